This design comes from an exercise in tuning for small area and a short achievable clock period on the open sky130 flow, not from production work. At most, simulation tests tie the RTL to the original design; equivalence was not proved. The runs stand in the order in which they began. Some may have run side by side, so a run need not build on the results above it, and the first need not be the original design. Not every run is shown, and edits may drop behaviour that the tests do not exercise. No functional check of the RTL was part of runs 2 to 8 and 23.

<file path="flow/config.mk">
export PLATFORM = sky130hd
export DESIGN_NAME = LIFSIM
export DESIGN_NICKNAME = LIFSIM
export VERILOG_FILES = /design/flow/design.v
export SDC_FILE = /design/flow/constraint.sdc
export NUM_CORES = 4
export LEC_CHECK = 0
export CAP_MARGIN = 20
export CORE_MARGIN = 2
export CORE_UTILIZATION = 40
export SLEW_MARGIN = 20
</file>
<file path="flow/constraint.sdc">
create_clock -name core_clock -period 7.0 [get_ports {clk}]
set_input_delay 1.4000 -clock core_clock [delete_from_list [all_inputs] [get_ports {clk}]]
set_output_delay 1.4000 -clock core_clock [all_outputs]
set_load 0.01 [all_outputs]
</file>
<file path="flow/run.sh">
#!/bin/bash
# synth_recipe.tcl (not shown) runs the flow's synth.tcl, then flattens the netlist and writes it again
# the make line also repeats each setting of config.mk as NAME=value (left out here)
make -C /OpenROAD-flow-scripts/flow DESIGN_CONFIG=/design/flow/config.mk WORK_HOME=/design/flow/orfs CLKGATE_MAP_FILE= SYNTH_SCRIPT=/design/flow/synth_recipe.tcl finish
</file>
<file path="flow/design.v">
module LIFSIM (
    input  wire        clk,
    input  wire        reset,
    input  wire [15:0] I_app,
    input  wire [15:0] I_fb,
    output wire [15:0] V_mem,
    output wire [15:0] V_out,
    output wire [15:0] U_leak,
    output wire [31:0] dU_dt,
    output wire [31:0] dV_dt
);
    reg [15:0] u_r;      
    reg [15:0] du_r;     
    reg [15:0] v_r;      
    reg [15:0] dv_r;     
    reg        fire_r;   
    reg        spk_r;    
    wire [27:0] prod = v_r * 16'd3277;
    wire [15:0] dv_n = v_r - {4'd0, prod[27:16]};
    always @(posedge clk) begin
        if (reset) begin
            u_r    <= 16'd0;
            du_r   <= 16'd0;
            v_r    <= 16'd0;
            dv_r   <= 16'd0;
            fire_r <= 1'b0;
            spk_r  <= 1'b0;
        end else begin
            du_r   <= {1'b0, u_r[15:1]} + {15'd0, u_r[0]};
            u_r    <= I_app + I_fb + du_r;
            fire_r <= $signed(v_r) >= 16'sd3277;
            spk_r  <= fire_r;
            if (fire_r) begin
                v_r  <= 16'd0;
                dv_r <= 16'd0;
            end else begin
                v_r  <= u_r + dv_r;
                dv_r <= dv_n;
            end
        end
    end
    assign V_mem  = v_r;
    assign V_out  = {15'd0, spk_r};
    assign U_leak = u_r;
    assign dU_dt  = {16'd0, du_r};
    assign dV_dt  = {16'd0, dv_r};
endmodule
</file>
==> results of run 1 <==
area by class of cell:
| type | count | area (µm²) |
|---|---|---|
| Fill cell | 1956 | 10600 |
| Multi-Input combinational cell | 688 | 6140 |
| Sequential cell | 66 | 1320 |
| Timing Repair Buffer | 109 | 1060 |
| Inverter | 143 | 537 |
| Tap cell | 270 | 338 |
| Clock buffer | 13 | 250 |
| Clock inverter | 3 | 15.0 |
synthesized netlist by cell type (18+ instances only):
master   instances  area, µm²
buf_4           48        360
a21o_1          22        165
a21oi_1         42        210
fa_1            74       1480
nand3_1         18       90.1
xor2_1          34        298
ha_1           155       1940
nand2_1         36        135
dfxtp_1         66       1320
xnor2_1         28        245
o21ai_0         27        135
nor2_1          66        248
inv_1          143        537
logic make-up after synthesis:
logic type | Yosys count | share of synthesized area [%]
xor+xnor | 62 | 6.60
flops | 66 | 16.1
mux | 3 | 0.365
other cells | 1 | 0.0456
fa+ha+maj | 229 | 41.6
buf+inv | 203 | 11.5
compound gates | 143 | 11.6
simple gates | 204 | 12.3
registers in the layout, indices dropped and copies added (netlist names):
| signal | flops |
|---|---|
| v_r | 16 |
| fire_r | 1 |
| u_r | 16 |
| dv_r | 16 |
| spk_r | 1 |
| du_r | 16 |
per-stage QoR:
step / worst slack (ns) / hold slack (ns) / utilization (%) / cell area (µm²)
after floorplan: 0.907 / 0.475 / - / 8400
after global placement: 0.509 / 0.515 / 46.4 / 9390
after detailed placement: 0.353 / 0.507 / 46.4 / 9390
after CTS: 0.338 / 0.519 / 47.7 / 9660
after global routing: 0.0657 / 0.558 / 47.8 / 9670
final: 0.470 / 0.519 / 47.8 / 9670
path summary, 6_finish.rpt:
check | startpoint | to | slack, ns
max | v_r[1] | dv_r[14] | 0.47
min | fire_r | spk_r | 0.52
max reg2reg | v_r[1] | dv_r[14] | 0.47
min reg2reg | fire_r | spk_r | 0.52
critical path, cell delays in order (launching register included):
cell and delay (ns):
dfxtp_1 0.61, inv_1 0.14, ha_1 0.33, ha_1 0.28, inv_1 0.05, fa_1 0.52, inv_1 0.05, fa_1 0.53
inv_1 0.06, fa_1 0.52, inv_1 0.04, ha_1 0.32, and3_1 0.19, and3_4 0.17, a211o_1 0.31, a211o_2 0.36
a21oi_1 0.19, xor2_1 0.17, ha_1 0.30, a21oi_1 0.29, o21ai_0 0.26, a311oi_2 0.40, nand2_1 0.12, xnor2_1 0.15
nor2_1 0.05
routing by layer:
metal	vias to the layer above	wire, µm
met5	-	0
met4	0	155
met3	12	737
met2	131	9140
met1	2929	9690
li1	3153	-
==> qor.yml, run 1 <==
cts_made_buffers: 9
wl_per_cell_um: 15.3
synth-async-reset-ratio_pct: 0
cp_data_required_time_ns: 7.20
grt_pass1_vias: 6272
layout_commonest_cell: "ha_1"
slew_viol_final: 0
htreeDepth: 3
cap_viol_max_count: 0
synthesis.instances: 911
whs_path_depth: 1
ys_seq_area_share_pct: 16.1
first_pass_iters: 4
path_clk_slew_ns: 0.06
drt_wl_total_um: 19700
ant_nets: 0
syn_area_per_cell_um2: 9.03
place.gp.congestion: 0.875
hold_viol_final: 0
clock_latency_ns: 0.34
grt_busiest_layer: "met2"
setup_tns_ns: 0
die_x_um: 147
cts_root_buf: "clkbuf_16"
placeableCoreArea_um2: 20200
finalSetupViolations: 0
tightest_slew_ns: 0.700
grt_util_met2_pct: 30.9
rsz0062_at_grt: "no"
synth_cell_type_count: 57
syn_to_final_growth_pct: 17.5
track_usage_pct: 18.6
post_cts_buffers: 0
timing.slew.headroom_pct: 52.8
critical_path_arrival_ns: 6.74
grt_remaining_overflow: 0
rr_worst_depth: 24
finalNetCount: 1280
end_kind: "flip-flop"
yosysWarningCount: 1
drc: 0
syn_area_um2: 8230
yosys_most_used_dff: "dfxtp_1"
synth_edf_count: 0
place_hpwl_um: 16600
met3_usage_pct: 2.35
cts_tree: "built"
via_per_inst: 4.82
status: "timing/DRC/antenna clean"
drive_gt1_share_pct: 3.62
cts.sinks: 66
cts_buffer_depth: 2
drt-initial-drc-count: 318
ctsHoldBuffers: 0
fin_skew_ns: 0.0123
grt_pass1_wl_um: 32300
critPathLaunchType: "flip-flop"
layout.cells.non_filler: 1292
grt_max_degree: 42
min-delay-path-class: "reg2reg"
vias: 6225
max_freq_mhz: 153
path_max_fanout: 10
antenna_found_initial: 0
dp_cells: 1276
port_buffers: 98
io_pins: 146
grtUsageMet1_pct: 26.2
final_cell_mix: "155 x ha_1, 143 x inv_1, 98 x clkdlybuf4s50_1, 74 x fa_1"
period_minus_slack_ns: 6.53
die_h_um: 147
die_area_um2: 21700
ys_ff_latch: 66
critPathKind: "reg2reg"
fin_crit_sh_pct: 93.3
num_antenna_cells: 0
cts_resized: 0
initial_core_util_pct: 40.7
fp-row-count: 52
Power of run 1 is not shown: default switching activity piles up to over one toggle a cycle in this logic, so the estimate is an artifact.
==> run 2, diff against run 1 <==
--- a/flow/design.v
+++ b/flow/design.v
@@ -17,4 +17,5 @@
     reg        spk_r;    
-    wire [27:0] prod = v_r * 16'd3277;
-    wire [15:0] dv_n = v_r - {4'd0, prod[27:16]};
+    wire [17:0] t = {2'b0,v_r} + {1'b0,v_r,1'b0};
+    wire [31:0] prod = {4'b0,t,10'b0} + {8'b0,t,6'b0} + {12'b0,t,2'b0} + {16'b0,v_r};
+    wire [15:0] dv_n = v_r - prod[31:16];
     always @(posedge clk) begin
==> run 2 against run 1 <==
  * Synthesized area down 16%
  * First-iteration DRC count is 31% lower
  * Final cell count decreased by 13%
  * Critical path depth up 6
  * Critical endpoint is now dv_r[13]
==> qor.yml, run 2 <==
whs_path_depth: 1  # unchanged
ys_ff_latch: 66  # unchanged
yosys-mux-area-fraction_pct: 0.291  # -0.074 points
ctsHoldBuffers: 0  # unchanged
synth_simple_gate_area_share_pct: 15.7  # +3.4 points
first_pass_iters: 4  # unchanged
syn_area_um2: 6870  # -16%
slowest_stage: "fa_1"
drc: 0  # unchanged
synthTopCellsByArea: "ha_1 21%, dfxtp_1 19%, fa_1 11%"
synth_cell_type_count: 66  # +16%
num_antenna_cells: 0  # unchanged
drt-initial-drc-count: 221  # -31%
synthMostInstantiatedCell: "ha_1"
drt_wl_total_um: 16400  # -17%
layout_commonest_cell: "ha_1"
ant_nets: 0  # unchanged
critPathKind: "reg2reg"
yosysWarningCount: 1  # unchanged
io_pins: 146  # unchanged
critical_path_arrival_ns: 6.81  # +0.07 ns
place_hpwl_um: 13600  # -18%
end_kind: "flip-flop"
max_freq_mhz: 152  # -0.94%
die_area_um2: 18200  # -16%
synth_compound_area_share_pct: 15.1  # +3.5 points
fin_ws_ns: 0.408  # -0.0621 ns
place.gp.congestion: 0.919  # +5.1%
cp_data_required_time_ns: 7.21  # about the same
clock_latency_ns: 0.33  # about the same
cts.sinks: 66  # unchanged
synth_top_area_cell: "ha_1"
slowest_delay_ns: 0.52  # -0.09 ns
final_cell_mix: "113 x ha_1, 98 x clkdlybuf4s50_1, 79 x nor2_1, 71 x inv_1, 65 x dfxtp_1"
ys_seq_area_share_pct: 19.2  # +3.2 points
synth_top_area_share_pct: 20.7  # -2.8 points
timing.slew.headroom_pct: 23.1  # -30 points
tightest_slew_ns: 1.15  # +0.449 ns
fp-row-count: 47  # -9.6%
synthesis.instances: 774  # -15%
cts_root_buf: "clkbuf_16"
synth-xor-area-share_pct: 8.25  # +1.6 points
drive_gt1_share_pct: 7.68  # +4.1 points
yosys_most_used_dff: "dfxtp_1"
rr_worst_depth: 30  # +25%
synth_top_family_by_area: "adder cells"
cts_buffer_depth: 2  # unchanged
path_max_fanout: 3  # -7
final.fill_count: 1621  # -17%
cts_tree: "built"
wl_per_cell_um: 14.6  # -4.2%
syn_area_per_cell_um2: 8.88  # -1.6%
cap_viol_max_count: 0  # unchanged
fin_skew_ns: 0.00893  # -0.00340 ns
grt_max_degree: 37  # -12%
period_minus_slack_ns: 6.59  # +0.0621 ns
min-delay-path-class: "reg2reg"
finalSetupViolations: 0  # unchanged
finalNetCount: 1082  # -15%
htreeDepth: 3  # unchanged
placeableCoreArea_um2: 16700  # -17%
initial_core_util_pct: 41.2  # +0.51 points
antenna_found_initial: 0  # unchanged
utilization_pct: 50.5  # +2.7 points
die_h_um: 135  # -8.4%
vias: 5573  # -10%
fin_crit_sh_pct: 94.2  # +0.89 points
pre_cts_ws_ns: -0.00219  # -0.355 ns
track_usage_pct: 18.6  # -0.019 points
path_clk_slew_ns: 0.05  # about the same
grt_remaining_overflow: 0  # unchanged
via_per_inst: 4.98  # +3.4%
hold_viol_final: 0  # unchanged
rr_startpoint: "v_r[1]"
synth_adder_area_share_pct: 31.8  # -9.8 points
slew_viol_final: 0  # unchanged
r2r_slack_ns: 0.41  # -0.06 ns
cts_made_buffers: 9  # unchanged
die_x_um: 135  # -8.4%
yosys-top-cells-count: "114 x ha_1, 79 x nor2_1, 71 x inv_1"
hold_end: "spk_r"
grt_pass1_vias: 5399  # -14%
reg2reg_to: "dv_r[13]"
hp-start: "fire_r"
syn_to_final_growth_pct: 22.7
grt_pass1_wl_um: 26800  # -17%
synth_edf_count: 0  # unchanged
status: "timing/DRC/antenna clean"
synth-async-reset-ratio_pct: 0  # unchanged
port_buffers: 98  # unchanged
critPathLaunchType: "flip-flop"
-- run 2: cells by family (layout without fill, tap and decap cells) --
| family | after synthesis | in the layout |
|---|---|---|
| AO/OA/AOI/OAI | 151 | 151 |
| XOR/XNOR | 63 | 63 |
| adder cells (fa/ha/maj) | 152 | 152 |
| buffers and inverters | 128 | 207 |
| flip-flops | 66 | 66 |
| multiplexers | 2 | 2 |
| other | 1 | 47 |
| AND/OR/NAND/NOR | 211 | 211 |
-- run 2: stage by stage --
| stage | hold slack (ns) | TNS (ns) | std cells | area, µm² |
|---|---|---|---|---|
| 4_1_cts | 0.494 | 0 | 1116 | 8370 |
| 2_1_floorplan | 0.453 | 0 | 820 | 7050 |
| 5_1_grt | 0.519 | -0.0181 | 1119 | 8430 |
| 6_report | 0.488 | 0 | 1119 | 8430 |
| 3_5_place_dp | 0.484 | -0.00219 | 1102 | 8070 |
| 3_3_place_gp | 0.477 | 0 | 1102 | 8070 |
-- run 2: worst max path at each step --
stage               startpoint       end  slack (ns)  depth (start not counted)
global route            v_r[1]  dv_r[14]       -0.01                         31
finish                  v_r[1]  dv_r[13]        0.41                         30
floorplan               v_r[0]  dv_r[14]        0.16                         31
global placement        v_r[1]  dv_r[14]        0.13                         31
CTS                     v_r[1]  dv_r[14]        0.02                         31
detailed placement      v_r[1]  dv_r[14]      -0.002                         31
-- run 2: final cells by class --
class	count	area [µm²]	share of cell area (%)
clock buffer	12	256	3.04
clock inverter	2	37.5	0.445
inverter	71	267	3.16
multi-input combinational	626	5110	60.6
sequential	66	1320	15.7
tap	220	275	3.26
timing repair buffer	122	1160	13.8
-- run 2: metal layers --
metal / GRT usage, % / routed length [µm]
met4: 2.84 / 131
met1: 26.8 / 8240
met2: 29.6 / 7280
met3: 3.30 / 723
met5: 0 / 0
-- run 2: what timing repair did --
item | in CTS | in global routing
pin swaps | 0 | 8
setup endpoints to repair | 1 | 8
gates cloned | 0 | 0
gates resized for setup | 1 | 12
setup buffers | 0 | 3
-- run 2: worst max-delay path: cells and delay by family (launching register included) --
| family | cells | cell delay [ns] |
|---|---|---|
| buffers and inverters | 3 | 0.18 |
| flip-flops | 1 | 0.34 |
| adder cells (fa/ha/maj) | 6 | 2.11 |
| XOR/XNOR | 1 | 0.20 |
| AO/OA/AOI/OAI | 14 | 2.44 |
| multiplexers | 1 | 0.12 |
| AND/OR/NAND/NOR | 5 | 1.07 |
Power of run 2 is left out for the same reason.
==> run 3, diff against run 2 <==
--- a/flow/design.v
+++ b/flow/design.v
@@ -17,5 +17,4 @@
     reg        spk_r;    
-    wire [17:0] t = {2'b0,v_r} + {1'b0,v_r,1'b0};
-    wire [31:0] prod = {4'b0,t,10'b0} + {8'b0,t,6'b0} + {12'b0,t,2'b0} + {16'b0,v_r};
-    wire [15:0] dv_n = v_r - prod[31:16];
+    wire [31:0] s = {v_r,16'b0} + ~{5'b0,v_r,11'b0} + ~{6'b0,v_r,10'b0} + ~{9'b0,v_r,7'b0} + ~{10'b0,v_r,6'b0} + ~{13'b0,v_r,3'b0} + ~{14'b0,v_r,2'b0} + ~{16'b0,v_r} + 32'd7 + 32'd65535;
+    wire [15:0] dv_n = s[31:16];
     always @(posedge clk) begin
==> run 3 against run 2 <==
  * Synthesized cell count grew 1.9%
  * Clock skew is 0.0024 ns lower
  * Core utilization is 2.1 points lower
  * Setup slack improved by 1.5 ns
  * Count of clock-buffer cells in the layout is the same
  * Still clean on timing, DRC and antenna
  * Global-route usage fell by 0.64 points
==> qor.yml, run 3 <==
status: "timing/DRC/antenna clean"
yosys_most_used_dff: "dfxtp_1"
cts_tree: "built"
num_antenna_cells: 0  # unchanged
finalSetupViolations: 0  # unchanged
final.fill_count: 1750  # +8.0%
slowest_stage: "fa_1"
min-delay-path-class: "reg2reg"
antenna_found_initial: 0  # unchanged
seq_area_um2: 1320  # about the same
hold_viol_final: 0  # unchanged
path_max_fanout: 8  # +5
crit_chain: "inv_1, fa_1, fa_1, fa_1, inv_1, fa_1, inv_1, ha_1, and4_1, nand3_1, a211o_1, and2_4, o22ai_4, a31oi_1, and4_1, a211o_1"
cts_buffer_depth: 2  # unchanged
crit_path_frequent_cell: "fa_1"
slowest_delay_ns: 0.55  # +0.03 ns
post_cts_buffers: 0  # unchanged
final_cell_mix: "122 x ha_1, 120 x inv_1, 98 x clkdlybuf4s50_1, 81 x fa_1, 66 x dfxtp_1"
ys_seq_area_share_pct: 17.9  # -1.4 points
ant_nets: 0  # unchanged
rsz0062_at_grt: "no"
drc: 0  # unchanged
ys_ff_latch: 66  # unchanged
grt_pass1_wl_um: 28200  # +5.0%
cts.sinks: 66  # unchanged
placeableCoreArea_um2: 18000  # +7.9%
fin_skew_ns: 0.00650  # -0.00243 ns
synth_top_area_cell: "fa_1"
utilization_pct: 48.4  # -2.1 points
track_usage_pct: 17.9  # -0.64 points
yosys-top-cells-count: "122 x ha_1, 120 x inv_1, 81 x fa_1"
timing.slew.headroom_pct: 63.7  # +41 points
syn_to_final_growth_pct: 18.0
setup.worst_path.start: "v_r[6]"
fp-row-count: 49  # +4.3%
drive_gt1_share_pct: 2.58  # -5.1 points
syn_area_per_cell_um2: 9.37  # +5.5%
whs_path_depth: 2  # +1
wl_per_cell_um: 15.2  # +3.6%
place.gp.congestion: 0.858  # -6.7%
initial_core_util_pct: 41.0  # -0.14 points
grt_max_degree: 42  # +14%
cap_viol_max_count: 0  # unchanged
end_kind: "flip-flop"
cp_data_required_time_ns: 7.22  # about the same
fin_crit_sh_pct: 72.9  # -21 points
setup_tns_ns: 0  # unchanged
syn_area_um2: 7390  # +7.6%
synthTopCellsByArea: "fa_1 22%, ha_1 21%, dfxtp_1 18%"
synth-async-reset-ratio_pct: 0  # unchanged
die_h_um: 140  # +3.6%
drt-initial-drc-count: 232  # +5.0%
via_per_inst: 4.83  # -3.0%
synth_cell_type_count: 53  # -20%
synth_edf_count: 0  # unchanged
synthMostInstantiatedCell: "ha_1"
drt_wl_total_um: 17000  # +3.6%
yosysWarningCount: 1  # unchanged
period_minus_slack_ns: 5.10  # -1.49 ns
synthesis.instances: 789  # +1.9%
port_buffers: 98  # unchanged
first_pass_iters: 4  # unchanged
critPathLaunchType: "flip-flop"
vias: 5404  # -3.0%
hp-start: "u_r[11]"
layout_commonest_cell: "ha_1"
critical_path_arrival_ns: 5.32  # -1.49 ns
multi_input_area_um2: 5390  # +5.5%
tightest_slew_ns: 0.542  # -0.607 ns
ctsHoldBuffers: 0  # unchanged
synth_top_area_share_pct: 21.9  # +1.2 points
finalNetCount: 1123  # +3.8%
rr_worst_depth: 16  # -47%
die_area_um2: 19600  # +7.3%
cts_resized: 0  # -1
clock_latency_ns: 0.34  # about the same
place_hpwl_um: 14400  # +6.0%
grt_remaining_overflow: 0  # unchanged
critPathKind: "reg2reg"
max_freq_mhz: 196  # +29%
io_pins: 146  # unchanged
cts_root_buf: "clkbuf_16"
path_clk_slew_ns: 0.05  # about the same
cts_made_buffers: 9  # unchanged
htreeDepth: 3  # unchanged
rr_startpoint: "v_r[6]"
grt_pass1_vias: 5546  # +2.7%
slew_viol_final: 0  # unchanged
die_x_um: 140  # +3.6%
run 3: stage by stage:
stage	setup WS [ns]	hold slack, ns	instances	instance area, µm²
finish	1.90	0.533	1119	8730
detailed placement	1.91	0.521	1104	8440
global route	1.59	0.555	1119	8730
CTS	1.88	0.535	1119	8730
global placement	1.97	0.513	1104	8440
floorplan	2.20	0.475	835	7570
run 3: path summary, 6_finish.rpt:
path	to	slack, ns
hold reg to reg	du_r[10]	0.53
hold / removal	du_r[10]	0.53
setup / recovery	dv_r[15]	1.90
setup reg to reg	dv_r[15]	1.90
run 3: layer usage:
layer / vias to the layer above / global-route usage, % / part of all wire [%]
met1: 2599 / 23.9 / 46
met4: 0 / 2.21 / 0.46
li1: 2701 / - / -
met3: 6 / 3.25 / 3.5
met5: - / 0 / 0
met2: 98 / 31.3 / 50
run 3: cell type report:
cell class | instances | share of cell area, %
multi-input combinational | 590 | 61.8
sequential | 66 | 15.1
timing repair buffer | 99 | 11.3
inverter | 120 | 5.16
tap | 229 | 3.28
clock buffer | 12 | 2.82
clock inverter | 3 | 0.459
run 3: logic make-up after synthesis:
kind of cell | count (synthesis) | share of synthesized area, %
fa+ha+maj | 203 | 42.6
buf+inv | 179 | 11.5
simple gates | 166 | 11.0
compound gates | 123 | 10.9
flops | 66 | 17.9
xor+xnor | 48 | 5.69
mux | 3 | 0.406
other cells | 1 | 0.0507
run 3: worst max-delay path, delay by kind of cell, from the launching register on:
| family | cells | cell delay [ns] |
|---|---|---|
| flops | 1 | 0.46 |
| fa+ha+maj | 5 | 2.47 |
| simple gates | 4 | 0.70 |
| compound gates | 4 | 1.02 |
| buf+inv | 3 | 0.31 |
Power of run 3 is left out for the same reason.
==> run 4, diff against run 3 <==
--- a/flow/design.v
+++ b/flow/design.v
@@ -17,4 +17,5 @@
     reg        spk_r;    
-    wire [31:0] s = {v_r,16'b0} + ~{5'b0,v_r,11'b0} + ~{6'b0,v_r,10'b0} + ~{9'b0,v_r,7'b0} + ~{10'b0,v_r,6'b0} + ~{13'b0,v_r,3'b0} + ~{14'b0,v_r,2'b0} + ~{16'b0,v_r} + 32'd7 + 32'd65535;
-    wire [15:0] dv_n = s[31:16];
+    wire [17:0] t = {2'b0,v_r} + {1'b0,v_r,1'b0};
+    wire [31:0] prod = {4'b0,t,10'b0} + {8'b0,t,6'b0} + {12'b0,t,2'b0} + {16'b0,v_r};
+    wire [15:0] dv_n = v_r - prod[31:16];
     always @(posedge clk) begin
--- a/flow/config.mk
+++ b/flow/config.mk
@@ -7,2 +7,3 @@
 export LEC_CHECK = 0
+export ABC_CLOCK_PERIOD_IN_PS = 2500
 export CAP_MARGIN = 20
@@ -10,2 +11,3 @@
 export CORE_UTILIZATION = 40
+export SETUP_SLACK_MARGIN = 4.5
 export SLEW_MARGIN = 20
==> run 4 against run 3 <==
  * Register-to-register slack lost 1.2 ns
  * Hold slack lost 0.012 ns
  * Sequential share of layout area shrank 0.67 points
  * Critical endpoint is now dv_r[13]
  * Synthesized area shrank 7.0%
  * Final cell count grew 5.0%
  * Critical path type unchanged
  * Critical path depth grew 14
  * Via count grew 8.9%
  * Largest cell class unchanged
==> qor.yml, run 4 <==
clock_latency_ns: 0.33  # about the same
crit_buf_inv: 3  # unchanged
die_area_um2: 18200  # -6.8%
ant_nets: 0  # unchanged
syn_area_per_cell_um2: 8.88  # -5.2%
max_freq_mhz: 159  # -19%
period_minus_slack_ns: 6.29  # +1.18 ns
synth-async-reset-ratio_pct: 0  # unchanged
synth_edf_count: 0  # unchanged
critical_path_arrival_ns: 6.50  # +1.18 ns
placeableCoreArea_um2: 16700  # -7.3%
layout.cells.non_filler: 1175  # +5.0%
rr_startpoint: "v_r[1]"
drt_wl_total_um: 18600  # +9.4%
hold_viol_final: 0  # unchanged
status: "timing/DRC/antenna clean"
wl_per_cell_um: 15.8  # +4.2%
yosys-top-cells-count: "114 x ha_1, 79 x nor2_1, 71 x inv_1"
port_buffers: 98  # unchanged
vias: 5884  # +8.9%
tightest_slew_ns: 0.637  # +0.0951 ns
ctsHoldBuffers: 0  # unchanged
num_antenna_cells: 0  # unchanged
hold_end: "du_r[15]"
grt_pass1_wl_um: 29100  # +3.3%
synthMostInstantiatedCell: "ha_1"
place_hpwl_um: 13500  # -6.3%
first_pass_iters: 5  # +1
finalNetCount: 1136  # +1.2%
cap_viol_max_count: 0  # unchanged
cts.sinks: 66  # unchanged
io_pins: 146  # unchanged
whs_path_depth: 1  # -1
antenna_found_initial: 0  # unchanged
track_usage_pct: 20.3  # +2.4 points
r2r_slack_ns: 0.71  # -1.18 ns
setup_tns_ns: 0  # unchanged
synth_top_area_cell: "ha_1"
fin_skew_ns: 0.00676  # +0.000261 ns
synth_top_area_share_pct: 20.7  # -1.2 points
min-delay-path-class: "reg2reg"
slowest_delay_ns: 0.53  # -0.02 ns
syn_area_um2: 6870  # -7.0%
cp_data_required_time_ns: 7.22  # about the same
fin_crit_sh_pct: 89.8  # +17 points
rr_worst_depth: 30  # +14
finalSetupViolations: 0  # unchanged
slew_viol_final: 0  # unchanged
fp-row-count: 47  # -4.1%
cts_made_buffers: 9  # unchanged
die_x_um: 135  # -3.5%
cts_root_buf: "clkbuf_16"
rsz0062_at_grt: "yes"
via_per_inst: 5.01  # +3.7%
timing.slew.headroom_pct: 57.5  # -6.3 points
holdWs_ns: 0.521  # -0.0122 ns
synth_cell_type_count: 66  # +25%
critPathLaunchType: "flip-flop"
path_max_fanout: 5  # -3
dp_cells: 1088  # -1.4%
slowest_stage: "fa_1"
syn_to_final_growth_pct: 38.8
synthTopCellsByArea: "ha_1 21%, dfxtp_1 19%, fa_1 11%"
yosys_most_used_dff: "dfxtp_1"
cts_buffer_depth: 2  # unchanged
drc: 0  # unchanged
drt-initial-drc-count: 268  # +16%
path_clk_slew_ns: 0.05  # about the same
die_h_um: 135  # -3.5%
yosysWarningCount: 1  # unchanged
grt_pass1_vias: 5691  # +2.6%
cts_tree: "built"
ys_ff_latch: 66  # unchanged
drive_gt1_share_pct: 26.3  # +24 points
ys_seq_area_share_pct: 19.2  # +1.4 points
htreeDepth: 3  # unchanged
reg2reg_to: "dv_r[13]"
final_cell_mix: "101 x ha_1, 73 x nor2_1, 64 x inv_1, 59 x dlygate4sd2_1, 53 x buf_4"
layout_commonest_cell: "ha_1"
critPathKind: "reg2reg"
crit_family: "compound AO/OA/AOI/OAI gates"
place.gp.congestion: 0.854  # -0.37%
grt_remaining_overflow: 0  # unchanged
utilization_pct: 57.1  # +8.7 points
end_kind: "flip-flop"
grt_max_degree: 19  # -55%
initial_core_util_pct: 41.2  # +0.14 points
synthesis.instances: 774  # -1.9%
hp-start: "u_r[15]"
==> run 4: changes by cell type after synthesis, sizes merged, moves of 8 or more <==
| cell | change |
|---|---|
| fa | -43 |
| nor2 | +19 |
| nor3 | +13 |
| xnor2 | +13 |
| ha | -8 |
| inv | -49 |
| nand2b | +8 |
| o21a | +9 |
==> run 4: how the worst max path moves through the flow <==
stage	from	to	slack, ns	cells past startpoint
2_1_floorplan	v_r[0]	dv_r[13]	1.0	30
4_1_cts	v_r[1]	dv_r[14]	0.76	31
3_5_place_dp	v_r[4]	dv_r[14]	0.35	27
6_report	v_r[1]	dv_r[13]	0.71	30
3_3_place_gp	v_r[4]	dv_r[14]	0.38	27
5_1_grt	v_r[1]	dv_r[15]	0.45	30
==> run 4: worst reg2reg max path: cells and delay by family, from the launching register on <==
family	cells	cell delay (ns)
buf+inv	3	0.16
compound gates	14	2.40
flops	1	0.38
mux	1	0.12
xor+xnor	1	0.19
simple gates	5	0.96
fa+ha+maj	6	1.98
==> run 4: routing by layer <==
metal | global-route usage [%] | routed length [µm]
met5 | 0 | 0
met4 | 3.88 | 226
met3 | 3.19 | 716
met2 | 32.6 | 8640
met1 | 29.0 | 8970
==> run 4: cells by family after synthesis <==
kind of cell	share of synthesized area (%)
AND/OR/NAND/NOR	15.7
AO/OA/AOI/OAI	15.1
flip-flops	19.2
buffers and inverters	9.61
multiplexers	0.291
XOR/XNOR	8.25
adder cells (fa/ha/maj)	31.8
other	0.0546
==> run 4: timing repair <==
action                                  CTS  global route
endpoints found under the hold margin     0             0
endpoints found under the setup margin  112            41
gates cloned                              2             0
pin swaps                                60            74
setup buffers                            45            24
resized for setup                       200            74
==> run 4: layout make-up <==
class / instances / area, µm²
flip-flops and latches: 66 / 1380
repair buffers: 175 / 1610
inverters: 71 / 267
clock inverters: 5 / 55.1
fillers: 1522 / 7160
multi-input cells: 627 / 5720
clock buffers: 11 / 233
well taps: 220 / 275
==> run 4: per-stage QoR <==
stage / area, µm² / setup WS, ns
4_1_cts: 9100 / 0.761
5_1_grt: 9540 / 0.455
3_3_place_gp: 8130 / 0.376
6_report: 9540 / 0.712
3_5_place_dp: 8130 / 0.353
2_1_floorplan: 7220 / 0.995
Power of run 4 is left out for the same reason.
==> run 5, diff against run 4 <==
--- a/flow/design.v
+++ b/flow/design.v
@@ -17,5 +17,4 @@
     reg        spk_r;    
-    wire [17:0] t = {2'b0,v_r} + {1'b0,v_r,1'b0};
-    wire [31:0] prod = {4'b0,t,10'b0} + {8'b0,t,6'b0} + {12'b0,t,2'b0} + {16'b0,v_r};
-    wire [15:0] dv_n = v_r - prod[31:16];
+    wire [31:0] s = {v_r,16'b0} + ~{5'b0,v_r,11'b0} + ~{6'b0,v_r,10'b0} + ~{9'b0,v_r,7'b0} + ~{10'b0,v_r,6'b0} + ~{13'b0,v_r,3'b0} + ~{14'b0,v_r,2'b0} + ~{16'b0,v_r} + 32'd7 + 32'd65535;
+    wire [15:0] dv_n = s[31:16];
     always @(posedge clk) begin
==> run 5 against run 4 <==
  * Global-route usage down 0.42 points
  * Synthesized cell count is 1.9% higher
  * Sequential share of layout area down 0.52 points
  * Critical path depth is 13 lower
  * Synthesized area increased by 7.6%
  * Final cell count increased by 3.1%
  * Fmax rose by 38%
  * Highest routed layer unchanged
==> qor.yml, run 5 <==
synth_edf_count: 0  # unchanged
via_per_inst: 4.79  # -4.3%
placeableCoreArea_um2: 18000  # +7.9%
ys_ff_latch: 66  # unchanged
yosys-top-cells-count: "122 x ha_1, 120 x inv_1, 81 x fa_1"
finalNetCount: 1215  # +7.0%
die_h_um: 140  # +3.6%
crit_path_frequent_cell: "fa_1"
setup_tns_ns: 0  # unchanged
place.gp.congestion: 0.878  # +2.7%
clock_latency_ns: 0.34  # about the same
min-delay-path-class: "reg2reg"
grt_pass1_wl_um: 31000  # +6.6%
status: "timing/DRC/antenna clean"
cp_data_required_time_ns: 7.23  # about the same
crit_buf_inv: 4  # +1
syn_area_um2: 7390  # +7.6%
ys_seq_area_share_pct: 17.9  # -1.4 points
place_hpwl_um: 14600  # +8.0%
port_buffers: 98  # unchanged
cts_root_buf: "clkbuf_16"
synth_top_area_share_pct: 21.9  # +1.2 points
drt-initial-drc-count: 244  # -9.0%
synth_cell_type_count: 53  # -20%
drt_wl_total_um: 19600  # +5.4%
slowest_delay_ns: 0.55  # +0.02 ns
vias: 5808  # -1.3%
crit_family: "adder cells"
cap_viol_max_count: 0  # unchanged
num_antenna_cells: 0  # unchanged
synthesis.instances: 789  # +1.9%
slew_viol_final: 0  # unchanged
track_usage_pct: 19.9  # -0.42 points
max_freq_mhz: 219  # +38%
cts.sinks: 66  # unchanged
drc: 0  # unchanged
fin_crit_sh_pct: 65.2  # -25 points
cts_made_buffers: 9  # unchanged
hold_viol_final: 0  # unchanged
fp-row-count: 49  # +4.3%
grt_max_degree: 42  # +23
cts_buffer_depth: 2  # unchanged
io_pins: 146  # unchanged
htreeDepth: 3  # unchanged
antenna_found_initial: 0  # unchanged
first_pass_iters: 4  # -1
grt_pass1_vias: 5957  # +4.7%
synth-async-reset-ratio_pct: 0  # unchanged
wl_per_cell_um: 16.1  # +2.2%
rsz0062_at_grt: "yes"
ant_nets: 0  # unchanged
cts_tree: "built"
period_minus_slack_ns: 4.57  # -1.72 ns
slowest_stage: "fa_1"
critPathLaunchType: "flip-flop"
path_clk_slew_ns: 0.06  # about the same
drive_gt1_share_pct: 25.7  # -0.55 points
critical_path_arrival_ns: 4.80  # -1.70 ns
yosys_most_used_dff: "dfxtp_1"
syn_area_per_cell_um2: 9.37  # +5.5%
layout_commonest_cell: "ha_1"
synthTopCellsByArea: "fa_1 22%, ha_1 21%, dfxtp_1 18%"
fin_skew_ns: 0.00595  # -0.000815 ns
final_cell_mix: "106 x ha_1, 94 x inv_1, 77 x fa_1, 73 x buf_4, 65 x dlygate4sd2_1"
end_kind: "flip-flop"
die_x_um: 140  # +3.6%
yosysWarningCount: 1  # unchanged
syn_to_final_growth_pct: 35.3
finalSetupViolations: 0  # unchanged
synth_top_area_cell: "fa_1"
ctsHoldBuffers: 0  # unchanged
crit_chain: "inv_8, fa_1, inv_1, fa_1, inv_2, fa_1, fa_1, ha_4, and4_4, nand3_2, a211o_1, and2_4, o22ai_4, buf_12, a31oi_4, and4_1, a211o_1"
grt_remaining_overflow: 0  # unchanged
path_max_fanout: 3  # -2
die_area_um2: 19600  # +7.3%
critPathKind: "reg2reg"
synthMostInstantiatedCell: "ha_1"
initial_core_util_pct: 41.0  # -0.14 points
-- run 5: changes by cell type after synthesis, moves of 9 or more --
cell / change
inv_1: +49
xnor2_1: -11
nor2_1: -19
nor3_1: -11
fa_1: +43
o21a_1: -9
-- run 5: metal layers --
| metal | up-vias | global-route usage [%] | part of all wire [%] |
|---|---|---|---|
| li1 | 2887 | - | - |
| met1 | 2797 | 25.9 | 44 |
| met2 | 105 | 34.2 | 51 |
| met3 | 19 | 3.76 | 4.2 |
| met4 | 0 | 4.58 | 1.6 |
| met5 | - | 0 | 0 |
-- run 5: cells by family after synthesis --
| kind of cell | Yosys count | synth area share (%) |
|---|---|---|
| AOI/OAI and AO/OA | 123 | 10.9 |
| and+or+nand+nor | 166 | 11.0 |
| DFF | 66 | 17.9 |
| xor gates and xnor gates | 48 | 5.69 |
| other | 1 | 0.0507 |
| adders and majority gates | 203 | 42.6 |
| muxes | 3 | 0.406 |
| buffers and inverters | 179 | 11.5 |
-- run 5: area by class of cell --
type | count | area (µm²)
clock buffers | 10 | 239
clock inverters | 6 | 38.8
fillers | 1635 | 8020
inverters | 120 | 510
multi-input cells | 591 | 5870
flip-flops and latches | 66 | 1400
well taps | 229 | 287
repair buffers | 190 | 1670
-- run 5: what timing repair did --
| action | CTS | global route |
|---|---|---|
| pin swaps | 49 | 42 |
| buffers inserted | 59 | 32 |
| gates cloned | 0 | 1 |
| setup endpoints to repair | 111 | 53 |
| gates resized for setup | 179 | 60 |
-- run 5: through the flow --
stage	setup slack [ns]	area [µm²]	hold WS, ns	util [%]	std cells
2_1_floorplan	2.51	7770	0.475	-	835
4_1_cts	2.41	9560	0.525	53.1	1179
5_1_grt	2.29	10000	0.529	55.5	1212
6_report	2.43	10000	0.514	55.5	1212
3_3_place_gp	2.27	8640	0.505	48.0	1104
3_5_place_dp	2.19	8640	0.497	48.0	1104
-- run 5: final timing paths --
kind           start       end  slack (ns)  cells after the start
max          v_r[13]  dv_r[15]        2.43                     17
max reg2reg  v_r[13]  dv_r[15]        2.43                     17
min          u_r[15]  du_r[15]        0.51                      1
min reg2reg  u_r[15]  du_r[15]        0.51                      1
Power of run 5 is left out for the same reason.
==> run 6, diff against run 5 <==
==> flow/design.v (replaced) <==
module LIFSIM (
    input  wire        clk,
    input  wire        reset,
    input  wire [15:0] I_app,
    input  wire [15:0] I_fb,
    output wire [15:0] V_mem,
    output wire [15:0] V_out,
    output wire [15:0] U_leak,
    output wire [31:0] dU_dt,
    output wire [31:0] dV_dt
);
    reg [15:0] u_r;      
    reg [15:0] du_r;     
    reg [15:0] v_r;      
    reg [15:0] dv_r;     
    reg        fire_r;   
    reg        spk_r;    
    wire n1 = I_app[0] ^ I_fb[0];
    wire n2 = n1 ^ du_r[0];
    wire n3 = I_app[0] & I_fb[0];
    wire n4 = I_app[0] | I_fb[0];
    wire n5 = du_r[0] & n4;
    wire n6 = n3 | n5;
    wire n7 = I_app[1] ^ I_fb[1];
    wire n8 = n7 ^ du_r[1];
    wire n9 = I_app[1] & I_fb[1];
    wire n10 = I_app[1] | I_fb[1];
    wire n11 = du_r[1] & n10;
    wire n12 = n9 | n11;
    wire n13 = I_app[2] ^ I_fb[2];
    wire n14 = n13 ^ du_r[2];
    wire n15 = I_app[2] & I_fb[2];
    wire n16 = I_app[2] | I_fb[2];
    wire n17 = du_r[2] & n16;
    wire n18 = n15 | n17;
    wire n19 = I_app[3] ^ I_fb[3];
    wire n20 = n19 ^ du_r[3];
    wire n21 = I_app[3] & I_fb[3];
    wire n22 = I_app[3] | I_fb[3];
    wire n23 = du_r[3] & n22;
    wire n24 = n21 | n23;
    wire n25 = I_app[4] ^ I_fb[4];
    wire n26 = n25 ^ du_r[4];
    wire n27 = I_app[4] & I_fb[4];
    wire n28 = I_app[4] | I_fb[4];
    wire n29 = du_r[4] & n28;
    wire n30 = n27 | n29;
    wire n31 = I_app[5] ^ I_fb[5];
    wire n32 = n31 ^ du_r[5];
    wire n33 = I_app[5] & I_fb[5];
    wire n34 = I_app[5] | I_fb[5];
    wire n35 = du_r[5] & n34;
    wire n36 = n33 | n35;
    wire n37 = I_app[6] ^ I_fb[6];
    wire n38 = n37 ^ du_r[6];
    wire n39 = I_app[6] & I_fb[6];
    wire n40 = I_app[6] | I_fb[6];
    wire n41 = du_r[6] & n40;
    wire n42 = n39 | n41;
    wire n43 = I_app[7] ^ I_fb[7];
    wire n44 = n43 ^ du_r[7];
    wire n45 = I_app[7] & I_fb[7];
    wire n46 = I_app[7] | I_fb[7];
    wire n47 = du_r[7] & n46;
    wire n48 = n45 | n47;
    wire n49 = I_app[8] ^ I_fb[8];
    wire n50 = n49 ^ du_r[8];
    wire n51 = I_app[8] & I_fb[8];
    wire n52 = I_app[8] | I_fb[8];
    wire n53 = du_r[8] & n52;
    wire n54 = n51 | n53;
    wire n55 = I_app[9] ^ I_fb[9];
    wire n56 = n55 ^ du_r[9];
    wire n57 = I_app[9] & I_fb[9];
    wire n58 = I_app[9] | I_fb[9];
    wire n59 = du_r[9] & n58;
    wire n60 = n57 | n59;
    wire n61 = I_app[10] ^ I_fb[10];
    wire n62 = n61 ^ du_r[10];
    wire n63 = I_app[10] & I_fb[10];
    wire n64 = I_app[10] | I_fb[10];
    wire n65 = du_r[10] & n64;
    wire n66 = n63 | n65;
    wire n67 = I_app[11] ^ I_fb[11];
    wire n68 = n67 ^ du_r[11];
    wire n69 = I_app[11] & I_fb[11];
    wire n70 = I_app[11] | I_fb[11];
    wire n71 = du_r[11] & n70;
    wire n72 = n69 | n71;
    wire n73 = I_app[12] ^ I_fb[12];
    wire n74 = n73 ^ du_r[12];
    wire n75 = I_app[12] & I_fb[12];
    wire n76 = I_app[12] | I_fb[12];
    wire n77 = du_r[12] & n76;
    wire n78 = n75 | n77;
    wire n79 = I_app[13] ^ I_fb[13];
    wire n80 = n79 ^ du_r[13];
    wire n81 = I_app[13] & I_fb[13];
    wire n82 = I_app[13] | I_fb[13];
    wire n83 = du_r[13] & n82;
    wire n84 = n81 | n83;
    wire n85 = I_app[14] ^ I_fb[14];
    wire n86 = n85 ^ du_r[14];
    wire n87 = I_app[14] & I_fb[14];
    wire n88 = I_app[14] | I_fb[14];
    wire n89 = du_r[14] & n88;
    wire n90 = n87 | n89;
    wire n91 = I_app[15] ^ I_fb[15];
    wire n92 = n91 ^ du_r[15];
    wire n93 = I_app[15] & I_fb[15];
    wire n94 = I_app[15] | I_fb[15];
    wire n95 = du_r[15] & n94;
    wire n96 = n93 | n95;
    wire n97 = n8 ^ n6;
    wire n98 = n8 & n6;
    wire n99 = n14 ^ n12;
    wire n100 = n14 & n12;
    wire n101 = n20 ^ n18;
    wire n102 = n20 & n18;
    wire n103 = n26 ^ n24;
    wire n104 = n26 & n24;
    wire n105 = n32 ^ n30;
    wire n106 = n32 & n30;
    wire n107 = n38 ^ n36;
    wire n108 = n38 & n36;
    wire n109 = n44 ^ n42;
    wire n110 = n44 & n42;
    wire n111 = n50 ^ n48;
    wire n112 = n50 & n48;
    wire n113 = n56 ^ n54;
    wire n114 = n56 & n54;
    wire n115 = n62 ^ n60;
    wire n116 = n62 & n60;
    wire n117 = n68 ^ n66;
    wire n118 = n68 & n66;
    wire n119 = n74 ^ n72;
    wire n120 = n74 & n72;
    wire n121 = n80 ^ n78;
    wire n122 = n80 & n78;
    wire n123 = n86 ^ n84;
    wire n124 = n86 & n84;
    wire n125 = n92 ^ n90;
    wire n126 = n92 & n90;
    wire n127 = n97 & n2;
    wire n128 = n101 & n100;
    wire n129 = n102 | n128;
    wire n130 = n101 & n99;
    wire n131 = n105 & n104;
    wire n132 = n106 | n131;
    wire n133 = n105 & n103;
    wire n134 = n109 & n108;
    wire n135 = n110 | n134;
    wire n136 = n109 & n107;
    wire n137 = n113 & n112;
    wire n138 = n114 | n137;
    wire n139 = n113 & n111;
    wire n140 = n117 & n116;
    wire n141 = n118 | n140;
    wire n142 = n117 & n115;
    wire n143 = n121 & n120;
    wire n144 = n122 | n143;
    wire n145 = n121 & n119;
    wire n146 = n125 & n124;
    wire n147 = n126 | n146;
    wire n148 = n125 & n123;
    wire n149 = n99 & n98;
    wire n150 = n100 | n149;
    wire n151 = n99 & n127;
    wire n152 = n130 & n98;
    wire n153 = n129 | n152;
    wire n154 = n130 & n127;
    wire n155 = n107 & n132;
    wire n156 = n108 | n155;
    wire n157 = n107 & n133;
    wire n158 = n136 & n132;
    wire n159 = n135 | n158;
    wire n160 = n136 & n133;
    wire n161 = n115 & n138;
    wire n162 = n116 | n161;
    wire n163 = n115 & n139;
    wire n164 = n142 & n138;
    wire n165 = n141 | n164;
    wire n166 = n142 & n139;
    wire n167 = n123 & n144;
    wire n168 = n124 | n167;
    wire n169 = n123 & n145;
    wire n170 = n148 & n144;
    wire n171 = n147 | n170;
    wire n172 = n148 & n145;
    wire n173 = n103 & n153;
    wire n174 = n104 | n173;
    wire n175 = n103 & n154;
    wire n176 = n133 & n153;
    wire n177 = n132 | n176;
    wire n178 = n133 & n154;
    wire n179 = n157 & n153;
    wire n180 = n156 | n179;
    wire n181 = n157 & n154;
    wire n182 = n160 & n153;
    wire n183 = n159 | n182;
    wire n184 = n160 & n154;
    wire n185 = n119 & n165;
    wire n186 = n120 | n185;
    wire n187 = n119 & n166;
    wire n188 = n145 & n165;
    wire n189 = n144 | n188;
    wire n190 = n145 & n166;
    wire n191 = n169 & n165;
    wire n192 = n168 | n191;
    wire n193 = n169 & n166;
    wire n194 = n172 & n165;
    wire n195 = n171 | n194;
    wire n196 = n172 & n166;
    wire n197 = n111 & n183;
    wire n198 = n112 | n197;
    wire n199 = n111 & n184;
    wire n200 = n139 & n183;
    wire n201 = n138 | n200;
    wire n202 = n139 & n184;
    wire n203 = n163 & n183;
    wire n204 = n162 | n203;
    wire n205 = n163 & n184;
    wire n206 = n166 & n183;
    wire n207 = n165 | n206;
    wire n208 = n166 & n184;
    wire n209 = n187 & n183;
    wire n210 = n186 | n209;
    wire n211 = n187 & n184;
    wire n212 = n190 & n183;
    wire n213 = n189 | n212;
    wire n214 = n190 & n184;
    wire n215 = n193 & n183;
    wire n216 = n192 | n215;
    wire n217 = n193 & n184;
    wire n218 = n196 & n183;
    wire n219 = n195 | n218;
    wire n220 = n196 & n184;
    wire n221 = n99 ^ n98;
    wire n222 = n101 ^ n150;
    wire n223 = n103 ^ n153;
    wire n224 = n105 ^ n174;
    wire n225 = n107 ^ n177;
    wire n226 = n109 ^ n180;
    wire n227 = n111 ^ n183;
    wire n228 = n113 ^ n198;
    wire n229 = n115 ^ n201;
    wire n230 = n117 ^ n204;
    wire n231 = n119 ^ n207;
    wire n232 = n121 ^ n210;
    wire n233 = n123 ^ n213;
    wire n234 = n125 ^ n216;
    wire n235 = u_r[1] & u_r[0];
    wire n236 = u_r[1] & u_r[0];
    wire n237 = u_r[2] & n236;
    wire n238 = u_r[2] & u_r[1];
    wire n239 = u_r[4] & u_r[3];
    wire n240 = u_r[6] & u_r[5];
    wire n241 = u_r[8] & u_r[7];
    wire n242 = u_r[10] & u_r[9];
    wire n243 = u_r[12] & u_r[11];
    wire n244 = u_r[14] & u_r[13];
    wire n245 = u_r[3] & n237;
    wire n246 = u_r[3] & n238;
    wire n247 = n239 & n237;
    wire n248 = n239 & n238;
    wire n249 = u_r[7] & n240;
    wire n250 = n241 & n240;
    wire n251 = u_r[11] & n242;
    wire n252 = n243 & n242;
    wire n253 = u_r[15] & n244;
    wire n254 = u_r[5] & n247;
    wire n255 = u_r[5] & n248;
    wire n256 = n240 & n247;
    wire n257 = n240 & n248;
    wire n258 = n249 & n247;
    wire n259 = n249 & n248;
    wire n260 = n250 & n247;
    wire n261 = n250 & n248;
    wire n262 = u_r[13] & n252;
    wire n263 = n244 & n252;
    wire n264 = n253 & n252;
    wire n265 = u_r[9] & n260;
    wire n266 = u_r[9] & n261;
    wire n267 = n242 & n260;
    wire n268 = n242 & n261;
    wire n269 = n251 & n260;
    wire n270 = n251 & n261;
    wire n271 = n252 & n260;
    wire n272 = n252 & n261;
    wire n273 = n262 & n260;
    wire n274 = n262 & n261;
    wire n275 = n263 & n260;
    wire n276 = n263 & n261;
    wire n277 = n264 & n260;
    wire n278 = n264 & n261;
    wire n279 = u_r[1] ^ u_r[0];
    wire n280 = u_r[2] ^ n236;
    wire n281 = u_r[3] ^ n237;
    wire n282 = u_r[4] ^ n245;
    wire n283 = u_r[5] ^ n247;
    wire n284 = u_r[6] ^ n254;
    wire n285 = u_r[7] ^ n256;
    wire n286 = u_r[8] ^ n258;
    wire n287 = u_r[9] ^ n260;
    wire n288 = u_r[10] ^ n265;
    wire n289 = u_r[11] ^ n267;
    wire n290 = u_r[12] ^ n269;
    wire n291 = u_r[13] ^ n271;
    wire n292 = u_r[14] ^ n273;
    wire n293 = u_r[15] ^ n275;
    wire n294 = u_r[0] ^ dv_r[0];
    wire n295 = u_r[0] & dv_r[0];
    wire n296 = u_r[1] ^ dv_r[1];
    wire n297 = u_r[1] & dv_r[1];
    wire n298 = u_r[2] ^ dv_r[2];
    wire n299 = u_r[2] & dv_r[2];
    wire n300 = u_r[3] ^ dv_r[3];
    wire n301 = u_r[3] & dv_r[3];
    wire n302 = u_r[4] ^ dv_r[4];
    wire n303 = u_r[4] & dv_r[4];
    wire n304 = u_r[5] ^ dv_r[5];
    wire n305 = u_r[5] & dv_r[5];
    wire n306 = u_r[6] ^ dv_r[6];
    wire n307 = u_r[6] & dv_r[6];
    wire n308 = u_r[7] ^ dv_r[7];
    wire n309 = u_r[7] & dv_r[7];
    wire n310 = u_r[8] ^ dv_r[8];
    wire n311 = u_r[8] & dv_r[8];
    wire n312 = u_r[9] ^ dv_r[9];
    wire n313 = u_r[9] & dv_r[9];
    wire n314 = u_r[10] ^ dv_r[10];
    wire n315 = u_r[10] & dv_r[10];
    wire n316 = u_r[11] ^ dv_r[11];
    wire n317 = u_r[11] & dv_r[11];
    wire n318 = u_r[12] ^ dv_r[12];
    wire n319 = u_r[12] & dv_r[12];
    wire n320 = u_r[13] ^ dv_r[13];
    wire n321 = u_r[13] & dv_r[13];
    wire n322 = u_r[14] ^ dv_r[14];
    wire n323 = u_r[14] & dv_r[14];
    wire n324 = u_r[15] ^ dv_r[15];
    wire n325 = u_r[15] & dv_r[15];
    wire n326 = n296 & n295;
    wire n327 = n297 | n326;
    wire n328 = n296 & n294;
    wire n329 = n300 & n299;
    wire n330 = n301 | n329;
    wire n331 = n300 & n298;
    wire n332 = n304 & n303;
    wire n333 = n305 | n332;
    wire n334 = n304 & n302;
    wire n335 = n308 & n307;
    wire n336 = n309 | n335;
    wire n337 = n308 & n306;
    wire n338 = n312 & n311;
    wire n339 = n313 | n338;
    wire n340 = n312 & n310;
    wire n341 = n316 & n315;
    wire n342 = n317 | n341;
    wire n343 = n316 & n314;
    wire n344 = n320 & n319;
    wire n345 = n321 | n344;
    wire n346 = n320 & n318;
    wire n347 = n324 & n323;
    wire n348 = n325 | n347;
    wire n349 = n324 & n322;
    wire n350 = n298 & n327;
    wire n351 = n299 | n350;
    wire n352 = n298 & n328;
    wire n353 = n331 & n327;
    wire n354 = n330 | n353;
    wire n355 = n331 & n328;
    wire n356 = n306 & n333;
    wire n357 = n307 | n356;
    wire n358 = n306 & n334;
    wire n359 = n337 & n333;
    wire n360 = n336 | n359;
    wire n361 = n337 & n334;
    wire n362 = n314 & n339;
    wire n363 = n315 | n362;
    wire n364 = n314 & n340;
    wire n365 = n343 & n339;
    wire n366 = n342 | n365;
    wire n367 = n343 & n340;
    wire n368 = n322 & n345;
    wire n369 = n323 | n368;
    wire n370 = n322 & n346;
    wire n371 = n349 & n345;
    wire n372 = n348 | n371;
    wire n373 = n349 & n346;
    wire n374 = n302 & n354;
    wire n375 = n303 | n374;
    wire n376 = n302 & n355;
    wire n377 = n334 & n354;
    wire n378 = n333 | n377;
    wire n379 = n334 & n355;
    wire n380 = n358 & n354;
    wire n381 = n357 | n380;
    wire n382 = n358 & n355;
    wire n383 = n361 & n354;
    wire n384 = n360 | n383;
    wire n385 = n361 & n355;
    wire n386 = n318 & n366;
    wire n387 = n319 | n386;
    wire n388 = n318 & n367;
    wire n389 = n346 & n366;
    wire n390 = n345 | n389;
    wire n391 = n346 & n367;
    wire n392 = n370 & n366;
    wire n393 = n369 | n392;
    wire n394 = n370 & n367;
    wire n395 = n373 & n366;
    wire n396 = n372 | n395;
    wire n397 = n373 & n367;
    wire n398 = n310 & n384;
    wire n399 = n311 | n398;
    wire n400 = n310 & n385;
    wire n401 = n340 & n384;
    wire n402 = n339 | n401;
    wire n403 = n340 & n385;
    wire n404 = n364 & n384;
    wire n405 = n363 | n404;
    wire n406 = n364 & n385;
    wire n407 = n367 & n384;
    wire n408 = n366 | n407;
    wire n409 = n367 & n385;
    wire n410 = n388 & n384;
    wire n411 = n387 | n410;
    wire n412 = n388 & n385;
    wire n413 = n391 & n384;
    wire n414 = n390 | n413;
    wire n415 = n391 & n385;
    wire n416 = n394 & n384;
    wire n417 = n393 | n416;
    wire n418 = n394 & n385;
    wire n419 = n397 & n384;
    wire n420 = n396 | n419;
    wire n421 = n397 & n385;
    wire n422 = n296 ^ n295;
    wire n423 = n298 ^ n327;
    wire n424 = n300 ^ n351;
    wire n425 = n302 ^ n354;
    wire n426 = n304 ^ n375;
    wire n427 = n306 ^ n378;
    wire n428 = n308 ^ n381;
    wire n429 = n310 ^ n384;
    wire n430 = n312 ^ n399;
    wire n431 = n314 ^ n402;
    wire n432 = n316 ^ n405;
    wire n433 = n318 ^ n408;
    wire n434 = n320 ^ n411;
    wire n435 = n322 ^ n414;
    wire n436 = n324 ^ n417;
    wire n437 = ~v_r[0];
    wire n438 = ~v_r[1];
    wire n439 = ~v_r[2];
    wire n440 = ~v_r[3];
    wire n441 = ~v_r[4];
    wire n442 = ~v_r[5];
    wire n443 = ~v_r[6];
    wire n444 = ~v_r[7];
    wire n445 = ~v_r[8];
    wire n446 = ~v_r[9];
    wire n447 = ~v_r[10];
    wire n448 = ~v_r[11];
    wire n449 = ~v_r[12];
    wire n450 = ~v_r[13];
    wire n451 = ~v_r[14];
    wire n452 = ~v_r[15];
    wire n453 = n447 ^ n445;
    wire n454 = n447 & n445;
    wire n455 = n448 ^ n446;
    wire n456 = n455 ^ n445;
    wire n457 = n448 & n446;
    wire n458 = n448 | n446;
    wire n459 = n445 & n458;
    wire n460 = n457 | n459;
    wire n461 = n442 ^ n441;
    wire n462 = n442 & n441;
    wire n463 = n449 ^ n447;
    wire n464 = n463 ^ n446;
    wire n465 = n449 & n447;
    wire n466 = n449 | n447;
    wire n467 = n446 & n466;
    wire n468 = n465 | n467;
    wire n469 = n443 ^ n442;
    wire n470 = n443 & n442;
    wire n471 = n450 ^ n448;
    wire n472 = n471 ^ n447;
    wire n473 = n450 & n448;
    wire n474 = n450 | n448;
    wire n475 = n447 & n474;
    wire n476 = n473 | n475;
    wire n477 = n444 ^ n443;
    wire n478 = n444 & n443;
    wire n479 = n451 ^ n449;
    wire n480 = n479 ^ n448;
    wire n481 = n451 & n449;
    wire n482 = n451 | n449;
    wire n483 = n448 & n482;
    wire n484 = n481 | n483;
    wire n485 = n445 ^ n444;
    wire n486 = n445 & n444;
    wire n487 = n452 ^ n450;
    wire n488 = n487 ^ n449;
    wire n489 = n452 & n450;
    wire n490 = n452 | n450;
    wire n491 = n449 & n490;
    wire n492 = n489 | n491;
    wire n493 = n446 ^ n445;
    wire n494 = n446 & n445;
    wire n495 = v_r[0] ^ n451;
    wire n496 = n495 ^ n450;
    wire n497 = v_r[0] & n451;
    wire n498 = v_r[0] | n451;
    wire n499 = n450 & n498;
    wire n500 = n497 | n499;
    wire n501 = n447 ^ n446;
    wire n502 = n447 & n446;
    wire n503 = v_r[1] ^ n452;
    wire n504 = n503 ^ n451;
    wire n505 = v_r[1] & n452;
    wire n506 = v_r[1] | n452;
    wire n507 = n451 & n506;
    wire n508 = n505 | n507;
    wire n509 = n448 ^ n447;
    wire n510 = n448 & n447;
    wire n511 = v_r[2] ^ n452;
    wire n512 = n511 ^ n449;
    wire n513 = v_r[2] & n452;
    wire n514 = v_r[2] | n452;
    wire n515 = n449 & n514;
    wire n516 = n513 | n515;
    wire n517 = n448 ^ n445;
    wire n518 = n448 & n445;
    wire n519 = v_r[3] ^ n450;
    wire n520 = v_r[3] & n450;
    wire n521 = v_r[4] ^ n451;
    wire n522 = v_r[4] & n451;
    wire n523 = v_r[5] ^ n452;
    wire n524 = v_r[5] & n452;
    wire n525 = n443 ^ n441;
    wire n526 = n443 & n441;
    wire n527 = n444 ^ n442;
    wire n528 = n527 ^ n441;
    wire n529 = n444 & n442;
    wire n530 = n444 | n442;
    wire n531 = n441 & n530;
    wire n532 = n529 | n531;
    wire n533 = n438 ^ n437;
    wire n534 = n438 & n437;
    wire n535 = n445 ^ n443;
    wire n536 = n535 ^ n442;
    wire n537 = n445 & n443;
    wire n538 = n445 | n443;
    wire n539 = n442 & n538;
    wire n540 = n537 | n539;
    wire n541 = n439 ^ n438;
    wire n542 = n439 & n438;
    wire n543 = n446 ^ n444;
    wire n544 = n543 ^ n443;
    wire n545 = n446 & n444;
    wire n546 = n446 | n444;
    wire n547 = n443 & n546;
    wire n548 = n545 | n547;
    wire n549 = n440 ^ n439;
    wire n550 = n440 & n439;
    wire n551 = n444 ^ n441;
    wire n552 = n551 ^ n440;
    wire n553 = n444 & n441;
    wire n554 = n444 | n441;
    wire n555 = n440 & n554;
    wire n556 = n553 | n555;
    wire n557 = ~n437;
    wire n558 = n557 ^ n453;
    wire n559 = n437 | n453;
    wire n560 = n438 ^ n437;
    wire n561 = ~n560;
    wire n562 = n438 | n437;
    wire n563 = n454 ^ n456;
    wire n564 = n563 ^ n461;
    wire n565 = n454 & n456;
    wire n566 = n454 | n456;
    wire n567 = n461 & n566;
    wire n568 = n565 | n567;
    wire n569 = n439 ^ n438;
    wire n570 = n569 ^ n460;
    wire n571 = n439 & n438;
    wire n572 = n439 | n438;
    wire n573 = n460 & n572;
    wire n574 = n571 | n573;
    wire n575 = n462 ^ n464;
    wire n576 = n575 ^ n469;
    wire n577 = n462 & n464;
    wire n578 = n462 | n464;
    wire n579 = n469 & n578;
    wire n580 = n577 | n579;
    wire n581 = n440 ^ n439;
    wire n582 = n581 ^ n468;
    wire n583 = n440 & n439;
    wire n584 = n440 | n439;
    wire n585 = n468 & n584;
    wire n586 = n583 | n585;
    wire n587 = n470 ^ n472;
    wire n588 = n587 ^ n477;
    wire n589 = n470 & n472;
    wire n590 = n470 | n472;
    wire n591 = n477 & n590;
    wire n592 = n589 | n591;
    wire n593 = n441 ^ n440;
    wire n594 = n593 ^ n476;
    wire n595 = n441 & n440;
    wire n596 = n441 | n440;
    wire n597 = n476 & n596;
    wire n598 = n595 | n597;
    wire n599 = n478 ^ n480;
    wire n600 = n599 ^ n485;
    wire n601 = n478 & n480;
    wire n602 = n478 | n480;
    wire n603 = n485 & n602;
    wire n604 = n601 | n603;
    wire n605 = n442 ^ n441;
    wire n606 = n605 ^ n484;
    wire n607 = n442 & n441;
    wire n608 = n442 | n441;
    wire n609 = n484 & n608;
    wire n610 = n607 | n609;
    wire n611 = n486 ^ n488;
    wire n612 = n611 ^ n493;
    wire n613 = n486 & n488;
    wire n614 = n486 | n488;
    wire n615 = n493 & n614;
    wire n616 = n613 | n615;
    wire n617 = n443 ^ n442;
    wire n618 = n617 ^ n492;
    wire n619 = n443 & n442;
    wire n620 = n443 | n442;
    wire n621 = n492 & n620;
    wire n622 = n619 | n621;
    wire n623 = n494 ^ n496;
    wire n624 = n623 ^ n501;
    wire n625 = n494 & n496;
    wire n626 = n494 | n496;
    wire n627 = n501 & n626;
    wire n628 = n625 | n627;
    wire n629 = n444 ^ n443;
    wire n630 = n629 ^ n500;
    wire n631 = n444 & n443;
    wire n632 = n444 | n443;
    wire n633 = n500 & n632;
    wire n634 = n631 | n633;
    wire n635 = n502 ^ n504;
    wire n636 = n635 ^ n509;
    wire n637 = n502 & n504;
    wire n638 = n502 | n504;
    wire n639 = n509 & n638;
    wire n640 = n637 | n639;
    wire n641 = ~n444;
    wire n642 = n641 ^ n508;
    wire n643 = n444 | n508;
    wire n644 = n510 ^ n512;
    wire n645 = n644 ^ n517;
    wire n646 = n510 & n512;
    wire n647 = n510 | n512;
    wire n648 = n517 & n647;
    wire n649 = n646 | n648;
    wire n650 = n449 ^ n446;
    wire n651 = n650 ^ n445;
    wire n652 = n449 & n446;
    wire n653 = n449 | n446;
    wire n654 = n445 & n653;
    wire n655 = n652 | n654;
    wire n656 = n516 ^ n518;
    wire n657 = n656 ^ n519;
    wire n658 = n516 & n518;
    wire n659 = n516 | n518;
    wire n660 = n519 & n659;
    wire n661 = n658 | n660;
    wire n662 = n450 ^ n447;
    wire n663 = n662 ^ n446;
    wire n664 = n450 & n447;
    wire n665 = n450 | n447;
    wire n666 = n446 & n665;
    wire n667 = n664 | n666;
    wire n668 = ~n520;
    wire n669 = n668 ^ n521;
    wire n670 = n520 | n521;
    wire n671 = n451 ^ n448;
    wire n672 = n671 ^ n447;
    wire n673 = n451 & n448;
    wire n674 = n451 | n448;
    wire n675 = n447 & n674;
    wire n676 = n673 | n675;
    wire n677 = ~n522;
    wire n678 = n677 ^ n523;
    wire n679 = n522 | n523;
    wire n680 = v_r[6] ^ n452;
    wire n681 = n680 ^ n449;
    wire n682 = v_r[6] & n452;
    wire n683 = v_r[6] | n452;
    wire n684 = n449 & n683;
    wire n685 = n682 | n684;
    wire n686 = n448 ^ n524;
    wire n687 = n448 & n524;
    wire n688 = v_r[7] ^ n450;
    wire n689 = v_r[7] & n450;
    wire n690 = v_r[8] ^ n451;
    wire n691 = v_r[8] & n451;
    wire n692 = v_r[9] ^ n452;
    wire n693 = v_r[9] & n452;
    wire n694 = n440 ^ n438;
    wire n695 = n440 & n438;
    wire n696 = n441 ^ n439;
    wire n697 = n441 & n439;
    wire n698 = n442 ^ n440;
    wire n699 = n442 & n440;
    wire n700 = n440 ^ n437;
    wire n701 = ~n700;
    wire n702 = n440 | n437;
    wire n703 = ~n526;
    wire n704 = n703 ^ n528;
    wire n705 = n526 | n528;
    wire n706 = n532 ^ n534;
    wire n707 = n706 ^ n536;
    wire n708 = n532 & n534;
    wire n709 = n532 | n534;
    wire n710 = n536 & n709;
    wire n711 = n708 | n710;
    wire n712 = n540 ^ n542;
    wire n713 = n712 ^ n544;
    wire n714 = n540 & n542;
    wire n715 = n540 | n542;
    wire n716 = n544 & n715;
    wire n717 = n714 | n716;
    wire n718 = n548 ^ n550;
    wire n719 = n718 ^ n552;
    wire n720 = n548 & n550;
    wire n721 = n548 | n550;
    wire n722 = n552 & n721;
    wire n723 = n720 | n722;
    wire n724 = n556 ^ n559;
    wire n725 = n724 ^ n561;
    wire n726 = n556 & n559;
    wire n727 = n556 | n559;
    wire n728 = n561 & n727;
    wire n729 = n726 | n728;
    wire n730 = n562 ^ n568;
    wire n731 = n730 ^ n570;
    wire n732 = n562 & n568;
    wire n733 = n562 | n568;
    wire n734 = n570 & n733;
    wire n735 = n732 | n734;
    wire n736 = n574 ^ n580;
    wire n737 = n736 ^ n582;
    wire n738 = n574 & n580;
    wire n739 = n574 | n580;
    wire n740 = n582 & n739;
    wire n741 = n738 | n740;
    wire n742 = n586 ^ n592;
    wire n743 = n742 ^ n594;
    wire n744 = n586 & n592;
    wire n745 = n586 | n592;
    wire n746 = n594 & n745;
    wire n747 = n744 | n746;
    wire n748 = n598 ^ n604;
    wire n749 = n748 ^ n606;
    wire n750 = n598 & n604;
    wire n751 = n598 | n604;
    wire n752 = n606 & n751;
    wire n753 = n750 | n752;
    wire n754 = n610 ^ n616;
    wire n755 = n754 ^ n618;
    wire n756 = n610 & n616;
    wire n757 = n610 | n616;
    wire n758 = n618 & n757;
    wire n759 = n756 | n758;
    wire n760 = n622 ^ n628;
    wire n761 = n760 ^ n630;
    wire n762 = n622 & n628;
    wire n763 = n622 | n628;
    wire n764 = n630 & n763;
    wire n765 = n762 | n764;
    wire n766 = n634 ^ n640;
    wire n767 = n766 ^ n642;
    wire n768 = n634 & n640;
    wire n769 = n634 | n640;
    wire n770 = n642 & n769;
    wire n771 = n768 | n770;
    wire n772 = n643 ^ n649;
    wire n773 = n772 ^ n651;
    wire n774 = n643 & n649;
    wire n775 = n643 | n649;
    wire n776 = n651 & n775;
    wire n777 = n774 | n776;
    wire n778 = n655 ^ n661;
    wire n779 = n778 ^ n663;
    wire n780 = n655 & n661;
    wire n781 = n655 | n661;
    wire n782 = n663 & n781;
    wire n783 = n780 | n782;
    wire n784 = n667 ^ n670;
    wire n785 = n784 ^ n672;
    wire n786 = n667 & n670;
    wire n787 = n667 | n670;
    wire n788 = n672 & n787;
    wire n789 = n786 | n788;
    wire n790 = n676 ^ n679;
    wire n791 = n790 ^ n681;
    wire n792 = n676 & n679;
    wire n793 = n676 | n679;
    wire n794 = n681 & n793;
    wire n795 = n792 | n794;
    wire n796 = n449 ^ n685;
    wire n797 = n796 ^ n687;
    wire n798 = n449 & n685;
    wire n799 = n449 | n685;
    wire n800 = n687 & n799;
    wire n801 = n798 | n800;
    wire n802 = ~n450;
    wire n803 = n802 ^ n689;
    wire n804 = n450 | n689;
    wire n805 = ~n451;
    wire n806 = n805 ^ n691;
    wire n807 = n451 | n691;
    wire n808 = v_r[10] ^ n452;
    wire n809 = v_r[10] & n452;
    wire n810 = n439 ^ n437;
    wire n811 = n439 & n437;
    wire n812 = ~n437;
    wire n813 = n812 ^ n694;
    wire n814 = n437 | n694;
    wire n815 = n438 ^ n695;
    wire n816 = n815 ^ n696;
    wire n817 = n438 & n695;
    wire n818 = n438 | n695;
    wire n819 = n696 & n818;
    wire n820 = n817 | n819;
    wire n821 = n439 ^ n697;
    wire n822 = n821 ^ n698;
    wire n823 = n439 & n697;
    wire n824 = n439 | n697;
    wire n825 = n698 & n824;
    wire n826 = n823 | n825;
    wire n827 = n525 ^ n699;
    wire n828 = n827 ^ n701;
    wire n829 = n525 & n699;
    wire n830 = n525 | n699;
    wire n831 = n701 & n830;
    wire n832 = n829 | n831;
    wire n833 = n533 ^ n702;
    wire n834 = n833 ^ n704;
    wire n835 = n533 & n702;
    wire n836 = n533 | n702;
    wire n837 = n704 & n836;
    wire n838 = n835 | n837;
    wire n839 = n541 ^ n705;
    wire n840 = n839 ^ n707;
    wire n841 = n541 & n705;
    wire n842 = n541 | n705;
    wire n843 = n707 & n842;
    wire n844 = n841 | n843;
    wire n845 = n549 ^ n711;
    wire n846 = n845 ^ n713;
    wire n847 = n549 & n711;
    wire n848 = n549 | n711;
    wire n849 = n713 & n848;
    wire n850 = n847 | n849;
    wire n851 = n558 ^ n717;
    wire n852 = n851 ^ n719;
    wire n853 = n558 & n717;
    wire n854 = n558 | n717;
    wire n855 = n719 & n854;
    wire n856 = n853 | n855;
    wire n857 = n564 ^ n723;
    wire n858 = n857 ^ n725;
    wire n859 = n564 & n723;
    wire n860 = n564 | n723;
    wire n861 = n725 & n860;
    wire n862 = n859 | n861;
    wire n863 = n576 ^ n729;
    wire n864 = n863 ^ n731;
    wire n865 = n576 & n729;
    wire n866 = n576 | n729;
    wire n867 = n731 & n866;
    wire n868 = n865 | n867;
    wire n869 = n588 ^ n735;
    wire n870 = n869 ^ n737;
    wire n871 = n588 & n735;
    wire n872 = n588 | n735;
    wire n873 = n737 & n872;
    wire n874 = n871 | n873;
    wire n875 = n600 ^ n741;
    wire n876 = n875 ^ n743;
    wire n877 = n600 & n741;
    wire n878 = n600 | n741;
    wire n879 = n743 & n878;
    wire n880 = n877 | n879;
    wire n881 = n612 ^ n747;
    wire n882 = n881 ^ n749;
    wire n883 = n612 & n747;
    wire n884 = n612 | n747;
    wire n885 = n749 & n884;
    wire n886 = n883 | n885;
    wire n887 = n624 ^ n753;
    wire n888 = n887 ^ n755;
    wire n889 = n624 & n753;
    wire n890 = n624 | n753;
    wire n891 = n755 & n890;
    wire n892 = n889 | n891;
    wire n893 = n636 ^ n759;
    wire n894 = n893 ^ n761;
    wire n895 = n636 & n759;
    wire n896 = n636 | n759;
    wire n897 = n761 & n896;
    wire n898 = n895 | n897;
    wire n899 = n645 ^ n765;
    wire n900 = n899 ^ n767;
    wire n901 = n645 & n765;
    wire n902 = n645 | n765;
    wire n903 = n767 & n902;
    wire n904 = n901 | n903;
    wire n905 = n657 ^ n771;
    wire n906 = n905 ^ n773;
    wire n907 = n657 & n771;
    wire n908 = n657 | n771;
    wire n909 = n773 & n908;
    wire n910 = n907 | n909;
    wire n911 = n669 ^ n777;
    wire n912 = n911 ^ n779;
    wire n913 = n669 & n777;
    wire n914 = n669 | n777;
    wire n915 = n779 & n914;
    wire n916 = n913 | n915;
    wire n917 = n678 ^ n783;
    wire n918 = n917 ^ n785;
    wire n919 = n678 & n783;
    wire n920 = n678 | n783;
    wire n921 = n785 & n920;
    wire n922 = n919 | n921;
    wire n923 = n686 ^ n789;
    wire n924 = n923 ^ n791;
    wire n925 = n686 & n789;
    wire n926 = n686 | n789;
    wire n927 = n791 & n926;
    wire n928 = n925 | n927;
    wire n929 = n688 ^ n795;
    wire n930 = n929 ^ n797;
    wire n931 = n688 & n795;
    wire n932 = n688 | n795;
    wire n933 = n797 & n932;
    wire n934 = n931 | n933;
    wire n935 = n690 ^ n801;
    wire n936 = n935 ^ n803;
    wire n937 = n690 & n801;
    wire n938 = n690 | n801;
    wire n939 = n803 & n938;
    wire n940 = n937 | n939;
    wire n941 = n692 ^ n804;
    wire n942 = n941 ^ n806;
    wire n943 = n692 & n804;
    wire n944 = n692 | n804;
    wire n945 = n806 & n944;
    wire n946 = n943 | n945;
    wire n947 = n693 ^ n807;
    wire n948 = n947 ^ n808;
    wire n949 = n693 & n807;
    wire n950 = n693 | n807;
    wire n951 = n808 & n950;
    wire n952 = n949 | n951;
    wire n953 = v_r[11] ^ n809;
    wire n954 = v_r[11] & n809;
    wire n955 = ~v_r[12];
    wire n956 = ~v_r[13];
    wire n957 = ~v_r[14];
    wire n958 = ~v_r[15];
    wire n959 = ~n810;
    wire n960 = n811 ^ n813;
    wire n961 = n811 & n813;
    wire n962 = n814 ^ n816;
    wire n963 = n814 & n816;
    wire n964 = n820 ^ n822;
    wire n965 = n820 & n822;
    wire n966 = n826 ^ n828;
    wire n967 = n826 & n828;
    wire n968 = n832 ^ n834;
    wire n969 = n832 & n834;
    wire n970 = n838 ^ n840;
    wire n971 = n838 & n840;
    wire n972 = n844 ^ n846;
    wire n973 = n844 & n846;
    wire n974 = n850 ^ n852;
    wire n975 = n850 & n852;
    wire n976 = n856 ^ n858;
    wire n977 = n856 & n858;
    wire n978 = n862 ^ n864;
    wire n979 = n862 & n864;
    wire n980 = n868 ^ n870;
    wire n981 = n868 & n870;
    wire n982 = n874 ^ n876;
    wire n983 = n874 & n876;
    wire n984 = n880 ^ n882;
    wire n985 = n880 & n882;
    wire n986 = n886 ^ n888;
    wire n987 = n886 & n888;
    wire n988 = n892 ^ n894;
    wire n989 = n892 & n894;
    wire n990 = n898 ^ n900;
    wire n991 = n898 & n900;
    wire n992 = n904 ^ n906;
    wire n993 = n904 & n906;
    wire n994 = n910 ^ n912;
    wire n995 = n910 & n912;
    wire n996 = n916 ^ n918;
    wire n997 = n916 & n918;
    wire n998 = n922 ^ n924;
    wire n999 = n922 & n924;
    wire n1000 = n928 ^ n930;
    wire n1001 = n928 & n930;
    wire n1002 = n934 ^ n936;
    wire n1003 = n934 & n936;
    wire n1004 = n940 ^ n942;
    wire n1005 = n940 & n942;
    wire n1006 = n946 ^ n948;
    wire n1007 = n946 & n948;
    wire n1008 = n952 ^ n953;
    wire n1009 = n952 & n953;
    wire n1010 = n954 ^ n955;
    wire n1011 = n954 & n955;
    wire n1012 = v_r[12] ^ n956;
    wire n1013 = v_r[12] & n956;
    wire n1014 = v_r[13] ^ n957;
    wire n1015 = v_r[13] & n957;
    wire n1016 = v_r[14] ^ n958;
    wire n1017 = v_r[14] & n958;
    wire n1018 = n438 & n437;
    wire n1019 = n960 & n810;
    wire n1020 = n961 | n1019;
    wire n1021 = n960 & n959;
    wire n1022 = n964 & n963;
    wire n1023 = n965 | n1022;
    wire n1024 = n964 & n962;
    wire n1025 = n968 & n967;
    wire n1026 = n969 | n1025;
    wire n1027 = n968 & n966;
    wire n1028 = n972 & n971;
    wire n1029 = n973 | n1028;
    wire n1030 = n972 & n970;
    wire n1031 = n976 & n975;
    wire n1032 = n977 | n1031;
    wire n1033 = n976 & n974;
    wire n1034 = n980 & n979;
    wire n1035 = n981 | n1034;
    wire n1036 = n980 & n978;
    wire n1037 = n984 & n983;
    wire n1038 = n985 | n1037;
    wire n1039 = n984 & n982;
    wire n1040 = n988 & n987;
    wire n1041 = n989 | n1040;
    wire n1042 = n988 & n986;
    wire n1043 = n992 & n991;
    wire n1044 = n993 | n1043;
    wire n1045 = n992 & n990;
    wire n1046 = n996 & n995;
    wire n1047 = n997 | n1046;
    wire n1048 = n996 & n994;
    wire n1049 = n1000 & n999;
    wire n1050 = n1001 | n1049;
    wire n1051 = n1000 & n998;
    wire n1052 = n1004 & n1003;
    wire n1053 = n1005 | n1052;
    wire n1054 = n1004 & n1002;
    wire n1055 = n1008 & n1007;
    wire n1056 = n1009 | n1055;
    wire n1057 = n1008 & n1006;
    wire n1058 = n1012 & n1011;
    wire n1059 = n1013 | n1058;
    wire n1060 = n1012 & n1010;
    wire n1061 = n1016 & n1015;
    wire n1062 = n1017 | n1061;
    wire n1063 = n1016 & n1014;
    wire n1064 = n959 & n1018;
    wire n1065 = n1021 & n1018;
    wire n1066 = n966 & n1023;
    wire n1067 = n967 | n1066;
    wire n1068 = n966 & n1024;
    wire n1069 = n1027 & n1023;
    wire n1070 = n1026 | n1069;
    wire n1071 = n1027 & n1024;
    wire n1072 = n974 & n1029;
    wire n1073 = n975 | n1072;
    wire n1074 = n974 & n1030;
    wire n1075 = n1033 & n1029;
    wire n1076 = n1032 | n1075;
    wire n1077 = n1033 & n1030;
    wire n1078 = n982 & n1035;
    wire n1079 = n983 | n1078;
    wire n1080 = n982 & n1036;
    wire n1081 = n1039 & n1035;
    wire n1082 = n1038 | n1081;
    wire n1083 = n1039 & n1036;
    wire n1084 = n990 & n1041;
    wire n1085 = n991 | n1084;
    wire n1086 = n990 & n1042;
    wire n1087 = n1045 & n1041;
    wire n1088 = n1044 | n1087;
    wire n1089 = n1045 & n1042;
    wire n1090 = n998 & n1047;
    wire n1091 = n999 | n1090;
    wire n1092 = n998 & n1048;
    wire n1093 = n1051 & n1047;
    wire n1094 = n1050 | n1093;
    wire n1095 = n1051 & n1048;
    wire n1096 = n1006 & n1053;
    wire n1097 = n1007 | n1096;
    wire n1098 = n1006 & n1054;
    wire n1099 = n1057 & n1053;
    wire n1100 = n1056 | n1099;
    wire n1101 = n1057 & n1054;
    wire n1102 = n1014 & n1059;
    wire n1103 = n1015 | n1102;
    wire n1104 = n1014 & n1060;
    wire n1105 = n1063 & n1059;
    wire n1106 = n1062 | n1105;
    wire n1107 = n1063 & n1060;
    wire n1108 = n962 & n1020;
    wire n1109 = n963 | n1108;
    wire n1110 = n962 & n1065;
    wire n1111 = n1024 & n1020;
    wire n1112 = n1023 | n1111;
    wire n1113 = n1024 & n1065;
    wire n1114 = n1068 & n1020;
    wire n1115 = n1067 | n1114;
    wire n1116 = n1068 & n1065;
    wire n1117 = n1071 & n1020;
    wire n1118 = n1070 | n1117;
    wire n1119 = n1071 & n1065;
    wire n1120 = n978 & n1076;
    wire n1121 = n979 | n1120;
    wire n1122 = n978 & n1077;
    wire n1123 = n1036 & n1076;
    wire n1124 = n1035 | n1123;
    wire n1125 = n1036 & n1077;
    wire n1126 = n1080 & n1076;
    wire n1127 = n1079 | n1126;
    wire n1128 = n1080 & n1077;
    wire n1129 = n1083 & n1076;
    wire n1130 = n1082 | n1129;
    wire n1131 = n1083 & n1077;
    wire n1132 = n994 & n1088;
    wire n1133 = n995 | n1132;
    wire n1134 = n994 & n1089;
    wire n1135 = n1048 & n1088;
    wire n1136 = n1047 | n1135;
    wire n1137 = n1048 & n1089;
    wire n1138 = n1092 & n1088;
    wire n1139 = n1091 | n1138;
    wire n1140 = n1092 & n1089;
    wire n1141 = n1095 & n1088;
    wire n1142 = n1094 | n1141;
    wire n1143 = n1095 & n1089;
    wire n1144 = n1010 & n1100;
    wire n1145 = n1011 | n1144;
    wire n1146 = n1010 & n1101;
    wire n1147 = n1060 & n1100;
    wire n1148 = n1059 | n1147;
    wire n1149 = n1060 & n1101;
    wire n1150 = n1104 & n1100;
    wire n1151 = n1103 | n1150;
    wire n1152 = n1104 & n1101;
    wire n1153 = n1107 & n1100;
    wire n1154 = n1106 | n1153;
    wire n1155 = n1107 & n1101;
    wire n1156 = n970 & n1118;
    wire n1157 = n971 | n1156;
    wire n1158 = n970 & n1119;
    wire n1159 = n1030 & n1118;
    wire n1160 = n1029 | n1159;
    wire n1161 = n1030 & n1119;
    wire n1162 = n1074 & n1118;
    wire n1163 = n1073 | n1162;
    wire n1164 = n1074 & n1119;
    wire n1165 = n1077 & n1118;
    wire n1166 = n1076 | n1165;
    wire n1167 = n1077 & n1119;
    wire n1168 = n1122 & n1118;
    wire n1169 = n1121 | n1168;
    wire n1170 = n1122 & n1119;
    wire n1171 = n1125 & n1118;
    wire n1172 = n1124 | n1171;
    wire n1173 = n1125 & n1119;
    wire n1174 = n1128 & n1118;
    wire n1175 = n1127 | n1174;
    wire n1176 = n1128 & n1119;
    wire n1177 = n1131 & n1118;
    wire n1178 = n1130 | n1177;
    wire n1179 = n1131 & n1119;
    wire n1180 = n1002 & n1142;
    wire n1181 = n1003 | n1180;
    wire n1182 = n1002 & n1143;
    wire n1183 = n1054 & n1142;
    wire n1184 = n1053 | n1183;
    wire n1185 = n1054 & n1143;
    wire n1186 = n1098 & n1142;
    wire n1187 = n1097 | n1186;
    wire n1188 = n1098 & n1143;
    wire n1189 = n1101 & n1142;
    wire n1190 = n1100 | n1189;
    wire n1191 = n1101 & n1143;
    wire n1192 = n1146 & n1142;
    wire n1193 = n1145 | n1192;
    wire n1194 = n1146 & n1143;
    wire n1195 = n1149 & n1142;
    wire n1196 = n1148 | n1195;
    wire n1197 = n1149 & n1143;
    wire n1198 = n1152 & n1142;
    wire n1199 = n1151 | n1198;
    wire n1200 = n1152 & n1143;
    wire n1201 = n1155 & n1142;
    wire n1202 = n1154 | n1201;
    wire n1203 = n1155 & n1143;
    wire n1204 = n986 & n1178;
    wire n1205 = n987 | n1204;
    wire n1206 = n986 & n1179;
    wire n1207 = n1042 & n1178;
    wire n1208 = n1041 | n1207;
    wire n1209 = n1042 & n1179;
    wire n1210 = n1086 & n1178;
    wire n1211 = n1085 | n1210;
    wire n1212 = n1086 & n1179;
    wire n1213 = n1089 & n1178;
    wire n1214 = n1088 | n1213;
    wire n1215 = n1089 & n1179;
    wire n1216 = n1134 & n1178;
    wire n1217 = n1133 | n1216;
    wire n1218 = n1134 & n1179;
    wire n1219 = n1137 & n1178;
    wire n1220 = n1136 | n1219;
    wire n1221 = n1137 & n1179;
    wire n1222 = n1140 & n1178;
    wire n1223 = n1139 | n1222;
    wire n1224 = n1140 & n1179;
    wire n1225 = n1143 & n1178;
    wire n1226 = n1142 | n1225;
    wire n1227 = n1143 & n1179;
    wire n1228 = n1182 & n1178;
    wire n1229 = n1181 | n1228;
    wire n1230 = n1182 & n1179;
    wire n1231 = n1185 & n1178;
    wire n1232 = n1184 | n1231;
    wire n1233 = n1185 & n1179;
    wire n1234 = n1188 & n1178;
    wire n1235 = n1187 | n1234;
    wire n1236 = n1188 & n1179;
    wire n1237 = n1191 & n1178;
    wire n1238 = n1190 | n1237;
    wire n1239 = n1191 & n1179;
    wire n1240 = n1194 & n1178;
    wire n1241 = n1193 | n1240;
    wire n1242 = n1194 & n1179;
    wire n1243 = n1197 & n1178;
    wire n1244 = n1196 | n1243;
    wire n1245 = n1197 & n1179;
    wire n1246 = n1200 & n1178;
    wire n1247 = n1199 | n1246;
    wire n1248 = n1200 & n1179;
    wire n1249 = n1203 & n1178;
    wire n1250 = n1202 | n1249;
    wire n1251 = n1203 & n1179;
    wire n1252 = n960 ^ n810;
    wire n1253 = n962 ^ n1020;
    wire n1254 = n964 ^ n1109;
    wire n1255 = n966 ^ n1112;
    wire n1256 = n968 ^ n1115;
    wire n1257 = n970 ^ n1118;
    wire n1258 = n972 ^ n1157;
    wire n1259 = n974 ^ n1160;
    wire n1260 = n976 ^ n1163;
    wire n1261 = n978 ^ n1166;
    wire n1262 = n980 ^ n1169;
    wire n1263 = n982 ^ n1172;
    wire n1264 = n984 ^ n1175;
    wire n1265 = n986 ^ n1178;
    wire n1266 = n988 ^ n1205;
    wire n1267 = n990 ^ n1208;
    wire n1268 = n992 ^ n1211;
    wire n1269 = n994 ^ n1214;
    wire n1270 = n996 ^ n1217;
    wire n1271 = n998 ^ n1220;
    wire n1272 = n1000 ^ n1223;
    wire n1273 = n1002 ^ n1226;
    wire n1274 = n1004 ^ n1229;
    wire n1275 = n1006 ^ n1232;
    wire n1276 = n1008 ^ n1235;
    wire n1277 = n1010 ^ n1238;
    wire n1278 = n1012 ^ n1241;
    wire n1279 = n1014 ^ n1244;
    wire n1280 = n1016 ^ n1247;
    wire [15:0] u_n  = {n234, n233, n232, n231, n230, n229, n228, n227, n226, n225, n224, n223, n222, n221, n97, n2};
    wire [15:0] du_n = {n277, n293, n292, n291, n290, n289, n288, n287, n286, n285, n284, n283, n282, n281, n280, n279};
    wire [15:0] v_n  = {n436, n435, n434, n433, n432, n431, n430, n429, n428, n427, n426, n425, n424, n423, n422, n294};
    wire [15:0] dv_n = {n1280, n1279, n1278, n1277, n1276, n1275, n1274, n1273, n1272, n1271, n1270, n1269, n1268, n1267, n1266, n1265};
    always @(posedge clk) begin
        if (reset) begin
            u_r    <= 16'd0;
            du_r   <= 16'd0;
            v_r    <= 16'd0;
            dv_r   <= 16'd0;
            fire_r <= 1'b0;
            spk_r  <= 1'b0;
        end else begin
            u_r    <= u_n;
            du_r   <= du_n;
            fire_r <= $signed(v_r) >= 16'sd3277;
            spk_r  <= fire_r;
            if (fire_r) begin
                v_r  <= 16'd0;
                dv_r <= 16'd0;
            end else begin
                v_r  <= v_n;
                dv_r <= dv_n;
            end
        end
    end
    assign V_mem  = v_r;
    assign V_out  = {15'd0, spk_r};
    assign U_leak = u_r;
    assign dU_dt  = {16'd0, du_r};
    assign dV_dt  = {16'd0, dv_r};
endmodule
--- a/flow/config.mk
+++ b/flow/config.mk
@@ -10,4 +10,3 @@
 export CORE_MARGIN = 2
-export CORE_UTILIZATION = 40
-export SETUP_SLACK_MARGIN = 4.5
+export CORE_UTILIZATION = 60
 export SLEW_MARGIN = 20
==> run 6 against run 5 <==
  * Die area is 34% lower
  * Critical path type unchanged
  * Still clean on timing, DRC and antenna
  * Global-route usage up 6.1 points
  * Flip-flop and latch count unchanged
  * Largest cell class unchanged
  * Fmax is 9.1% lower
==> qor.yml, run 6 <==
status: "timing/DRC/antenna clean"
cts_buffer_depth: 2  # unchanged
yosys_most_used_dff: "dfxtp_1"
fp-row-count: 40  # -18%
synthMostInstantiatedCell: "inv_1"
die_h_um: 114  # -19%
drt_wl_total_um: 16000  # -18%
synthesis.instances: 752  # -4.7%
end_kind: "flip-flop"
critical_path_arrival_ns: 5.25  # +0.45 ns
port_buffers: 98  # unchanged
htreeDepth: 3  # unchanged
die_area_um2: 12900  # -34%
initial_core_util_pct: 60.7  # +20 points
finalNetCount: 1084  # -11%
grt_remaining_overflow: 0  # unchanged
cts.sinks: 66  # unchanged
setup_tns_ns: 0  # unchanged
place.gp.congestion: 0.908  # +3.5%
multi_input_area_um2: 5100  # -13%
cts_resized: 0  # -100%
slew_viol_final: 0  # unchanged
slowest_stage: "a2111oi_2"
grt_max_degree: 39  # -7.1%
cts_root_buf: "clkbuf_16"
cts_made_buffers: 9  # unchanged
min-delay-path-class: "reg2reg"
cts_tree: "built"
finalSetupViolations: 0  # unchanged
hold_viol_final: 0  # unchanged
place_hpwl_um: 13500  # -7.3%
synth_cell_type_count: 49  # -7.5%
io_pins: 146  # unchanged
post_cts_buffers: 0  # -100%
critPathKind: "reg2reg"
rsz0062_at_grt: "no"
ys_ff_latch: 66  # unchanged
ctsHoldBuffers: 0  # unchanged
wl_per_cell_um: 16.0  # -0.99%
synth_top_area_cell: "fa_1"
seq_area_um2: 1320  # -5.4%
via_per_inst: 5.18  # +8.0%
antenna_found_initial: 0  # unchanged
vias: 5183  # -11%
first_pass_iters: 4  # unchanged
synth_edf_count: 0  # unchanged
drc: 0  # unchanged
grt_pass1_wl_um: 26300  # -15%
syn_area_per_cell_um2: 9.57  # +2.1%
placeableCoreArea_um2: 11900  # -34%
grt_pass1_vias: 5333  # -10%
yosysWarningCount: 1  # unchanged
period_minus_slack_ns: 5.02  # +0.455 ns
final_cell_mix: "142 x inv_1, 111 x ha_1, 98 x clkdlybuf4s50_1, 90 x fa_1, 66 x dfxtp_1"
max_freq_mhz: 199  # -9.1%
cap_viol_max_count: 0  # unchanged
crit_chain: "inv_1, fa_1, fa_1, inv_1, fa_1, fa_1, inv_1, ha_1, nand4_2, nor3_2, a2111oi_2, a211oi_1, or4_1, and3_1"
num_antenna_cells: 0  # unchanged
tightest_slew_ns: 0.669
fin_crit_sh_pct: 71.7  # +6.5 points
ant_nets: 0  # unchanged
path_max_fanout: 8  # +5
drive_gt1_share_pct: 3.51  # -22 points
syn_to_final_growth_pct: 17.0
crit_path_frequent_cell: "fa_1"
clock_latency_ns: 0.34  # about the same
yosys-top-cells-count: "142 x inv_1, 111 x ha_1, 90 x fa_1"
path_clk_slew_ns: 0.06  # about the same
die_x_um: 114  # -19%
slowest_delay_ns: 0.67  # +0.12 ns
synth-async-reset-ratio_pct: 0  # unchanged
critPathLaunchType: "flip-flop"
final.fill_count: 942  # -42%
synth_top_area_share_pct: 25.0  # +3.1 points
timing.slew.headroom_pct: 55.3
syn_area_um2: 7200  # -2.7%
layout_commonest_cell: "inv_1"
fin_skew_ns: 0.00818  # +0.00223 ns
drt-initial-drc-count: 218  # -11%
ys_seq_area_share_pct: 18.4  # +0.49 points
track_usage_pct: 25.9  # +6.1 points
synthTopCellsByArea: "fa_1 25%, ha_1 19%, dfxtp_1 18%"
cp_data_required_time_ns: 7.23  # about the same
==> run 6: logic make-up after synthesis <==
kind of cell / Yosys count / share of synthesized area (%)
flip-flops: 66 / 18.4
other: 1 / 0.0521
adder cells (fa/ha/maj): 201 / 44.3
multiplexers: 2 / 0.296
AND/OR/NAND/NOR: 149 / 10.5
AO/OA/AOI/OAI: 95 / 8.76
XOR/XNOR: 37 / 4.50
buffers and inverters: 201 / 13.2
==> run 6: worst max-delay path, delay by kind of cell (launching register included) <==
family | cells | cell delay, ns
flops | 1 | 0.47
fa+ha+maj | 5 | 2.22
buf+inv | 3 | 0.42
simple gates | 4 | 0.90
compound gates | 2 | 0.91
==> run 6: final timing paths <==
check | cells past startpoint | slack, ns | end | start
worst max-delay path | 14 | 1.98 | dv_r[6] | v_r[12]
worst min-delay path | 1 | 0.52 | spk_r | fire_r
worst max register to register | 14 | 1.98 | dv_r[6] | v_r[12]
worst min register to register | 1 | 0.52 | spk_r | fire_r
==> run 6: area by class of cell <==
class	count	area share, %
multi-input cells	531	60.5
flip-flops and latches	66	15.7
repair buffers	99	11.7
inverters	142	6.33
clock buffers	9	2.67
well taps	147	2.18
clock inverters	7	0.832
==> run 6: metrics by stage <==
stage	util (%)	cell area (µm²)	instances	hold slack, ns	setup WS [ns]
floorplan	-	7370	798	0.465	2.38
global placement	68.5	8130	985	0.504	2.20
detailed placement	68.5	8130	985	0.496	1.99
CTS	71.0	8420	1001	0.517	1.97
global route	71.0	8420	1001	0.540	1.64
finish	71.0	8420	1001	0.520	1.98
==> run 6: per-layer routing <==
metal / routed length (µm) / share of wire [%] / GRT usage (%)
met1: 6910 / 43 / 33.5
met2: 8050 / 50 / 44.9
met3: 837 / 5.2 / 5.74
met4: 199 / 1.2 / 5.77
met5: 0 / 0 / 0
Power of run 6 is left out for the same reason.
==> run 7, diff against run 6 <==
==> flow/design.v (replaced) <==
module LIFSIM (
    input  wire        clk,
    input  wire        reset,
    input  wire [15:0] I_app,
    input  wire [15:0] I_fb,
    output wire [15:0] V_mem,
    output wire [15:0] V_out,
    output wire [15:0] U_leak,
    output wire [31:0] dU_dt,
    output wire [31:0] dV_dt
);
    reg [15:0] u_r;      
    reg [15:0] du_r;     
    reg [15:0] v_r;      
    reg [15:0] dv_r;     
    reg        fire_r;   
    reg        spk_r;    
    wire n1 = I_app[0] ^ I_fb[0];
    wire n2 = n1 ^ du_r[0];
    wire n3 = I_app[0] & I_fb[0];
    wire n4 = I_app[0] | I_fb[0];
    wire n5 = du_r[0] & n4;
    wire n6 = n3 | n5;
    wire n7 = I_app[1] ^ I_fb[1];
    wire n8 = n7 ^ du_r[1];
    wire n9 = I_app[1] & I_fb[1];
    wire n10 = I_app[1] | I_fb[1];
    wire n11 = du_r[1] & n10;
    wire n12 = n9 | n11;
    wire n13 = I_app[2] ^ I_fb[2];
    wire n14 = n13 ^ du_r[2];
    wire n15 = I_app[2] & I_fb[2];
    wire n16 = I_app[2] | I_fb[2];
    wire n17 = du_r[2] & n16;
    wire n18 = n15 | n17;
    wire n19 = I_app[3] ^ I_fb[3];
    wire n20 = n19 ^ du_r[3];
    wire n21 = I_app[3] & I_fb[3];
    wire n22 = I_app[3] | I_fb[3];
    wire n23 = du_r[3] & n22;
    wire n24 = n21 | n23;
    wire n25 = I_app[4] ^ I_fb[4];
    wire n26 = n25 ^ du_r[4];
    wire n27 = I_app[4] & I_fb[4];
    wire n28 = I_app[4] | I_fb[4];
    wire n29 = du_r[4] & n28;
    wire n30 = n27 | n29;
    wire n31 = I_app[5] ^ I_fb[5];
    wire n32 = n31 ^ du_r[5];
    wire n33 = I_app[5] & I_fb[5];
    wire n34 = I_app[5] | I_fb[5];
    wire n35 = du_r[5] & n34;
    wire n36 = n33 | n35;
    wire n37 = I_app[6] ^ I_fb[6];
    wire n38 = n37 ^ du_r[6];
    wire n39 = I_app[6] & I_fb[6];
    wire n40 = I_app[6] | I_fb[6];
    wire n41 = du_r[6] & n40;
    wire n42 = n39 | n41;
    wire n43 = I_app[7] ^ I_fb[7];
    wire n44 = n43 ^ du_r[7];
    wire n45 = I_app[7] & I_fb[7];
    wire n46 = I_app[7] | I_fb[7];
    wire n47 = du_r[7] & n46;
    wire n48 = n45 | n47;
    wire n49 = I_app[8] ^ I_fb[8];
    wire n50 = n49 ^ du_r[8];
    wire n51 = I_app[8] & I_fb[8];
    wire n52 = I_app[8] | I_fb[8];
    wire n53 = du_r[8] & n52;
    wire n54 = n51 | n53;
    wire n55 = I_app[9] ^ I_fb[9];
    wire n56 = n55 ^ du_r[9];
    wire n57 = I_app[9] & I_fb[9];
    wire n58 = I_app[9] | I_fb[9];
    wire n59 = du_r[9] & n58;
    wire n60 = n57 | n59;
    wire n61 = I_app[10] ^ I_fb[10];
    wire n62 = n61 ^ du_r[10];
    wire n63 = I_app[10] & I_fb[10];
    wire n64 = I_app[10] | I_fb[10];
    wire n65 = du_r[10] & n64;
    wire n66 = n63 | n65;
    wire n67 = I_app[11] ^ I_fb[11];
    wire n68 = n67 ^ du_r[11];
    wire n69 = I_app[11] & I_fb[11];
    wire n70 = I_app[11] | I_fb[11];
    wire n71 = du_r[11] & n70;
    wire n72 = n69 | n71;
    wire n73 = I_app[12] ^ I_fb[12];
    wire n74 = n73 ^ du_r[12];
    wire n75 = I_app[12] & I_fb[12];
    wire n76 = I_app[12] | I_fb[12];
    wire n77 = du_r[12] & n76;
    wire n78 = n75 | n77;
    wire n79 = I_app[13] ^ I_fb[13];
    wire n80 = n79 ^ du_r[13];
    wire n81 = I_app[13] & I_fb[13];
    wire n82 = I_app[13] | I_fb[13];
    wire n83 = du_r[13] & n82;
    wire n84 = n81 | n83;
    wire n85 = I_app[14] ^ I_fb[14];
    wire n86 = n85 ^ du_r[14];
    wire n87 = I_app[14] & I_fb[14];
    wire n88 = I_app[14] | I_fb[14];
    wire n89 = du_r[14] & n88;
    wire n90 = n87 | n89;
    wire n91 = I_app[15] ^ I_fb[15];
    wire n92 = n91 ^ du_r[15];
    wire n93 = I_app[15] & I_fb[15];
    wire n94 = I_app[15] | I_fb[15];
    wire n95 = du_r[15] & n94;
    wire n96 = n93 | n95;
    wire n97 = n8 ^ n6;
    wire n98 = n8 & n6;
    wire n99 = n14 ^ n12;
    wire n100 = n14 & n12;
    wire n101 = n20 ^ n18;
    wire n102 = n20 & n18;
    wire n103 = n26 ^ n24;
    wire n104 = n26 & n24;
    wire n105 = n32 ^ n30;
    wire n106 = n32 & n30;
    wire n107 = n38 ^ n36;
    wire n108 = n38 & n36;
    wire n109 = n44 ^ n42;
    wire n110 = n44 & n42;
    wire n111 = n50 ^ n48;
    wire n112 = n50 & n48;
    wire n113 = n56 ^ n54;
    wire n114 = n56 & n54;
    wire n115 = n62 ^ n60;
    wire n116 = n62 & n60;
    wire n117 = n68 ^ n66;
    wire n118 = n68 & n66;
    wire n119 = n74 ^ n72;
    wire n120 = n74 & n72;
    wire n121 = n80 ^ n78;
    wire n122 = n80 & n78;
    wire n123 = n86 ^ n84;
    wire n124 = n86 & n84;
    wire n125 = n92 ^ n90;
    wire n126 = n92 & n90;
    wire n127 = n97 & n2;
    wire n128 = n101 & n100;
    wire n129 = n102 | n128;
    wire n130 = n101 & n99;
    wire n131 = n105 & n104;
    wire n132 = n106 | n131;
    wire n133 = n105 & n103;
    wire n134 = n109 & n108;
    wire n135 = n110 | n134;
    wire n136 = n109 & n107;
    wire n137 = n113 & n112;
    wire n138 = n114 | n137;
    wire n139 = n113 & n111;
    wire n140 = n117 & n116;
    wire n141 = n118 | n140;
    wire n142 = n117 & n115;
    wire n143 = n121 & n120;
    wire n144 = n122 | n143;
    wire n145 = n121 & n119;
    wire n146 = n125 & n124;
    wire n147 = n126 | n146;
    wire n148 = n125 & n123;
    wire n149 = n130 & n98;
    wire n150 = n129 | n149;
    wire n151 = n130 & n127;
    wire n152 = n136 & n132;
    wire n153 = n135 | n152;
    wire n154 = n136 & n133;
    wire n155 = n142 & n138;
    wire n156 = n141 | n155;
    wire n157 = n142 & n139;
    wire n158 = n148 & n144;
    wire n159 = n147 | n158;
    wire n160 = n148 & n145;
    wire n161 = n154 & n150;
    wire n162 = n153 | n161;
    wire n163 = n154 & n151;
    wire n164 = n160 & n156;
    wire n165 = n159 | n164;
    wire n166 = n160 & n157;
    wire n167 = n166 & n162;
    wire n168 = n165 | n167;
    wire n169 = n166 & n163;
    wire n170 = n157 & n162;
    wire n171 = n156 | n170;
    wire n172 = n157 & n163;
    wire n173 = n133 & n150;
    wire n174 = n132 | n173;
    wire n175 = n133 & n151;
    wire n176 = n139 & n162;
    wire n177 = n138 | n176;
    wire n178 = n139 & n163;
    wire n179 = n145 & n171;
    wire n180 = n144 | n179;
    wire n181 = n145 & n172;
    wire n182 = n99 & n98;
    wire n183 = n100 | n182;
    wire n184 = n99 & n127;
    wire n185 = n103 & n150;
    wire n186 = n104 | n185;
    wire n187 = n103 & n151;
    wire n188 = n107 & n174;
    wire n189 = n108 | n188;
    wire n190 = n107 & n175;
    wire n191 = n111 & n162;
    wire n192 = n112 | n191;
    wire n193 = n111 & n163;
    wire n194 = n115 & n177;
    wire n195 = n116 | n194;
    wire n196 = n115 & n178;
    wire n197 = n119 & n171;
    wire n198 = n120 | n197;
    wire n199 = n119 & n172;
    wire n200 = n123 & n180;
    wire n201 = n124 | n200;
    wire n202 = n123 & n181;
    wire n203 = n99 ^ n98;
    wire n204 = n101 ^ n183;
    wire n205 = n103 ^ n150;
    wire n206 = n105 ^ n186;
    wire n207 = n107 ^ n174;
    wire n208 = n109 ^ n189;
    wire n209 = n111 ^ n162;
    wire n210 = n113 ^ n192;
    wire n211 = n115 ^ n177;
    wire n212 = n117 ^ n195;
    wire n213 = n119 ^ n171;
    wire n214 = n121 ^ n198;
    wire n215 = n123 ^ n180;
    wire n216 = n125 ^ n201;
    wire n217 = u_r[1] & u_r[0];
    wire n218 = u_r[1] & u_r[0];
    wire n219 = u_r[2] & n218;
    wire n220 = u_r[2] & u_r[1];
    wire n221 = u_r[4] & u_r[3];
    wire n222 = u_r[6] & u_r[5];
    wire n223 = u_r[8] & u_r[7];
    wire n224 = u_r[10] & u_r[9];
    wire n225 = u_r[12] & u_r[11];
    wire n226 = u_r[14] & u_r[13];
    wire n227 = u_r[3] & n219;
    wire n228 = u_r[3] & n220;
    wire n229 = n221 & n219;
    wire n230 = n221 & n220;
    wire n231 = u_r[7] & n222;
    wire n232 = n223 & n222;
    wire n233 = u_r[11] & n224;
    wire n234 = n225 & n224;
    wire n235 = u_r[15] & n226;
    wire n236 = u_r[5] & n229;
    wire n237 = u_r[5] & n230;
    wire n238 = n222 & n229;
    wire n239 = n222 & n230;
    wire n240 = n231 & n229;
    wire n241 = n231 & n230;
    wire n242 = n232 & n229;
    wire n243 = n232 & n230;
    wire n244 = u_r[13] & n234;
    wire n245 = n226 & n234;
    wire n246 = n235 & n234;
    wire n247 = u_r[9] & n242;
    wire n248 = u_r[9] & n243;
    wire n249 = n224 & n242;
    wire n250 = n224 & n243;
    wire n251 = n233 & n242;
    wire n252 = n233 & n243;
    wire n253 = n234 & n242;
    wire n254 = n234 & n243;
    wire n255 = n244 & n242;
    wire n256 = n244 & n243;
    wire n257 = n245 & n242;
    wire n258 = n245 & n243;
    wire n259 = n246 & n242;
    wire n260 = n246 & n243;
    wire n261 = u_r[1] ^ u_r[0];
    wire n262 = u_r[2] ^ n218;
    wire n263 = u_r[3] ^ n219;
    wire n264 = u_r[4] ^ n227;
    wire n265 = u_r[5] ^ n229;
    wire n266 = u_r[6] ^ n236;
    wire n267 = u_r[7] ^ n238;
    wire n268 = u_r[8] ^ n240;
    wire n269 = u_r[9] ^ n242;
    wire n270 = u_r[10] ^ n247;
    wire n271 = u_r[11] ^ n249;
    wire n272 = u_r[12] ^ n251;
    wire n273 = u_r[13] ^ n253;
    wire n274 = u_r[14] ^ n255;
    wire n275 = u_r[15] ^ n257;
    wire n276 = u_r[0] ^ dv_r[0];
    wire n277 = u_r[0] & dv_r[0];
    wire n278 = u_r[1] ^ dv_r[1];
    wire n279 = u_r[1] & dv_r[1];
    wire n280 = u_r[2] ^ dv_r[2];
    wire n281 = u_r[2] & dv_r[2];
    wire n282 = u_r[3] ^ dv_r[3];
    wire n283 = u_r[3] & dv_r[3];
    wire n284 = u_r[4] ^ dv_r[4];
    wire n285 = u_r[4] & dv_r[4];
    wire n286 = u_r[5] ^ dv_r[5];
    wire n287 = u_r[5] & dv_r[5];
    wire n288 = u_r[6] ^ dv_r[6];
    wire n289 = u_r[6] & dv_r[6];
    wire n290 = u_r[7] ^ dv_r[7];
    wire n291 = u_r[7] & dv_r[7];
    wire n292 = u_r[8] ^ dv_r[8];
    wire n293 = u_r[8] & dv_r[8];
    wire n294 = u_r[9] ^ dv_r[9];
    wire n295 = u_r[9] & dv_r[9];
    wire n296 = u_r[10] ^ dv_r[10];
    wire n297 = u_r[10] & dv_r[10];
    wire n298 = u_r[11] ^ dv_r[11];
    wire n299 = u_r[11] & dv_r[11];
    wire n300 = u_r[12] ^ dv_r[12];
    wire n301 = u_r[12] & dv_r[12];
    wire n302 = u_r[13] ^ dv_r[13];
    wire n303 = u_r[13] & dv_r[13];
    wire n304 = u_r[14] ^ dv_r[14];
    wire n305 = u_r[14] & dv_r[14];
    wire n306 = u_r[15] ^ dv_r[15];
    wire n307 = u_r[15] & dv_r[15];
    wire n308 = n278 & n277;
    wire n309 = n279 | n308;
    wire n310 = n278 & n276;
    wire n311 = n282 & n281;
    wire n312 = n283 | n311;
    wire n313 = n282 & n280;
    wire n314 = n286 & n285;
    wire n315 = n287 | n314;
    wire n316 = n286 & n284;
    wire n317 = n290 & n289;
    wire n318 = n291 | n317;
    wire n319 = n290 & n288;
    wire n320 = n294 & n293;
    wire n321 = n295 | n320;
    wire n322 = n294 & n292;
    wire n323 = n298 & n297;
    wire n324 = n299 | n323;
    wire n325 = n298 & n296;
    wire n326 = n302 & n301;
    wire n327 = n303 | n326;
    wire n328 = n302 & n300;
    wire n329 = n306 & n305;
    wire n330 = n307 | n329;
    wire n331 = n306 & n304;
    wire n332 = n313 & n309;
    wire n333 = n312 | n332;
    wire n334 = n313 & n310;
    wire n335 = n319 & n315;
    wire n336 = n318 | n335;
    wire n337 = n319 & n316;
    wire n338 = n325 & n321;
    wire n339 = n324 | n338;
    wire n340 = n325 & n322;
    wire n341 = n331 & n327;
    wire n342 = n330 | n341;
    wire n343 = n331 & n328;
    wire n344 = n337 & n333;
    wire n345 = n336 | n344;
    wire n346 = n337 & n334;
    wire n347 = n343 & n339;
    wire n348 = n342 | n347;
    wire n349 = n343 & n340;
    wire n350 = n349 & n345;
    wire n351 = n348 | n350;
    wire n352 = n349 & n346;
    wire n353 = n340 & n345;
    wire n354 = n339 | n353;
    wire n355 = n340 & n346;
    wire n356 = n316 & n333;
    wire n357 = n315 | n356;
    wire n358 = n316 & n334;
    wire n359 = n322 & n345;
    wire n360 = n321 | n359;
    wire n361 = n322 & n346;
    wire n362 = n328 & n354;
    wire n363 = n327 | n362;
    wire n364 = n328 & n355;
    wire n365 = n280 & n309;
    wire n366 = n281 | n365;
    wire n367 = n280 & n310;
    wire n368 = n284 & n333;
    wire n369 = n285 | n368;
    wire n370 = n284 & n334;
    wire n371 = n288 & n357;
    wire n372 = n289 | n371;
    wire n373 = n288 & n358;
    wire n374 = n292 & n345;
    wire n375 = n293 | n374;
    wire n376 = n292 & n346;
    wire n377 = n296 & n360;
    wire n378 = n297 | n377;
    wire n379 = n296 & n361;
    wire n380 = n300 & n354;
    wire n381 = n301 | n380;
    wire n382 = n300 & n355;
    wire n383 = n304 & n363;
    wire n384 = n305 | n383;
    wire n385 = n304 & n364;
    wire n386 = n278 ^ n277;
    wire n387 = n280 ^ n309;
    wire n388 = n282 ^ n366;
    wire n389 = n284 ^ n333;
    wire n390 = n286 ^ n369;
    wire n391 = n288 ^ n357;
    wire n392 = n290 ^ n372;
    wire n393 = n292 ^ n345;
    wire n394 = n294 ^ n375;
    wire n395 = n296 ^ n360;
    wire n396 = n298 ^ n378;
    wire n397 = n300 ^ n354;
    wire n398 = n302 ^ n381;
    wire n399 = n304 ^ n363;
    wire n400 = n306 ^ n384;
    wire n401 = ~v_r[0];
    wire n402 = ~v_r[1];
    wire n403 = ~v_r[2];
    wire n404 = ~v_r[3];
    wire n405 = ~v_r[4];
    wire n406 = ~v_r[5];
    wire n407 = ~v_r[6];
    wire n408 = ~v_r[7];
    wire n409 = ~v_r[8];
    wire n410 = ~v_r[9];
    wire n411 = ~v_r[10];
    wire n412 = ~v_r[11];
    wire n413 = ~v_r[12];
    wire n414 = ~v_r[13];
    wire n415 = ~v_r[14];
    wire n416 = ~v_r[15];
    wire n417 = n411 ^ n409;
    wire n418 = n411 & n409;
    wire n419 = n412 ^ n410;
    wire n420 = n419 ^ n409;
    wire n421 = n412 & n410;
    wire n422 = n412 | n410;
    wire n423 = n409 & n422;
    wire n424 = n421 | n423;
    wire n425 = n406 ^ n405;
    wire n426 = n406 & n405;
    wire n427 = n413 ^ n411;
    wire n428 = n427 ^ n410;
    wire n429 = n413 & n411;
    wire n430 = n413 | n411;
    wire n431 = n410 & n430;
    wire n432 = n429 | n431;
    wire n433 = n407 ^ n406;
    wire n434 = n407 & n406;
    wire n435 = n414 ^ n412;
    wire n436 = n435 ^ n411;
    wire n437 = n414 & n412;
    wire n438 = n414 | n412;
    wire n439 = n411 & n438;
    wire n440 = n437 | n439;
    wire n441 = n408 ^ n407;
    wire n442 = n408 & n407;
    wire n443 = n415 ^ n413;
    wire n444 = n443 ^ n412;
    wire n445 = n415 & n413;
    wire n446 = n415 | n413;
    wire n447 = n412 & n446;
    wire n448 = n445 | n447;
    wire n449 = n409 ^ n408;
    wire n450 = n409 & n408;
    wire n451 = n416 ^ n414;
    wire n452 = n451 ^ n413;
    wire n453 = n416 & n414;
    wire n454 = n416 | n414;
    wire n455 = n413 & n454;
    wire n456 = n453 | n455;
    wire n457 = n410 ^ n409;
    wire n458 = n410 & n409;
    wire n459 = v_r[0] ^ n415;
    wire n460 = n459 ^ n414;
    wire n461 = v_r[0] & n415;
    wire n462 = v_r[0] | n415;
    wire n463 = n414 & n462;
    wire n464 = n461 | n463;
    wire n465 = n411 ^ n410;
    wire n466 = n411 & n410;
    wire n467 = v_r[1] ^ n416;
    wire n468 = n467 ^ n415;
    wire n469 = v_r[1] & n416;
    wire n470 = v_r[1] | n416;
    wire n471 = n415 & n470;
    wire n472 = n469 | n471;
    wire n473 = n412 ^ n411;
    wire n474 = n412 & n411;
    wire n475 = v_r[2] ^ n416;
    wire n476 = n475 ^ n413;
    wire n477 = v_r[2] & n416;
    wire n478 = v_r[2] | n416;
    wire n479 = n413 & n478;
    wire n480 = n477 | n479;
    wire n481 = n412 ^ n409;
    wire n482 = n412 & n409;
    wire n483 = v_r[3] ^ n414;
    wire n484 = v_r[3] & n414;
    wire n485 = v_r[4] ^ n415;
    wire n486 = v_r[4] & n415;
    wire n487 = v_r[5] ^ n416;
    wire n488 = v_r[5] & n416;
    wire n489 = n407 ^ n405;
    wire n490 = n407 & n405;
    wire n491 = n408 ^ n406;
    wire n492 = n491 ^ n405;
    wire n493 = n408 & n406;
    wire n494 = n408 | n406;
    wire n495 = n405 & n494;
    wire n496 = n493 | n495;
    wire n497 = n402 ^ n401;
    wire n498 = n402 & n401;
    wire n499 = n409 ^ n407;
    wire n500 = n499 ^ n406;
    wire n501 = n409 & n407;
    wire n502 = n409 | n407;
    wire n503 = n406 & n502;
    wire n504 = n501 | n503;
    wire n505 = n403 ^ n402;
    wire n506 = n403 & n402;
    wire n507 = n410 ^ n408;
    wire n508 = n507 ^ n407;
    wire n509 = n410 & n408;
    wire n510 = n410 | n408;
    wire n511 = n407 & n510;
    wire n512 = n509 | n511;
    wire n513 = n404 ^ n403;
    wire n514 = n404 & n403;
    wire n515 = n408 ^ n405;
    wire n516 = n515 ^ n404;
    wire n517 = n408 & n405;
    wire n518 = n408 | n405;
    wire n519 = n404 & n518;
    wire n520 = n517 | n519;
    wire n521 = ~n401;
    wire n522 = n521 ^ n417;
    wire n523 = n401 | n417;
    wire n524 = n402 ^ n401;
    wire n525 = ~n524;
    wire n526 = n402 | n401;
    wire n527 = n418 ^ n420;
    wire n528 = n527 ^ n425;
    wire n529 = n418 & n420;
    wire n530 = n418 | n420;
    wire n531 = n425 & n530;
    wire n532 = n529 | n531;
    wire n533 = n403 ^ n402;
    wire n534 = n533 ^ n424;
    wire n535 = n403 & n402;
    wire n536 = n403 | n402;
    wire n537 = n424 & n536;
    wire n538 = n535 | n537;
    wire n539 = n426 ^ n428;
    wire n540 = n539 ^ n433;
    wire n541 = n426 & n428;
    wire n542 = n426 | n428;
    wire n543 = n433 & n542;
    wire n544 = n541 | n543;
    wire n545 = n404 ^ n403;
    wire n546 = n545 ^ n432;
    wire n547 = n404 & n403;
    wire n548 = n404 | n403;
    wire n549 = n432 & n548;
    wire n550 = n547 | n549;
    wire n551 = n434 ^ n436;
    wire n552 = n551 ^ n441;
    wire n553 = n434 & n436;
    wire n554 = n434 | n436;
    wire n555 = n441 & n554;
    wire n556 = n553 | n555;
    wire n557 = n405 ^ n404;
    wire n558 = n557 ^ n440;
    wire n559 = n405 & n404;
    wire n560 = n405 | n404;
    wire n561 = n440 & n560;
    wire n562 = n559 | n561;
    wire n563 = n442 ^ n444;
    wire n564 = n563 ^ n449;
    wire n565 = n442 & n444;
    wire n566 = n442 | n444;
    wire n567 = n449 & n566;
    wire n568 = n565 | n567;
    wire n569 = n406 ^ n405;
    wire n570 = n569 ^ n448;
    wire n571 = n406 & n405;
    wire n572 = n406 | n405;
    wire n573 = n448 & n572;
    wire n574 = n571 | n573;
    wire n575 = n450 ^ n452;
    wire n576 = n575 ^ n457;
    wire n577 = n450 & n452;
    wire n578 = n450 | n452;
    wire n579 = n457 & n578;
    wire n580 = n577 | n579;
    wire n581 = n407 ^ n406;
    wire n582 = n581 ^ n456;
    wire n583 = n407 & n406;
    wire n584 = n407 | n406;
    wire n585 = n456 & n584;
    wire n586 = n583 | n585;
    wire n587 = n458 ^ n460;
    wire n588 = n587 ^ n465;
    wire n589 = n458 & n460;
    wire n590 = n458 | n460;
    wire n591 = n465 & n590;
    wire n592 = n589 | n591;
    wire n593 = n408 ^ n407;
    wire n594 = n593 ^ n464;
    wire n595 = n408 & n407;
    wire n596 = n408 | n407;
    wire n597 = n464 & n596;
    wire n598 = n595 | n597;
    wire n599 = n466 ^ n468;
    wire n600 = n599 ^ n473;
    wire n601 = n466 & n468;
    wire n602 = n466 | n468;
    wire n603 = n473 & n602;
    wire n604 = n601 | n603;
    wire n605 = ~n408;
    wire n606 = n605 ^ n472;
    wire n607 = n408 | n472;
    wire n608 = n474 ^ n476;
    wire n609 = n608 ^ n481;
    wire n610 = n474 & n476;
    wire n611 = n474 | n476;
    wire n612 = n481 & n611;
    wire n613 = n610 | n612;
    wire n614 = n413 ^ n410;
    wire n615 = n614 ^ n409;
    wire n616 = n413 & n410;
    wire n617 = n413 | n410;
    wire n618 = n409 & n617;
    wire n619 = n616 | n618;
    wire n620 = n480 ^ n482;
    wire n621 = n620 ^ n483;
    wire n622 = n480 & n482;
    wire n623 = n480 | n482;
    wire n624 = n483 & n623;
    wire n625 = n622 | n624;
    wire n626 = n414 ^ n411;
    wire n627 = n626 ^ n410;
    wire n628 = n414 & n411;
    wire n629 = n414 | n411;
    wire n630 = n410 & n629;
    wire n631 = n628 | n630;
    wire n632 = ~n484;
    wire n633 = n632 ^ n485;
    wire n634 = n484 | n485;
    wire n635 = n415 ^ n412;
    wire n636 = n635 ^ n411;
    wire n637 = n415 & n412;
    wire n638 = n415 | n412;
    wire n639 = n411 & n638;
    wire n640 = n637 | n639;
    wire n641 = ~n486;
    wire n642 = n641 ^ n487;
    wire n643 = n486 | n487;
    wire n644 = v_r[6] ^ n416;
    wire n645 = n644 ^ n413;
    wire n646 = v_r[6] & n416;
    wire n647 = v_r[6] | n416;
    wire n648 = n413 & n647;
    wire n649 = n646 | n648;
    wire n650 = n412 ^ n488;
    wire n651 = n412 & n488;
    wire n652 = v_r[7] ^ n414;
    wire n653 = v_r[7] & n414;
    wire n654 = v_r[8] ^ n415;
    wire n655 = v_r[8] & n415;
    wire n656 = v_r[9] ^ n416;
    wire n657 = v_r[9] & n416;
    wire n658 = n404 ^ n402;
    wire n659 = n404 & n402;
    wire n660 = n405 ^ n403;
    wire n661 = n405 & n403;
    wire n662 = n406 ^ n404;
    wire n663 = n406 & n404;
    wire n664 = n404 ^ n401;
    wire n665 = ~n664;
    wire n666 = n404 | n401;
    wire n667 = ~n490;
    wire n668 = n667 ^ n492;
    wire n669 = n490 | n492;
    wire n670 = n496 ^ n498;
    wire n671 = n670 ^ n500;
    wire n672 = n496 & n498;
    wire n673 = n496 | n498;
    wire n674 = n500 & n673;
    wire n675 = n672 | n674;
    wire n676 = n504 ^ n506;
    wire n677 = n676 ^ n508;
    wire n678 = n504 & n506;
    wire n679 = n504 | n506;
    wire n680 = n508 & n679;
    wire n681 = n678 | n680;
    wire n682 = n512 ^ n514;
    wire n683 = n682 ^ n516;
    wire n684 = n512 & n514;
    wire n685 = n512 | n514;
    wire n686 = n516 & n685;
    wire n687 = n684 | n686;
    wire n688 = n520 ^ n523;
    wire n689 = n688 ^ n525;
    wire n690 = n520 & n523;
    wire n691 = n520 | n523;
    wire n692 = n525 & n691;
    wire n693 = n690 | n692;
    wire n694 = n526 ^ n532;
    wire n695 = n694 ^ n534;
    wire n696 = n526 & n532;
    wire n697 = n526 | n532;
    wire n698 = n534 & n697;
    wire n699 = n696 | n698;
    wire n700 = n538 ^ n544;
    wire n701 = n700 ^ n546;
    wire n702 = n538 & n544;
    wire n703 = n538 | n544;
    wire n704 = n546 & n703;
    wire n705 = n702 | n704;
    wire n706 = n550 ^ n556;
    wire n707 = n706 ^ n558;
    wire n708 = n550 & n556;
    wire n709 = n550 | n556;
    wire n710 = n558 & n709;
    wire n711 = n708 | n710;
    wire n712 = n562 ^ n568;
    wire n713 = n712 ^ n570;
    wire n714 = n562 & n568;
    wire n715 = n562 | n568;
    wire n716 = n570 & n715;
    wire n717 = n714 | n716;
    wire n718 = n574 ^ n580;
    wire n719 = n718 ^ n582;
    wire n720 = n574 & n580;
    wire n721 = n574 | n580;
    wire n722 = n582 & n721;
    wire n723 = n720 | n722;
    wire n724 = n586 ^ n592;
    wire n725 = n724 ^ n594;
    wire n726 = n586 & n592;
    wire n727 = n586 | n592;
    wire n728 = n594 & n727;
    wire n729 = n726 | n728;
    wire n730 = n598 ^ n604;
    wire n731 = n730 ^ n606;
    wire n732 = n598 & n604;
    wire n733 = n598 | n604;
    wire n734 = n606 & n733;
    wire n735 = n732 | n734;
    wire n736 = n607 ^ n613;
    wire n737 = n736 ^ n615;
    wire n738 = n607 & n613;
    wire n739 = n607 | n613;
    wire n740 = n615 & n739;
    wire n741 = n738 | n740;
    wire n742 = n619 ^ n625;
    wire n743 = n742 ^ n627;
    wire n744 = n619 & n625;
    wire n745 = n619 | n625;
    wire n746 = n627 & n745;
    wire n747 = n744 | n746;
    wire n748 = n631 ^ n634;
    wire n749 = n748 ^ n636;
    wire n750 = n631 & n634;
    wire n751 = n631 | n634;
    wire n752 = n636 & n751;
    wire n753 = n750 | n752;
    wire n754 = n640 ^ n643;
    wire n755 = n754 ^ n645;
    wire n756 = n640 & n643;
    wire n757 = n640 | n643;
    wire n758 = n645 & n757;
    wire n759 = n756 | n758;
    wire n760 = n413 ^ n649;
    wire n761 = n760 ^ n651;
    wire n762 = n413 & n649;
    wire n763 = n413 | n649;
    wire n764 = n651 & n763;
    wire n765 = n762 | n764;
    wire n766 = ~n414;
    wire n767 = n766 ^ n653;
    wire n768 = n414 | n653;
    wire n769 = ~n415;
    wire n770 = n769 ^ n655;
    wire n771 = n415 | n655;
    wire n772 = v_r[10] ^ n416;
    wire n773 = v_r[10] & n416;
    wire n774 = n403 ^ n401;
    wire n775 = n403 & n401;
    wire n776 = ~n401;
    wire n777 = n776 ^ n658;
    wire n778 = n401 | n658;
    wire n779 = n402 ^ n659;
    wire n780 = n779 ^ n660;
    wire n781 = n402 & n659;
    wire n782 = n402 | n659;
    wire n783 = n660 & n782;
    wire n784 = n781 | n783;
    wire n785 = n403 ^ n661;
    wire n786 = n785 ^ n662;
    wire n787 = n403 & n661;
    wire n788 = n403 | n661;
    wire n789 = n662 & n788;
    wire n790 = n787 | n789;
    wire n791 = n489 ^ n663;
    wire n792 = n791 ^ n665;
    wire n793 = n489 & n663;
    wire n794 = n489 | n663;
    wire n795 = n665 & n794;
    wire n796 = n793 | n795;
    wire n797 = n497 ^ n666;
    wire n798 = n797 ^ n668;
    wire n799 = n497 & n666;
    wire n800 = n497 | n666;
    wire n801 = n668 & n800;
    wire n802 = n799 | n801;
    wire n803 = n505 ^ n669;
    wire n804 = n803 ^ n671;
    wire n805 = n505 & n669;
    wire n806 = n505 | n669;
    wire n807 = n671 & n806;
    wire n808 = n805 | n807;
    wire n809 = n513 ^ n675;
    wire n810 = n809 ^ n677;
    wire n811 = n513 & n675;
    wire n812 = n513 | n675;
    wire n813 = n677 & n812;
    wire n814 = n811 | n813;
    wire n815 = n522 ^ n681;
    wire n816 = n815 ^ n683;
    wire n817 = n522 & n681;
    wire n818 = n522 | n681;
    wire n819 = n683 & n818;
    wire n820 = n817 | n819;
    wire n821 = n528 ^ n687;
    wire n822 = n821 ^ n689;
    wire n823 = n528 & n687;
    wire n824 = n528 | n687;
    wire n825 = n689 & n824;
    wire n826 = n823 | n825;
    wire n827 = n540 ^ n693;
    wire n828 = n827 ^ n695;
    wire n829 = n540 & n693;
    wire n830 = n540 | n693;
    wire n831 = n695 & n830;
    wire n832 = n829 | n831;
    wire n833 = n552 ^ n699;
    wire n834 = n833 ^ n701;
    wire n835 = n552 & n699;
    wire n836 = n552 | n699;
    wire n837 = n701 & n836;
    wire n838 = n835 | n837;
    wire n839 = n564 ^ n705;
    wire n840 = n839 ^ n707;
    wire n841 = n564 & n705;
    wire n842 = n564 | n705;
    wire n843 = n707 & n842;
    wire n844 = n841 | n843;
    wire n845 = n576 ^ n711;
    wire n846 = n845 ^ n713;
    wire n847 = n576 & n711;
    wire n848 = n576 | n711;
    wire n849 = n713 & n848;
    wire n850 = n847 | n849;
    wire n851 = n588 ^ n717;
    wire n852 = n851 ^ n719;
    wire n853 = n588 & n717;
    wire n854 = n588 | n717;
    wire n855 = n719 & n854;
    wire n856 = n853 | n855;
    wire n857 = n600 ^ n723;
    wire n858 = n857 ^ n725;
    wire n859 = n600 & n723;
    wire n860 = n600 | n723;
    wire n861 = n725 & n860;
    wire n862 = n859 | n861;
    wire n863 = n609 ^ n729;
    wire n864 = n863 ^ n731;
    wire n865 = n609 & n729;
    wire n866 = n609 | n729;
    wire n867 = n731 & n866;
    wire n868 = n865 | n867;
    wire n869 = n621 ^ n735;
    wire n870 = n869 ^ n737;
    wire n871 = n621 & n735;
    wire n872 = n621 | n735;
    wire n873 = n737 & n872;
    wire n874 = n871 | n873;
    wire n875 = n633 ^ n741;
    wire n876 = n875 ^ n743;
    wire n877 = n633 & n741;
    wire n878 = n633 | n741;
    wire n879 = n743 & n878;
    wire n880 = n877 | n879;
    wire n881 = n642 ^ n747;
    wire n882 = n881 ^ n749;
    wire n883 = n642 & n747;
    wire n884 = n642 | n747;
    wire n885 = n749 & n884;
    wire n886 = n883 | n885;
    wire n887 = n650 ^ n753;
    wire n888 = n887 ^ n755;
    wire n889 = n650 & n753;
    wire n890 = n650 | n753;
    wire n891 = n755 & n890;
    wire n892 = n889 | n891;
    wire n893 = n652 ^ n759;
    wire n894 = n893 ^ n761;
    wire n895 = n652 & n759;
    wire n896 = n652 | n759;
    wire n897 = n761 & n896;
    wire n898 = n895 | n897;
    wire n899 = n654 ^ n765;
    wire n900 = n899 ^ n767;
    wire n901 = n654 & n765;
    wire n902 = n654 | n765;
    wire n903 = n767 & n902;
    wire n904 = n901 | n903;
    wire n905 = n656 ^ n768;
    wire n906 = n905 ^ n770;
    wire n907 = n656 & n768;
    wire n908 = n656 | n768;
    wire n909 = n770 & n908;
    wire n910 = n907 | n909;
    wire n911 = n657 ^ n771;
    wire n912 = n911 ^ n772;
    wire n913 = n657 & n771;
    wire n914 = n657 | n771;
    wire n915 = n772 & n914;
    wire n916 = n913 | n915;
    wire n917 = v_r[11] ^ n773;
    wire n918 = v_r[11] & n773;
    wire n919 = ~v_r[12];
    wire n920 = ~v_r[13];
    wire n921 = ~v_r[14];
    wire n922 = ~v_r[15];
    wire n923 = ~n774;
    wire n924 = n775 ^ n777;
    wire n925 = n775 & n777;
    wire n926 = n778 ^ n780;
    wire n927 = n778 & n780;
    wire n928 = n784 ^ n786;
    wire n929 = n784 & n786;
    wire n930 = n790 ^ n792;
    wire n931 = n790 & n792;
    wire n932 = n796 ^ n798;
    wire n933 = n796 & n798;
    wire n934 = n802 ^ n804;
    wire n935 = n802 & n804;
    wire n936 = n808 ^ n810;
    wire n937 = n808 & n810;
    wire n938 = n814 ^ n816;
    wire n939 = n814 & n816;
    wire n940 = n820 ^ n822;
    wire n941 = n820 & n822;
    wire n942 = n826 ^ n828;
    wire n943 = n826 & n828;
    wire n944 = n832 ^ n834;
    wire n945 = n832 & n834;
    wire n946 = n838 ^ n840;
    wire n947 = n838 & n840;
    wire n948 = n844 ^ n846;
    wire n949 = n844 & n846;
    wire n950 = n850 ^ n852;
    wire n951 = n850 & n852;
    wire n952 = n856 ^ n858;
    wire n953 = n856 & n858;
    wire n954 = n862 ^ n864;
    wire n955 = n862 & n864;
    wire n956 = n868 ^ n870;
    wire n957 = n868 & n870;
    wire n958 = n874 ^ n876;
    wire n959 = n874 & n876;
    wire n960 = n880 ^ n882;
    wire n961 = n880 & n882;
    wire n962 = n886 ^ n888;
    wire n963 = n886 & n888;
    wire n964 = n892 ^ n894;
    wire n965 = n892 & n894;
    wire n966 = n898 ^ n900;
    wire n967 = n898 & n900;
    wire n968 = n904 ^ n906;
    wire n969 = n904 & n906;
    wire n970 = n910 ^ n912;
    wire n971 = n910 & n912;
    wire n972 = n916 ^ n917;
    wire n973 = n916 & n917;
    wire n974 = n918 ^ n919;
    wire n975 = n918 & n919;
    wire n976 = v_r[12] ^ n920;
    wire n977 = v_r[12] & n920;
    wire n978 = v_r[13] ^ n921;
    wire n979 = v_r[13] & n921;
    wire n980 = v_r[14] ^ n922;
    wire n981 = v_r[14] & n922;
    wire n982 = n402 & n401;
    wire n983 = n924 & n774;
    wire n984 = n925 | n983;
    wire n985 = n924 & n923;
    wire n986 = n928 & n927;
    wire n987 = n929 | n986;
    wire n988 = n928 & n926;
    wire n989 = n932 & n931;
    wire n990 = n933 | n989;
    wire n991 = n932 & n930;
    wire n992 = n936 & n935;
    wire n993 = n937 | n992;
    wire n994 = n936 & n934;
    wire n995 = n940 & n939;
    wire n996 = n941 | n995;
    wire n997 = n940 & n938;
    wire n998 = n944 & n943;
    wire n999 = n945 | n998;
    wire n1000 = n944 & n942;
    wire n1001 = n948 & n947;
    wire n1002 = n949 | n1001;
    wire n1003 = n948 & n946;
    wire n1004 = n952 & n951;
    wire n1005 = n953 | n1004;
    wire n1006 = n952 & n950;
    wire n1007 = n956 & n955;
    wire n1008 = n957 | n1007;
    wire n1009 = n956 & n954;
    wire n1010 = n960 & n959;
    wire n1011 = n961 | n1010;
    wire n1012 = n960 & n958;
    wire n1013 = n964 & n963;
    wire n1014 = n965 | n1013;
    wire n1015 = n964 & n962;
    wire n1016 = n968 & n967;
    wire n1017 = n969 | n1016;
    wire n1018 = n968 & n966;
    wire n1019 = n972 & n971;
    wire n1020 = n973 | n1019;
    wire n1021 = n972 & n970;
    wire n1022 = n976 & n975;
    wire n1023 = n977 | n1022;
    wire n1024 = n976 & n974;
    wire n1025 = n980 & n979;
    wire n1026 = n981 | n1025;
    wire n1027 = n980 & n978;
    wire n1028 = n985 & n982;
    wire n1029 = n991 & n987;
    wire n1030 = n990 | n1029;
    wire n1031 = n991 & n988;
    wire n1032 = n997 & n993;
    wire n1033 = n996 | n1032;
    wire n1034 = n997 & n994;
    wire n1035 = n1003 & n999;
    wire n1036 = n1002 | n1035;
    wire n1037 = n1003 & n1000;
    wire n1038 = n1009 & n1005;
    wire n1039 = n1008 | n1038;
    wire n1040 = n1009 & n1006;
    wire n1041 = n1015 & n1011;
    wire n1042 = n1014 | n1041;
    wire n1043 = n1015 & n1012;
    wire n1044 = n1021 & n1017;
    wire n1045 = n1020 | n1044;
    wire n1046 = n1021 & n1018;
    wire n1047 = n1027 & n1023;
    wire n1048 = n1026 | n1047;
    wire n1049 = n1027 & n1024;
    wire n1050 = n1031 & n984;
    wire n1051 = n1030 | n1050;
    wire n1052 = n1031 & n1028;
    wire n1053 = n1037 & n1033;
    wire n1054 = n1036 | n1053;
    wire n1055 = n1037 & n1034;
    wire n1056 = n1043 & n1039;
    wire n1057 = n1042 | n1056;
    wire n1058 = n1043 & n1040;
    wire n1059 = n1049 & n1045;
    wire n1060 = n1048 | n1059;
    wire n1061 = n1049 & n1046;
    wire n1062 = n1055 & n1051;
    wire n1063 = n1054 | n1062;
    wire n1064 = n1055 & n1052;
    wire n1065 = n1061 & n1057;
    wire n1066 = n1060 | n1065;
    wire n1067 = n1061 & n1058;
    wire n1068 = n1067 & n1063;
    wire n1069 = n1066 | n1068;
    wire n1070 = n1067 & n1064;
    wire n1071 = n1058 & n1063;
    wire n1072 = n1057 | n1071;
    wire n1073 = n1058 & n1064;
    wire n1074 = n1034 & n1051;
    wire n1075 = n1033 | n1074;
    wire n1076 = n1034 & n1052;
    wire n1077 = n1040 & n1063;
    wire n1078 = n1039 | n1077;
    wire n1079 = n1040 & n1064;
    wire n1080 = n1046 & n1072;
    wire n1081 = n1045 | n1080;
    wire n1082 = n1046 & n1073;
    wire n1083 = n988 & n984;
    wire n1084 = n987 | n1083;
    wire n1085 = n988 & n1028;
    wire n1086 = n994 & n1051;
    wire n1087 = n993 | n1086;
    wire n1088 = n994 & n1052;
    wire n1089 = n1000 & n1075;
    wire n1090 = n999 | n1089;
    wire n1091 = n1000 & n1076;
    wire n1092 = n1006 & n1063;
    wire n1093 = n1005 | n1092;
    wire n1094 = n1006 & n1064;
    wire n1095 = n1012 & n1078;
    wire n1096 = n1011 | n1095;
    wire n1097 = n1012 & n1079;
    wire n1098 = n1018 & n1072;
    wire n1099 = n1017 | n1098;
    wire n1100 = n1018 & n1073;
    wire n1101 = n1024 & n1081;
    wire n1102 = n1023 | n1101;
    wire n1103 = n1024 & n1082;
    wire n1104 = n923 & n982;
    wire n1105 = n926 & n984;
    wire n1106 = n927 | n1105;
    wire n1107 = n926 & n1028;
    wire n1108 = n930 & n1084;
    wire n1109 = n931 | n1108;
    wire n1110 = n930 & n1085;
    wire n1111 = n934 & n1051;
    wire n1112 = n935 | n1111;
    wire n1113 = n934 & n1052;
    wire n1114 = n938 & n1087;
    wire n1115 = n939 | n1114;
    wire n1116 = n938 & n1088;
    wire n1117 = n942 & n1075;
    wire n1118 = n943 | n1117;
    wire n1119 = n942 & n1076;
    wire n1120 = n946 & n1090;
    wire n1121 = n947 | n1120;
    wire n1122 = n946 & n1091;
    wire n1123 = n950 & n1063;
    wire n1124 = n951 | n1123;
    wire n1125 = n950 & n1064;
    wire n1126 = n954 & n1093;
    wire n1127 = n955 | n1126;
    wire n1128 = n954 & n1094;
    wire n1129 = n958 & n1078;
    wire n1130 = n959 | n1129;
    wire n1131 = n958 & n1079;
    wire n1132 = n962 & n1096;
    wire n1133 = n963 | n1132;
    wire n1134 = n962 & n1097;
    wire n1135 = n966 & n1072;
    wire n1136 = n967 | n1135;
    wire n1137 = n966 & n1073;
    wire n1138 = n970 & n1099;
    wire n1139 = n971 | n1138;
    wire n1140 = n970 & n1100;
    wire n1141 = n974 & n1081;
    wire n1142 = n975 | n1141;
    wire n1143 = n974 & n1082;
    wire n1144 = n978 & n1102;
    wire n1145 = n979 | n1144;
    wire n1146 = n978 & n1103;
    wire n1147 = n924 ^ n774;
    wire n1148 = n926 ^ n984;
    wire n1149 = n928 ^ n1106;
    wire n1150 = n930 ^ n1084;
    wire n1151 = n932 ^ n1109;
    wire n1152 = n934 ^ n1051;
    wire n1153 = n936 ^ n1112;
    wire n1154 = n938 ^ n1087;
    wire n1155 = n940 ^ n1115;
    wire n1156 = n942 ^ n1075;
    wire n1157 = n944 ^ n1118;
    wire n1158 = n946 ^ n1090;
    wire n1159 = n948 ^ n1121;
    wire n1160 = n950 ^ n1063;
    wire n1161 = n952 ^ n1124;
    wire n1162 = n954 ^ n1093;
    wire n1163 = n956 ^ n1127;
    wire n1164 = n958 ^ n1078;
    wire n1165 = n960 ^ n1130;
    wire n1166 = n962 ^ n1096;
    wire n1167 = n964 ^ n1133;
    wire n1168 = n966 ^ n1072;
    wire n1169 = n968 ^ n1136;
    wire n1170 = n970 ^ n1099;
    wire n1171 = n972 ^ n1139;
    wire n1172 = n974 ^ n1081;
    wire n1173 = n976 ^ n1142;
    wire n1174 = n978 ^ n1102;
    wire n1175 = n980 ^ n1145;
    wire [15:0] u_n  = {n216, n215, n214, n213, n212, n211, n210, n209, n208, n207, n206, n205, n204, n203, n97, n2};
    wire [15:0] du_n = {n259, n275, n274, n273, n272, n271, n270, n269, n268, n267, n266, n265, n264, n263, n262, n261};
    wire [15:0] v_n  = {n400, n399, n398, n397, n396, n395, n394, n393, n392, n391, n390, n389, n388, n387, n386, n276};
    wire [15:0] dv_n = {n1175, n1174, n1173, n1172, n1171, n1170, n1169, n1168, n1167, n1166, n1165, n1164, n1163, n1162, n1161, n1160};
    always @(posedge clk) begin
        if (reset) begin
            u_r    <= 16'd0;
            du_r   <= 16'd0;
            v_r    <= 16'd0;
            dv_r   <= 16'd0;
            fire_r <= 1'b0;
            spk_r  <= 1'b0;
        end else begin
            u_r    <= u_n;
            du_r   <= du_n;
            fire_r <= $signed(v_r) >= 16'sd3277;
            spk_r  <= fire_r;
            if (fire_r) begin
                v_r  <= 16'd0;
                dv_r <= 16'd0;
            end else begin
                v_r  <= v_n;
                dv_r <= dv_n;
            end
        end
    end
    assign V_mem  = v_r;
    assign V_out  = {15'd0, spk_r};
    assign U_leak = u_r;
    assign dU_dt  = {16'd0, du_r};
    assign dV_dt  = {16'd0, dv_r};
endmodule
==> run 7 against run 6 <==
  * Final cell count down 5.2%
  * Synthesized cell count down 6.3%
  * First-iteration DRC count down 25%
  * Critical path type unchanged
  * Setup slack worse by 0.093 ns
  * Sequential share of layout area up 0.15 points
  * Wire length down 5.7%
  * Critical endpoint is now dv_r[15]
==> qor.yml, run 7 <==
status: "timing/DRC/antenna clean"
cts_tree: "built"
cap_viol_max_count: 0  # unchanged
drt-initial-drc-count: 163  # -25%
slowest_delay_ns: 0.60  # -0.07 ns
initial_core_util_pct: 61.8  # +1.1 points
synth_edf_count: 0  # unchanged
cts_made_buffers: 9  # unchanged
cts.sinks: 66  # unchanged
synth_top_area_cell: "fa_1"
final.fill_count: 903  # -4.1%
synth-async-reset-ratio_pct: 0  # unchanged
cp_data_required_time_ns: 7.20  # -0.03 ns
synth_top_area_share_pct: 29.5  # +4.5 points
fp-row-count: 39  # -2.5%
synth_cell_type_count: 42  # -14%
synthesis.instances: 705  # -6.3%
post_cts_buffers: 0  # unchanged
finalNetCount: 1048  # -3.3%
syn_to_final_growth_pct: 17.3
wl_per_cell_um: 15.9  # -0.57%
grt_remaining_overflow: 0  # unchanged
port_buffers: 98  # unchanged
whs_path_depth: 1  # unchanged
min-delay-path-class: "reg2reg"
ys_ff_latch: 66  # unchanged
cts_resized: 0  # unchanged
crit_path_frequent_cell: "fa_1"
io_pins: 146  # unchanged
syn_area_per_cell_um2: 10.1  # +5.4%
track_usage_pct: 25.6  # -0.35 points
yosys_most_used_dff: "dfxtp_1"
ctsHoldBuffers: 0  # unchanged
end_kind: "flip-flop"
ant_nets: 0  # unchanged
die_x_um: 113  # -0.55%
fin_skew_ns: 0.0116  # +0.00340 ns
die_h_um: 113  # -0.55%
rsz0062_at_grt: "no"
cp.depth: 17  # +3
clock_latency_ns: 0.32  # -0.02 ns
layout_commonest_cell: "inv_1"
multi_input_area_um2: 5020  # -1.5%
hold_viol_final: 0  # unchanged
via_per_inst: 5.09  # -1.7%
tightest_slew_ns: 0.696  # +0.0264 ns
grt_max_degree: 37  # -5.1%
slowest_stage: "fa_1"
num_antenna_cells: 0  # unchanged
grt_pass1_vias: 5211  # -2.3%
antenna_found_initial: 0  # unchanged
synthMostInstantiatedCell: "inv_1"
synthTopCellsByArea: "fa_1 30%, ha_1 19%, dfxtp_1 19%"
die_area_um2: 12700  # -1.1%
max_freq_mhz: 196  # -1.8%
first_pass_iters: 21  # +17
seq_area_um2: 1320  # unchanged
drt_wl_total_um: 15100  # -5.7%
cts_buffer_depth: 2  # unchanged
finalSetupViolations: 0  # unchanged
grt_pass1_wl_um: 25500  # -2.9%
crit_family: "adder cells"
cts_root_buf: "clkbuf_16"
rr_worst_depth: 17  # +3
drive_gt1_share_pct: 2.98  # -0.54 points
period_minus_slack_ns: 5.11  # +0.0927 ns
critical_path_arrival_ns: 5.31  # +0.06 ns
placeableCoreArea_um2: 11500  # -2.9%
slew_viol_final: 0  # unchanged
setup_tns_ns: 0  # unchanged
path_clk_slew_ns: 0.05  # about the same
yosys-top-cells-count: "140 x inv_1, 107 x ha_1, 105 x fa_1"
vias: 4831  # -6.8%
crit_chain: "inv_1, fa_1, inv_1, fa_1, fa_1, fa_1, inv_1, ha_1, nand4_2, nor3_2, o2111ai_1, a211oi_2, nor2_1, o31a_1, fa_1, xnor2_1, nor2_1"
critPathLaunchType: "flip-flop"
final_cell_mix: "140 x inv_1, 107 x ha_1, 105 x fa_1, 98 x clkdlybuf4s50_1, 66 x dfxtp_1"
htreeDepth: 3  # unchanged
path_max_fanout: 8  # unchanged
syn_area_um2: 7110  # -1.1%
fin_crit_sh_pct: 73.0  # +1.3 points
timing.slew.headroom_pct: 53.5  # -1.8 points
crit_buf_inv: 3  # unchanged
yosysWarningCount: 1  # unchanged
ys_seq_area_share_pct: 18.6  # +0.21 points
drc: 0  # unchanged
place.gp.congestion: 0.941  # +3.6%
critPathKind: "reg2reg"
place_hpwl_um: 12800  # -5.1%
## run 7: cell count changes after synthesis, sizes merged, moves of 6 or more
cell / previous run / this run
a21oi: 30 / 20
xnor2: 20 / 28
nor3: 22 / 2
and2: 4 / 16
a211oi: 7 / 1
fa: 90 / 105
nand2: 22 / 12
## run 7: kinds of logic after synthesis
| family | Yosys count | share of synthesized area, % |
|---|---|---|
| compound gates | 65 | 6.05 |
| xor+xnor | 40 | 4.92 |
| fa+ha+maj | 212 | 48.4 |
| buf+inv | 199 | 13.2 |
| flops | 66 | 18.6 |
| other cells | 1 | 0.0527 |
| simple gates | 122 | 8.79 |
## run 7: final timing paths
check	slack, ns	end	startpoint
worst min register to register	0.48	spk_r	fire_r
worst max register to register	1.89	dv_r[15]	v_r[12]
worst max-delay path	1.89	dv_r[15]	v_r[12]
worst min-delay path	0.48	spk_r	fire_r
## run 7: through the flow
stage / hold WS [ns] / cells / setup slack, ns / util [%] / cell area (µm²)
final: 0.478 / 949 / 1.89 / 72.4 / 8340
after floorplan: 0.453 / 751 / 2.18 / - / 7290
after detailed placement: 0.466 / 934 / 1.88 / 69.8 / 8040
after global placement: 0.472 / 934 / 2.01 / 69.8 / 8040
after global routing: 0.518 / 949 / 1.57 / 72.4 / 8340
after CTS: 0.478 / 949 / 1.86 / 72.4 / 8340
## run 7: worst register-to-register path: stages (launching register included)
cell and delay [ns]:
dfxtp_1 0.52, inv_1 0.29, fa_1 0.60, inv_1 0.05, fa_1 0.41, fa_1 0.48
fa_1 0.49, inv_1 0.04, ha_1 0.32, nand4_2 0.12, nor3_2 0.19, o2111ai_1 0.17
a211oi_2 0.25, nor2_1 0.14, o31a_1 0.34, fa_1 0.38, xnor2_1 0.16, nor2_1 0.06
## run 7: per-layer routing
layer | part of all wire (%) | wire length [µm] | global-route usage (%) | up-vias
li1 | - | - | - | 2284
met1 | 42 | 6370 | 32.4 | 2372
met2 | 51 | 7620 | 44.9 | 151
met3 | 5.2 | 783 | 5.73 | 24
met4 | 2.0 | 306 | 6.10 | 0
met5 | 0 | 0 | 0 | -
## run 7: area by class of cell
cell class	instances	area share, %
clock buffers	13	3.24
clock inverters	2	0.420
inverters	140	6.30
multi-input cells	486	60.2
flip-flops and latches	66	15.8
well taps	143	2.14
repair buffers	99	11.8
Power of run 7 is left out for the same reason.
## Run 8: large edit since run 7, in outline
flow/design.v: 1224 -> 1324 lines; modules unchanged: 0
  LIFSIM: edited, 1224 -> 1324 lines, shown in part
==> module LIFSIM as of run 8, first 60 of 1324 lines <==
module LIFSIM (
    input  wire        clk,
    input  wire        reset,
    input  wire [15:0] I_app,
    input  wire [15:0] I_fb,
    output wire [15:0] V_mem,
    output wire [15:0] V_out,
    output wire [15:0] U_leak,
    output wire [31:0] dU_dt,
    output wire [31:0] dV_dt
);
    reg [15:0] u_r;      
    reg [15:0] du_r;     
    reg [15:0] v_r;      
    reg [15:0] dv_r;     
    reg        fire_r;   
    reg        spk_r;    
    wire n1 = I_app[0] ^ I_fb[0];
    wire n2 = n1 ^ du_r[0];
    wire n3 = I_app[0] & I_fb[0];
    wire n4 = I_app[0] | I_fb[0];
    wire n5 = du_r[0] & n4;
    wire n6 = n3 | n5;
    wire n7 = I_app[1] ^ I_fb[1];
    wire n8 = n7 ^ du_r[1];
    wire n9 = I_app[1] & I_fb[1];
    wire n10 = I_app[1] | I_fb[1];
    wire n11 = du_r[1] & n10;
    wire n12 = n9 | n11;
    wire n13 = I_app[2] ^ I_fb[2];
    wire n14 = n13 ^ du_r[2];
    wire n15 = I_app[2] & I_fb[2];
    wire n16 = I_app[2] | I_fb[2];
    wire n17 = du_r[2] & n16;
    wire n18 = n15 | n17;
    wire n19 = I_app[3] ^ I_fb[3];
    wire n20 = n19 ^ du_r[3];
    wire n21 = I_app[3] & I_fb[3];
    wire n22 = I_app[3] | I_fb[3];
    wire n23 = du_r[3] & n22;
    wire n24 = n21 | n23;
    wire n25 = I_app[4] ^ I_fb[4];
    wire n26 = n25 ^ du_r[4];
    wire n27 = I_app[4] & I_fb[4];
    wire n28 = I_app[4] | I_fb[4];
    wire n29 = du_r[4] & n28;
    wire n30 = n27 | n29;
    wire n31 = I_app[5] ^ I_fb[5];
    wire n32 = n31 ^ du_r[5];
    wire n33 = I_app[5] & I_fb[5];
    wire n34 = I_app[5] | I_fb[5];
    wire n35 = du_r[5] & n34;
    wire n36 = n33 | n35;
    wire n37 = I_app[6] ^ I_fb[6];
    wire n38 = n37 ^ du_r[6];
    wire n39 = I_app[6] & I_fb[6];
    wire n40 = I_app[6] | I_fb[6];
    wire n41 = du_r[6] & n40;
    wire n42 = n39 | n41;
    wire n43 = I_app[7] ^ I_fb[7];
--- a/flow/config.mk
+++ b/flow/config.mk
@@ -7,3 +7,2 @@
 export LEC_CHECK = 0
-export ABC_CLOCK_PERIOD_IN_PS = 2500
 export CAP_MARGIN = 20
==> run 8 against run 7 <==
  * Largest cell class unchanged
  * Register-to-register slack worse by 0.05 ns
  * Hold slack better by 0.058 ns
  * Clock skew up 0.011 ns
  * Final area down 8.3%
  * Wire length up 3.8%
  * Synthesized cell count up 10%
==> qor.yml, run 8 <==
status: "timing/DRC/antenna clean"
min-delay-path-class: "reg2reg"
met3_usage_pct: 4.30  # -1.4 points
final.fill_count: 856  # -5.2%
path_max_fanout: 9  # +1
fin_ws_ns: 1.83  # -0.0549 ns
synth_top_area_cell: "dfxtp_1"
period_minus_slack_ns: 5.17  # +0.0549 ns
initial_core_util_pct: 61.2  # -0.55 points
critical_path_arrival_ns: 5.42  # +0.11 ns
slowest_delay_ns: 0.52  # -0.08 ns
finalSetupViolations: 0  # unchanged
ant_nets: 0  # unchanged
crit_path_frequent_cell: "inv_1"
yosys-top-cells-count: "96 x ha_1, 82 x nor2_1, 66 x dfxtp_1"
place.gp.congestion: 0.933  # -0.88%
grt_remaining_overflow: 0  # unchanged
slew_viol_final: 0  # unchanged
hold_end: "du_r[15]"
synthesis.instances: 776  # +10%
syn_area_um2: 6580  # -7.5%
clock_latency_ns: 0.35  # +0.03 ns
ctsHoldBuffers: 0  # unchanged
cap_viol_max_count: 0  # unchanged
rr_startpoint: "v_r[9]"
grt_util_met2_pct: 44.7  # -0.21 points
crit_buf_inv: 3  # unchanged
cts_resized: 0  # unchanged
synth_edf_count: 0  # unchanged
reg2reg_to: "dv_r[15]"
fp-row-count: 38  # -2.6%
utilization_pct: 71.2  # -1.3 points
synth_top_area_share_pct: 20.1  # -9.5 points
post-route-cell-area_um2: 7650  # -8.3%
post_cts_buffers: 0  # unchanged
vias: 5494  # +14%
pre_cts_ws_ns: 1.88  # +0.00831 ns
cts_tree: "built"
via_per_inst: 5.46  # +7.3%
synth-async-reset-ratio_pct: 0  # unchanged
fin_skew_ns: 0.0223  # +0.0108 ns
port_buffers: 98  # unchanged
layout_commonest_cell: "clkdlybuf4s50_1"
die_area_um2: 11800  # -7.3%
whs_path_depth: 1  # unchanged
track_usage_pct: 26.5  # +0.90 points
grt_max_degree: 38  # +2.7%
place_hpwl_um: 12700  # -1.0%
ys_ff_latch: 66  # unchanged
die_h_um: 109  # -3.7%
critPathLaunchType: "flip-flop"
placeableCoreArea_um2: 10700  # -6.7%
wl_per_cell_um: 15.6  # -2.1%
first_pass_iters: 6  # -71%
syn_area_per_cell_um2: 8.48  # -16%
setup_tns_ns: 0  # unchanged
cts.sinks: 66  # unchanged
drc: 0  # unchanged
htreeDepth: 3  # unchanged
synth_cell_type_count: 53  # +26%
slowest_stage: "dfxtp_1"
timing.slew.headroom_pct: 45.5  # -8.0 points
antenna_found_initial: 0  # unchanged
drt-initial-drc-count: 307  # +88%
drive_gt1_share_pct: 2.77  # -0.21 points
grt_busiest_layer: "met2"
critPathKind: "reg2reg"
rr_worst_depth: 20  # +3
end_kind: "flip-flop"
hold_viol_final: 0  # unchanged
crit_family: "adder cells"
crit_chain: "inv_1, ha_1, nor2_1, a21oi_1, nand2_1, o21ai_0, inv_1, fa_1, inv_1, fa_1, ha_1, a21oi_1, o21ai_0, a221oi_1, a211oi_2, o2111ai_1, a21oi_2, a21oi_2, or4_1, and4_1"
synthMostInstantiatedCell: "ha_1"
max_freq_mhz: 193  # -1.1%
die_x_um: 109  # -3.7%
rsz0062_at_grt: "no"
yosysWarningCount: 1  # unchanged
fin_crit_sh_pct: 73.8  # +0.78 points
cts_root_buf: "clkbuf_8"
final_cell_mix: "98 x clkdlybuf4s50_1, 96 x ha_1, 82 x nor2_1, 66 x dfxtp_1, 65 x inv_1"
hp-start: "u_r[15]"
cts_buffer_depth: 2  # unchanged
path_clk_slew_ns: 0.09  # +0.04 ns
placed_area_um2: 7460  # -7.1%
grtUsageMet1_pct: 35.7  # +3.3 points
synthTopCellsByArea: "dfxtp_1 20%, ha_1 18%, fa_1 12%"
tightest_slew_ns: 0.807  # +0.111 ns
cp_data_required_time_ns: 7.26  # +0.06 ns
ys_seq_area_share_pct: 20.1  # +1.5 points
drt_wl_total_um: 15700  # +3.8%
grt_pass1_wl_um: 24400  # -4.3%
yosys_most_used_dff: "dfxtp_1"
syn_to_final_growth_pct: 16.3
io_pins: 146  # unchanged
finalNetCount: 1030  # -1.7%
cts_made_buffers: 9  # unchanged
r2r_slack_ns: 1.83  # -0.05 ns
num_antenna_cells: 0  # unchanged
grt_pass1_vias: 5081  # -2.5%
-- run 8: cell types whose count changed after synthesis, moves of 7 or more --
| cell | change |
|---|---|
| inv_1 | -75 |
| fa_1 | -67 |
| o21ai_0 | +37 |
| nand2_1 | +36 |
| nor2_1 | +35 |
| a21oi_1 | +30 |
| and2_1 | -11 |
| clkbuf_1 | +11 |
| ha_1 | -11 |
| xor2_1 | +11 |
| mux2i_1 | +10 |
| nor3_1 | +9 |
| nor2b_1 | +7 |
-- run 8: cell families after synthesis --
logic type / after synthesis / share of synthesized area (%)
adders and majority gates: 134 / 29.8
DFF: 66 / 20.1
and+or+nand+nor: 213 / 15.1
other: 1 / 0.0570
xor gates and xnor gates: 51 / 6.79
muxes: 14 / 2.61
AOI/OAI and AO/OA: 162 / 14.9
buffers and inverters: 135 / 10.6
-- run 8: through the flow --
step	cells	hold WS (ns)
after floorplan	822	0.465
after global placement	991	0.532
after detailed placement	991	0.523
after CTS	1006	0.538
after global routing	1006	0.569
final	1006	0.536
-- run 8: worst reg2reg max path, stage by stage (launching register included) --
cell       delay (ns)
dfxtp_1          0.52
inv_1            0.15
ha_1             0.43
nor2_1           0.09
a21oi_1          0.16
nand2_1          0.06
o21ai_0          0.22
inv_1            0.11
fa_1             0.49
inv_1            0.05
fa_1             0.44
ha_1             0.42
a21oi_1          0.10
o21ai_0          0.23
a221oi_1         0.16
a211oi_2         0.26
o2111ai_1        0.20
a21oi_2          0.21
a21oi_2          0.11
or4_1            0.47
and4_1           0.18
-- run 8: area by class of cell --
type,count,area [µm²],area share (%)
multi-input combinational,621,4740,61.9
sequential,66,1320,17.3
tap,140,175,2.29
inverter,65,244,3.19
timing repair buffer,99,988,12.9
clock buffer,12,145,1.90
clock inverter,3,40.0,0.523
-- run 8: worst max path at each step --
| stage | start | endpoint | slack [ns] | cells past startpoint |
|---|---|---|---|---|
| 6_report | v_r[9] | dv_r[15] | 1.83 | 20 |
| 2_1_floorplan | v_r[4] | dv_r[15] | 2.38 | 16 |
| 3_5_place_dp | v_r[8] | dv_r[15] | 1.88 | 16 |
| 5_1_grt | v_r[9] | dv_r[15] | 1.38 | 20 |
| 4_1_cts | v_r[9] | dv_r[15] | 1.87 | 20 |
| 3_3_place_gp | v_r[9] | dv_r[15] | 2.06 | 20 |
-- run 8: per-layer routing --
layer	wire length, µm	up-vias	part of all wire [%]
met5	0	-	0
met4	216	0	1.4
met3	945	21	6.0
met2	7540	193	48
met1	6960	2593	44
li1	-	2687	-
Power of run 8 is left out for the same reason.
==> run 9, diff against run 8 <==
==> flow/design.v (replaced) <==
module LIFSIM (
    input  wire        clk,
    input  wire        reset,
    input  wire [15:0] I_app,
    input  wire [15:0] I_fb,
    output wire [15:0] V_mem,
    output wire [15:0] V_out,
    output wire [15:0] U_leak,
    output wire [31:0] dU_dt,
    output wire [31:0] dV_dt
);
    reg [15:0] u_r;      
    reg [15:0] du_r;     
    reg [15:0] v_r;      
    reg [15:0] dv_r;     
    reg        fire_r;   
    reg        spk_r;    
    wire n1 = I_app[0] ^ I_fb[0];
    wire n2 = n1 ^ du_r[0];
    wire n3 = I_app[0] & I_fb[0];
    wire n4 = I_app[0] | I_fb[0];
    wire n5 = du_r[0] & n4;
    wire n6 = n3 | n5;
    wire n7 = I_app[1] ^ I_fb[1];
    wire n8 = n7 ^ du_r[1];
    wire n9 = I_app[1] & I_fb[1];
    wire n10 = I_app[1] | I_fb[1];
    wire n11 = du_r[1] & n10;
    wire n12 = n9 | n11;
    wire n13 = I_app[2] ^ I_fb[2];
    wire n14 = n13 ^ du_r[2];
    wire n15 = I_app[2] & I_fb[2];
    wire n16 = I_app[2] | I_fb[2];
    wire n17 = du_r[2] & n16;
    wire n18 = n15 | n17;
    wire n19 = I_app[3] ^ I_fb[3];
    wire n20 = n19 ^ du_r[3];
    wire n21 = I_app[3] & I_fb[3];
    wire n22 = I_app[3] | I_fb[3];
    wire n23 = du_r[3] & n22;
    wire n24 = n21 | n23;
    wire n25 = I_app[4] ^ I_fb[4];
    wire n26 = n25 ^ du_r[4];
    wire n27 = I_app[4] & I_fb[4];
    wire n28 = I_app[4] | I_fb[4];
    wire n29 = du_r[4] & n28;
    wire n30 = n27 | n29;
    wire n31 = I_app[5] ^ I_fb[5];
    wire n32 = n31 ^ du_r[5];
    wire n33 = I_app[5] & I_fb[5];
    wire n34 = I_app[5] | I_fb[5];
    wire n35 = du_r[5] & n34;
    wire n36 = n33 | n35;
    wire n37 = I_app[6] ^ I_fb[6];
    wire n38 = n37 ^ du_r[6];
    wire n39 = I_app[6] & I_fb[6];
    wire n40 = I_app[6] | I_fb[6];
    wire n41 = du_r[6] & n40;
    wire n42 = n39 | n41;
    wire n43 = I_app[7] ^ I_fb[7];
    wire n44 = n43 ^ du_r[7];
    wire n45 = I_app[7] & I_fb[7];
    wire n46 = I_app[7] | I_fb[7];
    wire n47 = du_r[7] & n46;
    wire n48 = n45 | n47;
    wire n49 = I_app[8] ^ I_fb[8];
    wire n50 = n49 ^ du_r[8];
    wire n51 = I_app[8] & I_fb[8];
    wire n52 = I_app[8] | I_fb[8];
    wire n53 = du_r[8] & n52;
    wire n54 = n51 | n53;
    wire n55 = I_app[9] ^ I_fb[9];
    wire n56 = n55 ^ du_r[9];
    wire n57 = I_app[9] & I_fb[9];
    wire n58 = I_app[9] | I_fb[9];
    wire n59 = du_r[9] & n58;
    wire n60 = n57 | n59;
    wire n61 = I_app[10] ^ I_fb[10];
    wire n62 = n61 ^ du_r[10];
    wire n63 = I_app[10] & I_fb[10];
    wire n64 = I_app[10] | I_fb[10];
    wire n65 = du_r[10] & n64;
    wire n66 = n63 | n65;
    wire n67 = I_app[11] ^ I_fb[11];
    wire n68 = n67 ^ du_r[11];
    wire n69 = I_app[11] & I_fb[11];
    wire n70 = I_app[11] | I_fb[11];
    wire n71 = du_r[11] & n70;
    wire n72 = n69 | n71;
    wire n73 = I_app[12] ^ I_fb[12];
    wire n74 = n73 ^ du_r[12];
    wire n75 = I_app[12] & I_fb[12];
    wire n76 = I_app[12] | I_fb[12];
    wire n77 = du_r[12] & n76;
    wire n78 = n75 | n77;
    wire n79 = I_app[13] ^ I_fb[13];
    wire n80 = n79 ^ du_r[13];
    wire n81 = I_app[13] & I_fb[13];
    wire n82 = I_app[13] | I_fb[13];
    wire n83 = du_r[13] & n82;
    wire n84 = n81 | n83;
    wire n85 = I_app[14] ^ I_fb[14];
    wire n86 = n85 ^ du_r[14];
    wire n87 = I_app[14] & I_fb[14];
    wire n88 = I_app[14] | I_fb[14];
    wire n89 = du_r[14] & n88;
    wire n90 = n87 | n89;
    wire n91 = I_app[15] ^ I_fb[15];
    wire n92 = n91 ^ du_r[15];
    wire n93 = I_app[15] & I_fb[15];
    wire n94 = I_app[15] | I_fb[15];
    wire n95 = du_r[15] & n94;
    wire n96 = n93 | n95;
    wire n97 = n8 ^ n6;
    wire n98 = n8 & n6;
    wire n99 = n14 ^ n12;
    wire n100 = n14 & n12;
    wire n101 = n20 ^ n18;
    wire n102 = n20 & n18;
    wire n103 = n26 ^ n24;
    wire n104 = n26 & n24;
    wire n105 = n32 ^ n30;
    wire n106 = n32 & n30;
    wire n107 = n38 ^ n36;
    wire n108 = n38 & n36;
    wire n109 = n44 ^ n42;
    wire n110 = n44 & n42;
    wire n111 = n50 ^ n48;
    wire n112 = n50 & n48;
    wire n113 = n56 ^ n54;
    wire n114 = n56 & n54;
    wire n115 = n62 ^ n60;
    wire n116 = n62 & n60;
    wire n117 = n68 ^ n66;
    wire n118 = n68 & n66;
    wire n119 = n74 ^ n72;
    wire n120 = n74 & n72;
    wire n121 = n80 ^ n78;
    wire n122 = n80 & n78;
    wire n123 = n86 ^ n84;
    wire n124 = n86 & n84;
    wire n125 = n92 ^ n90;
    wire n126 = n92 & n90;
    wire n127 = n97 & n2;
    wire n128 = n101 & n100;
    wire n129 = n102 | n128;
    wire n130 = n101 & n99;
    wire n131 = n105 & n104;
    wire n132 = n106 | n131;
    wire n133 = n105 & n103;
    wire n134 = n109 & n108;
    wire n135 = n110 | n134;
    wire n136 = n109 & n107;
    wire n137 = n113 & n112;
    wire n138 = n114 | n137;
    wire n139 = n113 & n111;
    wire n140 = n117 & n116;
    wire n141 = n118 | n140;
    wire n142 = n117 & n115;
    wire n143 = n121 & n120;
    wire n144 = n122 | n143;
    wire n145 = n121 & n119;
    wire n146 = n125 & n124;
    wire n147 = n126 | n146;
    wire n148 = n125 & n123;
    wire n149 = n130 & n98;
    wire n150 = n129 | n149;
    wire n151 = n130 & n127;
    wire n152 = n136 & n132;
    wire n153 = n135 | n152;
    wire n154 = n136 & n133;
    wire n155 = n142 & n138;
    wire n156 = n141 | n155;
    wire n157 = n142 & n139;
    wire n158 = n148 & n144;
    wire n159 = n147 | n158;
    wire n160 = n148 & n145;
    wire n161 = n154 & n150;
    wire n162 = n153 | n161;
    wire n163 = n154 & n151;
    wire n164 = n160 & n156;
    wire n165 = n159 | n164;
    wire n166 = n160 & n157;
    wire n167 = n166 & n162;
    wire n168 = n165 | n167;
    wire n169 = n166 & n163;
    wire n170 = n157 & n162;
    wire n171 = n156 | n170;
    wire n172 = n157 & n163;
    wire n173 = n133 & n150;
    wire n174 = n132 | n173;
    wire n175 = n133 & n151;
    wire n176 = n139 & n162;
    wire n177 = n138 | n176;
    wire n178 = n139 & n163;
    wire n179 = n145 & n171;
    wire n180 = n144 | n179;
    wire n181 = n145 & n172;
    wire n182 = n99 & n98;
    wire n183 = n100 | n182;
    wire n184 = n99 & n127;
    wire n185 = n103 & n150;
    wire n186 = n104 | n185;
    wire n187 = n103 & n151;
    wire n188 = n107 & n174;
    wire n189 = n108 | n188;
    wire n190 = n107 & n175;
    wire n191 = n111 & n162;
    wire n192 = n112 | n191;
    wire n193 = n111 & n163;
    wire n194 = n115 & n177;
    wire n195 = n116 | n194;
    wire n196 = n115 & n178;
    wire n197 = n119 & n171;
    wire n198 = n120 | n197;
    wire n199 = n119 & n172;
    wire n200 = n123 & n180;
    wire n201 = n124 | n200;
    wire n202 = n123 & n181;
    wire n203 = n99 ^ n98;
    wire n204 = n101 ^ n183;
    wire n205 = n103 ^ n150;
    wire n206 = n105 ^ n186;
    wire n207 = n107 ^ n174;
    wire n208 = n109 ^ n189;
    wire n209 = n111 ^ n162;
    wire n210 = n113 ^ n192;
    wire n211 = n115 ^ n177;
    wire n212 = n117 ^ n195;
    wire n213 = n119 ^ n171;
    wire n214 = n121 ^ n198;
    wire n215 = n123 ^ n180;
    wire n216 = n125 ^ n201;
    wire n217 = u_r[1] & u_r[0];
    wire n218 = u_r[1] & u_r[0];
    wire n219 = u_r[2] & n218;
    wire n220 = u_r[2] & u_r[1];
    wire n221 = u_r[4] & u_r[3];
    wire n222 = u_r[6] & u_r[5];
    wire n223 = u_r[8] & u_r[7];
    wire n224 = u_r[10] & u_r[9];
    wire n225 = u_r[12] & u_r[11];
    wire n226 = u_r[14] & u_r[13];
    wire n227 = u_r[3] & n219;
    wire n228 = u_r[3] & n220;
    wire n229 = n221 & n219;
    wire n230 = n221 & n220;
    wire n231 = u_r[7] & n222;
    wire n232 = n223 & n222;
    wire n233 = u_r[11] & n224;
    wire n234 = n225 & n224;
    wire n235 = u_r[15] & n226;
    wire n236 = u_r[5] & n229;
    wire n237 = u_r[5] & n230;
    wire n238 = n222 & n229;
    wire n239 = n222 & n230;
    wire n240 = n231 & n229;
    wire n241 = n231 & n230;
    wire n242 = n232 & n229;
    wire n243 = n232 & n230;
    wire n244 = u_r[13] & n234;
    wire n245 = n226 & n234;
    wire n246 = n235 & n234;
    wire n247 = u_r[9] & n242;
    wire n248 = u_r[9] & n243;
    wire n249 = n224 & n242;
    wire n250 = n224 & n243;
    wire n251 = n233 & n242;
    wire n252 = n233 & n243;
    wire n253 = n234 & n242;
    wire n254 = n234 & n243;
    wire n255 = n244 & n242;
    wire n256 = n244 & n243;
    wire n257 = n245 & n242;
    wire n258 = n245 & n243;
    wire n259 = n246 & n242;
    wire n260 = n246 & n243;
    wire n261 = u_r[1] ^ u_r[0];
    wire n262 = u_r[2] ^ n218;
    wire n263 = u_r[3] ^ n219;
    wire n264 = u_r[4] ^ n227;
    wire n265 = u_r[5] ^ n229;
    wire n266 = u_r[6] ^ n236;
    wire n267 = u_r[7] ^ n238;
    wire n268 = u_r[8] ^ n240;
    wire n269 = u_r[9] ^ n242;
    wire n270 = u_r[10] ^ n247;
    wire n271 = u_r[11] ^ n249;
    wire n272 = u_r[12] ^ n251;
    wire n273 = u_r[13] ^ n253;
    wire n274 = u_r[14] ^ n255;
    wire n275 = u_r[15] ^ n257;
    wire n276 = u_r[0] ^ dv_r[0];
    wire n277 = u_r[0] & dv_r[0];
    wire n278 = u_r[1] ^ dv_r[1];
    wire n279 = u_r[1] & dv_r[1];
    wire n280 = u_r[2] ^ dv_r[2];
    wire n281 = u_r[2] & dv_r[2];
    wire n282 = u_r[3] ^ dv_r[3];
    wire n283 = u_r[3] & dv_r[3];
    wire n284 = u_r[4] ^ dv_r[4];
    wire n285 = u_r[4] & dv_r[4];
    wire n286 = u_r[5] ^ dv_r[5];
    wire n287 = u_r[5] & dv_r[5];
    wire n288 = u_r[6] ^ dv_r[6];
    wire n289 = u_r[6] & dv_r[6];
    wire n290 = u_r[7] ^ dv_r[7];
    wire n291 = u_r[7] & dv_r[7];
    wire n292 = u_r[8] ^ dv_r[8];
    wire n293 = u_r[8] & dv_r[8];
    wire n294 = u_r[9] ^ dv_r[9];
    wire n295 = u_r[9] & dv_r[9];
    wire n296 = u_r[10] ^ dv_r[10];
    wire n297 = u_r[10] & dv_r[10];
    wire n298 = u_r[11] ^ dv_r[11];
    wire n299 = u_r[11] & dv_r[11];
    wire n300 = u_r[12] ^ dv_r[12];
    wire n301 = u_r[12] & dv_r[12];
    wire n302 = u_r[13] ^ dv_r[13];
    wire n303 = u_r[13] & dv_r[13];
    wire n304 = u_r[14] ^ dv_r[14];
    wire n305 = u_r[14] & dv_r[14];
    wire n306 = u_r[15] ^ dv_r[15];
    wire n307 = u_r[15] & dv_r[15];
    wire n308 = n278 & n277;
    wire n309 = n279 | n308;
    wire n310 = n278 & n276;
    wire n311 = n282 & n281;
    wire n312 = n283 | n311;
    wire n313 = n282 & n280;
    wire n314 = n286 & n285;
    wire n315 = n287 | n314;
    wire n316 = n286 & n284;
    wire n317 = n290 & n289;
    wire n318 = n291 | n317;
    wire n319 = n290 & n288;
    wire n320 = n294 & n293;
    wire n321 = n295 | n320;
    wire n322 = n294 & n292;
    wire n323 = n298 & n297;
    wire n324 = n299 | n323;
    wire n325 = n298 & n296;
    wire n326 = n302 & n301;
    wire n327 = n303 | n326;
    wire n328 = n302 & n300;
    wire n329 = n306 & n305;
    wire n330 = n307 | n329;
    wire n331 = n306 & n304;
    wire n332 = n280 & n309;
    wire n333 = n281 | n332;
    wire n334 = n280 & n310;
    wire n335 = n313 & n309;
    wire n336 = n312 | n335;
    wire n337 = n313 & n310;
    wire n338 = n288 & n315;
    wire n339 = n289 | n338;
    wire n340 = n288 & n316;
    wire n341 = n319 & n315;
    wire n342 = n318 | n341;
    wire n343 = n319 & n316;
    wire n344 = n296 & n321;
    wire n345 = n297 | n344;
    wire n346 = n296 & n322;
    wire n347 = n325 & n321;
    wire n348 = n324 | n347;
    wire n349 = n325 & n322;
    wire n350 = n304 & n327;
    wire n351 = n305 | n350;
    wire n352 = n304 & n328;
    wire n353 = n331 & n327;
    wire n354 = n330 | n353;
    wire n355 = n331 & n328;
    wire n356 = n284 & n336;
    wire n357 = n285 | n356;
    wire n358 = n284 & n337;
    wire n359 = n316 & n336;
    wire n360 = n315 | n359;
    wire n361 = n316 & n337;
    wire n362 = n340 & n336;
    wire n363 = n339 | n362;
    wire n364 = n340 & n337;
    wire n365 = n343 & n336;
    wire n366 = n342 | n365;
    wire n367 = n343 & n337;
    wire n368 = n300 & n348;
    wire n369 = n301 | n368;
    wire n370 = n300 & n349;
    wire n371 = n328 & n348;
    wire n372 = n327 | n371;
    wire n373 = n328 & n349;
    wire n374 = n352 & n348;
    wire n375 = n351 | n374;
    wire n376 = n352 & n349;
    wire n377 = n355 & n348;
    wire n378 = n354 | n377;
    wire n379 = n355 & n349;
    wire n380 = n292 & n366;
    wire n381 = n293 | n380;
    wire n382 = n292 & n367;
    wire n383 = n322 & n366;
    wire n384 = n321 | n383;
    wire n385 = n322 & n367;
    wire n386 = n346 & n366;
    wire n387 = n345 | n386;
    wire n388 = n346 & n367;
    wire n389 = n349 & n366;
    wire n390 = n348 | n389;
    wire n391 = n349 & n367;
    wire n392 = n370 & n366;
    wire n393 = n369 | n392;
    wire n394 = n370 & n367;
    wire n395 = n373 & n366;
    wire n396 = n372 | n395;
    wire n397 = n373 & n367;
    wire n398 = n376 & n366;
    wire n399 = n375 | n398;
    wire n400 = n376 & n367;
    wire n401 = n379 & n366;
    wire n402 = n378 | n401;
    wire n403 = n379 & n367;
    wire n404 = n278 ^ n277;
    wire n405 = n280 ^ n309;
    wire n406 = n282 ^ n333;
    wire n407 = n284 ^ n336;
    wire n408 = n286 ^ n357;
    wire n409 = n288 ^ n360;
    wire n410 = n290 ^ n363;
    wire n411 = n292 ^ n366;
    wire n412 = n294 ^ n381;
    wire n413 = n296 ^ n384;
    wire n414 = n298 ^ n387;
    wire n415 = n300 ^ n390;
    wire n416 = n302 ^ n393;
    wire n417 = n304 ^ n396;
    wire n418 = n306 ^ n399;
    wire [20:0] pp0;
    wire [15:0] pp0_m0 = 16'h5555;
    assign pp0[0] = pp0_m0[v_r[3:0]];
    wire [15:0] pp0_m1 = 16'h3333;
    assign pp0[1] = pp0_m1[v_r[3:0]];
    wire [15:0] pp0_m2 = 16'ha5a5;
    assign pp0[2] = pp0_m2[v_r[3:0]];
    wire [15:0] pp0_m3 = 16'hc639;
    assign pp0[3] = pp0_m3[v_r[3:0]];
    wire [15:0] pp0_m4 = 16'had6b;
    assign pp0[4] = pp0_m4[v_r[3:0]];
    wire [15:0] pp0_m5 = 16'h9ce7;
    assign pp0[5] = pp0_m5[v_r[3:0]];
    wire [15:0] pp0_m6 = 16'hd6b5;
    assign pp0[6] = pp0_m6[v_r[3:0]];
    wire [15:0] pp0_m7 = 16'he739;
    assign pp0[7] = pp0_m7[v_r[3:0]];
    wire [15:0] pp0_m8 = 16'had6b;
    assign pp0[8] = pp0_m8[v_r[3:0]];
    wire [15:0] pp0_m9 = 16'h9ce7;
    assign pp0[9] = pp0_m9[v_r[3:0]];
    wire [15:0] pp0_m10 = 16'hd6b5;
    assign pp0[10] = pp0_m10[v_r[3:0]];
    wire [15:0] pp0_m11 = 16'he739;
    assign pp0[11] = pp0_m11[v_r[3:0]];
    wire [15:0] pp0_m12 = 16'had6b;
    assign pp0[12] = pp0_m12[v_r[3:0]];
    wire [15:0] pp0_m13 = 16'h9ce7;
    assign pp0[13] = pp0_m13[v_r[3:0]];
    wire [15:0] pp0_m14 = 16'h7c1f;
    assign pp0[14] = pp0_m14[v_r[3:0]];
    wire [15:0] pp0_m15 = 16'h03ff;
    assign pp0[15] = pp0_m15[v_r[3:0]];
    wire [15:0] pp0_m16 = 16'haaaa;
    assign pp0[16] = pp0_m16[v_r[3:0]];
    wire [15:0] pp0_m17 = 16'hcccc;
    assign pp0[17] = pp0_m17[v_r[3:0]];
    wire [15:0] pp0_m18 = 16'hf0f0;
    assign pp0[18] = pp0_m18[v_r[3:0]];
    wire [15:0] pp0_m19 = 16'hff00;
    assign pp0[19] = pp0_m19[v_r[3:0]];
    wire [15:0] pp0_m20 = 16'h0000;
    assign pp0[20] = pp0_m20[v_r[3:0]];
    wire [19:0] pp1;
    wire [15:0] pp1_m0 = 16'haaaa;
    assign pp1[0] = pp1_m0[v_r[7:4]];
    wire [15:0] pp1_m1 = 16'h6666;
    assign pp1[1] = pp1_m1[v_r[7:4]];
    wire [15:0] pp1_m2 = 16'hb4b4;
    assign pp1[2] = pp1_m2[v_r[7:4]];
    wire [15:0] pp1_m3 = 16'hc738;
    assign pp1[3] = pp1_m3[v_r[7:4]];
    wire [15:0] pp1_m4 = 16'had6a;
    assign pp1[4] = pp1_m4[v_r[7:4]];
    wire [15:0] pp1_m5 = 16'h9ce6;
    assign pp1[5] = pp1_m5[v_r[7:4]];
    wire [15:0] pp1_m6 = 16'hd6b4;
    assign pp1[6] = pp1_m6[v_r[7:4]];
    wire [15:0] pp1_m7 = 16'he738;
    assign pp1[7] = pp1_m7[v_r[7:4]];
    wire [15:0] pp1_m8 = 16'had6a;
    assign pp1[8] = pp1_m8[v_r[7:4]];
    wire [15:0] pp1_m9 = 16'h9ce6;
    assign pp1[9] = pp1_m9[v_r[7:4]];
    wire [15:0] pp1_m10 = 16'hd6b4;
    assign pp1[10] = pp1_m10[v_r[7:4]];
    wire [15:0] pp1_m11 = 16'he738;
    assign pp1[11] = pp1_m11[v_r[7:4]];
    wire [15:0] pp1_m12 = 16'had6a;
    assign pp1[12] = pp1_m12[v_r[7:4]];
    wire [15:0] pp1_m13 = 16'h9ce6;
    assign pp1[13] = pp1_m13[v_r[7:4]];
    wire [15:0] pp1_m14 = 16'h7c1e;
    assign pp1[14] = pp1_m14[v_r[7:4]];
    wire [15:0] pp1_m15 = 16'h03fe;
    assign pp1[15] = pp1_m15[v_r[7:4]];
    wire [15:0] pp1_m16 = 16'h5554;
    assign pp1[16] = pp1_m16[v_r[7:4]];
    wire [15:0] pp1_m17 = 16'h9998;
    assign pp1[17] = pp1_m17[v_r[7:4]];
    wire [15:0] pp1_m18 = 16'he1e0;
    assign pp1[18] = pp1_m18[v_r[7:4]];
    wire [15:0] pp1_m19 = 16'hfe00;
    assign pp1[19] = pp1_m19[v_r[7:4]];
    wire [19:0] pp2;
    wire [15:0] pp2_m0 = 16'haaaa;
    assign pp2[0] = pp2_m0[v_r[11:8]];
    wire [15:0] pp2_m1 = 16'h6666;
    assign pp2[1] = pp2_m1[v_r[11:8]];
    wire [15:0] pp2_m2 = 16'hb4b4;
    assign pp2[2] = pp2_m2[v_r[11:8]];
    wire [15:0] pp2_m3 = 16'hc738;
    assign pp2[3] = pp2_m3[v_r[11:8]];
    wire [15:0] pp2_m4 = 16'had6a;
    assign pp2[4] = pp2_m4[v_r[11:8]];
    wire [15:0] pp2_m5 = 16'h9ce6;
    assign pp2[5] = pp2_m5[v_r[11:8]];
    wire [15:0] pp2_m6 = 16'hd6b4;
    assign pp2[6] = pp2_m6[v_r[11:8]];
    wire [15:0] pp2_m7 = 16'he738;
    assign pp2[7] = pp2_m7[v_r[11:8]];
    wire [15:0] pp2_m8 = 16'had6a;
    assign pp2[8] = pp2_m8[v_r[11:8]];
    wire [15:0] pp2_m9 = 16'h9ce6;
    assign pp2[9] = pp2_m9[v_r[11:8]];
    wire [15:0] pp2_m10 = 16'hd6b4;
    assign pp2[10] = pp2_m10[v_r[11:8]];
    wire [15:0] pp2_m11 = 16'he738;
    assign pp2[11] = pp2_m11[v_r[11:8]];
    wire [15:0] pp2_m12 = 16'had6a;
    assign pp2[12] = pp2_m12[v_r[11:8]];
    wire [15:0] pp2_m13 = 16'h9ce6;
    assign pp2[13] = pp2_m13[v_r[11:8]];
    wire [15:0] pp2_m14 = 16'h7c1e;
    assign pp2[14] = pp2_m14[v_r[11:8]];
    wire [15:0] pp2_m15 = 16'h03fe;
    assign pp2[15] = pp2_m15[v_r[11:8]];
    wire [15:0] pp2_m16 = 16'h5554;
    assign pp2[16] = pp2_m16[v_r[11:8]];
    wire [15:0] pp2_m17 = 16'h9998;
    assign pp2[17] = pp2_m17[v_r[11:8]];
    wire [15:0] pp2_m18 = 16'he1e0;
    assign pp2[18] = pp2_m18[v_r[11:8]];
    wire [15:0] pp2_m19 = 16'hfe00;
    assign pp2[19] = pp2_m19[v_r[11:8]];
    wire [19:0] pp3;
    wire [15:0] pp3_m0 = 16'haaaa;
    assign pp3[0] = pp3_m0[v_r[15:12]];
    wire [15:0] pp3_m1 = 16'h6666;
    assign pp3[1] = pp3_m1[v_r[15:12]];
    wire [15:0] pp3_m2 = 16'hb4b4;
    assign pp3[2] = pp3_m2[v_r[15:12]];
    wire [15:0] pp3_m3 = 16'hc738;
    assign pp3[3] = pp3_m3[v_r[15:12]];
    wire [15:0] pp3_m4 = 16'had6a;
    assign pp3[4] = pp3_m4[v_r[15:12]];
    wire [15:0] pp3_m5 = 16'h9ce6;
    assign pp3[5] = pp3_m5[v_r[15:12]];
    wire [15:0] pp3_m6 = 16'hd6b4;
    assign pp3[6] = pp3_m6[v_r[15:12]];
    wire [15:0] pp3_m7 = 16'he738;
    assign pp3[7] = pp3_m7[v_r[15:12]];
    wire [15:0] pp3_m8 = 16'had6a;
    assign pp3[8] = pp3_m8[v_r[15:12]];
    wire [15:0] pp3_m9 = 16'h9ce6;
    assign pp3[9] = pp3_m9[v_r[15:12]];
    wire [15:0] pp3_m10 = 16'hd6b4;
    assign pp3[10] = pp3_m10[v_r[15:12]];
    wire [15:0] pp3_m11 = 16'he738;
    assign pp3[11] = pp3_m11[v_r[15:12]];
    wire [15:0] pp3_m12 = 16'had6a;
    assign pp3[12] = pp3_m12[v_r[15:12]];
    wire [15:0] pp3_m13 = 16'h9ce6;
    assign pp3[13] = pp3_m13[v_r[15:12]];
    wire [15:0] pp3_m14 = 16'h7c1e;
    assign pp3[14] = pp3_m14[v_r[15:12]];
    wire [15:0] pp3_m15 = 16'h03fe;
    assign pp3[15] = pp3_m15[v_r[15:12]];
    wire [15:0] pp3_m16 = 16'h5554;
    assign pp3[16] = pp3_m16[v_r[15:12]];
    wire [15:0] pp3_m17 = 16'h9998;
    assign pp3[17] = pp3_m17[v_r[15:12]];
    wire [15:0] pp3_m18 = 16'he1e0;
    assign pp3[18] = pp3_m18[v_r[15:12]];
    wire [15:0] pp3_m19 = 16'hfe00;
    assign pp3[19] = pp3_m19[v_r[15:12]];
    wire n419 = pp0[12] ^ pp1[8];
    wire n420 = pp0[12] & pp1[8];
    wire n421 = pp0[13] ^ pp1[9];
    wire n422 = n421 ^ pp2[5];
    wire n423 = pp0[13] & pp1[9];
    wire n424 = pp0[13] | pp1[9];
    wire n425 = pp2[5] & n424;
    wire n426 = n423 | n425;
    wire n427 = pp0[14] ^ pp1[10];
    wire n428 = n427 ^ pp2[6];
    wire n429 = pp0[14] & pp1[10];
    wire n430 = pp0[14] | pp1[10];
    wire n431 = pp2[6] & n430;
    wire n432 = n429 | n431;
    wire n433 = pp0[15] ^ pp1[11];
    wire n434 = n433 ^ pp2[7];
    wire n435 = pp0[15] & pp1[11];
    wire n436 = pp0[15] | pp1[11];
    wire n437 = pp2[7] & n436;
    wire n438 = n435 | n437;
    wire n439 = pp0[16] ^ pp1[12];
    wire n440 = n439 ^ pp2[8];
    wire n441 = pp0[16] & pp1[12];
    wire n442 = pp0[16] | pp1[12];
    wire n443 = pp2[8] & n442;
    wire n444 = n441 | n443;
    wire n445 = pp0[17] ^ pp1[13];
    wire n446 = n445 ^ pp2[9];
    wire n447 = pp0[17] & pp1[13];
    wire n448 = pp0[17] | pp1[13];
    wire n449 = pp2[9] & n448;
    wire n450 = n447 | n449;
    wire n451 = pp0[18] ^ pp1[14];
    wire n452 = n451 ^ pp2[10];
    wire n453 = pp0[18] & pp1[14];
    wire n454 = pp0[18] | pp1[14];
    wire n455 = pp2[10] & n454;
    wire n456 = n453 | n455;
    wire n457 = pp0[19] ^ pp1[15];
    wire n458 = n457 ^ pp2[11];
    wire n459 = pp0[19] & pp1[15];
    wire n460 = pp0[19] | pp1[15];
    wire n461 = pp2[11] & n460;
    wire n462 = n459 | n461;
    wire n463 = pp0[20] ^ pp1[16];
    wire n464 = n463 ^ pp2[12];
    wire n465 = pp0[20] & pp1[16];
    wire n466 = pp0[20] | pp1[16];
    wire n467 = pp2[12] & n466;
    wire n468 = n465 | n467;
    wire n469 = pp1[17] ^ pp2[13];
    wire n470 = pp1[17] & pp2[13];
    wire n471 = pp1[18] ^ pp2[14];
    wire n472 = pp1[18] & pp2[14];
    wire n473 = pp1[19] ^ pp2[15];
    wire n474 = pp1[19] & pp2[15];
    wire n475 = pp0[8] ^ pp1[4];
    wire n476 = pp0[8] & pp1[4];
    wire n477 = pp0[9] ^ pp1[5];
    wire n478 = n477 ^ pp2[1];
    wire n479 = pp0[9] & pp1[5];
    wire n480 = pp0[9] | pp1[5];
    wire n481 = pp2[1] & n480;
    wire n482 = n479 | n481;
    wire n483 = pp0[10] ^ pp1[6];
    wire n484 = n483 ^ pp2[2];
    wire n485 = pp0[10] & pp1[6];
    wire n486 = pp0[10] | pp1[6];
    wire n487 = pp2[2] & n486;
    wire n488 = n485 | n487;
    wire n489 = pp0[11] ^ pp1[7];
    wire n490 = n489 ^ pp2[3];
    wire n491 = pp0[11] & pp1[7];
    wire n492 = pp0[11] | pp1[7];
    wire n493 = pp2[3] & n492;
    wire n494 = n491 | n493;
    wire n495 = pp2[4] ^ pp3[0];
    wire n496 = n495 ^ n419;
    wire n497 = pp2[4] & pp3[0];
    wire n498 = pp2[4] | pp3[0];
    wire n499 = n419 & n498;
    wire n500 = n497 | n499;
    wire n501 = pp3[1] ^ n420;
    wire n502 = n501 ^ n422;
    wire n503 = pp3[1] & n420;
    wire n504 = pp3[1] | n420;
    wire n505 = n422 & n504;
    wire n506 = n503 | n505;
    wire n507 = pp3[2] ^ n426;
    wire n508 = n507 ^ n428;
    wire n509 = pp3[2] & n426;
    wire n510 = pp3[2] | n426;
    wire n511 = n428 & n510;
    wire n512 = n509 | n511;
    wire n513 = pp3[3] ^ n432;
    wire n514 = n513 ^ n434;
    wire n515 = pp3[3] & n432;
    wire n516 = pp3[3] | n432;
    wire n517 = n434 & n516;
    wire n518 = n515 | n517;
    wire n519 = pp3[4] ^ n438;
    wire n520 = n519 ^ n440;
    wire n521 = pp3[4] & n438;
    wire n522 = pp3[4] | n438;
    wire n523 = n440 & n522;
    wire n524 = n521 | n523;
    wire n525 = pp3[5] ^ n444;
    wire n526 = n525 ^ n446;
    wire n527 = pp3[5] & n444;
    wire n528 = pp3[5] | n444;
    wire n529 = n446 & n528;
    wire n530 = n527 | n529;
    wire n531 = pp3[6] ^ n450;
    wire n532 = n531 ^ n452;
    wire n533 = pp3[6] & n450;
    wire n534 = pp3[6] | n450;
    wire n535 = n452 & n534;
    wire n536 = n533 | n535;
    wire n537 = pp3[7] ^ n456;
    wire n538 = n537 ^ n458;
    wire n539 = pp3[7] & n456;
    wire n540 = pp3[7] | n456;
    wire n541 = n458 & n540;
    wire n542 = n539 | n541;
    wire n543 = pp3[8] ^ n462;
    wire n544 = n543 ^ n464;
    wire n545 = pp3[8] & n462;
    wire n546 = pp3[8] | n462;
    wire n547 = n464 & n546;
    wire n548 = n545 | n547;
    wire n549 = pp3[9] ^ n468;
    wire n550 = n549 ^ n469;
    wire n551 = pp3[9] & n468;
    wire n552 = pp3[9] | n468;
    wire n553 = n469 & n552;
    wire n554 = n551 | n553;
    wire n555 = pp3[10] ^ n470;
    wire n556 = n555 ^ n471;
    wire n557 = pp3[10] & n470;
    wire n558 = pp3[10] | n470;
    wire n559 = n471 & n558;
    wire n560 = n557 | n559;
    wire n561 = pp3[11] ^ n472;
    wire n562 = n561 ^ n473;
    wire n563 = pp3[11] & n472;
    wire n564 = pp3[11] | n472;
    wire n565 = n473 & n564;
    wire n566 = n563 | n565;
    wire n567 = pp2[16] ^ pp3[12];
    wire n568 = n567 ^ n474;
    wire n569 = pp2[16] & pp3[12];
    wire n570 = pp2[16] | pp3[12];
    wire n571 = n474 & n570;
    wire n572 = n569 | n571;
    wire n573 = pp2[17] ^ pp3[13];
    wire n574 = pp2[17] & pp3[13];
    wire n575 = pp2[18] ^ pp3[14];
    wire n576 = pp2[18] & pp3[14];
    wire n577 = pp2[19] ^ pp3[15];
    wire n578 = pp2[19] & pp3[15];
    wire n579 = pp0[4] ^ pp1[0];
    wire n580 = pp0[4] & pp1[0];
    wire n581 = pp0[5] ^ pp1[1];
    wire n582 = pp0[5] & pp1[1];
    wire n583 = pp0[6] ^ pp1[2];
    wire n584 = pp0[6] & pp1[2];
    wire n585 = pp0[7] ^ pp1[3];
    wire n586 = pp0[7] & pp1[3];
    wire n587 = pp2[0] ^ n475;
    wire n588 = pp2[0] & n475;
    wire n589 = n476 ^ n478;
    wire n590 = n476 & n478;
    wire n591 = n482 ^ n484;
    wire n592 = n482 & n484;
    wire n593 = n488 ^ n490;
    wire n594 = n488 & n490;
    wire n595 = n494 ^ n496;
    wire n596 = n494 & n496;
    wire n597 = n500 ^ n502;
    wire n598 = n500 & n502;
    wire n599 = n506 ^ n508;
    wire n600 = n506 & n508;
    wire n601 = n512 ^ n514;
    wire n602 = n512 & n514;
    wire n603 = n518 ^ n520;
    wire n604 = n518 & n520;
    wire n605 = n524 ^ n526;
    wire n606 = n524 & n526;
    wire n607 = n530 ^ n532;
    wire n608 = n530 & n532;
    wire n609 = n536 ^ n538;
    wire n610 = n536 & n538;
    wire n611 = n542 ^ n544;
    wire n612 = n542 & n544;
    wire n613 = n548 ^ n550;
    wire n614 = n548 & n550;
    wire n615 = n554 ^ n556;
    wire n616 = n554 & n556;
    wire n617 = n560 ^ n562;
    wire n618 = n560 & n562;
    wire n619 = n566 ^ n568;
    wire n620 = n566 & n568;
    wire n621 = n572 ^ n573;
    wire n622 = n572 & n573;
    wire n623 = n574 ^ n575;
    wire n624 = n574 & n575;
    wire n625 = n576 ^ n577;
    wire n626 = n576 & n577;
    wire n627 = pp3[16] ^ n578;
    wire n628 = pp3[16] & n578;
    wire n629 = pp0[1] & pp0[0];
    wire n630 = pp0[3] & pp0[2];
    wire n631 = n581 & n580;
    wire n632 = n582 | n631;
    wire n633 = n581 & n579;
    wire n634 = n585 & n584;
    wire n635 = n586 | n634;
    wire n636 = n585 & n583;
    wire n637 = n589 & n588;
    wire n638 = n590 | n637;
    wire n639 = n589 & n587;
    wire n640 = n593 & n592;
    wire n641 = n594 | n640;
    wire n642 = n593 & n591;
    wire n643 = n597 & n596;
    wire n644 = n598 | n643;
    wire n645 = n597 & n595;
    wire n646 = n601 & n600;
    wire n647 = n602 | n646;
    wire n648 = n601 & n599;
    wire n649 = n605 & n604;
    wire n650 = n606 | n649;
    wire n651 = n605 & n603;
    wire n652 = n609 & n608;
    wire n653 = n610 | n652;
    wire n654 = n609 & n607;
    wire n655 = n613 & n612;
    wire n656 = n614 | n655;
    wire n657 = n613 & n611;
    wire n658 = n617 & n616;
    wire n659 = n618 | n658;
    wire n660 = n617 & n615;
    wire n661 = n621 & n620;
    wire n662 = n622 | n661;
    wire n663 = n621 & n619;
    wire n664 = n625 & n624;
    wire n665 = n626 | n664;
    wire n666 = n625 & n623;
    wire n667 = pp3[17] & n628;
    wire n668 = pp3[17] & n627;
    wire n669 = pp3[19] & pp3[18];
    wire n670 = pp0[2] & n629;
    wire n671 = n630 & n629;
    wire n672 = n583 & n632;
    wire n673 = n584 | n672;
    wire n674 = n583 & n633;
    wire n675 = n636 & n632;
    wire n676 = n635 | n675;
    wire n677 = n636 & n633;
    wire n678 = n591 & n638;
    wire n679 = n592 | n678;
    wire n680 = n591 & n639;
    wire n681 = n642 & n638;
    wire n682 = n641 | n681;
    wire n683 = n642 & n639;
    wire n684 = n599 & n644;
    wire n685 = n600 | n684;
    wire n686 = n599 & n645;
    wire n687 = n648 & n644;
    wire n688 = n647 | n687;
    wire n689 = n648 & n645;
    wire n690 = n607 & n650;
    wire n691 = n608 | n690;
    wire n692 = n607 & n651;
    wire n693 = n654 & n650;
    wire n694 = n653 | n693;
    wire n695 = n654 & n651;
    wire n696 = n615 & n656;
    wire n697 = n616 | n696;
    wire n698 = n615 & n657;
    wire n699 = n660 & n656;
    wire n700 = n659 | n699;
    wire n701 = n660 & n657;
    wire n702 = n623 & n662;
    wire n703 = n624 | n702;
    wire n704 = n623 & n663;
    wire n705 = n666 & n662;
    wire n706 = n665 | n705;
    wire n707 = n666 & n663;
    wire n708 = pp3[18] & n667;
    wire n709 = pp3[18] & n668;
    wire n710 = n669 & n667;
    wire n711 = n669 & n668;
    wire n712 = n579 & n671;
    wire n713 = n633 & n671;
    wire n714 = n674 & n671;
    wire n715 = n677 & n671;
    wire n716 = n595 & n682;
    wire n717 = n596 | n716;
    wire n718 = n595 & n683;
    wire n719 = n645 & n682;
    wire n720 = n644 | n719;
    wire n721 = n645 & n683;
    wire n722 = n686 & n682;
    wire n723 = n685 | n722;
    wire n724 = n686 & n683;
    wire n725 = n689 & n682;
    wire n726 = n688 | n725;
    wire n727 = n689 & n683;
    wire n728 = n611 & n694;
    wire n729 = n612 | n728;
    wire n730 = n611 & n695;
    wire n731 = n657 & n694;
    wire n732 = n656 | n731;
    wire n733 = n657 & n695;
    wire n734 = n698 & n694;
    wire n735 = n697 | n734;
    wire n736 = n698 & n695;
    wire n737 = n701 & n694;
    wire n738 = n700 | n737;
    wire n739 = n701 & n695;
    wire n740 = n627 & n706;
    wire n741 = n628 | n740;
    wire n742 = n627 & n707;
    wire n743 = n668 & n706;
    wire n744 = n667 | n743;
    wire n745 = n668 & n707;
    wire n746 = n709 & n706;
    wire n747 = n708 | n746;
    wire n748 = n709 & n707;
    wire n749 = n711 & n706;
    wire n750 = n710 | n749;
    wire n751 = n711 & n707;
    wire n752 = n587 & n676;
    wire n753 = n588 | n752;
    wire n754 = n587 & n715;
    wire n755 = n639 & n676;
    wire n756 = n638 | n755;
    wire n757 = n639 & n715;
    wire n758 = n680 & n676;
    wire n759 = n679 | n758;
    wire n760 = n680 & n715;
    wire n761 = n683 & n676;
    wire n762 = n682 | n761;
    wire n763 = n683 & n715;
    wire n764 = n718 & n676;
    wire n765 = n717 | n764;
    wire n766 = n718 & n715;
    wire n767 = n721 & n676;
    wire n768 = n720 | n767;
    wire n769 = n721 & n715;
    wire n770 = n724 & n676;
    wire n771 = n723 | n770;
    wire n772 = n724 & n715;
    wire n773 = n727 & n676;
    wire n774 = n726 | n773;
    wire n775 = n727 & n715;
    wire n776 = n619 & n738;
    wire n777 = n620 | n776;
    wire n778 = n619 & n739;
    wire n779 = n663 & n738;
    wire n780 = n662 | n779;
    wire n781 = n663 & n739;
    wire n782 = n704 & n738;
    wire n783 = n703 | n782;
    wire n784 = n704 & n739;
    wire n785 = n707 & n738;
    wire n786 = n706 | n785;
    wire n787 = n707 & n739;
    wire n788 = n742 & n738;
    wire n789 = n741 | n788;
    wire n790 = n742 & n739;
    wire n791 = n745 & n738;
    wire n792 = n744 | n791;
    wire n793 = n745 & n739;
    wire n794 = n748 & n738;
    wire n795 = n747 | n794;
    wire n796 = n748 & n739;
    wire n797 = n751 & n738;
    wire n798 = n750 | n797;
    wire n799 = n751 & n739;
    wire n800 = n603 & n774;
    wire n801 = n604 | n800;
    wire n802 = n603 & n775;
    wire n803 = n651 & n774;
    wire n804 = n650 | n803;
    wire n805 = n651 & n775;
    wire n806 = n692 & n774;
    wire n807 = n691 | n806;
    wire n808 = n692 & n775;
    wire n809 = n695 & n774;
    wire n810 = n694 | n809;
    wire n811 = n695 & n775;
    wire n812 = n730 & n774;
    wire n813 = n729 | n812;
    wire n814 = n730 & n775;
    wire n815 = n733 & n774;
    wire n816 = n732 | n815;
    wire n817 = n733 & n775;
    wire n818 = n736 & n774;
    wire n819 = n735 | n818;
    wire n820 = n736 & n775;
    wire n821 = n739 & n774;
    wire n822 = n738 | n821;
    wire n823 = n739 & n775;
    wire n824 = n778 & n774;
    wire n825 = n777 | n824;
    wire n826 = n778 & n775;
    wire n827 = n781 & n774;
    wire n828 = n780 | n827;
    wire n829 = n781 & n775;
    wire n830 = n784 & n774;
    wire n831 = n783 | n830;
    wire n832 = n784 & n775;
    wire n833 = n787 & n774;
    wire n834 = n786 | n833;
    wire n835 = n787 & n775;
    wire n836 = n790 & n774;
    wire n837 = n789 | n836;
    wire n838 = n790 & n775;
    wire n839 = n793 & n774;
    wire n840 = n792 | n839;
    wire n841 = n793 & n775;
    wire n842 = n796 & n774;
    wire n843 = n795 | n842;
    wire n844 = n796 & n775;
    wire n845 = n799 & n774;
    wire n846 = n798 | n845;
    wire n847 = n799 & n775;
    wire n848 = n581 ^ n580;
    wire n849 = n583 ^ n632;
    wire n850 = n585 ^ n673;
    wire n851 = n587 ^ n676;
    wire n852 = n589 ^ n753;
    wire n853 = n591 ^ n756;
    wire n854 = n593 ^ n759;
    wire n855 = n595 ^ n762;
    wire n856 = n597 ^ n765;
    wire n857 = n599 ^ n768;
    wire n858 = n601 ^ n771;
    wire n859 = n603 ^ n774;
    wire n860 = n605 ^ n801;
    wire n861 = n607 ^ n804;
    wire n862 = n609 ^ n807;
    wire n863 = n611 ^ n810;
    wire n864 = n613 ^ n813;
    wire n865 = n615 ^ n816;
    wire n866 = n617 ^ n819;
    wire n867 = n619 ^ n822;
    wire n868 = n621 ^ n825;
    wire n869 = n623 ^ n828;
    wire n870 = n625 ^ n831;
    wire n871 = n627 ^ n834;
    wire n872 = pp3[17] ^ n837;
    wire n873 = pp3[18] ^ n840;
    wire n874 = pp3[19] ^ n843;
    wire [15:0] u_n  = {n216, n215, n214, n213, n212, n211, n210, n209, n208, n207, n206, n205, n204, n203, n97, n2};
    wire [15:0] du_n = {n259, n275, n274, n273, n272, n271, n270, n269, n268, n267, n266, n265, n264, n263, n262, n261};
    wire [15:0] v_n  = {n418, n417, n416, n415, n414, n413, n412, n411, n410, n409, n408, n407, n406, n405, n404, n276};
    wire [15:0] dv_n = {n874, n873, n872, n871, n870, n869, n868, n867, n866, n865, n864, n863, n862, n861, n860, n859};
    always @(posedge clk) begin
        if (reset) begin
            u_r    <= 16'd0;
            du_r   <= 16'd0;
            v_r    <= 16'd0;
            dv_r   <= 16'd0;
            fire_r <= 1'b0;
            spk_r  <= 1'b0;
        end else begin
            u_r    <= u_n;
            du_r   <= du_n;
            fire_r <= $signed(v_r) >= 16'sd3277;
            spk_r  <= fire_r;
            if (fire_r) begin
                v_r  <= 16'd0;
                dv_r <= 16'd0;
            end else begin
                v_r  <= v_n;
                dv_r <= dv_n;
            end
        end
    end
    assign V_mem  = v_r;
    assign V_out  = {15'd0, spk_r};
    assign U_leak = u_r;
    assign dU_dt  = {16'd0, du_r};
    assign dV_dt  = {16'd0, dv_r};
endmodule
==> flow/flow/run.sh (new file) <==
#!/bin/bash
# Standard ORFS layout; only synthesis's abc mapping (flow/my_synth.tcl) and the port
# buffer cell differ. Each tool's output goes to a log in this folder.
set -euo pipefail
W=$(pwd)
export MY_ABC_SCRIPT=$W/flow/abc_main.script
export MY_CONE_SCRIPT=$W/flow/abc_cone.script
export MY_NO_FA=1
PORTBUF=$(cat $W/flow/portbuf 2>/dev/null || echo sky130_fd_sc_hd__buf_1)
bash standard.sh SYNTH_SCRIPT=$W/flow/my_synth.tcl "BUFFER_PORTS_ARGS=-buffer_cell $PORTBUF" finish > $W/make_finish.log 2>&1
==> flow/flow/abc_cone.script (new file) <==
strash
dch -f
map -D 700
topo
upsize -D 700
dnsize -D 700
==> flow/flow/abc_main.script (new file) <==
strash
dch -f
map -D 2000
topo
upsize -D 2000
dnsize -D 2000
==> flow/flow/my_synth.tcl (new file) <==
proc synth {args} { yosys synth -nofsm -noshare {*}$args }
# Same synthesis as synth_recipe.tcl, with a different abc script and delay target.
proc abc {args} {
  set out {}
  set skip 0
  foreach a $args {
    if { $skip } { set skip 0; continue }
    if { $a eq "-script" || $a eq "-D" } { set skip 1; continue }
    lappend out $a
  }
  if { [info exists ::env(MY_ABC_SCRIPT)] && $::env(MY_ABC_SCRIPT) ne "" } {
    lappend out -script $::env(MY_ABC_SCRIPT)
  } else {
    lappend out -script $::env(SCRIPTS_DIR)/abc_speed.script
  }
  if { [info exists ::env(MY_ABC_D)] && $::env(MY_ABC_D) ne "" } {
    lappend out -D $::env(MY_ABC_D)
  }
  if { [info exists ::env(MY_CONE_SCRIPT)] && $::env(MY_CONE_SCRIPT) ne "" } {
    # map the input cone of the U_leak registers first, with its own (tighter) script
    set cone {}
    foreach a $out { lappend cone $a }
    set i [lsearch $cone -script]
    set cone [lreplace $cone [expr {$i + 1}] [expr {$i + 1}] $::env(MY_CONE_SCRIPT)]
    yosys select -set ucone c:u_r* %ci*:-sky130_fd_sc_hd__dfxtp_1\[Q\]
    yosys select -list @ucone
    yosys abc {*}$cone @ucone
  }
  yosys abc {*}$out
}
if { [info exists ::env(MY_NO_FA)] && $::env(MY_NO_FA) eq "1" } {
  proc extract_fa {args} { puts "extract_fa skipped" }
}
source $::env(SCRIPTS_DIR)/synth.tcl
# left out here: clear keep_hierarchy, flatten, clean up, hide names made inside functions, write 1_2_yosys.v
==> flow/standard.sh (new file) <==
#!/bin/bash
# synth_recipe.tcl (not shown) runs the flow's synth.tcl, then flattens the netlist and writes it again
# the make line also repeats each setting of config.mk as NAME=value (left out here)
make -C /OpenROAD-flow-scripts/flow DESIGN_CONFIG=/design/flow/config.mk WORK_HOME=/design/flow/orfs CLKGATE_MAP_FILE= SYNTH_SCRIPT=/design/flow/synth_recipe.tcl "${@:-finish}"
removed: flow/run.sh
==> run 9 against run 8 <==
  * Die area down 0.36%
  * Final area down 7.3%
  * Register-to-register slack better by 1.8 ns
  * Non-clock buffer count up 1
  * Core utilization down 5.2 points
==> qor.yml, run 9 <==
status: "timing/DRC/antenna clean"
port_buffers: 98  # unchanged
drt_wl_total_um: 16100  # +2.9%
yosys_most_used_dff: "dfxtp_1"
critical_path_arrival_ns: 3.69  # -1.73 ns
synthTopCellsByArea: "dfxtp_1 20%, nand2_1 15%, nor2_1 8.7%"
ant_nets: 0  # unchanged
grt_pass1_wl_um: 25900  # +5.9%
drive_gt1_share_pct: 7.58  # +4.8 points
fin_skew_ns: 0.0109  # -0.0115 ns
yosys-top-cells-count: "261 x nand2_1, 152 x nor2_1, 112 x clkinv_1"
r2r_slack_ns: 3.59  # +1.76 ns
finalNetCount: 1243  # +21%
timing.slew.headroom_pct: 60.0  # +15 points
whs_path_depth: 2  # +1
final_cell_mix: "261 x nand2_1, 152 x nor2_1, 112 x clkinv_1, 98 x buf_1, 78 x a21oi_1"
min-delay-path-class: "reg2reg"
crit_path_frequent_cell: "nand2_1"
grt_pass1_vias: 5823  # +15%
vias: 7121  # +30%
reg2reg_to: "dv_r[12]"
wl_per_cell_um: 11.9  # -23%
clock_latency_ns: 0.35  # about the same
fin_crit_sh_pct: 48.7  # -25 points
die_area_um2: 11800  # -0.36%
place_hpwl_um: 13200  # +4.3%
critPathKind: "reg2reg"
finalSetupViolations: 0  # unchanged
htreeDepth: 3  # unchanged
setup_tns_ns: 0  # unchanged
rr_startpoint: "v_r[12]"
io_pins: 146  # unchanged
via_per_inst: 5.26  # -3.6%
synth-async-reset-ratio_pct: 0  # unchanged
track_usage_pct: 27.3  # +0.87 points
cts_made_buffers: 9  # unchanged
die_x_um: 109  # -0.18%
fp-row-count: 38  # unchanged
post_cts_buffers: 0  # unchanged
cp_data_required_time_ns: 7.28  # +0.02 ns
cts_tree: "built"
place.gp.congestion: 0.914  # -2.0%
slowest_delay_ns: 0.47  # -0.05 ns
crit_chain: "nand2_1, clkinv_1, nor2_1, o21ai_1, a21boi_1, clkinv_1, nand2_1, nand2_1, xor2_2, xor2_2, nand2_1, nor2_1, nand2_1, o21bai_2, nand3_1, nand4_1, nand2_1, a21oi_1"
path_clk_slew_ns: 0.08  # about the same
syn_area_per_cell_um2: 5.96  # -30%
slew_viol_final: 0  # unchanged
period_minus_slack_ns: 3.41  # -1.76 ns
die_h_um: 109  # -0.18%
yosysWarningCount: 1  # unchanged
rsz0062_at_grt: "no"
crit_family: "simple AND/OR/NAND/NOR gates"
critPathLaunchType: "flip-flop"
cts_resized: 0  # unchanged
hold_viol_final: 0  # unchanged
syn_area_um2: 6550  # -0.38%
ctsHoldBuffers: 0  # unchanged
placeableCoreArea_um2: 10700  # unchanged
ys_ff_latch: 66  # unchanged
num_antenna_cells: 0  # unchanged
hold_end: "spk_r"
drt-initial-drc-count: 388  # +26%
rr_worst_depth: 18  # -10%
first_pass_iters: 5  # -1
max_freq_mhz: 293  # +52%
tightest_slew_ns: 0.598  # -0.209 ns
initial_core_util_pct: 61.0  # -0.23 points
end_kind: "flip-flop"
drc: 0  # unchanged
hp-start: "fire_r"
path_max_fanout: 8  # -1
syn_to_final_growth_pct: 8.25
ys_seq_area_share_pct: 20.2  # +0.077 points
synth_top_area_share_pct: 20.2  # +0.077 points
cts.sinks: 66  # unchanged
cap_viol_max_count: 0  # unchanged
utilization_pct: 66.0  # -5.2 points
antenna_found_initial: 0  # unchanged
grt_max_degree: 23  # -39%
synth_edf_count: 0  # unchanged
layout_commonest_cell: "nand2_1"
synth_cell_type_count: 62  # +17%
synthesis.instances: 1100  # +42%
slowest_stage: "a21boi_1"
synthMostInstantiatedCell: "nand2_1"
grt_remaining_overflow: 0  # unchanged
cts_root_buf: "clkbuf_8"
synth_top_area_cell: "dfxtp_1"
cts_buffer_depth: 2  # unchanged
crit_buf_inv: 2  # -1
-- run 9: stage by stage --
stage          cells  hold slack (ns)  worst slack [ns]  cell area, µm²
6_report        1353            0.423              3.59            7090
2_1_floorplan   1146            0.398              4.19            6730
3_3_place_gp    1338            0.409              3.69            6920
4_1_cts         1353            0.430              3.62            7090
3_5_place_dp    1338            0.414              3.63            6920
5_1_grt         1353            0.454              3.15            7090
-- run 9: layout make-up --
type                            instances  area [µm²]
Multi-Input combinational cell        900        4550
Fill cell                            1090        3650
Sequential cell                        66        1320
Inverter                              132         495
Timing Repair Buffer                  100         383
Tap cell                              140         175
Clock buffer                           11         141
Clock inverter                          4        28.8
-- run 9: worst max path at each step --
stage            start        to  slack (ns)  cells after the start
2_1_floorplan  v_r[14]  dv_r[13]        4.19                     18
3_3_place_gp   v_r[12]  dv_r[12]        3.69                     18
3_5_place_dp   v_r[12]  dv_r[12]        3.63                     18
4_1_cts        v_r[12]  dv_r[12]        3.62                     18
5_1_grt        v_r[13]  dv_r[14]        3.15                     17
6_report       v_r[12]  dv_r[12]        3.59                     18
-- run 9: metal layers --
| metal | up-vias | part of all wire [%] | global-route usage, % |
|---|---|---|---|
| li1 | 3770 | - | - |
| met1 | 3085 | 47 | 36.5 |
| met2 | 247 | 44 | 45.0 |
| met3 | 19 | 7.6 | 6.45 |
| met4 | 0 | 1.2 | 5.49 |
| met5 | - | 0 | 0 |
-- run 9: kinds of logic (layout without fill, tap and decap cells) --
family,after synthesis,after routing,synth area share [%]
simple gates,553,553,36.4
compound gates,253,253,23.3
buf+inv,180,247,13.1
flops,66,66,20.2
xor+xnor,45,45,6.70
fa+ha+maj,2,2,0.325
other cells,1,47,0.0572
-- run 9: worst register-to-register path: cells and delay by family (launching register included) --
kind            cells  cell delay [ns]
simple gates       10             1.23
compound gates      4             0.94
xor+xnor            2             0.48
flops               1             0.39
buf+inv             2             0.29
Power of run 9 is left out for the same reason.
==> run 10, diff against run 9 <==
--- a/flow/flow/run.sh
+++ b/flow/flow/run.sh
@@ -9,2 +9,2 @@
 PORTBUF=$(cat $W/flow/portbuf 2>/dev/null || echo sky130_fd_sc_hd__buf_1)
-bash standard.sh SYNTH_SCRIPT=$W/flow/my_synth.tcl "BUFFER_PORTS_ARGS=-buffer_cell $PORTBUF" finish > $W/make_finish.log 2>&1
+bash standard.sh SYNTH_SCRIPT=$W/flow/my_synth.tcl "BUFFER_PORTS_ARGS=-buffer_cell $PORTBUF" $(cat $W/flow/extra 2>/dev/null || true) finish > $W/make_finish.log 2>&1
==> flow/flow/extra (new file) <==
SKIP_REPAIR_TIE_FANOUT=1
--- a/flow/config.mk
+++ b/flow/config.mk
@@ -10,2 +10,3 @@
 export CORE_UTILIZATION = 60
+export SETUP_SLACK_MARGIN = 4.0
 export SLEW_MARGIN = 20
==> run 10 against run 9 <==
  * Still clean on timing, DRC and antenna
  * Count of clock-buffer cells in the layout decreased by 1
  * Global-route usage increased by 0.79 points
  * Final cell count decreased by 1.3%
  * Non-clock buffer count increased by 28
  * Core utilization increased by 7.5 points
  * Die area unchanged
  * Final area increased by 11%
  * First-iteration DRC count increased by 14%
  * Wire length increased by 11%
  * Fmax increased by 11%
  * Critical path depth increased by 2
  * Setup slack improved by 0.35 ns
  * Largest cell class unchanged
==> qor.yml, run 10 <==
status: "timing/DRC/antenna clean"
grt_pass1_vias: 6020  # +3.4%
initial_core_util_pct: 61.0  # unchanged
track_usage_pct: 28.1  # +0.79 points
htreeDepth: 3  # unchanged
synthTopCellsByArea: "dfxtp_1 20%, nand2_1 15%, nor2_1 8.7%"
port_buffers: 98  # unchanged
hp-start: "fire_r"
syn_to_final_growth_pct: 20.5
synth_cell_type_count: 62  # unchanged
multi_input_area_um2: 4980  # +9.5%
critPathKind: "reg2reg"
die_x_um: 109  # unchanged
synth_top_area_share_pct: 20.2  # unchanged
ys_seq_area_share_pct: 20.2  # unchanged
end_kind: "flip-flop"
grt_pass1_wl_um: 26900  # +4.1%
cp_data_required_time_ns: 7.23  # -0.05 ns
synth_edf_count: 0  # unchanged
synthMostInstantiatedCell: "nand2_1"
r2r_slack_ns: 3.94  # +0.35 ns
utilization_pct: 73.5  # +7.5 points
hold_viol_final: 0  # unchanged
ys_ff_latch: 66  # unchanged
period_minus_slack_ns: 3.06  # -0.349 ns
die_h_um: 109  # unchanged
vias: 7349  # +3.2%
rr_startpoint: "v_r[9]"
final.fill_count: 916  # -16%
rr_worst_depth: 20  # +2
layout_commonest_cell: "nand2_1"
io_pins: 146  # unchanged
path_clk_slew_ns: 0.08  # about the same
yosysWarningCount: 1  # unchanged
place.gp.congestion: 0.966  # +5.6%
slew_viol_final: 0  # unchanged
via_per_inst: 5.50  # +4.5%
cts_root_buf: "clkbuf_8"
grt_remaining_overflow: 0  # unchanged
hold_end: "spk_r"
synthesis.instances: 1100  # unchanged
syn_area_per_cell_um2: 5.96  # unchanged
synth_top_area_cell: "dfxtp_1"
reg2reg_to: "dv_r[8]"
drt_wl_total_um: 18000  # +11%
grt_max_degree: 48  # +110%
min-delay-path-class: "reg2reg"
setup_tns_ns: 0  # unchanged
finalSetupViolations: 0  # unchanged
yosys-top-cells-count: "261 x nand2_1, 152 x nor2_1, 112 x clkinv_1"
wl_per_cell_um: 13.4  # +13%
first_pass_iters: 7  # +2
fin_skew_ns: 0.0131  # +0.00226 ns
clock_latency_ns: 0.35  # about the same
final_cell_mix: "240 x nand2_1, 128 x nor2_1, 103 x clkinv_1, 96 x buf_1, 67 x a21oi_1"
yosys_most_used_dff: "dfxtp_1"
finalNetCount: 1225  # -1.4%
fp-row-count: 38  # unchanged
ant_nets: 0  # unchanged
timing.slew.headroom_pct: 60.5  # +0.42 points
drive_gt1_share_pct: 20.8  # +13 points
synth-async-reset-ratio_pct: 0  # unchanged
num_antenna_cells: 0  # unchanged
drc: 0  # unchanged
critical_path_arrival_ns: 3.29  # -0.40 ns
max_freq_mhz: 327  # +11%
place_hpwl_um: 13000  # -1.9%
seq_area_um2: 1370  # +3.6%
tightest_slew_ns: 0.587  # -0.0113 ns
cts.sinks: 66  # unchanged
cts_buffer_depth: 2  # unchanged
path_max_fanout: 8  # unchanged
cts_tree: "built"
cts_made_buffers: 9  # unchanged
antenna_found_initial: 0  # unchanged
drt-initial-drc-count: 442  # +14%
die_area_um2: 11800  # unchanged
whs_path_depth: 2  # unchanged
cap_viol_max_count: 0  # unchanged
fin_crit_sh_pct: 43.7  # -5.0 points
placeableCoreArea_um2: 10700  # unchanged
syn_area_um2: 6550  # unchanged
critPathLaunchType: "flip-flop"
rsz0062_at_grt: "yes"
[run 10: cell counts after synthesis]
No cell type changed its count.
[run 10: logic make-up after synthesis]
family / after synthesis / synth area share [%]
XOR/XNOR: 45 / 6.70
flip-flops: 66 / 20.2
adder cells (fa/ha/maj): 2 / 0.325
other: 1 / 0.0572
buffers and inverters: 180 / 13.1
AND/OR/NAND/NOR: 553 / 36.4
AO/OA/AOI/OAI: 253 / 23.3
[run 10: how the worst max path moves through the flow]
| stage | start | endpoint | slack (ns) | cells past startpoint |
|---|---|---|---|---|
| after CTS | v_r[5] | dv_r[13] | 3.96 | 19 |
| after detailed placement | v_r[4] | dv_r[13] | 3.70 | 17 |
| after floorplan | v_r[14] | dv_r[13] | 4.19 | 18 |
| after global placement | v_r[5] | dv_r[8] | 3.73 | 19 |
| final | v_r[9] | dv_r[8] | 3.94 | 20 |
| after global routing | v_r[9] | dv_r[13] | 3.72 | 21 |
[run 10: final cells by class]
cell class              count  area share [%]
clock buffers              10            1.74
inverters                 132            6.37
repair buffers            128            7.86
multi-input cells         854            63.1
well taps                 140            2.22
flip-flops and latches     66            17.3
clock inverters             6            1.44
[run 10: repair_timing]
action	in CTS	in global routing
endpoints found under the hold margin	0	0
endpoints found under the setup margin	18	28
buffers inserted	11	17
hold buffers	0	0
resized for setup	60	125
pin swaps	9	38
[run 10: critical path, stage by stage, from the launching register on]
cell and delay [ns]:
dfxtp_4 0.44, nand2_1 0.13, nand2_1 0.11, inv_2 0.07
o211ai_1 0.21, o21ai_2 0.12, inv_2 0.15, nand2_1 0.09
nand2_1 0.06, nand2_1 0.09, nand2_1 0.13, nor2_4 0.05
o21bai_1 0.15, nand4_1 0.16, a211oi_2 0.16, buf_4 0.16
a21oi_4 0.06, buf_12 0.16, o21ai_4 0.17, nand2_1 0.07
nor3b_2 0.16
[run 10: stage by stage]
stage               worst slack [ns]  area (µm²)  hold slack [ns]  cells
floorplan                       4.19        6550            0.398   1100
global placement                3.73        6750            0.411   1292
detailed placement              3.70        6750            0.405   1292
CTS                             3.96        7290            0.421   1319
global route                    3.72        7900            0.441   1336
finish                          3.94        7900            0.421   1336
[run 10: routing by layer]
layer,track usage (%),vias to the layer above,wire length (µm)
li1,-,3780,-
met1,38.2,3257,8170
met2,46.6,269,8310
met3,5.24,43,1160
met4,5.77,0,323
met5,0,-,0
Power of run 10 is left out for the same reason.
==> run 11, diff against run 10 <==
--- a/flow/design.v
+++ b/flow/design.v
@@ -435,3 +435,3 @@
     wire n418 = n306 ^ n399;
-    wire [20:0] pp0;
+    wire [19:0] pp0;
     wire [15:0] pp0_m0 = 16'h5555;
@@ -466,3 +466,3 @@
     assign pp0[14] = pp0_m14[v_r[3:0]];
-    wire [15:0] pp0_m15 = 16'h03ff;
+    wire [15:0] pp0_m15 = 16'h3ff;
     assign pp0[15] = pp0_m15[v_r[3:0]];
@@ -476,4 +476,2 @@
     assign pp0[19] = pp0_m19[v_r[3:0]];
-    wire [15:0] pp0_m20 = 16'h0000;
-    assign pp0[20] = pp0_m20[v_r[3:0]];
     wire [19:0] pp1;
@@ -509,3 +507,3 @@
     assign pp1[14] = pp1_m14[v_r[7:4]];
-    wire [15:0] pp1_m15 = 16'h03fe;
+    wire [15:0] pp1_m15 = 16'h3fe;
     assign pp1[15] = pp1_m15[v_r[7:4]];
@@ -550,3 +548,3 @@
     assign pp2[14] = pp2_m14[v_r[11:8]];
-    wire [15:0] pp2_m15 = 16'h03fe;
+    wire [15:0] pp2_m15 = 16'h3fe;
     assign pp2[15] = pp2_m15[v_r[11:8]];
@@ -591,3 +589,3 @@
     assign pp3[14] = pp3_m14[v_r[15:12]];
-    wire [15:0] pp3_m15 = 16'h03fe;
+    wire [15:0] pp3_m15 = 16'h3fe;
     assign pp3[15] = pp3_m15[v_r[15:12]];
@@ -645,414 +643,410 @@
     wire n462 = n459 | n461;
-    wire n463 = pp0[20] ^ pp1[16];
-    wire n464 = n463 ^ pp2[12];
-    wire n465 = pp0[20] & pp1[16];
-    wire n466 = pp0[20] | pp1[16];
-    wire n467 = pp2[12] & n466;
-    wire n468 = n465 | n467;
-    wire n469 = pp1[17] ^ pp2[13];
-    wire n470 = pp1[17] & pp2[13];
-    wire n471 = pp1[18] ^ pp2[14];
-    wire n472 = pp1[18] & pp2[14];
-    wire n473 = pp1[19] ^ pp2[15];
-    wire n474 = pp1[19] & pp2[15];
-    wire n475 = pp0[8] ^ pp1[4];
-    wire n476 = pp0[8] & pp1[4];
-    wire n477 = pp0[9] ^ pp1[5];
-    wire n478 = n477 ^ pp2[1];
-    wire n479 = pp0[9] & pp1[5];
-    wire n480 = pp0[9] | pp1[5];
-    wire n481 = pp2[1] & n480;
-    wire n482 = n479 | n481;
-    wire n483 = pp0[10] ^ pp1[6];
-    wire n484 = n483 ^ pp2[2];
-    wire n485 = pp0[10] & pp1[6];
-    wire n486 = pp0[10] | pp1[6];
-    wire n487 = pp2[2] & n486;
-    wire n488 = n485 | n487;
-    wire n489 = pp0[11] ^ pp1[7];
-    wire n490 = n489 ^ pp2[3];
-    wire n491 = pp0[11] & pp1[7];
-    wire n492 = pp0[11] | pp1[7];
-    wire n493 = pp2[3] & n492;
-    wire n494 = n491 | n493;
-    wire n495 = pp2[4] ^ pp3[0];
-    wire n496 = n495 ^ n419;
-    wire n497 = pp2[4] & pp3[0];
-    wire n498 = pp2[4] | pp3[0];
-    wire n499 = n419 & n498;
-    wire n500 = n497 | n499;
-    wire n501 = pp3[1] ^ n420;
-    wire n502 = n501 ^ n422;
-    wire n503 = pp3[1] & n420;
-    wire n504 = pp3[1] | n420;
-    wire n505 = n422 & n504;
-    wire n506 = n503 | n505;
-    wire n507 = pp3[2] ^ n426;
-    wire n508 = n507 ^ n428;
-    wire n509 = pp3[2] & n426;
-    wire n510 = pp3[2] | n426;
-    wire n511 = n428 & n510;
-    wire n512 = n509 | n511;
-    wire n513 = pp3[3] ^ n432;
-    wire n514 = n513 ^ n434;
-    wire n515 = pp3[3] & n432;
-    wire n516 = pp3[3] | n432;
-    wire n517 = n434 & n516;
-    wire n518 = n515 | n517;
-    wire n519 = pp3[4] ^ n438;
-    wire n520 = n519 ^ n440;
-    wire n521 = pp3[4] & n438;
-    wire n522 = pp3[4] | n438;
-    wire n523 = n440 & n522;
-    wire n524 = n521 | n523;
-    wire n525 = pp3[5] ^ n444;
-    wire n526 = n525 ^ n446;
-    wire n527 = pp3[5] & n444;
-    wire n528 = pp3[5] | n444;
-    wire n529 = n446 & n528;
-    wire n530 = n527 | n529;
-    wire n531 = pp3[6] ^ n450;
-    wire n532 = n531 ^ n452;
-    wire n533 = pp3[6] & n450;
-    wire n534 = pp3[6] | n450;
-    wire n535 = n452 & n534;
-    wire n536 = n533 | n535;
-    wire n537 = pp3[7] ^ n456;
-    wire n538 = n537 ^ n458;
-    wire n539 = pp3[7] & n456;
-    wire n540 = pp3[7] | n456;
-    wire n541 = n458 & n540;
-    wire n542 = n539 | n541;
-    wire n543 = pp3[8] ^ n462;
-    wire n544 = n543 ^ n464;
-    wire n545 = pp3[8] & n462;
-    wire n546 = pp3[8] | n462;
-    wire n547 = n464 & n546;
-    wire n548 = n545 | n547;
-    wire n549 = pp3[9] ^ n468;
-    wire n550 = n549 ^ n469;
-    wire n551 = pp3[9] & n468;
-    wire n552 = pp3[9] | n468;
-    wire n553 = n469 & n552;
-    wire n554 = n551 | n553;
-    wire n555 = pp3[10] ^ n470;
-    wire n556 = n555 ^ n471;
-    wire n557 = pp3[10] & n470;
-    wire n558 = pp3[10] | n470;
-    wire n559 = n471 & n558;
-    wire n560 = n557 | n559;
-    wire n561 = pp3[11] ^ n472;
-    wire n562 = n561 ^ n473;
-    wire n563 = pp3[11] & n472;
-    wire n564 = pp3[11] | n472;
-    wire n565 = n473 & n564;
-    wire n566 = n563 | n565;
-    wire n567 = pp2[16] ^ pp3[12];
-    wire n568 = n567 ^ n474;
-    wire n569 = pp2[16] & pp3[12];
-    wire n570 = pp2[16] | pp3[12];
-    wire n571 = n474 & n570;
-    wire n572 = n569 | n571;
-    wire n573 = pp2[17] ^ pp3[13];
-    wire n574 = pp2[17] & pp3[13];
-    wire n575 = pp2[18] ^ pp3[14];
-    wire n576 = pp2[18] & pp3[14];
-    wire n577 = pp2[19] ^ pp3[15];
-    wire n578 = pp2[19] & pp3[15];
-    wire n579 = pp0[4] ^ pp1[0];
-    wire n580 = pp0[4] & pp1[0];
-    wire n581 = pp0[5] ^ pp1[1];
-    wire n582 = pp0[5] & pp1[1];
-    wire n583 = pp0[6] ^ pp1[2];
-    wire n584 = pp0[6] & pp1[2];
-    wire n585 = pp0[7] ^ pp1[3];
-    wire n586 = pp0[7] & pp1[3];
-    wire n587 = pp2[0] ^ n475;
-    wire n588 = pp2[0] & n475;
-    wire n589 = n476 ^ n478;
-    wire n590 = n476 & n478;
-    wire n591 = n482 ^ n484;
-    wire n592 = n482 & n484;
-    wire n593 = n488 ^ n490;
-    wire n594 = n488 & n490;
-    wire n595 = n494 ^ n496;
-    wire n596 = n494 & n496;
-    wire n597 = n500 ^ n502;
-    wire n598 = n500 & n502;
-    wire n599 = n506 ^ n508;
-    wire n600 = n506 & n508;
-    wire n601 = n512 ^ n514;
-    wire n602 = n512 & n514;
-    wire n603 = n518 ^ n520;
-    wire n604 = n518 & n520;
-    wire n605 = n524 ^ n526;
-    wire n606 = n524 & n526;
-    wire n607 = n530 ^ n532;
-    wire n608 = n530 & n532;
-    wire n609 = n536 ^ n538;
-    wire n610 = n536 & n538;
-    wire n611 = n542 ^ n544;
-    wire n612 = n542 & n544;
-    wire n613 = n548 ^ n550;
-    wire n614 = n548 & n550;
-    wire n615 = n554 ^ n556;
-    wire n616 = n554 & n556;
-    wire n617 = n560 ^ n562;
-    wire n618 = n560 & n562;
-    wire n619 = n566 ^ n568;
-    wire n620 = n566 & n568;
+    wire n463 = pp1[16] ^ pp2[12];
+    wire n464 = pp1[16] & pp2[12];
+    wire n465 = pp1[17] ^ pp2[13];
+    wire n466 = pp1[17] & pp2[13];
+    wire n467 = pp1[18] ^ pp2[14];
+    wire n468 = pp1[18] & pp2[14];
+    wire n469 = pp1[19] ^ pp2[15];
+    wire n470 = pp1[19] & pp2[15];
+    wire n471 = pp0[8] ^ pp1[4];
+    wire n472 = pp0[8] & pp1[4];
+    wire n473 = pp0[9] ^ pp1[5];
+    wire n474 = n473 ^ pp2[1];
+    wire n475 = pp0[9] & pp1[5];
+    wire n476 = pp0[9] | pp1[5];
+    wire n477 = pp2[1] & n476;
+    wire n478 = n475 | n477;
+    wire n479 = pp0[10] ^ pp1[6];
+    wire n480 = n479 ^ pp2[2];
+    wire n481 = pp0[10] & pp1[6];
+    wire n482 = pp0[10] | pp1[6];
+    wire n483 = pp2[2] & n482;
+    wire n484 = n481 | n483;
+    wire n485 = pp0[11] ^ pp1[7];
+    wire n486 = n485 ^ pp2[3];
+    wire n487 = pp0[11] & pp1[7];
+    wire n488 = pp0[11] | pp1[7];
+    wire n489 = pp2[3] & n488;
+    wire n490 = n487 | n489;
+    wire n491 = pp2[4] ^ pp3[0];
+    wire n492 = n491 ^ n419;
+    wire n493 = pp2[4] & pp3[0];
+    wire n494 = pp2[4] | pp3[0];
+    wire n495 = n419 & n494;
+    wire n496 = n493 | n495;
+    wire n497 = pp3[1] ^ n420;
+    wire n498 = n497 ^ n422;
+    wire n499 = pp3[1] & n420;
+    wire n500 = pp3[1] | n420;
+    wire n501 = n422 & n500;
+    wire n502 = n499 | n501;
+    wire n503 = pp3[2] ^ n426;
+    wire n504 = n503 ^ n428;
+    wire n505 = pp3[2] & n426;
+    wire n506 = pp3[2] | n426;
+    wire n507 = n428 & n506;
+    wire n508 = n505 | n507;
+    wire n509 = pp3[3] ^ n432;
+    wire n510 = n509 ^ n434;
+    wire n511 = pp3[3] & n432;
+    wire n512 = pp3[3] | n432;
+    wire n513 = n434 & n512;
+    wire n514 = n511 | n513;
+    wire n515 = pp3[4] ^ n438;
+    wire n516 = n515 ^ n440;
+    wire n517 = pp3[4] & n438;
+    wire n518 = pp3[4] | n438;
+    wire n519 = n440 & n518;
+    wire n520 = n517 | n519;
+    wire n521 = pp3[5] ^ n444;
+    wire n522 = n521 ^ n446;
+    wire n523 = pp3[5] & n444;
+    wire n524 = pp3[5] | n444;
+    wire n525 = n446 & n524;
+    wire n526 = n523 | n525;
+    wire n527 = pp3[6] ^ n450;
+    wire n528 = n527 ^ n452;
+    wire n529 = pp3[6] & n450;
+    wire n530 = pp3[6] | n450;
+    wire n531 = n452 & n530;
+    wire n532 = n529 | n531;
+    wire n533 = pp3[7] ^ n456;
+    wire n534 = n533 ^ n458;
+    wire n535 = pp3[7] & n456;
+    wire n536 = pp3[7] | n456;
+    wire n537 = n458 & n536;
+    wire n538 = n535 | n537;
+    wire n539 = pp3[8] ^ n462;
+    wire n540 = n539 ^ n463;
+    wire n541 = pp3[8] & n462;
+    wire n542 = pp3[8] | n462;
+    wire n543 = n463 & n542;
+    wire n544 = n541 | n543;
+    wire n545 = pp3[9] ^ n464;
+    wire n546 = n545 ^ n465;
+    wire n547 = pp3[9] & n464;
+    wire n548 = pp3[9] | n464;
+    wire n549 = n465 & n548;
+    wire n550 = n547 | n549;
+    wire n551 = pp3[10] ^ n466;
+    wire n552 = n551 ^ n467;
+    wire n553 = pp3[10] & n466;
+    wire n554 = pp3[10] | n466;
+    wire n555 = n467 & n554;
+    wire n556 = n553 | n555;
+    wire n557 = pp3[11] ^ n468;
+    wire n558 = n557 ^ n469;
+    wire n559 = pp3[11] & n468;
+    wire n560 = pp3[11] | n468;
+    wire n561 = n469 & n560;
+    wire n562 = n559 | n561;
+    wire n563 = pp2[16] ^ pp3[12];
+    wire n564 = n563 ^ n470;
+    wire n565 = pp2[16] & pp3[12];
+    wire n566 = pp2[16] | pp3[12];
+    wire n567 = n470 & n566;
+    wire n568 = n565 | n567;
+    wire n569 = pp2[17] ^ pp3[13];
+    wire n570 = pp2[17] & pp3[13];
+    wire n571 = pp2[18] ^ pp3[14];
+    wire n572 = pp2[18] & pp3[14];
+    wire n573 = pp2[19] ^ pp3[15];
+    wire n574 = pp2[19] & pp3[15];
+    wire n575 = pp0[4] ^ pp1[0];
+    wire n576 = pp0[4] & pp1[0];
+    wire n577 = pp0[5] ^ pp1[1];
+    wire n578 = pp0[5] & pp1[1];
+    wire n579 = pp0[6] ^ pp1[2];
+    wire n580 = pp0[6] & pp1[2];
+    wire n581 = pp0[7] ^ pp1[3];
+    wire n582 = pp0[7] & pp1[3];
+    wire n583 = pp2[0] ^ n471;
+    wire n584 = pp2[0] & n471;
+    wire n585 = n472 ^ n474;
+    wire n586 = n472 & n474;
+    wire n587 = n478 ^ n480;
+    wire n588 = n478 & n480;
+    wire n589 = n484 ^ n486;
+    wire n590 = n484 & n486;
+    wire n591 = n490 ^ n492;
+    wire n592 = n490 & n492;
+    wire n593 = n496 ^ n498;
+    wire n594 = n496 & n498;
+    wire n595 = n502 ^ n504;
+    wire n596 = n502 & n504;
+    wire n597 = n508 ^ n510;
+    wire n598 = n508 & n510;
+    wire n599 = n514 ^ n516;
+    wire n600 = n514 & n516;
+    wire n601 = n520 ^ n522;
+    wire n602 = n520 & n522;
+    wire n603 = n526 ^ n528;
+    wire n604 = n526 & n528;
+    wire n605 = n532 ^ n534;
+    wire n606 = n532 & n534;
+    wire n607 = n538 ^ n540;
+    wire n608 = n538 & n540;
+    wire n609 = n544 ^ n546;
+    wire n610 = n544 & n546;
+    wire n611 = n550 ^ n552;
+    wire n612 = n550 & n552;
+    wire n613 = n556 ^ n558;
+    wire n614 = n556 & n558;
+    wire n615 = n562 ^ n564;
+    wire n616 = n562 & n564;
+    wire n617 = n568 ^ n569;
+    wire n618 = n568 & n569;
+    wire n619 = n570 ^ n571;
+    wire n620 = n570 & n571;
     wire n621 = n572 ^ n573;
     wire n622 = n572 & n573;
-    wire n623 = n574 ^ n575;
-    wire n624 = n574 & n575;
-    wire n625 = n576 ^ n577;
-    wire n626 = n576 & n577;
-    wire n627 = pp3[16] ^ n578;
-    wire n628 = pp3[16] & n578;
-    wire n629 = pp0[1] & pp0[0];
-    wire n630 = pp0[3] & pp0[2];
-    wire n631 = n581 & n580;
-    wire n632 = n582 | n631;
-    wire n633 = n581 & n579;
-    wire n634 = n585 & n584;
-    wire n635 = n586 | n634;
-    wire n636 = n585 & n583;
-    wire n637 = n589 & n588;
-    wire n638 = n590 | n637;
-    wire n639 = n589 & n587;
-    wire n640 = n593 & n592;
-    wire n641 = n594 | n640;
-    wire n642 = n593 & n591;
-    wire n643 = n597 & n596;
-    wire n644 = n598 | n643;
-    wire n645 = n597 & n595;
-    wire n646 = n601 & n600;
-    wire n647 = n602 | n646;
-    wire n648 = n601 & n599;
-    wire n649 = n605 & n604;
-    wire n650 = n606 | n649;
-    wire n651 = n605 & n603;
-    wire n652 = n609 & n608;
-    wire n653 = n610 | n652;
-    wire n654 = n609 & n607;
-    wire n655 = n613 & n612;
-    wire n656 = n614 | n655;
-    wire n657 = n613 & n611;
-    wire n658 = n617 & n616;
-    wire n659 = n618 | n658;
-    wire n660 = n617 & n615;
-    wire n661 = n621 & n620;
-    wire n662 = n622 | n661;
-    wire n663 = n621 & n619;
-    wire n664 = n625 & n624;
-    wire n665 = n626 | n664;
-    wire n666 = n625 & n623;
-    wire n667 = pp3[17] & n628;
-    wire n668 = pp3[17] & n627;
-    wire n669 = pp3[19] & pp3[18];
-    wire n670 = pp0[2] & n629;
-    wire n671 = n630 & n629;
-    wire n672 = n583 & n632;
-    wire n673 = n584 | n672;
-    wire n674 = n583 & n633;
-    wire n675 = n636 & n632;
-    wire n676 = n635 | n675;
-    wire n677 = n636 & n633;
-    wire n678 = n591 & n638;
-    wire n679 = n592 | n678;
-    wire n680 = n591 & n639;
-    wire n681 = n642 & n638;
-    wire n682 = n641 | n681;
-    wire n683 = n642 & n639;
-    wire n684 = n599 & n644;
-    wire n685 = n600 | n684;
-    wire n686 = n599 & n645;
-    wire n687 = n648 & n644;
-    wire n688 = n647 | n687;
-    wire n689 = n648 & n645;
-    wire n690 = n607 & n650;
-    wire n691 = n608 | n690;
-    wire n692 = n607 & n651;
-    wire n693 = n654 & n650;
-    wire n694 = n653 | n693;
-    wire n695 = n654 & n651;
-    wire n696 = n615 & n656;
-    wire n697 = n616 | n696;
-    wire n698 = n615 & n657;
-    wire n699 = n660 & n656;
-    wire n700 = n659 | n699;
-    wire n701 = n660 & n657;
-    wire n702 = n623 & n662;
-    wire n703 = n624 | n702;
-    wire n704 = n623 & n663;
-    wire n705 = n666 & n662;
-    wire n706 = n665 | n705;
-    wire n707 = n666 & n663;
-    wire n708 = pp3[18] & n667;
-    wire n709 = pp3[18] & n668;
-    wire n710 = n669 & n667;
-    wire n711 = n669 & n668;
-    wire n712 = n579 & n671;
-    wire n713 = n633 & n671;
-    wire n714 = n674 & n671;
-    wire n715 = n677 & n671;
-    wire n716 = n595 & n682;
-    wire n717 = n596 | n716;
-    wire n718 = n595 & n683;
-    wire n719 = n645 & n682;
-    wire n720 = n644 | n719;
-    wire n721 = n645 & n683;
-    wire n722 = n686 & n682;
-    wire n723 = n685 | n722;
-    wire n724 = n686 & n683;
-    wire n725 = n689 & n682;
-    wire n726 = n688 | n725;
-    wire n727 = n689 & n683;
-    wire n728 = n611 & n694;
-    wire n729 = n612 | n728;
-    wire n730 = n611 & n695;
-    wire n731 = n657 & n694;
-    wire n732 = n656 | n731;
-    wire n733 = n657 & n695;
-    wire n734 = n698 & n694;
-    wire n735 = n697 | n734;
-    wire n736 = n698 & n695;
-    wire n737 = n701 & n694;
-    wire n738 = n700 | n737;
-    wire n739 = n701 & n695;
-    wire n740 = n627 & n706;
-    wire n741 = n628 | n740;
-    wire n742 = n627 & n707;
-    wire n743 = n668 & n706;
-    wire n744 = n667 | n743;
-    wire n745 = n668 & n707;
-    wire n746 = n709 & n706;
-    wire n747 = n708 | n746;
-    wire n748 = n709 & n707;
-    wire n749 = n711 & n706;
-    wire n750 = n710 | n749;
-    wire n751 = n711 & n707;
-    wire n752 = n587 & n676;
-    wire n753 = n588 | n752;
-    wire n754 = n587 & n715;
-    wire n755 = n639 & n676;
-    wire n756 = n638 | n755;
-    wire n757 = n639 & n715;
-    wire n758 = n680 & n676;
-    wire n759 = n679 | n758;
-    wire n760 = n680 & n715;
-    wire n761 = n683 & n676;
-    wire n762 = n682 | n761;
-    wire n763 = n683 & n715;
-    wire n764 = n718 & n676;
-    wire n765 = n717 | n764;
-    wire n766 = n718 & n715;
-    wire n767 = n721 & n676;
-    wire n768 = n720 | n767;
-    wire n769 = n721 & n715;
-    wire n770 = n724 & n676;
-    wire n771 = n723 | n770;
-    wire n772 = n724 & n715;
-    wire n773 = n727 & n676;
-    wire n774 = n726 | n773;
-    wire n775 = n727 & n715;
-    wire n776 = n619 & n738;
-    wire n777 = n620 | n776;
-    wire n778 = n619 & n739;
-    wire n779 = n663 & n738;
-    wire n780 = n662 | n779;
-    wire n781 = n663 & n739;
-    wire n782 = n704 & n738;
-    wire n783 = n703 | n782;
-    wire n784 = n704 & n739;
-    wire n785 = n707 & n738;
-    wire n786 = n706 | n785;
-    wire n787 = n707 & n739;
-    wire n788 = n742 & n738;
-    wire n789 = n741 | n788;
-    wire n790 = n742 & n739;
-    wire n791 = n745 & n738;
-    wire n792 = n744 | n791;
-    wire n793 = n745 & n739;
-    wire n794 = n748 & n738;
-    wire n795 = n747 | n794;
-    wire n796 = n748 & n739;
-    wire n797 = n751 & n738;
-    wire n798 = n750 | n797;
-    wire n799 = n751 & n739;
-    wire n800 = n603 & n774;
-    wire n801 = n604 | n800;
-    wire n802 = n603 & n775;
-    wire n803 = n651 & n774;
-    wire n804 = n650 | n803;
-    wire n805 = n651 & n775;
-    wire n806 = n692 & n774;
-    wire n807 = n691 | n806;
-    wire n808 = n692 & n775;
-    wire n809 = n695 & n774;
-    wire n810 = n694 | n809;
-    wire n811 = n695 & n775;
-    wire n812 = n730 & n774;
-    wire n813 = n729 | n812;
-    wire n814 = n730 & n775;
-    wire n815 = n733 & n774;
-    wire n816 = n732 | n815;
-    wire n817 = n733 & n775;
-    wire n818 = n736 & n774;
-    wire n819 = n735 | n818;
-    wire n820 = n736 & n775;
-    wire n821 = n739 & n774;
-    wire n822 = n738 | n821;
-    wire n823 = n739 & n775;
-    wire n824 = n778 & n774;
-    wire n825 = n777 | n824;
-    wire n826 = n778 & n775;
-    wire n827 = n781 & n774;
-    wire n828 = n780 | n827;
-    wire n829 = n781 & n775;
-    wire n830 = n784 & n774;
-    wire n831 = n783 | n830;
-    wire n832 = n784 & n775;
-    wire n833 = n787 & n774;
-    wire n834 = n786 | n833;
-    wire n835 = n787 & n775;
-    wire n836 = n790 & n774;
-    wire n837 = n789 | n836;
-    wire n838 = n790 & n775;
-    wire n839 = n793 & n774;
-    wire n840 = n792 | n839;
-    wire n841 = n793 & n775;
-    wire n842 = n796 & n774;
-    wire n843 = n795 | n842;
-    wire n844 = n796 & n775;
-    wire n845 = n799 & n774;
-    wire n846 = n798 | n845;
-    wire n847 = n799 & n775;
-    wire n848 = n581 ^ n580;
-    wire n849 = n583 ^ n632;
-    wire n850 = n585 ^ n673;
-    wire n851 = n587 ^ n676;
-    wire n852 = n589 ^ n753;
-    wire n853 = n591 ^ n756;
-    wire n854 = n593 ^ n759;
-    wire n855 = n595 ^ n762;
-    wire n856 = n597 ^ n765;
-    wire n857 = n599 ^ n768;
-    wire n858 = n601 ^ n771;
-    wire n859 = n603 ^ n774;
-    wire n860 = n605 ^ n801;
-    wire n861 = n607 ^ n804;
-    wire n862 = n609 ^ n807;
-    wire n863 = n611 ^ n810;
-    wire n864 = n613 ^ n813;
-    wire n865 = n615 ^ n816;
-    wire n866 = n617 ^ n819;
-    wire n867 = n619 ^ n822;
-    wire n868 = n621 ^ n825;
-    wire n869 = n623 ^ n828;
-    wire n870 = n625 ^ n831;
-    wire n871 = n627 ^ n834;
-    wire n872 = pp3[17] ^ n837;
-    wire n873 = pp3[18] ^ n840;
-    wire n874 = pp3[19] ^ n843;
+    wire n623 = pp3[16] ^ n574;
+    wire n624 = pp3[16] & n574;
+    wire n625 = pp0[1] & pp0[0];
+    wire n626 = pp0[3] & pp0[2];
+    wire n627 = n577 & n576;
+    wire n628 = n578 | n627;
+    wire n629 = n577 & n575;
+    wire n630 = n581 & n580;
+    wire n631 = n582 | n630;
+    wire n632 = n581 & n579;
+    wire n633 = n585 & n584;
+    wire n634 = n586 | n633;
+    wire n635 = n585 & n583;
+    wire n636 = n589 & n588;
+    wire n637 = n590 | n636;
+    wire n638 = n589 & n587;
+    wire n639 = n593 & n592;
+    wire n640 = n594 | n639;
+    wire n641 = n593 & n591;
+    wire n642 = n597 & n596;
+    wire n643 = n598 | n642;
+    wire n644 = n597 & n595;
+    wire n645 = n601 & n600;
+    wire n646 = n602 | n645;
+    wire n647 = n601 & n599;
+    wire n648 = n605 & n604;
+    wire n649 = n606 | n648;
+    wire n650 = n605 & n603;
+    wire n651 = n609 & n608;
+    wire n652 = n610 | n651;
+    wire n653 = n609 & n607;
+    wire n654 = n613 & n612;
+    wire n655 = n614 | n654;
+    wire n656 = n613 & n611;
+    wire n657 = n617 & n616;
+    wire n658 = n618 | n657;
+    wire n659 = n617 & n615;
+    wire n660 = n621 & n620;
+    wire n661 = n622 | n660;
+    wire n662 = n621 & n619;
+    wire n663 = pp3[17] & n624;
+    wire n664 = pp3[17] & n623;
+    wire n665 = pp3[19] & pp3[18];
+    wire n666 = pp0[2] & n625;
+    wire n667 = n626 & n625;
+    wire n668 = n579 & n628;
+    wire n669 = n580 | n668;
+    wire n670 = n579 & n629;
+    wire n671 = n632 & n628;
+    wire n672 = n631 | n671;
+    wire n673 = n632 & n629;
+    wire n674 = n587 & n634;
+    wire n675 = n588 | n674;
+    wire n676 = n587 & n635;
+    wire n677 = n638 & n634;
+    wire n678 = n637 | n677;
+    wire n679 = n638 & n635;
+    wire n680 = n595 & n640;
+    wire n681 = n596 | n680;
+    wire n682 = n595 & n641;
+    wire n683 = n644 & n640;
+    wire n684 = n643 | n683;
+    wire n685 = n644 & n641;
+    wire n686 = n603 & n646;
+    wire n687 = n604 | n686;
+    wire n688 = n603 & n647;
+    wire n689 = n650 & n646;
+    wire n690 = n649 | n689;
+    wire n691 = n650 & n647;
+    wire n692 = n611 & n652;
+    wire n693 = n612 | n692;
+    wire n694 = n611 & n653;
+    wire n695 = n656 & n652;
+    wire n696 = n655 | n695;
+    wire n697 = n656 & n653;
+    wire n698 = n619 & n658;
+    wire n699 = n620 | n698;
+    wire n700 = n619 & n659;
+    wire n701 = n662 & n658;
+    wire n702 = n661 | n701;
+    wire n703 = n662 & n659;
+    wire n704 = pp3[18] & n663;
+    wire n705 = pp3[18] & n664;
+    wire n706 = n665 & n663;
+    wire n707 = n665 & n664;
+    wire n708 = n575 & n667;
+    wire n709 = n629 & n667;
+    wire n710 = n670 & n667;
+    wire n711 = n673 & n667;
+    wire n712 = n591 & n678;
+    wire n713 = n592 | n712;
+    wire n714 = n591 & n679;
+    wire n715 = n641 & n678;
+    wire n716 = n640 | n715;
+    wire n717 = n641 & n679;
+    wire n718 = n682 & n678;
+    wire n719 = n681 | n718;
+    wire n720 = n682 & n679;
+    wire n721 = n685 & n678;
+    wire n722 = n684 | n721;
+    wire n723 = n685 & n679;
+    wire n724 = n607 & n690;
+    wire n725 = n608 | n724;
+    wire n726 = n607 & n691;
+    wire n727 = n653 & n690;
+    wire n728 = n652 | n727;
+    wire n729 = n653 & n691;
+    wire n730 = n694 & n690;
+    wire n731 = n693 | n730;
+    wire n732 = n694 & n691;
+    wire n733 = n697 & n690;
+    wire n734 = n696 | n733;
+    wire n735 = n697 & n691;
+    wire n736 = n623 & n702;
+    wire n737 = n624 | n736;
+    wire n738 = n623 & n703;
+    wire n739 = n664 & n702;
+    wire n740 = n663 | n739;
+    wire n741 = n664 & n703;
+    wire n742 = n705 & n702;
+    wire n743 = n704 | n742;
+    wire n744 = n705 & n703;
+    wire n745 = n707 & n702;
+    wire n746 = n706 | n745;
+    wire n747 = n707 & n703;
+    wire n748 = n583 & n672;
+    wire n749 = n584 | n748;
+    wire n750 = n583 & n711;
+    wire n751 = n635 & n672;
+    wire n752 = n634 | n751;
+    wire n753 = n635 & n711;
+    wire n754 = n676 & n672;
+    wire n755 = n675 | n754;
+    wire n756 = n676 & n711;
+    wire n757 = n679 & n672;
+    wire n758 = n678 | n757;
+    wire n759 = n679 & n711;
+    wire n760 = n714 & n672;
+    wire n761 = n713 | n760;
+    wire n762 = n714 & n711;
+    wire n763 = n717 & n672;
+    wire n764 = n716 | n763;
+    wire n765 = n717 & n711;
+    wire n766 = n720 & n672;
+    wire n767 = n719 | n766;
+    wire n768 = n720 & n711;
+    wire n769 = n723 & n672;
+    wire n770 = n722 | n769;
+    wire n771 = n723 & n711;
+    wire n772 = n615 & n734;
+    wire n773 = n616 | n772;
+    wire n774 = n615 & n735;
+    wire n775 = n659 & n734;
+    wire n776 = n658 | n775;
+    wire n777 = n659 & n735;
+    wire n778 = n700 & n734;
+    wire n779 = n699 | n778;
+    wire n780 = n700 & n735;
+    wire n781 = n703 & n734;
+    wire n782 = n702 | n781;
+    wire n783 = n703 & n735;
+    wire n784 = n738 & n734;
+    wire n785 = n737 | n784;
+    wire n786 = n738 & n735;
+    wire n787 = n741 & n734;
+    wire n788 = n740 | n787;
+    wire n789 = n741 & n735;
+    wire n790 = n744 & n734;
+    wire n791 = n743 | n790;
+    wire n792 = n744 & n735;
+    wire n793 = n747 & n734;
+    wire n794 = n746 | n793;
+    wire n795 = n747 & n735;
+    wire n796 = n599 & n770;
+    wire n797 = n600 | n796;
+    wire n798 = n599 & n771;
+    wire n799 = n647 & n770;
+    wire n800 = n646 | n799;
+    wire n801 = n647 & n771;
+    wire n802 = n688 & n770;
+    wire n803 = n687 | n802;
+    wire n804 = n688 & n771;
+    wire n805 = n691 & n770;
+    wire n806 = n690 | n805;
+    wire n807 = n691 & n771;
+    wire n808 = n726 & n770;
+    wire n809 = n725 | n808;
+    wire n810 = n726 & n771;
+    wire n811 = n729 & n770;
+    wire n812 = n728 | n811;
+    wire n813 = n729 & n771;
+    wire n814 = n732 & n770;
+    wire n815 = n731 | n814;
+    wire n816 = n732 & n771;
+    wire n817 = n735 & n770;
+    wire n818 = n734 | n817;
+    wire n819 = n735 & n771;
+    wire n820 = n774 & n770;
+    wire n821 = n773 | n820;
+    wire n822 = n774 & n771;
+    wire n823 = n777 & n770;
+    wire n824 = n776 | n823;
+    wire n825 = n777 & n771;
+    wire n826 = n780 & n770;
+    wire n827 = n779 | n826;
+    wire n828 = n780 & n771;
+    wire n829 = n783 & n770;
+    wire n830 = n782 | n829;
+    wire n831 = n783 & n771;
+    wire n832 = n786 & n770;
+    wire n833 = n785 | n832;
+    wire n834 = n786 & n771;
+    wire n835 = n789 & n770;
+    wire n836 = n788 | n835;
+    wire n837 = n789 & n771;
+    wire n838 = n792 & n770;
+    wire n839 = n791 | n838;
+    wire n840 = n792 & n771;
+    wire n841 = n795 & n770;
+    wire n842 = n794 | n841;
+    wire n843 = n795 & n771;
+    wire n844 = n577 ^ n576;
+    wire n845 = n579 ^ n628;
+    wire n846 = n581 ^ n669;
+    wire n847 = n583 ^ n672;
+    wire n848 = n585 ^ n749;
+    wire n849 = n587 ^ n752;
+    wire n850 = n589 ^ n755;
+    wire n851 = n591 ^ n758;
+    wire n852 = n593 ^ n761;
+    wire n853 = n595 ^ n764;
+    wire n854 = n597 ^ n767;
+    wire n855 = n599 ^ n770;
+    wire n856 = n601 ^ n797;
+    wire n857 = n603 ^ n800;
+    wire n858 = n605 ^ n803;
+    wire n859 = n607 ^ n806;
+    wire n860 = n609 ^ n809;
+    wire n861 = n611 ^ n812;
+    wire n862 = n613 ^ n815;
+    wire n863 = n615 ^ n818;
+    wire n864 = n617 ^ n821;
+    wire n865 = n619 ^ n824;
+    wire n866 = n621 ^ n827;
+    wire n867 = n623 ^ n830;
+    wire n868 = pp3[17] ^ n833;
+    wire n869 = pp3[18] ^ n836;
+    wire n870 = pp3[19] ^ n839;
     wire [15:0] u_n  = {n216, n215, n214, n213, n212, n211, n210, n209, n208, n207, n206, n205, n204, n203, n97, n2};
@@ -1060,3 +1054,3 @@
     wire [15:0] v_n  = {n418, n417, n416, n415, n414, n413, n412, n411, n410, n409, n408, n407, n406, n405, n404, n276};
-    wire [15:0] dv_n = {n874, n873, n872, n871, n870, n869, n868, n867, n866, n865, n864, n863, n862, n861, n860, n859};
+    wire [15:0] dv_n = {n870, n869, n868, n867, n866, n865, n864, n863, n862, n861, n860, n859, n858, n857, n856, n855};
     always @(posedge clk) begin
--- a/flow/config.mk
+++ b/flow/config.mk
@@ -10,3 +10,6 @@
 export CORE_UTILIZATION = 60
-export SETUP_SLACK_MARGIN = 4.0
+export CTS_BUF_LIST = sky130_fd_sc_hd__clkbuf_4
+export CTS_CLUSTER_DIAMETER = 150
+export CTS_CLUSTER_SIZE = 40
+export SETUP_SLACK_MARGIN = 3.7
 export SLEW_MARGIN = 20
==> run 11 against run 10 <==
  * Synthesized cell count is 2.3% lower
  * Fmax is 0.63% lower
  * Final area is 12% lower
  * First-iteration DRC count is 14% higher
  * Die area is 2.3% lower
  * Flip-flop and latch count stayed put
  * Core utilization is 6.1 points lower
  * Synthesized area is 2.4% lower
  * Critical path depth is 4 lower
  * Non-clock buffer count is 22 lower
  * Via count is 5.1% lower
  * Critical path type unchanged
  * Highest routed layer unchanged
==> qor.yml, run 11 <==
status: "timing/DRC/antenna clean"
syn_area_um2: 6400  # -2.4%
slew_viol_final: 0  # unchanged
drt-initial-drc-count: 506  # +14%
post-route-cell-area_um2: 6960  # -12%
yosys_most_used_dff: "dfxtp_1"
grt_max_degree: 48  # unchanged
die_area_um2: 11500  # -2.3%
grt_pass1_wl_um: 25400  # -5.7%
initial_core_util_pct: 62.0  # +0.99 points
end_kind: "flip-flop"
synthesis.instances: 1075  # -2.3%
ant_nets: 0  # unchanged
ys_ff_latch: 66  # unchanged
place_hpwl_um: 12600  # -2.6%
fin_crit_sh_pct: 44.0  # +0.28 points
setup_tns_ns: 0  # unchanged
drc: 0  # unchanged
placed_area_um2: 6590  # -2.4%
hold_viol_final: 0  # unchanged
synth_edf_count: 0  # unchanged
cts_made_buffers: 9  # unchanged
vias: 6975  # -5.1%
wl_per_cell_um: 12.6  # -6.1%
cts_root_buf: "clkbuf_4"
track_usage_pct: 27.4  # -0.78 points
layout_commonest_cell: "nand2_1"
synthTopCellsByArea: "dfxtp_1 21%, nand2_1 14%, nor2_1 9.6%"
drt_wl_total_um: 16200  # -10%
die_h_um: 107  # -1.1%
synth_top_area_cell: "dfxtp_1"
path_clk_slew_ns: 0.10  # +0.02 ns
placeableCoreArea_um2: 10300  # -3.9%
final_cell_mix: "243 x nand2_1, 154 x nor2_1, 108 x clkinv_1, 98 x buf_1, 68 x a21oi_1"
period_minus_slack_ns: 3.08  # +0.0193 ns
finalNetCount: 1178  # -3.8%
first_pass_iters: 5  # -2
yosys-top-cells-count: "247 x nand2_1, 163 x nor2_1, 108 x clkinv_1"
synth_cell_type_count: 57  # -8.1%
grt_pass1_vias: 5724  # -4.9%
finalSetupViolations: 0  # unchanged
cts.sinks: 66  # unchanged
cap_viol_max_count: 0  # unchanged
fin_skew_ns: 0.0172  # +0.00403 ns
cts_buffer_depth: 2  # unchanged
fp-row-count: 37  # -2.6%
cts_tree: "built"
grt_remaining_overflow: 0  # unchanged
die_x_um: 107  # -1.1%
place.gp.congestion: 0.966  # about the same
critPathLaunchType: "flip-flop"
antenna_found_initial: 0  # unchanged
syn_area_per_cell_um2: 5.95  # about the same
synthMostInstantiatedCell: "nand2_1"
via_per_inst: 5.44  # -1.0%
critPathKind: "reg2reg"
yosysWarningCount: 1  # unchanged
synth-async-reset-ratio_pct: 0  # unchanged
drive_gt1_share_pct: 10.7  # -10 points
min-delay-path-class: "reg2reg"
port_buffers: 98  # unchanged
clock_latency_ns: 0.42  # +0.07 ns
path_max_fanout: 6  # -2
synth_top_area_share_pct: 20.6  # +0.49 points
ys_seq_area_share_pct: 20.6  # +0.49 points
rsz0062_at_grt: "no"
final.fill_count: 1009  # +10%
syn_to_final_growth_pct: 8.78
num_antenna_cells: 0  # unchanged
critical_path_arrival_ns: 3.39  # +0.10 ns
ctsHoldBuffers: 0  # unchanged
io_pins: 146  # unchanged
cp_data_required_time_ns: 7.31  # +0.08 ns
htreeDepth: 3  # unchanged
max_freq_mhz: 325  # -0.63%
run 11: worst paths after layout:
kind / start / end / slack [ns] / cells past startpoint
setup / recovery: v_r[2] / dv_r[11] / 3.92 / 16
hold / removal: fire_r / spk_r / 0.42 / 2
setup reg to reg: v_r[2] / dv_r[11] / 3.92 / 16
hold reg to reg: fire_r / spk_r / 0.42 / 2
run 11: logic make-up (layout without fill, tap and decap cells):
group                      after synthesis  after routing  synth area share, %
and+or+nand+nor                        544            544                 36.5
adders and majority gates                2              2                0.313
other                                    1              1               0.0586
AOI/OAI and AO/OA                      245            245                 23.3
xor gates and xnor gates                43             43                 6.12
DFF                                     66             66                 20.6
buffers and inverters                  174            244                 13.0
run 11: worst max-delay path: stages (launching register included):
cell and delay [ns]:
dfxtp_1 0.44, inv_2 0.11, nor2_2 0.19, clkinv_1 0.08, o21ai_1 0.15, o21ai_0 0.13, nand2_1 0.16, nand2_1 0.11
xor2_1 0.18, a21boi_1 0.20, o22ai_1 0.13, nand3b_4 0.20, a211oi_4 0.30, buf_4 0.20, o211ai_1 0.11, a31oi_1 0.20
nor2_1 0.06
run 11: area by class of cell:
| class | count | area (µm²) | share of cell area, % |
|---|---|---|---|
| inverter | 126 | 473 | 6.79 |
| timing repair buffer | 106 | 428 | 6.15 |
| clock buffer | 11 | 82.6 | 1.19 |
| multi-input combinational | 835 | 4420 | 63.6 |
| clock inverter | 1 | 30.0 | 0.431 |
| tap | 136 | 170 | 2.44 |
| sequential | 66 | 1350 | 19.4 |
run 11: stage by stage:
stage	utilization, %	worst slack (ns)	std cells	hold WS, ns
finish	67.4	3.92	1281	0.423
global route	67.4	3.64	1281	0.448
CTS	65.0	3.70	1275	0.428
detailed placement	63.8	3.69	1263	0.411
global placement	63.8	3.64	1263	0.410
floorplan	-	4.20	1075	0.398
run 11: per-layer routing:
metal	up-vias	global-route usage, %	share of wire, %
met1	3059	36.7	47
li1	3672	-	-
met3	29	4.72	6.3
met4	0	8.16	1.8
met5	-	0	0
met2	215	44.9	45
run 11: timing repair:
action / 4_1_cts / 5_1_grt
endpoints found under the hold margin: 0 / 0
endpoints found under the setup margin: 6 / 18
pin swaps: 0 / 5
resized for setup: 2 / 57
setup buffers: 0 / 6
Power of run 11 is left out for the same reason.
==> run 12, diff against run 11 <==
--- a/flow/config.mk
+++ b/flow/config.mk
@@ -10,6 +10,3 @@
 export CORE_UTILIZATION = 60
-export CTS_BUF_LIST = sky130_fd_sc_hd__clkbuf_4
-export CTS_CLUSTER_DIAMETER = 150
-export CTS_CLUSTER_SIZE = 40
-export SETUP_SLACK_MARGIN = 3.7
+export SETUP_SLACK_MARGIN = 4.0
 export SLEW_MARGIN = 20
==> run 12 against run 11 <==
  * Setup slack better by 0.048 ns
  * Critical path depth rose by 2
  * Final area rose by 13%
  * Via count up 6.5%
  * Clock skew decreased by 0.0052 ns
  * Register-to-register slack gained 0.05 ns
  * Flip-flop and latch count unchanged
  * Non-clock buffer count rose by 34
  * Wire length up 16%
==> qor.yml, run 12 <==
cts_root_buf: "clkbuf_8"
die_x_um: 107  # unchanged
synth_simple_gate_area_share_pct: 36.5  # unchanged
setup_tns_ns: 0  # unchanged
ant_nets: 0  # unchanged
synth-xor-area-share_pct: 6.12  # unchanged
yosysWarningCount: 1  # unchanged
synthMostInstantiatedCell: "nand2_1"
synth-async-reset-ratio_pct: 0  # unchanged
antenna_found_initial: 0  # unchanged
cts_buffer_depth: 2  # unchanged
utilization_pct: 76.5  # +9.1 points
synthesis.instances: 1075  # unchanged
holdWs_ns: 0.419  # -0.00436 ns
status: "timing/DRC/antenna clean"
synth_top_family_by_area: "simple AND/OR/NAND/NOR gates"
pre_cts_ws_ns: 3.69  # unchanged
place_hpwl_um: 12600  # unchanged
cp_data_required_time_ns: 7.29  # -0.02 ns
path_max_fanout: 8  # +2
wl_per_cell_um: 14.2  # +13%
min-delay-path-class: "reg2reg"
synth_adder_area_share_pct: 0.313  # unchanged
rsz0062_at_grt: "yes"
die_h_um: 107  # unchanged
ys_seq_area_share_pct: 20.6  # unchanged
yosys-top-cells-count: "247 x nand2_1, 163 x nor2_1, 108 x clkinv_1"
synth_cell_type_count: 57  # unchanged
place.gp.congestion: 0.966  # unchanged
path_clk_slew_ns: 0.07  # -0.03 ns
setup.worst_path.start: "v_r[10]"
synth_top_area_share_pct: 20.6  # unchanged
critPathLaunchType: "flip-flop"
grt_max_degree: 48  # unchanged
syn_area_um2: 6400  # unchanged
fin_ws_ns: 3.97  # +0.0478 ns
slew_viol_final: 0  # unchanged
fin_skew_ns: 0.0120  # -0.00517 ns
fin_crit_sh_pct: 43.3  # -0.68 points
cts_tree: "built"
yosys-mux-area-fraction_pct: 0  # unchanged
port_buffers: 98  # unchanged
drt-initial-drc-count: 640  # +26%
r2r_slack_ns: 3.97  # +0.05 ns
max_freq_mhz: 330  # +1.6%
rr_worst_depth: 18  # +2
placeableCoreArea_um2: 10300  # unchanged
drive_gt1_share_pct: 22.8  # +12 points
synth_compound_area_share_pct: 23.3  # unchanged
yosys_most_used_dff: "dfxtp_1"
period_minus_slack_ns: 3.03  # -0.0478 ns
grt_remaining_overflow: 0  # unchanged
final.fill_count: 833  # -17%
grt_pass1_vias: 5843  # +2.1%
io_pins: 146  # unchanged
vias: 7428  # +6.5%
fp-row-count: 37  # unchanged
die_area_um2: 11500  # unchanged
layout_commonest_cell: "nand2_1"
ys_ff_latch: 66  # unchanged
rr_startpoint: "v_r[10]"
initial_core_util_pct: 62.0  # unchanged
final_cell_mix: "206 x nand2_1, 137 x nor2_1, 101 x clkinv_1, 94 x buf_1, 56 x a21oi_1"
track_usage_pct: 27.9  # +0.59 points
via_per_inst: 5.65  # +3.7%
critPathCapture: "dv_r[15]"
drc: 0  # unchanged
synthTopCellsByArea: "dfxtp_1 21%, nand2_1 14%, nor2_1 9.6%"
cts.sinks: 66  # unchanged
syn_area_per_cell_um2: 5.95  # unchanged
critical_path_arrival_ns: 3.33  # -0.06 ns
reg2reg_to: "dv_r[15]"
htreeDepth: 3  # unchanged
end_kind: "flip-flop"
clock_latency_ns: 0.36  # -0.06 ns
hold_viol_final: 0  # unchanged
synth_top_area_cell: "dfxtp_1"
drt_wl_total_um: 18700  # +16%
ctsHoldBuffers: 0  # unchanged
grt_pass1_wl_um: 25900  # +2.2%
num_antenna_cells: 0  # unchanged
cts_made_buffers: 9  # unchanged
cap_viol_max_count: 0  # unchanged
critPathKind: "reg2reg"
synth_edf_count: 0  # unchanged
finalNetCount: 1212  # +2.9%
first_pass_iters: 7  # +2
finalSetupViolations: 0  # unchanged
syn_to_final_growth_pct: 23.4
-- run 12: cell counts after synthesis --
No cell type changed its count.
-- run 12: worst max-delay path, cell delays in order, from the launching register on --
cell and delay [ns]:
dfxtp_4 0.39, inv_6 0.11, nor2_1 0.07, nand2_1 0.12, nand3_4 0.12, a22o_4 0.27, o21bai_4 0.20, nand2_2 0.09
nand2_2 0.07, nand2_4 0.09, xor2_4 0.21, xor2_4 0.25, nand2_2 0.12, o21a_4 0.25, o21bai_4 0.24, nand2_1 0.13
nand3_1 0.10, nor2_1 0.05, nor2_1 0.09
-- run 12: stage by stage --
| step | area [µm²] | cells |
|---|---|---|
| floorplan | 6400 | 1075 |
| global placement | 6590 | 1263 |
| detailed placement | 6590 | 1263 |
| CTS | 6930 | 1282 |
| global route | 7900 | 1315 |
| finish | 7900 | 1315 |
-- run 12: layout make-up --
cell class | count | area [µm²] | share of cell area (%)
multi-input combinational | 835 | 4970 | 63.0
sequential | 66 | 1370 | 17.4
clock inverter | 1 | 30.0 | 0.380
timing repair buffer | 140 | 731 | 9.25
clock buffer | 11 | 131 | 1.66
inverter | 126 | 488 | 6.18
tap | 136 | 170 | 2.15
-- run 12: cell families (layout without fill, tap and decap cells) --
family / after synthesis / count (layout)
buf+inv: 174 / 278
flops: 66 / 66
xor+xnor: 43 / 43
fa+ha+maj: 2 / 2
other cells: 1 / 1
simple gates: 544 / 544
compound gates: 245 / 245
-- run 12: metal layers --
layer | global-route usage (%) | vias to the layer above | share of wire, %
met5 | 0 | - | 0
met4 | 7.88 | 0 | 3.3
met2 | 47.0 | 330 | 47
li1 | - | 3735 | -
met1 | 37.3 | 3296 | 42
met3 | 4.00 | 67 | 7.0
-- run 12: how the worst min path moves through the flow --
stage,startpoint,to,slack (ns),cells past startpoint
3_5_place_dp,fire_r,spk_r,0.41,2
3_3_place_gp,fire_r,spk_r,0.41,2
2_1_floorplan,fire_r,spk_r,0.40,2
4_1_cts,fire_r,spk_r,0.42,2
5_1_grt,fire_r,spk_r,0.44,2
6_report,fire_r,spk_r,0.42,2
-- run 12: timing repair --
item | 4_1_cts | 5_1_grt
buffers inserted | 7 | 33
setup endpoints to repair | 17 | 29
pin swaps | 4 | 54
cloned | 0 | 0
gates resized for setup | 36 | 196
Power of run 12 is left out for the same reason.
==> run 13, diff against run 12 <==
--- a/flow/config.mk
+++ b/flow/config.mk
@@ -9,4 +9,4 @@
 export CORE_MARGIN = 2
-export CORE_UTILIZATION = 60
-export SETUP_SLACK_MARGIN = 4.0
+export CORE_UTILIZATION = 70
+export SETUP_SLACK_MARGIN = 3.85
 export SLEW_MARGIN = 20
==> run 13 against run 12 <==
  * Die area decreased by 14%
  * Wire length decreased by 7.0%
  * Global-route usage increased by 4.6 points
  * First-iteration DRC count decreased by 20%
  * Setup slack got worse by 0.070 ns
  * Fmax decreased by 2.3%
  * Synthesized cell count unchanged
  * Clock skew increased by 0.0015 ns
  * Flip-flop and latch count unchanged
  * Critical endpoint is now dv_r[10]
==> qor.yml, run 13 <==
tightest_slew_ns: 0.616
antenna_found_initial: 0  # unchanged
finalSetupViolations: 0  # unchanged
fin_crit_sh_pct: 44.3  # +1.0 points
max_freq_mhz: 322  # -2.3%
drt_wl_total_um: 17400  # -7.0%
port_buffers: 98  # unchanged
die_area_um2: 9920  # -14%
place.gp.congestion: 1.04  # +7.9%
die_x_um: 99.6  # -7.1%
io_pins: 146  # unchanged
cts_made_buffers: 9  # unchanged
htreeDepth: 3  # unchanged
timing.slew.headroom_pct: 58.5
track_usage_pct: 32.5  # +4.6 points
grt_pass1_vias: 6186  # +5.9%
syn_area_per_cell_um2: 5.95  # unchanged
period_minus_slack_ns: 3.10  # +0.0699 ns
setup_tns_ns: 0  # unchanged
yosysWarningCount: 1  # unchanged
cts.sinks: 66  # unchanged
layout_commonest_cell: "nand2_1"
fin_ws_ns: 3.90  # -0.0699 ns
vias: 7294  # -1.8%
fin_skew_ns: 0.0135  # +0.00148 ns
synth-async-reset-ratio_pct: 0  # unchanged
cap_viol_max_count: 0  # unchanged
initial_core_util_pct: 72.7  # +11 points
utilization_pct: 82.8  # +6.3 points
grt_max_degree: 48  # unchanged
critPathLaunchType: "flip-flop"
final.fill_count: 641  # -23%
min-delay-path-class: "reg2reg"
via_per_inst: 5.76  # +1.9%
placed_area_um2: 6560  # -0.53%
finalNetCount: 1188  # -2.0%
syn_area_um2: 6400  # unchanged
synth_edf_count: 0  # unchanged
ys_seq_area_share_pct: 20.6  # unchanged
first_pass_iters: 5  # -2
ant_nets: 0  # unchanged
cts_tree: "built"
drc: 0  # unchanged
synth_cell_type_count: 57  # unchanged
wl_per_cell_um: 13.7  # -3.4%
synthTopCellsByArea: "dfxtp_1 21%, nand2_1 14%, nor2_1 9.6%"
synthesis.instances: 1075  # unchanged
drive_gt1_share_pct: 16.2  # -6.6 points
synth_top_area_share_pct: 20.6  # unchanged
cts_root_buf: "clkbuf_8"
grt_remaining_overflow: 0  # unchanged
status: "timing/DRC/antenna clean"
num_antenna_cells: 0  # unchanged
drt-initial-drc-count: 509  # -20%
critPathKind: "reg2reg"
cts_buffer_depth: 2  # unchanged
rsz0062_at_grt: "yes"
end_kind: "flip-flop"
yosys-top-cells-count: "247 x nand2_1, 163 x nor2_1, 108 x clkinv_1"
final_cell_mix: "228 x nand2_1, 147 x nor2_1, 103 x clkinv_1, 98 x buf_1, 61 x a21oi_1"
die_h_um: 99.6  # -7.1%
post-route-cell-area_um2: 7290  # -7.7%
cp_data_required_time_ns: 7.26  # -0.03 ns
path_max_fanout: 6  # -2
critical_path_arrival_ns: 3.37  # +0.04 ns
grt_pass1_wl_um: 27000  # +4.1%
synth_top_area_cell: "dfxtp_1"
syn_to_final_growth_pct: 14.0
slew_viol_final: 0  # unchanged
clock_latency_ns: 0.36  # about the same
yosys_most_used_dff: "dfxtp_1"
fp-row-count: 34  # -8.1%
place_hpwl_um: 12600  # about the same
ys_ff_latch: 66  # unchanged
path_clk_slew_ns: 0.08  # about the same
ctsHoldBuffers: 0  # unchanged
placeableCoreArea_um2: 8810  # -15%
synthMostInstantiatedCell: "nand2_1"
hold_viol_final: 0  # unchanged
pre_cts_ws_ns: 3.75  # +0.0569 ns
[run 13: cell counts after synthesis]
Identical to the previous run, type by type.
[run 13: per-stage QoR]
stage          std cells  hold WS (ns)
2_1_floorplan       1075         0.398
3_3_place_gp        1235         0.409
3_5_place_dp        1235         0.413
4_1_cts             1254         0.422
5_1_grt             1267         0.452
6_report            1267         0.422
[run 13: layer usage]
layer  part of all wire, %  track usage (%)
met4                   1.5             7.69
met2                    48             54.0
met5                     0                0
met3                   8.8             7.94
met1                    42             42.8
[run 13: cell families (layout without fill, tap and decap cells)]
logic type	after synthesis	count (layout)	synth area share (%)
DFF	66	66	20.6
xor gates and xnor gates	43	43	6.12
buffers and inverters	174	258	13.0
other	1	1	0.0586
adders and majority gates	2	2	0.313
and+or+nand+nor	544	544	36.5
AOI/OAI and AO/OA	245	245	23.3
[run 13: timing repair]
item,CTS,global route
setup endpoints to repair,14,22
resized for setup,13,115
pin swaps,2,17
buffers inserted,3,13
hold endpoints to repair,0,0
[run 13: final timing paths]
check	from	end	slack (ns)	cells after the start
worst min-delay path	fire_r	spk_r	0.42	2
worst max register to register	v_r[5]	dv_r[10]	3.90	16
worst min register to register	fire_r	spk_r	0.42	2
worst max-delay path	v_r[5]	dv_r[10]	3.90	16
[run 13: layout make-up]
type                       instances  area [µm²]  area share [%]
clock buffer                      10         128            1.75
sequential                        66        1370            18.7
multi-input combinational        835        4620            63.3
inverter                         126         478            6.55
clock inverter                     6        67.6           0.927
tap                              108         135            1.85
timing repair buffer             116         503            6.90
[run 13: worst max-delay path, stage by stage (launching register included)]
cell	delay [ns]
dfxtp_4	0.38
nor2_2	0.17
nand2_2	0.11
nand2_2	0.13
o22ai_2	0.12
or2_1	0.28
nand2_1	0.11
xor2_2	0.24
xor2_2	0.22
o22ai_2	0.11
nand3b_4	0.20
a211oi_4	0.29
buf_4	0.21
o211ai_1	0.10
nand4_1	0.12
nand2_1	0.06
nor2_1	0.16
Power of run 13 is left out for the same reason.
==> run 14, diff against run 13 <==
--- a/flow/config.mk
+++ b/flow/config.mk
@@ -9,4 +9,4 @@
 export CORE_MARGIN = 2
-export CORE_UTILIZATION = 70
-export SETUP_SLACK_MARGIN = 3.85
+export CORE_UTILIZATION = 60
+export SETUP_SLACK_MARGIN = 3.7
 export SLEW_MARGIN = 20
==> run 14 against run 13 <==
  * Still clean
  * Synthesized area unchanged
  * Global-route usage is 5.1 points lower
  * Clock skew is 0.0021 ns lower
  * Final cell count increased by 1.0%
  * Fmax grew 0.45%
  * Register-to-register slack about the same
  * Via count decreased by 4.3%
  * Sequential share of layout area increased by 0.62 points
  * Non-clock buffer count down 11
  * Wire length is 7.0% lower
  * Critical endpoint is now dv_r[11]
==> qor.yml, run 14 <==
synth_edf_count: 0  # unchanged
synth_top_area_share_pct: 20.6  # unchanged
ctsHoldBuffers: 0  # unchanged
die_x_um: 107  # +7.7%
io_pins: 146  # unchanged
yosys-top-cells-count: "247 x nand2_1, 163 x nor2_1, 108 x clkinv_1"
synthTopCellsByArea: "dfxtp_1 21%, nand2_1 14%, nor2_1 9.6%"
cts_root_buf: "clkbuf_8"
ys_seq_area_share_pct: 20.6  # unchanged
drc: 0  # unchanged
yosysWarningCount: 1  # unchanged
htreeDepth: 3  # unchanged
fin_skew_ns: 0.0114  # -0.00210 ns
layout_commonest_cell: "nand2_1"
grt_remaining_overflow: 0  # unchanged
clock_latency_ns: 0.35  # about the same
critical_path_arrival_ns: 3.32  # -0.05 ns
rsz0062_at_grt: "no"
port_buffers: 98  # unchanged
grt_pass1_vias: 5756  # -7.0%
track_usage_pct: 27.5  # -5.1 points
synthesis.instances: 1075  # unchanged
num_antenna_cells: 0  # unchanged
antenna_found_initial: 0  # unchanged
max_freq_mhz: 324  # +0.45%
fin_crit_sh_pct: 44.1  # -0.20 points
synthMostInstantiatedCell: "nand2_1"
path_max_fanout: 6  # unchanged
grtUsageMet1_pct: 36.9  # -5.9 points
end_kind: "flip-flop"
cp_data_required_time_ns: 7.23  # -0.03 ns
ant_nets: 0  # unchanged
initial_core_util_pct: 62.0  # -11 points
synth-async-reset-ratio_pct: 0  # unchanged
hold_viol_final: 0  # unchanged
cts.sinks: 66  # unchanged
grt_util_met2_pct: 45.5  # -8.5 points
syn_area_per_cell_um2: 5.95  # unchanged
wl_per_cell_um: 12.7  # -7.9%
dp_cells: 1263  # +2.3%
grt_busiest_layer: "met2"
cap_viol_max_count: 0  # unchanged
finalSetupViolations: 0  # unchanged
die_area_um2: 11500  # +16%
period_minus_slack_ns: 3.09  # -0.0139 ns
place_hpwl_um: 12600  # about the same
yosys_most_used_dff: "dfxtp_1"
drt_wl_total_um: 16200  # -7.0%
met3_usage_pct: 4.18  # -3.8 points
min-delay-path-class: "reg2reg"
synth_cell_type_count: 57  # unchanged
critPathKind: "reg2reg"
critPathLaunchType: "flip-flop"
cts_tree: "built"
drive_gt1_share_pct: 10.2  # -6.0 points
placeableCoreArea_um2: 10300  # +17%
grt_pass1_wl_um: 25600  # -5.4%
first_pass_iters: 6  # +1
grt_max_degree: 48  # unchanged
syn_to_final_growth_pct: 8.70
die_h_um: 107  # +7.7%
status: "timing/DRC/antenna clean"
place.gp.congestion: 0.966  # -7.3%
drt-initial-drc-count: 592  # +16%
syn_area_um2: 6400  # unchanged
synth_top_area_cell: "dfxtp_1"
cts_made_buffers: 9  # unchanged
finalNetCount: 1177  # -0.93%
cts_buffer_depth: 2  # unchanged
vias: 6983  # -4.3%
path_clk_slew_ns: 0.07  # about the same
layout.cells.non_filler: 1280  # +1.0%
fp-row-count: 37  # +8.8%
slew_viol_final: 0  # unchanged
final_cell_mix: "244 x nand2_1, 154 x nor2_1, 108 x clkinv_1, 98 x buf_1, 68 x a21oi_1"
via_per_inst: 5.46  # -5.2%
ys_ff_latch: 66  # unchanged
setup_tns_ns: 0  # unchanged
==> run 14: critical path, cell delays in order (launching register included) <==
cell and delay (ns):
dfxtp_2 0.43, nand2_1 0.15, nand2_1 0.12, nand2_1 0.07, nand2_1 0.10, nand2_1 0.10, or2_1 0.25, nand2_1 0.12
xor2_2 0.21, xor2_1 0.24, o22ai_1 0.13, nand3b_4 0.20, a211oi_4 0.29, buf_4 0.20, o211ai_1 0.11, a31oi_1 0.20
nor2_1 0.06
==> run 14: cell type report <==
| class | instances | area (µm²) |
|---|---|---|
| multi-input combinational | 835 | 4390 |
| clock buffer | 11 | 131 |
| clock inverter | 1 | 30.0 |
| timing repair buffer | 105 | 420 |
| inverter | 126 | 473 |
| fill | 1009 | 3370 |
| sequential | 66 | 1350 |
| tap | 136 | 170 |
==> run 14: what timing repair did <==
item,4_1_cts,5_1_grt
setup endpoints to repair,4,18
gates resized for setup,2,49
buffers inserted,0,5
pin swaps,0,4
==> run 14: through the flow <==
step	worst slack, ns	utilization [%]	hold WS [ns]	cell area (µm²)
after floorplan	4.20	-	0.398	6400
after global placement	3.64	63.8	0.410	6590
after detailed placement	3.69	63.8	0.411	6590
after CTS	3.69	65.5	0.422	6760
after global routing	3.65	67.4	0.442	6960
final	3.91	67.4	0.419	6960
==> run 14: path summary, 6_finish.rpt <==
check        slack [ns]       end    from  cells past startpoint
max                3.91  dv_r[11]  v_r[4]                     16
min                0.42     spk_r  fire_r                      2
max reg2reg        3.91  dv_r[11]  v_r[4]                     16
min reg2reg        0.42     spk_r  fire_r                      2
==> run 14: cell families (layout without fill, tap and decap cells) <==
family	count (synthesis)	after routing	synth area share, %
buffers and inverters	174	243	13.0
adder cells (fa/ha/maj)	2	2	0.313
flip-flops	66	66	20.6
AND/OR/NAND/NOR	544	544	36.5
XOR/XNOR	43	43	6.12
AO/OA/AOI/OAI	245	245	23.3
other	1	1	0.0586
==> run 14: per-layer routing <==
metal	wire, µm	part of all wire, %
met1	7660	47
met5	0	0
met3	933	5.8
met2	7300	45
met4	297	1.8
Power of run 14 is left out for the same reason.
==> run 15, diff against run 14 <==
==> flow/flow/run.sh (replaced) <==
#!/bin/bash
# Standard ORFS layout; only synthesis's abc mapping (flow/my_synth.tcl), the port
# buffer cell and the make settings in flow/extra differ. Tool output goes to logs here.
set -euo pipefail
W=$(pwd)
export MY_ABC_SCRIPT=$W/flow/abc_main.script
export MY_CONE_SCRIPT=$W/flow/abc_cone.script
export MY_NO_FA=1
EXTRA=()
if [[ -f $W/flow/extra ]]; then mapfile -t EXTRA < $W/flow/extra; fi
bash standard.sh SYNTH_SCRIPT=$W/flow/my_synth.tcl "${EXTRA[@]}" finish > $W/make_finish.log 2>&1
==> flow/flow/abc_cone.script (replaced) <==
strash
dch -f
map -D 1200
topo
upsize -D 1200
dnsize -D 1200
==> flow/flow/abc_main.script (replaced) <==
strash
dch -f
map -D 2400
topo
upsize -D 2400
dnsize -D 2400
==> flow/flow/extra (replaced) <==
BUFFER_PORTS_ARGS=-buffer_cell sky130_fd_sc_hd__buf_1
SKIP_REPAIR_TIE_FANOUT=1
==> run 15 against run 14 <==
  * Still clean on timing, DRC and antenna
  * Clock skew rose by 0.016 ns
  * Final cell count rose by 0.39%
  * Core utilization rose by 5.2 points
  * Synthesized cell count fell by 1.4%
  * Non-clock buffer count rose by 17
  * Fmax fell by 7.2%
==> qor.yml, run 15 <==
status: "timing/DRC/antenna clean"
final.fill_count: 906  # -10%
cp_data_required_time_ns: 7.24  # about the same
first_pass_iters: 5  # -1
synth_cell_type_count: 55  # -3.5%
finalSetupViolations: 0  # unchanged
utilization_pct: 72.5  # +5.2 points
seq_area_um2: 1360  # +1.3%
critPathCapture: "dv_r[11]"
synth_adder_area_share_pct: 0.339  # +0.026 points
ys_seq_area_share_pct: 21.0  # +0.40 points
r2r_slack_ns: 3.67  # -0.24 ns
final_cell_mix: "199 x nand2_1, 173 x nor2_1, 98 x buf_1, 97 x clkinv_1, 62 x a21oi_1"
critical_path_arrival_ns: 3.57  # +0.25 ns
grtUsageMet1_pct: 38.0  # +1.1 points
drc: 0  # unchanged
synth-xor-area-share_pct: 6.20  # +0.078 points
die_h_um: 106  # -0.92%
synthTopCellsByArea: "dfxtp_1 21%, nand2_1 13%, nor2_1 11%"
syn_to_final_growth_pct: 18.2
setup.worst_path.start: "v_r[5]"
synth_top_family_by_area: "simple AND/OR/NAND/NOR gates"
grt_pass1_wl_um: 25400  # -0.54%
place_hpwl_um: 12300  # -2.2%
cts_buffer_depth: 2  # unchanged
layout_commonest_cell: "nand2_1"
grt_pass1_vias: 5617  # -2.4%
reg2reg_to: "dv_r[11]"
synth_compound_area_share_pct: 21.1  # -2.2 points
synth_top_area_share_pct: 21.0  # +0.40 points
rsz0062_at_grt: "yes"
vias: 6935  # -0.69%
place.gp.congestion: 0.970  # +0.39%
drive_gt1_share_pct: 19.5  # +9.3 points
post-route-cell-area_um2: 7420  # +6.7%
placed_area_um2: 6470  # -1.8%
clock_latency_ns: 0.37  # +0.02 ns
end_kind: "flip-flop"
period_minus_slack_ns: 3.33  # +0.239 ns
ant_nets: 0  # unchanged
cap_viol_max_count: 0  # unchanged
fin_skew_ns: 0.0274  # +0.0161 ns
ys_ff_latch: 66  # unchanged
yosys-top-cells-count: "218 x nand2_1, 192 x nor2_1, 101 x clkinv_1"
cts_root_buf: "clkbuf_8"
rr_startpoint: "v_r[5]"
synth-async-reset-ratio_pct: 0  # unchanged
yosys_most_used_dff: "dfxtp_1"
path_max_fanout: 6  # unchanged
port_buffers: 98  # unchanged
antenna_found_initial: 0  # unchanged
critPathKind: "reg2reg"
setup_tns_ns: 0  # unchanged
met3_usage_pct: 4.11  # -0.069 points
synthesis.instances: 1060  # -1.4%
fin_crit_sh_pct: 47.5  # +3.4 points
cts.sinks: 66  # unchanged
htreeDepth: 3  # unchanged
syn_area_um2: 6280  # -1.9%
rr_worst_depth: 19  # +3
hold_viol_final: 0  # unchanged
finalNetCount: 1179  # +0.17%
path_clk_slew_ns: 0.10  # +0.03 ns
io_pins: 146  # unchanged
multi_input_area_um2: 4580  # +4.4%
grt_max_degree: 48  # unchanged
die_area_um2: 11300  # -1.8%
min-delay-path-class: "reg2reg"
fp-row-count: 37  # unchanged
yosys-mux-area-fraction_pct: 0  # unchanged
drt_wl_total_um: 16700  # +3.2%
fin_ws_ns: 3.67  # -0.239 ns
initial_core_util_pct: 61.4  # -0.63 points
hp-start: "fire_r"
via_per_inst: 5.40  # -1.1%
die_x_um: 106  # -0.92%
pre_cts_ws_ns: 3.66  # -0.0322 ns
grt_busiest_layer: "met2"
track_usage_pct: 27.4  # -0.090 points
synth_top_area_cell: "dfxtp_1"
cts_tree: "built"
grt_remaining_overflow: 0  # unchanged
synthMostInstantiatedCell: "nand2_1"
slew_viol_final: 0  # unchanged
critPathLaunchType: "flip-flop"
synth_simple_gate_area_share_pct: 37.1  # +0.63 points
drt-initial-drc-count: 452  # -24%
max_freq_mhz: 301  # -7.2%
synth_edf_count: 0  # unchanged
cts_made_buffers: 9  # unchanged
num_antenna_cells: 0  # unchanged
syn_area_per_cell_um2: 5.92  # -0.51%
grt_util_met2_pct: 44.7  # -0.79 points
placeableCoreArea_um2: 10200  # -0.90%
yosysWarningCount: 1  # unchanged
wl_per_cell_um: 13.0  # +2.8%
run 15: critical path, stage by stage, from the launching register on:
cell and delay [ns]:
dfxtp_4 0.40, nand2_4 0.09, inv_2 0.07, buf_4 0.13, o21ai_1 0.21, nand2_2 0.18
nor2_2 0.15, inv_1 0.05, nand2_1 0.06, xor2_1 0.21, nand2_1 0.08, nand2_1 0.16
xor2_2 0.22, buf_4 0.15, nand4_1 0.23, nor4_4 0.33, nor2_4 0.10, o21bai_1 0.17
xor2_1 0.15, nor2_1 0.05
run 15: worst min-delay path by stage:
stage             to  slack (ns)  cells past startpoint
2_1_floorplan  spk_r        0.40                      2
5_1_grt        spk_r        0.46                      2
4_1_cts        spk_r        0.42                      2
3_3_place_gp   spk_r        0.41                      2
6_report       spk_r        0.42                      2
3_5_place_dp   spk_r        0.41                      2
run 15: final cells by class:
type | count | share of cell area [%]
timing repair buffer | 122 | 7.54
multi-input combinational | 807 | 61.7
tap | 136 | 2.29
clock inverter | 4 | 1.03
sequential | 66 | 18.4
inverter | 139 | 7.20
clock buffer | 11 | 1.90
run 15: what timing repair did:
item	4_1_cts	5_1_grt
setup buffers	1	21
resized for setup	14	136
pin swaps	2	27
endpoints found under the setup margin	10	19
hold buffers	0	0
run 15: cell families after synthesis:
kind of cell | count (synthesis)
AO/OA/AOI/OAI | 224
XOR/XNOR | 41
adder cells (fa/ha/maj) | 2
buffers and inverters | 187
flip-flops | 66
other | 1
AND/OR/NAND/NOR | 539
run 15: metrics by stage:
step	hold slack (ns)	std cells
after floorplan	0.398	1060
final	0.421	1285
after global placement	0.410	1248
after CTS	0.422	1264
after detailed placement	0.408	1248
after global routing	0.462	1285
run 15: metal layers:
metal	vias up	share of wire (%)	routed length (µm)
li1	3590	-	-
met1	3093	44	7340
met2	224	46	7750
met3	28	8.0	1340
met4	0	1.7	285
met5	-	0	0
Power of run 15 is left out for the same reason.
==> run 16, diff against run 15 <==
==> flow/flow/abc_main.script (replaced) <==
strash
dch -f
map -D 2000
topo
upsize -D 2000
dnsize -D 2000
--- a/flow/config.mk
+++ b/flow/config.mk
@@ -10,3 +10,3 @@
 export CORE_UTILIZATION = 60
-export SETUP_SLACK_MARGIN = 3.7
+export SETUP_SLACK_MARGIN = 3.55
 export SLEW_MARGIN = 20
==> run 16 against run 15 <==
  * Core utilization decreased by 6.2 points
  * Synthesized area increased by 1.9%
  * Sequential share of layout area increased by 1.1 points
  * Setup slack improved by 0.12 ns
  * Die area increased by 1.9%
  * Fmax increased by 3.7%
==> qor.yml, run 16 <==
critical_path_arrival_ns: 3.47  # -0.10 ns
whs_path_depth: 2  # unchanged
synthTopCellsByArea: "dfxtp_1 21%, nand2_1 14%, nor2_1 9.6%"
finalNetCount: 1175  # -0.34%
yosysWarningCount: 1  # unchanged
vias: 6922  # -0.19%
io_pins: 146  # unchanged
drt-initial-drc-count: 533  # +18%
r2r_slack_ns: 3.79  # +0.12 ns
clock_latency_ns: 0.35  # -0.02 ns
slowest_delay_ns: 0.37  # -0.03 ns
syn_area_per_cell_um2: 5.95  # +0.51%
fp-row-count: 37  # unchanged
first_pass_iters: 5  # unchanged
syn_to_final_growth_pct: 7.12
min-delay-path-class: "reg2reg"
cap_viol_max_count: 0  # unchanged
placeableCoreArea_um2: 10300  # +0.91%
initial_core_util_pct: 62.0  # +0.63 points
reg2reg_to: "dv_r[13]"
crit_path_frequent_cell: "nand2_1"
drt_wl_total_um: 16000  # -4.3%
fin_crit_sh_pct: 45.8  # -1.7 points
cts_buffer_depth: 2  # unchanged
place.gp.congestion: 0.966  # -0.39%
layout_commonest_cell: "nand2_1"
drc: 0  # unchanged
die_area_um2: 11500  # +1.9%
drive_gt1_share_pct: 8.14  # -11 points
period_minus_slack_ns: 3.21  # -0.120 ns
antenna_found_initial: 0  # unchanged
grt_remaining_overflow: 0  # unchanged
path_clk_slew_ns: 0.07  # -0.03 ns
critPathKind: "reg2reg"
status: "timing/DRC/antenna clean"
ant_nets: 0  # unchanged
synth_cell_type_count: 57  # +3.6%
ys_ff_latch: 66  # unchanged
setup.worst_path.start: "v_r[6]"
htreeDepth: 3  # unchanged
final_cell_mix: "247 x nand2_1, 160 x nor2_1, 108 x clkinv_1, 98 x buf_1, 70 x a21oi_1"
synth_simple_gate_area_share_pct: 36.5  # -0.63 points
grt_util_met2_pct: 45.5  # +0.74 points
rr_worst_depth: 16  # -3
grt_max_degree: 48  # unchanged
synth_top_area_share_pct: 20.6  # -0.40 points
synth_compound_area_share_pct: 23.3  # +2.2 points
path_max_fanout: 9  # +3
synth_top_family_by_area: "simple AND/OR/NAND/NOR gates"
met3_usage_pct: 4.18  # +0.069 points
grtUsageMet1_pct: 36.9  # -1.1 points
synth_top_area_cell: "dfxtp_1"
grt_pass1_wl_um: 25500  # +0.46%
cts_made_buffers: 9  # unchanged
track_usage_pct: 27.5  # +0.078 points
slowest_stage: "dfxtp_2"
critPathLaunchType: "flip-flop"
synthesis.instances: 1075  # +1.4%
max_freq_mhz: 312  # +3.7%
synth_adder_area_share_pct: 0.313  # -0.026 points
num_antenna_cells: 0  # unchanged
fin_skew_ns: 0.0121  # -0.0153 ns
crit_chain: "inv_2, nand2_1, a31oi_1, o22ai_2, or2_1, nand2_1, xor2_1, xor2_1, o22ai_1, nand3b_4, a211oi_4, buf_4, o21ai_1, nand2_1, nand2_1, a21oi_1"
ctsHoldBuffers: 0  # unchanged
die_h_um: 107  # +0.93%
grt_pass1_vias: 5747  # +2.3%
die_x_um: 107  # +0.93%
finalSetupViolations: 0  # unchanged
syn_area_um2: 6400  # +1.9%
setup_tns_ns: 0  # unchanged
cp_data_required_time_ns: 7.27  # +0.03 ns
via_per_inst: 5.42  # +0.36%
end_kind: "flip-flop"
ys_seq_area_share_pct: 20.6  # -0.40 points
hold_viol_final: 0  # unchanged
grt_busiest_layer: "met2"
hold_end: "spk_r"
synth-xor-area-share_pct: 6.12  # -0.078 points
wl_per_cell_um: 12.5  # -3.8%
rsz0062_at_grt: "no"
place_hpwl_um: 12600  # +2.3%
yosys-mux-area-fraction_pct: 0  # unchanged
cts_root_buf: "clkbuf_8"
synth-async-reset-ratio_pct: 0  # unchanged
yosys_most_used_dff: "dfxtp_1"
cts.sinks: 66  # unchanged
cts_tree: "built"
synth_edf_count: 0  # unchanged
yosys-top-cells-count: "247 x nand2_1, 163 x nor2_1, 108 x clkinv_1"
synthMostInstantiatedCell: "nand2_1"
port_buffers: 98  # unchanged
hp-start: "fire_r"
rr_startpoint: "v_r[6]"
slew_viol_final: 0  # unchanged
-- run 16: how the worst max path moves through the flow --
stage                    end  cells after the start
floorplan            u_r[11]                     12
global placement    dv_r[14]                     15
detailed placement  dv_r[13]                     15
CTS                 dv_r[13]                     15
global route        dv_r[15]                     21
finish              dv_r[13]                     16
-- run 16: per-stage QoR --
stage / std cells / util [%] / cell area, µm² / hold slack [ns] / setup WS [ns]
6_report: 1278 / 66.4 / 6850 / 0.419 / 3.79
5_1_grt: 1278 / 66.4 / 6850 / 0.442 / 3.56
4_1_cts: 1275 / 65.4 / 6750 / 0.422 / 3.66
3_5_place_dp: 1263 / 63.8 / 6590 / 0.411 / 3.69
3_3_place_gp: 1263 / 63.8 / 6590 / 0.410 / 3.64
2_1_floorplan: 1075 / - / 6400 / 0.398 / 4.20
-- run 16: cell families (layout without fill, tap and decap cells) --
logic type | after synthesis | count (layout)
flops | 66 | 66
compound gates | 245 | 245
xor+xnor | 43 | 43
other cells | 1 | 1
buf+inv | 174 | 241
fa+ha+maj | 2 | 2
simple gates | 544 | 544
-- run 16: timing repair --
| item | CTS | global route |
|---|---|---|
| setup endpoints to repair | 0 | 17 |
| hold endpoints to repair | 0 | 0 |
| buffers inserted | 0 | 3 |
| resized for setup | 0 | 25 |
-- run 16: worst max-delay path: cells and delay by family (launching register included) --
family | cells | cell delay (ns)
XOR/XNOR | 2 | 0.44
AND/OR/NAND/NOR | 6 | 0.93
flip-flops | 1 | 0.37
AO/OA/AOI/OAI | 6 | 1.03
buffers and inverters | 2 | 0.35
-- run 16: area by class of cell --
cell class / instances / area [µm²]
tap: 136 / 170
clock inverter: 1 / 30.0
sequential: 66 / 1330
clock buffer: 11 / 131
fill: 1014 / 3470
multi-input combinational: 835 / 4310
inverter: 126 / 473
timing repair buffer: 103 / 405
-- run 16: layer usage --
layer	share of wire, %	vias to the layer above
li1	-	3648
met5	0	-
met4	1.9	0
met3	5.4	31
met2	45	199
met1	48	3044
Power of run 16 is left out for the same reason.
==> run 17, diff against run 16 <==
--- a/flow/config.mk
+++ b/flow/config.mk
@@ -10,3 +10,4 @@
 export CORE_UTILIZATION = 60
-export SETUP_SLACK_MARGIN = 3.55
+export PLACE_DENSITY = 0.75
+export SETUP_SLACK_MARGIN = 3.7
 export SLEW_MARGIN = 20
==> run 17 against run 16 <==
  * Still clean on timing, DRC and antenna
  * Clock skew decreased by 0.0024 ns
  * First-iteration DRC count decreased by 11%
  * Via count increased by 0.75%
  * Synthesized cell count unchanged
  * Non-clock buffer count increased by 3
  * Final area increased by 3.2%
  * Register-to-register slack improved by 0.07 ns
  * Hold slack improved by 0.0043 ns
  * Count of clock-buffer cells in the layout unchanged
  * Synthesized area unchanged
  * Critical endpoint is now dv_r[7]
  * Highest routed layer unchanged
==> qor.yml, run 17 <==
cts.sinks: 66  # unchanged
critPathKind: "reg2reg"
grt_pass1_wl_um: 26400  # +3.5%
track_usage_pct: 28.6  # +1.1 points
port_buffers: 98  # unchanged
final.fill_count: 1044  # +3.0%
critical_path_arrival_ns: 3.44  # -0.03 ns
htreeDepth: 3  # unchanged
ant_nets: 0  # unchanged
layout.cells.non_filler: 1286  # +0.63%
io_pins: 146  # unchanged
tightest_slew_ns: 0.489
drt_wl_total_um: 16600  # +4.0%
grtUsageMet1_pct: 38.8  # +1.9 points
status: "timing/DRC/antenna clean"
initial_core_util_pct: 62.0  # unchanged
antenna_found_initial: 0  # unchanged
synth_edf_count: 0  # unchanged
drc: 0  # unchanged
clock_latency_ns: 0.37  # +0.02 ns
end_kind: "flip-flop"
cp_data_required_time_ns: 7.29  # +0.02 ns
synthesis.instances: 1075  # unchanged
met3_usage_pct: 4.60  # +0.42 points
place.gp.congestion: 0.932  # -3.5%
synth_top_area_share_pct: 20.6  # unchanged
yosys_most_used_dff: "dfxtp_1"
vias: 6974  # +0.75%
place_hpwl_um: 12700  # +0.88%
die_h_um: 107  # unchanged
syn_to_final_growth_pct: 10.6
dp_cells: 1263  # unchanged
finalNetCount: 1179  # +0.34%
cts_buffer_depth: 2  # unchanged
ctsHoldBuffers: 0  # unchanged
yosys-top-cells-count: "247 x nand2_1, 163 x nor2_1, 108 x clkinv_1"
fp-row-count: 37  # unchanged
cap_viol_max_count: 0  # unchanged
synth_top_area_cell: "dfxtp_1"
fin_crit_sh_pct: 44.9  # -0.95 points
synth-async-reset-ratio_pct: 0  # unchanged
slew_viol_final: 0  # unchanged
post-route-cell-area_um2: 7070  # +3.2%
timing.slew.headroom_pct: 67.1
synth_cell_type_count: 57  # unchanged
rr_worst_depth: 17  # +1
final_cell_mix: "243 x nand2_1, 155 x nor2_1, 107 x clkinv_1, 98 x buf_1, 65 x a21oi_1"
num_antenna_cells: 0  # unchanged
grt_util_met2_pct: 47.3  # +1.9 points
wl_per_cell_um: 12.9  # +3.4%
synthMostInstantiatedCell: "nand2_1"
period_minus_slack_ns: 3.14  # -0.0664 ns
ys_ff_latch: 66  # unchanged
grt_max_degree: 48  # unchanged
drt-initial-drc-count: 475  # -11%
syn_area_per_cell_um2: 5.95  # unchanged
die_area_um2: 11500  # unchanged
hold_viol_final: 0  # unchanged
synthTopCellsByArea: "dfxtp_1 21%, nand2_1 14%, nor2_1 9.6%"
rsz0062_at_grt: "yes"
via_per_inst: 5.42  # +0.12%
placed_area_um2: 6590  # unchanged
grt_remaining_overflow: 0  # unchanged
grt_busiest_layer: "met2"
min-delay-path-class: "reg2reg"
grt_pass1_vias: 5844  # +1.7%
critPathLaunchType: "flip-flop"
cts_tree: "built"
whs_path_depth: 2  # unchanged
setup_tns_ns: 0  # unchanged
die_x_um: 107  # unchanged
path_clk_slew_ns: 0.07  # about the same
syn_area_um2: 6400  # unchanged
fin_skew_ns: 0.00973  # -0.00242 ns
max_freq_mhz: 318  # +2.1%
cts_made_buffers: 9  # unchanged
finalSetupViolations: 0  # unchanged
first_pass_iters: 5  # unchanged
path_max_fanout: 6  # -3
yosysWarningCount: 1  # unchanged
layout_commonest_cell: "nand2_1"
cts_root_buf: "clkbuf_8"
ys_seq_area_share_pct: 20.6  # unchanged
drive_gt1_share_pct: 11.3  # +3.2 points
placeableCoreArea_um2: 10300  # unchanged
==> run 17: cell types whose count changed in the layout (fill, tap and decap cells not counted), sizes merged <==
cell | previous run | this run
clkinvlp | 0 | 1
bufinv | 1 | 2
inv | 18 | 19
buf | 103 | 106
nor2 | 173 | 174
clkinv | 108 | 109
==> run 17: final timing paths <==
| path | start | to | slack [ns] |
|---|---|---|---|
| setup / recovery | v_r[4] | dv_r[7] | 3.86 |
| hold / removal | fire_r | spk_r | 0.42 |
| setup reg to reg | v_r[4] | dv_r[7] | 3.86 |
| hold reg to reg | fire_r | spk_r | 0.42 |
==> run 17: cells by family after synthesis <==
kind of cell	Yosys count	share of synthesized area [%]
and+or+nand+nor	544	36.5
xor gates and xnor gates	43	6.12
adders and majority gates	2	0.313
other	1	0.0586
DFF	66	20.6
AOI/OAI and AO/OA	245	23.3
buffers and inverters	174	13.0
==> run 17: worst max-delay path, cell delays in order (launching register included) <==
cell	delay (ns)
dfxtp_2	0.42
nand2_1	0.15
nand2_1	0.12
nand2_1	0.07
nand2_1	0.11
nand2_1	0.11
or2_1	0.25
nand2_1	0.08
xor2_1	0.25
xor2_1	0.25
o22ai_1	0.14
nand3b_4	0.20
a211oi_4	0.19
buf_4	0.18
nor2_4	0.07
o211ai_1	0.24
nand2_1	0.09
a31oi_1	0.13
==> run 17: timing repair <==
| action | in CTS | in global routing |
|---|---|---|
| endpoints found under the setup margin | 8 | 19 |
| endpoints found under the hold margin | 0 | 0 |
| pin swaps | 1 | 7 |
| gates resized for setup | 5 | 57 |
| gates cloned | 0 | 1 |
| setup buffers | 0 | 6 |
==> run 17: area by class of cell <==
class / instances / area, µm² / area share (%)
clock buffers: 11 / 141 / 2.00
inverters: 126 / 473 / 6.69
multi-input cells: 836 / 4440 / 62.7
flip-flops and latches: 66 / 1350 / 19.1
clock inverters: 5 / 77.6 / 1.10
repair buffers: 106 / 428 / 6.05
well taps: 136 / 170 / 2.41
==> run 17: metal layers <==
metal / share of wire (%) / vias to the layer above
met5: 0 / -
met4: 1.5 / 0
met3: 6.9 / 21
met2: 45 / 212
met1: 46 / 3065
li1: - / 3676
==> run 17: through the flow <==
| stage | setup slack (ns) | utilization [%] | hold slack, ns |
|---|---|---|---|
| after floorplan | 4.20 | - | 0.398 |
| after global placement | 3.66 | 63.8 | 0.408 |
| after detailed placement | 3.68 | 63.8 | 0.411 |
| after CTS | 3.71 | 66.1 | 0.423 |
| after global routing | 3.60 | 68.5 | 0.450 |
| final | 3.86 | 68.5 | 0.423 |
Power of run 17 is left out for the same reason.
==> run 18, diff against run 17 <==
--- a/flow/config.mk
+++ b/flow/config.mk
@@ -10,4 +10,3 @@
 export CORE_UTILIZATION = 60
-export PLACE_DENSITY = 0.75
-export SETUP_SLACK_MARGIN = 3.7
+export SETUP_SLACK_MARGIN = 3.8
 export SLEW_MARGIN = 20
==> run 18 against run 17 <==
  * Critical path depth decreased by 2
  * Die area stayed put
  * Sequential share of layout area shrank 0.14 points
  * Non-clock buffer count increased by 7
  * Hold slack lost 0.0042 ns
  * Via count rose by 1.1%
  * Count of clock-buffer cells in the layout is the same
==> qor.yml, run 18 <==
status: "timing/DRC/antenna clean"
grt_max_degree: 48  # unchanged
ys_seq_area_share_pct: 20.6  # unchanged
grt_pass1_vias: 5757  # -1.5%
period_minus_slack_ns: 3.04  # -0.104 ns
critPathLaunchType: "flip-flop"
cts_buffer_depth: 2  # unchanged
grt_pass1_wl_um: 25600  # -3.3%
rr_startpoint: "v_r[5]"
synth_top_area_share_pct: 20.6  # unchanged
critPathKind: "reg2reg"
synth_cell_type_count: 57  # unchanged
ys_ff_latch: 66  # unchanged
max_freq_mhz: 329  # +3.4%
place.gp.congestion: 0.966  # +3.6%
multi_input_area_um2: 4510  # +1.7%
grt_util_met2_pct: 45.7  # -1.6 points
antenna_found_initial: 0  # unchanged
ctsHoldBuffers: 0  # unchanged
fin_crit_sh_pct: 43.4  # -1.5 points
die_x_um: 107  # unchanged
via_per_inst: 5.48  # +0.99%
yosysWarningCount: 1  # unchanged
die_h_um: 107  # unchanged
rr_worst_depth: 15  # -2
cap_viol_max_count: 0  # unchanged
drt_wl_total_um: 16400  # -1.4%
synthesis.instances: 1075  # unchanged
synth_edf_count: 0  # unchanged
wl_per_cell_um: 12.7  # -1.5%
hold_viol_final: 0  # unchanged
syn_area_per_cell_um2: 5.95  # unchanged
synth_top_area_cell: "dfxtp_1"
finalNetCount: 1185  # +0.51%
r2r_slack_ns: 3.96  # +0.10 ns
grt_remaining_overflow: 0  # unchanged
reg2reg_to: "dv_r[2]"
placeableCoreArea_um2: 10300  # unchanged
cts_root_buf: "clkbuf_8"
path_clk_slew_ns: 0.07  # about the same
synth-async-reset-ratio_pct: 0  # unchanged
fin_skew_ns: 0.0120  # +0.00224 ns
clock_latency_ns: 0.35  # -0.02 ns
cp_data_required_time_ns: 7.23  # -0.06 ns
path_max_fanout: 11  # +5
drt-initial-drc-count: 499  # +5.1%
layout_commonest_cell: "nand2_1"
track_usage_pct: 27.5  # -1.1 points
syn_area_um2: 6400  # unchanged
finalSetupViolations: 0  # unchanged
drc: 0  # unchanged
vias: 7054  # +1.1%
critPathCapture: "dv_r[2]"
drive_gt1_share_pct: 12.8  # +1.5 points
rsz0062_at_grt: "yes"
first_pass_iters: 6  # +1
synthTopCellsByArea: "dfxtp_1 21%, nand2_1 14%, nor2_1 9.6%"
cts_tree: "built"
die_area_um2: 11500  # unchanged
slew_viol_final: 0  # unchanged
final_cell_mix: "238 x nand2_1, 153 x nor2_1, 106 x clkinv_1, 98 x buf_1, 63 x a21oi_1"
met3_usage_pct: 4.18  # -0.42 points
cts.sinks: 66  # unchanged
cts_made_buffers: 9  # unchanged
io_pins: 146  # unchanged
htreeDepth: 3  # unchanged
yosys-top-cells-count: "247 x nand2_1, 163 x nor2_1, 108 x clkinv_1"
port_buffers: 98  # unchanged
fp-row-count: 37  # unchanged
synthMostInstantiatedCell: "nand2_1"
min-delay-path-class: "reg2reg"
end_kind: "flip-flop"
yosys_most_used_dff: "dfxtp_1"
place_hpwl_um: 12600  # -0.87%
setup_tns_ns: 0  # unchanged
syn_to_final_growth_pct: 11.8
initial_core_util_pct: 62.0  # unchanged
grtUsageMet1_pct: 36.9  # -1.8 points
critical_path_arrival_ns: 3.27  # -0.17 ns
num_antenna_cells: 0  # unchanged
setup.worst_path.start: "v_r[5]"
grt_busiest_layer: "met2"
final.fill_count: 984  # -5.7%
seq_area_um2: 1350  # +0.37%
ant_nets: 0  # unchanged
==> run 18: cell types whose count changed in the layout (fill, tap and decap cells not counted), moves of 3 or more <==
cell and delta:
o21ai_1 -3, nand2_2 +5, o21ai_2 +4, buf_4 +6, nand2_1 -5
==> run 18: logic make-up (layout without fill, tap and decap cells) <==
group	Yosys count	after routing	synth area share, %
AO/OA/AOI/OAI	245	245	23.3
other	1	1	0.0586
AND/OR/NAND/NOR	544	544	36.5
flip-flops	66	66	20.6
adder cells (fa/ha/maj)	2	2	0.313
XOR/XNOR	43	43	6.12
buffers and inverters	174	251	13.0
==> run 18: cell type report <==
class | instances | area share (%)
Tap cell | 136 | 2.38
Timing Repair Buffer | 113 | 6.77
Multi-Input combinational cell | 835 | 63.1
Clock buffer | 11 | 1.84
Sequential cell | 66 | 18.9
Inverter | 126 | 6.61
Clock inverter | 1 | 0.420
==> run 18: per-layer routing <==
layer,vias to the layer above,part of all wire [%],routed length [µm]
met1,3107,47,7650
met4,0,1.7,283
met3,40,6.0,989
met5,-,0,0
li1,3675,-,-
met2,232,46,7490
==> run 18: through the flow <==
| step | cells | area, µm² | hold WS (ns) | util (%) | worst slack, ns |
|---|---|---|---|---|---|
| 6_report | 1288 | 7150 | 0.419 | 69.3 | 3.96 |
| 5_1_grt | 1288 | 7150 | 0.442 | 69.3 | 3.72 |
| 4_1_cts | 1276 | 6780 | 0.422 | 65.7 | 3.79 |
| 3_5_place_dp | 1263 | 6590 | 0.411 | 63.8 | 3.69 |
| 3_3_place_gp | 1263 | 6590 | 0.410 | 63.8 | 3.64 |
| 2_1_floorplan | 1075 | 6400 | 0.398 | - | 4.20 |
==> run 18: critical path, stage by stage, from the launching register on <==
cell and delay, ns:
dfxtp_4 0.38, nor2_2 0.17, nand2_1 0.13, nand2_1 0.17, o22ai_2 0.14, or2_1 0.26
nand2_1 0.08, xor2_1 0.23, a21boi_0 0.17, o22ai_1 0.24, nand3b_4 0.20, o21ai_4 0.10
nor2_4 0.31, o21ai_1 0.12, o21ai_0 0.16, a21oi_1 0.05
==> run 18: how the worst min path moves through the flow <==
| stage | from | to | slack, ns | cells past startpoint |
|---|---|---|---|---|
| after floorplan | fire_r | spk_r | 0.40 | 2 |
| after global placement | fire_r | spk_r | 0.41 | 2 |
| after detailed placement | fire_r | spk_r | 0.41 | 2 |
| after CTS | fire_r | spk_r | 0.42 | 2 |
| after global routing | fire_r | spk_r | 0.44 | 2 |
| final | fire_r | spk_r | 0.42 | 2 |
==> run 18: repair_timing <==
item,CTS,global route
pin swaps,1,7
gates resized for setup,6,78
setup buffers,1,12
setup endpoints to repair,14,23
Power of run 18 is left out for the same reason.
==> run 19, diff against run 18 <==
==> flow/flow/abc_main.script (replaced) <==
strash
dch
map -B 0.9
topo
stime -c
buffer -c
upsize -c
dnsize -c
--- a/flow/config.mk
+++ b/flow/config.mk
@@ -10,3 +10,3 @@
 export CORE_UTILIZATION = 60
-export SETUP_SLACK_MARGIN = 3.8
+export SETUP_SLACK_MARGIN = 3.7
 export SLEW_MARGIN = 20
==> run 19 against run 18 <==
  * Die area rose by 17%
  * Still clean
  * Sequential share of layout area fell by 2.2 points
  * Wire length rose by 13%
  * Synthesized cell count rose by 27%
  * Via count rose by 16%
  * Synthesized area rose by 18%
  * Final cell count rose by 23%
  * Clock skew fell by 0.0054 ns
  * Core utilization fell by 3.6 points
  * Register-to-register slack improved by 0.06 ns
  * Count of clock-buffer cells in the layout fell by 2
==> qor.yml, run 19 <==
seq_area_um2: 1330  # -1.9%
whs_path_depth: 2  # unchanged
synth_edf_count: 0  # unchanged
route.met2.wl_um: 8600  # +15%
yosysWarningCount: 1  # unchanged
placeableCoreArea_um2: 12100  # +17%
yosys-top-cells-count: "441 x nand2_1, 140 x nor2_1, 138 x nand3_1"
status: "timing/DRC/antenna clean"
post-route-cell-area_um2: 7960  # +11%
first_pass_iters: 5  # -1
fin_skew_ns: 0.00657  # -0.00540 ns
synth_top_family_by_area: "simple AND/OR/NAND/NOR gates"
synth_adder_area_share_pct: 0  # -0.31 points
reg2reg_to: "dv_r[11]"
cp_data_required_time_ns: 7.25  # +0.02 ns
finalSetupViolations: 0  # unchanged
synth_top_area_cell: "nand2_1"
io_pins: 146  # unchanged
synthTopCellsByArea: "nand2_1 22%, dfxtp_1 18%, nand3_1 9.2%"
min-delay-path-class: "reg2reg"
syn_area_um2: 7520  # +18%
synth-async-reset-ratio_pct: 0  # unchanged
max_freq_mhz: 336  # +2.2%
synth_top_area_share_pct: 22.0  # +1.3 points
synthesis.instances: 1361  # +27%
syn_area_per_cell_um2: 5.53  # -7.1%
cts_root_buf: "clkbuf_16"
synth-xor-area-share_pct: 1.16  # -5.0 points
met1Wirelength_um: 8360  # +9.3%
yosys-mux-area-fraction_pct: 0  # unchanged
grt_pass1_wl_um: 29900  # +17%
layout_commonest_cell: "nand2_1"
synth_compound_area_share_pct: 14.0  # -9.4 points
clock_latency_ns: 0.33  # -0.02 ns
vias: 8161  # +16%
hp-start: "fire_r"
yosys_most_used_dff: "dfxtp_1"
antenna_found_initial: 0  # unchanged
fin_ws_ns: 4.03  # +0.0645 ns
fin_crit_sh_pct: 42.5  # -0.92 points
path_clk_slew_ns: 0.06  # about the same
tightest_slew_ns: 0.541
setup_tns_ns: 0  # unchanged
rr_startpoint: "v_r[0]"
ys_seq_area_share_pct: 17.6  # -3.1 points
grt_remaining_overflow: 0  # unchanged
critPathKind: "reg2reg"
final.fill_count: 1248  # +27%
cts_made_buffers: 9  # unchanged
port_buffers: 98  # unchanged
placed_area_um2: 7630  # +16%
slew_viol_final: 0  # unchanged
num_antenna_cells: 0  # unchanged
layout.cells.non_filler: 1578  # +23%
initial_core_util_pct: 62.1  # +0.15 points
place.gp.congestion: 0.948  # -1.8%
drc: 0  # unchanged
drt-initial-drc-count: 457  # -8.4%
cap_viol_max_count: 0  # unchanged
grt_pass1_vias: 6856  # +19%
dp_cells: 1562  # +24%
final_cell_mix: "441 x nand2_1, 140 x nor2_1, 138 x nand3_1, 114 x inv_1, 98 x buf_1"
ys_ff_latch: 66  # unchanged
synthMostInstantiatedCell: "nand2_1"
die_area_um2: 13500  # +17%
grt_max_degree: 48  # unchanged
die_h_um: 116  # +8.1%
synth_cell_type_count: 52  # -8.8%
cts_buffer_depth: 2  # unchanged
fp-row-count: 40  # +8.1%
period_minus_slack_ns: 2.97  # -0.0645 ns
die_x_um: 116  # +8.1%
critPathLaunchType: "flip-flop"
finalNetCount: 1439  # +21%
syn_to_final_growth_pct: 5.79
r2r_slack_ns: 4.03  # +0.06 ns
routed.top_layer: "met4"
track_usage_pct: 27.4  # -0.080 points
wl_per_cell_um: 11.7  # -8.1%
drt_wl_total_um: 18500  # +13%
cts_tree: "built"
critical_path_arrival_ns: 3.22  # -0.05 ns
ant_nets: 0  # unchanged
place_hpwl_um: 15000  # +19%
drive_gt1_share_pct: 11.6  # -1.2 points
multi_input_area_um2: 5050  # +12%
hold_viol_final: 0  # unchanged
timing.slew.headroom_pct: 63.6
htreeDepth: 3  # unchanged
cts.sinks: 66  # unchanged
via_per_inst: 5.17  # -5.6%
rsz0062_at_grt: "no"
end_kind: "flip-flop"
rr_worst_depth: 20  # +5
hold_end: "spk_r"
synth_simple_gate_area_share_pct: 52.0  # +15 points
ctsHoldBuffers: 0  # unchanged
path_max_fanout: 15  # +4
met3_length_um: 911  # -7.9%
pre_cts_ws_ns: 3.84  # +0.151 ns
## run 19: changes by cell type in the layout (fill, tap and decap cells not counted), sizes merged, moves of 17 or more
| cell | change |
|---|---|
| clkinv | -71 |
| inv | +126 |
| nand2 | +236 |
| nand3 | +109 |
| nor3 | -17 |
| o21ai | -24 |
| xor2 | -28 |
## run 19: metal layers
metal	up-vias	global-route usage, %
met2	178	47.9
met1	3532	33.9
met4	0	11.2
met5	-	0
li1	4419	-
met3	32	3.97
## run 19: critical path, stage by stage (launching register included)
cell     delay, ns
dfxtp_1       0.57
nand2_1       0.19
nand2_1       0.11
nand2_1       0.05
nand2_1       0.07
nand2_1       0.09
nor2_1        0.30
nand2_1       0.16
nand2_1       0.12
inv_1         0.04
nand2_1       0.07
nand2_1       0.05
nand3_1       0.08
nand2_1       0.05
nor2_1        0.11
nand3_1       0.10
nand2_2       0.31
nand2_1       0.12
nand4_1       0.11
nand2_1       0.05
nor2_1        0.13
## run 19: worst max-delay path by stage
| stage | from | depth (start not counted) | to | slack (ns) |
|---|---|---|---|---|
| floorplan | I_fb[3] | 12 | u_r[11] | 4.20 |
| global placement | I_app[0] | 12 | u_r[11] | 3.89 |
| detailed placement | I_app[0] | 12 | u_r[11] | 3.84 |
| CTS | v_r[4] | 20 | dv_r[11] | 3.87 |
| global route | v_r[0] | 22 | dv_r[11] | 3.73 |
| finish | v_r[0] | 20 | dv_r[11] | 4.03 |
## run 19: cells by family after synthesis
kind of cell,count (synthesis)
other,1
AOI/OAI and AO/OA,178
DFF,66
buffers and inverters,245
and+or+nand+nor,861
xor gates and xnor gates,10
## run 19: final cells by class
type | instances | area share (%)
inverter | 178 | 8.39
sequential | 66 | 16.7
timing repair buffer | 100 | 4.81
tap | 168 | 2.64
multi-input combinational | 1050 | 63.5
clock buffer | 9 | 2.83
clock inverter | 7 | 1.18
## run 19: stage by stage
| stage | hold slack (ns) | utilization [%] |
|---|---|---|
| after floorplan | 0.403 | - |
| after global placement | 0.417 | 63.0 |
| after detailed placement | 0.419 | 63.0 |
| after CTS | 0.429 | 65.7 |
| after global routing | 0.451 | 65.7 |
| final | 0.428 | 65.7 |
## run 19: what timing repair did
action                                  4_1_cts  5_1_grt
endpoints found under the setup margin        0       10
resized for setup                             0        5
setup buffers                                 0        0
Power of run 19 is not shown: the default activity estimate is doubtful for this run.
==> run 20, diff against run 19 <==
--- a/flow/config.mk
+++ b/flow/config.mk
@@ -10,3 +10,3 @@
 export CORE_UTILIZATION = 60
-export SETUP_SLACK_MARGIN = 3.7
+export SETUP_SLACK_MARGIN = 4.0
 export SLEW_MARGIN = 20
==> run 20 against run 19 <==
  * Hold slack is essentially flat
  * Clock skew is essentially flat
  * Core utilization grew 0.58 points
  * Die area is the same
  * Critical path type is now in2reg
  * Setup slack gained 0.20 ns
  * Still clean on timing, DRC and antenna
  * Final cell count is essentially flat
==> qor.yml, run 20 <==
status: "timing/DRC/antenna clean"
syn_area_um2: 7520  # unchanged
place.gp.congestion: 0.948  # unchanged
yosys-top-cells-count: "441 x nand2_1, 140 x nor2_1, 138 x nand3_1"
slew_viol_final: 0  # unchanged
die_x_um: 116  # unchanged
hold_viol_final: 0  # unchanged
critical_path_arrival_ns: 2.99  # -0.23 ns
reg2reg_to: "dv_r[11]"
grt_pass1_wl_um: 29900  # unchanged
critPathKind: "in2reg"
yosysWarningCount: 1  # unchanged
path_clk_slew_ns: 0.06  # about the same
synth_top_area_share_pct: 22.0  # unchanged
htreeDepth: 3  # unchanged
utilization_pct: 66.3  # +0.58 points
slowest_stage: "a21oi_2"
placed_area_um2: 7630  # unchanged
setup.worst_path.start: "I_app[9]"
grt_remaining_overflow: 0  # unchanged
slowest_delay_ns: 0.22  # -0.35 ns
cap_viol_max_count: 0  # unchanged
wl_per_cell_um: 11.8  # +0.68%
drive_gt1_share_pct: 13.0  # +1.4 points
cts_root_buf: "clkbuf_16"
port_buffers: 98  # unchanged
synth_top_area_cell: "nand2_1"
syn_area_per_cell_um2: 5.53  # unchanged
crit_path_frequent_cell: "a21oi_2"
rr_startpoint: "v_r[2]"
synthMostInstantiatedCell: "nand2_1"
clock_latency_ns: 0.33  # about the same
max_freq_mhz: 360  # +7.0%
layout_commonest_cell: "nand2_1"
fp-row-count: 40  # unchanged
cts.sinks: 66  # unchanged
grt_max_degree: 48  # unchanged
ctsHoldBuffers: 0  # unchanged
cts_made_buffers: 9  # unchanged
via_per_inst: 5.18  # +0.16%
period_minus_slack_ns: 2.78  # -0.195 ns
antenna_found_initial: 0  # unchanged
setup_tns_ns: 0  # unchanged
finalSetupViolations: 0  # unchanged
place_hpwl_um: 15000  # unchanged
synth_edf_count: 0  # unchanged
cts_tree: "built"
min-delay-path-class: "reg2reg"
placeableCoreArea_um2: 12100  # unchanged
rsz0062_at_grt: "yes"
ys_seq_area_share_pct: 17.6  # unchanged
ys_ff_latch: 66  # unchanged
num_antenna_cells: 0  # unchanged
ant_nets: 0  # unchanged
drt_wl_total_um: 18600  # +0.74%
drt-initial-drc-count: 436  # -4.6%
first_pass_iters: 5  # unchanged
grt_pass1_vias: 6856  # unchanged
die_area_um2: 13500  # unchanged
cts_buffer_depth: 2  # unchanged
die_h_um: 116  # unchanged
fin_crit_sh_pct: 39.7  # -2.8 points
critPathLaunchType: "primary input"
end_kind: "flip-flop"
timing.slew.headroom_pct: 63.9  # +0.28 points
critPathCapture: "u_r[14]"
synth_cell_type_count: 52  # unchanged
final_cell_mix: "441 x nand2_1, 138 x nor2_1, 138 x nand3_1, 114 x inv_1, 96 x buf_1"
path_max_fanout: 4  # -11
track_usage_pct: 27.4  # unchanged
synth-async-reset-ratio_pct: 0  # unchanged
finalNetCount: 1440  # +0.069%
final.fill_count: 1241  # -0.56%
r2r_slack_ns: 4.28  # +0.25 ns
drc: 0  # unchanged
yosys_most_used_dff: "dfxtp_1"
io_pins: 146  # unchanged
rr_worst_depth: 18  # -10%
post-route-cell-area_um2: 8030  # +0.88%
tightest_slew_ns: 0.537  # -0.00416 ns
fin_skew_ns: 0.00649  # -0.0000741 ns
synthTopCellsByArea: "nand2_1 22%, dfxtp_1 18%, nand3_1 9.2%"
vias: 8179  # +0.22%
hp-start: "fire_r"
initial_core_util_pct: 62.1  # unchanged
crit_chain: "buf_1, nand2_1, a21oi_2, nand2_1, a21o_1, a21oi_2, o211ai_2, a21oi_2, o21bai_1, o21ai_0, nor2_1"
synthesis.instances: 1361  # unchanged
syn_to_final_growth_pct: 6.72
cp_data_required_time_ns: 7.22  # -0.03 ns
run 20: cell count changes in the layout (fill, tap and decap cells not counted), moves of 2 or more:
cell and change:
nor2_1 -2, dfxtp_1 -11, dfxtp_2 +6, buf_1 -2
a21oi_2 +2, clkbuf_2 +2, a21oi_1 -2, dfxtp_4 +5
run 20: repair_timing:
| item | CTS | global route |
|---|---|---|
| buffers inserted | 0 | 1 |
| resized for setup | 2 | 30 |
| pin swaps | 0 | 1 |
| setup endpoints to repair | 14 | 20 |
run 20: worst min-delay path by stage:
stage	endpoint	slack [ns]	depth (start not counted)
2_1_floorplan	spk_r	0.40	2
3_3_place_gp	spk_r	0.42	2
3_5_place_dp	spk_r	0.42	2
4_1_cts	spk_r	0.43	2
5_1_grt	spk_r	0.45	2
6_report	spk_r	0.43	2
run 20: area by class of cell:
cell class / instances / area [µm²] / area share (%)
Tap cell: 168 / 210 / 2.62
Clock buffer: 9 / 225 / 2.80
Timing Repair Buffer: 101 / 393 / 4.89
Inverter: 178 / 671 / 8.35
Clock inverter: 7 / 93.8 / 1.17
Sequential cell: 66 / 1350 / 16.9
Multi-Input combinational cell: 1050 / 5080 / 63.3
run 20: layer usage:
metal  track usage [%]  part of all wire (%)
met3              3.97                   5.2
met2              47.9                    47
met1              33.9                    45
met5                 0                     0
met4              11.2                   3.2
run 20: logic make-up after synthesis:
logic type | share of synthesized area (%)
DFF | 17.6
AOI/OAI and AO/OA | 14.0
and+or+nand+nor | 52.0
other | 0.0498
buffers and inverters | 15.3
xor gates and xnor gates | 1.16
run 20: worst max-delay path: cells and delay by family:
family,cells,cell delay [ns]
compound gates,7,1.20
simple gates,3,0.27
buf+inv,1,0.12
run 20: metrics by stage:
stage,instances,worst slack [ns],hold slack [ns]
final,1579,4.22,0.428
after global routing,1579,3.99,0.451
after CTS,1578,4.02,0.429
after detailed placement,1562,3.84,0.419
after global placement,1562,3.89,0.417
after floorplan,1361,4.20,0.403
Power of run 20 is not shown: the default activity estimate is doubtful for this run.
==> run 21, diff against run 20 <==
==> flow/flow/abc_main.script (replaced) <==
strash
dch -f
map -B 0.9
topo
stime -c
buffer -c
upsize -c
dnsize -c
==> run 21 against run 20 <==
  * Core utilization grew 0.084 points
  * Die area decreased by 4.4%
  * Count of clock-buffer cells in the layout rose by 3
  * Largest cell class unchanged
==> qor.yml, run 21 <==
grt_pass1_vias: 6896  # +0.58%
cp_data_required_time_ns: 7.23  # about the same
grtUsageMet1_pct: 40.8  # +6.9 points
min-delay-path-class: "reg2reg"
grt_pass1_wl_um: 31300  # +4.7%
placeableCoreArea_um2: 11600  # -4.5%
holdWs_ns: 0.429  # +0.000438 ns
synth_cell_type_count: 50  # -3.8%
setup_tns_ns: 0  # unchanged
critPathKind: "in2reg"
cts_root_buf: "clkbuf_16"
fin_crit_sh_pct: 40.4  # +0.74 points
yosys_most_used_dff: "dfxtp_1"
met3_usage_pct: 4.73  # +0.75 points
path_max_fanout: 8  # +4
antenna_found_initial: 0  # unchanged
end_kind: "flip-flop"
fin_skew_ns: 0.0113  # +0.00478 ns
status: "timing/DRC/antenna clean"
slowest_delay_ns: 0.25  # +0.03 ns
grt_max_degree: 48  # unchanged
drive_gt1_share_pct: 9.22  # -3.8 points
ant_nets: 0  # unchanged
grt_remaining_overflow: 0  # unchanged
port_buffers: 98  # unchanged
synth_top_area_share_pct: 23.5  # +1.5 points
period_minus_slack_ns: 2.83  # +0.0521 ns
ctsHoldBuffers: 0  # unchanged
cap_viol_max_count: 0  # unchanged
synth_edf_count: 0  # unchanged
track_usage_pct: 29.5  # +2.1 points
path_clk_slew_ns: 0.06  # about the same
die_h_um: 113  # -2.2%
place.gp.congestion: 0.918  # -3.2%
fp-row-count: 39  # -2.5%
finalSetupViolations: 0  # unchanged
vias: 8186  # +0.086%
cts_buffer_depth: 2  # unchanged
post_cts_buffers: 0  # unchanged
rsz0062_at_grt: "no"
io_pins: 146  # unchanged
max_freq_mhz: 353  # -1.8%
first_pass_iters: 5  # unchanged
synth_top_area_cell: "nand2_1"
slowest_stage: "buf_1"
pre_cts_ws_ns: 3.79  # -0.0519 ns
grt_util_met2_pct: 48.3  # +0.43 points
utilization_pct: 66.4  # +0.084 points
synthMostInstantiatedCell: "nand2_1"
num_antenna_cells: 0  # unchanged
ys_ff_latch: 66  # unchanged
wl_per_cell_um: 12.4  # +5.2%
cts.sinks: 66  # unchanged
die_area_um2: 12900  # -4.4%
htreeDepth: 3  # unchanged
tightest_slew_ns: 0.592  # +0.0543 ns
slew_viol_final: 0  # unchanged
drt-initial-drc-count: 577  # +32%
die_x_um: 113  # -2.2%
fin_ws_ns: 4.17  # -0.0521 ns
critical_path_arrival_ns: 3.06  # +0.07 ns
cts_made_buffers: 9  # unchanged
yosysWarningCount: 1  # unchanged
critPathLaunchType: "primary input"
initial_core_util_pct: 62.1  # about the same
yosys-top-cells-count: "450 x nand2_1, 148 x nor2_1, 134 x nand3_1"
drc: 0  # unchanged
drt_wl_total_um: 18900  # +1.3%
synthesis.instances: 1326  # -2.6%
final_cell_mix: "448 x nand2_1, 143 x nor2_1, 134 x nand3_1, 118 x inv_1, 97 x buf_1"
syn_area_per_cell_um2: 5.41  # -2.1%
clock_latency_ns: 0.34  # about the same
crit_chain: "buf_1, a21o_1, o211ai_1, nand3_1, nand2_1, nor2_1, nand4_2, nand2_2, nand3_1, a21boi_2, o21ai_0, nand2_1, nor2_1"
synth-async-reset-ratio_pct: 0  # unchanged
hold_viol_final: 0  # unchanged
syn_area_um2: 7180  # -4.6%
via_per_inst: 5.38  # +3.9%
layout_commonest_cell: "nand2_1"
grt_busiest_layer: "met2"
ys_seq_area_share_pct: 18.4  # +0.84 points
cts_tree: "built"
synthTopCellsByArea: "nand2_1 24%, dfxtp_1 18%, nand3_1 9.3%"
syn_to_final_growth_pct: 6.94
timing.slew.headroom_pct: 60.6  # -3.3 points
finalNetCount: 1407  # -2.3%
place_hpwl_um: 15200  # +1.5%
run 21: changes by cell type after synthesis, sizes merged, moves of 3 or more:
cell	change
nand3	-20
a21oi	-6
nor3	+7
o21ai	+7
nor3b	+3
nand2	-12
inv	-12
run 21: final timing paths:
| path | endpoint | start | slack [ns] | depth (start not counted) |
|---|---|---|---|---|
| worst max-delay path | u_r[11] | I_app[7] | 4.17 | 13 |
| worst min-delay path | spk_r | fire_r | 0.43 | 2 |
| worst max register to register | dv_r[8] | v_r[12] | 4.27 | 18 |
| worst min register to register | spk_r | fire_r | 0.43 | 2 |
run 21: cell families after synthesis:
family	Yosys count	share of synthesized area, %
AND/OR/NAND/NOR	842	51.1
AO/OA/AOI/OAI	178	14.3
XOR/XNOR	11	1.34
other	1	0.0522
flip-flops	66	18.4
buffers and inverters	228	14.8
run 21: area by class of cell:
type	count	area (µm²)
multi-input combinational	1032	4840
clock buffer	12	256
fill	1185	3890
sequential	66	1350
timing repair buffer	100	384
clock inverter	4	50.0
inverter	164	616
tap	143	179
run 21: routing by layer:
layer  wire length (µm)  share of wire (%)
met4                282                1.5
met1               8950                 47
met3               1210                6.4
met2               8410                 45
met5                  0                  0
run 21: repair_timing:
| action | CTS | global route |
|---|---|---|
| cloned | 0 | 0 |
| resized for setup | 1 | 37 |
| setup endpoints to repair | 2 | 28 |
run 21: through the flow:
| stage | instances | area (µm²) |
|---|---|---|
| finish | 1521 | 7680 |
| global route | 1521 | 7680 |
| CTS | 1521 | 7600 |
| detailed placement | 1505 | 7290 |
| global placement | 1505 | 7290 |
| floorplan | 1326 | 7180 |
run 21: worst max-delay path: cells and delay by family:
family                 cells  cell delay, ns
buffers and inverters      1            0.25
AO/OA/AOI/OAI              4            0.54
AND/OR/NAND/NOR            8            0.87
Power of run 21 is not shown: the default activity estimate is doubtful for this run.
==> run 22, diff against run 21 <==
==> flow/flow/abc_main.script (replaced) <==
strash
dch -f
map -D 2000
topo
stime -c
buffer -c
upsize -c
dnsize -c
--- a/flow/config.mk
+++ b/flow/config.mk
@@ -10,3 +10,3 @@
 export CORE_UTILIZATION = 60
-export SETUP_SLACK_MARGIN = 4.0
+export SETUP_SLACK_MARGIN = 3.8
 export SLEW_MARGIN = 20
==> run 22 against run 21 <==
  * Highest routed layer unchanged
  * Still clean on timing, DRC and antenna
  * Final cell count shrank 15%
  * Final area shrank 5.3%
  * Via count shrank 15%
  * Core utilization grew 1.3 points
==> qor.yml, run 22 <==
antenna_found_initial: 0  # unchanged
hold_end: "spk_r"
ys_ff_latch: 66  # unchanged
place.gp.congestion: 0.930  # +1.3%
clock_latency_ns: 0.35  # about the same
yosysWarningCount: 1  # unchanged
io_pins: 146  # unchanged
final_cell_mix: "236 x nand2_1, 151 x nor2_1, 98 x buf_1, 82 x inv_1, 63 x a21oi_1"
slew_viol_final: 0  # unchanged
r2r_slack_ns: 3.95  # -0.32 ns
synth_edf_count: 0  # unchanged
num_antenna_cells: 0  # unchanged
cts_tree: "built"
synth_top_area_share_pct: 20.1  # -3.4 points
fin_skew_ns: 0.0223  # +0.0111 ns
synthTopCellsByArea: "dfxtp_1 20%, nand2_1 14%, nor2_1 9.2%"
die_h_um: 109  # -4.2%
met3_length_um: 951  # -21%
critPathLaunchType: "flip-flop"
cts_root_buf: "clkbuf_8"
cts_buffer_depth: 2  # unchanged
vias: 6966  # -15%
critical_path_arrival_ns: 3.31  # +0.25 ns
wl_per_cell_um: 12.8  # +3.6%
drt_wl_total_um: 16600  # -12%
path_max_fanout: 6  # -2
syn_area_per_cell_um2: 6.06  # +12%
layout_commonest_cell: "nand2_1"
drc: 0  # unchanged
first_pass_iters: 5  # unchanged
place_hpwl_um: 12900  # -15%
grt_pass1_wl_um: 26000  # -17%
period_minus_slack_ns: 3.05  # +0.217 ns
htreeDepth: 3  # unchanged
yosys_most_used_dff: "dfxtp_1"
max_freq_mhz: 328  # -7.1%
ant_nets: 0  # unchanged
syn_to_final_growth_pct: 10.6
die_x_um: 109  # -4.2%
met1Wirelength_um: 7880  # -12%
route.met2.wl_um: 7650  # -9.1%
status: "timing/DRC/antenna clean"
setup_tns_ns: 0  # unchanged
yosys-top-cells-count: "241 x nand2_1, 161 x nor2_1, 82 x inv_1"
grt_max_degree: 48  # unchanged
synth_top_family_by_area: "simple AND/OR/NAND/NOR gates"
synthMostInstantiatedCell: "nand2_1"
via_per_inst: 5.39  # +0.10%
cts.sinks: 66  # unchanged
finalNetCount: 1182  # -16%
min-delay-path-class: "reg2reg"
cp_data_required_time_ns: 7.26  # +0.03 ns
die_area_um2: 11800  # -8.2%
drive_gt1_share_pct: 13.3  # +4.1 points
rr_worst_depth: 15  # -3
port_buffers: 98  # unchanged
fin_crit_sh_pct: 43.5  # +3.1 points
synth_adder_area_share_pct: 0.305  # +0.30 points
ctsHoldBuffers: 0  # unchanged
placeableCoreArea_um2: 10700  # -7.1%
routed.top_layer: "met4"
end_kind: "flip-flop"
ys_seq_area_share_pct: 20.1  # +1.7 points
path_clk_slew_ns: 0.09  # +0.03 ns
synth_compound_area_share_pct: 23.7  # +9.4 points
initial_core_util_pct: 61.1  # -0.94 points
whs_path_depth: 2  # unchanged
track_usage_pct: 27.6  # -2.0 points
synthesis.instances: 1085  # -18%
cts_made_buffers: 9  # unchanged
hold_viol_final: 0  # unchanged
hp-start: "fire_r"
synth_top_area_cell: "dfxtp_1"
tightest_slew_ns: 0.493  # -0.0985 ns
critPathKind: "reg2reg"
rsz0062_at_grt: "yes"
syn_area_um2: 6570  # -8.5%
grt_pass1_vias: 5757  # -17%
synth_cell_type_count: 66  # +32%
rr_startpoint: "v_r[6]"
finalSetupViolations: 0  # unchanged
drt-initial-drc-count: 440  # -24%
grt_remaining_overflow: 0  # unchanged
yosys-mux-area-fraction_pct: 0  # unchanged
fp-row-count: 38  # -2.6%
reg2reg_to: "dv_r[12]"
synth-xor-area-share_pct: 6.19  # +4.8 points
synth_simple_gate_area_share_pct: 36.1  # -15 points
cap_viol_max_count: 0  # unchanged
synth-async-reset-ratio_pct: 0  # unchanged
timing.slew.headroom_pct: 66.8  # +6.3 points
[run 22: logic make-up after synthesis]
group	after synthesis
simple gates	544
compound gates	245
buf+inv	184
flops	66
xor+xnor	43
fa+ha+maj	2
other cells	1
[run 22: area by class of cell]
class,count,area (µm²)
Sequential cell,66,1360
Tap cell,140,175
Inverter,126,477
Fill cell,1042,3480
Timing Repair Buffer,110,483
Clock inverter,4,98.8
Clock buffer,12,145
Multi-Input combinational cell,835,4540
[run 22: worst max path at each step]
| stage | startpoint | slack (ns) | to | depth (start not counted) |
|---|---|---|---|---|
| finish | v_r[6] | 3.95 | dv_r[12] | 15 |
| global route | v_r[5] | 3.74 | dv_r[10] | 19 |
| CTS | v_r[5] | 3.83 | dv_r[8] | 18 |
| detailed placement | v_r[11] | 3.57 | dv_r[1] | 14 |
| global placement | v_r[11] | 3.66 | dv_r[1] | 14 |
| floorplan | I_fb[3] | 4.20 | u_r[11] | 12 |
[run 22: per-stage QoR]
stage / setup WS [ns] / std cells / cell area [µm²] / util (%) / hold slack [ns]
4_1_cts: 3.83 / 1284 / 6970 / 64.9 / 0.432
6_report: 3.95 / 1293 / 7270 / 67.7 / 0.430
2_1_floorplan: 4.20 / 1085 / 6570 / - / 0.403
3_5_place_dp: 3.57 / 1267 / 6710 / 62.5 / 0.417
5_1_grt: 3.74 / 1293 / 7270 / 67.7 / 0.451
3_3_place_gp: 3.66 / 1267 / 6710 / 62.5 / 0.410
[run 22: worst max-delay path, cell delays in order, from the launching register on]
cell	delay [ns]
dfxtp_2	0.43
nand2_1	0.13
a31oi_2	0.27
o22ai_2	0.17
or2_4	0.27
nand2_2	0.07
xor2_2	0.19
xor2_1	0.21
o22ai_1	0.11
nand3b_4	0.20
a211oi_4	0.25
buf_4	0.21
o211ai_1	0.11
nand4_1	0.11
nand2_1	0.07
a21oi_1	0.15
[run 22: repair_timing]
action,4_1_cts,5_1_grt
setup buffers,1,9
endpoints found under the setup margin,15,23
resized for setup,5,61
pin swaps,1,12
[run 22: metal layers]
metal  global-route usage [%]  vias to the layer above
met1                     37.9                     3122
met5                        0                        -
met4                     5.77                        0
met3                     4.48                       12
li1                         -                     3644
met2                     45.8                      188
Power of run 22 is left out: the tool's default activity adds up to more than one toggle a clock period on the data nets, which glitch-free logic cannot reach.
==> run 23, diff against run 22 <==
==> flow/design.v (replaced) <==
module LIFSIM (
    input  wire        clk,
    input  wire        reset,
    input  wire [15:0] I_app,
    input  wire [15:0] I_fb,
    output wire [15:0] V_mem,
    output wire [15:0] V_out,
    output wire [15:0] U_leak,
    output wire [31:0] dU_dt,
    output wire [31:0] dV_dt
);
    reg [15:0] u_r;      
    reg [15:0] du_r;     
    reg [15:0] v_r;      
    reg [15:0] dv_r;     
    reg        fire_r;   
    reg        spk_r;    
    wire n1 = I_app[0] ^ I_fb[0];
    wire n2 = n1 ^ du_r[0];
    wire n3 = I_app[0] & I_fb[0];
    wire n4 = I_app[0] | I_fb[0];
    wire n5 = du_r[0] & n4;
    wire n6 = n3 | n5;
    wire n7 = I_app[1] ^ I_fb[1];
    wire n8 = n7 ^ du_r[1];
    wire n9 = I_app[1] & I_fb[1];
    wire n10 = I_app[1] | I_fb[1];
    wire n11 = du_r[1] & n10;
    wire n12 = n9 | n11;
    wire n13 = I_app[2] ^ I_fb[2];
    wire n14 = n13 ^ du_r[2];
    wire n15 = I_app[2] & I_fb[2];
    wire n16 = I_app[2] | I_fb[2];
    wire n17 = du_r[2] & n16;
    wire n18 = n15 | n17;
    wire n19 = I_app[3] ^ I_fb[3];
    wire n20 = n19 ^ du_r[3];
    wire n21 = I_app[3] & I_fb[3];
    wire n22 = I_app[3] | I_fb[3];
    wire n23 = du_r[3] & n22;
    wire n24 = n21 | n23;
    wire n25 = I_app[4] ^ I_fb[4];
    wire n26 = n25 ^ du_r[4];
    wire n27 = I_app[4] & I_fb[4];
    wire n28 = I_app[4] | I_fb[4];
    wire n29 = du_r[4] & n28;
    wire n30 = n27 | n29;
    wire n31 = I_app[5] ^ I_fb[5];
    wire n32 = n31 ^ du_r[5];
    wire n33 = I_app[5] & I_fb[5];
    wire n34 = I_app[5] | I_fb[5];
    wire n35 = du_r[5] & n34;
    wire n36 = n33 | n35;
    wire n37 = I_app[6] ^ I_fb[6];
    wire n38 = n37 ^ du_r[6];
    wire n39 = I_app[6] & I_fb[6];
    wire n40 = I_app[6] | I_fb[6];
    wire n41 = du_r[6] & n40;
    wire n42 = n39 | n41;
    wire n43 = I_app[7] ^ I_fb[7];
    wire n44 = n43 ^ du_r[7];
    wire n45 = I_app[7] & I_fb[7];
    wire n46 = I_app[7] | I_fb[7];
    wire n47 = du_r[7] & n46;
    wire n48 = n45 | n47;
    wire n49 = I_app[8] ^ I_fb[8];
    wire n50 = n49 ^ du_r[8];
    wire n51 = I_app[8] & I_fb[8];
    wire n52 = I_app[8] | I_fb[8];
    wire n53 = du_r[8] & n52;
    wire n54 = n51 | n53;
    wire n55 = I_app[9] ^ I_fb[9];
    wire n56 = n55 ^ du_r[9];
    wire n57 = I_app[9] & I_fb[9];
    wire n58 = I_app[9] | I_fb[9];
    wire n59 = du_r[9] & n58;
    wire n60 = n57 | n59;
    wire n61 = I_app[10] ^ I_fb[10];
    wire n62 = n61 ^ du_r[10];
    wire n63 = I_app[10] & I_fb[10];
    wire n64 = I_app[10] | I_fb[10];
    wire n65 = du_r[10] & n64;
    wire n66 = n63 | n65;
    wire n67 = I_app[11] ^ I_fb[11];
    wire n68 = n67 ^ du_r[11];
    wire n69 = I_app[11] & I_fb[11];
    wire n70 = I_app[11] | I_fb[11];
    wire n71 = du_r[11] & n70;
    wire n72 = n69 | n71;
    wire n73 = I_app[12] ^ I_fb[12];
    wire n74 = n73 ^ du_r[12];
    wire n75 = I_app[12] & I_fb[12];
    wire n76 = I_app[12] | I_fb[12];
    wire n77 = du_r[12] & n76;
    wire n78 = n75 | n77;
    wire n79 = I_app[13] ^ I_fb[13];
    wire n80 = n79 ^ du_r[13];
    wire n81 = I_app[13] & I_fb[13];
    wire n82 = I_app[13] | I_fb[13];
    wire n83 = du_r[13] & n82;
    wire n84 = n81 | n83;
    wire n85 = I_app[14] ^ I_fb[14];
    wire n86 = n85 ^ du_r[14];
    wire n87 = I_app[14] & I_fb[14];
    wire n88 = I_app[14] | I_fb[14];
    wire n89 = du_r[14] & n88;
    wire n90 = n87 | n89;
    wire n91 = I_app[15] ^ I_fb[15];
    wire n92 = n91 ^ du_r[15];
    wire n93 = I_app[15] & I_fb[15];
    wire n94 = I_app[15] | I_fb[15];
    wire n95 = du_r[15] & n94;
    wire n96 = n93 | n95;
    wire n97 = u_r[1] & u_r[0];
    wire n98 = u_r[1] & u_r[0];
    wire n99 = u_r[2] & n98;
    wire n100 = u_r[2] & u_r[1];
    wire n101 = u_r[4] & u_r[3];
    wire n102 = u_r[6] & u_r[5];
    wire n103 = u_r[8] & u_r[7];
    wire n104 = u_r[10] & u_r[9];
    wire n105 = u_r[12] & u_r[11];
    wire n106 = u_r[14] & u_r[13];
    wire n107 = u_r[3] & n99;
    wire n108 = u_r[3] & n100;
    wire n109 = n101 & n99;
    wire n110 = n101 & n100;
    wire n111 = u_r[7] & n102;
    wire n112 = n103 & n102;
    wire n113 = u_r[11] & n104;
    wire n114 = n105 & n104;
    wire n115 = u_r[15] & n106;
    wire n116 = u_r[5] & n109;
    wire n117 = u_r[5] & n110;
    wire n118 = n102 & n109;
    wire n119 = n102 & n110;
    wire n120 = n111 & n109;
    wire n121 = n111 & n110;
    wire n122 = n112 & n109;
    wire n123 = n112 & n110;
    wire n124 = u_r[13] & n114;
    wire n125 = n106 & n114;
    wire n126 = n115 & n114;
    wire n127 = u_r[9] & n122;
    wire n128 = u_r[9] & n123;
    wire n129 = n104 & n122;
    wire n130 = n104 & n123;
    wire n131 = n113 & n122;
    wire n132 = n113 & n123;
    wire n133 = n114 & n122;
    wire n134 = n114 & n123;
    wire n135 = n124 & n122;
    wire n136 = n124 & n123;
    wire n137 = n125 & n122;
    wire n138 = n125 & n123;
    wire n139 = n126 & n122;
    wire n140 = n126 & n123;
    wire n141 = u_r[1] ^ u_r[0];
    wire n142 = u_r[2] ^ n98;
    wire n143 = u_r[3] ^ n99;
    wire n144 = u_r[4] ^ n107;
    wire n145 = u_r[5] ^ n109;
    wire n146 = u_r[6] ^ n116;
    wire n147 = u_r[7] ^ n118;
    wire n148 = u_r[8] ^ n120;
    wire n149 = u_r[9] ^ n122;
    wire n150 = u_r[10] ^ n127;
    wire n151 = u_r[11] ^ n129;
    wire n152 = u_r[12] ^ n131;
    wire n153 = u_r[13] ^ n133;
    wire n154 = u_r[14] ^ n135;
    wire n155 = u_r[15] ^ n137;
    wire n156 = u_r[0] ^ dv_r[0];
    wire n157 = u_r[0] & dv_r[0];
    wire n158 = u_r[1] ^ dv_r[1];
    wire n159 = u_r[1] & dv_r[1];
    wire n160 = u_r[2] ^ dv_r[2];
    wire n161 = u_r[2] & dv_r[2];
    wire n162 = u_r[3] ^ dv_r[3];
    wire n163 = u_r[3] & dv_r[3];
    wire n164 = u_r[4] ^ dv_r[4];
    wire n165 = u_r[4] & dv_r[4];
    wire n166 = u_r[5] ^ dv_r[5];
    wire n167 = u_r[5] & dv_r[5];
    wire n168 = u_r[6] ^ dv_r[6];
    wire n169 = u_r[6] & dv_r[6];
    wire n170 = u_r[7] ^ dv_r[7];
    wire n171 = u_r[7] & dv_r[7];
    wire n172 = u_r[8] ^ dv_r[8];
    wire n173 = u_r[8] & dv_r[8];
    wire n174 = u_r[9] ^ dv_r[9];
    wire n175 = u_r[9] & dv_r[9];
    wire n176 = u_r[10] ^ dv_r[10];
    wire n177 = u_r[10] & dv_r[10];
    wire n178 = u_r[11] ^ dv_r[11];
    wire n179 = u_r[11] & dv_r[11];
    wire n180 = u_r[12] ^ dv_r[12];
    wire n181 = u_r[12] & dv_r[12];
    wire n182 = u_r[13] ^ dv_r[13];
    wire n183 = u_r[13] & dv_r[13];
    wire n184 = u_r[14] ^ dv_r[14];
    wire n185 = u_r[14] & dv_r[14];
    wire n186 = u_r[15] ^ dv_r[15];
    wire n187 = u_r[15] & dv_r[15];
    wire n188 = n158 & n157;
    wire n189 = n159 | n188;
    wire n190 = n158 & n156;
    wire n191 = n162 & n161;
    wire n192 = n163 | n191;
    wire n193 = n162 & n160;
    wire n194 = n166 & n165;
    wire n195 = n167 | n194;
    wire n196 = n166 & n164;
    wire n197 = n170 & n169;
    wire n198 = n171 | n197;
    wire n199 = n170 & n168;
    wire n200 = n174 & n173;
    wire n201 = n175 | n200;
    wire n202 = n174 & n172;
    wire n203 = n178 & n177;
    wire n204 = n179 | n203;
    wire n205 = n178 & n176;
    wire n206 = n182 & n181;
    wire n207 = n183 | n206;
    wire n208 = n182 & n180;
    wire n209 = n186 & n185;
    wire n210 = n187 | n209;
    wire n211 = n186 & n184;
    wire n212 = n160 & n189;
    wire n213 = n161 | n212;
    wire n214 = n160 & n190;
    wire n215 = n193 & n189;
    wire n216 = n192 | n215;
    wire n217 = n193 & n190;
    wire n218 = n168 & n195;
    wire n219 = n169 | n218;
    wire n220 = n168 & n196;
    wire n221 = n199 & n195;
    wire n222 = n198 | n221;
    wire n223 = n199 & n196;
    wire n224 = n176 & n201;
    wire n225 = n177 | n224;
    wire n226 = n176 & n202;
    wire n227 = n205 & n201;
    wire n228 = n204 | n227;
    wire n229 = n205 & n202;
    wire n230 = n184 & n207;
    wire n231 = n185 | n230;
    wire n232 = n184 & n208;
    wire n233 = n211 & n207;
    wire n234 = n210 | n233;
    wire n235 = n211 & n208;
    wire n236 = n164 & n216;
    wire n237 = n165 | n236;
    wire n238 = n164 & n217;
    wire n239 = n196 & n216;
    wire n240 = n195 | n239;
    wire n241 = n196 & n217;
    wire n242 = n220 & n216;
    wire n243 = n219 | n242;
    wire n244 = n220 & n217;
    wire n245 = n223 & n216;
    wire n246 = n222 | n245;
    wire n247 = n223 & n217;
    wire n248 = n180 & n228;
    wire n249 = n181 | n248;
    wire n250 = n180 & n229;
    wire n251 = n208 & n228;
    wire n252 = n207 | n251;
    wire n253 = n208 & n229;
    wire n254 = n232 & n228;
    wire n255 = n231 | n254;
    wire n256 = n232 & n229;
    wire n257 = n235 & n228;
    wire n258 = n234 | n257;
    wire n259 = n235 & n229;
    wire n260 = n172 & n246;
    wire n261 = n173 | n260;
    wire n262 = n172 & n247;
    wire n263 = n202 & n246;
    wire n264 = n201 | n263;
    wire n265 = n202 & n247;
    wire n266 = n226 & n246;
    wire n267 = n225 | n266;
    wire n268 = n226 & n247;
    wire n269 = n229 & n246;
    wire n270 = n228 | n269;
    wire n271 = n229 & n247;
    wire n272 = n250 & n246;
    wire n273 = n249 | n272;
    wire n274 = n250 & n247;
    wire n275 = n253 & n246;
    wire n276 = n252 | n275;
    wire n277 = n253 & n247;
    wire n278 = n256 & n246;
    wire n279 = n255 | n278;
    wire n280 = n256 & n247;
    wire n281 = n259 & n246;
    wire n282 = n258 | n281;
    wire n283 = n259 & n247;
    wire n284 = n158 ^ n157;
    wire n285 = n160 ^ n189;
    wire n286 = n162 ^ n213;
    wire n287 = n164 ^ n216;
    wire n288 = n166 ^ n237;
    wire n289 = n168 ^ n240;
    wire n290 = n170 ^ n243;
    wire n291 = n172 ^ n246;
    wire n292 = n174 ^ n261;
    wire n293 = n176 ^ n264;
    wire n294 = n178 ^ n267;
    wire n295 = n180 ^ n270;
    wire n296 = n182 ^ n273;
    wire n297 = n184 ^ n276;
    wire n298 = n186 ^ n279;
    wire [19:0] pp0;
    wire [15:0] pp0_m0 = 16'h5555;
    assign pp0[0] = pp0_m0[v_r[3:0]];
    wire [15:0] pp0_m1 = 16'h3333;
    assign pp0[1] = pp0_m1[v_r[3:0]];
    wire [15:0] pp0_m2 = 16'ha5a5;
    assign pp0[2] = pp0_m2[v_r[3:0]];
    wire [15:0] pp0_m3 = 16'hc639;
    assign pp0[3] = pp0_m3[v_r[3:0]];
    wire [15:0] pp0_m4 = 16'had6b;
    assign pp0[4] = pp0_m4[v_r[3:0]];
    wire [15:0] pp0_m5 = 16'h9ce7;
    assign pp0[5] = pp0_m5[v_r[3:0]];
    wire [15:0] pp0_m6 = 16'hd6b5;
    assign pp0[6] = pp0_m6[v_r[3:0]];
    wire [15:0] pp0_m7 = 16'he739;
    assign pp0[7] = pp0_m7[v_r[3:0]];
    wire [15:0] pp0_m8 = 16'had6b;
    assign pp0[8] = pp0_m8[v_r[3:0]];
    wire [15:0] pp0_m9 = 16'h9ce7;
    assign pp0[9] = pp0_m9[v_r[3:0]];
    wire [15:0] pp0_m10 = 16'hd6b5;
    assign pp0[10] = pp0_m10[v_r[3:0]];
    wire [15:0] pp0_m11 = 16'he739;
    assign pp0[11] = pp0_m11[v_r[3:0]];
    wire [15:0] pp0_m12 = 16'had6b;
    assign pp0[12] = pp0_m12[v_r[3:0]];
    wire [15:0] pp0_m13 = 16'h9ce7;
    assign pp0[13] = pp0_m13[v_r[3:0]];
    wire [15:0] pp0_m14 = 16'h7c1f;
    assign pp0[14] = pp0_m14[v_r[3:0]];
    wire [15:0] pp0_m15 = 16'h3ff;
    assign pp0[15] = pp0_m15[v_r[3:0]];
    wire [15:0] pp0_m16 = 16'haaaa;
    assign pp0[16] = pp0_m16[v_r[3:0]];
    wire [15:0] pp0_m17 = 16'hcccc;
    assign pp0[17] = pp0_m17[v_r[3:0]];
    wire [15:0] pp0_m18 = 16'hf0f0;
    assign pp0[18] = pp0_m18[v_r[3:0]];
    wire [15:0] pp0_m19 = 16'hff00;
    assign pp0[19] = pp0_m19[v_r[3:0]];
    wire [19:0] pp1;
    wire [15:0] pp1_m0 = 16'haaaa;
    assign pp1[0] = pp1_m0[v_r[7:4]];
    wire [15:0] pp1_m1 = 16'h6666;
    assign pp1[1] = pp1_m1[v_r[7:4]];
    wire [15:0] pp1_m2 = 16'hb4b4;
    assign pp1[2] = pp1_m2[v_r[7:4]];
    wire [15:0] pp1_m3 = 16'hc738;
    assign pp1[3] = pp1_m3[v_r[7:4]];
    wire [15:0] pp1_m4 = 16'had6a;
    assign pp1[4] = pp1_m4[v_r[7:4]];
    wire [15:0] pp1_m5 = 16'h9ce6;
    assign pp1[5] = pp1_m5[v_r[7:4]];
    wire [15:0] pp1_m6 = 16'hd6b4;
    assign pp1[6] = pp1_m6[v_r[7:4]];
    wire [15:0] pp1_m7 = 16'he738;
    assign pp1[7] = pp1_m7[v_r[7:4]];
    wire [15:0] pp1_m8 = 16'had6a;
    assign pp1[8] = pp1_m8[v_r[7:4]];
    wire [15:0] pp1_m9 = 16'h9ce6;
    assign pp1[9] = pp1_m9[v_r[7:4]];
    wire [15:0] pp1_m10 = 16'hd6b4;
    assign pp1[10] = pp1_m10[v_r[7:4]];
    wire [15:0] pp1_m11 = 16'he738;
    assign pp1[11] = pp1_m11[v_r[7:4]];
    wire [15:0] pp1_m12 = 16'had6a;
    assign pp1[12] = pp1_m12[v_r[7:4]];
    wire [15:0] pp1_m13 = 16'h9ce6;
    assign pp1[13] = pp1_m13[v_r[7:4]];
    wire [15:0] pp1_m14 = 16'h7c1e;
    assign pp1[14] = pp1_m14[v_r[7:4]];
    wire [15:0] pp1_m15 = 16'h3fe;
    assign pp1[15] = pp1_m15[v_r[7:4]];
    wire [15:0] pp1_m16 = 16'h5554;
    assign pp1[16] = pp1_m16[v_r[7:4]];
    wire [15:0] pp1_m17 = 16'h9998;
    assign pp1[17] = pp1_m17[v_r[7:4]];
    wire [15:0] pp1_m18 = 16'he1e0;
    assign pp1[18] = pp1_m18[v_r[7:4]];
    wire [15:0] pp1_m19 = 16'hfe00;
    assign pp1[19] = pp1_m19[v_r[7:4]];
    wire [19:0] pp2;
    wire [15:0] pp2_m0 = 16'haaaa;
    assign pp2[0] = pp2_m0[v_r[11:8]];
    wire [15:0] pp2_m1 = 16'h6666;
    assign pp2[1] = pp2_m1[v_r[11:8]];
    wire [15:0] pp2_m2 = 16'hb4b4;
    assign pp2[2] = pp2_m2[v_r[11:8]];
    wire [15:0] pp2_m3 = 16'hc738;
    assign pp2[3] = pp2_m3[v_r[11:8]];
    wire [15:0] pp2_m4 = 16'had6a;
    assign pp2[4] = pp2_m4[v_r[11:8]];
    wire [15:0] pp2_m5 = 16'h9ce6;
    assign pp2[5] = pp2_m5[v_r[11:8]];
    wire [15:0] pp2_m6 = 16'hd6b4;
    assign pp2[6] = pp2_m6[v_r[11:8]];
    wire [15:0] pp2_m7 = 16'he738;
    assign pp2[7] = pp2_m7[v_r[11:8]];
    wire [15:0] pp2_m8 = 16'had6a;
    assign pp2[8] = pp2_m8[v_r[11:8]];
    wire [15:0] pp2_m9 = 16'h9ce6;
    assign pp2[9] = pp2_m9[v_r[11:8]];
    wire [15:0] pp2_m10 = 16'hd6b4;
    assign pp2[10] = pp2_m10[v_r[11:8]];
    wire [15:0] pp2_m11 = 16'he738;
    assign pp2[11] = pp2_m11[v_r[11:8]];
    wire [15:0] pp2_m12 = 16'had6a;
    assign pp2[12] = pp2_m12[v_r[11:8]];
    wire [15:0] pp2_m13 = 16'h9ce6;
    assign pp2[13] = pp2_m13[v_r[11:8]];
    wire [15:0] pp2_m14 = 16'h7c1e;
    assign pp2[14] = pp2_m14[v_r[11:8]];
    wire [15:0] pp2_m15 = 16'h3fe;
    assign pp2[15] = pp2_m15[v_r[11:8]];
    wire [15:0] pp2_m16 = 16'h5554;
    assign pp2[16] = pp2_m16[v_r[11:8]];
    wire [15:0] pp2_m17 = 16'h9998;
    assign pp2[17] = pp2_m17[v_r[11:8]];
    wire [15:0] pp2_m18 = 16'he1e0;
    assign pp2[18] = pp2_m18[v_r[11:8]];
    wire [15:0] pp2_m19 = 16'hfe00;
    assign pp2[19] = pp2_m19[v_r[11:8]];
    wire [19:0] pp3;
    wire [15:0] pp3_m0 = 16'haaaa;
    assign pp3[0] = pp3_m0[v_r[15:12]];
    wire [15:0] pp3_m1 = 16'h6666;
    assign pp3[1] = pp3_m1[v_r[15:12]];
    wire [15:0] pp3_m2 = 16'hb4b4;
    assign pp3[2] = pp3_m2[v_r[15:12]];
    wire [15:0] pp3_m3 = 16'hc738;
    assign pp3[3] = pp3_m3[v_r[15:12]];
    wire [15:0] pp3_m4 = 16'had6a;
    assign pp3[4] = pp3_m4[v_r[15:12]];
    wire [15:0] pp3_m5 = 16'h9ce6;
    assign pp3[5] = pp3_m5[v_r[15:12]];
    wire [15:0] pp3_m6 = 16'hd6b4;
    assign pp3[6] = pp3_m6[v_r[15:12]];
    wire [15:0] pp3_m7 = 16'he738;
    assign pp3[7] = pp3_m7[v_r[15:12]];
    wire [15:0] pp3_m8 = 16'had6a;
    assign pp3[8] = pp3_m8[v_r[15:12]];
    wire [15:0] pp3_m9 = 16'h9ce6;
    assign pp3[9] = pp3_m9[v_r[15:12]];
    wire [15:0] pp3_m10 = 16'hd6b4;
    assign pp3[10] = pp3_m10[v_r[15:12]];
    wire [15:0] pp3_m11 = 16'he738;
    assign pp3[11] = pp3_m11[v_r[15:12]];
    wire [15:0] pp3_m12 = 16'had6a;
    assign pp3[12] = pp3_m12[v_r[15:12]];
    wire [15:0] pp3_m13 = 16'h9ce6;
    assign pp3[13] = pp3_m13[v_r[15:12]];
    wire [15:0] pp3_m14 = 16'h7c1e;
    assign pp3[14] = pp3_m14[v_r[15:12]];
    wire [15:0] pp3_m15 = 16'h3fe;
    assign pp3[15] = pp3_m15[v_r[15:12]];
    wire [15:0] pp3_m16 = 16'h5554;
    assign pp3[16] = pp3_m16[v_r[15:12]];
    wire [15:0] pp3_m17 = 16'h9998;
    assign pp3[17] = pp3_m17[v_r[15:12]];
    wire [15:0] pp3_m18 = 16'he1e0;
    assign pp3[18] = pp3_m18[v_r[15:12]];
    wire [15:0] pp3_m19 = 16'hfe00;
    assign pp3[19] = pp3_m19[v_r[15:12]];
    wire n299 = pp0[12] ^ pp1[8];
    wire n300 = pp0[12] & pp1[8];
    wire n301 = pp0[13] ^ pp1[9];
    wire n302 = n301 ^ pp2[5];
    wire n303 = pp0[13] & pp1[9];
    wire n304 = pp0[13] | pp1[9];
    wire n305 = pp2[5] & n304;
    wire n306 = n303 | n305;
    wire n307 = pp0[14] ^ pp1[10];
    wire n308 = n307 ^ pp2[6];
    wire n309 = pp0[14] & pp1[10];
    wire n310 = pp0[14] | pp1[10];
    wire n311 = pp2[6] & n310;
    wire n312 = n309 | n311;
    wire n313 = pp0[15] ^ pp1[11];
    wire n314 = n313 ^ pp2[7];
    wire n315 = pp0[15] & pp1[11];
    wire n316 = pp0[15] | pp1[11];
    wire n317 = pp2[7] & n316;
    wire n318 = n315 | n317;
    wire n319 = pp0[16] ^ pp1[12];
    wire n320 = n319 ^ pp2[8];
    wire n321 = pp0[16] & pp1[12];
    wire n322 = pp0[16] | pp1[12];
    wire n323 = pp2[8] & n322;
    wire n324 = n321 | n323;
    wire n325 = pp0[17] ^ pp1[13];
    wire n326 = n325 ^ pp2[9];
    wire n327 = pp0[17] & pp1[13];
    wire n328 = pp0[17] | pp1[13];
    wire n329 = pp2[9] & n328;
    wire n330 = n327 | n329;
    wire n331 = pp0[18] ^ pp1[14];
    wire n332 = n331 ^ pp2[10];
    wire n333 = pp0[18] & pp1[14];
    wire n334 = pp0[18] | pp1[14];
    wire n335 = pp2[10] & n334;
    wire n336 = n333 | n335;
    wire n337 = pp0[19] ^ pp1[15];
    wire n338 = n337 ^ pp2[11];
    wire n339 = pp0[19] & pp1[15];
    wire n340 = pp0[19] | pp1[15];
    wire n341 = pp2[11] & n340;
    wire n342 = n339 | n341;
    wire n343 = pp1[16] ^ pp2[12];
    wire n344 = pp1[16] & pp2[12];
    wire n345 = pp1[17] ^ pp2[13];
    wire n346 = pp1[17] & pp2[13];
    wire n347 = pp1[18] ^ pp2[14];
    wire n348 = pp1[18] & pp2[14];
    wire n349 = pp1[19] ^ pp2[15];
    wire n350 = pp1[19] & pp2[15];
    wire n351 = pp0[8] ^ pp1[4];
    wire n352 = pp0[8] & pp1[4];
    wire n353 = pp0[9] ^ pp1[5];
    wire n354 = n353 ^ pp2[1];
    wire n355 = pp0[9] & pp1[5];
    wire n356 = pp0[9] | pp1[5];
    wire n357 = pp2[1] & n356;
    wire n358 = n355 | n357;
    wire n359 = pp0[10] ^ pp1[6];
    wire n360 = n359 ^ pp2[2];
    wire n361 = pp0[10] & pp1[6];
    wire n362 = pp0[10] | pp1[6];
    wire n363 = pp2[2] & n362;
    wire n364 = n361 | n363;
    wire n365 = pp0[11] ^ pp1[7];
    wire n366 = n365 ^ pp2[3];
    wire n367 = pp0[11] & pp1[7];
    wire n368 = pp0[11] | pp1[7];
    wire n369 = pp2[3] & n368;
    wire n370 = n367 | n369;
    wire n371 = pp2[4] ^ pp3[0];
    wire n372 = n371 ^ n299;
    wire n373 = pp2[4] & pp3[0];
    wire n374 = pp2[4] | pp3[0];
    wire n375 = n299 & n374;
    wire n376 = n373 | n375;
    wire n377 = pp3[1] ^ n300;
    wire n378 = n377 ^ n302;
    wire n379 = pp3[1] & n300;
    wire n380 = pp3[1] | n300;
    wire n381 = n302 & n380;
    wire n382 = n379 | n381;
    wire n383 = pp3[2] ^ n306;
    wire n384 = n383 ^ n308;
    wire n385 = pp3[2] & n306;
    wire n386 = pp3[2] | n306;
    wire n387 = n308 & n386;
    wire n388 = n385 | n387;
    wire n389 = pp3[3] ^ n312;
    wire n390 = n389 ^ n314;
    wire n391 = pp3[3] & n312;
    wire n392 = pp3[3] | n312;
    wire n393 = n314 & n392;
    wire n394 = n391 | n393;
    wire n395 = pp3[4] ^ n318;
    wire n396 = n395 ^ n320;
    wire n397 = pp3[4] & n318;
    wire n398 = pp3[4] | n318;
    wire n399 = n320 & n398;
    wire n400 = n397 | n399;
    wire n401 = pp3[5] ^ n324;
    wire n402 = n401 ^ n326;
    wire n403 = pp3[5] & n324;
    wire n404 = pp3[5] | n324;
    wire n405 = n326 & n404;
    wire n406 = n403 | n405;
    wire n407 = pp3[6] ^ n330;
    wire n408 = n407 ^ n332;
    wire n409 = pp3[6] & n330;
    wire n410 = pp3[6] | n330;
    wire n411 = n332 & n410;
    wire n412 = n409 | n411;
    wire n413 = pp3[7] ^ n336;
    wire n414 = n413 ^ n338;
    wire n415 = pp3[7] & n336;
    wire n416 = pp3[7] | n336;
    wire n417 = n338 & n416;
    wire n418 = n415 | n417;
    wire n419 = pp3[8] ^ n342;
    wire n420 = n419 ^ n343;
    wire n421 = pp3[8] & n342;
    wire n422 = pp3[8] | n342;
    wire n423 = n343 & n422;
    wire n424 = n421 | n423;
    wire n425 = pp3[9] ^ n344;
    wire n426 = n425 ^ n345;
    wire n427 = pp3[9] & n344;
    wire n428 = pp3[9] | n344;
    wire n429 = n345 & n428;
    wire n430 = n427 | n429;
    wire n431 = pp3[10] ^ n346;
    wire n432 = n431 ^ n347;
    wire n433 = pp3[10] & n346;
    wire n434 = pp3[10] | n346;
    wire n435 = n347 & n434;
    wire n436 = n433 | n435;
    wire n437 = pp3[11] ^ n348;
    wire n438 = n437 ^ n349;
    wire n439 = pp3[11] & n348;
    wire n440 = pp3[11] | n348;
    wire n441 = n349 & n440;
    wire n442 = n439 | n441;
    wire n443 = pp2[16] ^ pp3[12];
    wire n444 = n443 ^ n350;
    wire n445 = pp2[16] & pp3[12];
    wire n446 = pp2[16] | pp3[12];
    wire n447 = n350 & n446;
    wire n448 = n445 | n447;
    wire n449 = pp2[17] ^ pp3[13];
    wire n450 = pp2[17] & pp3[13];
    wire n451 = pp2[18] ^ pp3[14];
    wire n452 = pp2[18] & pp3[14];
    wire n453 = pp2[19] ^ pp3[15];
    wire n454 = pp2[19] & pp3[15];
    wire n455 = pp0[4] ^ pp1[0];
    wire n456 = pp0[4] & pp1[0];
    wire n457 = pp0[5] ^ pp1[1];
    wire n458 = pp0[5] & pp1[1];
    wire n459 = pp0[6] ^ pp1[2];
    wire n460 = pp0[6] & pp1[2];
    wire n461 = pp0[7] ^ pp1[3];
    wire n462 = pp0[7] & pp1[3];
    wire n463 = pp2[0] ^ n351;
    wire n464 = pp2[0] & n351;
    wire n465 = n352 ^ n354;
    wire n466 = n352 & n354;
    wire n467 = n358 ^ n360;
    wire n468 = n358 & n360;
    wire n469 = n364 ^ n366;
    wire n470 = n364 & n366;
    wire n471 = n370 ^ n372;
    wire n472 = n370 & n372;
    wire n473 = n376 ^ n378;
    wire n474 = n376 & n378;
    wire n475 = n382 ^ n384;
    wire n476 = n382 & n384;
    wire n477 = n388 ^ n390;
    wire n478 = n388 & n390;
    wire n479 = n394 ^ n396;
    wire n480 = n394 & n396;
    wire n481 = n400 ^ n402;
    wire n482 = n400 & n402;
    wire n483 = n406 ^ n408;
    wire n484 = n406 & n408;
    wire n485 = n412 ^ n414;
    wire n486 = n412 & n414;
    wire n487 = n418 ^ n420;
    wire n488 = n418 & n420;
    wire n489 = n424 ^ n426;
    wire n490 = n424 & n426;
    wire n491 = n430 ^ n432;
    wire n492 = n430 & n432;
    wire n493 = n436 ^ n438;
    wire n494 = n436 & n438;
    wire n495 = n442 ^ n444;
    wire n496 = n442 & n444;
    wire n497 = n448 ^ n449;
    wire n498 = n448 & n449;
    wire n499 = n450 ^ n451;
    wire n500 = n450 & n451;
    wire n501 = n452 ^ n453;
    wire n502 = n452 & n453;
    wire n503 = pp3[16] ^ n454;
    wire n504 = pp3[16] & n454;
    wire n505 = pp0[1] & pp0[0];
    wire n506 = pp0[3] & pp0[2];
    wire n507 = n457 & n456;
    wire n508 = n458 | n507;
    wire n509 = n457 & n455;
    wire n510 = n461 & n460;
    wire n511 = n462 | n510;
    wire n512 = n461 & n459;
    wire n513 = n465 & n464;
    wire n514 = n466 | n513;
    wire n515 = n465 & n463;
    wire n516 = n469 & n468;
    wire n517 = n470 | n516;
    wire n518 = n469 & n467;
    wire n519 = n473 & n472;
    wire n520 = n474 | n519;
    wire n521 = n473 & n471;
    wire n522 = n477 & n476;
    wire n523 = n478 | n522;
    wire n524 = n477 & n475;
    wire n525 = n481 & n480;
    wire n526 = n482 | n525;
    wire n527 = n481 & n479;
    wire n528 = n485 & n484;
    wire n529 = n486 | n528;
    wire n530 = n485 & n483;
    wire n531 = n489 & n488;
    wire n532 = n490 | n531;
    wire n533 = n489 & n487;
    wire n534 = n493 & n492;
    wire n535 = n494 | n534;
    wire n536 = n493 & n491;
    wire n537 = n497 & n496;
    wire n538 = n498 | n537;
    wire n539 = n497 & n495;
    wire n540 = n501 & n500;
    wire n541 = n502 | n540;
    wire n542 = n501 & n499;
    wire n543 = pp3[17] & n504;
    wire n544 = pp3[17] & n503;
    wire n545 = pp3[19] & pp3[18];
    wire n546 = pp0[2] & n505;
    wire n547 = n506 & n505;
    wire n548 = n459 & n508;
    wire n549 = n460 | n548;
    wire n550 = n459 & n509;
    wire n551 = n512 & n508;
    wire n552 = n511 | n551;
    wire n553 = n512 & n509;
    wire n554 = n467 & n514;
    wire n555 = n468 | n554;
    wire n556 = n467 & n515;
    wire n557 = n518 & n514;
    wire n558 = n517 | n557;
    wire n559 = n518 & n515;
    wire n560 = n475 & n520;
    wire n561 = n476 | n560;
    wire n562 = n475 & n521;
    wire n563 = n524 & n520;
    wire n564 = n523 | n563;
    wire n565 = n524 & n521;
    wire n566 = n483 & n526;
    wire n567 = n484 | n566;
    wire n568 = n483 & n527;
    wire n569 = n530 & n526;
    wire n570 = n529 | n569;
    wire n571 = n530 & n527;
    wire n572 = n491 & n532;
    wire n573 = n492 | n572;
    wire n574 = n491 & n533;
    wire n575 = n536 & n532;
    wire n576 = n535 | n575;
    wire n577 = n536 & n533;
    wire n578 = n499 & n538;
    wire n579 = n500 | n578;
    wire n580 = n499 & n539;
    wire n581 = n542 & n538;
    wire n582 = n541 | n581;
    wire n583 = n542 & n539;
    wire n584 = pp3[18] & n543;
    wire n585 = pp3[18] & n544;
    wire n586 = n545 & n543;
    wire n587 = n545 & n544;
    wire n588 = n455 & n547;
    wire n589 = n509 & n547;
    wire n590 = n550 & n547;
    wire n591 = n553 & n547;
    wire n592 = n471 & n558;
    wire n593 = n472 | n592;
    wire n594 = n471 & n559;
    wire n595 = n521 & n558;
    wire n596 = n520 | n595;
    wire n597 = n521 & n559;
    wire n598 = n562 & n558;
    wire n599 = n561 | n598;
    wire n600 = n562 & n559;
    wire n601 = n565 & n558;
    wire n602 = n564 | n601;
    wire n603 = n565 & n559;
    wire n604 = n487 & n570;
    wire n605 = n488 | n604;
    wire n606 = n487 & n571;
    wire n607 = n533 & n570;
    wire n608 = n532 | n607;
    wire n609 = n533 & n571;
    wire n610 = n574 & n570;
    wire n611 = n573 | n610;
    wire n612 = n574 & n571;
    wire n613 = n577 & n570;
    wire n614 = n576 | n613;
    wire n615 = n577 & n571;
    wire n616 = n503 & n582;
    wire n617 = n504 | n616;
    wire n618 = n503 & n583;
    wire n619 = n544 & n582;
    wire n620 = n543 | n619;
    wire n621 = n544 & n583;
    wire n622 = n585 & n582;
    wire n623 = n584 | n622;
    wire n624 = n585 & n583;
    wire n625 = n587 & n582;
    wire n626 = n586 | n625;
    wire n627 = n587 & n583;
    wire n628 = n463 & n552;
    wire n629 = n464 | n628;
    wire n630 = n463 & n591;
    wire n631 = n515 & n552;
    wire n632 = n514 | n631;
    wire n633 = n515 & n591;
    wire n634 = n556 & n552;
    wire n635 = n555 | n634;
    wire n636 = n556 & n591;
    wire n637 = n559 & n552;
    wire n638 = n558 | n637;
    wire n639 = n559 & n591;
    wire n640 = n594 & n552;
    wire n641 = n593 | n640;
    wire n642 = n594 & n591;
    wire n643 = n597 & n552;
    wire n644 = n596 | n643;
    wire n645 = n597 & n591;
    wire n646 = n600 & n552;
    wire n647 = n599 | n646;
    wire n648 = n600 & n591;
    wire n649 = n603 & n552;
    wire n650 = n602 | n649;
    wire n651 = n603 & n591;
    wire n652 = n495 & n614;
    wire n653 = n496 | n652;
    wire n654 = n495 & n615;
    wire n655 = n539 & n614;
    wire n656 = n538 | n655;
    wire n657 = n539 & n615;
    wire n658 = n580 & n614;
    wire n659 = n579 | n658;
    wire n660 = n580 & n615;
    wire n661 = n583 & n614;
    wire n662 = n582 | n661;
    wire n663 = n583 & n615;
    wire n664 = n618 & n614;
    wire n665 = n617 | n664;
    wire n666 = n618 & n615;
    wire n667 = n621 & n614;
    wire n668 = n620 | n667;
    wire n669 = n621 & n615;
    wire n670 = n624 & n614;
    wire n671 = n623 | n670;
    wire n672 = n624 & n615;
    wire n673 = n627 & n614;
    wire n674 = n626 | n673;
    wire n675 = n627 & n615;
    wire n676 = n479 & n650;
    wire n677 = n480 | n676;
    wire n678 = n479 & n651;
    wire n679 = n527 & n650;
    wire n680 = n526 | n679;
    wire n681 = n527 & n651;
    wire n682 = n568 & n650;
    wire n683 = n567 | n682;
    wire n684 = n568 & n651;
    wire n685 = n571 & n650;
    wire n686 = n570 | n685;
    wire n687 = n571 & n651;
    wire n688 = n606 & n650;
    wire n689 = n605 | n688;
    wire n690 = n606 & n651;
    wire n691 = n609 & n650;
    wire n692 = n608 | n691;
    wire n693 = n609 & n651;
    wire n694 = n612 & n650;
    wire n695 = n611 | n694;
    wire n696 = n612 & n651;
    wire n697 = n615 & n650;
    wire n698 = n614 | n697;
    wire n699 = n615 & n651;
    wire n700 = n654 & n650;
    wire n701 = n653 | n700;
    wire n702 = n654 & n651;
    wire n703 = n657 & n650;
    wire n704 = n656 | n703;
    wire n705 = n657 & n651;
    wire n706 = n660 & n650;
    wire n707 = n659 | n706;
    wire n708 = n660 & n651;
    wire n709 = n663 & n650;
    wire n710 = n662 | n709;
    wire n711 = n663 & n651;
    wire n712 = n666 & n650;
    wire n713 = n665 | n712;
    wire n714 = n666 & n651;
    wire n715 = n669 & n650;
    wire n716 = n668 | n715;
    wire n717 = n669 & n651;
    wire n718 = n672 & n650;
    wire n719 = n671 | n718;
    wire n720 = n672 & n651;
    wire n721 = n675 & n650;
    wire n722 = n674 | n721;
    wire n723 = n675 & n651;
    wire n724 = n457 ^ n456;
    wire n725 = n459 ^ n508;
    wire n726 = n461 ^ n549;
    wire n727 = n463 ^ n552;
    wire n728 = n465 ^ n629;
    wire n729 = n467 ^ n632;
    wire n730 = n469 ^ n635;
    wire n731 = n471 ^ n638;
    wire n732 = n473 ^ n641;
    wire n733 = n475 ^ n644;
    wire n734 = n477 ^ n647;
    wire n735 = n479 ^ n650;
    wire n736 = n481 ^ n677;
    wire n737 = n483 ^ n680;
    wire n738 = n485 ^ n683;
    wire n739 = n487 ^ n686;
    wire n740 = n489 ^ n689;
    wire n741 = n491 ^ n692;
    wire n742 = n493 ^ n695;
    wire n743 = n495 ^ n698;
    wire n744 = n497 ^ n701;
    wire n745 = n499 ^ n704;
    wire n746 = n501 ^ n707;
    wire n747 = n503 ^ n710;
    wire n748 = pp3[17] ^ n713;
    wire n749 = pp3[18] ^ n716;
    wire n750 = pp3[19] ^ n719;
    wire [15:0] u_n  = I_app + I_fb + du_r;
    wire [15:0] du_n = {n139, n155, n154, n153, n152, n151, n150, n149, n148, n147, n146, n145, n144, n143, n142, n141};
    wire [15:0] v_n  = {n298, n297, n296, n295, n294, n293, n292, n291, n290, n289, n288, n287, n286, n285, n284, n156};
    wire [15:0] dv_n = {n750, n749, n748, n747, n746, n745, n744, n743, n742, n741, n740, n739, n738, n737, n736, n735};
    always @(posedge clk) begin
        if (reset) begin
            u_r    <= 16'd0;
            du_r   <= 16'd0;
            v_r    <= 16'd0;
            dv_r   <= 16'd0;
            fire_r <= 1'b0;
            spk_r  <= 1'b0;
        end else begin
            u_r    <= u_n;
            du_r   <= du_n;
            fire_r <= $signed(v_r) >= 16'sd3277;
            spk_r  <= fire_r;
            if (fire_r) begin
                v_r  <= 16'd0;
                dv_r <= 16'd0;
            end else begin
                v_r  <= v_n;
                dv_r <= dv_n;
            end
        end
    end
    assign V_mem  = v_r;
    assign V_out  = {15'd0, spk_r};
    assign U_leak = u_r;
    assign dU_dt  = {16'd0, du_r};
    assign dV_dt  = {16'd0, dv_r};
endmodule
==> flow/flow/abc_main.script (replaced) <==
strash
dch -f
map -B 0.9
topo
stime -c
buffer -c
upsize -c
dnsize -c
--- a/flow/config.mk
+++ b/flow/config.mk
@@ -10,3 +10,3 @@
 export CORE_UTILIZATION = 60
-export SETUP_SLACK_MARGIN = 3.8
+export SETUP_SLACK_MARGIN = 4.0
 export SLEW_MARGIN = 20
==> run 23 against run 22 <==
  * Flip-flop and latch count unchanged
  * Hold slack improved by 0.033 ns
  * Synthesized area increased by 14%
  * Core utilization decreased by 1.9 points
  * Register-to-register slack improved by 0.32 ns
  * Fmax increased by 11%
  * Still clean
  * Final cell count increased by 23%
  * Critical path depth decreased by 1
  * Count of clock-buffer cells in the layout decreased by 3
  * Final area increased by 9.1%
==> qor.yml, run 23 <==
crit_chain: "buf_1, inv_1, nor2_2, nor2_1, nand2_1, o21ai_0, nand3_1, nand2_1, nor2_2, nand2_1, nand2_1, nand2_1, a21o_1, a21oi_1"
finalSetupViolations: 0  # unchanged
cts_root_buf: "clkbuf_16"
utilization_pct: 65.7  # -1.9 points
antenna_found_initial: 0  # unchanged
synth_top_area_cell: "nand2_1"
layout_commonest_cell: "nand2_1"
wl_per_cell_um: 12.3  # -4.0%
drive_gt1_share_pct: 11.4  # -1.9 points
place_hpwl_um: 15700  # +22%
path_clk_slew_ns: 0.06  # -0.03 ns
synth_edf_count: 0  # unchanged
yosys-top-cells-count: "476 x nand2_1, 152 x nor2_1, 132 x nand3_1"
timing.slew.headroom_pct: 42.8  # -24 points
setup_tns_ns: 0  # unchanged
cts_made_buffers: 9  # unchanged
yosysWarningCount: 1  # unchanged
vias: 8313  # +19%
synth_top_area_share_pct: 23.9  # +3.8 points
hold_viol_final: 0  # unchanged
slowest_stage: "nor2_2"
rr_startpoint: "v_r[6]"
tightest_slew_ns: 0.858  # +0.365 ns
syn_area_per_cell_um2: 5.45  # -10%
grt_remaining_overflow: 0  # unchanged
cts_tree: "built"
synth_cell_type_count: 52  # -21%
ys_seq_area_share_pct: 17.7  # -2.4 points
seq_area_um2: 1350  # -0.28%
rsz0062_at_grt: "yes"
crit_family: "simple AND/OR/NAND/NOR gates"
finalNetCount: 1450  # +23%
min-delay-path-class: "reg2reg"
grt_max_degree: 48  # unchanged
placeableCoreArea_um2: 12100  # +12%
cts_buffer_depth: 2  # unchanged
ctsHoldBuffers: 0  # unchanged
final_cell_mix: "476 x nand2_1, 151 x nor2_1, 132 x nand3_1, 101 x inv_1, 98 x buf_1"
synthMostInstantiatedCell: "nand2_1"
ys_ff_latch: 66  # unchanged
multi_input_area_um2: 5110  # +13%
drt_wl_total_um: 19600  # +18%
rr_worst_depth: 19  # +4
synth-async-reset-ratio_pct: 0  # unchanged
slowest_delay_ns: 0.19  # -0.24 ns
max_freq_mhz: 364  # +11%
met3_length_um: 936  # -1.6%
fin_crit_sh_pct: 39.2  # -4.3 points
period_minus_slack_ns: 2.74  # -0.302 ns
die_area_um2: 13400  # +13%
syn_area_um2: 7470  # +14%
port_buffers: 98  # unchanged
drc: 0  # unchanged
grt_pass1_vias: 7057  # +23%
hp-start: "fire_r"
drt-initial-drc-count: 528  # +20%
ant_nets: 0  # unchanged
via_per_inst: 5.23  # -2.9%
clock_latency_ns: 0.34  # about the same
reg2reg_to: "dv_r[12]"
cp_data_required_time_ns: 7.25  # about the same
end_kind: "flip-flop"
io_pins: 146  # unchanged
slew_viol_final: 0  # unchanged
grt_pass1_wl_um: 32300  # +24%
hold_end: "spk_r"
synthTopCellsByArea: "nand2_1 24%, dfxtp_1 18%, nand3_1 8.8%"
fp-row-count: 40  # +5.3%
routed.top_layer: "met4"
die_x_um: 116  # +6.4%
crit_buf_inv: 2  # +1
post-route-cell-area_um2: 7930  # +9.1%
critPathLaunchType: "primary input"
critical_path_arrival_ns: 2.99  # -0.32 ns
met1Wirelength_um: 9110  # +16%
critPathKind: "in2reg"
cap_viol_max_count: 0  # unchanged
first_pass_iters: 5  # unchanged
whs_path_depth: 2  # unchanged
r2r_slack_ns: 4.27  # +0.32 ns
final.fill_count: 1211  # +16%
htreeDepth: 3  # unchanged
status: "timing/DRC/antenna clean"
cts.sinks: 66  # unchanged
path_max_fanout: 4  # -2
num_antenna_cells: 0  # unchanged
placed_area_um2: 7590  # +13%
route.met2.wl_um: 9120  # +19%
synthesis.instances: 1371  # +26%
yosys_most_used_dff: "dfxtp_1"
die_h_um: 116  # +6.4%
initial_core_util_pct: 61.9  # +0.80 points
cts_resized: 0  # -5
fin_skew_ns: 0.00741  # -0.0149 ns
syn_to_final_growth_pct: 6.13
track_usage_pct: 29.7  # +2.1 points
holdWs_ns: 0.464  # +0.0332 ns
place.gp.congestion: 1.00  # +8.0%
post_cts_buffers: 0  # -1
crit_path_frequent_cell: "nand2_1"
[run 23: changes by cell type after synthesis, moves of 11 or more]
| cell | delta |
|---|---|
| nand2_1 | +235 |
| nand3_1 | +84 |
| inv_2 | +35 |
| clkinv_1 | -23 |
| xor2_1 | -21 |
| inv_1 | +19 |
| nor2_2 | +19 |
| nor3_1 | -15 |
| nand4_1 | +11 |
[run 23: final cells by class]
class / instances / share of cell area, %
clock buffer: 9 / 2.84
clock inverter: 7 / 0.884
inverter: 157 / 7.43
multi-input combinational: 1083 / 64.4
sequential: 66 / 17.0
tap: 168 / 2.65
timing repair buffer: 99 / 4.73
[run 23: cells by family (layout without fill, tap and decap cells)]
logic type                 after synthesis  after routing  synth area share [%]
other                                    1              1                0.0502
AOI/OAI and AO/OA                      192            192                  14.8
xor gates and xnor gates                13             13                  1.62
and+or+nand+nor                        876            876                  51.5
buffers and inverters                  222            272                  14.2
DFF                                     66             66                  17.7
adders and majority gates                1              1                 0.134
[run 23: stage by stage]
stage | setup slack [ns] | instances
2_1_floorplan | 4.30 | 1371
3_3_place_gp | 3.94 | 1573
3_5_place_dp | 3.96 | 1573
6_report | 4.26 | 1589
4_1_cts | 4.04 | 1589
5_1_grt | 3.96 | 1589
[run 23: worst max path at each step]
stage	start	to	slack, ns	depth (start not counted)
2_1_floorplan	I_app[14]	u_r[15]	4.30	9
3_3_place_gp	I_app[5]	u_r[14]	3.94	13
3_5_place_dp	I_fb[3]	u_r[15]	3.96	13
4_1_cts	v_r[8]	dv_r[14]	4.04	19
5_1_grt	v_r[6]	dv_r[10]	3.96	21
6_report	I_fb[2]	u_r[8]	4.26	14
[run 23: metal layers]
layer | GRT usage, % | vias to the layer above
met2 | 50.6 | 240
li1 | - | 4452
met1 | 39.3 | 3585
met3 | 3.50 | 36
met4 | 9.08 | 0
met5 | 0 | -
[run 23: worst reg2reg max path: stages, from the launching register on]
cell,delay (ns)
dfxtp_4,0.39
inv_2,0.17
nand2_1,0.17
nand2_1,0.09
nand2_1,0.06
nand2_1,0.08
nand3_1,0.17
nand3_1,0.17
nand2_1,0.06
nand2_1,0.15
inv_2,0.04
nand2_1,0.09
nand2_1,0.09
nor2_2,0.15
nand2_2,0.17
nor3_1,0.22
nand2_1,0.10
nand4_1,0.11
nand2_1,0.06
nor2_1,0.11
Power of run 23 is not shown: the default activity estimate is doubtful for this run.
==> run 24, diff against run 23 <==
==> flow/design.v: back to that of run 11 <==
--- a/flow/config.mk
+++ b/flow/config.mk
@@ -10,3 +10,3 @@
 export CORE_UTILIZATION = 60
-export SETUP_SLACK_MARGIN = 4.0
+export SETUP_SLACK_MARGIN = 4.2
 export SLEW_MARGIN = 20
==> run 24 against run 23 <==
  * Global-route usage shrank 0.12 points
  * Fmax decreased by 1.1%
  * Core utilization rose by 5.1 points
  * Final area grew 3.3%
  * Register-to-register slack gained 0.13 ns
  * Non-clock buffer count increased by 12
  * Flip-flop and latch count unchanged
  * Die area down 3.8%
  * Critical path type unchanged
  * Highest routed layer unchanged
==> qor.yml, run 24 <==
drt_wl_total_um: 20000  # +2.0%
hold_viol_final: 0  # unchanged
critPathKind: "in2reg"
cts.sinks: 66  # unchanged
cts_made_buffers: 9  # unchanged
rsz0062_at_grt: "yes"
first_pass_iters: 6  # +1
slew_viol_final: 0  # unchanged
synth_top_area_cell: "nand2_1"
grt_pass1_wl_um: 31300  # -2.9%
finalSetupViolations: 0  # unchanged
clock_latency_ns: 0.34  # about the same
initial_core_util_pct: 62.1  # +0.14 points
synth_cell_type_count: 50  # -3.8%
track_usage_pct: 29.6  # -0.12 points
drive_gt1_share_pct: 16.0  # +4.6 points
reg2reg_to: "dv_r[9]"
num_antenna_cells: 0  # unchanged
yosysWarningCount: 1  # unchanged
syn_area_um2: 7180  # -3.9%
final_cell_mix: "424 x nand2_1, 132 x nor2_1, 125 x nand3_1, 112 x inv_1, 85 x buf_1"
place_hpwl_um: 15200  # -3.2%
whs_path_depth: 2  # unchanged
die_area_um2: 12900  # -3.8%
synth_simple_gate_area_share_pct: 51.1  # -0.42 points
cp_data_required_time_ns: 7.23  # -0.02 ns
synth_compound_area_share_pct: 14.3  # -0.55 points
synth_top_family_by_area: "simple AND/OR/NAND/NOR gates"
finalNetCount: 1419  # -2.1%
cap_viol_max_count: 0  # unchanged
die_x_um: 113  # -1.9%
synthesis.instances: 1326  # -3.3%
via_per_inst: 5.43  # +3.9%
path_max_fanout: 3  # -1
status: "timing/DRC/antenna clean"
placeableCoreArea_um2: 11600  # -4.1%
critPathLaunchType: "primary input"
place.gp.congestion: 0.918  # -8.6%
die_h_um: 113  # -1.9%
syn_to_final_growth_pct: 14.1
grt_remaining_overflow: 0  # unchanged
rr_worst_depth: 20  # +1
synth_edf_count: 0  # unchanged
setup.worst_path.start: "I_app[1]"
syn_area_per_cell_um2: 5.41  # -0.64%
ys_seq_area_share_pct: 18.4  # +0.72 points
antenna_found_initial: 0  # unchanged
setup_tns_ns: 0  # unchanged
io_pins: 146  # unchanged
hold_end: "spk_r"
synthTopCellsByArea: "nand2_1 24%, dfxtp_1 18%, nand3_1 9.3%"
max_freq_mhz: 361  # -1.1%
wl_per_cell_um: 13.0  # +5.7%
path_clk_slew_ns: 0.06  # about the same
yosys-mux-area-fraction_pct: 0  # unchanged
cts_root_buf: "clkbuf_16"
ys_ff_latch: 66  # unchanged
r2r_slack_ns: 4.40  # +0.13 ns
drt-initial-drc-count: 577  # +9.3%
yosys_most_used_dff: "dfxtp_1"
synth_top_area_share_pct: 23.5  # -0.39 points
port_buffers: 98  # unchanged
layout_commonest_cell: "nand2_1"
grt_max_degree: 48  # unchanged
fp-row-count: 39  # -2.5%
htreeDepth: 3  # unchanged
period_minus_slack_ns: 2.77  # +0.0297 ns
min-delay-path-class: "reg2reg"
fin_skew_ns: 0.00943  # +0.00201 ns
drc: 0  # unchanged
yosys-top-cells-count: "450 x nand2_1, 148 x nor2_1, 134 x nand3_1"
synth-xor-area-share_pct: 1.34  # -0.28 points
cts_buffer_depth: 2  # unchanged
fin_crit_sh_pct: 39.6  # +0.42 points
grt_pass1_vias: 6912  # -2.1%
ant_nets: 0  # unchanged
vias: 8331  # +0.22%
synth-async-reset-ratio_pct: 0  # unchanged
end_kind: "flip-flop"
synthMostInstantiatedCell: "nand2_1"
cts_tree: "built"
hp-start: "fire_r"
critical_path_arrival_ns: 3.01  # +0.02 ns
synth_adder_area_share_pct: 0  # -0.13 points
rr_startpoint: "v_r[5]"
==> run 24: metal layers <==
layer / track usage, % / up-vias / part of all wire [%]
li1: - / 4350 / -
met1: 40.8 / 3693 / 46
met2: 48.3 / 255 / 46
met3: 5.05 / 33 / 6.5
met4: 7.40 / 0 / 1.7
met5: 0 / - / 0
==> run 24: area by class of cell <==
| cell class | count | area [µm²] |
|---|---|---|
| Fill cell | 1115 | 3370 |
| Tap cell | 143 | 179 |
| Clock buffer | 12 | 256 |
| Clock inverter | 4 | 50.0 |
| Multi-Input combinational cell | 1033 | 5220 |
| Sequential cell | 66 | 1380 |
| Inverter | 164 | 627 |
| Timing Repair Buffer | 111 | 482 |
==> run 24: kinds of logic after synthesis <==
logic type	Yosys count
buf+inv	228
simple gates	842
xor+xnor	11
compound gates	178
flops	66
other cells	1
==> run 24: how the worst max path moves through the flow <==
stage	endpoint	slack [ns]	cells after the start
2_1_floorplan	u_r[11]	4.20	12
3_3_place_gp	u_r[11]	3.81	13
3_5_place_dp	u_r[11]	3.79	13
4_1_cts	dv_r[8]	4.21	18
5_1_grt	u_r[11]	4.10	12
6_report	u_r[11]	4.23	12
==> run 24: what timing repair did <==
action / 4_1_cts / 5_1_grt
buffers inserted: 0 / 11
resized for setup: 19 / 148
endpoints found under the setup margin: 19 / 34
gates cloned: 0 / 1
hold buffers: 0 / 0
pin swaps: 2 / 31
==> run 24: worst max-delay path, stage by stage <==
cell	delay [ns]
buf_1	0.14
nand2_2	0.12
a21oi_2	0.24
a21oi_1	0.12
o211ai_4	0.23
nand4_4	0.15
nand2_4	0.13
nand3_2	0.09
a21boi_2	0.19
o21ai_1	0.07
nand2_1	0.06
nor2_1	0.05
==> run 24: through the flow <==
step	setup slack (ns)	area, µm²	std cells	hold WS (ns)	util (%)
3_5_place_dp	3.79	7290	1505	0.424	63.1
2_1_floorplan	4.20	7180	1326	0.403	-
4_1_cts	4.21	7630	1521	0.430	66.0
3_3_place_gp	3.81	7290	1505	0.417	63.1
6_report	4.23	8190	1533	0.430	70.9
5_1_grt	4.10	8190	1533	0.458	70.9
Power of run 24 is not shown: the default activity estimate is doubtful for this run.
==> run 25, diff against run 24 <==
==> flow/flow/run.sh (replaced) <==
#!/bin/bash
# Standard ORFS layout; only synthesis's abc mapping (flow/my_synth.tcl) and the port
# buffer cell differ. Each tool's output goes to a log in this folder.
set -euo pipefail
W=$(pwd)
export MY_ABC_SCRIPT=$W/flow/abc_main.script
export MY_CONE_SCRIPT=$W/flow/abc_cone.script
export MY_NO_FA=1
PORTBUF=$(cat $W/flow/portbuf 2>/dev/null || echo sky130_fd_sc_hd__buf_1)
bash standard.sh SYNTH_SCRIPT=$W/flow/my_synth.tcl "BUFFER_PORTS_ARGS=-buffer_cell $PORTBUF" $(cat $W/flow/extra 2>/dev/null || true) finish > $W/make_finish.log 2>&1
==> flow/flow/abc_cone.script (replaced) <==
strash
dch -f
map -D 700
topo
upsize -D 700
dnsize -D 700
==> flow/flow/abc_main.script (replaced) <==
strash
dch -f
map -D 2000
topo
upsize -D 2000
dnsize -D 2000
==> flow/flow/extra (replaced) <==
SKIP_REPAIR_TIE_FANOUT=1
--- a/flow/config.mk
+++ b/flow/config.mk
@@ -10,3 +10,4 @@
 export CORE_UTILIZATION = 60
-export SETUP_SLACK_MARGIN = 4.2
+export PLACE_DENSITY = 0.5
+export SETUP_SLACK_MARGIN = 3.7
 export SLEW_MARGIN = 20
==> run 25 against run 24 <==
  * Sequential share of layout area grew 2.5 points
  * Global-route usage shrank 2.1 points
  * Hold slack lost 0.011 ns
  * First-iteration DRC count grew 2.6%
  * Synthesized cell count shrank 19%
  * Critical path type is now reg2reg
  * Critical endpoint is now dv_r[11]
  * Largest cell class unchanged
  * Highest routed layer unchanged
==> qor.yml, run 25 <==
status: "timing/DRC/antenna clean"
grt_pass1_vias: 5756  # -17%
grt_max_degree: 48  # unchanged
place.gp.congestion: 0.966  # +5.2%
synth_top_area_share_pct: 20.6  # -2.9 points
ys_seq_area_share_pct: 20.6  # +2.2 points
fin_crit_sh_pct: 44.1  # +4.5 points
yosys-top-cells-count: "247 x nand2_1, 163 x nor2_1, 108 x clkinv_1"
hold_viol_final: 0  # unchanged
placeableCoreArea_um2: 10300  # -11%
grt_util_met2_pct: 45.5  # -2.8 points
cts_made_buffers: 9  # unchanged
cts_buffer_depth: 2  # unchanged
grtUsageMet1_pct: 36.9  # -3.9 points
cts_tree: "built"
io_pins: 146  # unchanged
via_per_inst: 5.46  # +0.39%
setup.worst_path.start: "v_r[4]"
ys_ff_latch: 66  # unchanged
grt_busiest_layer: "met2"
synth_cell_type_count: 57  # +14%
drc: 0  # unchanged
fin_skew_ns: 0.0114  # +0.00195 ns
synthesis.instances: 1075  # -19%
drt-initial-drc-count: 592  # +2.6%
wl_per_cell_um: 12.7  # -2.9%
critPathLaunchType: "flip-flop"
cap_viol_max_count: 0  # unchanged
drive_gt1_share_pct: 10.2  # -5.8 points
cts.sinks: 66  # unchanged
min-delay-path-class: "reg2reg"
first_pass_iters: 6  # unchanged
synth_top_area_cell: "dfxtp_1"
finalNetCount: 1177  # -17%
grt_remaining_overflow: 0  # unchanged
syn_to_final_growth_pct: 8.70
cts_root_buf: "clkbuf_8"
syn_area_per_cell_um2: 5.95  # +9.9%
place_hpwl_um: 12600  # -17%
period_minus_slack_ns: 3.09  # +0.315 ns
cp_data_required_time_ns: 7.23  # about the same
clock_latency_ns: 0.35  # about the same
met3_usage_pct: 4.18  # -0.87 points
die_h_um: 107  # -5.4%
htreeDepth: 3  # unchanged
critPathKind: "reg2reg"
setup_tns_ns: 0  # unchanged
path_max_fanout: 6  # +3
initial_core_util_pct: 62.0  # -0.099 points
ant_nets: 0  # unchanged
die_x_um: 107  # -5.4%
end_kind: "flip-flop"
vias: 6983  # -16%
max_freq_mhz: 324  # -10%
rr_startpoint: "v_r[4]"
finalSetupViolations: 0  # unchanged
synthTopCellsByArea: "dfxtp_1 21%, nand2_1 14%, nor2_1 9.6%"
track_usage_pct: 27.5  # -2.1 points
fp-row-count: 37  # -5.1%
critical_path_arrival_ns: 3.32  # +0.31 ns
yosysWarningCount: 1  # unchanged
syn_area_um2: 6400  # -11%
grt_pass1_wl_um: 25600  # -18%
hp-start: "fire_r"
synthMostInstantiatedCell: "nand2_1"
yosys_most_used_dff: "dfxtp_1"
die_area_um2: 11500  # -10%
synth_edf_count: 0  # unchanged
slew_viol_final: 0  # unchanged
drt_wl_total_um: 16200  # -19%
rsz0062_at_grt: "no"
path_clk_slew_ns: 0.07  # about the same
port_buffers: 98  # unchanged
num_antenna_cells: 0  # unchanged
synth-async-reset-ratio_pct: 0  # unchanged
antenna_found_initial: 0  # unchanged
final_cell_mix: "244 x nand2_1, 154 x nor2_1, 108 x clkinv_1, 98 x buf_1, 68 x a21oi_1"
layout_commonest_cell: "nand2_1"
[run 25: cell count changes after synthesis, sizes merged, moves of 7 or more]
cell | previous run | this run
nor3 | 18 | 28
nor3b | 11 | 0
or2 | 6 | 15
a31oi | 2 | 12
nand4 | 19 | 12
buf | 59 | 48
xor2 | 5 | 33
nor2 | 164 | 173
clkinv | 30 | 108
o21ai | 71 | 88
nand3 | 138 | 49
nand2 | 474 | 250
o211ai | 8 | 15
inv | 134 | 18
[run 25: metal layers]
layer,up-vias,share of wire (%)
met2,215,45
li1,3662,-
met5,-,0
met4,0,1.8
met3,36,5.8
met1,3070,47
[run 25: stage by stage]
step / hold WS [ns] / cells / cell area [µm²] / setup WS, ns / util, %
after detailed placement: 0.411 / 1263 / 6590 / 3.69 / 63.8
after global routing: 0.442 / 1280 / 6960 / 3.65 / 67.4
after global placement: 0.410 / 1263 / 6590 / 3.64 / 63.8
final: 0.419 / 1280 / 6960 / 3.91 / 67.4
after CTS: 0.422 / 1275 / 6760 / 3.69 / 65.5
after floorplan: 0.398 / 1075 / 6400 / 4.20 / -
[run 25: cell type report]
type | instances | area (µm²)
Fill cell | 1009 | 3370
Inverter | 126 | 473
Timing Repair Buffer | 105 | 420
Sequential cell | 66 | 1350
Multi-Input combinational cell | 835 | 4390
Clock inverter | 1 | 30.0
Clock buffer | 11 | 131
Tap cell | 136 | 170
[run 25: logic make-up after synthesis]
logic type | count (synthesis) | synth area share, %
other | 1 | 0.0586
flip-flops | 66 | 20.6
adder cells (fa/ha/maj) | 2 | 0.313
buffers and inverters | 174 | 13.0
AND/OR/NAND/NOR | 544 | 36.5
XOR/XNOR | 43 | 6.12
AO/OA/AOI/OAI | 245 | 23.3
[run 25: what timing repair did]
action / 4_1_cts / 5_1_grt
buffers inserted: 0 / 5
cloned: 0 / 0
setup endpoints to repair: 4 / 18
hold buffers: 0 / 0
gates resized for setup: 2 / 49
pin swaps: 0 / 4
[run 25: final timing paths]
kind | endpoint | slack (ns) | cells after the start
worst min register to register | spk_r | 0.42 | 2
worst min-delay path | spk_r | 0.42 | 2
worst max-delay path | dv_r[11] | 3.91 | 16
worst max register to register | dv_r[11] | 3.91 | 16
[run 25: critical path, stage by stage, from the launching register on]
cell      delay, ns
dfxtp_2        0.43
nand2_1        0.15
nand2_1        0.12
nand2_1        0.07
nand2_1        0.10
nand2_1        0.10
or2_1          0.25
nand2_1        0.12
xor2_2         0.21
xor2_1         0.24
o22ai_1        0.13
nand3b_4       0.20
a211oi_4       0.29
buf_4          0.20
o211ai_1       0.11
a31oi_1        0.20
nor2_1         0.06
Power of run 25 is not shown: default switching activity piles up to over one toggle a cycle in this logic, so the estimate is an artifact.
==> run 26, diff against run 25 <==
--- a/flow/config.mk
+++ b/flow/config.mk
@@ -9,4 +9,3 @@
 export CORE_MARGIN = 2
-export CORE_UTILIZATION = 60
-export PLACE_DENSITY = 0.5
+export CORE_UTILIZATION = 45
 export SETUP_SLACK_MARGIN = 3.7
==> run 26 against run 25 <==
  * Core utilization is 15 points lower
  * Register-to-register slack hardly changed
  * Fmax is 0.34% lower
  * Global-route usage is 5.5 points lower
  * Sequential share of layout area is 0.65 points lower
  * Critical path depth is 1 higher
  * Non-clock buffer count is 2 higher
  * First-iteration DRC count is 31% lower
  * Flip-flop and latch count stayed put
  * Still clean on timing, DRC and antenna
  * Final cell count is 4.0% higher
  * Highest routed layer unchanged
==> qor.yml, run 26 <==
synthMostInstantiatedCell: "nand2_1"
num_antenna_cells: 0  # unchanged
grt_pass1_wl_um: 26500  # +3.6%
hold_viol_final: 0  # unchanged
grtUsageMet1_pct: 29.9  # -6.9 points
tightest_slew_ns: 0.517
wl_per_cell_um: 12.9  # +2.0%
cts_root_buf: "clkbuf_16"
drt_wl_total_um: 17200  # +6.0%
grt_busiest_layer: "met2"
grt_util_met2_pct: 35.3  # -10 points
grt_pass1_vias: 5724  # -0.56%
final_cell_mix: "242 x nand2_1, 154 x nor2_1, 107 x clkinv_1, 98 x buf_1, 69 x a21oi_1"
synth_top_family_by_area: "simple AND/OR/NAND/NOR gates"
synth_top_area_cell: "dfxtp_1"
path_clk_slew_ns: 0.06  # about the same
yosys-top-cells-count: "247 x nand2_1, 163 x nor2_1, 108 x clkinv_1"
r2r_slack_ns: 3.90  # about the same
cap_viol_max_count: 0  # unchanged
io_pins: 146  # unchanged
cts_tree: "built"
final.fill_count: 1467  # +45%
placed_area_um2: 6650  # +0.84%
setup_tns_ns: 0  # unchanged
cp_data_required_time_ns: 7.24  # about the same
reg2reg_to: "dv_r[6]"
timing.slew.headroom_pct: 65.2
drc: 0  # unchanged
synthTopCellsByArea: "dfxtp_1 21%, nand2_1 14%, nor2_1 9.6%"
max_freq_mhz: 323  # -0.34%
first_pass_iters: 5  # -1
layout.cells.non_filler: 1331  # +4.0%
port_buffers: 98  # unchanged
yosysWarningCount: 1  # unchanged
post-route-cell-area_um2: 7200  # +3.6%
yosys-mux-area-fraction_pct: 0  # unchanged
min-delay-path-class: "reg2reg"
synth_adder_area_share_pct: 0.313  # unchanged
placeableCoreArea_um2: 13900  # +34%
syn_area_per_cell_um2: 5.95  # unchanged
cts_made_buffers: 9  # unchanged
path_max_fanout: 8  # +2
period_minus_slack_ns: 3.10  # +0.0105 ns
synth-xor-area-share_pct: 6.12  # unchanged
syn_area_um2: 6400  # unchanged
track_usage_pct: 22.0  # -5.5 points
syn_to_final_growth_pct: 12.6
antenna_found_initial: 0  # unchanged
cts_buffer_depth: 2  # unchanged
die_x_um: 123  # +15%
place.gp.congestion: 0.939  # -2.8%
initial_core_util_pct: 46.1  # -16 points
htreeDepth: 3  # unchanged
critPathKind: "reg2reg"
ys_ff_latch: 66  # unchanged
end_kind: "flip-flop"
slew_viol_final: 0  # unchanged
place_hpwl_um: 13400  # +5.8%
synthesis.instances: 1075  # unchanged
rr_worst_depth: 17  # +1
rsz0062_at_grt: "no"
synth_cell_type_count: 57  # unchanged
layout_commonest_cell: "nand2_1"
die_h_um: 123  # +15%
clock_latency_ns: 0.35  # about the same
drt-initial-drc-count: 409  # -31%
ys_seq_area_share_pct: 20.6  # unchanged
finalNetCount: 1180  # +0.25%
synth_simple_gate_area_share_pct: 36.5  # unchanged
dp_cells: 1307  # +3.5%
finalSetupViolations: 0  # unchanged
critPathLaunchType: "flip-flop"
drive_gt1_share_pct: 11.3  # +1.1 points
cts.sinks: 66  # unchanged
ant_nets: 0  # unchanged
grt_max_degree: 48  # unchanged
synth_edf_count: 0  # unchanged
setup.worst_path.start: "v_r[10]"
rr_startpoint: "v_r[10]"
fp-row-count: 43  # +16%
die_area_um2: 15200  # +32%
met3_usage_pct: 3.92  # -0.26 points
vias: 6860  # -1.8%
status: "timing/DRC/antenna clean"
yosys_most_used_dff: "dfxtp_1"
fin_crit_sh_pct: 44.3  # +0.15 points
critPathCapture: "dv_r[6]"
via_per_inst: 5.15  # -5.5%
synth-async-reset-ratio_pct: 0  # unchanged
fin_skew_ns: 0.00985  # -0.00152 ns
synth_top_area_share_pct: 20.6  # unchanged
critical_path_arrival_ns: 3.33  # about the same
grt_remaining_overflow: 0  # unchanged
synth_compound_area_share_pct: 23.3  # unchanged
run 26: cells by family after synthesis:
family          after synthesis
buf+inv                     174
fa+ha+maj                     2
xor+xnor                     43
flops                        66
simple gates                544
other cells                   1
compound gates              245
run 26: worst min-delay path by stage:
stage | start | slack (ns) | cells after the start | endpoint
2_1_floorplan | fire_r | 0.40 | 2 | spk_r
3_3_place_gp | fire_r | 0.41 | 2 | spk_r
3_5_place_dp | fire_r | 0.42 | 2 | spk_r
4_1_cts | fire_r | 0.43 | 2 | spk_r
5_1_grt | fire_r | 0.44 | 2 | spk_r
6_report | fire_r | 0.42 | 2 | spk_r
run 26: worst max-delay path, cell delays in order, from the launching register on:
cell and delay [ns]:
dfxtp_2 0.42, inv_2 0.12, nor2_4 0.16, nand2_1 0.08, a21oi_1 0.25, a31o_2 0.26
buf_4 0.15, xor2_1 0.21, a21boi_1 0.12, o22ai_1 0.20, nand3b_4 0.21, a211oi_4 0.05
buf_6 0.16, buf_4 0.14, o211ai_1 0.25, nand3_1 0.11, nand2_1 0.07, nor2_1 0.04
run 26: metal layers:
layer | wire length, µm | share of wire, %
met3 | 1030 | 6.0
met2 | 7830 | 46
met1 | 8050 | 47
met5 | 0 | 0
met4 | 258 | 1.5
run 26: per-stage QoR:
| stage | util (%) | hold slack [ns] | setup WS [ns] |
|---|---|---|---|
| floorplan | - | 0.398 | 4.20 |
| detailed placement | 47.9 | 0.420 | 3.67 |
| CTS | 50.1 | 0.426 | 3.72 |
| finish | 51.9 | 0.422 | 3.90 |
| global placement | 47.9 | 0.412 | 3.65 |
| global route | 51.9 | 0.443 | 3.64 |
run 26: area by class of cell:
cell class,count,area (µm²),area share (%)
clock buffers,10,239,3.32
clock inverters,6,65.1,0.903
inverters,126,473,6.57
multi-input cells,836,4420,61.3
flip-flops and latches,66,1350,18.7
well taps,180,225,3.13
repair buffers,107,439,6.10
run 26: what timing repair did:
| item | 4_1_cts | 5_1_grt |
|---|---|---|
| hold buffers | 0 | 0 |
| gates cloned | 0 | 1 |
| setup buffers | 0 | 7 |
| setup endpoints to repair | 12 | 20 |
| hold endpoints to repair | 0 | 0 |
| pin swaps | 0 | 7 |
| gates resized for setup | 3 | 57 |
Power of run 26 is left out for the same reason.

==> what the ideal ports hide <==
In the flow no input, the clock included, has a driving cell. The finished layouts below were timed again as built, in two steps. Step 1, drivers: a clkbuf_16 drives clk and a buf_2 each remaining input, both assumed. Step 2 moves the port delays by t, midway between the first and last clock arrival at a register: inputs arrive t later, outputs are due t later. That takes back most of the time a late clock gives input paths. Slacks: ideal / step 1 / step 2; pairs: ideal / step 1.
| run | shift t [ns] | setup WS [ns] | hold slack, ns | clock arrival spread, ns | worst register clock-pin slew, ns |
|---|---|---|---|---|---|
| run 1 | 0.369 | 0.470 / 0.470 / 0.470 | 0.519 / 0.519 / 0.519 | 0.012 / 0.012 | 0.06 / 0.06 |
| run 2 | 0.360 | 0.408 / 0.408 / 0.408 | 0.488 / 0.488 / 0.488 | 0.009 / 0.008 | 0.05 / 0.05 |
| run 3 | 0.365 | 1.895 / 1.895 / 1.895 | 0.533 / 0.533 / 0.533 | 0.007 / 0.007 | 0.06 / 0.06 |
| run 4 | 0.359 | 0.712 / 0.712 / 0.712 | 0.521 / 0.521 / 0.521 | 0.007 / 0.007 | 0.05 / 0.05 |
| run 5 | 0.377 | 2.435 / 2.435 / 2.435 | 0.514 / 0.514 / 0.514 | 0.006 / 0.007 | 0.06 / 0.06 |
| run 6 | 0.362 | 1.980 / 1.980 / 1.980 | 0.520 / 0.520 / 0.520 | 0.008 / 0.008 | 0.06 / 0.06 |
| run 7 | 0.353 | 1.887 / 1.887 / 1.887 | 0.478 / 0.478 / 0.478 | 0.012 / 0.011 | 0.05 / 0.05 |
| run 8 | 0.373 | 1.832 / 1.832 / 1.832 | 0.536 / 0.536 / 0.536 | 0.023 / 0.022 | 0.09 / 0.09 |
| run 9 | 0.380 | 3.590 / 3.590 / 3.590 | 0.423 / 0.423 / 0.423 | 0.011 / 0.010 | 0.08 / 0.08 |
| run 10 | 0.378 | 3.939 / 3.939 / 3.769 | 0.421 / 0.421 / 0.421 | 0.013 / 0.014 | 0.08 / 0.08 |
| run 11 | 0.446 | 3.920 / 3.920 / 3.726 | 0.423 / 0.423 / 0.423 | 0.017 / 0.017 | 0.10 / 0.10 |
| run 12 | 0.384 | 3.968 / 3.968 / 3.824 | 0.419 / 0.419 / 0.419 | 0.012 / 0.012 | 0.07 / 0.07 |
| run 13 | 0.379 | 3.898 / 3.898 / 3.774 | 0.422 / 0.422 / 0.422 | 0.014 / 0.014 | 0.08 / 0.08 |
| run 14 | 0.378 | 3.912 / 3.912 / 3.730 | 0.419 / 0.419 / 0.419 | 0.012 / 0.011 | 0.07 / 0.07 |
| run 15 | 0.388 | 3.673 / 3.673 / 3.673 | 0.421 / 0.421 / 0.421 | 0.028 / 0.028 | 0.10 / 0.10 |
| run 16 | 0.376 | 3.792 / 3.792 / 3.723 | 0.419 / 0.419 / 0.419 | 0.013 / 0.013 | 0.07 / 0.07 |
| run 17 | 0.397 | 3.859 / 3.859 / 3.723 | 0.423 / 0.423 / 0.423 | 0.010 / 0.010 | 0.08 / 0.08 |
| run 18 | 0.373 | 3.963 / 3.963 / 3.722 | 0.419 / 0.419 / 0.419 | 0.012 / 0.012 | 0.07 / 0.07 |
| run 19 | 0.363 | 4.028 / 4.028 / 3.827 | 0.428 / 0.428 / 0.428 | 0.007 / 0.006 | 0.06 / 0.06 |
| run 20 | 0.363 | 4.223 / 4.237 / 3.874 | 0.428 / 0.428 / 0.428 | 0.007 / 0.006 | 0.06 / 0.06 |
| run 21 | 0.376 | 4.171 / 4.171 / 3.795 | 0.429 / 0.429 / 0.429 | 0.011 / 0.011 | 0.06 / 0.06 |
| run 22 | 0.376 | 3.954 / 3.954 / 3.769 | 0.430 / 0.430 / 0.430 | 0.022 / 0.023 | 0.09 / 0.09 |
| run 23 | 0.371 | 4.256 / 4.266 / 3.899 | 0.464 / 0.464 / 0.464 | 0.007 / 0.008 | 0.06 / 0.06 |
| run 24 | 0.374 | 4.226 / 4.231 / 3.856 | 0.430 / 0.430 / 0.430 | 0.009 / 0.009 | 0.06 / 0.06 |
| run 25 | 0.378 | 3.912 / 3.912 / 3.730 | 0.419 / 0.419 / 0.419 | 0.012 / 0.011 | 0.07 / 0.07 |
| run 26 | 0.384 | 3.901 / 3.901 / 3.785 | 0.422 / 0.422 / 0.422 | 0.010 / 0.010 | 0.06 / 0.06 |
After both steps every run listed still meets setup and hold. The setup slack of run 21, which loses most, moves by 0.000 ns with the drivers and by -0.376 ns with both steps.
